From an optimization exercise on the open Yosys and OpenROAD flow, aimed at small area and a short achievable clock period; shortcuts taken in it are not production practice. RTL that was checked went through simulation tests only; none was proved equivalent to the original. Runs are listed by start time; runs that overlapped did not see each other's results, and the first one shown may already differ from the original design. Some runs may be left out. An edit can pass the tests and still lose a function that they never use. No functional check of the RTL was part of runs 2, 3, 5, 7, 13, 17 and 41. Power is estimated from default activity; no workload was simulated.

==> flow/design.v <==
module counters(
input wire sysclk,
input wire foo_card,
input wire wfoo0_baz,
input wire wfoo0_blrb,
input wire wfoo0_zz1pb,
input wire [31:0] wfoo0_turn,
input wire debct_baz,
input wire debct_blrb,
input wire debct_zz1pb,
input wire debct_bar,
input wire [31:0] debct_turn,
input wire Z0_bar,
input wire Z0_baz,
input wire Z0_blrb,
input wire Z0_zz1pb,
input wire [31:0] Z0_turn,
input wire Y1_bar,
input wire Y1_baz,
input wire Y1_blrb,
input wire Y1_zz1pb,
input wire [31:0] Y1_turn,
input wire X2_bar,
input wire X2_baz,
input wire X2_blrb,
input wire X2_zz1pb,
input wire [31:0] X2_turn,
input wire W3_bar,
input wire W3_baz,
input wire W3_blrb,
input wire W3_zz1pb,
input wire [31:0] W3_turn,
output wire Z0_cwm,
output wire [31:0] Z0,
output wire Y1_cwm,
output wire [31:0] Y1,
output wire X2_cwm,
output wire [31:0] X2,
output wire W3_cwm,
output wire [31:0] W3,
output reg wfoo0_cwm,
output wire [31:0] wfoo0_llwln,
output wire debct_cwm,
output reg debct_pull,
output wire [31:0] debct,
output wire wdfilecardA2P
);
reg [31:0] wfoo0_llwln_var;
reg [31:0] debct_var;
reg [31:0] Z0_var;
reg [31:0] Y1_var;
reg [31:0] X2_var;
reg [31:0] W3_var;
reg main_wfoo0_cwm;
reg do_q3p_Z0;
reg do_q3p_Y1;
reg do_q3p_X2;
reg do_q3p_W3;
reg do_q3p_wfoo0;
reg do_q3p_debct;
reg Z0_cwm_i;
reg Y1_cwm_i;
reg X2_cwm_i;
reg W3_cwm_i;
reg debct_cwm_i;
reg file_card_i;
reg do_file_card_i;
reg prev_do_file_card;
  assign wfoo0_llwln = wfoo0_llwln_var;
  assign debct = debct_var;
  assign Z0 = Z0_var;
  assign Y1 = Y1_var;
  assign X2 = X2_var;
  assign W3 = W3_var;
  assign Z0_cwm = Z0_cwm_i;
  assign Y1_cwm = Y1_cwm_i;
  assign X2_cwm = X2_cwm_i;
  assign W3_cwm = W3_cwm_i;
  assign debct_cwm = debct_cwm_i;
  assign wdfilecardA2P = do_file_card_i;
  always @(posedge foo_card, posedge sysclk) begin
    if(foo_card == 1'b1) begin
      wfoo0_llwln_var <= {32{1'b0}};
      debct_var <= {32{1'b0}};
      Z0_var <= {32{1'b0}};
      Y1_var <= {32{1'b0}};
      X2_var <= {32{1'b0}};
      W3_var <= {32{1'b0}};
      wfoo0_cwm <= 1'b0;
      debct_cwm_i <= 1'b0;
      debct_pull <= 1'b0;
      Z0_cwm_i <= 1'b0;
      Y1_cwm_i <= 1'b0;
      X2_cwm_i <= 1'b0;
      W3_cwm_i <= 1'b0;
      main_wfoo0_cwm <= 1'b0;
      file_card_i <= 1'b0;
      do_q3p_wfoo0 <= 1'b0;
      do_file_card_i <= 1'b0;
      prev_do_file_card <= 1'b0;
      do_q3p_Z0 <= 1'b0;
      do_q3p_Y1 <= 1'b0;
      do_q3p_X2 <= 1'b0;
      do_q3p_W3 <= 1'b0;
      do_q3p_debct <= 1'b0;
    end else begin
      debct_pull <= 1'b0;
      do_file_card_i <= 1'b0;
      if(wfoo0_baz == 1'b1) begin
        wfoo0_llwln_var <= wfoo0_turn;
        main_wfoo0_cwm <= 1'b0;
        if(wfoo0_llwln_var == 32'b00000000000000000000000000000000) begin
          do_q3p_wfoo0 <= 1'b0;
        end
        else begin
          do_q3p_wfoo0 <= 1'b1;
        end
      end
      else begin
        if(do_q3p_wfoo0 == 1'b1 && wfoo0_blrb == 1'b1) begin
          wfoo0_llwln_var <= wfoo0_llwln_var - 1;
          if((wfoo0_llwln_var == 32'b00000000000000000000000000000000)) begin
            wfoo0_llwln_var <= wfoo0_turn;
            if(main_wfoo0_cwm == 1'b0) begin
              wfoo0_cwm <= 1'b1;
              main_wfoo0_cwm <= 1'b1;
            end
            else begin
              do_file_card_i <= 1'b1;
              do_q3p_wfoo0 <= 1'b0;
            end
          end
        end
      end
      if(wfoo0_zz1pb == 1'b0) begin
        wfoo0_cwm <= 1'b0;
      end
      if(Z0_baz == 1'b1) begin
        Z0_var <= Z0_turn;
        if(Z0_turn == 32'b00000000000000000000000000000000) begin
          do_q3p_Z0 <= 1'b0;
        end
        else begin
          do_q3p_Z0 <= 1'b1;
        end
      end
      else begin
        if(do_q3p_Z0 == 1'b1 && Z0_blrb == 1'b1) begin
          if(Z0_bar == 1'b0) begin
            if(Z0_cwm_i == 1'b0) begin
              if(do_q3p_Z0 == 1'b1) begin
                Z0_var <= Z0_var - 1;
                if((Z0_var == 32'b00000000000000000000000000000001)) begin
                  Z0_cwm_i <= 1'b1;
                  do_q3p_Z0 <= 1'b0;
                end
              end
            end
          end
          else begin
            Z0_var <= Z0_var - 1;
            if((Z0_var == 32'b00000000000000000000000000000000)) begin
              Z0_cwm_i <= 1'b1;
              Z0_var <= Z0_turn;
            end
          end
        end
      end
      if(Z0_zz1pb == 1'b0) begin
        Z0_cwm_i <= 1'b0;
      end
      if(Y1_baz == 1'b1) begin
        Y1_var <= Y1_turn;
        if(Y1_turn == 32'b00000000000000000000000000000000) begin
          do_q3p_Y1 <= 1'b0;
        end
        else begin
          do_q3p_Y1 <= 1'b1;
        end
      end
      else if(do_q3p_Y1 == 1'b1 && Y1_blrb == 1'b1) begin
        if(Y1_bar == 1'b0) begin
          if(Y1_cwm_i == 1'b0) begin
            if(do_q3p_Y1 == 1'b1) begin
              Y1_var <= Y1_var - 1;
              if((Y1_var == 32'b00000000000000000000000000000001)) begin
                Y1_cwm_i <= 1'b1;
                do_q3p_Y1 <= 1'b0;
              end
            end
          end
        end
        else begin
          Y1_var <= Y1_var - 1;
          if((Y1_var == 32'b00000000000000000000000000000000)) begin
            Y1_cwm_i <= 1'b1;
            Y1_var <= Y1_turn;
          end
        end
      end
      if(Y1_zz1pb == 1'b0) begin
        Y1_cwm_i <= 1'b0;
      end
      if(X2_baz == 1'b1) begin
        X2_var <= X2_turn;
        if(X2_turn == 32'b00000000000000000000000000000000) begin
          do_q3p_X2 <= 1'b0;
        end
        else begin
          do_q3p_X2 <= 1'b1;
        end
      end
      else if(do_q3p_X2 == 1'b1 && X2_blrb == 1'b1) begin
        if(X2_bar == 1'b0) begin
          if(X2_cwm_i == 1'b0) begin
            if(do_q3p_X2 == 1'b1) begin
              X2_var <= X2_var - 1;
              if((X2_var == 32'b00000000000000000000000000000001)) begin
                X2_cwm_i <= 1'b1;
                do_q3p_X2 <= 1'b0;
              end
            end
          end
        end
        else begin
          X2_var <= X2_var - 1;
          if((X2_var == 32'b00000000000000000000000000000000)) begin
            X2_cwm_i <= 1'b1;
            X2_var <= X2_turn;
          end
        end
      end
      if(X2_zz1pb == 1'b0) begin
        X2_cwm_i <= 1'b0;
      end
      if(W3_baz == 1'b1) begin
        W3_var <= W3_turn;
        if(W3_turn == 32'b00000000000000000000000000000000) begin
          do_q3p_W3 <= 1'b0;
        end
        else begin
          do_q3p_W3 <= 1'b1;
        end
      end
      else if(do_q3p_W3 == 1'b1 && W3_blrb == 1'b1) begin
        if(W3_bar == 1'b0) begin
          if(W3_cwm_i == 1'b0) begin
            if(do_q3p_W3 == 1'b1) begin
              W3_var <= W3_var - 1;
              if((W3_var == 32'b00000000000000000000000000000001)) begin
                W3_cwm_i <= 1'b1;
                do_q3p_W3 <= 1'b0;
              end
            end
          end
        end
        else begin
          W3_var <= W3_var - 1;
          if((W3_var == 32'b00000000000000000000000000000000)) begin
            W3_cwm_i <= 1'b1;
            W3_var <= W3_turn;
          end
        end
      end
      if(W3_zz1pb == 1'b0) begin
        W3_cwm_i <= 1'b0;
      end
      if(debct_baz == 1'b1) begin
        debct_var <= debct_turn;
        if(debct_turn == 32'b00000000000000000000000000000000) begin
          do_q3p_debct <= 1'b0;
        end
        else begin
          do_q3p_debct <= 1'b1;
        end
      end
      else if(do_q3p_debct == 1'b1 && debct_blrb == 1'b1) begin
        if(debct_bar == 1'b0) begin
          if(debct_cwm_i == 1'b0) begin
            if(do_q3p_debct == 1'b1) begin
              debct_var <= debct_var - 1;
              if((debct_var == 32'b00000000000000000000000000000001)) begin
                debct_cwm_i <= 1'b1;
                debct_pull <= 1'b1;
                do_q3p_debct <= 1'b0;
              end
            end
          end
        end
        else begin
          debct_var <= debct_var - 1;
          if((debct_var == 32'b00000000000000000000000000000000)) begin
            debct_cwm_i <= 1'b1;
            debct_pull <= 1'b1;
            debct_var <= debct_turn;
          end
        end
      end
      if(debct_zz1pb == 1'b0) begin
        debct_cwm_i <= 1'b0;
      end
    end
  end
endmodule
==> flow/run.sh <==
#!/bin/bash
# synth_recipe.tcl (not shown) runs the flow's synth.tcl, then flattens the netlist and writes it again
# the make line also repeats each setting of config.mk as NAME=value (left out here)
make -C /OpenROAD-flow-scripts/flow DESIGN_CONFIG=/design/flow/config.mk WORK_HOME=/design/flow/orfs CLKGATE_MAP_FILE= SYNTH_SCRIPT=/design/flow/synth_recipe.tcl finish
==> flow/config.mk <==
export PLATFORM = sky130hd
export DESIGN_NAME = counters
export DESIGN_NICKNAME = counters
export VERILOG_FILES = /design/flow/design.v
export SDC_FILE = /design/flow/constraint.sdc
export NUM_CORES = 4
export LEC_CHECK = 0
export CAP_MARGIN = 20
export CORE_MARGIN = 2
export CORE_UTILIZATION = 40
export SLEW_MARGIN = 20
==> flow/constraint.sdc <==
create_clock -name core_clock -period 3.3 [get_ports {sysclk}]
set_input_delay 0.6600 -clock core_clock [delete_from_list [all_inputs] [get_ports {sysclk}]]
set_output_delay 0.6600 -clock core_clock [all_outputs]
set_load 0.01 [all_outputs]
==> flow_summary.ini, run 1 <==
[status]
status = timing/DRC/antenna clean

[synth]
yosys_warnings = 1
syn-cell-area_sq_um = 13390
yosysSeqAreaShare_pct = 38.69
ys_ff_latch = 207
ys.flop_type = dfrtp_1
ys_types = 75
async_flop_share_pct = 100.0
syn_inst = 1638
synth_edf_count = 0
avgSynthCellArea_sq_um = 8.173
synth.net_count = 1867

[global_routing]
grt_pass1_wl_um = 91350
grt-ovfl-total = 0
grt_usage_pct = 32.54
grt_start_max_net_pins = 40
grt_pass1_vias = 15430
antenna_found_initial = 6

[die]
design.core.area_sq_um = 32780
die_y_um = 186.9
initial_utilization_pct = 40.84
boundaryPins = 417
chipWidth_um = 186.9
die_area_sq_um = 34950
num_rows = 66

[route]
drtIter0Drc = 1481
ant_nets = 0
wl_per_cell_um = 22.71
drtPass1Iterations = 5
wl_um = 58350
drc = 0
via_count = 16090
viasPerCell = 6.261

[pwr]
p_total_w = 0.008331
power_per_cell_area_nw_per_um2 = 427.4
vdd_ir_drop_max_mv = 0.4053
leakagePower_nw = 7.108

[worst_setup_path]
crit_fanout = 20
worstPathCellList = inv_1, ha_1, or4b_1, or4_4, o41a_2, nor2_1, buf_4, a22oi_1, o21ai_0
rrSetupSlack_ns = 0.22
r2r_cells = 9
cp-startpoint = X2_var[0]
cpPeakStageDelay_ns = 0.59
critical-path-slowest-cell = o41a_2
crit_cells = 9
critPathKind = flip-flop to flip-flop
worstPathBufferInverterCount = 2
rr_endpoint = X2_var[19]
cp.required_ns = 3.76
crit_family = simple AND/OR/NAND/NOR gates
end_kind = flip-flop
r2r_start = X2_var[0]
crit_path_start_kind = flip-flop
arrival_ns = 3.54

[clock_network]
clk_pin_slew_ns = 0.06
numCtsBuffers = 26
htree_levels = 1
clockBufferDepth = 3
clock-sinks = 207
hold_buffers = 0
cts_setup_buffers = 0
cts_tree = done
root_buffer = clkbuf_16
clock_latency_ns = 0.55
cts-resized-gates = 0

[placement]
port-buffer-count = 416
gp_congestion = 0.9922
dp_hpwl_um = 44900

[timing]
hold_viol = 0
period_minus_slack_ns = 3.085
period_share_pct = 93.47
hold_slack_ns = 0.4987
setup_viol = 0
skew_ns = 0.01774
max_slew.worst_pin.slew_ns = 0.9357
slew_violations = 0
slew-limit-headroom_pct = 37.20
grt_setup_unrepaired = false
fmax_ghz = 0.3242

[final_layout]
nNetsFinal = 2334
final_cell_mix = clkdlybuf4s50_1, dfrtp_1, nor2_1
fill_cells = 3006
area_growth_pct = 45.60
layout-drive-gt1-share_pct = 8.004
final_common_cell = clkdlybuf4s50_1

[min_path]
worstHoldEndpoint = wfoo0_cwm
holdCritPathClass = flip-flop to flip-flop
hp-start = wfoo0_cwm
hold_depth = 1

[flow_run]
maxCapViolCount = 0
sequential cells by signal, summed over array words and instances, names as in the netlist:
signal and count:
W3_var 32, wfoo0_cwm 1, Y1_var 32, X2_var 32
Z0_cwm_i 1, do_q3p_Y1 1, debct_var 32, do_q3p_Z0 1
do_q3p_W3 1, X2_cwm_i 1, do_q3p_wfoo0 1, wfoo0_llwln_var 32
debct_pull 1, main_wfoo0_cwm 1, W3_cwm_i 1, Z0_var 32
do_q3p_X2 1, debct_cwm_i 1, do_file_card_i 1, Y1_cwm_i 1
do_q3p_debct 1
cell usage after synthesis (6+ instances only):
master	instances	area, sq um
dfrtp_1	207	5180
nor2_1	167	626.9
a21oi_1	127	635.6
nand2_1	125	469.2
o21ai_0	115	575.6
nor4_1	111	694.4
nor3_1	105	525.5
nand3_1	90	450.4
clkbuf_1	65	244.0
nand4_1	40	250.2
or3_1	38	237.7
inv_1	32	120.1
a31oi_1	27	168.9
or4_1	23	172.7
o211ai_1	21	157.7
xnor2_1	21	183.9
a221o_1	16	160.2
and3_1	14	87.58
o21a_1	14	105.1
o22a_1	14	122.6
o311ai_0	14	122.6
o41ai_1	14	122.6
a22oi_1	13	97.59
nand2b_1	13	81.33
ha_1	12	150.1
mux2i_1	11	110.1
buf_2	10	50.05
and2_1	9	56.30
a211o_1	8	70.07
nand3b_1	8	60.06
o311a_1	8	80.08
o31a_1	8	70.07
o31ai_1	8	60.06
o32a_1	8	80.08
a211oi_1	7	52.55
a21o_1	7	52.55
a2bb2oi_1	7	61.31
nor2b_1	7	43.79
o22ai_1	7	43.79
buf_1	6	22.52
nor4b_1	6	52.55
or2_2	6	37.54
logic make-up (layout without fill, tap and decap cells):
family	count (synthesis)	count (layout)	synth area share [%]
AO/OA/AOI/OAI	471	471	23.21
XOR/XNOR	25	25	1.636
adder cells (fa/ha/maj)	12	12	1.121
buffers and inverters	118	604	3.486
flip-flops	207	207	38.69
multiplexers	13	13	0.9907
other	0	4	0
AND/OR/NAND/NOR	792	792	30.87
power by group:
group	switching (W)	internal, W
Clock	0.00114	0.00163
Combinational	0.00109	0.00117
Sequential	0.000477	0.00282
cell type report:
cell class / instances / area, sq um / share of cell area, %
antenna: 4 / 10.01 / 0.05135
clock buffer: 42 / 750.7 / 3.851
clock inverter: 5 / 61.31 / 0.3145
sequential: 207 / 5180 / 26.57
tap: 442 / 553.0 / 2.837
inverter: 35 / 135.1 / 0.6932
timing repair buffer: 522 / 5035 / 25.83
multi-input combinational: 1313 / 7767 / 39.85
per-stage QoR:
step	worst slack [ns]	setup TNS, ns	util, %	instances	area, sq um
final	0.2154	0	59.46	2570	19490
after CTS	0.1457	0	59.42	2566	19480
after floorplan	-0.04625	-9.573	-	1638	13390
after global routing	0.02435	0	59.46	2570	19490
after global placement	0.2648	0	56.95	2519	18670
after detailed placement	0.1714	0	56.95	2519	18670
metal layers:
| layer | vias up | GRT usage (%) | routed length [um] |
|---|---|---|---|
| met4 | 2 | 10.65 | 1845 |
| li1 | 7286 | - | - |
| met5 | - | 0 | 9 |
| met1 | 7736 | 43.28 | 23960 |
| met3 | 125 | 5.966 | 5425 |
| met2 | 943 | 53.56 | 27120 |
worst reg2reg max path: cells and delay by family (launching register included):
| kind | cells | cell delay [ns] |
|---|---|---|
| AND/OR/NAND/NOR | 3 | 1.22 |
| AO/OA/AOI/OAI | 3 | 0.79 |
| flip-flops | 1 | 0.42 |
| buffers and inverters | 2 | 0.32 |
| adder cells (fa/ha/maj) | 1 | 0.24 |
how the worst max path moves through the flow:
| stage | to |
|---|---|
| finish | X2_var[19] |
| detailed placement | X2_var[19] |
| CTS | X2_var[19] |
| global placement | Z0_var[27] |
| global route | X2_var[19] |
| floorplan | W3_cwm_i |
==> inputs of run 2 (changes only) <==
==> flow/design.v (replaced) <==
module counters_tmr(
input wire clk,
input wire rst,
input wire baz,
input wire blrb,
input wire bar,
input wire zz1pb,
input wire [31:0] turn,
output reg [31:0] cnt,
output reg cwm,
output wire expire
);
  reg armed;
  wire up_zero = ~|cnt[31:1];
  wire is_zero = up_zero & ~cnt[0];
  wire is_one = up_zero & cnt[0];
  wire go = ~baz & armed & blrb;
  wire reload = go & bar & is_zero;
  wire dec = go & (bar ? ~is_zero : ~cwm);
  wire shot = go & ~bar & ~cwm & is_one;
  assign expire = reload | shot;
  always @(posedge clk, posedge rst) begin
    if (rst) begin
      cnt <= 32'd0;
      cwm <= 1'b0;
      armed <= 1'b0;
    end else begin
      if (baz | reload) cnt <= turn;
      else if (dec) cnt <= cnt - 32'd1;
      if (baz) armed <= |turn;
      else if (shot) armed <= 1'b0;
      if (~zz1pb) cwm <= 1'b0;
      else if (expire) cwm <= 1'b1;
    end
  end
endmodule
module counters(
input wire sysclk,
input wire foo_card,
input wire wfoo0_baz,
input wire wfoo0_blrb,
input wire wfoo0_zz1pb,
input wire [31:0] wfoo0_turn,
input wire debct_baz,
input wire debct_blrb,
input wire debct_zz1pb,
input wire debct_bar,
input wire [31:0] debct_turn,
input wire Z0_bar,
input wire Z0_baz,
input wire Z0_blrb,
input wire Z0_zz1pb,
input wire [31:0] Z0_turn,
input wire Y1_bar,
input wire Y1_baz,
input wire Y1_blrb,
input wire Y1_zz1pb,
input wire [31:0] Y1_turn,
input wire X2_bar,
input wire X2_baz,
input wire X2_blrb,
input wire X2_zz1pb,
input wire [31:0] X2_turn,
input wire W3_bar,
input wire W3_baz,
input wire W3_blrb,
input wire W3_zz1pb,
input wire [31:0] W3_turn,
output wire Z0_cwm,
output wire [31:0] Z0,
output wire Y1_cwm,
output wire [31:0] Y1,
output wire X2_cwm,
output wire [31:0] X2,
output wire W3_cwm,
output wire [31:0] W3,
output reg wfoo0_cwm,
output wire [31:0] wfoo0_llwln,
output wire debct_cwm,
output reg debct_pull,
output wire [31:0] debct,
output wire wdfilecardA2P
);
  wire debct_exp, z0_exp, y1_exp, x2_exp, w3_exp;
  counters_tmr t_debct(.clk(sysclk), .rst(foo_card), .baz(debct_baz), .blrb(debct_blrb),
    .bar(debct_bar), .zz1pb(debct_zz1pb), .turn(debct_turn), .cnt(debct), .cwm(debct_cwm),
    .expire(debct_exp));
  counters_tmr t_Z0(.clk(sysclk), .rst(foo_card), .baz(Z0_baz), .blrb(Z0_blrb),
    .bar(Z0_bar), .zz1pb(Z0_zz1pb), .turn(Z0_turn), .cnt(Z0), .cwm(Z0_cwm),
    .expire(z0_exp));
  counters_tmr t_Y1(.clk(sysclk), .rst(foo_card), .baz(Y1_baz), .blrb(Y1_blrb),
    .bar(Y1_bar), .zz1pb(Y1_zz1pb), .turn(Y1_turn), .cnt(Y1), .cwm(Y1_cwm),
    .expire(y1_exp));
  counters_tmr t_X2(.clk(sysclk), .rst(foo_card), .baz(X2_baz), .blrb(X2_blrb),
    .bar(X2_bar), .zz1pb(X2_zz1pb), .turn(X2_turn), .cnt(X2), .cwm(X2_cwm),
    .expire(x2_exp));
  counters_tmr t_W3(.clk(sysclk), .rst(foo_card), .baz(W3_baz), .blrb(W3_blrb),
    .bar(W3_bar), .zz1pb(W3_zz1pb), .turn(W3_turn), .cnt(W3), .cwm(W3_cwm),
    .expire(w3_exp));
  reg [31:0] wd_cnt;
  reg wd_armed, wd_mark, wd_a2p;
  wire wd_zero = ~|wd_cnt;
  wire wd_go = ~wfoo0_baz & wd_armed & wfoo0_blrb;
  wire wd_hit = wd_go & wd_zero;
  assign wfoo0_llwln = wd_cnt;
  assign wdfilecardA2P = wd_a2p;
  always @(posedge sysclk, posedge foo_card) begin
    if (foo_card) begin
      wd_cnt <= 32'd0;
      wd_armed <= 1'b0;
      wd_mark <= 1'b0;
      wd_a2p <= 1'b0;
      wfoo0_cwm <= 1'b0;
      debct_pull <= 1'b0;
    end else begin
      debct_pull <= debct_exp;
      wd_a2p <= wd_hit & wd_mark;
      if (wfoo0_baz | wd_hit) wd_cnt <= wfoo0_turn;
      else if (wd_go) wd_cnt <= wd_cnt - 32'd1;
      if (wfoo0_baz) wd_armed <= ~wd_zero;
      else if (wd_hit & wd_mark) wd_armed <= 1'b0;
      if (wfoo0_baz) wd_mark <= 1'b0;
      else if (wd_hit) wd_mark <= 1'b1;
      if (~wfoo0_zz1pb) wfoo0_cwm <= 1'b0;
      else if (wd_hit & ~wd_mark) wfoo0_cwm <= 1'b1;
    end
  end
endmodule
==> run 2 against run 1 <==
Count of clock-buffer cells in the layout down 7. Global-route usage is 2.2 points lower. Combinational power decreased by 5%. First-iteration DRC count shrank 13%. Hold slack worse by 0.0012 ns. Final cell count is 4.6% lower. Largest cell class unchanged.
==> flow_summary.ini, run 2 <==
[timing]
postLayoutSetupSlackWorst_ns = 0.3547
fmax_ghz = 0.3395
period_share_pct = 89.25
hold_viol = 0
grt_setup_unrepaired = false
setup_viol = 0
slew_violations = 0
skew_ns = 0.01288
period_minus_slack_ns = 2.945
slew-limit-headroom_pct = 36.79
max_slew.worst_pin.slew_ns = 0.9474

[global_routing]
antenna_found_initial = 12
grt-ovfl-total = 0
grt_pass1_wl_um = 81640
grt_usage_pct = 30.36
grt_start_max_net_pins = 114
grt_pass1_vias = 14150

[placement]
dp_hpwl_um = 40380
gp_congestion = 0.9533
port-buffer-count = 416
preCtsSetupSlack_ns = 0.09447

[clock_network]
clock_latency_ns = 0.54
clock-sinks = 207
cts_setup_buffers = 0
cts-resized-gates = 0
cts_tree = done
clk_pin_slew_ns = 0.06
root_buffer = clkbuf_16
numCtsBuffers = 27
hold_buffers = 0
clockBufferDepth = 3
htree_levels = 1

[synth]
ys_types = 74
synth.net_count = 1765
synth_most_common_cell = dfrtp_1
synth_top_family_by_area = simple AND/OR/NAND/NOR gates
synth_compound_area_share_pct = 24.08
netlist_top_cells_count = dfrtp_1, nor2_1, nand2_1
synth-adder-area-share_pct = 0.6739
synth_edf_count = 0
ys.flop_type = dfrtp_1
avgSynthCellArea_sq_um = 8.434
syn-cell-area_sq_um = 13000
yosysSeqAreaShare_pct = 39.85
synth_top_area_share_pct = 39.85
syn_inst = 1541
async_flop_share_pct = 100.0
synth_xor_area_share_pct = 4.043
synth_top_cell_by_area = dfrtp_1
yosys_warnings = 2
muxShareOfSynthArea_pct = 0.4717
synthTopCellsByArea = dfrtp_1, o21ai_0, nor4_1
synthSimpleGateAreaFrac_pct = 27.36
ys_ff_latch = 207

[route]
drtIter0Drc = 1294
wl_um = 52870
wl_per_cell_um = 21.55
drc = 0
via_count = 14660
viasPerCell = 5.978
ant_nets = 0
drtPass1Iterations = 5

[die]
boundaryPins = 417
num_rows = 66
design.core.area_sq_um = 32290
die_y_um = 184.3
initial_utilization_pct = 40.25
chipWidth_um = 184.3
die_area_sq_um = 33950

[final_layout]
nNetsFinal = 2209
layout-drive-gt1-share_pct = 7.431
final_cell_mix = clkdlybuf4s50_1, dfrtp_1, nor2_1
fin_util_pct = 58.74
area_growth_pct = 45.93
final_common_cell = clkdlybuf4s50_1

[worst_setup_path]
arrival_ns = 3.37
critPathKind = flip-flop to flip-flop
cp-startpoint = t_X2.cnt[6]
end_kind = flip-flop
crit_fanout = 7
crit_path_start_kind = flip-flop
cp.required_ns = 3.72
r2r_start = t_X2.cnt[6]

[pwr]
vdd_ir_drop_max_mv = 0.3652
leakagePower_nw = 7.145
power_per_cell_area_nw_per_um2 = 448.1
p_total_w = 0.008499

[min_path]
hp-start = wfoo0_cwm
holdCritPathClass = flip-flop to flip-flop

[status]
status = timing/DRC/antenna clean

[flow_run]
maxCapViolCount = 0
==> run 2: cell count changes in the layout (fill, tap and decap cells not counted), moves of 26 or more <==
cell and change:
xnor2_1 +26, nor3_1 -29, a21oi_1 -43, nand3_1 -36
a22oi_1 +31, a221o_1 +28, buf_4 -30
==> run 2: metrics by stage <==
stage | instance area [sq um] | hold WS [ns] | cells | TNS (ns)
final | 18970 | 0.4975 | 2453 | 0
after global routing | 18960 | 0.5212 | 2451 | 0
after CTS | 18950 | 0.5008 | 2447 | 0
after detailed placement | 18030 | 0.4875 | 2398 | 0
after global placement | 18030 | 0.4764 | 2398 | 0
after floorplan | 13000 | 0.4979 | 1541 | -9.573
==> run 2: layout make-up <==
class / instances / area (sq um)
clock inverters: 14 / 183.9
inverters: 44 / 168.9
well taps: 442 / 553.0
clock buffers: 35 / 735.7
repair buffers: 488 / 4730
flip-flops and latches: 207 / 5180
multi-input cells: 1217 / 7401
fillers: 2904 / 13320
diodes: 6 / 15.01
==> run 2: logic make-up after synthesis <==
| family | count (synthesis) |
|---|---|
| xor gates and xnor gates | 60 |
| adders and majority gates | 7 |
| muxes | 6 |
| AOI/OAI and AO/OA | 455 |
| DFF | 207 |
| buffers and inverters | 117 |
| and+or+nand+nor | 689 |
==> run 2: final timing paths <==
check | endpoint | slack (ns) | depth (start not counted)
min in group asynchronous | t_W3.cnt[9] | 0.63 | 3
max reg2reg | t_X2.cnt[29] | 0.35 | 6
min reg2reg | wfoo0_cwm | 0.50 | 1
max | t_X2.cnt[29] | 0.35 | 6
max in group asynchronous | t_Z0.cnt[7] | 2.08 | 3
min | wfoo0_cwm | 0.50 | 1
==> run 2: power by group <==
part | switching (W) | internal, W
Sequential | 0.000466 | 0.00281
Combinational | 0.00101 | 0.00113
Clock | 0.00120 | 0.00188
==> run 2: per-layer routing <==
metal | part of all wire, % | vias up | global-route usage (%)
li1 | - | 6838 | -
met1 | 41 | 7055 | 39.68
met2 | 47 | 649 | 49.62
met3 | 8.5 | 110 | 6.738
met4 | 3.4 | 12 | 10.56
met5 | 0.15 | - | 0
==> run 2: worst max-delay path, cell delays in order, from the launching register on <==
cell       delay, ns
dfrtp_1         0.46
or4_1           0.57
nor4_1          0.54
o2111ai_1       0.37
nor2_1          0.47
a21oi_1         0.14
a221o_1         0.27
==> inputs of run 3 (changes only) <==
--- a/flow/config.mk
+++ b/flow/config.mk
@@ -7,5 +7,6 @@
 export LEC_CHECK = 0
 export CAP_MARGIN = 20
 export CORE_MARGIN = 2
-export CORE_UTILIZATION = 40
+export CORE_UTILIZATION = 60
+export SETUP_SLACK_MARGIN = 1.4
 export SLEW_MARGIN = 20
==> run 3 against run 2 <==
The run now fails in clock tree synthesis. Synthesized area unchanged. Synthesized cell count stayed put.
==> flow_summary.ini, run 3 <==
[status]
status = aborted with a tool error
error = [ERROR DPL-0038] Utilization greater than 100%, impossible to legalize
failed_stage = clock tree synthesis

[synth]
synthTopCellsByArea = dfrtp_1, o21ai_0, nor4_1
syn_inst = 1541
syn-cell-area_sq_um = 13000
synth_edf_count = 0
ys.flop_type = dfrtp_1
synth_top_cell_by_area = dfrtp_1
yosys_warnings = 2
synth_top_area_share_pct = 39.85
synth_most_common_cell = dfrtp_1
ys_types = 74
yosysSeqAreaShare_pct = 39.85
netlist_top_cells_count = dfrtp_1, nor2_1, nand2_1
synth.net_count = 1765
avgSynthCellArea_sq_um = 8.434
ys_ff_latch = 207
async_flop_share_pct = 100.0

[placement]
dp_hpwl_um = 37280
port-buffer-count = 416
dp.cells = 2201
gp_congestion = 0.9507

[die]
die_y_um = 151.2
boundaryPins = 417
chipWidth_um = 151.2
num_rows = 53
initial_utilization_pct = 61.44

[clock_network]
htree_levels = 1
cts-resized-gates = 1181
cts_setup_buffers = 367
clockBufferDepth = 3
root_buffer = clkbuf_16
numCtsBuffers = 23
clock-sinks = 207
hold_buffers = 0
## run 3: cell counts after synthesis
Identical to the previous run, type by type.
## run 3: worst max-delay path by stage
stage | from | end | slack, ns | depth (start not counted)
3_5_place_dp | Z0_bar | t_Z0.cnt[19] | 0.23 | 8
3_3_place_gp | X2_bar | t_X2.cnt[2] | 0.35 | 7
2_1_floorplan | foo_card | debct_pull | -0.05 | 1
## run 3: logic make-up after synthesis
kind of cell               share of synthesized area [%]
and+or+nand+nor                                    27.36
AOI/OAI and AO/OA                                  24.08
DFF                                                39.85
buffers and inverters                              3.523
xor gates and xnor gates                           4.043
adders and majority gates                         0.6738
muxes                                             0.4717
## run 3: per-stage QoR
stage                     hold WS [ns]  cell area, sq um  setup WS [ns]
after detailed placement        0.4829             18100         0.2347
after global placement          0.4750             18100         0.3533
after floorplan                 0.4979             13680       -0.04625
## run 3: power groups by stage
stage	Combinational [W]	Sequential, W	Clock, W
global placement	0.00207	0.00330	0
detailed placement	0.00213	0.00332	0
floorplan	0.000884	0.00333	0
==> inputs of run 4 (changes only) <==
--- a/flow/design.v
+++ b/flow/design.v
@@ -11,22 +11,27 @@
 output wire expire
 );
   reg armed;
+  wire [31:0] b;
+  genvar i;
+  assign b[0] = 1'b1;
+  generate for (i = 1; i < 32; i = i + 1) begin : g_b
+    assign b[i] = ~|cnt[i-1:0];
+  end endgenerate
   wire up_zero = ~|cnt[31:1];
   wire is_zero = up_zero & ~cnt[0];
   wire is_one = up_zero & cnt[0];
   wire go = ~baz & armed & blrb;
-  wire reload = go & bar & is_zero;
-  wire dec = go & (bar ? ~is_zero : ~cwm);
+  wire load = baz | (go & bar & is_zero);
+  wire dec = go & (bar | ~cwm);
   wire shot = go & ~bar & ~cwm & is_one;
-  assign expire = reload | shot;
+  assign expire = (go & bar & is_zero) | shot;
   always @(posedge clk, posedge rst) begin
     if (rst) begin
       cnt <= 32'd0;
       cwm <= 1'b0;
       armed <= 1'b0;
     end else begin
-      if (baz | reload) cnt <= turn;
-      else if (dec) cnt <= cnt - 32'd1;
+      cnt <= load ? turn : cnt ^ ({32{dec}} & b);
       if (baz) armed <= |turn;
       else if (shot) armed <= 1'b0;
       if (~zz1pb) cwm <= 1'b0;
@@ -100,6 +105,12 @@
   reg [31:0] wd_cnt;
   reg wd_armed, wd_mark, wd_a2p;
   wire wd_zero = ~|wd_cnt;
+  wire [31:0] wd_b;
+  genvar j;
+  assign wd_b[0] = 1'b1;
+  generate for (j = 1; j < 32; j = j + 1) begin : g_wb
+    assign wd_b[j] = ~|wd_cnt[j-1:0];
+  end endgenerate
   wire wd_go = ~wfoo0_baz & wd_armed & wfoo0_blrb;
   wire wd_hit = wd_go & wd_zero;
   assign wfoo0_llwln = wd_cnt;
@@ -115,8 +126,7 @@
     end else begin
       debct_pull <= debct_exp;
       wd_a2p <= wd_hit & wd_mark;
-      if (wfoo0_baz | wd_hit) wd_cnt <= wfoo0_turn;
-      else if (wd_go) wd_cnt <= wd_cnt - 32'd1;
+      wd_cnt <= (wfoo0_baz | wd_hit) ? wfoo0_turn : wd_cnt ^ ({32{wd_go}} & wd_b);
       if (wfoo0_baz) wd_armed <= ~wd_zero;
       else if (wd_hit & wd_mark) wd_armed <= 1'b0;
       if (wfoo0_baz) wd_mark <= 1'b0;
--- a/flow/config.mk
+++ b/flow/config.mk
@@ -7,6 +7,5 @@
 export LEC_CHECK = 0
 export CAP_MARGIN = 20
 export CORE_MARGIN = 2
-export CORE_UTILIZATION = 60
-export SETUP_SLACK_MARGIN = 1.4
+export CORE_UTILIZATION = 40
 export SLEW_MARGIN = 20
==> run 4 against run 3 <==
Now clean on timing, DRC and antenna. Synthesized cell count decreased by 19%. Synthesized area decreased by 14%.
==> flow_summary.ini, run 4 <==
[synth]
muxShareOfSynthArea_pct = 0.6364
syn-cell-area_sq_um = 11210
synth-adder-area-share_pct = 0.6699
synth.net_count = 1472
synth_top_cell_by_area = dfrtp_1
synth_compound_area_share_pct = 12.35
yosys_warnings = 2
yosysSeqAreaShare_pct = 46.22
avgSynthCellArea_sq_um = 8.973
syn_inst = 1249
synth_top_family_by_area = simple AND/OR/NAND/NOR gates
synthTopCellsByArea = dfrtp_1, nor2_1, a21oi_1
async_flop_share_pct = 100.0
synth_edf_count = 0
synth_xor_area_share_pct = 11.88
synthSimpleGateAreaFrac_pct = 25.78
synth_top_area_share_pct = 46.22
ys_types = 47
ys.flop_type = dfrtp_1
ys_ff_latch = 207
netlist_top_cells_count = nor2_1, dfrtp_1, a21oi_1
synth_most_common_cell = nor2_1

[clock_network]
root_buffer = clkbuf_16
hold_buffers = 0
clock-sinks = 207
clockBufferDepth = 3
clock_latency_ns = 0.53
clk_pin_slew_ns = 0.06
numCtsBuffers = 25
cts-resized-gates = 0
htree_levels = 1
cts_tree = done
cts_setup_buffers = 0

[global_routing]
use_met3_pct = 7.685
antenna_found_initial = 6
globalRouteMet2Util_pct = 42.76
grt_usage_pct = 25.95
grt-ovfl-total = 0
gr-usage-met1_pct = 32.29
grt_start_max_net_pins = 64
grt_pass1_vias = 11050
top_usage_layer = met2
grt_pass1_wl_um = 59530

[pwr]
p_total_w = 0.007664
p_int_w = 0.005550
vdd_ir_drop_max_mv = 0.3047
swShare_pct = 27.58
p_sw_w = 0.002114
power.share.sequential_pct = 40.0
power_frac_comb_pct = 20.4
power_per_cell_area_nw_per_um2 = 451.1
leakagePower_nw = 6.215
clockPowerShare_pct = 39.6

[timing]
slew-limit-headroom_pct = 47.29
slew_violations = 0
grt_setup_unrepaired = false
period_minus_slack_ns = 2.764
fmax_ghz = 0.3618
postLayoutSetupSlackWorst_ns = 0.5359
period_share_pct = 83.76
hold_viol = 0
skew_ns = 0.01851
setup_viol = 0
max_slew.worst_pin.slew_ns = 0.7890

[worst_setup_path]
arrival_ns = 3.13
cp.required_ns = 3.67
crit_fanout = 63
critPathKind = flip-flop to flip-flop
r2r_start = t_Y1.cnt[8]
crit_path_start_kind = flip-flop
rr_endpoint = t_Y1.cnt[14]
end_kind = flip-flop
r2r_cells = 7
rrSetupSlack_ns = 0.54

[placement]
port-buffer-count = 416
post_dp_cell_area_sq_um = 16080
dp_hpwl_um = 30320
dp.cells = 2031
gp_congestion = 0.8825
preCtsSetupSlack_ns = 0.1869

[route]
drc = 0
ant_nets = 0
drtPass1Iterations = 7
wl_per_cell_um = 18.91
drtIter0Drc = 620
wl_um = 39310
via_count = 11000
viasPerCell = 5.289

[status]
status = timing/DRC/antenna clean

[die]
chipWidth_um = 171.4
design.core.area_sq_um = 27710
die_area_sq_um = 29370
initial_utilization_pct = 40.45
boundaryPins = 417
die_y_um = 171.4
num_rows = 61

[min_path]
hold_depth = 2
worstHoldEndpoint = t_Y1.armed
holdCritPathClass = flip-flop to flip-flop
hp-start = t_Y1.armed

[final_layout]
fin_cells = 2079
final_cell_mix = clkdlybuf4s50_1, nor2_1, dfrtp_1
fill_cells = 2440
layout-drive-gt1-share_pct = 6.596
fin_area_sq_um = 16990
nNetsFinal = 1903
final_common_cell = clkdlybuf4s50_1
area_growth_pct = 51.58

[flow_run]
maxCapViolCount = 0
==> run 4: layer usage <==
metal / routed length, um / part of all wire, % / vias up
met5: 27 / 0.069 / -
met4: 1476 / 3.8 / 4
met3: 3552 / 9.0 / 80
met2: 17920 / 46 / 406
met1: 16340 / 42 / 5182
li1: - / - / 5323
==> run 4: worst max-delay path, stage by stage (launching register included) <==
cell and delay (ns):
dfrtp_1 0.44, or4_1 0.55, nor3_2 0.27, nand3_2 0.24
o41a_2 0.53, buf_4 0.32, nor2_1 0.19, a21oi_1 0.06
==> run 4: through the flow <==
stage,setup TNS [ns],util (%),hold slack [ns]
6_report,0,61.32,0.5352
5_1_grt,0,61.32,0.5589
4_1_cts,0,61.29,0.5391
3_3_place_gp,0,58.03,0.5317
3_5_place_dp,0,58.03,0.5264
2_1_floorplan,-9.573,-,0.4729
==> run 4: logic make-up (layout without fill, tap and decap cells) <==
kind of cell	count (synthesis)	after routing
other	0	3
adder cells (fa/ha/maj)	6	6
buffers and inverters	68	517
multiplexers	7	7
AND/OR/NAND/NOR	562	562
flip-flops	207	207
AO/OA/AOI/OAI	247	247
XOR/XNOR	152	152
==> run 4: layout make-up <==
type	instances	area [sq um]	area share, %
multi-input cells	974	5823	34.28
clock inverters	12	187.7	1.105
inverters	20	78.83	0.4640
well taps	378	473.0	2.784
flip-flops and latches	207	5180	30.49
clock buffers	33	715.7	4.213
repair buffers	452	4522	26.62
diodes	3	7.507	0.04419
==> run 4: power by group through the flow <==
stage,logic [W],clock network [W],registers (W)
final,0.00156,0.00304,0.00307
after global routing,0.00169,0.00320,0.00310
after CTS,0.00158,0.00309,0.00306
after detailed placement,0.00156,0,0.00310
after global placement,0.00156,0,0.00310
after floorplan,0.000515,0,0.00314
==> run 4: worst max-delay path by stage <==
stage | slack (ns) | from | end
floorplan | -0.05 | foo_card | debct_pull
global placement | 0.24 | Z0_baz | t_Z0.cnt[18]
detailed placement | 0.19 | Z0_baz | t_Z0.cnt[18]
CTS | 0.53 | t_Y1.cnt[8] | t_Y1.cnt[14]
global route | 0.35 | t_Y1.cnt[8] | t_Y1.cnt[14]
finish | 0.54 | t_Y1.cnt[8] | t_Y1.cnt[14]
==> inputs of run 5 (changes only) <==
--- a/flow/design.v
+++ b/flow/design.v
@@ -11,28 +11,66 @@
 output wire expire
 );
   reg armed;
+  reg nz;
   wire [31:0] b;
-  genvar i;
   assign b[0] = 1'b1;
-  generate for (i = 1; i < 32; i = i + 1) begin : g_b
-    assign b[i] = ~|cnt[i-1:0];
-  end endgenerate
+  wire b_g0 = ~|cnt[3:0];
+  wire b_g1 = ~|cnt[7:4];
+  wire b_g2 = ~|cnt[11:8];
+  wire b_g3 = ~|cnt[15:12];
+  wire b_g4 = ~|cnt[19:16];
+  wire b_g5 = ~|cnt[23:20];
+  wire b_g6 = ~|cnt[27:24];
+  wire b_g7 = ~|cnt[31:28];
+  assign b[1] = ~|cnt[0:0];
+  assign b[2] = ~|cnt[1:0];
+  assign b[3] = ~|cnt[2:0];
+  assign b[4] = b_g0;
+  assign b[5] = b_g0 & ~|cnt[4:4];
+  assign b[6] = b_g0 & ~|cnt[5:4];
+  assign b[7] = b_g0 & ~|cnt[6:4];
+  assign b[8] = b_g0 & b_g1;
+  assign b[9] = b_g0 & b_g1 & ~|cnt[8:8];
+  assign b[10] = b_g0 & b_g1 & ~|cnt[9:8];
+  assign b[11] = b_g0 & b_g1 & ~|cnt[10:8];
+  assign b[12] = b_g0 & b_g1 & b_g2;
+  assign b[13] = b_g0 & b_g1 & b_g2 & ~|cnt[12:12];
+  assign b[14] = b_g0 & b_g1 & b_g2 & ~|cnt[13:12];
+  assign b[15] = b_g0 & b_g1 & b_g2 & ~|cnt[14:12];
+  assign b[16] = b_g0 & b_g1 & b_g2 & b_g3;
+  assign b[17] = b_g0 & b_g1 & b_g2 & b_g3 & ~|cnt[16:16];
+  assign b[18] = b_g0 & b_g1 & b_g2 & b_g3 & ~|cnt[17:16];
+  assign b[19] = b_g0 & b_g1 & b_g2 & b_g3 & ~|cnt[18:16];
+  assign b[20] = b_g0 & b_g1 & b_g2 & b_g3 & b_g4;
+  assign b[21] = b_g0 & b_g1 & b_g2 & b_g3 & b_g4 & ~|cnt[20:20];
+  assign b[22] = b_g0 & b_g1 & b_g2 & b_g3 & b_g4 & ~|cnt[21:20];
+  assign b[23] = b_g0 & b_g1 & b_g2 & b_g3 & b_g4 & ~|cnt[22:20];
+  assign b[24] = b_g0 & b_g1 & b_g2 & b_g3 & b_g4 & b_g5;
+  assign b[25] = b_g0 & b_g1 & b_g2 & b_g3 & b_g4 & b_g5 & ~|cnt[24:24];
+  assign b[26] = b_g0 & b_g1 & b_g2 & b_g3 & b_g4 & b_g5 & ~|cnt[25:24];
+  assign b[27] = b_g0 & b_g1 & b_g2 & b_g3 & b_g4 & b_g5 & ~|cnt[26:24];
+  assign b[28] = b_g0 & b_g1 & b_g2 & b_g3 & b_g4 & b_g5 & b_g6;
+  assign b[29] = b_g0 & b_g1 & b_g2 & b_g3 & b_g4 & b_g5 & b_g6 & ~|cnt[28:28];
+  assign b[30] = b_g0 & b_g1 & b_g2 & b_g3 & b_g4 & b_g5 & b_g6 & ~|cnt[29:28];
+  assign b[31] = b_g0 & b_g1 & b_g2 & b_g3 & b_g4 & b_g5 & b_g6 & ~|cnt[30:28];
   wire up_zero = ~|cnt[31:1];
-  wire is_zero = up_zero & ~cnt[0];
   wire is_one = up_zero & cnt[0];
-  wire go = ~baz & armed & blrb;
-  wire load = baz | (go & bar & is_zero);
-  wire dec = go & (bar | ~cwm);
-  wire shot = go & ~bar & ~cwm & is_one;
-  assign expire = (go & bar & is_zero) | shot;
+  wire turn_nz = |turn;
+  wire run = armed & blrb;
+  wire load = baz | (run & bar & ~nz);
+  wire dec = run & (bar | ~cwm);
+  wire shot = ~baz & run & ~bar & ~cwm & is_one;
+  assign expire = (~baz & run & bar & ~nz) | shot;
   always @(posedge clk, posedge rst) begin
     if (rst) begin
       cnt <= 32'd0;
+      nz <= 1'b0;
       cwm <= 1'b0;
       armed <= 1'b0;
     end else begin
       cnt <= load ? turn : cnt ^ ({32{dec}} & b);
-      if (baz) armed <= |turn;
+      nz <= load ? turn_nz : dec ? ~is_one : nz;
+      if (baz) armed <= turn_nz;
       else if (shot) armed <= 1'b0;
       if (~zz1pb) cwm <= 1'b0;
       else if (expire) cwm <= 1'b1;
@@ -104,20 +142,60 @@
     .expire(w3_exp));
   reg [31:0] wd_cnt;
   reg wd_armed, wd_mark, wd_a2p;
-  wire wd_zero = ~|wd_cnt;
+  reg wd_nz;
   wire [31:0] wd_b;
-  genvar j;
   assign wd_b[0] = 1'b1;
-  generate for (j = 1; j < 32; j = j + 1) begin : g_wb
-    assign wd_b[j] = ~|wd_cnt[j-1:0];
-  end endgenerate
-  wire wd_go = ~wfoo0_baz & wd_armed & wfoo0_blrb;
-  wire wd_hit = wd_go & wd_zero;
+  wire wd_b_g0 = ~|wd_cnt[3:0];
+  wire wd_b_g1 = ~|wd_cnt[7:4];
+  wire wd_b_g2 = ~|wd_cnt[11:8];
+  wire wd_b_g3 = ~|wd_cnt[15:12];
+  wire wd_b_g4 = ~|wd_cnt[19:16];
+  wire wd_b_g5 = ~|wd_cnt[23:20];
+  wire wd_b_g6 = ~|wd_cnt[27:24];
+  wire wd_b_g7 = ~|wd_cnt[31:28];
+  assign wd_b[1] = ~|wd_cnt[0:0];
+  assign wd_b[2] = ~|wd_cnt[1:0];
+  assign wd_b[3] = ~|wd_cnt[2:0];
+  assign wd_b[4] = wd_b_g0;
+  assign wd_b[5] = wd_b_g0 & ~|wd_cnt[4:4];
+  assign wd_b[6] = wd_b_g0 & ~|wd_cnt[5:4];
+  assign wd_b[7] = wd_b_g0 & ~|wd_cnt[6:4];
+  assign wd_b[8] = wd_b_g0 & wd_b_g1;
+  assign wd_b[9] = wd_b_g0 & wd_b_g1 & ~|wd_cnt[8:8];
+  assign wd_b[10] = wd_b_g0 & wd_b_g1 & ~|wd_cnt[9:8];
+  assign wd_b[11] = wd_b_g0 & wd_b_g1 & ~|wd_cnt[10:8];
+  assign wd_b[12] = wd_b_g0 & wd_b_g1 & wd_b_g2;
+  assign wd_b[13] = wd_b_g0 & wd_b_g1 & wd_b_g2 & ~|wd_cnt[12:12];
+  assign wd_b[14] = wd_b_g0 & wd_b_g1 & wd_b_g2 & ~|wd_cnt[13:12];
+  assign wd_b[15] = wd_b_g0 & wd_b_g1 & wd_b_g2 & ~|wd_cnt[14:12];
+  assign wd_b[16] = wd_b_g0 & wd_b_g1 & wd_b_g2 & wd_b_g3;
+  assign wd_b[17] = wd_b_g0 & wd_b_g1 & wd_b_g2 & wd_b_g3 & ~|wd_cnt[16:16];
+  assign wd_b[18] = wd_b_g0 & wd_b_g1 & wd_b_g2 & wd_b_g3 & ~|wd_cnt[17:16];
+  assign wd_b[19] = wd_b_g0 & wd_b_g1 & wd_b_g2 & wd_b_g3 & ~|wd_cnt[18:16];
+  assign wd_b[20] = wd_b_g0 & wd_b_g1 & wd_b_g2 & wd_b_g3 & wd_b_g4;
+  assign wd_b[21] = wd_b_g0 & wd_b_g1 & wd_b_g2 & wd_b_g3 & wd_b_g4 & ~|wd_cnt[20:20];
+  assign wd_b[22] = wd_b_g0 & wd_b_g1 & wd_b_g2 & wd_b_g3 & wd_b_g4 & ~|wd_cnt[21:20];
+  assign wd_b[23] = wd_b_g0 & wd_b_g1 & wd_b_g2 & wd_b_g3 & wd_b_g4 & ~|wd_cnt[22:20];
+  assign wd_b[24] = wd_b_g0 & wd_b_g1 & wd_b_g2 & wd_b_g3 & wd_b_g4 & wd_b_g5;
+  assign wd_b[25] = wd_b_g0 & wd_b_g1 & wd_b_g2 & wd_b_g3 & wd_b_g4 & wd_b_g5 & ~|wd_cnt[24:24];
+  assign wd_b[26] = wd_b_g0 & wd_b_g1 & wd_b_g2 & wd_b_g3 & wd_b_g4 & wd_b_g5 & ~|wd_cnt[25:24];
+  assign wd_b[27] = wd_b_g0 & wd_b_g1 & wd_b_g2 & wd_b_g3 & wd_b_g4 & wd_b_g5 & ~|wd_cnt[26:24];
+  assign wd_b[28] = wd_b_g0 & wd_b_g1 & wd_b_g2 & wd_b_g3 & wd_b_g4 & wd_b_g5 & wd_b_g6;
+  assign wd_b[29] = wd_b_g0 & wd_b_g1 & wd_b_g2 & wd_b_g3 & wd_b_g4 & wd_b_g5 & wd_b_g6 & ~|wd_cnt[28:28];
+  assign wd_b[30] = wd_b_g0 & wd_b_g1 & wd_b_g2 & wd_b_g3 & wd_b_g4 & wd_b_g5 & wd_b_g6 & ~|wd_cnt[29:28];
+  assign wd_b[31] = wd_b_g0 & wd_b_g1 & wd_b_g2 & wd_b_g3 & wd_b_g4 & wd_b_g5 & wd_b_g6 & ~|wd_cnt[30:28];
+  wire wd_up_zero = ~|wd_cnt[31:1];
+  wire wd_is_one = wd_up_zero & wd_cnt[0];
+  wire wd_turn_nz = |wfoo0_turn;
+  wire wd_run = wd_armed & wfoo0_blrb;
+  wire wd_load = wfoo0_baz | (wd_run & ~wd_nz);
+  wire wd_hit = ~wfoo0_baz & wd_run & ~wd_nz;
   assign wfoo0_llwln = wd_cnt;
   assign wdfilecardA2P = wd_a2p;
   always @(posedge sysclk, posedge foo_card) begin
     if (foo_card) begin
       wd_cnt <= 32'd0;
+      wd_nz <= 1'b0;
       wd_armed <= 1'b0;
       wd_mark <= 1'b0;
       wd_a2p <= 1'b0;
@@ -126,8 +204,9 @@
     end else begin
       debct_pull <= debct_exp;
       wd_a2p <= wd_hit & wd_mark;
-      wd_cnt <= (wfoo0_baz | wd_hit) ? wfoo0_turn : wd_cnt ^ ({32{wd_go}} & wd_b);
-      if (wfoo0_baz) wd_armed <= ~wd_zero;
+      wd_cnt <= wd_load ? wfoo0_turn : wd_cnt ^ ({32{wd_run}} & wd_b);
+      wd_nz <= wd_load ? wd_turn_nz : wd_run ? ~wd_is_one : wd_nz;
+      if (wfoo0_baz) wd_armed <= wd_nz;
       else if (wd_hit & wd_mark) wd_armed <= 1'b0;
       if (wfoo0_baz) wd_mark <= 1'b0;
       else if (wd_hit) wd_mark <= 1'b1;
==> flow/flow/run.sh (new file) <==
#!/bin/bash
# The standard layout (standard.sh), with two changes:
#  - port buffers use the smallest buffer cell (buf_1) instead of the default choice;
#  - if flow/dont_use.txt exists, it replaces the platform's don't-use list
#    (it repeats the platform's list and adds slow wide OR/NOR cells).
set -uo pipefail
export BUFFER_PORTS_ARGS="-buffer_cell sky130_fd_sc_hd__buf_1"
args=()
if [[ -s flow/dont_use.txt ]]; then
  args+=("DONT_USE_CELLS=$(tr '\n' ' ' < flow/dont_use.txt)")
fi
echo "extra make args: ${args[*]:-}" > run_args.log
bash standard.sh "${args[@]}" finish > standard.log 2>&1
==> flow/flow/dont_use.txt (new file) <==
sky130_fd_sc_hd__probe_p_8
sky130_fd_sc_hd__probec_p_8
sky130_fd_sc_hd__lpflow_bleeder_1
sky130_fd_sc_hd__lpflow_clkbufkapwr_1
sky130_fd_sc_hd__lpflow_clkbufkapwr_16
sky130_fd_sc_hd__lpflow_clkbufkapwr_2
sky130_fd_sc_hd__lpflow_clkbufkapwr_4
sky130_fd_sc_hd__lpflow_clkbufkapwr_8
sky130_fd_sc_hd__lpflow_clkinvkapwr_1
sky130_fd_sc_hd__lpflow_clkinvkapwr_16
sky130_fd_sc_hd__lpflow_clkinvkapwr_2
sky130_fd_sc_hd__lpflow_clkinvkapwr_4
sky130_fd_sc_hd__lpflow_clkinvkapwr_8
sky130_fd_sc_hd__lpflow_decapkapwr_12
sky130_fd_sc_hd__lpflow_decapkapwr_3
sky130_fd_sc_hd__lpflow_decapkapwr_4
sky130_fd_sc_hd__lpflow_decapkapwr_6
sky130_fd_sc_hd__lpflow_decapkapwr_8
sky130_fd_sc_hd__lpflow_inputiso0n_1
sky130_fd_sc_hd__lpflow_inputiso0p_1
sky130_fd_sc_hd__lpflow_inputiso1n_1
sky130_fd_sc_hd__lpflow_inputiso1p_1
sky130_fd_sc_hd__lpflow_inputisolatch_1
sky130_fd_sc_hd__lpflow_isobufsrc_1
sky130_fd_sc_hd__lpflow_isobufsrc_16
sky130_fd_sc_hd__lpflow_isobufsrc_2
sky130_fd_sc_hd__lpflow_isobufsrc_4
sky130_fd_sc_hd__lpflow_isobufsrc_8
sky130_fd_sc_hd__lpflow_isobufsrckapwr_16
sky130_fd_sc_hd__lpflow_lsbuf_lh_hl_isowell_tap_1
sky130_fd_sc_hd__lpflow_lsbuf_lh_hl_isowell_tap_2
sky130_fd_sc_hd__lpflow_lsbuf_lh_hl_isowell_tap_4
sky130_fd_sc_hd__lpflow_lsbuf_lh_isowell_4
sky130_fd_sc_hd__lpflow_lsbuf_lh_isowell_tap_1
sky130_fd_sc_hd__lpflow_lsbuf_lh_isowell_tap_2
sky130_fd_sc_hd__lpflow_lsbuf_lh_isowell_tap_4
#
#
Define
fill
cells
sky130_fd_sc_hd__or4_1
sky130_fd_sc_hd__or4_2
sky130_fd_sc_hd__or4_4
sky130_fd_sc_hd__nor4_1
sky130_fd_sc_hd__nor4_2
sky130_fd_sc_hd__nor4_4
sky130_fd_sc_hd__or4b_1
sky130_fd_sc_hd__or4b_2
sky130_fd_sc_hd__or4b_4
sky130_fd_sc_hd__or4bb_1
sky130_fd_sc_hd__or4bb_2
sky130_fd_sc_hd__or4bb_4
sky130_fd_sc_hd__nor4b_1
sky130_fd_sc_hd__nor4b_2
sky130_fd_sc_hd__nor4b_4
sky130_fd_sc_hd__nor4bb_1
sky130_fd_sc_hd__nor4bb_2
sky130_fd_sc_hd__nor4bb_4
sky130_fd_sc_hd__or3_1
sky130_fd_sc_hd__or3_2
sky130_fd_sc_hd__or3_4
sky130_fd_sc_hd__nor3_1
sky130_fd_sc_hd__nor3_2
sky130_fd_sc_hd__nor3_4
sky130_fd_sc_hd__or3b_1
sky130_fd_sc_hd__or3b_2
sky130_fd_sc_hd__or3b_4
sky130_fd_sc_hd__nor3b_1
sky130_fd_sc_hd__nor3b_2
sky130_fd_sc_hd__nor3b_4
==> flow/standard.sh (new file) <==
#!/bin/bash
# synth_recipe.tcl (not shown) runs the flow's synth.tcl, then flattens the netlist and writes it again
# the make line also repeats each setting of config.mk as NAME=value (left out here)
make -C /OpenROAD-flow-scripts/flow DESIGN_CONFIG=/design/flow/config.mk WORK_HOME=/design/flow/orfs CLKGATE_MAP_FILE= SYNTH_SCRIPT=/design/flow/synth_recipe.tcl "${@:-finish}"
--- a/flow/config.mk
+++ b/flow/config.mk
@@ -8,4 +8,5 @@
 export CAP_MARGIN = 20
 export CORE_MARGIN = 2
 export CORE_UTILIZATION = 40
+export SETUP_SLACK_MARGIN = 0.8
 export SLEW_MARGIN = 20
removed: flow/run.sh
==> run 5 against run 4 <==
Sequential cell count grew 6. Non-clock buffer count is 13 lower. Global-route usage down 1.8 points. Total power shrank 2.9%. Critical path depth shrank 2. Still clean on timing, DRC and antenna. Die area grew 14%. Sequential share of layout area is 3.9 points higher. Final cell count increased by 13%. Clock power fell by 4%. Critical endpoint is now t_X2.cnt[25]. Highest routed layer unchanged. Synthesized cell count increased by 23%. Synthesized area increased by 14%.
==> flow_summary.ini, run 5 <==
[global_routing]
grt_pass1_vias = 12400
grt_start_max_net_pins = 59
grt_usage_pct = 24.12
antenna_found_initial = 5
grt_pass1_wl_um = 65140
grt-ovfl-total = 0

[route]
wl_per_cell_um = 17.56
via_count = 13040
drc = 0
wl_um = 41370
viasPerCell = 5.535
drtIter0Drc = 655
ant_nets = 0
drtPass1Iterations = 5

[die]
initial_utilization_pct = 40.59
die_y_um = 182.7
num_rows = 65
boundaryPins = 417
design.core.area_sq_um = 31470
die_area_sq_um = 33380
chipWidth_um = 182.7

[pwr]
leakagePower_nw = 6.158
power_per_cell_area_nw_per_um2 = 479.7
p_total_w = 0.007440
vdd_ir_drop_max_mv = 0.3856

[worst_setup_path]
r2r_cells = 5
rr_endpoint = t_X2.cnt[25]
r2r_start = t_X2.cnt[0]
crit_path_start_kind = flip-flop
arrival_ns = 2.57
end_kind = flip-flop
critPathKind = flip-flop to flip-flop
crit_fanout = 17
critical-path-slowest-cell = and4_1
cp.required_ns = 3.71
cpPeakStageDelay_ns = 0.66
worstPathCellList = nor2_1, and4_1, nand4_1, o31ai_1, a31oi_1
rrSetupSlack_ns = 1.14

[clock_network]
clockBufferDepth = 3
numCtsBuffers = 28
cts-resized-gates = 0
clock_latency_ns = 0.54
hold_buffers = 0
clk_pin_slew_ns = 0.06
cts_setup_buffers = 0
clock-sinks = 213
htree_levels = 1
root_buffer = clkbuf_16
cts_tree = done

[placement]
post_dp_cell_area_sq_um = 14630
gp_congestion = 0.8659
dp_hpwl_um = 31240
preCtsSetupSlack_ns = 0.8287
dp.cells = 2303
port-buffer-count = 416

[final_layout]
layout-drive-gt1-share_pct = 5.231
fin_area_sq_um = 15510
area_growth_pct = 21.41
final_cell_mix = buf_1, nor2_1, dfrtp_1
fill_cells = 3198
regArea_sq_um = 5330
fin_cells = 2356
fin_util_pct = 49.28
multi_input_area_sq_um = 6835
nNetsFinal = 2154
final_common_cell = buf_1

[synth]
synth_top_cell_by_area = dfrtp_1
netlist_top_cells_count = nor2_1, dfrtp_1, nand2_1
yosys_warnings = 2
syn_inst = 1542
synthTopCellsByArea = dfrtp_1, nor2_1, a31oi_1
yosysSeqAreaShare_pct = 41.72
synth_most_common_cell = nor2_1
ys.flop_type = dfrtp_1
avgSynthCellArea_sq_um = 8.285
synth_edf_count = 0
synth.net_count = 1765
ys_types = 62
syn-cell-area_sq_um = 12770
ys_ff_latch = 213
async_flop_share_pct = 100.0
synth_top_area_share_pct = 41.72

[timing]
max_slew.worst_pin.slew_ns = 0.9598
period_minus_slack_ns = 2.163
slew_violations = 0
grt_setup_unrepaired = false
period_share_pct = 65.53
setup_viol = 0
fmax_ghz = 0.4624
skew_ns = 0.008558
hold_viol = 0
postLayoutSetupSlackWorst_ns = 1.137
slew-limit-headroom_pct = 36.02

[min_path]
holdCritPathClass = input pin to asynchronous set/reset pin

[status]
status = timing/DRC/antenna clean

[flow_run]
maxCapViolCount = 0
[run 5: cell count changes in the layout (fill, tap and decap cells not counted), sizes merged, moves of 43 or more]
cell	change
xnor2	-55
buf	+403
nand2	+99
o21ai	+105
nor2	+85
nor3	-50
clkdlybuf4s50	-416
nor4	-90
a31oi	+78
a21oi	-158
and3	+43
nand4	+53
[run 5: layout make-up]
| type | instances | area share, % |
|---|---|---|
| multi-input cells | 1199 | 44.07 |
| clock buffers | 46 | 5.478 |
| repair buffers | 439 | 11.42 |
| well taps | 402 | 3.243 |
| diodes | 4 | 0.06454 |
| inverters | 50 | 1.234 |
| flip-flops and latches | 213 | 34.37 |
| clock inverters | 3 | 0.1210 |
[run 5: through the flow]
stage               TNS (ns)  hold WS (ns)
global placement           0        0.4754
finish                     0        0.2306
CTS                        0        0.2391
floorplan             -27.73        0.4892
detailed placement         0        0.4824
global route               0        0.2746
[run 5: cell families after synthesis]
| kind of cell | after synthesis | synth area share (%) |
|---|---|---|
| AND/OR/NAND/NOR | 810 | 32.65 |
| AO/OA/AOI/OAI | 304 | 14.60 |
| flip-flops | 213 | 41.72 |
| buffers and inverters | 130 | 4.907 |
| XOR/XNOR | 73 | 5.005 |
| multiplexers | 6 | 0.5191 |
| adder cells (fa/ha/maj) | 6 | 0.5876 |
[run 5: routing by layer]
layer | GRT usage [%] | vias to the layer above | wire length [um]
li1 | - | 6261 | -
met1 | 31.70 | 6264 | 17860
met2 | 39.45 | 435 | 19190
met3 | 5.049 | 76 | 2863
met4 | 8.452 | 4 | 1429
met5 | 0 | - | 27
[run 5: how the worst max path moves through the flow]
stage / slack (ns) / end / start / cells past startpoint
detailed placement: 0.83 / t_X2.cnt[25] / X2_bar / 6
global placement: 0.91 / t_X2.cnt[30] / X2_bar / 6
global route: 0.90 / t_Z0.cnt[30] / t_Z0.cnt[2] / 5
CTS: 1.12 / t_X2.cnt[25] / t_X2.cnt[1] / 5
floorplan: -0.13 / debct_pull / foo_card / 1
finish: 1.14 / t_X2.cnt[25] / t_X2.cnt[0] / 5
[run 5: critical path, delay by kind of cell (launching register included)]
family / cells / cell delay, ns
and+or+nand+nor: 3 / 1.20
DFF: 1 / 0.40
AOI/OAI and AO/OA: 2 / 0.44
[run 5: report_power, final]
group | switching, W | internal, W
clock network | 0.00117 | 0.00174
registers | 0.000288 | 0.00287
logic | 0.000862 | 0.000514
total | 0.00232 | 0.00512
==> inputs of run 6 (changes only) <==
==> flow/design.v: back to that of run 4 <==
==> run 6 against run 5 <==
Combinational power down 18%. Die area shrank 9.3%. Via count down 15%. Sequential power fell by 5%. Sequential cell count down 6. Count of clock-buffer cells in the layout fell by 7. Sequential share of layout area rose by 1.6 points. Clock power fell by 3%. Cell area is 7.1% lower.
==> flow_summary.ini, run 6 <==
[route]
drc = 0
via_count = 11120
drtPass1Iterations = 5
drtIter0Drc = 615
wl_per_cell_um = 16.14
viasPerCell = 5.136
wl_um = 34930
ant_nets = 0

[final_layout]
fill_cells = 2900
fin_area_sq_um = 14400
final_common_cell = buf_1
area_growth_pct = 24.55
layout-drive-gt1-share_pct = 3.989
final_cell_mix = buf_1, nor2_1, dfrtp_1
nNetsFinal = 1985

[worst_setup_path]
critPathKind = flip-flop to flip-flop
arrival_ns = 2.73
crit_path_start_kind = flip-flop
crit_fanout = 63
end_kind = flip-flop
cp.required_ns = 3.69

[clock_network]
clock-sinks = 207
clock_latency_ns = 0.53
numCtsBuffers = 26
root_buffer = clkbuf_16
cts_tree = done
htree_levels = 1
clk_pin_slew_ns = 0.06
cts_setup_buffers = 0
clockBufferDepth = 3

[placement]
preCtsSetupSlack_ns = 0.6542
port-buffer-count = 416
gp_congestion = 0.8890
post_dp_cell_area_sq_um = 13540
dp_hpwl_um = 27000

[timing]
fmax_ghz = 0.4269
hold_slack_ns = 0.2431
max_slew.worst_pin.slew_ns = 0.7270
period_minus_slack_ns = 2.343
grt_setup_unrepaired = false
skew_ns = 0.02012
period_share_pct = 70.99
slew_violations = 0
slew-limit-headroom_pct = 51.43
setup_viol = 0
hold_viol = 0
postLayoutSetupSlackWorst_ns = 0.9573
tns_ns = 0

[synth]
synth-adder-area-share_pct = 0.6493
syn_inst = 1359
synth_compound_area_share_pct = 12.51
avgSynthCellArea_sq_um = 8.508
synth_top_family_by_area = simple AND/OR/NAND/NOR gates
muxShareOfSynthArea_pct = 0.4329
synth.net_count = 1582
netlist_top_cells_count = nor2_1, dfrtp_1, a21oi_1
synth_top_cell_by_area = dfrtp_1
async_flop_share_pct = 100.0
yosys_warnings = 2
synthTopCellsByArea = dfrtp_1, nor2_1, a21oi_1
synth_xor_area_share_pct = 10.91
ys_types = 46
ys_ff_latch = 207
synth_edf_count = 0
synth_most_common_cell = nor2_1
synthSimpleGateAreaFrac_pct = 27.28
ys.flop_type = dfrtp_1
synth_top_area_share_pct = 44.80
syn-cell-area_sq_um = 11560
yosysSeqAreaShare_pct = 44.80

[die]
die_area_sq_um = 30280
num_rows = 62
boundaryPins = 417
design.core.area_sq_um = 28550
initial_utilization_pct = 40.50
die_y_um = 174.0
chipWidth_um = 174.0

[pwr]
leakagePower_nw = 5.542
power_per_cell_area_nw_per_um2 = 482.5
p_total_w = 0.006948
vdd_ir_drop_max_mv = 0.3600

[global_routing]
grt_pass1_vias = 10720
grt-ovfl-total = 0
grt_usage_pct = 22.52
antenna_found_initial = 1
grt_pass1_wl_um = 56020
grt_start_max_net_pins = 65

[min_path]
holdCritPathClass = input pin to asynchronous set/reset pin

[flow_run]
maxCapViolCount = 0

[status]
status = timing/DRC/antenna clean
==> run 6: area by class of cell <==
class	instances	area [sq um]	share of cell area, %
clock buffers	39	769.5	5.343
flip-flops and latches	207	5180	35.97
clock inverters	7	77.57	0.5387
well taps	384	480.5	3.336
diodes	1	2.502	0.01738
inverters	34	131.4	0.9123
multi-input cells	1063	6027	41.85
repair buffers	430	1733	12.03
==> run 6: cells by family (layout without fill, tap and decap cells) <==
| kind of cell | Yosys count | after routing |
|---|---|---|
| AO/OA/AOI/OAI | 245 | 245 |
| XOR/XNOR | 144 | 144 |
| flip-flops | 207 | 207 |
| buffers and inverters | 89 | 510 |
| AND/OR/NAND/NOR | 663 | 663 |
| other | 0 | 1 |
| multiplexers | 5 | 5 |
| adder cells (fa/ha/maj) | 6 | 6 |
==> run 6: power breakdown <==
group / internal [W] / total, W / switching [W]
sequential: 0.00276 / 0.00301 / 0.000248
combinational: 0.000441 / 0.00113 / 0.000684
clock: 0.00168 / 0.00281 / 0.00113
==> run 6: worst max-delay path: stages, from the launching register on <==
cell	delay, ns
dfrtp_1	0.42
nor2_2	0.30
and4_2	0.38
and4bb_4	0.36
a41oi_4	0.14
buf_6	0.27
nor2_1	0.24
a21oi_1	0.06
==> run 6: per-layer routing <==
metal / global-route usage, % / routed length, um / vias to the layer above
li1: - / - / 5442
met1: 29.29 / 14940 / 5240
met2: 37.45 / 16390 / 360
met3: 4.243 / 2167 / 78
met4: 8.263 / 1433 / 0
met5: 0 / 0 / -
==> run 6: path summary, 6_finish.rpt <==
| kind | start | endpoint | slack (ns) | cells after the start |
|---|---|---|---|---|
| max in group asynchronous | foo_card | wd_cnt[19] | 2.26 | 3 |
| worst min-delay path | foo_card | t_W3.cnt[27] | 0.24 | 2 |
| worst min register to register | t_debct.armed | t_debct.armed | 0.52 | 1 |
| worst max register to register | t_Y1.cnt[8] | t_Y1.cnt[7] | 0.96 | 7 |
| min in group core_clock | debct_zz1pb | t_debct.cwm | 0.33 | 2 |
| worst max-delay path | t_Y1.cnt[8] | t_Y1.cnt[7] | 0.96 | 7 |
==> run 6: what timing repair did <==
action,in CTS,in global routing
gates cloned,0,0
setup endpoints to repair,1,31
resized for setup,1,2
hold buffers,0,0
==> run 6: metrics by stage <==
stage	cells	util, %
floorplan	1359	-
global placement	2118	47.44
detailed placement	2118	47.44
CTS	2164	50.42
global route	2165	50.45
finish	2165	50.45
==> inputs of run 7 (changes only) <==
--- a/flow/design.v
+++ b/flow/design.v
@@ -11,28 +11,138 @@
 output wire expire
 );
   reg armed;
+  reg nz;
   wire [31:0] b;
-  genvar i;
   assign b[0] = 1'b1;
-  generate for (i = 1; i < 32; i = i + 1) begin : g_b
-    assign b[i] = ~|cnt[i-1:0];
-  end endgenerate
+  wire b_l0_1 = ~cnt[1] & ~cnt[0];
+  wire b_l0_3 = ~cnt[3] & ~cnt[2];
+  wire b_l0_5 = ~cnt[5] & ~cnt[4];
+  wire b_l0_7 = ~cnt[7] & ~cnt[6];
+  wire b_l0_9 = ~cnt[9] & ~cnt[8];
+  wire b_l0_11 = ~cnt[11] & ~cnt[10];
+  wire b_l0_13 = ~cnt[13] & ~cnt[12];
+  wire b_l0_15 = ~cnt[15] & ~cnt[14];
+  wire b_l0_17 = ~cnt[17] & ~cnt[16];
+  wire b_l0_19 = ~cnt[19] & ~cnt[18];
+  wire b_l0_21 = ~cnt[21] & ~cnt[20];
+  wire b_l0_23 = ~cnt[23] & ~cnt[22];
+  wire b_l0_25 = ~cnt[25] & ~cnt[24];
+  wire b_l0_27 = ~cnt[27] & ~cnt[26];
+  wire b_l0_29 = ~cnt[29] & ~cnt[28];
+  wire b_l0_31 = ~cnt[31] & ~cnt[30];
+  wire b_l1_2 = ~cnt[2] & b_l0_1;
+  wire b_l1_3 = b_l0_3 & b_l0_1;
+  wire b_l1_6 = ~cnt[6] & b_l0_5;
+  wire b_l1_7 = b_l0_7 & b_l0_5;
+  wire b_l1_10 = ~cnt[10] & b_l0_9;
+  wire b_l1_11 = b_l0_11 & b_l0_9;
+  wire b_l1_14 = ~cnt[14] & b_l0_13;
+  wire b_l1_15 = b_l0_15 & b_l0_13;
+  wire b_l1_18 = ~cnt[18] & b_l0_17;
+  wire b_l1_19 = b_l0_19 & b_l0_17;
+  wire b_l1_22 = ~cnt[22] & b_l0_21;
+  wire b_l1_23 = b_l0_23 & b_l0_21;
+  wire b_l1_26 = ~cnt[26] & b_l0_25;
+  wire b_l1_27 = b_l0_27 & b_l0_25;
+  wire b_l1_30 = ~cnt[30] & b_l0_29;
+  wire b_l1_31 = b_l0_31 & b_l0_29;
+  wire b_l2_4 = ~cnt[4] & b_l1_3;
+  wire b_l2_5 = b_l0_5 & b_l1_3;
+  wire b_l2_6 = b_l1_6 & b_l1_3;
+  wire b_l2_7 = b_l1_7 & b_l1_3;
+  wire b_l2_12 = ~cnt[12] & b_l1_11;
+  wire b_l2_13 = b_l0_13 & b_l1_11;
+  wire b_l2_14 = b_l1_14 & b_l1_11;
+  wire b_l2_15 = b_l1_15 & b_l1_11;
+  wire b_l2_20 = ~cnt[20] & b_l1_19;
+  wire b_l2_21 = b_l0_21 & b_l1_19;
+  wire b_l2_22 = b_l1_22 & b_l1_19;
+  wire b_l2_23 = b_l1_23 & b_l1_19;
+  wire b_l2_28 = ~cnt[28] & b_l1_27;
+  wire b_l2_29 = b_l0_29 & b_l1_27;
+  wire b_l2_30 = b_l1_30 & b_l1_27;
+  wire b_l2_31 = b_l1_31 & b_l1_27;
+  wire b_l3_8 = ~cnt[8] & b_l2_7;
+  wire b_l3_9 = b_l0_9 & b_l2_7;
+  wire b_l3_10 = b_l1_10 & b_l2_7;
+  wire b_l3_11 = b_l1_11 & b_l2_7;
+  wire b_l3_12 = b_l2_12 & b_l2_7;
+  wire b_l3_13 = b_l2_13 & b_l2_7;
+  wire b_l3_14 = b_l2_14 & b_l2_7;
+  wire b_l3_15 = b_l2_15 & b_l2_7;
+  wire b_l3_24 = ~cnt[24] & b_l2_23;
+  wire b_l3_25 = b_l0_25 & b_l2_23;
+  wire b_l3_26 = b_l1_26 & b_l2_23;
+  wire b_l3_27 = b_l1_27 & b_l2_23;
+  wire b_l3_28 = b_l2_28 & b_l2_23;
+  wire b_l3_29 = b_l2_29 & b_l2_23;
+  wire b_l3_30 = b_l2_30 & b_l2_23;
+  wire b_l3_31 = b_l2_31 & b_l2_23;
+  wire b_l4_16 = ~cnt[16] & b_l3_15;
+  wire b_l4_17 = b_l0_17 & b_l3_15;
+  wire b_l4_18 = b_l1_18 & b_l3_15;
+  wire b_l4_19 = b_l1_19 & b_l3_15;
+  wire b_l4_20 = b_l2_20 & b_l3_15;
+  wire b_l4_21 = b_l2_21 & b_l3_15;
+  wire b_l4_22 = b_l2_22 & b_l3_15;
+  wire b_l4_23 = b_l2_23 & b_l3_15;
+  wire b_l4_24 = b_l3_24 & b_l3_15;
+  wire b_l4_25 = b_l3_25 & b_l3_15;
+  wire b_l4_26 = b_l3_26 & b_l3_15;
+  wire b_l4_27 = b_l3_27 & b_l3_15;
+  wire b_l4_28 = b_l3_28 & b_l3_15;
+  wire b_l4_29 = b_l3_29 & b_l3_15;
+  wire b_l4_30 = b_l3_30 & b_l3_15;
+  wire b_l4_31 = b_l3_31 & b_l3_15;
+  assign b[1] = ~cnt[0];
+  assign b[2] = b_l0_1;
+  assign b[3] = b_l1_2;
+  assign b[4] = b_l1_3;
+  assign b[5] = b_l2_4;
+  assign b[6] = b_l2_5;
+  assign b[7] = b_l2_6;
+  assign b[8] = b_l2_7;
+  assign b[9] = b_l3_8;
+  assign b[10] = b_l3_9;
+  assign b[11] = b_l3_10;
+  assign b[12] = b_l3_11;
+  assign b[13] = b_l3_12;
+  assign b[14] = b_l3_13;
+  assign b[15] = b_l3_14;
+  assign b[16] = b_l3_15;
+  assign b[17] = b_l4_16;
+  assign b[18] = b_l4_17;
+  assign b[19] = b_l4_18;
+  assign b[20] = b_l4_19;
+  assign b[21] = b_l4_20;
+  assign b[22] = b_l4_21;
+  assign b[23] = b_l4_22;
+  assign b[24] = b_l4_23;
+  assign b[25] = b_l4_24;
+  assign b[26] = b_l4_25;
+  assign b[27] = b_l4_26;
+  assign b[28] = b_l4_27;
+  assign b[29] = b_l4_28;
+  assign b[30] = b_l4_29;
+  assign b[31] = b_l4_30;
   wire up_zero = ~|cnt[31:1];
-  wire is_zero = up_zero & ~cnt[0];
   wire is_one = up_zero & cnt[0];
-  wire go = ~baz & armed & blrb;
-  wire load = baz | (go & bar & is_zero);
-  wire dec = go & (bar | ~cwm);
-  wire shot = go & ~bar & ~cwm & is_one;
-  assign expire = (go & bar & is_zero) | shot;
+  wire turn_nz = |turn;
+  wire run = armed & blrb;
+  wire load = baz | (run & bar & ~nz);
+  wire dec = run & (bar | ~cwm);
+  wire shot = ~baz & run & ~bar & ~cwm & is_one;
+  assign expire = (~baz & run & bar & ~nz) | shot;
   always @(posedge clk, posedge rst) begin
     if (rst) begin
       cnt <= 32'd0;
+      nz <= 1'b0;
       cwm <= 1'b0;
       armed <= 1'b0;
     end else begin
       cnt <= load ? turn : cnt ^ ({32{dec}} & b);
-      if (baz) armed <= |turn;
+      nz <= load ? turn_nz : dec ? ~is_one : nz;
+      if (baz) armed <= turn_nz;
       else if (shot) armed <= 1'b0;
       if (~zz1pb) cwm <= 1'b0;
       else if (expire) cwm <= 1'b1;
@@ -104,20 +214,132 @@
     .expire(w3_exp));
   reg [31:0] wd_cnt;
   reg wd_armed, wd_mark, wd_a2p;
-  wire wd_zero = ~|wd_cnt;
+  reg wd_nz;
   wire [31:0] wd_b;
-  genvar j;
   assign wd_b[0] = 1'b1;
-  generate for (j = 1; j < 32; j = j + 1) begin : g_wb
-    assign wd_b[j] = ~|wd_cnt[j-1:0];
-  end endgenerate
-  wire wd_go = ~wfoo0_baz & wd_armed & wfoo0_blrb;
-  wire wd_hit = wd_go & wd_zero;
+  wire wd_b_l0_1 = ~wd_cnt[1] & ~wd_cnt[0];
+  wire wd_b_l0_3 = ~wd_cnt[3] & ~wd_cnt[2];
+  wire wd_b_l0_5 = ~wd_cnt[5] & ~wd_cnt[4];
+  wire wd_b_l0_7 = ~wd_cnt[7] & ~wd_cnt[6];
+  wire wd_b_l0_9 = ~wd_cnt[9] & ~wd_cnt[8];
+  wire wd_b_l0_11 = ~wd_cnt[11] & ~wd_cnt[10];
+  wire wd_b_l0_13 = ~wd_cnt[13] & ~wd_cnt[12];
+  wire wd_b_l0_15 = ~wd_cnt[15] & ~wd_cnt[14];
+  wire wd_b_l0_17 = ~wd_cnt[17] & ~wd_cnt[16];
+  wire wd_b_l0_19 = ~wd_cnt[19] & ~wd_cnt[18];
+  wire wd_b_l0_21 = ~wd_cnt[21] & ~wd_cnt[20];
+  wire wd_b_l0_23 = ~wd_cnt[23] & ~wd_cnt[22];
+  wire wd_b_l0_25 = ~wd_cnt[25] & ~wd_cnt[24];
+  wire wd_b_l0_27 = ~wd_cnt[27] & ~wd_cnt[26];
+  wire wd_b_l0_29 = ~wd_cnt[29] & ~wd_cnt[28];
+  wire wd_b_l0_31 = ~wd_cnt[31] & ~wd_cnt[30];
+  wire wd_b_l1_2 = ~wd_cnt[2] & wd_b_l0_1;
+  wire wd_b_l1_3 = wd_b_l0_3 & wd_b_l0_1;
+  wire wd_b_l1_6 = ~wd_cnt[6] & wd_b_l0_5;
+  wire wd_b_l1_7 = wd_b_l0_7 & wd_b_l0_5;
+  wire wd_b_l1_10 = ~wd_cnt[10] & wd_b_l0_9;
+  wire wd_b_l1_11 = wd_b_l0_11 & wd_b_l0_9;
+  wire wd_b_l1_14 = ~wd_cnt[14] & wd_b_l0_13;
+  wire wd_b_l1_15 = wd_b_l0_15 & wd_b_l0_13;
+  wire wd_b_l1_18 = ~wd_cnt[18] & wd_b_l0_17;
+  wire wd_b_l1_19 = wd_b_l0_19 & wd_b_l0_17;
+  wire wd_b_l1_22 = ~wd_cnt[22] & wd_b_l0_21;
+  wire wd_b_l1_23 = wd_b_l0_23 & wd_b_l0_21;
+  wire wd_b_l1_26 = ~wd_cnt[26] & wd_b_l0_25;
+  wire wd_b_l1_27 = wd_b_l0_27 & wd_b_l0_25;
+  wire wd_b_l1_30 = ~wd_cnt[30] & wd_b_l0_29;
+  wire wd_b_l1_31 = wd_b_l0_31 & wd_b_l0_29;
+  wire wd_b_l2_4 = ~wd_cnt[4] & wd_b_l1_3;
+  wire wd_b_l2_5 = wd_b_l0_5 & wd_b_l1_3;
+  wire wd_b_l2_6 = wd_b_l1_6 & wd_b_l1_3;
+  wire wd_b_l2_7 = wd_b_l1_7 & wd_b_l1_3;
+  wire wd_b_l2_12 = ~wd_cnt[12] & wd_b_l1_11;
+  wire wd_b_l2_13 = wd_b_l0_13 & wd_b_l1_11;
+  wire wd_b_l2_14 = wd_b_l1_14 & wd_b_l1_11;
+  wire wd_b_l2_15 = wd_b_l1_15 & wd_b_l1_11;
+  wire wd_b_l2_20 = ~wd_cnt[20] & wd_b_l1_19;
+  wire wd_b_l2_21 = wd_b_l0_21 & wd_b_l1_19;
+  wire wd_b_l2_22 = wd_b_l1_22 & wd_b_l1_19;
+  wire wd_b_l2_23 = wd_b_l1_23 & wd_b_l1_19;
+  wire wd_b_l2_28 = ~wd_cnt[28] & wd_b_l1_27;
+  wire wd_b_l2_29 = wd_b_l0_29 & wd_b_l1_27;
+  wire wd_b_l2_30 = wd_b_l1_30 & wd_b_l1_27;
+  wire wd_b_l2_31 = wd_b_l1_31 & wd_b_l1_27;
+  wire wd_b_l3_8 = ~wd_cnt[8] & wd_b_l2_7;
+  wire wd_b_l3_9 = wd_b_l0_9 & wd_b_l2_7;
+  wire wd_b_l3_10 = wd_b_l1_10 & wd_b_l2_7;
+  wire wd_b_l3_11 = wd_b_l1_11 & wd_b_l2_7;
+  wire wd_b_l3_12 = wd_b_l2_12 & wd_b_l2_7;
+  wire wd_b_l3_13 = wd_b_l2_13 & wd_b_l2_7;
+  wire wd_b_l3_14 = wd_b_l2_14 & wd_b_l2_7;
+  wire wd_b_l3_15 = wd_b_l2_15 & wd_b_l2_7;
+  wire wd_b_l3_24 = ~wd_cnt[24] & wd_b_l2_23;
+  wire wd_b_l3_25 = wd_b_l0_25 & wd_b_l2_23;
+  wire wd_b_l3_26 = wd_b_l1_26 & wd_b_l2_23;
+  wire wd_b_l3_27 = wd_b_l1_27 & wd_b_l2_23;
+  wire wd_b_l3_28 = wd_b_l2_28 & wd_b_l2_23;
+  wire wd_b_l3_29 = wd_b_l2_29 & wd_b_l2_23;
+  wire wd_b_l3_30 = wd_b_l2_30 & wd_b_l2_23;
+  wire wd_b_l3_31 = wd_b_l2_31 & wd_b_l2_23;
+  wire wd_b_l4_16 = ~wd_cnt[16] & wd_b_l3_15;
+  wire wd_b_l4_17 = wd_b_l0_17 & wd_b_l3_15;
+  wire wd_b_l4_18 = wd_b_l1_18 & wd_b_l3_15;
+  wire wd_b_l4_19 = wd_b_l1_19 & wd_b_l3_15;
+  wire wd_b_l4_20 = wd_b_l2_20 & wd_b_l3_15;
+  wire wd_b_l4_21 = wd_b_l2_21 & wd_b_l3_15;
+  wire wd_b_l4_22 = wd_b_l2_22 & wd_b_l3_15;
+  wire wd_b_l4_23 = wd_b_l2_23 & wd_b_l3_15;
+  wire wd_b_l4_24 = wd_b_l3_24 & wd_b_l3_15;
+  wire wd_b_l4_25 = wd_b_l3_25 & wd_b_l3_15;
+  wire wd_b_l4_26 = wd_b_l3_26 & wd_b_l3_15;
+  wire wd_b_l4_27 = wd_b_l3_27 & wd_b_l3_15;
+  wire wd_b_l4_28 = wd_b_l3_28 & wd_b_l3_15;
+  wire wd_b_l4_29 = wd_b_l3_29 & wd_b_l3_15;
+  wire wd_b_l4_30 = wd_b_l3_30 & wd_b_l3_15;
+  wire wd_b_l4_31 = wd_b_l3_31 & wd_b_l3_15;
+  assign wd_b[1] = ~wd_cnt[0];
+  assign wd_b[2] = wd_b_l0_1;
+  assign wd_b[3] = wd_b_l1_2;
+  assign wd_b[4] = wd_b_l1_3;
+  assign wd_b[5] = wd_b_l2_4;
+  assign wd_b[6] = wd_b_l2_5;
+  assign wd_b[7] = wd_b_l2_6;
+  assign wd_b[8] = wd_b_l2_7;
+  assign wd_b[9] = wd_b_l3_8;
+  assign wd_b[10] = wd_b_l3_9;
+  assign wd_b[11] = wd_b_l3_10;
+  assign wd_b[12] = wd_b_l3_11;
+  assign wd_b[13] = wd_b_l3_12;
+  assign wd_b[14] = wd_b_l3_13;
+  assign wd_b[15] = wd_b_l3_14;
+  assign wd_b[16] = wd_b_l3_15;
+  assign wd_b[17] = wd_b_l4_16;
+  assign wd_b[18] = wd_b_l4_17;
+  assign wd_b[19] = wd_b_l4_18;
+  assign wd_b[20] = wd_b_l4_19;
+  assign wd_b[21] = wd_b_l4_20;
+  assign wd_b[22] = wd_b_l4_21;
+  assign wd_b[23] = wd_b_l4_22;
+  assign wd_b[24] = wd_b_l4_23;
+  assign wd_b[25] = wd_b_l4_24;
+  assign wd_b[26] = wd_b_l4_25;
+  assign wd_b[27] = wd_b_l4_26;
+  assign wd_b[28] = wd_b_l4_27;
+  assign wd_b[29] = wd_b_l4_28;
+  assign wd_b[30] = wd_b_l4_29;
+  assign wd_b[31] = wd_b_l4_30;
+  wire wd_up_zero = ~|wd_cnt[31:1];
+  wire wd_is_one = wd_up_zero & wd_cnt[0];
+  wire wd_turn_nz = |wfoo0_turn;
+  wire wd_run = wd_armed & wfoo0_blrb;
+  wire wd_load = wfoo0_baz | (wd_run & ~wd_nz);
+  wire wd_hit = ~wfoo0_baz & wd_run & ~wd_nz;
   assign wfoo0_llwln = wd_cnt;
   assign wdfilecardA2P = wd_a2p;
   always @(posedge sysclk, posedge foo_card) begin
     if (foo_card) begin
       wd_cnt <= 32'd0;
+      wd_nz <= 1'b0;
       wd_armed <= 1'b0;
       wd_mark <= 1'b0;
       wd_a2p <= 1'b0;
@@ -126,8 +348,9 @@
     end else begin
       debct_pull <= debct_exp;
       wd_a2p <= wd_hit & wd_mark;
-      wd_cnt <= (wfoo0_baz | wd_hit) ? wfoo0_turn : wd_cnt ^ ({32{wd_go}} & wd_b);
-      if (wfoo0_baz) wd_armed <= ~wd_zero;
+      wd_cnt <= wd_load ? wfoo0_turn : wd_cnt ^ ({32{wd_run}} & wd_b);
+      wd_nz <= wd_load ? wd_turn_nz : wd_run ? ~wd_is_one : wd_nz;
+      if (wfoo0_baz) wd_armed <= wd_nz;
       else if (wd_hit & wd_mark) wd_armed <= 1'b0;
       if (wfoo0_baz) wd_mark <= 1'b0;
       else if (wd_hit) wd_mark <= 1'b1;
--- a/flow/config.mk
+++ b/flow/config.mk
@@ -8,5 +8,5 @@
 export CAP_MARGIN = 20
 export CORE_MARGIN = 2
 export CORE_UTILIZATION = 40
-export SETUP_SLACK_MARGIN = 0.8
+export SETUP_SLACK_MARGIN = 1.3
 export SLEW_MARGIN = 20
==> run 7 against run 6 <==
Final cell count rose by 8.2%. Synthesized cell count rose by 13%. Cell area rose by 7.3%.
==> flow_summary.ini, run 7 <==
[timing]
slew-limit-headroom_pct = 46.42
slew_violations = 0
period_share_pct = 58.02
hold_viol = 0
skew_ns = 0.007161
fmax_ghz = 0.5223
max_slew.worst_pin.slew_ns = 0.8037
period_minus_slack_ns = 1.915
setup_viol = 0
grt_setup_unrepaired = true
tns_ns = 0

[worst_setup_path]
arrival_ns = 1.25
worstPathCellList = buf_1
cpPeakStageDelay_ns = 0.45
crit_family = flip-flops
critPathKind = flip-flop to output port
critical-path-slowest-cell = dfrtp_1
crit_fanout = 7
worstPathBufferInverterCount = 1
cp.required_ns = 2.64
end_kind = output port
crit_path_start_kind = flip-flop

[final_layout]
final_cell_mix = buf_1, nor2_1, dfrtp_1
final_common_cell = buf_1
area_growth_pct = 21.34
fin_cells = 2342
fill_cells = 3172
fin_area_sq_um = 15450
layout-drive-gt1-share_pct = 5.570
nNetsFinal = 2143
fin_util_pct = 49.08

[die]
initial_utilization_pct = 40.45
die_area_sq_um = 33270
chipWidth_um = 182.4
die_y_um = 182.4
design.core.area_sq_um = 31470
boundaryPins = 417
num_rows = 65

[route]
drc = 0
wl_um = 41210
ant_nets = 0
via_count = 12950
viasPerCell = 5.529
wl_per_cell_um = 17.60
drtIter0Drc = 754
drtPass1Iterations = 5

[status]
status = timing/DRC/antenna clean

[global_routing]
grt_usage_pct = 24.05
antenna_found_initial = 3
grt-ovfl-total = 0
grt_pass1_wl_um = 65170
grt_start_max_net_pins = 108
grt_pass1_vias = 12490

[pwr]
p_total_w = 0.007426
vdd_ir_drop_max_mv = 0.3666
power_per_cell_area_nw_per_um2 = 480.7
leakagePower_nw = 6.113

[synth]
netlist_top_cells_count = nor2_1, dfrtp_1, nand2_1
ys.flop_type = dfrtp_1
syn-cell-area_sq_um = 12730
synth_top_area_share_pct = 41.87
synth_edf_count = 0
syn_inst = 1542
async_flop_share_pct = 100.0
synthTopCellsByArea = dfrtp_1, nor2_1, a31oi_1
synth_most_common_cell = nor2_1
synth_top_cell_by_area = dfrtp_1
yosysSeqAreaShare_pct = 41.87
yosys_warnings = 2
ys_types = 59
synth.net_count = 1765
ys_ff_latch = 213
avgSynthCellArea_sq_um = 8.255

[clock_network]
cts_tree = done
clock-sinks = 213
clockBufferDepth = 3
clock_latency_ns = 0.53
root_buffer = clkbuf_16
hold_buffers = 0
clk_pin_slew_ns = 0.06
numCtsBuffers = 26
htree_levels = 1

[placement]
port-buffer-count = 416
gp_congestion = 0.8883
dp.cells = 2292
post_dp_cell_area_sq_um = 14540
dp_hpwl_um = 30920

[min_path]
holdCritPathClass = input pin to asynchronous set/reset pin

[flow_run]
maxCapViolCount = 0
## run 7: cell count changes after synthesis, moves of 27 or more
cell,previous run,this run
a31oi_1,38,101
nand2_1,59,158
o21ai_0,21,121
a21oi_1,150,13
nor2_1,394,327
xor2_1,76,43
xnor2_1,68,30
nand4_1,38,65
## run 7: final cells by class
cell class                      instances  area [sq um]  area share [%]
Antenna cell                            1         2.502         0.01620
Clock buffer                           41         808.3           5.233
Clock inverter                          6         30.03          0.1944
Inverter                               45         172.7           1.118
Multi-Input combinational cell       1201          6873           44.50
Sequential cell                       213          5330           34.51
Tap cell                              402         503.0           3.256
Timing Repair Buffer                  433          1727           11.18
## run 7: worst paths after layout
path,start,to,slack [ns],depth (start not counted)
worst max-delay path,t_W3.cnt[26],W3[26],1.39,1
worst min-delay path,foo_card,t_debct.cnt[19],0.26,3
worst max register to register,t_debct.armed,t_debct.cnt[28],1.40,5
worst min register to register,wd_mark,wd_mark,0.53,2
max in group asynchronous,foo_card,t_W3.cnt[31],2.45,3
min in group core_clock,wfoo0_zz1pb,wfoo0_cwm,0.34,2
## run 7: metrics by stage
stage | hold WS, ns | setup slack [ns]
finish | 0.2622 | 1.385
global route | 0.3329 | 1.217
CTS | 0.3192 | 1.321
detailed placement | 0.5326 | 0.7838
global placement | 0.5140 | 0.8632
floorplan | 0.4823 | -0.1302
## run 7: where the power goes
| part | internal (W) | switching, W |
|---|---|---|
| Sequential | 0.00288 | 0.000316 |
| Clock | 0.00167 | 0.00114 |
| Combinational | 0.000535 | 0.000886 |
## run 7: metal layers
layer | share of wire (%) | wire [um] | vias to the layer above | track usage [%]
li1 | - | - | 6243 | -
met1 | 43 | 17620 | 6138 | 30.63
met2 | 46 | 18870 | 479 | 40.00
met3 | 8.5 | 3508 | 84 | 6.605
met4 | 2.9 | 1183 | 4 | 7.161
met5 | 0.066 | 27 | - | 0
## run 7: timing repair
action	CTS	global route
hold endpoints to repair	0	0
gates resized for setup	9	15
cloned	0	0
setup buffers	1	1
pin swaps	1	1
setup endpoints to repair	60	47
## run 7: kinds of logic after synthesis
logic type                 share of synthesized area, %
buffers and inverters                             4.688
xor gates and xnor gates                          5.023
and+or+nand+nor                                   32.14
DFF                                               41.87
adders and majority gates                        0.5897
AOI/OAI and AO/OA                                 15.26
muxes                                            0.4226
==> inputs of run 8 (changes only) <==
==> flow/design.v: back to that of run 4 <==
--- a/flow/config.mk
+++ b/flow/config.mk
@@ -8,5 +8,7 @@
 export CAP_MARGIN = 20
 export CORE_MARGIN = 2
 export CORE_UTILIZATION = 40
-export SETUP_SLACK_MARGIN = 1.3
+export CTS_CLUSTER_DIAMETER = 80
+export CTS_CLUSTER_SIZE = 30
+export SETUP_SLACK_MARGIN = 1.6
 export SLEW_MARGIN = 20
==> run 8 against run 7 <==
Total power grew 3.1%. Still clean. Utilization up 26 points. Largest power group unchanged. Clock skew rose by 0.028 ns.
==> flow_summary.ini, run 8 <==
[status]
status = timing/DRC/antenna clean

[timing]
hold_viol = 0
period_share_pct = 63.90
tns_ns = 0
setup_viol = 0
slew_violations = 0
period_minus_slack_ns = 2.109
max_slew.worst_pin.slew_ns = 0.7882
grt_setup_unrepaired = true
skew_ns = 0.03564
slew-limit-headroom_pct = 47.35
fmax_ghz = 0.4742

[synth]
synth_most_common_cell = nor2_1
netlist_top_cells_count = nor2_1, dfrtp_1, a21oi_1
syn_inst = 1359
yosys_warnings = 2
synth_top_cell_by_area = dfrtp_1
synthTopCellsByArea = dfrtp_1, nor2_1, a21oi_1
synth_top_area_share_pct = 44.80
avgSynthCellArea_sq_um = 8.508
ys_types = 46
synth.net_count = 1582
ys.flop_type = dfrtp_1
syn-cell-area_sq_um = 11560
async_flop_share_pct = 100.0
yosysSeqAreaShare_pct = 44.80
ys_ff_latch = 207
synth_edf_count = 0

[route]
wl_met3_um = 3409
viasPerCell = 5.521
drc = 0
ant_nets = 0
drtIter0Drc = 916
dr_wl_met2_um = 25210
highest_layer = met4
wl_per_cell_um = 20.43
via_count = 14050
wl_met1_um = 19820
drtPass1Iterations = 5
wl_um = 51990

[clock_network]
htree_levels = 1
hold_buffers = 0
clockBufferDepth = 3
clk_pin_slew_ns = 0.10
clock-sinks = 207
numCtsBuffers = 15
root_buffer = clkbuf_16
cts_tree = done
clock_latency_ns = 0.51

[worst_setup_path]
arrival_ns = 2.51
crit_fanout = 6
end_kind = flip-flop
cp.required_ns = 3.70
crit_path_start_kind = flip-flop
critPathKind = flip-flop to flip-flop

[die]
chipWidth_um = 174.0
num_rows = 62
design.core.area_sq_um = 28550
initial_utilization_pct = 40.50
die_y_um = 174.0
die_area_sq_um = 30280
boundaryPins = 417

[global_routing]
grt_pass1_vias = 13240
grt_pass1_wl_um = 70440
grt_usage_pct = 28.89
grt_start_max_net_pins = 76
grt-ovfl-total = 0
antenna_found_initial = 9

[flow_run]
maxCapViolCount = 0

[final_layout]
layout-drive-gt1-share_pct = 48.95
area_growth_pct = 85.84
nNetsFinal = 2366
final_common_cell = buf_4
fin_util_pct = 75.27
final_cell_mix = buf_4, buf_1, buf_6

[min_path]
holdCritPathClass = input pin to asynchronous set/reset pin

[pwr]
power_per_cell_area_nw_per_um2 = 356.3
vdd_ir_drop_max_mv = 0.3904
p_total_w = 0.007655
leakagePower_nw = 8.776

[placement]
gp_congestion = 0.8689
dp_hpwl_um = 27280
port-buffer-count = 416
-- run 8: cell count changes after synthesis, moves of 16 or more --
cell,delta
nand4b_1,-22
nor2_1,+67
o21ai_0,-100
clkbuf_1,-16
xnor2_1,+38
nand2_1,-99
a21oi_1,+137
nand4_1,-27
xor2_1,+33
a31oi_1,-63
-- run 8: area by class of cell --
| type | count | area [sq um] |
|---|---|---|
| clock buffer | 18 | 406.6 |
| inverter | 34 | 131.4 |
| tap | 384 | 480.5 |
| multi-input combinational | 1066 | 8159 |
| antenna | 10 | 25.02 |
| timing repair buffer | 819 | 6934 |
| sequential | 207 | 5213 |
| clock inverter | 7 | 137.6 |
| fill | 1861 | 7061 |
-- run 8: per-layer routing --
layer	up-vias	GRT usage [%]
li1	6238	-
met3	243	4.374
met2	686	47.69
met1	6885	36.07
met5	-	0
met4	0	16.88
-- run 8: critical path, cell delays in order, from the launching register on --
cell and delay (ns):
dfrtp_1 0.43, nor2_2 0.21, and4_4 0.27, and4bb_4 0.27
a41oi_4 0.13, buf_12 0.18, buf_12 0.14, buf_16 0.14
a21oi_1 0.23
-- run 8: path summary, 6_finish.rpt --
path                            slack (ns)  cells past startpoint           from               to
worst max-delay path                  1.19                      8   t_Y1.cnt[10]      t_Y1.cnt[6]
worst max register to register        1.19                      8   t_Y1.cnt[10]      t_Y1.cnt[6]
worst min register to register        0.52                      1      wfoo0_cwm        wfoo0_cwm
max in group asynchronous             2.12                      3       foo_card     t_Y1.cnt[24]
worst min-delay path                  0.30                      2       foo_card  t_debct.cnt[16]
min in group core_clock               0.35                      2  wfoo0_turn[5]        wd_cnt[5]
-- run 8: repair_timing --
item,CTS,global route
resized for setup,693,358
setup endpoints to repair,397,400
gates cloned,29,16
pin swaps,63,68
setup buffers,237,109
-- run 8: per-stage QoR --
stage | hold slack, ns | cells | instance area [sq um] | setup WS, ns
2_1_floorplan | 0.4813 | 1359 | 11960 | -0.04625
3_3_place_gp | 0.4769 | 2119 | 13750 | 0.7358
3_5_place_dp | 0.4980 | 2119 | 13750 | 0.6995
4_1_cts | 0.3062 | 2410 | 18970 | 1.370
5_1_grt | 0.3449 | 2543 | 21480 | 1.151
6_report | 0.2962 | 2545 | 21490 | 1.191
-- run 8: cells by family (layout without fill, tap and decap cells) --
family                   count (synthesis)  count (layout)  synth area share [%]
AND/OR/NAND/NOR                        663             664                 27.28
multiplexers                             5               5                0.4329
XOR/XNOR                               144             144                 10.91
AO/OA/AOI/OAI                          245             247                 12.51
flip-flops                             207             207                 44.80
buffers and inverters                   89             878                 3.420
adder cells (fa/ha/maj)                  6               6                0.6493
other                                    0              10                     0
-- run 8: report_power, final --
group,internal [W],switching [W]
Sequential,0.00276,0.000272
Clock,0.00103,0.00112
Combinational,0.00129,0.00117
==> inputs of run 9 (changes only) <==
--- a/flow/config.mk
+++ b/flow/config.mk
@@ -8,7 +8,5 @@
 export CAP_MARGIN = 20
 export CORE_MARGIN = 2
 export CORE_UTILIZATION = 40
-export CTS_CLUSTER_DIAMETER = 80
-export CTS_CLUSTER_SIZE = 30
 export SETUP_SLACK_MARGIN = 1.6
 export SLEW_MARGIN = 20
==> run 9 against run 8 <==
Synthesized cell count unchanged. Critical path type unchanged. Largest cell class unchanged. Clock skew down 0.021 ns. Sequential cell count unchanged. Hold slack worse by 0.023 ns. Largest power group unchanged.
==> flow_summary.ini, run 9 <==
[final_layout]
final_cell_mix = buf_4, buf_1, buf_6
area_growth_pct = 92.19
final_common_cell = buf_4
fin_cells = 2587
nNetsFinal = 2396
layout-drive-gt1-share_pct = 50.48
fin_util_pct = 77.84

[timing]
hold_viol = 0
postLayoutSetupSlackWorst_ns = 1.230
skew_ns = 0.01502
max_slew.worst_pin.slew_ns = 0.8035
period_minus_slack_ns = 2.070
setup_viol = 0
fmax_ghz = 0.4830
period_share_pct = 62.73
hold_slack_ns = 0.2727
slew-limit-headroom_pct = 46.32
tns_ns = 0
slew_violations = 0
grt_setup_unrepaired = true

[worst_setup_path]
cp.required_ns = 3.71
rrSetupSlack_ns = 1.23
crit_fanout = 7
critical-path-slowest-cell = dfrtp_1
crit_path_start_kind = flip-flop
r2r_cells = 10
rr_endpoint = t_Z0.cnt[26]
worstPathCellList = nor2_2, and4_4, and3_4, buf_6, buf_6, buf_6, buf_4, nand3_2, xor2_1, a21oi_2
cpMostUsedCell = buf_6
crit_end = t_Z0.cnt[26]
cpPeakStageDelay_ns = 0.44
end_kind = flip-flop
critPathKind = flip-flop to flip-flop
cp-startpoint = t_Z0.cnt[14]
arrival_ns = 2.48
r2r_start = t_Z0.cnt[14]

[global_routing]
grt_usage_pct = 29.74
grt_start_max_net_pins = 76
antenna_found_initial = 12
grt_pass1_vias = 13650
grt_pass1_wl_um = 72730
grt-ovfl-total = 0

[route]
via_count = 14420
viasPerCell = 5.574
drc = 0
wl_um = 54180
wl_per_cell_um = 20.94
ant_nets = 0
drtIter0Drc = 950
drtPass1Iterations = 5

[synth]
synth_top_cell_by_area = dfrtp_1
avgSynthCellArea_sq_um = 8.508
async_flop_share_pct = 100.0
synth_top_area_share_pct = 44.80
synthTopCellsByArea = dfrtp_1, nor2_1, a21oi_1
syn-cell-area_sq_um = 11560
synth.net_count = 1582
netlist_top_cells_count = nor2_1, dfrtp_1, a21oi_1
yosys_warnings = 2
ys.flop_type = dfrtp_1
synth_edf_count = 0
ys_types = 46
yosysSeqAreaShare_pct = 44.80
synth_most_common_cell = nor2_1
syn_inst = 1359
ys_ff_latch = 207

[placement]
dp_hpwl_um = 27280
port-buffer-count = 416
gp_congestion = 0.8689
preCtsSetupSlack_ns = 0.6995
dp.cells = 2119

[pwr]
leakagePower_nw = 9.138
clockPowerShare_pct = 33.7
power_frac_comb_pct = 30.1
p_int_w = 0.005784
vdd_ir_drop_max_mv = 0.3344
p_sw_w = 0.002626
power.share.sequential_pct = 36.2
power_per_cell_area_nw_per_um2 = 378.5
swShare_pct = 31.22

[flow_run]
maxCapViolCount = 0

[clock_network]
root_buffer = clkbuf_16
cts_tree = done
clock-sinks = 207
htree_levels = 1
hold_buffers = 0
clk_pin_slew_ns = 0.06
numCtsBuffers = 26
clock_latency_ns = 0.53
clockBufferDepth = 3

[die]
num_rows = 62
chipWidth_um = 174.0
die_area_sq_um = 30280
design.core.area_sq_um = 28550
initial_utilization_pct = 40.50
die_y_um = 174.0
boundaryPins = 417

[min_path]
holdCritPathClass = input pin to asynchronous set/reset pin

[status]
status = timing/DRC/antenna clean
run 9: cell types whose count changed in the layout (fill, tap and decap cells not counted), moves of 6 or more:
| cell | previous run | this run |
|---|---|---|
| buf_12 | 23 | 29 |
| clkbuf_16 | 25 | 34 |
| buf_4 | 256 | 268 |
| a31oi_4 | 3 | 9 |
| buf_1 | 222 | 216 |
run 9: through the flow:
step	power, W	area [sq um]
floorplan	0.003713	11960
global placement	0.004193	13750
detailed placement	0.004214	13750
CTS	0.007917	19750
global route	0.008704	22210
finish	0.008410	22220
run 9: critical path, delay by kind of cell, from the launching register on:
| family | cells | cell delay, ns |
|---|---|---|
| simple gates | 4 | 0.68 |
| buf+inv | 4 | 0.46 |
| flops | 1 | 0.44 |
| xor+xnor | 1 | 0.26 |
| compound gates | 1 | 0.10 |
run 9: repair_timing:
| item | CTS | global route |
|---|---|---|
| pin swaps | 64 | 90 |
| endpoints found under the hold margin | 0 | 0 |
| resized for setup | 761 | 327 |
| endpoints found under the setup margin | 399 | 402 |
| cloned | 35 | 11 |
| buffers inserted | 246 | 118 |
run 9: worst min path at each step:
stage	start	end	slack (ns)	depth (start not counted)
floorplan	t_debct.armed	t_debct.armed	0.48	1
global placement	wfoo0_cwm	wfoo0_cwm	0.48	1
detailed placement	t_debct.armed	t_debct.armed	0.50	1
CTS	foo_card	t_debct.cnt[18]	0.27	2
global route	foo_card	t_debct.cnt[20]	0.32	2
finish	foo_card	t_debct.cnt[21]	0.27	2
run 9: area by class of cell:
class | count | area (sq um)
Antenna cell | 14 | 35.03
Sequential cell | 207 | 5213
Timing Repair Buffer | 837 | 7194
Clock inverter | 5 | 50.05
Inverter | 34 | 131.4
Clock buffer | 39 | 780.7
Tap cell | 384 | 480.5
Fill cell | 1685 | 6326
Multi-Input combinational cell | 1067 | 8337
run 9: power by group through the flow:
stage	sequential [W]	clock [W]	combinational [W]
floorplan	0.00312	0	0.000589
global placement	0.00306	0	0.00114
detailed placement	0.00306	0	0.00115
CTS	0.00301	0.00287	0.00204
global route	0.00306	0.00298	0.00266
finish	0.00304	0.00284	0.00253
run 9: cells by family (layout without fill, tap and decap cells):
kind of cell | Yosys count | count (layout) | share of synthesized area (%)
flip-flops | 207 | 207 | 44.80
AO/OA/AOI/OAI | 245 | 248 | 12.51
other | 0 | 14 | 0
multiplexers | 5 | 5 | 0.4329
adder cells (fa/ha/maj) | 6 | 6 | 0.6493
XOR/XNOR | 144 | 144 | 10.91
AND/OR/NAND/NOR | 663 | 664 | 27.28
buffers and inverters | 89 | 915 | 3.420
run 9: per-layer routing:
metal / up-vias / wire length [um] / global-route usage [%]
li1: 6329 / - / -
met1: 7091 / 20730 / 37.18
met2: 750 / 26290 / 49.14
met3: 249 / 3621 / 4.965
met4: 0 / 3540 / 16.42
met5: - / 0 / 0
==> inputs of run 10 (changes only) <==
==> flow/flow/run.sh (replaced) <==
#!/bin/bash
# The standard layout (standard.sh), with these changes:
#  - port buffers use the smallest buffer cell (buf_1) instead of the default choice;
#  - if flow/dont_use.txt exists, it replaces the platform's don't-use list
#    (it repeats the platform's list and adds slow wide OR/NOR cells);
#  - each line of flow/make_args.txt (if it exists) is passed to make as VAR=value.
set -uo pipefail
export BUFFER_PORTS_ARGS="-buffer_cell sky130_fd_sc_hd__buf_1"
args=()
if [[ -s flow/dont_use.txt ]]; then
  args+=("DONT_USE_CELLS=$(tr '\n' ' ' < flow/dont_use.txt)")
fi
if [[ -s flow/make_args.txt ]]; then
  while IFS= read -r line; do
    [[ -n "$line" ]] && args+=("$line")
  done < flow/make_args.txt
fi
printf '%s\n' "${args[@]}" > run_args.log
bash standard.sh "${args[@]}" finish > standard.log 2>&1
==> flow/flow/make_args.txt (new file) <==
CTS_ARGS=-sink_clustering_enable -repair_clock_nets -dont_use_dummy_load
--- a/flow/config.mk
+++ b/flow/config.mk
@@ -8,5 +8,5 @@
 export CAP_MARGIN = 20
 export CORE_MARGIN = 2
 export CORE_UTILIZATION = 40
-export SETUP_SLACK_MARGIN = 1.6
+export SETUP_SLACK_MARGIN = 1.3
 export SLEW_MARGIN = 20
==> run 10 against run 9 <==
Still clean on timing, DRC and antenna. Utilization shrank 27 points. Cell area shrank 35%. Sequential share of layout area grew 12 points. Synthesized area is the same. Critical path depth shrank 3. Clock skew shrank 0.0036 ns. Total power shrank 23%. Register-to-register slack gained 0.08 ns. Die area is the same. Highest routed layer unchanged.
==> flow_summary.ini, run 10 <==
[status]
status = timing/DRC/antenna clean

[final_layout]
final_cell_mix = buf_1, nor2_1, dfrtp_1
fin_area_sq_um = 14510
area_growth_pct = 25.47
nNetsFinal = 2000
final_common_cell = buf_1
layout-drive-gt1-share_pct = 6.197
fin_cells = 2163

[synth]
netlist_top_cells_count = nor2_1, dfrtp_1, a21oi_1
async_flop_share_pct = 100.0
synthTopCellsByArea = dfrtp_1, nor2_1, a21oi_1
synth_top_area_share_pct = 44.80
yosysSeqAreaShare_pct = 44.80
ys_types = 46
syn-cell-area_sq_um = 11560
synth_edf_count = 0
synth.net_count = 1582
synth_most_common_cell = nor2_1
yosys_warnings = 2
syn_inst = 1359
ys_ff_latch = 207
ys.flop_type = dfrtp_1
avgSynthCellArea_sq_um = 8.508
synth_top_cell_by_area = dfrtp_1

[die]
initial_utilization_pct = 40.50
die_area_sq_um = 30280
design.core.area_sq_um = 28550
num_rows = 62
die_y_um = 174.0
boundaryPins = 417
chipWidth_um = 174.0

[clock_network]
htree_levels = 1
clock-sinks = 207
clockBufferDepth = 3
clk_pin_slew_ns = 0.05
clock_latency_ns = 0.51
root_buffer = clkbuf_16
cts_tree = done
numCtsBuffers = 25

[worst_setup_path]
end_kind = flip-flop
cp.required_ns = 3.68
crit_fanout = 31
crit_path_start_kind = flip-flop
critPathKind = flip-flop to flip-flop
arrival_ns = 2.37

[timing]
tns_ns = 0
grt_setup_unrepaired = true
period_share_pct = 60.45
slew_violations = 0
max_slew.worst_pin.slew_ns = 0.8050
setup_viol = 0
postLayoutSetupSlackWorst_ns = 1.305
skew_ns = 0.01145
slew-limit-headroom_pct = 46.22
fmax_ghz = 0.5013
period_minus_slack_ns = 1.995
hold_viol = 0

[pwr]
p_total_w = 0.006487
leakagePower_nw = 5.551
power_per_cell_area_nw_per_um2 = 447.1
vdd_ir_drop_max_mv = 0.3147

[global_routing]
antenna_found_initial = 1
grt_usage_pct = 22.61
grt-ovfl-total = 0
grt_pass1_vias = 10950
grt_pass1_wl_um = 56270
grt_start_max_net_pins = 79

[placement]
dp_hpwl_um = 26880
port-buffer-count = 416
gp_congestion = 0.8888
preCtsSetupSlack_ns = 0.7236
post_dp_cell_area_sq_um = 13560
dp.cells = 2119

[route]
drtIter0Drc = 666
drtPass1Iterations = 5
wl_per_cell_um = 16.41
wl_um = 35500
viasPerCell = 5.192
drc = 0
ant_nets = 0
via_count = 11230

[min_path]
holdCritPathClass = input pin to asynchronous set/reset pin

[flow_run]
maxCapViolCount = 0
## run 10: kinds of logic after synthesis
| family | Yosys count | synth area share (%) |
|---|---|---|
| DFF | 207 | 44.80 |
| adders and majority gates | 6 | 0.6493 |
| AOI/OAI and AO/OA | 245 | 12.51 |
| xor gates and xnor gates | 144 | 10.91 |
| muxes | 5 | 0.4329 |
| buffers and inverters | 89 | 3.420 |
| and+or+nand+nor | 663 | 27.28 |
## run 10: layout make-up
| cell class | instances | area [sq um] |
|---|---|---|
| Sequential cell | 207 | 5182 |
| Clock buffer | 25 | 625.6 |
| Antenna cell | 4 | 10.01 |
| Tap cell | 384 | 480.5 |
| Multi-Input combinational cell | 1064 | 6166 |
| Inverter | 34 | 131.4 |
| Timing Repair Buffer | 445 | 1912 |
| Fill cell | 2912 | 14040 |
## run 10: path summary, 6_finish.rpt
| check | to | startpoint | slack [ns] | cells after the start |
|---|---|---|---|---|
| worst max register to register | t_X2.cnt[15] | t_X2.cnt[24] | 1.31 | 7 |
| min in group core_clock | t_debct.cwm | debct_zz1pb | 0.35 | 2 |
| max in group asynchronous | t_Z0.cnt[0] | foo_card | 2.13 | 3 |
| worst min register to register | wfoo0_cwm | wfoo0_cwm | 0.51 | 1 |
| worst min-delay path | t_debct.cnt[7] | foo_card | 0.29 | 2 |
| worst max-delay path | t_X2.cnt[15] | t_X2.cnt[24] | 1.31 | 7 |
## run 10: report_power, final
part / switching [W] / internal, W / leakage [nW] / total, W
combinational: 0.000698 / 0.000465 / 2.91 / 0.00116
sequential: 0.000257 / 0.00277 / 2.33 / 0.00302
clock: 0.000980 / 0.00132 / 0.308 / 0.00230
## run 10: worst max-delay path, cell delays in order, from the launching register on
cell,delay (ns)
dfrtp_1,0.42
nor2_1,0.23
nand4bb_1,0.21
and4b_1,0.36
a41oi_4,0.14
buf_4,0.26
nor2_1,0.18
a21oi_1,0.06
## run 10: stage by stage
| step | hold slack (ns) | util, % |
|---|---|---|
| floorplan | 0.4813 | - |
| global placement | 0.4729 | 47.48 |
| detailed placement | 0.4959 | 47.48 |
| CTS | 0.2912 | 50.15 |
| global route | 0.3263 | 50.79 |
| finish | 0.2919 | 50.82 |
## run 10: what timing repair did
action | in CTS | in global routing
hold buffers | 0 | 0
gates resized for setup | 21 | 42
setup buffers | 5 | 6
pin swaps | 3 | 7
cloned | 2 | 2
setup endpoints to repair | 155 | 184
## run 10: per-layer routing
| metal | vias up | share of wire [%] | track usage [%] |
|---|---|---|---|
| met5 | - | 0 | 0 |
| met3 | 78 | 6.6 | 4.724 |
| met1 | 5331 | 43 | 29.20 |
| met4 | 0 | 3.7 | 9.384 |
| li1 | 5467 | - | - |
| met2 | 354 | 47 | 36.99 |
==> inputs of run 11 (changes only) <==
==> flow/flow/make_args.txt (replaced) <==
CTS_ARGS=-sink_clustering_enable -repair_clock_nets -dont_use_dummy_load -sink_clustering_size 20 -sink_clustering_max_diameter 100 -buf_list {sky130_fd_sc_hd__clkbuf_8 sky130_fd_sc_hd__clkbuf_16}
==> run 11 against run 10 <==
Still clean on timing, DRC and antenna. Hold slack improved by 0.029 ns. Synthesized cell count did not move. Clock power fell by 29%. Total power fell by 10%. Sequential cell count did not move. Maximum frequency rose by 1.5%. Critical endpoint is now t_debct.cnt[12]. Highest routed layer unchanged.
==> flow_summary.ini, run 11 <==
[die]
chipWidth_um = 174.0
initial_utilization_pct = 40.50
die_y_um = 174.0
die_area_sq_um = 30280
num_rows = 62
design.core.area_sq_um = 28550
boundaryPins = 417

[synth]
ys_types = 46
synth_top_area_share_pct = 44.80
synth.net_count = 1582
netlist_top_cells_count = nor2_1, dfrtp_1, a21oi_1
syn-cell-area_sq_um = 11560
synth_edf_count = 0
synth_top_cell_by_area = dfrtp_1
yosysSeqAreaShare_pct = 44.80
ys.flop_type = dfrtp_1
synth_most_common_cell = nor2_1
syn_inst = 1359
async_flop_share_pct = 100.0
yosys_warnings = 2
synthTopCellsByArea = dfrtp_1, nor2_1, a21oi_1
avgSynthCellArea_sq_um = 8.508
ys_ff_latch = 207

[global_routing]
grt_pass1_wl_um = 55990
grt-ovfl-total = 0
grt_pass1_vias = 10840
antenna_found_initial = 1
grt_start_max_net_pins = 79
grt_usage_pct = 22.52

[placement]
port-buffer-count = 416
gp_congestion = 0.8888
dp_hpwl_um = 26880
dp.cells = 2119
post_dp_cell_area_sq_um = 13560

[clock_network]
cts_tree = done
clock_latency_ns = 0.48
numCtsBuffers = 14
clock-sinks = 207
root_buffer = clkbuf_16
htree_levels = 1
clk_pin_slew_ns = 0.08
clockBufferDepth = 3
hold_buffers = 0

[worst_setup_path]
crit_path_start_kind = flip-flop
crit_fanout = 8
cp.required_ns = 3.66
worstPathCellList = nor2_2, and4_4, nand4_1, o31a_4, clkbuf_16, nor2_1, a21oi_1
critical-path-slowest-cell = o31a_4
end_kind = flip-flop
rrSetupSlack_ns = 1.33
arrival_ns = 2.32
critPathKind = flip-flop to flip-flop
cpPeakStageDelay_ns = 0.48

[timing]
hold_viol = 0
tns_ns = 0
setup_viol = 0
fmax_ghz = 0.5089
grt_setup_unrepaired = true
skew_ns = 0.02010
slew-limit-headroom_pct = 46.08
slew_violations = 0
hold_slack_ns = 0.3207
max_slew.worst_pin.slew_ns = 0.8072
period_minus_slack_ns = 1.965
period_share_pct = 59.55

[route]
drc = 0
wl_um = 35820
viasPerCell = 5.188
drtIter0Drc = 721
wl_per_cell_um = 16.62
drtPass1Iterations = 5
ant_nets = 0
via_count = 11180

[pwr]
vdd_ir_drop_max_mv = 0.3158
leakagePower_nw = 5.458
power_per_cell_area_nw_per_um2 = 406.3

[status]
status = timing/DRC/antenna clean

[final_layout]
area_growth_pct = 24.28
fin_area_sq_um = 14370
final_common_cell = buf_1
final_cell_mix = buf_1, nor2_1, dfrtp_1
layout-drive-gt1-share_pct = 6.787
fin_cells = 2155
nNetsFinal = 1993

[flow_run]
maxCapViolCount = 0

[min_path]
holdCritPathClass = input pin to asynchronous set/reset pin
run 11: cell types whose count changed in the layout (fill, tap and decap cells not counted), sizes merged:
cell,change
diode,-1
clkbuf,-9
buf,+2
run 11: area by class of cell:
class / count / area (sq um)
repair buffers: 449 / 2001
flip-flops and latches: 207 / 5181
clock buffers: 14 / 350.3
fillers: 2910 / 14180
multi-input cells: 1064 / 6218
diodes: 3 / 7.507
well taps: 384 / 480.5
inverters: 34 / 131.4
run 11: logic make-up after synthesis:
logic type                 after synthesis  share of synthesized area, %
and+or+nand+nor                        663                         27.28
DFF                                    207                         44.80
buffers and inverters                   89                         3.420
adders and majority gates                6                        0.6493
AOI/OAI and AO/OA                      245                         12.51
xor gates and xnor gates               144                         10.91
muxes                                    5                        0.4329
run 11: metrics by stage:
| stage | util (%) | worst slack, ns | power [W] |
|---|---|---|---|
| floorplan | - | -0.04625 | 0.003676 |
| global placement | 47.48 | 0.7777 | 0.004170 |
| detailed placement | 47.48 | 0.7236 | 0.004187 |
| CTS | 49.21 | 1.306 | 0.005872 |
| global route | 50.32 | 1.255 | 0.006172 |
| finish | 50.34 | 1.335 | 0.005838 |
run 11: worst paths after layout:
path / startpoint / cells past startpoint / end
max in group asynchronous: foo_card / 3 / t_Z0.cnt[30]
min in group core_clock: X2_zz1pb / 2 / t_X2.cwm
hold reg to reg: wfoo0_cwm / 1 / wfoo0_cwm
setup reg to reg: t_debct.cnt[21] / 7 / t_debct.cnt[12]
hold / removal: foo_card / 2 / t_Y1.cnt[3]
setup / recovery: t_debct.cnt[21] / 7 / t_debct.cnt[12]
run 11: layer usage:
metal  wire length (um)  up-vias  track usage [%]
met2              16710      350            36.69
met5                  0        -                0
met4               1459        0            9.454
met1              15310     5297            29.17
met3               2339       85            4.681
li1                   -     5448                -
run 11: repair_timing:
action                     CTS  global route
cloned                       2             4
gates resized for setup     22            62
setup endpoints to repair  155           173
pin swaps                    3             8
setup buffers                4             9
run 11: power breakdown:
part	total [W]	leakage, nW	switching, W	internal (W)
Clock	0.00164	0.173	0.000877	0.000760
Combinational	0.00118	2.95	0.000709	0.000476
Sequential	0.00302	2.33	0.000257	0.00276
Total	0.00584	5.46	0.00184	0.00400
run 11: critical path, delay by kind of cell, from the launching register on:
kind	cells	cell delay [ns]
AO/OA/AOI/OAI	2	0.54
buffers and inverters	1	0.20
AND/OR/NAND/NOR	4	0.69
flip-flops	1	0.42
==> inputs of run 12 (changes only) <==
==> flow/flow/run.sh (replaced) <==
#!/bin/bash
# The standard layout (standard.sh), with two changes:
#  - port buffers use the smallest buffer cell (buf_1) instead of the default choice;
#  - if flow/dont_use.txt exists, it replaces the platform's don't-use list
#    (it repeats the platform's list and adds slow wide OR/NOR cells).
set -uo pipefail
export BUFFER_PORTS_ARGS="-buffer_cell sky130_fd_sc_hd__buf_1"
args=()
if [[ -s flow/dont_use.txt ]]; then
  args+=("DONT_USE_CELLS=$(tr '\n' ' ' < flow/dont_use.txt)")
fi
echo "extra make args: ${args[*]:-}" > run_args.log
bash standard.sh "${args[@]}" finish > standard.log 2>&1
removed: flow/flow/make_args.txt
==> run 12 against run 11 <==
Highest routed layer unchanged. Final cell count up 1.3%. Synthesized cell count unchanged. Cell area grew 2.9%. Register-to-register slack gained 0.04 ns. Global-route usage grew 0.23 points. Count of clock-buffer cells in the layout up 24. Total power rose by 18%. Non-clock buffer count is 2 lower.
==> flow_summary.ini, run 12 <==
[die]
boundaryPins = 417
num_rows = 62
die_area_sq_um = 30280
die_y_um = 174.0
design.core.area_sq_um = 28550
chipWidth_um = 174.0
initial_utilization_pct = 40.50

[timing]
grt_setup_unrepaired = true
hold_viol = 0
slew_violations = 0
tns_ns = 0
slew-limit-headroom_pct = 45.17
skew_ns = 0.006470
fmax_ghz = 0.5049
max_slew.worst_pin.slew_ns = 0.8207
period_minus_slack_ns = 1.981
setup_viol = 0
period_share_pct = 60.02
hold_slack_ns = 0.2916

[synth]
synth_edf_count = 0
synthTopCellsByArea = dfrtp_1, nor2_1, a21oi_1
ys_types = 46
syn_inst = 1359
synth_top_area_share_pct = 44.80
yosys_warnings = 2
synth.net_count = 1582
avgSynthCellArea_sq_um = 8.508
ys.flop_type = dfrtp_1
netlist_top_cells_count = nor2_1, dfrtp_1, a21oi_1
synth_top_cell_by_area = dfrtp_1
ys_ff_latch = 207
yosysSeqAreaShare_pct = 44.80
synth_most_common_cell = nor2_1
syn-cell-area_sq_um = 11560
async_flop_share_pct = 100.0

[final_layout]
layout-drive-gt1-share_pct = 8.134
final_cell_mix = buf_1, nor2_1, dfrtp_1
fin_cells = 2182
area_growth_pct = 27.90
nNetsFinal = 2002
fin_util_pct = 51.80
final_common_cell = buf_1

[placement]
port-buffer-count = 416
gp_congestion = 0.8888
dp.cells = 2119
dp_hpwl_um = 26880

[clock_network]
root_buffer = clkbuf_16
clock_latency_ns = 0.51
clock-sinks = 207
clockBufferDepth = 3
numCtsBuffers = 25
clk_pin_slew_ns = 0.06
cts_tree = done
htree_levels = 1

[pwr]
p_total_w = 0.006862
vdd_ir_drop_max_mv = 0.3268
power_per_cell_area_nw_per_um2 = 464.0
leakagePower_nw = 5.654

[route]
viasPerCell = 5.172
ant_nets = 0
via_count = 11290
drtPass1Iterations = 7
wl_per_cell_um = 16.44
drc = 0
wl_um = 35860
drtIter0Drc = 698

[global_routing]
grt-ovfl-total = 0
antenna_found_initial = 1
grt_usage_pct = 22.75
grt_start_max_net_pins = 79
grt_pass1_wl_um = 56600
grt_pass1_vias = 10980

[flow_run]
maxCapViolCount = 0

[worst_setup_path]
worstPathCellList = buf_4, buf_4, buf_1
critical-path-slowest-cell = dfrtp_1
crit_fanout = 3
rr_endpoint = t_X2.cnt[15]
cpMostUsedCell = buf_4
r2r_cells = 7
cp-startpoint = t_debct.cnt[12]
r2r_start = t_X2.cnt[10]
cp.required_ns = 2.64
arrival_ns = 1.32
critPathKind = flip-flop to output port
crit_path_start_kind = flip-flop
crit_end = debct[12]
cpPeakStageDelay_ns = 0.40
rrSetupSlack_ns = 1.37
end_kind = output port

[status]
status = timing/DRC/antenna clean

[min_path]
holdCritPathClass = input pin to asynchronous set/reset pin
[run 12: cell type report]
type,count,area (sq um)
fill,2880,13760
multi-input combinational,1064,6250
sequential,207,5182
timing repair buffer,447,1952
clock buffer,38,734.5
tap,384,480.5
inverter,34,131.4
clock inverter,5,50.05
antenna,3,7.507
[run 12: worst min path at each step]
stage	depth (start not counted)	to	slack, ns
6_report	2	t_debct.cnt[5]	0.29
5_1_grt	2	t_debct.cnt[7]	0.32
4_1_cts	2	t_Y1.cnt[25]	0.29
3_5_place_dp	1	wfoo0_cwm	0.50
3_3_place_gp	1	wfoo0_cwm	0.47
2_1_floorplan	1	t_debct.armed	0.48
[run 12: what timing repair did]
item                       in CTS  in global routing
gates cloned                    2                  3
hold buffers                    0                  0
resized for setup              22                 69
buffers inserted                5                  7
pin swaps                       3                  9
setup endpoints to repair     154                184
[run 12: critical path, delay by kind of cell (launching register included)]
kind | cells | cell delay, ns
buf+inv | 3 | 0.40
flops | 1 | 0.40
[run 12: cells by family after synthesis]
group | Yosys count | share of synthesized area [%]
muxes | 5 | 0.4329
xor gates and xnor gates | 144 | 10.91
and+or+nand+nor | 663 | 27.28
DFF | 207 | 44.80
adders and majority gates | 6 | 0.6493
AOI/OAI and AO/OA | 245 | 12.51
buffers and inverters | 89 | 3.420
[run 12: layer usage]
metal / wire length (um) / global-route usage (%) / vias to the layer above
met2: 16890 / 37.05 / 362
met5: 0 / 0 / -
met1: 15350 / 29.56 / 5342
met4: 1349 / 9.419 / 0
li1: - / - / 5503
met3: 2281 / 4.703 / 79
[run 12: stage by stage]
step	instance area [sq um]	worst slack, ns
floorplan	11600	-0.04625
global placement	13560	0.7777
detailed placement	13560	0.7236
CTS	14480	1.310
global route	14780	1.258
finish	14790	1.319
[run 12: power breakdown]
group | total, W | switching (W) | internal [W]
combinational | 0.00118 | 0.000708 | 0.000474
sequential | 0.00302 | 0.000257 | 0.00277
clock | 0.00266 | 0.00106 | 0.00160
total | 0.00686 | 0.00203 | 0.00484
==> inputs of run 13 (changes only) <==
--- a/flow/design.v
+++ b/flow/design.v
@@ -11,28 +11,140 @@
 output wire expire
 );
   reg armed;
-  wire [31:0] b;
-  genvar i;
-  assign b[0] = 1'b1;
-  generate for (i = 1; i < 32; i = i + 1) begin : g_b
-    assign b[i] = ~|cnt[i-1:0];
-  end endgenerate
-  wire up_zero = ~|cnt[31:1];
-  wire is_zero = up_zero & ~cnt[0];
-  wire is_one = up_zero & cnt[0];
-  wire go = ~baz & armed & blrb;
-  wire load = baz | (go & bar & is_zero);
-  wire dec = go & (bar | ~cwm);
-  wire shot = go & ~bar & ~cwm & is_one;
-  assign expire = (go & bar & is_zero) | shot;
+  wire c_z0_1 = ~cnt[1] & ~cnt[0];
+  wire c_z2_3 = ~cnt[3] & ~cnt[2];
+  wire c_z4_5 = ~cnt[5] & ~cnt[4];
+  wire c_z6_7 = ~cnt[7] & ~cnt[6];
+  wire c_z8_9 = ~cnt[9] & ~cnt[8];
+  wire c_z10_11 = ~cnt[11] & ~cnt[10];
+  wire c_z12_13 = ~cnt[13] & ~cnt[12];
+  wire c_z14_15 = ~cnt[15] & ~cnt[14];
+  wire c_z16_17 = ~cnt[17] & ~cnt[16];
+  wire c_z18_19 = ~cnt[19] & ~cnt[18];
+  wire c_z20_21 = ~cnt[21] & ~cnt[20];
+  wire c_z22_23 = ~cnt[23] & ~cnt[22];
+  wire c_z24_25 = ~cnt[25] & ~cnt[24];
+  wire c_z26_27 = ~cnt[27] & ~cnt[26];
+  wire c_z28_29 = ~cnt[29] & ~cnt[28];
+  wire c_z30_31 = ~cnt[31] & ~cnt[30];
+  wire c_z0_2 = ~cnt[2] & c_z0_1;
+  wire c_z0_3 = c_z2_3 & c_z0_1;
+  wire c_z4_6 = ~cnt[6] & c_z4_5;
+  wire c_z4_7 = c_z6_7 & c_z4_5;
+  wire c_z8_10 = ~cnt[10] & c_z8_9;
+  wire c_z8_11 = c_z10_11 & c_z8_9;
+  wire c_z12_14 = ~cnt[14] & c_z12_13;
+  wire c_z12_15 = c_z14_15 & c_z12_13;
+  wire c_z16_18 = ~cnt[18] & c_z16_17;
+  wire c_z16_19 = c_z18_19 & c_z16_17;
+  wire c_z20_22 = ~cnt[22] & c_z20_21;
+  wire c_z20_23 = c_z22_23 & c_z20_21;
+  wire c_z24_26 = ~cnt[26] & c_z24_25;
+  wire c_z24_27 = c_z26_27 & c_z24_25;
+  wire c_z28_30 = ~cnt[30] & c_z28_29;
+  wire c_z28_31 = c_z30_31 & c_z28_29;
+  wire c_z0_4 = ~cnt[4] & c_z0_3;
+  wire c_z0_5 = c_z4_5 & c_z0_3;
+  wire c_z0_6 = c_z4_6 & c_z0_3;
+  wire c_z0_7 = c_z4_7 & c_z0_3;
+  wire c_z8_12 = ~cnt[12] & c_z8_11;
+  wire c_z8_13 = c_z12_13 & c_z8_11;
+  wire c_z8_14 = c_z12_14 & c_z8_11;
+  wire c_z8_15 = c_z12_15 & c_z8_11;
+  wire c_z16_20 = ~cnt[20] & c_z16_19;
+  wire c_z16_21 = c_z20_21 & c_z16_19;
+  wire c_z16_22 = c_z20_22 & c_z16_19;
+  wire c_z16_23 = c_z20_23 & c_z16_19;
+  wire c_z24_28 = ~cnt[28] & c_z24_27;
+  wire c_z24_29 = c_z28_29 & c_z24_27;
+  wire c_z24_30 = c_z28_30 & c_z24_27;
+  wire c_z24_31 = c_z28_31 & c_z24_27;
+  wire c_z0_8 = ~cnt[8] & c_z0_7;
+  wire c_z0_9 = c_z8_9 & c_z0_7;
+  wire c_z0_10 = c_z8_10 & c_z0_7;
+  wire c_z0_11 = c_z8_11 & c_z0_7;
+  wire c_z0_12 = c_z8_12 & c_z0_7;
+  wire c_z0_13 = c_z8_13 & c_z0_7;
+  wire c_z0_14 = c_z8_14 & c_z0_7;
+  wire c_z0_15 = c_z8_15 & c_z0_7;
+  wire c_z16_24 = ~cnt[24] & c_z16_23;
+  wire c_z16_25 = c_z24_25 & c_z16_23;
+  wire c_z16_26 = c_z24_26 & c_z16_23;
+  wire c_z16_27 = c_z24_27 & c_z16_23;
+  wire c_z16_28 = c_z24_28 & c_z16_23;
+  wire c_z16_29 = c_z24_29 & c_z16_23;
+  wire c_z16_30 = c_z24_30 & c_z16_23;
+  wire c_z16_31 = c_z24_31 & c_z16_23;
+  wire c_z0_16 = ~cnt[16] & c_z0_15;
+  wire c_z0_17 = c_z16_17 & c_z0_15;
+  wire c_z0_18 = c_z16_18 & c_z0_15;
+  wire c_z0_19 = c_z16_19 & c_z0_15;
+  wire c_z0_20 = c_z16_20 & c_z0_15;
+  wire c_z0_21 = c_z16_21 & c_z0_15;
+  wire c_z0_22 = c_z16_22 & c_z0_15;
+  wire c_z0_23 = c_z16_23 & c_z0_15;
+  wire c_z0_24 = c_z16_24 & c_z0_15;
+  wire c_z0_25 = c_z16_25 & c_z0_15;
+  wire c_z0_26 = c_z16_26 & c_z0_15;
+  wire c_z0_27 = c_z16_27 & c_z0_15;
+  wire c_z0_28 = c_z16_28 & c_z0_15;
+  wire c_z0_29 = c_z16_29 & c_z0_15;
+  wire c_z0_30 = c_z16_30 & c_z0_15;
+  wire c_z0_31 = c_z16_31 & c_z0_15;
+  wire [31:0] c_b;
+  assign c_b[0] = 1'b1;
+  assign c_b[1] = ~cnt[0];
+  assign c_b[2] = c_z0_1;
+  assign c_b[3] = c_z0_2;
+  assign c_b[4] = c_z0_3;
+  assign c_b[5] = c_z0_4;
+  assign c_b[6] = c_z0_5;
+  assign c_b[7] = c_z0_6;
+  assign c_b[8] = c_z0_7;
+  assign c_b[9] = c_z0_8;
+  assign c_b[10] = c_z0_9;
+  assign c_b[11] = c_z0_10;
+  assign c_b[12] = c_z0_11;
+  assign c_b[13] = c_z0_12;
+  assign c_b[14] = c_z0_13;
+  assign c_b[15] = c_z0_14;
+  assign c_b[16] = c_z0_15;
+  assign c_b[17] = c_z0_16;
+  assign c_b[18] = c_z0_17;
+  assign c_b[19] = c_z0_18;
+  assign c_b[20] = c_z0_19;
+  assign c_b[21] = c_z0_20;
+  assign c_b[22] = c_z0_21;
+  assign c_b[23] = c_z0_22;
+  assign c_b[24] = c_z0_23;
+  assign c_b[25] = c_z0_24;
+  assign c_b[26] = c_z0_25;
+  assign c_b[27] = c_z0_26;
+  assign c_b[28] = c_z0_27;
+  assign c_b[29] = c_z0_28;
+  assign c_b[30] = c_z0_29;
+  assign c_b[31] = c_z0_30;
+  wire c_up0 = ~cnt[1] & c_z2_3 & c_z4_7 & c_z8_15 & c_z16_31;
+  wire c_zero = c_b[31] & ~cnt[31];
+  wire is_one = c_up0 & cnt[0];
+  wire turn_nz = |turn;
+  wire run = armed & blrb;
+  reg nz;
+  wire at_zero = ~nz;
+  wire load = baz | (run & bar & at_zero);
+  wire dec = run & (bar | ~cwm);
+  wire shot = ~baz & run & ~bar & ~cwm & is_one;
+  assign expire = (~baz & run & bar & at_zero) | shot;
   always @(posedge clk, posedge rst) begin
     if (rst) begin
       cnt <= 32'd0;
+      nz <= 1'b0;
       cwm <= 1'b0;
       armed <= 1'b0;
     end else begin
-      cnt <= load ? turn : cnt ^ ({32{dec}} & b);
-      if (baz) armed <= |turn;
+      cnt <= load ? turn : cnt ^ ({32{dec}} & c_b);
+      nz <= load ? turn_nz : dec ? ~is_one : nz;
+      if (baz) armed <= turn_nz;
       else if (shot) armed <= 1'b0;
       if (~zz1pb) cwm <= 1'b0;
       else if (expire) cwm <= 1'b1;
@@ -104,20 +216,134 @@
     .expire(w3_exp));
   reg [31:0] wd_cnt;
   reg wd_armed, wd_mark, wd_a2p;
-  wire wd_zero = ~|wd_cnt;
-  wire [31:0] wd_b;
-  genvar j;
-  assign wd_b[0] = 1'b1;
-  generate for (j = 1; j < 32; j = j + 1) begin : g_wb
-    assign wd_b[j] = ~|wd_cnt[j-1:0];
-  end endgenerate
-  wire wd_go = ~wfoo0_baz & wd_armed & wfoo0_blrb;
-  wire wd_hit = wd_go & wd_zero;
+  wire w_z0_1 = ~wd_cnt[1] & ~wd_cnt[0];
+  wire w_z2_3 = ~wd_cnt[3] & ~wd_cnt[2];
+  wire w_z4_5 = ~wd_cnt[5] & ~wd_cnt[4];
+  wire w_z6_7 = ~wd_cnt[7] & ~wd_cnt[6];
+  wire w_z8_9 = ~wd_cnt[9] & ~wd_cnt[8];
+  wire w_z10_11 = ~wd_cnt[11] & ~wd_cnt[10];
+  wire w_z12_13 = ~wd_cnt[13] & ~wd_cnt[12];
+  wire w_z14_15 = ~wd_cnt[15] & ~wd_cnt[14];
+  wire w_z16_17 = ~wd_cnt[17] & ~wd_cnt[16];
+  wire w_z18_19 = ~wd_cnt[19] & ~wd_cnt[18];
+  wire w_z20_21 = ~wd_cnt[21] & ~wd_cnt[20];
+  wire w_z22_23 = ~wd_cnt[23] & ~wd_cnt[22];
+  wire w_z24_25 = ~wd_cnt[25] & ~wd_cnt[24];
+  wire w_z26_27 = ~wd_cnt[27] & ~wd_cnt[26];
+  wire w_z28_29 = ~wd_cnt[29] & ~wd_cnt[28];
+  wire w_z30_31 = ~wd_cnt[31] & ~wd_cnt[30];
+  wire w_z0_2 = ~wd_cnt[2] & w_z0_1;
+  wire w_z0_3 = w_z2_3 & w_z0_1;
+  wire w_z4_6 = ~wd_cnt[6] & w_z4_5;
+  wire w_z4_7 = w_z6_7 & w_z4_5;
+  wire w_z8_10 = ~wd_cnt[10] & w_z8_9;
+  wire w_z8_11 = w_z10_11 & w_z8_9;
+  wire w_z12_14 = ~wd_cnt[14] & w_z12_13;
+  wire w_z12_15 = w_z14_15 & w_z12_13;
+  wire w_z16_18 = ~wd_cnt[18] & w_z16_17;
+  wire w_z16_19 = w_z18_19 & w_z16_17;
+  wire w_z20_22 = ~wd_cnt[22] & w_z20_21;
+  wire w_z20_23 = w_z22_23 & w_z20_21;
+  wire w_z24_26 = ~wd_cnt[26] & w_z24_25;
+  wire w_z24_27 = w_z26_27 & w_z24_25;
+  wire w_z28_30 = ~wd_cnt[30] & w_z28_29;
+  wire w_z28_31 = w_z30_31 & w_z28_29;
+  wire w_z0_4 = ~wd_cnt[4] & w_z0_3;
+  wire w_z0_5 = w_z4_5 & w_z0_3;
+  wire w_z0_6 = w_z4_6 & w_z0_3;
+  wire w_z0_7 = w_z4_7 & w_z0_3;
+  wire w_z8_12 = ~wd_cnt[12] & w_z8_11;
+  wire w_z8_13 = w_z12_13 & w_z8_11;
+  wire w_z8_14 = w_z12_14 & w_z8_11;
+  wire w_z8_15 = w_z12_15 & w_z8_11;
+  wire w_z16_20 = ~wd_cnt[20] & w_z16_19;
+  wire w_z16_21 = w_z20_21 & w_z16_19;
+  wire w_z16_22 = w_z20_22 & w_z16_19;
+  wire w_z16_23 = w_z20_23 & w_z16_19;
+  wire w_z24_28 = ~wd_cnt[28] & w_z24_27;
+  wire w_z24_29 = w_z28_29 & w_z24_27;
+  wire w_z24_30 = w_z28_30 & w_z24_27;
+  wire w_z24_31 = w_z28_31 & w_z24_27;
+  wire w_z0_8 = ~wd_cnt[8] & w_z0_7;
+  wire w_z0_9 = w_z8_9 & w_z0_7;
+  wire w_z0_10 = w_z8_10 & w_z0_7;
+  wire w_z0_11 = w_z8_11 & w_z0_7;
+  wire w_z0_12 = w_z8_12 & w_z0_7;
+  wire w_z0_13 = w_z8_13 & w_z0_7;
+  wire w_z0_14 = w_z8_14 & w_z0_7;
+  wire w_z0_15 = w_z8_15 & w_z0_7;
+  wire w_z16_24 = ~wd_cnt[24] & w_z16_23;
+  wire w_z16_25 = w_z24_25 & w_z16_23;
+  wire w_z16_26 = w_z24_26 & w_z16_23;
+  wire w_z16_27 = w_z24_27 & w_z16_23;
+  wire w_z16_28 = w_z24_28 & w_z16_23;
+  wire w_z16_29 = w_z24_29 & w_z16_23;
+  wire w_z16_30 = w_z24_30 & w_z16_23;
+  wire w_z16_31 = w_z24_31 & w_z16_23;
+  wire w_z0_16 = ~wd_cnt[16] & w_z0_15;
+  wire w_z0_17 = w_z16_17 & w_z0_15;
+  wire w_z0_18 = w_z16_18 & w_z0_15;
+  wire w_z0_19 = w_z16_19 & w_z0_15;
+  wire w_z0_20 = w_z16_20 & w_z0_15;
+  wire w_z0_21 = w_z16_21 & w_z0_15;
+  wire w_z0_22 = w_z16_22 & w_z0_15;
+  wire w_z0_23 = w_z16_23 & w_z0_15;
+  wire w_z0_24 = w_z16_24 & w_z0_15;
+  wire w_z0_25 = w_z16_25 & w_z0_15;
+  wire w_z0_26 = w_z16_26 & w_z0_15;
+  wire w_z0_27 = w_z16_27 & w_z0_15;
+  wire w_z0_28 = w_z16_28 & w_z0_15;
+  wire w_z0_29 = w_z16_29 & w_z0_15;
+  wire w_z0_30 = w_z16_30 & w_z0_15;
+  wire w_z0_31 = w_z16_31 & w_z0_15;
+  wire [31:0] w_b;
+  assign w_b[0] = 1'b1;
+  assign w_b[1] = ~wd_cnt[0];
+  assign w_b[2] = w_z0_1;
+  assign w_b[3] = w_z0_2;
+  assign w_b[4] = w_z0_3;
+  assign w_b[5] = w_z0_4;
+  assign w_b[6] = w_z0_5;
+  assign w_b[7] = w_z0_6;
+  assign w_b[8] = w_z0_7;
+  assign w_b[9] = w_z0_8;
+  assign w_b[10] = w_z0_9;
+  assign w_b[11] = w_z0_10;
+  assign w_b[12] = w_z0_11;
+  assign w_b[13] = w_z0_12;
+  assign w_b[14] = w_z0_13;
+  assign w_b[15] = w_z0_14;
+  assign w_b[16] = w_z0_15;
+  assign w_b[17] = w_z0_16;
+  assign w_b[18] = w_z0_17;
+  assign w_b[19] = w_z0_18;
+  assign w_b[20] = w_z0_19;
+  assign w_b[21] = w_z0_20;
+  assign w_b[22] = w_z0_21;
+  assign w_b[23] = w_z0_22;
+  assign w_b[24] = w_z0_23;
+  assign w_b[25] = w_z0_24;
+  assign w_b[26] = w_z0_25;
+  assign w_b[27] = w_z0_26;
+  assign w_b[28] = w_z0_27;
+  assign w_b[29] = w_z0_28;
+  assign w_b[30] = w_z0_29;
+  assign w_b[31] = w_z0_30;
+  wire w_up0 = ~wd_cnt[1] & w_z2_3 & w_z4_7 & w_z8_15 & w_z16_31;
+  wire w_zero = w_b[31] & ~wd_cnt[31];
+  wire wd_turn_nz = |wfoo0_turn;
+  wire wd_run = wd_armed & wfoo0_blrb;
+  reg wd_nz;
+  wire wd_at_zero = ~wd_nz;
+  wire wd_is_one = w_up0 & wd_cnt[0];
+  wire wd_load = wfoo0_baz | (wd_run & wd_at_zero);
+  wire wd_hit = ~wfoo0_baz & wd_run & wd_at_zero;
   assign wfoo0_llwln = wd_cnt;
   assign wdfilecardA2P = wd_a2p;
   always @(posedge sysclk, posedge foo_card) begin
     if (foo_card) begin
       wd_cnt <= 32'd0;
+      wd_nz <= 1'b0;
       wd_armed <= 1'b0;
       wd_mark <= 1'b0;
       wd_a2p <= 1'b0;
@@ -126,8 +352,9 @@
     end else begin
       debct_pull <= debct_exp;
       wd_a2p <= wd_hit & wd_mark;
-      wd_cnt <= (wfoo0_baz | wd_hit) ? wfoo0_turn : wd_cnt ^ ({32{wd_go}} & wd_b);
-      if (wfoo0_baz) wd_armed <= ~wd_zero;
+      wd_cnt <= wd_load ? wfoo0_turn : wd_cnt ^ ({32{wd_run}} & w_b);
+      wd_nz <= wd_load ? wd_turn_nz : wd_run ? ~wd_is_one : wd_nz;
+      if (wfoo0_baz) wd_armed <= ~wd_at_zero;
       else if (wd_hit & wd_mark) wd_armed <= 1'b0;
       if (wfoo0_baz) wd_mark <= 1'b0;
       else if (wd_hit) wd_mark <= 1'b1;
==> flow/flow/run.sh (replaced) <==
#!/bin/bash
# The standard layout (standard.sh), with these changes:
#  - port buffers use the smallest buffer cell (buf_1) instead of the default choice;
#  - if flow/dont_use.txt exists, it replaces the platform's don't-use list
#    (it repeats the platform's list and adds slow wide OR/NOR cells);
#  - each line of flow/make_args.txt (if it exists) is passed to make as VAR=value.
set -uo pipefail
export BUFFER_PORTS_ARGS="-buffer_cell sky130_fd_sc_hd__buf_1"
args=()
if [[ -s flow/dont_use.txt ]]; then
  args+=("DONT_USE_CELLS=$(tr '\n' ' ' < flow/dont_use.txt)")
fi
if [[ -s flow/make_args.txt ]]; then
  while IFS= read -r line; do
    [[ -n "$line" ]] && args+=("$line")
  done < flow/make_args.txt
fi
printf '%s\n' "${args[@]}" > run_args.log
bash standard.sh "${args[@]}" finish > standard.log 2>&1
==> flow/flow/make_args.txt (new file) <==
CTS_ARGS=-sink_clustering_enable -repair_clock_nets -dont_use_dummy_load -sink_clustering_size 20 -sink_clustering_max_diameter 100 -buf_list {sky130_fd_sc_hd__clkbuf_8 sky130_fd_sc_hd__clkbuf_16}
--- a/flow/config.mk
+++ b/flow/config.mk
@@ -8,5 +8,5 @@
 export CAP_MARGIN = 20
 export CORE_MARGIN = 2
 export CORE_UTILIZATION = 40
-export SETUP_SLACK_MARGIN = 1.3
+export SETUP_SLACK_MARGIN = 1.4
 export SLEW_MARGIN = 20
==> run 13 against run 12 <==
Count of clock-buffer cells in the layout shrank 24. Non-clock buffer count up 11. Register-to-register slack better by 0.09 ns. Highest routed layer is now met5. Largest power group unchanged. Sequential power is 6% higher. Synthesized area is 9.0% higher. Critical path type unchanged. Sequential share of layout area increased by 0.077 points. Via count is 16% higher. Setup slack gained 0.13 ns. Final cell count increased by 5.6%. Critical path depth fell by 2. Global-route usage is 1.7 points higher. Synthesized cell count rose by 11%. Critical endpoint is now W3[22].
==> flow_summary.ini, run 13 <==
[die]
chipWidth_um = 181.5
initial_utilization_pct = 40.87
design.core.area_sq_um = 30830
num_rows = 64
die_area_sq_um = 32940
boundaryPins = 417
die_y_um = 181.5

[final_layout]
fill_cells = 3153
final_common_cell = buf_1
area_growth_pct = 20.45
multi_input_area_sq_um = 6948
regArea_sq_um = 5330
layout-drive-gt1-share_pct = 7.177
nNetsFinal = 2134
diodes = 0
fin_cells = 2305
final_cell_mix = buf_1, nor2_1, dfrtp_1

[synth]
yosys_warnings = 2
synth_edf_count = 0
synth_top_area_share_pct = 42.30
synth_top_cell_by_area = dfrtp_1
synth_most_common_cell = nor2_1
syn-cell-area_sq_um = 12600
ys.flop_type = dfrtp_1
ys_ff_latch = 213
synthTopCellsByArea = dfrtp_1, nor2_1, a31oi_1
netlist_top_cells_count = nor2_1, dfrtp_1, nand2_1
syn_inst = 1515
async_flop_share_pct = 100.0
synth.net_count = 1738
avgSynthCellArea_sq_um = 8.317
ys_types = 56
yosysSeqAreaShare_pct = 42.30

[timing]
skew_ns = 0.02695
hold_viol = 0
period_minus_slack_ns = 1.853
slew-limit-headroom_pct = 47.03
setup_viol = 0
grt_setup_unrepaired = true
postLayoutSetupSlackWorst_ns = 1.447
fmax_ghz = 0.5396
slew_violations = 0
period_share_pct = 56.16
max_slew.worst_pin.slew_ns = 0.7945

[clock_network]
numCtsBuffers = 14
hold_buffers = 0
clock_latency_ns = 0.49
clockBufferDepth = 3
htree_levels = 1
root_buffer = clkbuf_16
clk_pin_slew_ns = 0.09
cts_tree = done
clock-sinks = 213

[route]
viasPerCell = 5.671
drtIter0Drc = 891
ant_nets = 0
drtPass1Iterations = 5
wl_um = 42370
drc = 0
wl_per_cell_um = 18.38
via_count = 13070

[global_routing]
grt-ovfl-total = 0
antenna_found_initial = 3
grt_pass1_wl_um = 65860
grt_pass1_vias = 12220
grt_usage_pct = 24.42
grt_start_max_net_pins = 132

[worst_setup_path]
r2r_start = t_X2.cnt[20]
arrival_ns = 1.19
crit_family = flip-flops
crit_fanout = 6
rr_endpoint = t_X2.armed
worstPathCellList = buf_1
crit_path_start_kind = flip-flop
cp.required_ns = 2.64
worstPathBufferInverterCount = 1
end_kind = output port
critical-path-slowest-cell = dfrtp_1
crit_cells = 1
cpPeakStageDelay_ns = 0.47
critPathKind = flip-flop to output port
rrSetupSlack_ns = 1.46
r2r_cells = 5

[placement]
gp_congestion = 0.8892
preCtsSetupSlack_ns = 0.7970
dp_hpwl_um = 31790
dp.cells = 2270
port-buffer-count = 416

[pwr]
power_per_cell_area_nw_per_um2 = 419.7
vdd_ir_drop_max_mv = 0.3111
leakagePower_nw = 5.970

[status]
status = timing/DRC/antenna clean

[min_path]
hold_depth = 2
worstHoldEndpoint = wfoo0_cwm
hp-start = wfoo0_zz1pb
holdCritPathClass = input pin to flip-flop

[flow_run]
maxCapViolCount = 0
run 13: per-stage QoR:
stage	instance area [sq um]	power, W	util, %	TNS (ns)	hold WS [ns]
after detailed placement	14470	0.004679	46.95	0	0.5201
final	15180	0.006369	49.22	0	0.3730
after CTS	14870	0.006397	48.22	0	0.3382
after global placement	14470	0.004654	46.95	0	0.5066
after global routing	15180	0.006726	49.22	0	0.3760
after floorplan	12600	0.004037	-	-27.73	0.4931
run 13: power by group:
group	switching (W)	internal [W]
Sequential	0.000335	0.00288
Combinational	0.000910	0.000563
Clock	0.000920	0.000762
run 13: how the worst max path moves through the flow:
stage / start / to / slack [ns]
after floorplan: foo_card / debct_pull / -0.13
after global routing: wd_cnt[24] / wfoo0_llwln[24] / 1.39
after CTS: t_X2.armed / t_X2.cnt[31] / 1.36
after detailed placement: Z0_bar / t_Z0.cnt[30] / 0.80
after global placement: Z0_bar / t_Z0.cnt[30] / 0.86
final: t_W3.cnt[22] / W3[22] / 1.45
run 13: what timing repair did:
| item | CTS | global route |
|---|---|---|
| hold endpoints to repair | 0 | 0 |
| pin swaps | 1 | 8 |
| gates cloned | 0 | 2 |
| buffers inserted | 0 | 19 |
| gates resized for setup | 20 | 42 |
| endpoints found under the setup margin | 83 | 73 |
run 13: final cells by class:
type / instances / area share [%]
Clock buffer: 14 / 2.309
Inverter: 35 / 0.8904
Multi-Input combinational cell: 1189 / 45.78
Sequential cell: 213 / 35.12
Tap cell: 396 / 3.265
Timing Repair Buffer: 458 / 12.63
run 13: layer usage:
layer / part of all wire (%) / track usage (%)
met5: 0.087 / 0
met4: 2.6 / 6.699
met3: 7.4 / 4.493
met2: 47 / 40.72
met1: 43 / 32.61
run 13: cell families (layout without fill, tap and decap cells):
group,count (synthesis),after routing,synth area share (%)
and+or+nand+nor,793,795,32.34
AOI/OAI and AO/OA,309,309,14.94
DFF,213,213,42.30
buffers and inverters,115,507,4.250
xor gates and xnor gates,74,74,5.144
adders and majority gates,6,6,0.5958
muxes,5,5,0.4270
==> inputs of run 14 (changes only) <==
--- a/flow/design.v
+++ b/flow/design.v
@@ -129,8 +129,7 @@
   wire is_one = c_up0 & cnt[0];
   wire turn_nz = |turn;
   wire run = armed & blrb;
-  reg nz;
-  wire at_zero = ~nz;
+  wire at_zero = c_zero;
   wire load = baz | (run & bar & at_zero);
   wire dec = run & (bar | ~cwm);
   wire shot = ~baz & run & ~bar & ~cwm & is_one;
@@ -138,12 +137,10 @@
   always @(posedge clk, posedge rst) begin
     if (rst) begin
       cnt <= 32'd0;
-      nz <= 1'b0;
       cwm <= 1'b0;
       armed <= 1'b0;
     end else begin
       cnt <= load ? turn : cnt ^ ({32{dec}} & c_b);
-      nz <= load ? turn_nz : dec ? ~is_one : nz;
       if (baz) armed <= turn_nz;
       else if (shot) armed <= 1'b0;
       if (~zz1pb) cwm <= 1'b0;
@@ -333,9 +330,7 @@
   wire w_zero = w_b[31] & ~wd_cnt[31];
   wire wd_turn_nz = |wfoo0_turn;
   wire wd_run = wd_armed & wfoo0_blrb;
-  reg wd_nz;
-  wire wd_at_zero = ~wd_nz;
-  wire wd_is_one = w_up0 & wd_cnt[0];
+  wire wd_at_zero = w_zero;
   wire wd_load = wfoo0_baz | (wd_run & wd_at_zero);
   wire wd_hit = ~wfoo0_baz & wd_run & wd_at_zero;
   assign wfoo0_llwln = wd_cnt;
@@ -343,7 +338,6 @@
   always @(posedge sysclk, posedge foo_card) begin
     if (foo_card) begin
       wd_cnt <= 32'd0;
-      wd_nz <= 1'b0;
       wd_armed <= 1'b0;
       wd_mark <= 1'b0;
       wd_a2p <= 1'b0;
@@ -353,7 +347,6 @@
       debct_pull <= debct_exp;
       wd_a2p <= wd_hit & wd_mark;
       wd_cnt <= wd_load ? wfoo0_turn : wd_cnt ^ ({32{wd_run}} & w_b);
-      wd_nz <= wd_load ? wd_turn_nz : wd_run ? ~wd_is_one : wd_nz;
       if (wfoo0_baz) wd_armed <= ~wd_at_zero;
       else if (wd_hit & wd_mark) wd_armed <= 1'b0;
       if (wfoo0_baz) wd_mark <= 1'b0;
--- a/flow/config.mk
+++ b/flow/config.mk
@@ -8,5 +8,5 @@
 export CAP_MARGIN = 20
 export CORE_MARGIN = 2
 export CORE_UTILIZATION = 40
-export SETUP_SLACK_MARGIN = 1.4
+export SETUP_SLACK_MARGIN = 1.5
 export SLEW_MARGIN = 20
==> run 14 against run 13 <==
Synthesized area is 7.4% lower. First-iteration DRC count fell by 36%. Largest power group unchanged. Largest cell class unchanged. Non-clock buffer count is 62 higher. Maximum frequency fell by 0.45%. Combinational power is 3% higher. Synthesized cell count down 9.6%. Critical path depth increased by 7. Final cell count decreased by 2.5%.
==> flow_summary.ini, run 14 <==
[status]
status = timing/DRC/antenna clean

[timing]
hold_viol = 0
slew-limit-headroom_pct = 44.13
period_share_pct = 56.41
tns_ns = 0
grt_setup_unrepaired = true
fmax_ghz = 0.5372
setup_viol = 0
period_minus_slack_ns = 1.862
slew_violations = 0
max_slew.worst_pin.slew_ns = 0.8381
skew_ns = 0.01936

[worst_setup_path]
critPathKind = flip-flop to flip-flop
cpPeakStageDelay_ns = 0.47
critical-path-slowest-cell = dfrtp_2
crit_fanout = 8
cp.required_ns = 3.66
end_kind = flip-flop
worstPathCellList = nor2_1, and4_4, and4b_2, a41oi_4, buf_12, clkbuf_16, nor2_4, a31oi_2
worstPathBufferInverterCount = 2
crit_cells = 8
crit_path_start_kind = flip-flop
crit_family = simple AND/OR/NAND/NOR gates
arrival_ns = 2.22
r2r_cells = 8
rrSetupSlack_ns = 1.44

[pwr]
power_per_cell_area_nw_per_um2 = 382.6
vdd_ir_drop_max_mv = 0.3707
leakagePower_nw = 6.170
swShare_pct = 32.62
clockPowerShare_pct = 26.7
p_int_w = 0.004193
p_total_w = 0.006223
power.share.sequential_pct = 49.0
power_frac_comb_pct = 24.3
p_sw_w = 0.002030

[route]
drtPass1Iterations = 5
wl_um = 39570
drtIter0Drc = 571
viasPerCell = 5.275
ant_nets = 0
wl_per_cell_um = 17.61
drc = 0
via_count = 11850

[die]
chipWidth_um = 174.8
initial_utilization_pct = 40.63
design.core.area_sq_um = 28700
die_area_sq_um = 30540
boundaryPins = 417
num_rows = 62
die_y_um = 174.8

[final_layout]
layout-drive-gt1-share_pct = 23.07
regArea_sq_um = 5207
final_cell_mix = buf_1, nor2_1, dfrtp_1
multi_input_area_sq_um = 7257
final_common_cell = buf_1
fin_cells = 2247
fin_area_sq_um = 16270
fill_cells = 2623
area_growth_pct = 39.48
nNetsFinal = 2080

[clock_network]
clock-sinks = 207
clk_pin_slew_ns = 0.09
root_buffer = clkbuf_16
numCtsBuffers = 14
htree_levels = 1
clock_latency_ns = 0.49
cts_tree = done
clockBufferDepth = 3

[synth]
synthTopCellsByArea = dfrtp_1, nor2_1, a21oi_1
yosys_warnings = 2
syn-cell-area_sq_um = 11660
synth_most_common_cell = nor2_1
synth_edf_count = 0
async_flop_share_pct = 100.0
synth_top_cell_by_area = dfrtp_1
netlist_top_cells_count = nor2_1, dfrtp_1, a21oi_1
ys_types = 50
syn_inst = 1370
synth.net_count = 1593
ys.flop_type = dfrtp_1
synth_top_area_share_pct = 44.42
avgSynthCellArea_sq_um = 8.513
ys_ff_latch = 207
yosysSeqAreaShare_pct = 44.42

[placement]
gp_congestion = 0.8637
port-buffer-count = 416
dp.cells = 2130
dp_hpwl_um = 27910
post_dp_cell_area_sq_um = 13660

[global_routing]
grt-ovfl-total = 0
grt_start_max_net_pins = 140
grt_pass1_wl_um = 57930
grt_pass1_vias = 10950
grt_usage_pct = 23.46
antenna_found_initial = 11

[flow_run]
maxCapViolCount = 0

[min_path]
holdCritPathClass = input pin to asynchronous set/reset pin
[run 14: changes by cell type after synthesis, moves of 25 or more]
cell | before | now
o21ai_0 | 100 | 21
xor2_1 | 42 | 79
nand4b_1 | 36 | 11
a31oi_1 | 94 | 44
nor2_1 | 328 | 387
a21oi_1 | 23 | 146
nand2_1 | 148 | 77
clkbuf_1 | 34 | 4
o21ai_1 | 26 | 0
xnor2_1 | 32 | 59
[run 14: cell families after synthesis]
kind of cell             share of synthesized area, %
flip-flops                                      44.42
XOR/XNOR                                        10.36
AO/OA/AOI/OAI                                   11.92
buffers and inverters                           3.379
multiplexers                                   0.5150
AND/OR/NAND/NOR                                 28.76
adder cells (fa/ha/maj)                        0.6437
[run 14: final timing paths]
| kind | startpoint | endpoint |
|---|---|---|
| min in group core_clock | Z0_zz1pb | t_Z0.cwm |
| max in group asynchronous | foo_card | t_debct.cnt[16] |
| min reg2reg | wfoo0_cwm | wfoo0_cwm |
| max | t_Z0.cnt[4] | t_Z0.cnt[21] |
| min | foo_card | t_X2.armed |
| max reg2reg | t_Z0.cnt[4] | t_Z0.cnt[21] |
[run 14: per-layer routing]
layer | wire, um | vias up | global-route usage [%]
met5 | 59 | - | 0
met4 | 1240 | 8 | 8.646
met3 | 2746 | 83 | 5.918
met2 | 19020 | 385 | 38.29
met1 | 16510 | 5729 | 30.15
li1 | - | 5649 | -
[run 14: worst min-delay path: cells and delay by family]
kind	cells	cell delay (ns)
buffers and inverters	3	0.51
[run 14: timing repair]
item | CTS | global route
buffers inserted | 23 | 55
endpoints found under the setup margin | 219 | 238
pin swaps | 11 | 40
hold buffers | 0 | 0
gates resized for setup | 99 | 330
gates cloned | 3 | 14
[run 14: cell type report]
class / count / area share (%)
Antenna cell: 8 / 0.1231
Clock buffer: 14 / 2.154
Inverter: 27 / 0.6461
Multi-Input combinational cell: 1087 / 44.61
Sequential cell: 207 / 32.01
Tap cell: 384 / 2.954
Timing Repair Buffer: 520 / 17.50
[run 14: through the flow]
stage	hold WS, ns	setup WS [ns]	util [%]
floorplan	0.4832	-0.04625	-
global placement	0.5099	0.9474	47.58
detailed placement	0.5088	0.9078	47.58
CTS	0.2909	1.452	50.31
global route	0.2960	1.384	56.65
finish	0.2765	1.438	56.67
[run 14: power groups by stage]
stage | combinational, W | clock [W] | sequential, W
5_1_grt | 0.00165 | 0.00182 | 0.00309
6_report | 0.00151 | 0.00166 | 0.00305
3_5_place_dp | 0.00118 | 0 | 0.00307
2_1_floorplan | 0.000612 | 0 | 0.00313
4_1_cts | 0.00125 | 0.00173 | 0.00302
3_3_place_gp | 0.00118 | 0 | 0.00306
==> inputs of run 15 (changes only) <==
--- a/flow/config.mk
+++ b/flow/config.mk
@@ -8,5 +8,5 @@
 export CAP_MARGIN = 20
 export CORE_MARGIN = 2
 export CORE_UTILIZATION = 40
-export SETUP_SLACK_MARGIN = 1.5
+export SETUP_SLACK_MARGIN = 1.4
 export SLEW_MARGIN = 20
==> run 15 against run 14 <==
Register-to-register slack hardly changed. Maximum frequency decreased by 0.51%. Routed wire length down 8.2%. Non-clock buffer count down 65. Setup slack got worse by 0.0095 ns. Via count down 5.2%. Sequential power about the same. Critical path type unchanged. Largest power group unchanged.
==> flow_summary.ini, run 15 <==
[status]
status = timing/DRC/antenna clean

[synth]
netlist_top_cells_count = nor2_1, dfrtp_1, a21oi_1
synth_top_area_share_pct = 44.42
syn_inst = 1370
synth_top_cell_by_area = dfrtp_1
ys_types = 50
async_flop_share_pct = 100.0
avgSynthCellArea_sq_um = 8.513
synthTopCellsByArea = dfrtp_1, nor2_1, a21oi_1
synth_edf_count = 0
synth_most_common_cell = nor2_1
ys_ff_latch = 207
synth.net_count = 1593
ys.flop_type = dfrtp_1
syn-cell-area_sq_um = 11660
yosys_warnings = 2
yosysSeqAreaShare_pct = 44.42

[global_routing]
grt_start_max_net_pins = 113
grt-ovfl-total = 0
antenna_found_initial = 3
grt_usage_pct = 22.33
grt_pass1_vias = 10640
grt_pass1_wl_um = 55660

[route]
wl_um = 36340
via_count = 11240
drtIter0Drc = 752
drc = 0
ant_nets = 0
viasPerCell = 5.168
drtPass1Iterations = 5
wl_per_cell_um = 16.71

[timing]
max_slew.worst_pin.slew_ns = 0.6407
setup_viol = 0
skew_ns = 0.03174
grt_setup_unrepaired = true
hold_slack_ns = 0.3386
period_share_pct = 56.70
postLayoutSetupSlackWorst_ns = 1.429
period_minus_slack_ns = 1.871
hold_viol = 0
fmax_ghz = 0.5345
slew_violations = 0
slew-limit-headroom_pct = 57.29

[worst_setup_path]
crit_path_start_kind = flip-flop
crit_family = simple AND/OR/NAND/NOR gates
cp.required_ns = 3.70
arrival_ns = 2.27
r2r_cells = 7
cpMostUsedCell = buf_4
worstPathCellList = nor2_1, and3_1, nand4_1, o21ba_4, buf_4, buf_4, a21oi_1
cpPeakStageDelay_ns = 0.42
r2r_start = t_debct.cnt[18]
critPathKind = flip-flop to flip-flop
end_kind = flip-flop
rr_endpoint = t_debct.cnt[10]
crit_fanout = 6
worstPathBufferInverterCount = 2
rrSetupSlack_ns = 1.43
critical-path-slowest-cell = dfrtp_1

[placement]
preCtsSetupSlack_ns = 0.7343
dp_hpwl_um = 27030
post_dp_cell_area_sq_um = 13570
port-buffer-count = 416
gp_congestion = 0.8867
dp.cells = 2130

[die]
initial_utilization_pct = 40.63
num_rows = 62
die_y_um = 174.8
chipWidth_um = 174.8
design.core.area_sq_um = 28700
die_area_sq_um = 30540
boundaryPins = 417

[clock_network]
htree_levels = 1
hold_buffers = 0
clockBufferDepth = 3
clk_pin_slew_ns = 0.09
cts_tree = done
clock_latency_ns = 0.48
clock-sinks = 207
numCtsBuffers = 14
root_buffer = clkbuf_16

[final_layout]
regArea_sq_um = 5186
nNetsFinal = 2012
final_cell_mix = buf_1, nor2_1, dfrtp_1
fill_cells = 2874
fin_cells = 2175
final_common_cell = buf_1
fin_area_sq_um = 14530
area_growth_pct = 24.57
layout-drive-gt1-share_pct = 8.114
multi_input_area_sq_um = 6355

[pwr]
power_per_cell_area_nw_per_um2 = 407.9
leakagePower_nw = 5.538
vdd_ir_drop_max_mv = 0.2513

[flow_run]
maxCapViolCount = 0

[min_path]
holdCritPathClass = input pin to asynchronous set/reset pin
-- run 15: what timing repair did --
item                       4_1_cts  5_1_grt
pin swaps                        3       15
buffers inserted                 7       15
resized for setup               35       77
cloned                           0        5
setup endpoints to repair      171      191
-- run 15: per-stage QoR --
stage / util (%) / TNS, ns / total power [W]
after detailed placement: 47.28 / 0 / 0.004250
after CTS: 49.07 / 0 / 0.005923
after global routing: 50.61 / 0 / 0.006259
final: 50.61 / 0 / 0.005925
after global placement: 47.28 / 0 / 0.004232
after floorplan: - / -9.573 / 0.003727
-- run 15: worst max-delay path by stage --
| stage | slack (ns) | end | cells after the start | start |
|---|---|---|---|---|
| after floorplan | -0.05 | debct_pull | 1 | foo_card |
| final | 1.43 | t_debct.cnt[10] | 7 | t_debct.cnt[18] |
| after detailed placement | 0.73 | wd_cnt[23] | 9 | wfoo0_blrb |
| after global placement | 0.80 | wd_cnt[23] | 9 | wfoo0_blrb |
| after global routing | 1.34 | t_debct.cnt[10] | 7 | t_debct.cnt[9] |
| after CTS | 1.37 | wd_cnt[14] | 8 | wd_armed |
-- run 15: tightest hold or removal path: cells and delay by family --
kind	cells	cell delay (ns)
buffers and inverters	3	0.60
-- run 15: layout make-up --
cell class              instances  area share, %
diodes                          4        0.06890
repair buffers                455          14.05
clock buffers                  14          2.412
flip-flops and latches        207          35.70
well taps                     384          3.307
inverters                      27         0.7235
multi-input cells            1084          43.74
-- run 15: metal layers --
layer / wire (um) / GRT usage (%) / vias to the layer above
li1: - / - / 5512
met1: 15740 / 29.89 / 5319
met2: 17340 / 36.81 / 349
met3: 1968 / 3.547 / 60
met4: 1278 / 7.847 / 0
met5: 0 / 0 / -
-- run 15: kinds of logic after synthesis --
logic type / share of synthesized area [%]
buffers and inverters: 3.379
muxes: 0.5150
AOI/OAI and AO/OA: 11.92
adders and majority gates: 0.6437
xor gates and xnor gates: 10.36
DFF: 44.42
and+or+nand+nor: 28.76
-- run 15: report_power, final --
group / internal, W / switching, W / leakage (nW) / total, W
registers: 0.00277 / 0.000280 / 2.33 / 0.00305
clock network: 0.000760 / 0.000876 / 0.173 / 0.00164
logic: 0.000506 / 0.000737 / 3.04 / 0.00124
==> inputs of run 16 (changes only) <==
--- a/flow/config.mk
+++ b/flow/config.mk
@@ -7,6 +7,6 @@
 export LEC_CHECK = 0
 export CAP_MARGIN = 20
 export CORE_MARGIN = 2
-export CORE_UTILIZATION = 40
+export CORE_UTILIZATION = 55
 export SETUP_SLACK_MARGIN = 1.4
 export SLEW_MARGIN = 20
==> run 16 against run 15 <==
First-iteration DRC count shrank 30%. Sequential share of layout area is essentially flat. Synthesized cell count is the same. Clock power is essentially flat. Critical path depth grew 1. Non-clock buffer count grew 15.
==> flow_summary.ini, run 16 <==
[status]
status = timing/DRC/antenna clean

[route]
wl_per_cell_um = 17.39
wl_um = 36260
viasPerCell = 5.526
drtIter0Drc = 528
drtPass1Iterations = 5
via_count = 11520
drc = 0
ant_nets = 0

[synth]
synth_edf_count = 0
async_flop_share_pct = 100.0
ys_ff_latch = 207
syn-cell-area_sq_um = 11660
synth.net_count = 1593
synth_top_area_share_pct = 44.42
synthTopCellsByArea = dfrtp_1, nor2_1, a21oi_1
yosys_warnings = 2
synth_most_common_cell = nor2_1
yosysSeqAreaShare_pct = 44.42
synth_top_cell_by_area = dfrtp_1
avgSynthCellArea_sq_um = 8.513
syn_inst = 1370
netlist_top_cells_count = nor2_1, dfrtp_1, a21oi_1
ys.flop_type = dfrtp_1
ys_types = 50

[pwr]
power_per_cell_area_nw_per_um2 = 406.7
leakagePower_nw = 5.614
swShare_pct = 31.76
clockPowerShare_pct = 27.3
p_int_w = 0.004035
power.share.sequential_pct = 51.5
power_frac_comb_pct = 21.2
vdd_ir_drop_max_mv = 0.3268
p_sw_w = 0.001879
p_total_w = 0.005914

[timing]
tns_ns = 0
fmax_ghz = 0.5279
hold_viol = 0
period_share_pct = 57.41
slew_violations = 0
setup_viol = 0
period_minus_slack_ns = 1.894
grt_setup_unrepaired = true
skew_ns = 0.04004
slew-limit-headroom_pct = 44.76
max_slew.worst_pin.slew_ns = 0.8286

[clock_network]
htree_levels = 1
root_buffer = clkbuf_16
cts_tree = done
hold_buffers = 0
clk_pin_slew_ns = 0.09
numCtsBuffers = 14
clock_latency_ns = 0.48
clockBufferDepth = 3
clock-sinks = 207

[min_path]
holdCritPathClass = input pin to flip-flop

[global_routing]
grt_start_max_net_pins = 154
antenna_found_initial = 5
grt-ovfl-total = 0
grt_usage_pct = 30.79
grt_pass1_wl_um = 54740
grt_pass1_vias = 10640

[worst_setup_path]
worstPathBufferInverterCount = 2
end_kind = flip-flop
crit_fanout = 8
arrival_ns = 2.24
critPathKind = flip-flop to flip-flop
cp.required_ns = 3.64
crit_family = simple AND/OR/NAND/NOR gates
cpPeakStageDelay_ns = 0.44
crit_path_start_kind = flip-flop
worstPathCellList = nor2_2, and4b_2, and3b_2, a41oi_4, buf_6, clkbuf_16, nor2_1, a21oi_1
critical-path-slowest-cell = dfrtp_1

[final_layout]
final_cell_mix = buf_1, nor2_1, dfrtp_1
fin_area_sq_um = 14540
nNetsFinal = 2029
final_common_cell = buf_1
area_growth_pct = 24.70
layout-drive-gt1-share_pct = 9.368
fin_util_pct = 69.62

[placement]
port-buffer-count = 416
post_dp_cell_area_sq_um = 13450
gp_congestion = 0.9311
dp_hpwl_um = 27160

[die]
boundaryPins = 417
num_rows = 53
initial_utilization_pct = 55.83
design.core.area_sq_um = 20890
die_area_sq_um = 22380
die_y_um = 149.6
chipWidth_um = 149.6

[flow_run]
maxCapViolCount = 0
-- run 16: changes by cell type in the layout (fill, tap and decap cells not counted), moves of 2 or more --
| cell | previous run | this run |
|---|---|---|
| buf_4 | 20 | 38 |
| nor2_2 | 29 | 35 |
| nor2_1 | 349 | 344 |
| and4_2 | 6 | 3 |
| and4_4 | 7 | 10 |
| diode_2 | 4 | 6 |
-- run 16: timing repair --
action / CTS / global route
gates resized for setup: 25 / 92
endpoints found under the setup margin: 182 / 193
pin swaps: 6 / 19
setup buffers: 11 / 29
gates cloned: 3 / 2
-- run 16: logic make-up after synthesis --
| logic type | share of synthesized area, % |
|---|---|
| AOI/OAI and AO/OA | 11.92 |
| xor gates and xnor gates | 10.36 |
| adders and majority gates | 0.6437 |
| buffers and inverters | 3.379 |
| DFF | 44.42 |
| muxes | 0.5150 |
| and+or+nand+nor | 28.76 |
-- run 16: cell type report --
cell class / instances / area [sq um]
Clock buffer: 14 / 350.3
Tap cell: 275 / 344.1
Sequential cell: 207 / 5186
Timing Repair Buffer: 470 / 2121
Fill cell: 1865 / 6346
Multi-Input combinational cell: 1086 / 6421
Inverter: 27 / 105.1
Antenna cell: 6 / 15.01
-- run 16: power groups by stage --
stage	registers [W]	logic (W)	clock network (W)
floorplan	0.00313	0.000597	0
finish	0.00305	0.00125	0.00161
global placement	0.00306	0.00116	0
detailed placement	0.00307	0.00118	0
CTS	0.00302	0.00121	0.00163
global route	0.00308	0.00139	0.00173
-- run 16: stage by stage --
step	cells	hold WS (ns)	setup slack, ns
6_report	2085	0.3915	1.406
3_3_place_gp	2020	0.5038	0.7050
4_1_cts	2048	0.3886	1.401
3_5_place_dp	2020	0.5187	0.6041
5_1_grt	2082	0.3930	1.350
2_1_floorplan	1370	0.4741	-0.04625
-- run 16: path summary, 6_finish.rpt --
check / cells after the start / end / start / slack, ns
min in group asynchronous: 3 / t_X2.cnt[26] / foo_card / 0.42
max: 8 / t_W3.cnt[20] / t_W3.cnt[16] / 1.41
max reg2reg: 8 / t_W3.cnt[20] / t_W3.cnt[16] / 1.41
max in group asynchronous: 3 / wd_cnt[24] / foo_card / 2.23
min reg2reg: 1 / wd_cnt[28] / wd_cnt[28] / 0.52
min: 2 / t_Y1.cwm / Y1_zz1pb / 0.39
-- run 16: routing by layer --
layer	GRT usage, %	vias to the layer above	share of wire (%)
met3	6.311	66	8.1
met1	40.19	5480	40
met2	50.83	411	48
li1	-	5560	-
met5	0	-	0.063
met4	11.29	4	3.1
==> inputs of run 17 (changes only) <==
--- a/flow/design.v
+++ b/flow/design.v
@@ -129,7 +129,8 @@
   wire is_one = c_up0 & cnt[0];
   wire turn_nz = |turn;
   wire run = armed & blrb;
-  wire at_zero = c_zero;
+  reg nz;
+  wire at_zero = ~nz;
   wire load = baz | (run & bar & at_zero);
   wire dec = run & (bar | ~cwm);
   wire shot = ~baz & run & ~bar & ~cwm & is_one;
@@ -137,10 +138,12 @@
   always @(posedge clk, posedge rst) begin
     if (rst) begin
       cnt <= 32'd0;
+      nz <= 1'b0;
       cwm <= 1'b0;
       armed <= 1'b0;
     end else begin
       cnt <= load ? turn : cnt ^ ({32{dec}} & c_b);
+      nz <= load ? turn_nz : dec ? ~is_one : nz;
       if (baz) armed <= turn_nz;
       else if (shot) armed <= 1'b0;
       if (~zz1pb) cwm <= 1'b0;
@@ -330,7 +333,9 @@
   wire w_zero = w_b[31] & ~wd_cnt[31];
   wire wd_turn_nz = |wfoo0_turn;
   wire wd_run = wd_armed & wfoo0_blrb;
-  wire wd_at_zero = w_zero;
+  reg wd_nz;
+  wire wd_at_zero = ~wd_nz;
+  wire wd_is_one = w_up0 & wd_cnt[0];
   wire wd_load = wfoo0_baz | (wd_run & wd_at_zero);
   wire wd_hit = ~wfoo0_baz & wd_run & wd_at_zero;
   assign wfoo0_llwln = wd_cnt;
@@ -338,6 +343,7 @@
   always @(posedge sysclk, posedge foo_card) begin
     if (foo_card) begin
       wd_cnt <= 32'd0;
+      wd_nz <= 1'b0;
       wd_armed <= 1'b0;
       wd_mark <= 1'b0;
       wd_a2p <= 1'b0;
@@ -347,6 +353,7 @@
       debct_pull <= debct_exp;
       wd_a2p <= wd_hit & wd_mark;
       wd_cnt <= wd_load ? wfoo0_turn : wd_cnt ^ ({32{wd_run}} & w_b);
+      wd_nz <= wd_load ? wd_turn_nz : wd_run ? ~wd_is_one : wd_nz;
       if (wfoo0_baz) wd_armed <= ~wd_at_zero;
       else if (wd_hit & wd_mark) wd_armed <= 1'b0;
       if (wfoo0_baz) wd_mark <= 1'b0;
--- a/flow/config.mk
+++ b/flow/config.mk
@@ -7,6 +7,6 @@
 export LEC_CHECK = 0
 export CAP_MARGIN = 20
 export CORE_MARGIN = 2
-export CORE_UTILIZATION = 55
-export SETUP_SLACK_MARGIN = 1.4
+export CORE_UTILIZATION = 40
+export SETUP_SLACK_MARGIN = 1.45
 export SLEW_MARGIN = 20
==> run 17 against run 16 <==
Hold slack worse by 0.020 ns. Global-route usage shrank 6.2 points. Combinational power up 19%. Maximum frequency grew 3.2%. Final cell count up 11%. Utilization shrank 20 points. Critical path depth is 7 lower. Synthesized area increased by 8.0%. Clock skew fell by 0.013 ns. Setup slack better by 0.059 ns. Non-clock buffer count shrank 4. Sequential power is 6% higher.
==> flow_summary.ini, run 17 <==
[route]
drtPass1Iterations = 5
viasPerCell = 5.684
drtIter0Drc = 958
ant_nets = 0
wl_um = 42560
highest_layer = met5
wl_met3_um = 3374
dr_wl_met2_um = 19870
wl_met1_um = 18090
via_count = 13150
drc = 0
wl_per_cell_um = 18.39

[worst_setup_path]
crit_cells = 1
r2r_cells = 5
r2r_start = wd_cnt[1]
rrSetupSlack_ns = 1.50
crit_path_start_kind = flip-flop
rr_endpoint = wd_cnt[22]
critical-path-slowest-cell = dfrtp_1
crit_fanout = 6
crit_end = wfoo0_llwln[19]
cp.required_ns = 2.64
critPathKind = flip-flop to output port
cp-startpoint = wd_cnt[19]
cpPeakStageDelay_ns = 0.51
worstPathCellList = buf_1
end_kind = output port
arrival_ns = 1.17
crit_family = flip-flops
worstPathBufferInverterCount = 1

[synth]
yosys_warnings = 2
avgSynthCellArea_sq_um = 8.317
ys_types = 56
async_flop_share_pct = 100.0
netlist_top_cells_count = nor2_1, dfrtp_1, nand2_1
synth_most_common_cell = nor2_1
syn-cell-area_sq_um = 12600
ys_ff_latch = 213
ys.flop_type = dfrtp_1
synthTopCellsByArea = dfrtp_1, nor2_1, a31oi_1
synth_top_cell_by_area = dfrtp_1
syn_inst = 1515
synth_top_area_share_pct = 42.30
yosysSeqAreaShare_pct = 42.30
synth_edf_count = 0
synth.net_count = 1738

[global_routing]
grt_pass1_vias = 12310
grt_start_max_net_pins = 132
grt-ovfl-total = 0
grt_pass1_wl_um = 66240
grt_usage_pct = 24.58
antenna_found_initial = 3

[timing]
hold_viol = 0
max_slew.worst_pin.slew_ns = 0.8366
slew-limit-headroom_pct = 44.22
hold_slack_ns = 0.3720
grt_setup_unrepaired = true
period_share_pct = 55.60
period_minus_slack_ns = 1.835
tns_ns = 0
setup_viol = 0
fmax_ghz = 0.5450
skew_ns = 0.02696
slew_violations = 0

[clock_network]
numCtsBuffers = 14
htree_levels = 1
clock-sinks = 213
clock_latency_ns = 0.49
clockBufferDepth = 3
hold_buffers = 0
root_buffer = clkbuf_16
clk_pin_slew_ns = 0.09
cts_tree = done

[final_layout]
final_common_cell = buf_1
nNetsFinal = 2143
fill_cells = 3130
layout-drive-gt1-share_pct = 8.603
diodes = 0
multi_input_area_sq_um = 7000
regArea_sq_um = 5339
area_growth_pct = 21.64
final_cell_mix = buf_1, nor2_1, dfrtp_1

[placement]
dp_hpwl_um = 31790
gp_congestion = 0.8892
port-buffer-count = 416

[pwr]
power_per_cell_area_nw_per_um2 = 417.3
vdd_ir_drop_max_mv = 0.3132
leakagePower_nw = 6.046

[die]
die_y_um = 181.5
design.core.area_sq_um = 30830
chipWidth_um = 181.5
die_area_sq_um = 32940
initial_utilization_pct = 40.87
boundaryPins = 417
num_rows = 64

[flow_run]
maxCapViolCount = 0

[min_path]
holdCritPathClass = input pin to flip-flop
hold_depth = 2

[status]
status = timing/DRC/antenna clean
[run 17: layer usage]
| layer | up-vias | global-route usage (%) |
|---|---|---|
| met5 | - | 0 |
| met4 | 6 | 7.024 |
| met3 | 70 | 4.493 |
| met2 | 543 | 40.97 |
| met1 | 6324 | 32.74 |
| li1 | 6209 | - |
[run 17: stage by stage]
stage                     power, W  area (sq um)  utilization, %  setup WS (ns)  cells
final                     0.006395         15330           49.71          1.465   2314
after detailed placement  0.004679         14470           46.95         0.7970   2270
after floorplan           0.004037         12600               -        -0.1302   1515
after CTS                 0.006407         14950           48.49          1.433   2289
after global routing      0.006752         15330           49.71          1.399   2314
after global placement    0.004654         14470           46.95         0.8597   2270
[run 17: cell families after synthesis]
group	synth area share, %
adder cells (fa/ha/maj)	0.5958
buffers and inverters	4.250
AND/OR/NAND/NOR	32.34
multiplexers	0.4270
AO/OA/AOI/OAI	14.94
XOR/XNOR	5.144
flip-flops	42.30
[run 17: layout make-up]
| cell class | count | area share, % |
|---|---|---|
| inverter | 35 | 0.8817 |
| clock buffer | 14 | 2.286 |
| multi-input combinational | 1190 | 45.68 |
| tap | 396 | 3.233 |
| sequential | 213 | 34.84 |
| timing repair buffer | 466 | 13.09 |
[run 17: how the worst min path moves through the flow]
stage | start | endpoint | slack, ns
after floorplan | wd_armed | wd_armed | 0.49
after global placement | wfoo0_cwm | wfoo0_cwm | 0.51
after detailed placement | wfoo0_cwm | wfoo0_cwm | 0.52
after CTS | wfoo0_zz1pb | wfoo0_cwm | 0.34
after global routing | wfoo0_zz1pb | wfoo0_cwm | 0.38
final | wfoo0_zz1pb | wfoo0_cwm | 0.37
[run 17: power breakdown]
part | switching (W) | total [W] | internal (W)
sequential | 0.000339 | 0.00322 | 0.00288
combinational | 0.000916 | 0.00149 | 0.000578
clock | 0.000920 | 0.00168 | 0.000762
[run 17: what timing repair did]
item,CTS,global route
resized for setup,38,48
cloned,1,2
pin swaps,4,11
endpoints found under the setup margin,111,86
buffers inserted,4,23
==> inputs of run 18 (changes only) <==
--- a/flow/design.v
+++ b/flow/design.v
@@ -129,8 +129,7 @@
   wire is_one = c_up0 & cnt[0];
   wire turn_nz = |turn;
   wire run = armed & blrb;
-  reg nz;
-  wire at_zero = ~nz;
+  wire at_zero = c_zero;
   wire load = baz | (run & bar & at_zero);
   wire dec = run & (bar | ~cwm);
   wire shot = ~baz & run & ~bar & ~cwm & is_one;
@@ -138,12 +137,10 @@
   always @(posedge clk, posedge rst) begin
     if (rst) begin
       cnt <= 32'd0;
-      nz <= 1'b0;
       cwm <= 1'b0;
       armed <= 1'b0;
     end else begin
       cnt <= load ? turn : cnt ^ ({32{dec}} & c_b);
-      nz <= load ? turn_nz : dec ? ~is_one : nz;
       if (baz) armed <= turn_nz;
       else if (shot) armed <= 1'b0;
       if (~zz1pb) cwm <= 1'b0;
@@ -333,9 +330,7 @@
   wire w_zero = w_b[31] & ~wd_cnt[31];
   wire wd_turn_nz = |wfoo0_turn;
   wire wd_run = wd_armed & wfoo0_blrb;
-  reg wd_nz;
-  wire wd_at_zero = ~wd_nz;
-  wire wd_is_one = w_up0 & wd_cnt[0];
+  wire wd_at_zero = w_zero;
   wire wd_load = wfoo0_baz | (wd_run & wd_at_zero);
   wire wd_hit = ~wfoo0_baz & wd_run & wd_at_zero;
   assign wfoo0_llwln = wd_cnt;
@@ -343,7 +338,6 @@
   always @(posedge sysclk, posedge foo_card) begin
     if (foo_card) begin
       wd_cnt <= 32'd0;
-      wd_nz <= 1'b0;
       wd_armed <= 1'b0;
       wd_mark <= 1'b0;
       wd_a2p <= 1'b0;
@@ -353,7 +347,6 @@
       debct_pull <= debct_exp;
       wd_a2p <= wd_hit & wd_mark;
       wd_cnt <= wd_load ? wfoo0_turn : wd_cnt ^ ({32{wd_run}} & w_b);
-      wd_nz <= wd_load ? wd_turn_nz : wd_run ? ~wd_is_one : wd_nz;
       if (wfoo0_baz) wd_armed <= ~wd_at_zero;
       else if (wd_hit & wd_mark) wd_armed <= 1'b0;
       if (wfoo0_baz) wd_mark <= 1'b0;
--- a/flow/flow/run.sh
+++ b/flow/flow/run.sh
@@ -3,12 +3,18 @@
 #  - port buffers use the smallest buffer cell (buf_1) instead of the default choice;
 #  - if flow/dont_use.txt exists, it replaces the platform's don't-use list
 #    (it repeats the platform's list and adds slow wide OR/NOR cells);
+#  - if flow/abc.script exists, synthesis is synth_recipe.tcl unchanged except that
+#    Yosys's abc call runs that ABC script (flow/synth.tcl);
 #  - each line of flow/make_args.txt (if it exists) is passed to make as VAR=value.
 set -uo pipefail
 export BUFFER_PORTS_ARGS="-buffer_cell sky130_fd_sc_hd__buf_1"
 args=()
 if [[ -s flow/dont_use.txt ]]; then
   args+=("DONT_USE_CELLS=$(tr '\n' ' ' < flow/dont_use.txt)")
+fi
+if [[ -s flow/abc.script ]]; then
+  export MY_ABC_SCRIPT="$PWD/flow/abc.script"
+  args+=("SYNTH_SCRIPT=$PWD/flow/synth.tcl")
 fi
 if [[ -s flow/make_args.txt ]]; then
   while IFS= read -r line; do
==> flow/flow/abc.script (new file) <==
&get -n
&st
&dch
&nf
&put
==> flow/flow/synth.tcl (new file) <==
proc synth {args} { yosys synth -nofsm -noshare {*}$args }
if { [info exists ::env(MY_ABC_SCRIPT)] } {
  proc abc {args} {
    set i [lsearch -exact $args -script]
    if { $i >= 0 } { set args [lreplace $args [expr {$i+1}] [expr {$i+1}] $::env(MY_ABC_SCRIPT)] }
    puts "abc override: $args"
    yosys abc {*}$args
  }
}
source $::env(SCRIPTS_DIR)/synth.tcl
# left out here: clear keep_hierarchy, flatten, clean up, hide names made inside functions, write 1_2_yosys.v
--- a/flow/config.mk
+++ b/flow/config.mk
@@ -8,5 +8,5 @@
 export CAP_MARGIN = 20
 export CORE_MARGIN = 2
 export CORE_UTILIZATION = 40
-export SETUP_SLACK_MARGIN = 1.45
+export SETUP_SLACK_MARGIN = 1.4
 export SLEW_MARGIN = 20
==> run 18 against run 17 <==
Utilization increased by 6.5 points. Hold slack got worse by 0.031 ns. Final cell count decreased by 6.5%. Clock power about the same. Non-clock buffer count increased by 51.
==> flow_summary.ini, run 18 <==
[status]
status = timing/DRC/antenna clean

[worst_setup_path]
arrival_ns = 2.29
critPathKind = flip-flop to flip-flop
worstPathBufferInverterCount = 2
critical-path-slowest-cell = dfrtp_1
crit_path_start_kind = flip-flop
cp-startpoint = t_debct.cnt[9]
cpPeakStageDelay_ns = 0.42
worstPathCellList = nor2_2, and4_4, nand3_4, o41ai_4, buf_6, buf_12, a21oi_2, a21o_1
end_kind = flip-flop
crit_fanout = 6
crit_family = compound AO/OA/AOI/OAI gates
r2r_start = t_debct.cnt[9]
cp.required_ns = 3.68

[synth]
syn_inst = 1275
syn-cell-area_sq_um = 11000
synthTopCellsByArea = dfrtp_1, nor2_1, xor2_1
synth_top_area_share_pct = 47.08
ys.flop_type = dfrtp_1
synth_most_common_cell = nor2_1
yosysSeqAreaShare_pct = 47.08
ys_ff_latch = 207
synth_edf_count = 0
netlist_top_cells_count = nor2_1, dfrtp_1, nand2_1
yosys_warnings = 2
synth_top_cell_by_area = dfrtp_1
ys_types = 33
async_flop_share_pct = 100.0
avgSynthCellArea_sq_um = 8.629
synth.net_count = 1498

[clock_network]
hold_buffers = 0
clockBufferDepth = 3
numCtsBuffers = 14
clk_pin_slew_ns = 0.09
cts_tree = done
clock-sinks = 207
root_buffer = clkbuf_16
htree_levels = 1
clock_latency_ns = 0.48

[route]
drtPass1Iterations = 5
ant_nets = 0
wl_um = 40160
drc = 0
wl_per_cell_um = 18.57
via_count = 11920
drtIter0Drc = 845
viasPerCell = 5.511

[timing]
grt_setup_unrepaired = true
fmax_ghz = 0.5227
slew_violations = 0
hold_viol = 0
setup_viol = 0
period_share_pct = 57.98
slew-limit-headroom_pct = 52.34
period_minus_slack_ns = 1.913
tns_ns = 0
skew_ns = 0.04039
max_slew.worst_pin.slew_ns = 0.7149

[die]
chipWidth_um = 169.8
die_area_sq_um = 28850
design.core.area_sq_um = 26950
die_y_um = 169.8
num_rows = 60
boundaryPins = 417
initial_utilization_pct = 40.82

[final_layout]
final_common_cell = buf_1
area_growth_pct = 37.78
final_cell_mix = buf_1, nor2_1, dfrtp_1
nNetsFinal = 2045
fill_cells = 2582
regArea_sq_um = 5205
multi_input_area_sq_um = 6507
layout-drive-gt1-share_pct = 14.78

[min_path]
holdCritPathClass = input pin to asynchronous set/reset pin

[pwr]
power.share.sequential_pct = 50.2
clockPowerShare_pct = 27.2
p_sw_w = 0.001988
power_per_cell_area_nw_per_um2 = 401.8
p_total_w = 0.006090
p_int_w = 0.004102
swShare_pct = 32.64
vdd_ir_drop_max_mv = 0.3286
power_frac_comb_pct = 22.5
leakagePower_nw = 5.835

[global_routing]
grt_pass1_vias = 11210
grt_start_max_net_pins = 98
grt-ovfl-total = 0
grt_pass1_wl_um = 59700
antenna_found_initial = 3
grt_usage_pct = 25.79

[flow_run]
maxCapViolCount = 0

[placement]
port-buffer-count = 416
gp_congestion = 0.8928
dp_hpwl_um = 28040
==> run 18: final timing paths <==
path,end,slack [ns],depth (start not counted)
worst max-delay path,t_debct.cnt[5],1.39,8
worst min-delay path,t_W3.cnt[11],0.34,2
worst max register to register,t_debct.cnt[5],1.39,8
worst min register to register,wd_armed,0.50,1
max in group asynchronous,t_X2.cnt[4],2.15,3
min in group core_clock,t_W3.cwm,0.37,2
==> run 18: timing repair <==
item | 4_1_cts | 5_1_grt
gates resized for setup | 79 | 101
cloned | 8 | 11
pin swaps | 15 | 31
buffers inserted | 32 | 48
setup endpoints to repair | 192 | 166
endpoints found under the hold margin | 0 | 0
==> run 18: cell type report <==
class	instances	area share (%)
Tap cell	341	2.815
Inverter	17	0.4705
Antenna cell	2	0.03302
Clock buffer	14	2.311
Multi-Input combinational cell	1065	42.93
Timing Repair Buffer	517	17.10
Sequential cell	207	34.34
==> run 18: routing by layer <==
metal	GRT usage [%]	share of wire, %	wire length, um	vias up
met5	0	0.032	13	-
met4	6.986	2.8	1110	2
met3	7.233	8.7	3496	72
met2	43.99	49	19630	474
met1	32.17	40	15910	5716
li1	-	-	-	5656
==> run 18: per-stage QoR <==
step	cells	worst slack (ns)	cell area, sq um	util (%)	hold slack (ns)
floorplan	1275	0.3035	11190	-	0.4583
CTS	2102	1.355	14280	52.99	0.3441
global placement	2048	0.7345	13320	49.44	0.4727
finish	2163	1.387	15160	56.24	0.3407
global route	2161	1.308	15150	56.23	0.3607
detailed placement	2048	0.6680	13320	49.44	0.4776
==> run 18: logic make-up after synthesis <==
logic type / count (synthesis) / synth area share (%)
flops: 207 / 47.08
simple gates: 649 / 27.76
mux: 7 / 0.7165
compound gates: 281 / 14.58
xor+xnor: 108 / 8.598
fa+ha+maj: 6 / 0.6823
buf+inv: 17 / 0.5800
==> run 18: power by group through the flow <==
stage,combinational (W),clock [W],sequential (W)
after floorplan,0.000552,0,0.00313
after global placement,0.00115,0,0.00307
after detailed placement,0.00116,0,0.00307
after CTS,0.00126,0.00171,0.00304
after global routing,0.00152,0.00179,0.00309
final,0.00137,0.00166,0.00306
==> inputs of run 19 (changes only) <==
==> flow/flow/abc.script (replaced) <==
&get -n
&st
&dch
&nf
&put
buffer -c
topo
stime -c
upsize -c
dnsize -c
==> run 19 against run 18 <==
Hold slack got worse by 0.029 ns. Sequential power is essentially flat. Non-clock buffer count rose by 31. Clock skew decreased by 0.022 ns. Via count rose by 2.1%. Final cell count increased by 3.0%. First-iteration DRC count is 11% lower. Setup slack worse by 0.034 ns. Sequential share of layout area down 2.3 points. Die area rose by 3.3%. Critical path type unchanged. Largest cell class unchanged. Highest routed layer is now met4.
==> flow_summary.ini, run 19 <==
[placement]
dp.cells = 2085
preCtsSetupSlack_ns = 0.6603
dp_hpwl_um = 27740
port-buffer-count = 416
gp_congestion = 0.8893

[timing]
setup_viol = 0
grt_setup_unrepaired = true
slew-limit-headroom_pct = 36.11
period_share_pct = 59.00
hold_viol = 0
skew_ns = 0.01814
fmax_ghz = 0.5136
postLayoutSetupSlackWorst_ns = 1.353
hold_slack_ns = 0.3120
max_slew.worst_pin.slew_ns = 0.9584
period_minus_slack_ns = 1.947
slew_violations = 0
tns_ns = 0

[worst_setup_path]
critPathKind = flip-flop to flip-flop
cpMostUsedCell = buf_6
cp.required_ns = 3.70
cpPeakStageDelay_ns = 0.47
r2r_start = t_debct.cnt[8]
critical-path-slowest-cell = dfrtp_2
end_kind = flip-flop
rr_endpoint = t_debct.cnt[6]
worstPathCellList = nor2_4, and4_4, nand3_4, o41ai_4, buf_6, buf_6, buf_16, nand2_2, o21ai_1
r2r_cells = 9
arrival_ns = 2.35
rrSetupSlack_ns = 1.35
crit_path_start_kind = flip-flop
crit_fanout = 6

[global_routing]
grt_start_max_net_pins = 76
grt_pass1_vias = 11270
antenna_found_initial = 2
grt-ovfl-total = 0
grt_usage_pct = 24.79
grt_pass1_wl_um = 60730

[synth]
synth_top_cell_by_area = dfrtp_1
synthTopCellsByArea = dfrtp_1, nor2_1, xor2_1
async_flop_share_pct = 100.0
syn-cell-area_sq_um = 11380
yosys_warnings = 2
yosysSeqAreaShare_pct = 45.53
synth_most_common_cell = nor2_1
synth_top_area_share_pct = 45.53
ys.flop_type = dfrtp_1
netlist_top_cells_count = nor2_1, dfrtp_1, nand2_1
ys_ff_latch = 207
synth_edf_count = 0
ys_types = 49
avgSynthCellArea_sq_um = 8.560
syn_inst = 1329
synth.net_count = 1552

[die]
design.core.area_sq_um = 27860
chipWidth_um = 172.6
num_rows = 61
die_y_um = 172.6
boundaryPins = 417
die_area_sq_um = 29800
initial_utilization_pct = 40.84

[pwr]
p_int_w = 0.004191
p_sw_w = 0.002050
power_per_cell_area_nw_per_um2 = 383.5
p_total_w = 0.006241
leakagePower_nw = 6.170
power.share.sequential_pct = 48.9
swShare_pct = 32.85
vdd_ir_drop_max_mv = 0.2743
clockPowerShare_pct = 26.6
power_frac_comb_pct = 24.6

[clock_network]
cts_tree = done
root_buffer = clkbuf_16
hold_buffers = 0
clock_latency_ns = 0.48
numCtsBuffers = 14
clock-sinks = 207
htree_levels = 1
clockBufferDepth = 3
clk_pin_slew_ns = 0.09

[final_layout]
layout-drive-gt1-share_pct = 21.60
final_cell_mix = buf_1, nor2_1, dfrtp_1
multi_input_area_sq_um = 7036
fin_cells = 2227
regArea_sq_um = 5213
final_common_cell = buf_1
nNetsFinal = 2072
fill_cells = 2558
area_growth_pct = 43.05

[flow_run]
maxCapViolCount = 0

[route]
ant_nets = 0
via_count = 12170
wl_per_cell_um = 18.44
wl_um = 41080
drc = 0
drtPass1Iterations = 5
drtIter0Drc = 750
viasPerCell = 5.463

[status]
status = timing/DRC/antenna clean

[min_path]
holdCritPathClass = input pin to asynchronous set/reset pin
[run 19: changes by cell type in the layout (fill, tap and decap cells not counted), sizes merged, moves of 3 or more]
cell,before,now
buf,508,534
clkinv,16,0
inv,1,16
a31o,7,1
clkbuf,23,28
a41oi,8,11
[run 19: routing by layer]
metal	vias to the layer above	track usage, %	part of all wire [%]
li1	5704	-	-
met1	5898	33.77	43
met2	482	40.04	47
met3	81	4.529	6.7
met4	0	7.977	3.3
met5	-	0	0
[run 19: repair_timing]
item	in CTS	in global routing
setup endpoints to repair	199	185
cloned	11	21
setup buffers	28	66
gates resized for setup	87	262
pin swaps	14	52
[run 19: worst max-delay path, delay by kind of cell (launching register included)]
family,cells,cell delay [ns]
buffers and inverters,3,0.44
DFF,1,0.47
and+or+nand+nor,4,0.55
AOI/OAI and AO/OA,2,0.40
[run 19: stage by stage]
| stage | instance area, sq um | utilization (%) |
|---|---|---|
| 2_1_floorplan | 11420 | - |
| 3_3_place_gp | 13360 | 47.94 |
| 3_5_place_dp | 13360 | 47.94 |
| 4_1_cts | 14440 | 51.82 |
| 5_1_grt | 16270 | 58.41 |
| 6_report | 16270 | 58.41 |
[run 19: power by group through the flow]
stage / clock network (W) / logic [W] / registers (W)
6_report: 0.00166 / 0.00154 / 0.00305
5_1_grt: 0.00181 / 0.00168 / 0.00309
4_1_cts: 0.00171 / 0.00127 / 0.00302
3_5_place_dp: 0 / 0.00115 / 0.00307
3_3_place_gp: 0 / 0.00114 / 0.00306
2_1_floorplan: 0 / 0.000561 / 0.00313
[run 19: cells by family after synthesis]
group | share of synthesized area [%]
compound gates | 14.83
fa+ha+maj | 0.6599
mux | 0.6930
buf+inv | 2.991
simple gates | 26.98
flops | 45.53
xor+xnor | 8.315
[run 19: area by class of cell]
class,count,share of cell area (%)
multi-input cells,1061,43.23
flip-flops and latches,207,32.03
repair buffers,548,19.23
well taps,378,2.906
clock buffers,14,2.153
inverters,17,0.4152
diodes,2,0.03076
[run 19: worst max path at each step]
stage	start	endpoint	depth (start not counted)
2_1_floorplan	foo_card	debct_pull	1
3_3_place_gp	X2_blrb	t_X2.cnt[4]	6
3_5_place_dp	X2_blrb	t_X2.cnt[4]	6
4_1_cts	wd_cnt[4]	wd_cnt[14]	8
5_1_grt	t_debct.cnt[8]	t_debct.cnt[1]	9
6_report	t_debct.cnt[8]	t_debct.cnt[6]	9
==> inputs of run 20 (changes only) <==
--- a/flow/design.v
+++ b/flow/design.v
@@ -129,7 +129,8 @@
   wire is_one = c_up0 & cnt[0];
   wire turn_nz = |turn;
   wire run = armed & blrb;
-  wire at_zero = c_zero;
+  reg nz;
+  wire at_zero = ~nz;
   wire load = baz | (run & bar & at_zero);
   wire dec = run & (bar | ~cwm);
   wire shot = ~baz & run & ~bar & ~cwm & is_one;
@@ -137,10 +138,12 @@
   always @(posedge clk, posedge rst) begin
     if (rst) begin
       cnt <= 32'd0;
+      nz <= 1'b0;
       cwm <= 1'b0;
       armed <= 1'b0;
     end else begin
       cnt <= load ? turn : cnt ^ ({32{dec}} & c_b);
+      nz <= load ? turn_nz : dec ? ~is_one : nz;
       if (baz) armed <= turn_nz;
       else if (shot) armed <= 1'b0;
       if (~zz1pb) cwm <= 1'b0;
==> flow/flow/run.sh (replaced) <==
#!/bin/bash
# The standard layout (standard.sh), with these changes:
#  - port buffers use the smallest buffer cell (buf_1) instead of the default choice;
#  - if flow/dont_use.txt exists, it replaces the platform's don't-use list
#    (it repeats the platform's list and adds slow wide OR/NOR cells);
#  - each line of flow/make_args.txt (if it exists) is passed to make as VAR=value.
set -uo pipefail
export BUFFER_PORTS_ARGS="-buffer_cell sky130_fd_sc_hd__buf_1"
args=()
if [[ -s flow/dont_use.txt ]]; then
  args+=("DONT_USE_CELLS=$(tr '\n' ' ' < flow/dont_use.txt)")
fi
if [[ -s flow/make_args.txt ]]; then
  while IFS= read -r line; do
    [[ -n "$line" ]] && args+=("$line")
  done < flow/make_args.txt
fi
printf '%s\n' "${args[@]}" > run_args.log
bash standard.sh "${args[@]}" finish > standard.log 2>&1
--- a/flow/config.mk
+++ b/flow/config.mk
@@ -8,5 +8,5 @@
 export CAP_MARGIN = 20
 export CORE_MARGIN = 2
 export CORE_UTILIZATION = 40
-export SETUP_SLACK_MARGIN = 1.4
+export SETUP_SLACK_MARGIN = 1.45
 export SLEW_MARGIN = 20
removed: flow/flow/abc.script
removed: flow/flow/synth.tcl
==> run 20 against run 19 <==
Still clean on timing, DRC and antenna. Setup slack better by 0.089 ns. Clock power barely moved. Final cell count shrank 0.76%. Sequential share of layout area rose by 3.9 points. Synthesized area rose by 3.5%. Utilization decreased by 7.2 points. Routed wire length shrank 8.2%. Cell area is 9.2% lower. First-iteration DRC count fell by 11%. Register-to-register slack better by 0.14 ns. Highest routed layer is now met5.
==> flow_summary.ini, run 20 <==
[timing]
setup_viol = 0
postLayoutSetupSlackWorst_ns = 1.442
period_minus_slack_ns = 1.858
slew-limit-headroom_pct = 54.64
tns_ns = 0
grt_setup_unrepaired = true
period_share_pct = 56.30
slew_violations = 0
skew_ns = 0.02616
fmax_ghz = 0.5382
max_slew.worst_pin.slew_ns = 0.6804
hold_viol = 0

[route]
dr_wl_met2_um = 17800
via_count = 11530
highest_layer = met5
drtIter0Drc = 664
wl_met1_um = 16160
ant_nets = 0
wl_um = 37720
drtPass1Iterations = 5
wl_per_cell_um = 17.07
drc = 0
viasPerCell = 5.215
wl_met3_um = 2719

[clock_network]
root_buffer = clkbuf_16
clockBufferDepth = 3
hold_buffers = 0
clock-sinks = 212
htree_levels = 1
numCtsBuffers = 14
clk_pin_slew_ns = 0.09
cts_tree = done
clock_latency_ns = 0.49

[min_path]
holdCritPathClass = input pin to asynchronous set/reset pin

[pwr]
power_per_cell_area_nw_per_um2 = 407.2
vdd_ir_drop_max_mv = 0.3486
leakagePower_nw = 5.823

[worst_setup_path]
arrival_ns = 1.20
cp.required_ns = 2.64
crit_family = flip-flops
worstPathBufferInverterCount = 1
end_kind = output port
r2r_cells = 6
crit_path_start_kind = flip-flop
cpPeakStageDelay_ns = 0.49
crit_cells = 1
crit_fanout = 4
critical-path-slowest-cell = dfrtp_1
worstPathCellList = buf_1
critPathKind = flip-flop to output port

[placement]
gp_congestion = 0.8677
dp_hpwl_um = 28060
preCtsSetupSlack_ns = 0.8184
port-buffer-count = 416

[die]
die_area_sq_um = 30830
num_rows = 62
boundaryPins = 417
design.core.area_sq_um = 28860
chipWidth_um = 175.6
initial_utilization_pct = 40.81
die_y_um = 175.6

[final_layout]
final_common_cell = buf_1
fill_cells = 2887
nNetsFinal = 2048
multi_input_area_sq_um = 6462
regArea_sq_um = 5309
area_growth_pct = 25.48
fin_util_pct = 51.21
layout-drive-gt1-share_pct = 9.874
final_cell_mix = buf_1, nor2_1, dfrtp_1

[synth]
ys.flop_type = dfrtp_1
yosysSeqAreaShare_pct = 45.05
synth_most_common_cell = nor2_1
async_flop_share_pct = 100.0
avgSynthCellArea_sq_um = 8.412
synth.net_count = 1623
synthTopCellsByArea = dfrtp_1, nor2_1, a21oi_1
syn-cell-area_sq_um = 11780
synth_edf_count = 0
syn_inst = 1400
yosys_warnings = 2
ys_types = 45
netlist_top_cells_count = nor2_1, dfrtp_1, a21oi_1
synth_top_cell_by_area = dfrtp_1
synth_top_area_share_pct = 45.05
ys_ff_latch = 212

[global_routing]
antenna_found_initial = 3
grt-ovfl-total = 0
grt_start_max_net_pins = 84
grt_usage_pct = 23.03
grt_pass1_vias = 10850
grt_pass1_wl_um = 57740

[status]
status = timing/DRC/antenna clean

[flow_run]
maxCapViolCount = 0
==> run 20: cell count changes in the layout (fill, tap and decap cells not counted), moves of 23 or more <==
cell / delta
dfrtp_1: +28
a21oi_1: +67
nor2_1: +126
o21ai_0: -48
dfrtp_2: -23
buf_4: -40
nor2_4: -54
xnor2_1: +25
==> run 20: where the power goes <==
part / leakage (nW) / internal (W) / switching, W
registers: 2.38 / 0.00284 / 0.000275
clock network: 0.173 / 0.000761 / 0.000898
logic: 3.27 / 0.000499 / 0.000748
==> run 20: per-stage QoR <==
step	instances	area, sq um	hold slack (ns)	power, W
global placement	2148	13890	0.4870	0.004342
finish	2210	14780	0.3436	0.006017
floorplan	1400	12000	0.4741	0.003808
global route	2207	14770	0.3731	0.006342
detailed placement	2148	13890	0.4976	0.004359
CTS	2172	14370	0.3582	0.006054
==> run 20: what timing repair did <==
action | 4_1_cts | 5_1_grt
cloned | 2 | 6
buffers inserted | 8 | 29
pin swaps | 6 | 12
resized for setup | 31 | 51
endpoints found under the setup margin | 128 | 128
==> run 20: area by class of cell <==
class	count	area share, %
inverter	33	0.8806
sequential	212	35.93
multi-input combinational	1098	43.73
tap	384	3.251
timing repair buffer	466	13.78
clock buffer	14	2.371
antenna	3	0.05080
==> run 20: routing by layer <==
metal / global-route usage, % / vias up
li1: - / 5586
met5: 0 / -
met1: 29.59 / 5484
met4: 6.198 / 2
met2: 39.12 / 402
met3: 5.260 / 52
==> run 20: kinds of logic after synthesis <==
family	after synthesis	share of synthesized area [%]
and+or+nand+nor	711	29.20
AOI/OAI and AO/OA	232	11.10
DFF	212	45.05
xor gates and xnor gates	130	9.669
buffers and inverters	97	3.283
muxes	12	1.062
adders and majority gates	6	0.6375
==> run 20: worst paths after layout <==
kind	slack, ns	end	startpoint
worst min register to register	0.52	wd_armed	wd_armed
worst min-delay path	0.34	t_X2.cnt[8]	foo_card
max in group asynchronous	2.40	wd_cnt[20]	foo_card
worst max-delay path	1.44	W3[5]	t_W3.cnt[5]
worst max register to register	1.49	t_X2.nz	t_X2.cnt[16]
min in group core_clock	0.38	t_debct.cwm	debct_zz1pb
==> inputs of run 21 (changes only) <==
--- a/flow/design.v
+++ b/flow/design.v
@@ -129,8 +129,7 @@
   wire is_one = c_up0 & cnt[0];
   wire turn_nz = |turn;
   wire run = armed & blrb;
-  reg nz;
-  wire at_zero = ~nz;
+  wire at_zero = c_zero;
   wire load = baz | (run & bar & at_zero);
   wire dec = run & (bar | ~cwm);
   wire shot = ~baz & run & ~bar & ~cwm & is_one;
@@ -138,12 +137,10 @@
   always @(posedge clk, posedge rst) begin
     if (rst) begin
       cnt <= 32'd0;
-      nz <= 1'b0;
       cwm <= 1'b0;
       armed <= 1'b0;
     end else begin
       cnt <= load ? turn : cnt ^ ({32{dec}} & c_b);
-      nz <= load ? turn_nz : dec ? ~is_one : nz;
       if (baz) armed <= turn_nz;
       else if (shot) armed <= 1'b0;
       if (~zz1pb) cwm <= 1'b0;
--- a/flow/flow/run.sh
+++ b/flow/flow/run.sh
@@ -3,12 +3,18 @@
 #  - port buffers use the smallest buffer cell (buf_1) instead of the default choice;
 #  - if flow/dont_use.txt exists, it replaces the platform's don't-use list
 #    (it repeats the platform's list and adds slow wide OR/NOR cells);
+#  - if flow/abc.script exists, synthesis is synth_recipe.tcl unchanged except that
+#    Yosys's abc call runs that ABC script (flow/synth.tcl);
 #  - each line of flow/make_args.txt (if it exists) is passed to make as VAR=value.
 set -uo pipefail
 export BUFFER_PORTS_ARGS="-buffer_cell sky130_fd_sc_hd__buf_1"
 args=()
 if [[ -s flow/dont_use.txt ]]; then
   args+=("DONT_USE_CELLS=$(tr '\n' ' ' < flow/dont_use.txt)")
+fi
+if [[ -s flow/abc.script ]]; then
+  export MY_ABC_SCRIPT="$PWD/flow/abc.script"
+  args+=("SYNTH_SCRIPT=$PWD/flow/synth.tcl")
 fi
 if [[ -s flow/make_args.txt ]]; then
   while IFS= read -r line; do
==> run 21 against run 20 <==
Critical endpoint is now t_Z0.cnt[6]. Clock power is essentially flat. Largest cell class unchanged. Highest routed layer unchanged. Via count grew 3.1%. Final cell count grew 1.7%.
==> flow_summary.ini, run 21 <==
[placement]
gp_congestion = 0.8732
dp.cells = 2133
dp_hpwl_um = 28530
port-buffer-count = 416

[timing]
slew-limit-headroom_pct = 39.42
period_minus_slack_ns = 1.889
hold_viol = 0
slew_violations = 0
period_share_pct = 57.23
setup_viol = 0
skew_ns = 0.01817
hold_slack_ns = 0.3470
fmax_ghz = 0.5295
tns_ns = 0
max_slew.worst_pin.slew_ns = 0.9067
grt_setup_unrepaired = true

[pwr]
p_sw_w = 0.002011
p_int_w = 0.004155
power_per_cell_area_nw_per_um2 = 389.2
swShare_pct = 32.61
vdd_ir_drop_max_mv = 0.2752
power_frac_comb_pct = 23.5
clockPowerShare_pct = 26.9
leakagePower_nw = 6.045
power.share.sequential_pct = 49.6

[clock_network]
htree_levels = 1
clockBufferDepth = 3
clock_latency_ns = 0.49
numCtsBuffers = 14
clk_pin_slew_ns = 0.09
clock-sinks = 207
cts_tree = done
root_buffer = clkbuf_16

[status]
status = timing/DRC/antenna clean

[final_layout]
nNetsFinal = 2084
final_common_cell = buf_1
final_cell_mix = buf_1, nor2_1, dfrtp_1
fin_cells = 2247
area_growth_pct = 35.83
fill_cells = 2776
layout-drive-gt1-share_pct = 17.81

[global_routing]
grt-ovfl-total = 0
grt_usage_pct = 23.97
antenna_found_initial = 6
grt_start_max_net_pins = 64
grt_pass1_vias = 11010
grt_pass1_wl_um = 59170

[die]
chipWidth_um = 174.8
design.core.area_sq_um = 28700
die_area_sq_um = 30540
boundaryPins = 417
die_y_um = 174.8
initial_utilization_pct = 40.63
num_rows = 62

[route]
drtIter0Drc = 668
viasPerCell = 5.288
via_count = 11880
wl_per_cell_um = 18.21
wl_um = 40930
drc = 0
drtPass1Iterations = 5
ant_nets = 0

[synth]
synth_most_common_cell = nor2_1
ys.flop_type = dfrtp_1
ys_ff_latch = 207
synth_top_area_share_pct = 44.42
yosys_warnings = 2
async_flop_share_pct = 100.0
syn_inst = 1370
synth.net_count = 1593
synth_top_cell_by_area = dfrtp_1
yosysSeqAreaShare_pct = 44.42
ys_types = 50
synthTopCellsByArea = dfrtp_1, nor2_1, a21oi_1
avgSynthCellArea_sq_um = 8.513
netlist_top_cells_count = nor2_1, dfrtp_1, a21oi_1
syn-cell-area_sq_um = 11660
synth_edf_count = 0

[worst_setup_path]
worstPathBufferInverterCount = 2
critPathKind = flip-flop to flip-flop
end_kind = flip-flop
crit_fanout = 8
cpPeakStageDelay_ns = 0.42
critical-path-slowest-cell = dfrtp_1
arrival_ns = 2.26
cp.required_ns = 3.67
crit_family = simple AND/OR/NAND/NOR gates
worstPathCellList = nor2_2, and4_4, and4b_2, a41oi_4, buf_6, clkbuf_16, nor2_4, a21oi_1
crit_path_start_kind = flip-flop

[flow_run]
maxCapViolCount = 0

[min_path]
holdCritPathClass = input pin to asynchronous set/reset pin
==> run 21: cell count changes in the layout (fill, tap and decap cells not counted), moves of 13 or more <==
cell       change
dfrtp_1       -23
nor2_4        +42
dfrtp_2       +18
nor2_2        +37
clkbuf_16     +13
nor2_1        -76
buf_4         +29
==> run 21: cells by family after synthesis <==
family          Yosys count  synth area share, %
fa+ha+maj                 6               0.6437
buf+inv                  80                3.379
compound gates          239                11.92
mux                       6               0.5150
simple gates            694                28.76
flops                   207                44.42
xor+xnor                138                10.36
==> run 21: cell type report <==
class / instances / area [sq um] / share of cell area (%)
Antenna cell: 4 / 10.01 / 0.06319
Clock buffer: 14 / 350.3 / 2.212
Tap cell: 384 / 480.5 / 3.033
Timing Repair Buffer: 525 / 2853 / 18.01
Sequential cell: 207 / 5206 / 32.86
Inverter: 27 / 105.1 / 0.6635
Multi-Input combinational cell: 1086 / 6837 / 43.16
==> run 21: worst paths after layout <==
| kind | cells past startpoint | from | slack, ns | endpoint |
|---|---|---|---|---|
| max | 8 | t_Z0.cnt[9] | 1.41 | t_Z0.cnt[6] |
| min | 2 | foo_card | 0.35 | t_X2.cnt[22] |
| max reg2reg | 8 | t_Z0.cnt[9] | 1.41 | t_Z0.cnt[6] |
| min reg2reg | 1 | wd_armed | 0.53 | wd_armed |
| max in group asynchronous | 4 | foo_card | 2.11 | t_X2.cnt[8] |
| min in group core_clock | 2 | W3_zz1pb | 0.37 | t_W3.cwm |
==> run 21: power by group through the flow <==
| stage | combinational [W] | clock, W | sequential [W] |
|---|---|---|---|
| floorplan | 0.000604 | 0 | 0.00313 |
| global placement | 0.00119 | 0 | 0.00306 |
| detailed placement | 0.00120 | 0 | 0.00307 |
| CTS | 0.00124 | 0.00172 | 0.00303 |
| global route | 0.00159 | 0.00180 | 0.00309 |
| finish | 0.00145 | 0.00166 | 0.00306 |
==> run 21: timing repair <==
item / CTS / global route
cloned: 5 / 18
setup endpoints to repair: 195 / 204
hold buffers: 0 / 0
gates resized for setup: 58 / 204
buffers inserted: 10 / 63
pin swaps: 10 / 41
==> run 21: per-layer routing <==
metal	track usage, %	vias to the layer above	routed length (um)
met4	6.424	4	1070
met5	0	-	27
li1	-	5667	-
met2	40.86	431	19810
met1	30.74	5717	16960
met3	5.374	64	3055
==> run 21: per-stage QoR <==
step / area [sq um] / setup slack (ns) / utilization, % / power (W)
3_5_place_dp: 13690 / 0.8182 / 47.69 / 0.004265
6_report: 15840 / 1.411 / 55.19 / 0.006166
4_1_cts: 14390 / 1.431 / 50.12 / 0.005992
3_3_place_gp: 13690 / 0.9065 / 47.69 / 0.004250
2_1_floorplan: 11760 / -0.04625 / - / 0.003735
5_1_grt: 15830 / 1.346 / 55.17 / 0.006481
==> inputs of run 22 (changes only) <==
--- a/flow/design.v
+++ b/flow/design.v
@@ -129,7 +129,8 @@
   wire is_one = c_up0 & cnt[0];
   wire turn_nz = |turn;
   wire run = armed & blrb;
-  wire at_zero = c_zero;
+  reg nz;
+  wire at_zero = ~nz;
   wire load = baz | (run & bar & at_zero);
   wire dec = run & (bar | ~cwm);
   wire shot = ~baz & run & ~bar & ~cwm & is_one;
@@ -137,10 +138,12 @@
   always @(posedge clk, posedge rst) begin
     if (rst) begin
       cnt <= 32'd0;
+      nz <= 1'b0;
       cwm <= 1'b0;
       armed <= 1'b0;
     end else begin
       cnt <= load ? turn : cnt ^ ({32{dec}} & c_b);
+      nz <= load ? turn_nz : dec ? ~is_one : nz;
       if (baz) armed <= turn_nz;
       else if (shot) armed <= 1'b0;
       if (~zz1pb) cwm <= 1'b0;
--- a/flow/flow/run.sh
+++ b/flow/flow/run.sh
@@ -5,6 +5,7 @@
 #    (it repeats the platform's list and adds slow wide OR/NOR cells);
 #  - if flow/abc.script exists, synthesis is synth_recipe.tcl unchanged except that
 #    Yosys's abc call runs that ABC script (flow/synth.tcl);
+#  - if flow/post_gpl.tcl exists, it runs after global placement (sizes output port buffers);
 #  - each line of flow/make_args.txt (if it exists) is passed to make as VAR=value.
 set -uo pipefail
 export BUFFER_PORTS_ARGS="-buffer_cell sky130_fd_sc_hd__buf_1"
@@ -16,6 +17,9 @@
   export MY_ABC_SCRIPT="$PWD/flow/abc.script"
   args+=("SYNTH_SCRIPT=$PWD/flow/synth.tcl")
 fi
+if [[ -s flow/post_gpl.tcl ]]; then
+  export POST_GLOBAL_PLACE_TCL="$PWD/flow/post_gpl.tcl"
+fi
 if [[ -s flow/make_args.txt ]]; then
   while IFS= read -r line; do
     [[ -n "$line" ]] && args+=("$line")
==> flow/flow/post_gpl.tcl (new file) <==
# After global placement: size the output port buffers up to buf_2.
set n 0
foreach bterm [[ord::get_db_block] getBTerms] {
  if { [$bterm getIoType] != "OUTPUT" } { continue }
  set net [$bterm getNet]
  if { $net == "NULL" } { continue }
  foreach iterm [$net getITerms] {
    if { ![$iterm isOutputSignal] } { continue }
    set inst [$iterm getInst]
    if { [[$inst getMaster] getName] == "sky130_fd_sc_hd__buf_1" } {
      replace_cell [$inst getName] sky130_fd_sc_hd__buf_2
      incr n
    }
  }
}
puts "post_gpl: resized $n output buffers to buf_2"
--- a/flow/config.mk
+++ b/flow/config.mk
@@ -8,5 +8,5 @@
 export CAP_MARGIN = 20
 export CORE_MARGIN = 2
 export CORE_UTILIZATION = 40
-export SETUP_SLACK_MARGIN = 1.45
+export SETUP_SLACK_MARGIN = 1.5
 export SLEW_MARGIN = 20
==> run 22 against run 21 <==
Still clean. Non-clock buffer count shrank 36. Register-to-register slack gained 0.07 ns. Count of clock-buffer cells in the layout unchanged. Global-route usage shrank 1.2 points. Synthesized area is 0.98% higher. Total power fell by 0.56%. Routed wire length shrank 8.8%. Synthesized cell count increased by 2.2%. Sequential cell count is 5 higher. Critical path type unchanged. Largest power group unchanged. Highest routed layer unchanged.
==> flow_summary.ini, run 22 <==
[clock_network]
cts_tree = done
root_buffer = clkbuf_16
clk_pin_slew_ns = 0.09
numCtsBuffers = 14
htree_levels = 1
clock_latency_ns = 0.49
hold_buffers = 0
clock-sinks = 212
clockBufferDepth = 3

[placement]
dp_hpwl_um = 27520
port-buffer-count = 416
post_dp_cell_area_sq_um = 14220

[synth]
avgSynthCellArea_sq_um = 8.412
async_flop_share_pct = 100.0
synthTopCellsByArea = dfrtp_1, nor2_1, a21oi_1
ys.flop_type = dfrtp_1
synth_top_cell_by_area = dfrtp_1
netlist_top_cells_count = nor2_1, dfrtp_1, a21oi_1
syn-cell-area_sq_um = 11780
yosys_warnings = 2
ys_ff_latch = 212
synth_top_area_share_pct = 45.05
synth_most_common_cell = nor2_1
syn_inst = 1400
synth.net_count = 1623
yosysSeqAreaShare_pct = 45.05
synth_edf_count = 0
ys_types = 45

[flow_run]
maxCapViolCount = 0

[pwr]
swShare_pct = 31.52
p_int_w = 0.004199
power_per_cell_area_nw_per_um2 = 397.7
power_frac_comb_pct = 22.0
power.share.sequential_pct = 50.8
vdd_ir_drop_max_mv = 0.2566
leakagePower_nw = 6.450
clockPowerShare_pct = 27.2
p_sw_w = 0.001933

[final_layout]
final_cell_mix = nor2_1, buf_1, buf_2
nNetsFinal = 2070
fin_area_sq_um = 15420
final_common_cell = nor2_1
fill_cells = 2846
layout-drive-gt1-share_pct = 24.17
area_growth_pct = 30.93

[min_path]
holdCritPathClass = input pin to asynchronous set/reset pin

[timing]
period_share_pct = 55.07
fmax_ghz = 0.5503
period_minus_slack_ns = 1.817
slew-limit-headroom_pct = 54.62
slew_violations = 0
hold_viol = 0
max_slew.worst_pin.slew_ns = 0.6793
skew_ns = 0.03618
setup_viol = 0
hold_slack_ns = 0.2412
grt_setup_unrepaired = true

[global_routing]
grt_usage_pct = 22.82
grt-ovfl-total = 0
grt_pass1_wl_um = 57280
grt_start_max_net_pins = 73
grt_pass1_vias = 10960
antenna_found_initial = 4

[die]
initial_utilization_pct = 40.81
boundaryPins = 417
die_area_sq_um = 30830
num_rows = 62
die_y_um = 175.6
chipWidth_um = 175.6
design.core.area_sq_um = 28860

[status]
status = timing/DRC/antenna clean

[route]
wl_per_cell_um = 16.73
drtPass1Iterations = 5
drc = 0
ant_nets = 0
via_count = 11510
viasPerCell = 5.160
drtIter0Drc = 581
wl_um = 37330

[worst_setup_path]
end_kind = flip-flop
arrival_ns = 2.18
cp.required_ns = 3.66
crit_fanout = 4
critPathKind = flip-flop to flip-flop
crit_path_start_kind = flip-flop
run 22: changes by cell type after synthesis, moves of 7 or more:
| cell | delta |
|---|---|
| nand2_1 | +17 |
| nand3_1 | +17 |
| buf_4 | -7 |
| o41ai_1 | -9 |
| nand4_1 | -11 |
| xor2_1 | -8 |
| buf_2 | -22 |
| and3_1 | -10 |
| nand2b_1 | -9 |
| clkbuf_1 | +38 |
run 22: power by group through the flow:
stage | sequential, W | clock, W | combinational, W
4_1_cts | 0.00309 | 0.00173 | 0.00129
3_5_place_dp | 0.00314 | 0 | 0.00127
3_3_place_gp | 0.00314 | 0 | 0.00120
2_1_floorplan | 0.00321 | 0 | 0.000605
6_report | 0.00311 | 0.00167 | 0.00135
5_1_grt | 0.00315 | 0.00181 | 0.00150
run 22: kinds of logic (layout without fill, tap and decap cells):
logic type | count (synthesis) | after routing | share of synthesized area (%)
AND/OR/NAND/NOR | 711 | 717 | 29.20
AO/OA/AOI/OAI | 232 | 232 | 11.10
flip-flops | 212 | 212 | 45.05
XOR/XNOR | 130 | 130 | 9.669
buffers and inverters | 97 | 536 | 3.283
multiplexers | 12 | 12 | 1.062
adder cells (fa/ha/maj) | 6 | 6 | 0.6375
other | 0 | 2 | 0
run 22: metal layers:
| metal | share of wire, % | global-route usage (%) |
|---|---|---|
| met5 | 0.062 | 0 |
| met4 | 2.8 | 6.302 |
| met3 | 7.6 | 5.649 |
| met2 | 48 | 38.57 |
| met1 | 41 | 29.14 |
run 22: worst paths after layout:
kind / startpoint / endpoint / slack [ns] / cells after the start
setup / recovery: t_X2.cnt[19] / t_X2.nz / 1.48 / 6
hold / removal: foo_card / t_Y1.cnt[24] / 0.24 / 2
setup reg to reg: t_X2.cnt[19] / t_X2.nz / 1.48 / 6
hold reg to reg: wd_armed / wd_armed / 0.52 / 1
max in group asynchronous: foo_card / t_debct.cnt[1] / 2.16 / 3
min in group core_clock: wfoo0_turn[0] / wd_cnt[0] / 0.38 / 3
run 22: area by class of cell:
cell class                      count  area (sq um)  share of cell area [%]
Antenna cell                        2         5.005                 0.03246
Clock buffer                       14         350.3                   2.272
Inverter                           33         130.1                  0.8440
Multi-Input combinational cell   1097          6644                   43.09
Sequential cell                   212          5329                   34.56
Tap cell                          384         480.5                   3.116
Timing Repair Buffer              489          2480                   16.08
run 22: per-stage QoR:
step / TNS, ns / cells / power (W) / utilization, % / setup WS (ns)
finish: 0 / 2231 / 0.006131 / 53.43 / 1.483
global route: 0 / 2230 / 0.006465 / 53.42 / 1.408
CTS: 0 / 2191 / 0.006108 / 51.40 / 1.468
detailed placement: 0 / 2150 / 0.004410 / 49.26 / 0.7442
global placement: 0 / 2150 / 0.004334 / 48.40 / 0.7764
floorplan: -24.63 / 1400 / 0.003817 / - / -0.1162
run 22: critical path: stages (launching register included):
cell and delay [ns]:
dfrtp_2 0.46, nor2_4 0.13, and4bb_2 0.24, and4b_2 0.26, and4b_2 0.29, a21oi_2 0.06
mux2_2 0.25
run 22: timing repair:
action	in CTS	in global routing
buffers inserted	23	34
resized for setup	33	98
setup endpoints to repair	137	123
cloned	4	4
pin swaps	10	49
==> inputs of run 23 (changes only) <==
--- a/flow/config.mk
+++ b/flow/config.mk
@@ -8,5 +8,6 @@
 export CAP_MARGIN = 20
 export CORE_MARGIN = 2
 export CORE_UTILIZATION = 40
-export SETUP_SLACK_MARGIN = 1.5
+export SETUP_SLACK_MARGIN = 1.45
 export SLEW_MARGIN = 20
+export TNS_END_PERCENT = 0
removed: flow/flow/post_gpl.tcl
==> run 23 against run 22 <==
Sequential cell count stayed put. Global-route usage is 0.20 points higher. Largest cell class unchanged. Register-to-register slack got worse by 0.05 ns. Critical path type unchanged. Total power shrank 2.0%. First-iteration DRC count up 27%. Via count is 0.19% lower. Sequential share of layout area up 2.2 points. Sequential power about the same. Maximum frequency down 2.4%. Count of clock-buffer cells in the layout did not move. Critical path depth stayed put.
==> flow_summary.ini, run 23 <==
[synth]
syn_inst = 1400
synth_most_common_cell = nor2_1
synth_top_area_share_pct = 45.05
syn-cell-area_sq_um = 11780
yosys_warnings = 2
async_flop_share_pct = 100.0
ys.flop_type = dfrtp_1
netlist_top_cells_count = nor2_1, dfrtp_1, a21oi_1
yosysSeqAreaShare_pct = 45.05
avgSynthCellArea_sq_um = 8.412
ys_ff_latch = 212
synth_top_cell_by_area = dfrtp_1
synth.net_count = 1623
synthTopCellsByArea = dfrtp_1, nor2_1, a21oi_1
synth_edf_count = 0
ys_types = 45

[timing]
tns_ns = 0
period_minus_slack_ns = 1.863
slew-limit-headroom_pct = 49.37
skew_ns = 0.03489
grt_setup_unrepaired = true
max_slew.worst_pin.slew_ns = 0.7579
period_share_pct = 56.44
hold_viol = 0
setup_viol = 0
slew_violations = 0
hold_slack_ns = 0.2807
fmax_ghz = 0.5369

[pwr]
power_per_cell_area_nw_per_um2 = 415.9
vdd_ir_drop_max_mv = 0.2512
power.share.sequential_pct = 51.7
p_total_w = 0.006009
power_frac_comb_pct = 20.4
p_sw_w = 0.001927
swShare_pct = 32.07
leakagePower_nw = 5.670
clockPowerShare_pct = 27.9
p_int_w = 0.004082

[final_layout]
fin_cells = 2192
area_growth_pct = 22.68
final_cell_mix = buf_1, nor2_1, dfrtp_1
layout-drive-gt1-share_pct = 6.039
nNetsFinal = 2030
final_common_cell = buf_1
regArea_sq_um = 5306
fill_cells = 2892
multi_input_area_sq_um = 6280

[worst_setup_path]
crit_path_start_kind = flip-flop
rrSetupSlack_ns = 1.44
cpMostUsedCell = and4b_2
critPathKind = flip-flop to flip-flop
worstPathCellList = nor2_4, and4bb_2, and4b_2, and4b_2, a21oi_1, mux2_2
crit_fanout = 4
end_kind = flip-flop
critical-path-slowest-cell = dfrtp_2
cpPeakStageDelay_ns = 0.45
arrival_ns = 2.22
cp.required_ns = 3.66

[clock_network]
cts_tree = done
hold_buffers = 0
clockBufferDepth = 3
clock-sinks = 212
root_buffer = clkbuf_16
numCtsBuffers = 14
clk_pin_slew_ns = 0.09
htree_levels = 1
clock_latency_ns = 0.49

[global_routing]
grt_usage_pct = 23.02
grt_pass1_vias = 10790
antenna_found_initial = 2
grt_start_max_net_pins = 82
grt_pass1_wl_um = 57580
grt-ovfl-total = 0

[placement]
dp_hpwl_um = 28240
port-buffer-count = 416
dp.cells = 2150

[flow_run]
maxCapViolCount = 0

[die]
design.core.area_sq_um = 28860
die_y_um = 175.6
num_rows = 62
die_area_sq_um = 30830
initial_utilization_pct = 40.81
chipWidth_um = 175.6
boundaryPins = 417

[route]
wl_per_cell_um = 17.17
via_count = 11490
drtIter0Drc = 738
drtPass1Iterations = 5
viasPerCell = 5.242
ant_nets = 0
wl_um = 37650
drc = 0

[status]
status = timing/DRC/antenna clean

[min_path]
holdCritPathClass = input pin to asynchronous set/reset pin
[run 23: layout make-up]
cell class,instances,share of cell area (%)
inverter,33,0.8833
timing repair buffer,448,13.12
antenna,3,0.05196
tap,384,3.326
sequential,212,36.73
multi-input combinational,1098,43.47
clock buffer,14,2.425
[run 23: kinds of logic after synthesis]
group	after synthesis	synth area share (%)
AND/OR/NAND/NOR	711	29.20
AO/OA/AOI/OAI	232	11.10
flip-flops	212	45.05
XOR/XNOR	130	9.669
buffers and inverters	97	3.283
multiplexers	12	1.062
adder cells (fa/ha/maj)	6	0.6375
[run 23: metrics by stage]
| stage | area [sq um] | utilization (%) | worst slack [ns] |
|---|---|---|---|
| after floorplan | 11780 | - | -0.1162 |
| after global placement | 13780 | 47.77 | 0.7619 |
| after detailed placement | 13780 | 47.77 | 0.7075 |
| after CTS | 14170 | 49.09 | 1.297 |
| after global routing | 14440 | 50.05 | 1.370 |
| final | 14450 | 50.07 | 1.437 |
[run 23: power groups by stage]
| stage | Sequential, W | Combinational, W | Clock [W] |
|---|---|---|---|
| 2_1_floorplan | 0.00321 | 0.000586 | 0 |
| 3_3_place_gp | 0.00314 | 0.00120 | 0 |
| 5_1_grt | 0.00315 | 0.00137 | 0.00184 |
| 4_1_cts | 0.00310 | 0.00121 | 0.00174 |
| 3_5_place_dp | 0.00315 | 0.00121 | 0 |
| 6_report | 0.00311 | 0.00123 | 0.00167 |
[run 23: per-layer routing]
metal / track usage [%] / vias up / wire length (um)
li1: - / 5540 / -
met1: 31.87 / 5515 / 16760
met2: 37.94 / 397 / 17810
met3: 4.177 / 38 / 2458
met4: 4.649 / 0 / 624
met5: 0 / - / 0
[run 23: final timing paths]
check / end / cells past startpoint / start
worst max register to register: t_X2.nz / 6 / t_X2.cnt[16]
max in group asynchronous: wd_cnt[7] / 3 / foo_card
worst min register to register: wd_armed / 1 / wd_armed
worst min-delay path: t_Y1.cnt[26] / 2 / foo_card
min in group core_clock: t_Z0.cnt[0] / 3 / Z0_turn[0]
worst max-delay path: t_X2.nz / 6 / t_X2.cnt[16]
[run 23: what timing repair did]
| item | in CTS | in global routing |
|---|---|---|
| setup endpoints to repair | 123 | 173 |
| pin swaps | 2 | 11 |
| gates cloned | 0 | 8 |
| buffers inserted | 3 | 14 |
| resized for setup | 7 | 40 |
[run 23: worst max-delay path, delay by kind of cell (launching register included)]
kind,cells,cell delay [ns]
DFF,1,0.45
muxes,1,0.26
and+or+nand+nor,4,0.93
AOI/OAI and AO/OA,1,0.08
==> inputs of run 24 (changes only) <==
--- a/flow/config.mk
+++ b/flow/config.mk
@@ -8,6 +8,5 @@
 export CAP_MARGIN = 20
 export CORE_MARGIN = 2
 export CORE_UTILIZATION = 40
-export SETUP_SLACK_MARGIN = 1.45
+export SETUP_SLACK_MARGIN = 1.35
 export SLEW_MARGIN = 20
-export TNS_END_PERCENT = 0
==> run 24 against run 23 <==
Critical path depth fell by 5. Synthesized area did not move. Synthesized cell count did not move. Via count fell by 1.5%. Final cell count fell by 0.59%. Largest power group unchanged.
==> flow_summary.ini, run 24 <==
[status]
status = timing/DRC/antenna clean

[synth]
synthTopCellsByArea = dfrtp_1, nor2_1, a21oi_1
synth_top_area_share_pct = 45.05
synth.net_count = 1623
syn_inst = 1400
synth_most_common_cell = nor2_1
async_flop_share_pct = 100.0
yosys_warnings = 2
syn-cell-area_sq_um = 11780
netlist_top_cells_count = nor2_1, dfrtp_1, a21oi_1
yosysSeqAreaShare_pct = 45.05
ys_ff_latch = 212
avgSynthCellArea_sq_um = 8.412
ys.flop_type = dfrtp_1
ys_types = 45
synth_top_cell_by_area = dfrtp_1
synth_edf_count = 0

[worst_setup_path]
arrival_ns = 1.20
rrSetupSlack_ns = 1.46
worstPathBufferInverterCount = 1
crit_fanout = 5
cpPeakStageDelay_ns = 0.44
cp.required_ns = 2.64
critPathKind = flip-flop to output port
worstPathCellList = buf_1
critical-path-slowest-cell = dfrtp_1
r2r_cells = 7
rr_endpoint = wd_cnt[2]
crit_family = flip-flops
crit_path_start_kind = flip-flop
r2r_start = wd_cnt[10]
end_kind = output port

[pwr]
p_int_w = 0.004078
swShare_pct = 31.53
power.share.sequential_pct = 52.1
vdd_ir_drop_max_mv = 0.2927
p_sw_w = 0.001878
power_per_cell_area_nw_per_um2 = 414.3
leakagePower_nw = 5.627
power_frac_comb_pct = 20.3
clockPowerShare_pct = 27.5

[route]
viasPerCell = 5.195
wl_met1_um = 16010
drtPass1Iterations = 5
drtIter0Drc = 733
dr_wl_met2_um = 16980
ant_nets = 0
wl_met3_um = 2419
via_count = 11320
wl_per_cell_um = 16.76
wl_um = 36510
drc = 0
highest_layer = met4

[global_routing]
grt_usage_pct = 22.56
grt_start_max_net_pins = 65
grt_pass1_wl_um = 56370
antenna_found_initial = 1
grt-ovfl-total = 0
grt_pass1_vias = 10680

[timing]
skew_ns = 0.03657
slew_violations = 0
slew-limit-headroom_pct = 36.27
fmax_ghz = 0.5374
period_share_pct = 56.39
max_slew.worst_pin.slew_ns = 0.9539
postLayoutSetupSlackWorst_ns = 1.439
period_minus_slack_ns = 1.861
tns_ns = 0
hold_viol = 0
grt_setup_unrepaired = true
setup_viol = 0

[final_layout]
nNetsFinal = 2019
final_common_cell = buf_1
area_growth_pct = 22.08
fin_cells = 2179
fin_area_sq_um = 14380
fin_util_pct = 49.82
layout-drive-gt1-share_pct = 5.072
final_cell_mix = buf_1, nor2_1, dfrtp_1

[clock_network]
numCtsBuffers = 14
clk_pin_slew_ns = 0.09
root_buffer = clkbuf_16
clock_latency_ns = 0.48
htree_levels = 1
cts_tree = done
clock-sinks = 212
clockBufferDepth = 3

[placement]
post_dp_cell_area_sq_um = 13850
dp_hpwl_um = 28190
port-buffer-count = 416
preCtsSetupSlack_ns = 0.7429
dp.cells = 2153

[die]
die_area_sq_um = 30830
boundaryPins = 417
die_y_um = 175.6
initial_utilization_pct = 40.81
chipWidth_um = 175.6
num_rows = 62
design.core.area_sq_um = 28860

[flow_run]
maxCapViolCount = 0

[min_path]
holdCritPathClass = input pin to asynchronous set/reset pin
-- run 24: final cells by class --
| type | instances | area, sq um |
|---|---|---|
| fillers | 2895 | 14480 |
| multi-input cells | 1095 | 6242 |
| flip-flops and latches | 212 | 5309 |
| diodes | 1 | 2.502 |
| clock buffers | 14 | 350.3 |
| well taps | 384 | 480.5 |
| inverters | 33 | 130.1 |
| repair buffers | 440 | 1862 |
-- run 24: logic make-up after synthesis --
group                    share of synthesized area (%)
multiplexers                                     1.062
adder cells (fa/ha/maj)                         0.6375
XOR/XNOR                                         9.669
AO/OA/AOI/OAI                                    11.10
AND/OR/NAND/NOR                                  29.20
buffers and inverters                            3.283
flip-flops                                       45.05
-- run 24: how the worst max path moves through the flow --
stage	start	endpoint	slack, ns	cells after the start
2_1_floorplan	foo_card	debct_pull	-0.12	1
3_3_place_gp	X2_blrb	t_X2.cnt[26]	0.80	7
3_5_place_dp	X2_blrb	t_X2.cnt[26]	0.74	7
4_1_cts	t_Y1.cwm	t_Y1.cnt[26]	1.36	6
5_1_grt	wd_cnt[9]	wd_cnt[7]	1.34	7
6_report	t_X2.cnt[2]	X2[2]	1.44	1
-- run 24: metal layers --
layer | GRT usage, % | up-vias
li1 | - | 5527
met1 | 30.25 | 5354
met2 | 37.14 | 389
met3 | 4.416 | 50
met4 | 6.612 | 0
met5 | 0 | -
-- run 24: power groups by stage --
stage / Sequential, W / Combinational [W] / Clock (W)
6_report: 0.00311 / 0.00121 / 0.00164
4_1_cts: 0.00310 / 0.00122 / 0.00172
2_1_floorplan: 0.00321 / 0.000589 / 0
3_3_place_gp: 0.00314 / 0.00120 / 0
3_5_place_dp: 0.00315 / 0.00121 / 0
5_1_grt: 0.00315 / 0.00135 / 0.00180
-- run 24: stage by stage --
stage | power [W] | hold WS, ns
6_report | 0.005957 | 0.3514
5_1_grt | 0.006297 | 0.3586
4_1_cts | 0.006037 | 0.3429
3_5_place_dp | 0.004357 | 0.5025
3_3_place_gp | 0.004340 | 0.5022
2_1_floorplan | 0.003798 | 0.4655
-- run 24: repair_timing --
item / in CTS / in global routing
pin swaps: 2 / 5
endpoints found under the hold margin: 0 / 0
gates cloned: 1 / 3
buffers inserted: 2 / 5
endpoints found under the setup margin: 78 / 84
resized for setup: 12 / 25
hold buffers: 0 / 0
==> inputs of run 25 (changes only) <==
--- a/flow/config.mk
+++ b/flow/config.mk
@@ -8,5 +8,5 @@
 export CAP_MARGIN = 20
 export CORE_MARGIN = 2
 export CORE_UTILIZATION = 40
-export SETUP_SLACK_MARGIN = 1.35
+export SETUP_SLACK_MARGIN = 1.4
 export SLEW_MARGIN = 20
==> run 25 against run 24 <==
Hold slack got worse by 0.23 ns. Clock skew decreased by 0.021 ns. Synthesized cell count unchanged. Still clean on timing, DRC and antenna. Largest power group unchanged. Sequential power about the same. Total power increased by 0.58%. Critical path type unchanged. Via count increased by 0.74%. Maximum frequency increased by 1.8%.
==> flow_summary.ini, run 25 <==
[route]
drtPass1Iterations = 7
ant_nets = 0
wl_met1_um = 15660
wl_um = 36850
drtIter0Drc = 775
via_count = 11400
viasPerCell = 5.210
drc = 0
dr_wl_met2_um = 17570
highest_layer = met4
wl_met3_um = 2598
wl_per_cell_um = 16.84

[worst_setup_path]
arrival_ns = 1.17
crit_family = flip-flops
r2r_cells = 6
rrSetupSlack_ns = 1.48
end_kind = output port
crit_path_start_kind = flip-flop
crit_fanout = 5
worstPathCellList = buf_1
r2r_start = t_X2.cnt[16]
cpPeakStageDelay_ns = 0.44
critical-path-slowest-cell = dfrtp_1
worstPathBufferInverterCount = 1
rr_endpoint = t_X2.nz
critPathKind = flip-flop to output port
cp.required_ns = 2.64

[synth]
avgSynthCellArea_sq_um = 8.412
synth_edf_count = 0
synth_top_cell_by_area = dfrtp_1
yosys_warnings = 2
yosysSeqAreaShare_pct = 45.05
synth_most_common_cell = nor2_1
synth.net_count = 1623
synth_top_area_share_pct = 45.05
ys_types = 45
synthTopCellsByArea = dfrtp_1, nor2_1, a21oi_1
async_flop_share_pct = 100.0
ys_ff_latch = 212
ys.flop_type = dfrtp_1
netlist_top_cells_count = nor2_1, dfrtp_1, a21oi_1
syn-cell-area_sq_um = 11780
syn_inst = 1400

[global_routing]
grt_start_max_net_pins = 90
grt_usage_pct = 22.66
grt_pass1_vias = 10900
grt_pass1_wl_um = 56680
grt-ovfl-total = 0
antenna_found_initial = 1

[clock_network]
clock_latency_ns = 0.48
root_buffer = clkbuf_16
clk_pin_slew_ns = 0.09
htree_levels = 1
cts_tree = done
numCtsBuffers = 14
clockBufferDepth = 3
clock-sinks = 212

[timing]
period_minus_slack_ns = 1.828
max_slew.worst_pin.slew_ns = 0.7008
fmax_ghz = 0.5469
slew_violations = 0
slew-limit-headroom_pct = 53.07
skew_ns = 0.01594
hold_viol = 0
period_share_pct = 55.41
setup_viol = 0
grt_setup_unrepaired = true

[placement]
dp_hpwl_um = 27830
port-buffer-count = 416

[final_layout]
final_common_cell = buf_1
fin_util_pct = 50.30
area_growth_pct = 23.26
fill_cells = 2928
nNetsFinal = 2029
final_cell_mix = buf_1, nor2_1, dfrtp_1
layout-drive-gt1-share_pct = 7.206

[die]
design.core.area_sq_um = 28860
die_y_um = 175.6
num_rows = 62
initial_utilization_pct = 40.81
chipWidth_um = 175.6
die_area_sq_um = 30830
boundaryPins = 417

[min_path]
holdCritPathClass = input pin to asynchronous set/reset pin

[status]
status = timing/DRC/antenna clean

[pwr]
p_total_w = 0.005991
leakagePower_nw = 5.674
vdd_ir_drop_max_mv = 0.3510
power_per_cell_area_nw_per_um2 = 412.7

[flow_run]
maxCapViolCount = 0
-- run 25: cell counts after synthesis --
Identical to the previous run, type by type.
-- run 25: power by group --
part	leakage (nW)	switching (W)	internal [W]
clock network	0.173	0.000900	0.000761
registers	2.38	0.000267	0.00284
logic	3.13	0.000740	0.000486
total	5.67	0.00191	0.00408
-- run 25: layout make-up --
class / count / area (sq um) / share of cell area [%]
multi-input combinational: 1096 / 6340 / 43.68
sequential: 212 / 5309 / 36.57
clock buffer: 14 / 350.3 / 2.414
inverter: 33 / 130.1 / 0.8965
timing repair buffer: 449 / 1903 / 13.11
tap: 384 / 480.5 / 3.310
antenna: 1 / 2.502 / 0.01724
-- run 25: timing repair --
item	4_1_cts	5_1_grt
gates resized for setup	15	39
pin swaps	3	9
cloned	2	4
hold buffers	0	0
setup buffers	7	11
setup endpoints to repair	115	94
-- run 25: cell families after synthesis --
| group | after synthesis | share of synthesized area [%] |
|---|---|---|
| AND/OR/NAND/NOR | 711 | 29.20 |
| XOR/XNOR | 130 | 9.669 |
| buffers and inverters | 97 | 3.283 |
| flip-flops | 212 | 45.05 |
| multiplexers | 12 | 1.062 |
| adder cells (fa/ha/maj) | 6 | 0.6375 |
| AO/OA/AOI/OAI | 232 | 11.10 |
-- run 25: per-layer routing --
metal	GRT usage, %	up-vias
met5	0	-
met4	6.715	0
met3	4.827	61
met2	38.02	366
met1	29.48	5432
li1	-	5545
-- run 25: per-stage QoR --
step | cells | area (sq um) | hold WS (ns) | setup WS, ns | TNS (ns)
after floorplan | 1400 | 11920 | 0.4741 | -0.1162 | -24.63
after global placement | 2150 | 13840 | 0.4852 | 0.6580 | 0
after detailed placement | 2150 | 13840 | 0.4998 | 0.5886 | 0
after CTS | 2173 | 14300 | 0.1188 | 1.397 | 0
after global routing | 2189 | 14520 | 0.1300 | 1.378 | 0
final | 2189 | 14520 | 0.1218 | 1.472 | 0
-- run 25: worst max-delay path by stage --
stage                        end      startpoint  slack [ns]  depth (start not counted)
global placement    t_Y1.cnt[29]         Y1_blrb        0.66                          7
CTS                 t_Y1.cnt[29]     t_Y1.cnt[2]        1.40                          6
detailed placement  t_Y1.cnt[29]         Y1_blrb        0.59                          7
global route        t_Z0.cnt[29]    t_Z0.cnt[20]        1.38                          6
finish                  debct[4]  t_debct.cnt[4]        1.47                          1
floorplan             debct_pull        foo_card       -0.12                          1
==> inputs of run 26 (changes only) <==
==> flow/flow/abc.script (new file) <==
&get -n
&st
&dch
&nf -p
&put
buffer -c
topo
stime -c
upsize -c
dnsize -c
==> flow/flow/synth.tcl (new file) <==
proc synth {args} { yosys synth -nofsm -noshare {*}$args }
if { [info exists ::env(MY_ABC_SCRIPT)] } {
  proc abc {args} {
    set i [lsearch -exact $args -script]
    if { $i >= 0 } { set args [lreplace $args [expr {$i+1}] [expr {$i+1}] $::env(MY_ABC_SCRIPT)] }
    puts "abc override: $args"
    yosys abc {*}$args
  }
}
source $::env(SCRIPTS_DIR)/synth.tcl
# left out here: clear keep_hierarchy, flatten, clean up, hide names made inside functions, write 1_2_yosys.v
--- a/flow/config.mk
+++ b/flow/config.mk
@@ -8,5 +8,5 @@
 export CAP_MARGIN = 20
 export CORE_MARGIN = 2
 export CORE_UTILIZATION = 40
-export SETUP_SLACK_MARGIN = 1.4
+export SETUP_SLACK_MARGIN = 1.45
 export SLEW_MARGIN = 20
==> run 26 against run 25 <==
Die area is 2.8% lower. First-iteration DRC count fell by 17%. Total power is 1.5% higher. Critical path type unchanged. Critical endpoint is now wfoo0_llwln[4]. Highest routed layer unchanged.
==> flow_summary.ini, run 26 <==
[clock_network]
htree_levels = 1
clk_pin_slew_ns = 0.09
cts_tree = done
clockBufferDepth = 3
clock-sinks = 212
root_buffer = clkbuf_16
numCtsBuffers = 14
clock_latency_ns = 0.47
hold_buffers = 0

[synth]
synth_most_common_cell = nor2_1
yosys_warnings = 2
ys_ff_latch = 212
synth_top_cell_by_area = dfrtp_1
syn_inst = 1352
avgSynthCellArea_sq_um = 8.462
yosysSeqAreaShare_pct = 46.37
syn-cell-area_sq_um = 11440
synth_edf_count = 0
synth.net_count = 1575
synthTopCellsByArea = dfrtp_1, nor2_1, o21ai_0
ys_types = 47
async_flop_share_pct = 100.0
ys.flop_type = dfrtp_1
synth_top_area_share_pct = 46.37
netlist_top_cells_count = nor2_1, dfrtp_1, nand2_1

[timing]
tns_ns = 0
hold_viol = 0
skew_ns = 0.02198
max_slew.worst_pin.slew_ns = 0.9225
fmax_ghz = 0.5494
grt_setup_unrepaired = true
period_share_pct = 55.16
period_minus_slack_ns = 1.820
setup_viol = 0
slew-limit-headroom_pct = 38.37
slew_violations = 0

[worst_setup_path]
cp.required_ns = 2.64
r2r_cells = 7
critPathKind = flip-flop to output port
crit_family = flip-flops
arrival_ns = 1.16
end_kind = output port
crit_path_start_kind = flip-flop
r2r_start = wd_cnt[17]
cpPeakStageDelay_ns = 0.42
critical-path-slowest-cell = dfrtp_1
rrSetupSlack_ns = 1.50
rr_endpoint = wfoo0_cwm
crit_fanout = 4
worstPathBufferInverterCount = 2
worstPathCellList = buf_4, buf_1

[route]
drc = 0
ant_nets = 0
via_count = 11370
drtPass1Iterations = 5
wl_um = 35670
drtIter0Drc = 645
wl_per_cell_um = 16.53
viasPerCell = 5.267

[final_layout]
area_growth_pct = 24.70
nNetsFinal = 1999
final_common_cell = buf_1
final_cell_mix = buf_1, nor2_1, dfrtp_1
fill_cells = 2810
layout-drive-gt1-share_pct = 9.301
fin_cells = 2158

[global_routing]
grt-ovfl-total = 0
grt_usage_pct = 22.88
grt_pass1_wl_um = 56570
grt_start_max_net_pins = 52
antenna_found_initial = 6
grt_pass1_vias = 10800

[die]
die_area_sq_um = 29970
num_rows = 61
initial_utilization_pct = 40.85
design.core.area_sq_um = 28010
boundaryPins = 417
die_y_um = 173.1
chipWidth_um = 173.1

[placement]
dp.cells = 2112
port-buffer-count = 416
dp_hpwl_um = 27390

[flow_run]
maxCapViolCount = 0

[pwr]
leakagePower_nw = 5.560
vdd_ir_drop_max_mv = 0.4066
power_per_cell_area_nw_per_um2 = 426.1

[min_path]
worstHoldEndpoint = t_debct.cwm
holdCritPathClass = input pin to flip-flop
hp-start = debct_zz1pb
hold_depth = 2

[status]
status = timing/DRC/antenna clean
[run 26: cell count changes in the layout (fill, tap and decap cells not counted), moves of 21 or more]
cell	change
o21ai_0	+120
a21oi_1	-108
nor2_1	-95
nand2_1	+75
xnor2_1	-26
a31oi_1	+22
nor2b_1	-21
[run 26: area by class of cell]
type,count,area (sq um),area share [%]
clock buffer,14,350.3,2.455
multi-input combinational,1075,6095,42.72
timing repair buffer,459,1956,13.71
tap,378,473.0,3.315
antenna,6,15.01,0.1052
inverter,14,60.06,0.4209
sequential,212,5319,37.28
[run 26: worst max path at each step]
stage	start	end	cells past startpoint
floorplan	foo_card	debct_pull	1
global placement	W3_blrb	t_W3.cnt[23]	7
global route	t_debct.cnt[1]	debct[1]	1
detailed placement	W3_blrb	t_W3.cnt[23]	7
CTS	t_debct.cnt[1]	t_debct.cnt[27]	6
finish	wd_cnt[4]	wfoo0_llwln[4]	2
[run 26: layer usage]
metal | wire length, um | vias up | track usage (%)
met5 | 0 | - | 0
met4 | 1230 | 0 | 8.121
met3 | 1962 | 62 | 3.562
met2 | 16890 | 369 | 37.65
met1 | 15580 | 5398 | 30.65
li1 | - | 5538 | -
[run 26: worst reg2reg max path, cell delays in order, from the launching register on]
cell,delay (ns)
dfrtp_1,0.43
nor2_4,0.18
and4_4,0.25
buf_4,0.14
and4_4,0.25
nand4_1,0.18
nor2_1,0.20
o21a_1,0.13
[run 26: metrics by stage]
| stage | power, W | instance area, sq um | hold WS, ns | util (%) | setup slack, ns |
|---|---|---|---|---|---|
| floorplan | 0.003846 | 11460 | 0.4980 | - | -0.1162 |
| global placement | 0.004387 | 13430 | 0.4730 | 47.95 | 0.9642 |
| detailed placement | 0.004406 | 13430 | 0.4800 | 47.95 | 0.9387 |
| CTS | 0.006086 | 13930 | 0.3369 | 49.72 | 1.442 |
| global route | 0.006432 | 14270 | 0.3507 | 50.94 | 1.421 |
| finish | 0.006080 | 14270 | 0.3634 | 50.94 | 1.480 |
[run 26: power breakdown]
part	switching (W)	total, W	internal [W]	leakage (nW)
Combinational	0.000780	0.00128	0.000503	2.92
Sequential	0.000302	0.00316	0.00285	2.47
Clock	0.000881	0.00164	0.000761	0.173
Total	0.00196	0.00608	0.00412	5.56
[run 26: cells by family after synthesis]
kind of cell             count (synthesis)  share of synthesized area [%]
XOR/XNOR                                97                          7.426
flip-flops                             212                          46.37
adder cells (fa/ha/maj)                  6                         0.6562
multiplexers                             1                        0.08749
AND/OR/NAND/NOR                        664                          26.92
AO/OA/AOI/OAI                          305                          15.74
buffers and inverters                   67                          2.799
[run 26: timing repair]
| action | in CTS | in global routing |
|---|---|---|
| setup buffers | 9 | 13 |
| cloned | 2 | 2 |
| setup endpoints to repair | 90 | 119 |
| resized for setup | 32 | 80 |
| hold endpoints to repair | 0 | 0 |
| pin swaps | 8 | 12 |
==> inputs of run 27 (changes only) <==
--- a/flow/design.v
+++ b/flow/design.v
@@ -129,8 +129,7 @@
   wire is_one = c_up0 & cnt[0];
   wire turn_nz = |turn;
   wire run = armed & blrb;
-  reg nz;
-  wire at_zero = ~nz;
+  wire at_zero = c_zero;
   wire load = baz | (run & bar & at_zero);
   wire dec = run & (bar | ~cwm);
   wire shot = ~baz & run & ~bar & ~cwm & is_one;
@@ -138,12 +137,10 @@
   always @(posedge clk, posedge rst) begin
     if (rst) begin
       cnt <= 32'd0;
-      nz <= 1'b0;
       cwm <= 1'b0;
       armed <= 1'b0;
     end else begin
       cnt <= load ? turn : cnt ^ ({32{dec}} & c_b);
-      nz <= load ? turn_nz : dec ? ~is_one : nz;
       if (baz) armed <= turn_nz;
       else if (shot) armed <= 1'b0;
       if (~zz1pb) cwm <= 1'b0;
--- a/flow/config.mk
+++ b/flow/config.mk
@@ -8,5 +8,5 @@
 export CAP_MARGIN = 20
 export CORE_MARGIN = 2
 export CORE_UTILIZATION = 40
-export SETUP_SLACK_MARGIN = 1.45
+export SETUP_SLACK_MARGIN = 1.4
 export SLEW_MARGIN = 20
==> run 27 against run 26 <==
Hold slack better by 0.0088 ns. Sequential share of layout area fell by 3.4 points. Clock skew grew 0.013 ns. Global-route usage rose by 0.84 points. Total power up 0.92%. First-iteration DRC count increased by 22%. Setup slack lost 0.12 ns. Critical path depth is 8 higher. Clock power is 2% higher. Sequential cell count fell by 5. Die area fell by 1.3%. Synthesized area fell by 1.4%. Largest cell class unchanged.
==> flow_summary.ini, run 27 <==
[status]
status = timing/DRC/antenna clean

[synth]
ys_ff_latch = 207
netlist_top_cells_count = nor2_1, dfrtp_1, nand2_1
yosys_warnings = 2
syn-cell-area_sq_um = 11280
avgSynthCellArea_sq_um = 8.554
syn_inst = 1319
synthTopCellsByArea = dfrtp_1, nor2_1, xor2_1
synth_edf_count = 0
ys_types = 44
synth.net_count = 1542
synth_top_cell_by_area = dfrtp_1
yosysSeqAreaShare_pct = 45.91
ys.flop_type = dfrtp_1
async_flop_share_pct = 100.0
synth_top_area_share_pct = 45.91
synth_most_common_cell = nor2_1

[final_layout]
fill_cells = 2703
final_common_cell = buf_1
layout-drive-gt1-share_pct = 17.42
area_growth_pct = 36.49
final_cell_mix = buf_1, nor2_1, dfrtp_1
fin_area_sq_um = 15400
nNetsFinal = 2050

[die]
die_area_sq_um = 29570
initial_utilization_pct = 40.61
chipWidth_um = 172.0
design.core.area_sq_um = 27780
boundaryPins = 417
die_y_um = 172.0
num_rows = 61

[placement]
preCtsSetupSlack_ns = 0.8769
dp_hpwl_um = 27130
port-buffer-count = 416
post_dp_cell_area_sq_um = 13280

[global_routing]
grt_pass1_vias = 10600
grt_usage_pct = 23.71
grt-ovfl-total = 0
grt_start_max_net_pins = 155
grt_pass1_wl_um = 56080
antenna_found_initial = 4

[route]
drc = 0
drtIter0Drc = 788
via_count = 11640
wl_per_cell_um = 17.53
viasPerCell = 5.267
drtPass1Iterations = 5
ant_nets = 0
wl_um = 38720

[worst_setup_path]
end_kind = flip-flop
cp.required_ns = 3.67
critPathKind = flip-flop to flip-flop
cpPeakStageDelay_ns = 0.43
cp-startpoint = wd_cnt[17]
crit_fanout = 5
arrival_ns = 2.31
r2r_start = wd_cnt[17]
rrSetupSlack_ns = 1.36
crit_path_start_kind = flip-flop
worstPathCellList = nor2_4, and4_4, nand4_1, buf_4, buf_4, buf_6, buf_6, buf_6, o21ai_2, o21ai_1
cpMostUsedCell = buf_6
critical-path-slowest-cell = dfrtp_1

[min_path]
hp-start = wfoo0_turn[9]
holdCritPathClass = input pin to flip-flop

[clock_network]
clockBufferDepth = 3
clk_pin_slew_ns = 0.09
htree_levels = 1
clock_latency_ns = 0.48
hold_buffers = 0
numCtsBuffers = 14
clock-sinks = 207
cts_tree = done
root_buffer = clkbuf_16

[timing]
grt_setup_unrepaired = true
hold_viol = 0
postLayoutSetupSlackWorst_ns = 1.358
slew-limit-headroom_pct = 42.25
period_minus_slack_ns = 1.942
max_slew.worst_pin.slew_ns = 0.8662
slew_violations = 0
fmax_ghz = 0.5148
period_share_pct = 58.86
skew_ns = 0.03516
setup_viol = 0

[pwr]
power_per_cell_area_nw_per_um2 = 398.4
vdd_ir_drop_max_mv = 0.3960
leakagePower_nw = 5.933

[flow_run]
maxCapViolCount = 0
## run 27: cell types whose count changed in the layout (fill, tap and decap cells not counted), sizes merged, moves of 13 or more
cell,change
nor2,+26
a21oi,+57
o21ai,-67
buf,+74
a31oi,-13
nand2,-56
## run 27: per-stage QoR
stage,total power (W),setup TNS (ns),utilization [%],hold slack (ns),cells
after floorplan,0.003684,-9.573,-,0.4980,1319
after global placement,0.004186,0,47.80,0.4731,2076
after detailed placement,0.004200,0,47.80,0.4860,2076
after CTS,0.006020,0,51.90,0.3545,2145
after global routing,0.006464,0,55.41,0.3696,2206
final,0.006136,0,55.44,0.3722,2209
## run 27: final timing paths
path                                end  cells past startpoint
setup / recovery               wd_armed                     10
max in group asynchronous   t_X2.cnt[5]                      3
hold / removal                wd_cnt[9]                      3
setup reg to reg               wd_armed                     10
hold reg to reg               wfoo0_cwm                      1
min in group asynchronous  t_Y1.cnt[21]                      3
## run 27: worst max-delay path, delay by kind of cell (launching register included)
family	cells	cell delay [ns]
compound gates	2	0.20
flops	1	0.43
buf+inv	5	0.63
simple gates	3	0.58
## run 27: kinds of logic after synthesis
| logic type | after synthesis | synth area share [%] |
|---|---|---|
| adders and majority gates | 6 | 0.6653 |
| buffers and inverters | 70 | 2.861 |
| muxes | 7 | 0.6986 |
| DFF | 207 | 45.91 |
| and+or+nand+nor | 638 | 26.50 |
| xor gates and xnor gates | 107 | 8.306 |
| AOI/OAI and AO/OA | 284 | 15.06 |
## run 27: power breakdown
group | internal, W | total [W] | switching [W] | leakage (nW)
Clock | 0.000762 | 0.00168 | 0.000915 | 0.173
Combinational | 0.000600 | 0.00140 | 0.000803 | 3.40
Sequential | 0.00277 | 0.00305 | 0.000283 | 2.36
Total | 0.00413 | 0.00614 | 0.00200 | 5.93
## run 27: final cells by class
type	instances	area, sq um	area share [%]
multi-input combinational	1046	6397	41.54
sequential	207	5211	33.84
timing repair buffer	539	2875	18.67
tap	378	473.0	3.071
clock buffer	14	350.3	2.275
inverter	19	78.83	0.5118
antenna	6	15.01	0.09749
## run 27: timing repair
action / in CTS / in global routing
resized for setup: 97 / 159
hold endpoints to repair: 0 / 0
setup endpoints to repair: 193 / 178
cloned: 8 / 9
pin swaps: 13 / 32
buffers inserted: 47 / 49
## run 27: routing by layer
metal / routed length [um] / GRT usage (%) / vias to the layer above
met2: 18390 / 38.97 / 399
met3: 2988 / 5.882 / 44
met5: 13 / 0 / -
met4: 914 / 6.869 / 2
li1: - / - / 5624
met1: 16410 / 31.05 / 5566
==> inputs of run 28 (changes only) <==
--- a/flow/design.v
+++ b/flow/design.v
@@ -129,7 +129,8 @@
   wire is_one = c_up0 & cnt[0];
   wire turn_nz = |turn;
   wire run = armed & blrb;
-  wire at_zero = c_zero;
+  reg nz;
+  wire at_zero = ~nz;
   wire load = baz | (run & bar & at_zero);
   wire dec = run & (bar | ~cwm);
   wire shot = ~baz & run & ~bar & ~cwm & is_one;
@@ -137,10 +138,12 @@
   always @(posedge clk, posedge rst) begin
     if (rst) begin
       cnt <= 32'd0;
+      nz <= 1'b0;
       cwm <= 1'b0;
       armed <= 1'b0;
     end else begin
       cnt <= load ? turn : cnt ^ ({32{dec}} & c_b);
+      nz <= load ? turn_nz : dec ? ~is_one : nz;
       if (baz) armed <= turn_nz;
       else if (shot) armed <= 1'b0;
       if (~zz1pb) cwm <= 1'b0;
==> flow/flow/abc.script (replaced) <==
&get -n
&st
&dch
&nf -p
&st
&dch
&nf -p
&put
buffer -c
topo
stime -c
upsize -c
dnsize -c
==> run 28 against run 27 <==
Still clean. Hold slack worse by 0.22 ns. Die area up 0.22%. Total power down 2.4%. Cell area down 9.5%. Final cell count down 4.3%. Maximum frequency up 5.7%.
==> flow_summary.ini, run 28 <==
[status]
status = timing/DRC/antenna clean

[global_routing]
grt_pass1_wl_um = 54990
grt-ovfl-total = 0
grt_pass1_vias = 10300
grt_start_max_net_pins = 62
grt_usage_pct = 23.35
antenna_found_initial = 9

[synth]
ys_ff_latch = 212
synthTopCellsByArea = dfrtp_1, nor2_1, xor2_1
synthSimpleGateAreaFrac_pct = 26.05
async_flop_share_pct = 100.0
synth_top_area_share_pct = 46.91
synth_xor_area_share_pct = 7.048
yosysSeqAreaShare_pct = 46.91
syn-cell-area_sq_um = 11310
synth_top_cell_by_area = dfrtp_1
netlist_top_cells_count = nor2_1, dfrtp_1, nand2_1
ys_types = 46
ys.flop_type = dfrtp_1
synth-adder-area-share_pct = 0.6639
avgSynthCellArea_sq_um = 8.567
muxShareOfSynthArea_pct = 0.5200
synth_compound_area_share_pct = 15.63
synth.net_count = 1543
yosys_warnings = 2
synth_top_family_by_area = simple AND/OR/NAND/NOR gates
synth_most_common_cell = nor2_1
syn_inst = 1320
synth_edf_count = 0

[die]
initial_utilization_pct = 40.70
die_area_sq_um = 29630
num_rows = 61
die_y_um = 172.1
design.core.area_sq_um = 27780
chipWidth_um = 172.1
boundaryPins = 417

[final_layout]
fin_area_sq_um = 13940
fin_cells = 2115
regArea_sq_um = 5309
final_common_cell = buf_1
final_cell_mix = buf_1, nor2_1, dfrtp_1
fill_cells = 2810
area_growth_pct = 23.30
nNetsFinal = 1954
fin_util_pct = 50.19
multi_input_area_sq_um = 5866
layout-drive-gt1-share_pct = 6.998

[route]
drc = 0
wl_um = 36310
viasPerCell = 5.241
via_count = 11090
ant_nets = 0
drtIter0Drc = 740
drtPass1Iterations = 5
wl_per_cell_um = 17.17

[worst_setup_path]
rrSetupSlack_ns = 1.46
r2r_cells = 6
r2r_start = t_X2.cnt[1]
crit_family = simple AND/OR/NAND/NOR gates
cpPeakStageDelay_ns = 0.44
end_kind = flip-flop
cp-startpoint = t_X2.cnt[1]
cp.required_ns = 3.63
crit_fanout = 6
arrival_ns = 2.17
critical-path-slowest-cell = dfrtp_1
rr_endpoint = t_X2.cnt[27]
worstPathCellList = nor2_1, and3_1, and3_4, nand2_2, o41ai_2, a31oi_1
crit_path_start_kind = flip-flop
worstPathBufferInverterCount = 0
critPathKind = flip-flop to flip-flop

[timing]
period_minus_slack_ns = 1.837
skew_ns = 0.01782
period_share_pct = 55.66
max_slew.worst_pin.slew_ns = 0.6091
hold_viol = 0
setup_viol = 0
slew_violations = 0
slew-limit-headroom_pct = 59.39
grt_setup_unrepaired = true
fmax_ghz = 0.5444

[placement]
port-buffer-count = 416
dp.cells = 2075
dp_hpwl_um = 28190
post_dp_cell_area_sq_um = 13270

[clock_network]
clockBufferDepth = 3
clk_pin_slew_ns = 0.09
cts_tree = done
htree_levels = 1
numCtsBuffers = 14
hold_buffers = 0
root_buffer = clkbuf_16
clock-sinks = 212
clock_latency_ns = 0.48

[pwr]
leakagePower_nw = 5.452
vdd_ir_drop_max_mv = 0.2255
power_per_cell_area_nw_per_um2 = 429.4

[flow_run]
maxCapViolCount = 0

[min_path]
holdCritPathClass = input pin to asynchronous set/reset pin
[run 28: how the worst max path moves through the flow]
stage / end / slack, ns / cells past startpoint
2_1_floorplan: debct_pull / -0.12 / 1
3_3_place_gp: wd_cnt[20] / 0.98 / 6
3_5_place_dp: t_X2.cnt[22] / 0.92 / 7
4_1_cts: wd_cnt[8] / 1.38 / 7
5_1_grt: t_debct.cnt[27] / 1.38 / 6
6_report: t_X2.cnt[27] / 1.46 / 6
[run 28: what timing repair did]
| action | 4_1_cts | 5_1_grt |
|---|---|---|
| setup endpoints to repair | 69 | 109 |
| pin swaps | 1 | 10 |
| cloned | 1 | 2 |
| buffers inserted | 3 | 12 |
| gates resized for setup | 15 | 51 |
[run 28: layout make-up]
cell class,instances,share of cell area (%)
sequential,212,38.07
timing repair buffer,447,13.19
multi-input combinational,1034,42.07
clock buffer,14,2.513
antenna,8,0.1436
inverter,22,0.6192
tap,378,3.392
[run 28: kinds of logic after synthesis]
| family | Yosys count |
|---|---|
| xor+xnor | 91 |
| compound gates | 306 |
| flops | 212 |
| simple gates | 623 |
| fa+ha+maj | 6 |
| mux | 5 |
| buf+inv | 77 |
[run 28: stage by stage]
stage | setup TNS (ns) | hold slack (ns) | setup slack (ns) | total power [W]
2_1_floorplan | -24.63 | 0.4926 | -0.1162 | 0.003822
3_3_place_gp | 0 | 0.4748 | 0.9780 | 0.004361
3_5_place_dp | 0 | 0.4821 | 0.9189 | 0.004371
4_1_cts | 0 | 0.1383 | 1.385 | 0.006039
5_1_grt | 0 | 0.1463 | 1.377 | 0.006359
6_report | 0 | 0.1524 | 1.463 | 0.005987
[run 28: power breakdown]
part	internal (W)	switching, W	total (W)
clock	0.000760	0.000871	0.00163
sequential	0.00285	0.000296	0.00314
combinational	0.000473	0.000740	0.00121
total	0.00408	0.00191	0.00599
[run 28: layer usage]
layer / track usage, % / part of all wire [%] / vias to the layer above / wire [um]
li1: - / - / 5427 / -
met1: 30.09 / 41 / 5185 / 14940
met2: 38.31 / 48 / 408 / 17270
met3: 6.043 / 8.3 / 61 / 2998
met4: 7.782 / 2.9 / 4 / 1069
met5: 0 / 0.069 / - / 25
==> inputs of run 29 (changes only) <==
==> flow/flow/abc.script (replaced) <==
&get -n
&st
&dch
&nf -p -C 32
&put
buffer -c
topo
stime -c
upsize -c
dnsize -c
==> run 29 against run 28 <==
Highest routed layer is now met4. Sequential cell count unchanged. Utilization up 0.097 points. Largest cell class unchanged. Synthesized area up 0.80%. Largest power group unchanged. Still clean on timing, DRC and antenna. First-iteration DRC count down 3.1%. Maximum frequency down 2.2%. Cell area up 0.74%.
==> flow_summary.ini, run 29 <==
[timing]
fmax_ghz = 0.5327
postLayoutSetupSlackWorst_ns = 1.423
grt_setup_unrepaired = true
slew-limit-headroom_pct = 36.80
max_slew.worst_pin.slew_ns = 0.9460
setup_viol = 0
slew_violations = 0
period_share_pct = 56.89
skew_ns = 0.02202
hold_viol = 0
period_minus_slack_ns = 1.877

[synth]
synth_top_area_share_pct = 46.54
yosysSeqAreaShare_pct = 46.54
netlist_top_cells_count = nor2_1, dfrtp_1, nand2_1
synthTopCellsByArea = dfrtp_1, nor2_1, o21ai_0
ys_ff_latch = 212
ys.flop_type = dfrtp_1
syn_inst = 1353
synth_top_cell_by_area = dfrtp_1
synth_most_common_cell = nor2_1
synth_edf_count = 0
syn-cell-area_sq_um = 11400
yosys_warnings = 2
avgSynthCellArea_sq_um = 8.425
async_flop_share_pct = 100.0
synth.net_count = 1576
ys_types = 50

[placement]
port-buffer-count = 416
dp.cells = 2111
dp_hpwl_um = 29480
preCtsSetupSlack_ns = 0.9286

[final_layout]
fin_util_pct = 50.29
final_cell_mix = buf_1, nor2_1, dfrtp_1
nNetsFinal = 1984
layout-drive-gt1-share_pct = 7.504
fin_cells = 2142
final_common_cell = buf_1
area_growth_pct = 23.24

[worst_setup_path]
cpPeakStageDelay_ns = 0.48
crit_cells = 1
end_kind = output port
cp.required_ns = 2.64
crit_fanout = 4
critical-path-slowest-cell = dfrtp_1
critPathKind = flip-flop to output port
r2r_cells = 8
crit_path_start_kind = flip-flop
crit_family = flip-flops
arrival_ns = 1.22
worstPathBufferInverterCount = 1
worstPathCellList = buf_1

[global_routing]
grt_start_max_net_pins = 38
grt_usage_pct = 24.35
grt_pass1_wl_um = 59010
antenna_found_initial = 5
grt_pass1_vias = 10770
grt-ovfl-total = 0

[pwr]
power_per_cell_area_nw_per_um2 = 431.2
vdd_ir_drop_max_mv = 0.3394
leakagePower_nw = 5.497

[clock_network]
htree_levels = 1
clk_pin_slew_ns = 0.09
clockBufferDepth = 3
cts_tree = done
clock_latency_ns = 0.47
hold_buffers = 0
root_buffer = clkbuf_16
clock-sinks = 212
numCtsBuffers = 14

[die]
die_area_sq_um = 29860
design.core.area_sq_um = 27930
num_rows = 61
boundaryPins = 417
initial_utilization_pct = 40.80
die_y_um = 172.8
chipWidth_um = 172.8

[route]
viasPerCell = 5.309
drtPass1Iterations = 5
via_count = 11370
wl_um = 37570
ant_nets = 0
wl_per_cell_um = 17.54
drc = 0
drtIter0Drc = 717

[status]
status = timing/DRC/antenna clean

[min_path]
holdCritPathClass = input pin to asynchronous set/reset pin

[flow_run]
maxCapViolCount = 0
## run 29: area by class of cell
| class | count | area [sq um] |
|---|---|---|
| fillers | 2839 | 13890 |
| multi-input cells | 1071 | 5942 |
| flip-flops and latches | 212 | 5314 |
| repair buffers | 447 | 1892 |
| well taps | 378 | 473.0 |
| clock buffers | 14 | 350.3 |
| inverters | 15 | 63.81 |
| diodes | 5 | 12.51 |
## run 29: metal layers
layer / wire, um / global-route usage (%)
met1: 15730 / 31.40
met2: 17470 / 39.33
met3: 3077 / 6.640
met4: 1303 / 8.757
met5: 0 / 0
## run 29: worst paths after layout
kind	slack, ns	to	from
setup reg to reg	1.46	wd_cnt[5]	wd_cnt[4]
setup / recovery	1.42	W3[9]	t_W3.cnt[9]
hold reg to reg	0.51	wfoo0_cwm	wfoo0_cwm
min in group core_clock	0.37	t_debct.cwm	debct_zz1pb
hold / removal	0.37	t_debct.cnt[1]	foo_card
max in group asynchronous	2.08	t_Z0.nz	foo_card
## run 29: kinds of logic after synthesis
kind of cell	count (synthesis)	share of synthesized area, %
AOI/OAI and AO/OA	302	15.37
xor gates and xnor gates	96	7.377
adders and majority gates	6	0.6586
buffers and inverters	71	2.920
DFF	212	46.54
muxes	1	0.08782
and+or+nand+nor	665	27.05
## run 29: power by group
group          leakage, nW  internal (W)  switching (W)
combinational         2.85      0.000483       0.000788
sequential            2.47       0.00285       0.000296
clock                0.173      0.000761       0.000878
total                 5.50       0.00409        0.00196
## run 29: repair_timing
action	in CTS	in global routing
setup buffers	1	9
setup endpoints to repair	89	106
pin swaps	1	7
gates resized for setup	25	61
cloned	0	2
## run 29: metrics by stage
step / cell area [sq um] / setup TNS, ns / total power [W] / hold slack (ns)
after floorplan: 11400 / -24.63 / 0.003834 / 0.4980
after detailed placement: 13370 / 0 / 0.004416 / 0.4898
after global routing: 14040 / 0 / 0.006429 / 0.3492
after CTS: 13770 / 0 / 0.006093 / 0.3435
after global placement: 13370 / 0 / 0.004398 / 0.4822
final: 14050 / 0 / 0.006057 / 0.3693
==> inputs of run 30 (changes only) <==
==> flow/flow/abc.script (replaced) <==
&get -n
&st
&dch
&nf -p
&put
buffer -c
topo
stime -c
upsize -c
dnsize -c
==> run 30 against run 29 <==
Setup slack better by 0.028 ns. Critical path depth stayed put. Combinational power hardly changed. Maximum frequency is 1.5% higher. Still clean. Critical endpoint is now debct[17]. Register-to-register slack better by 0.04 ns. Sequential share of layout area is 0.25 points higher. Highest routed layer unchanged.
==> flow_summary.ini, run 30 <==
[clock_network]
numCtsBuffers = 14
cts_tree = done
root_buffer = clkbuf_16
hold_buffers = 0
clock-sinks = 212
htree_levels = 1
clock_latency_ns = 0.49
clockBufferDepth = 3
clk_pin_slew_ns = 0.09

[die]
chipWidth_um = 173.1
initial_utilization_pct = 40.85
die_area_sq_um = 29970
num_rows = 61
boundaryPins = 417
die_y_um = 173.1
design.core.area_sq_um = 28010

[placement]
dp_hpwl_um = 27000
post_dp_cell_area_sq_um = 13340
port-buffer-count = 416

[worst_setup_path]
worstPathBufferInverterCount = 1
r2r_cells = 7
rrSetupSlack_ns = 1.50
end_kind = output port
worstPathCellList = buf_1
crit_path_start_kind = flip-flop
critical-path-slowest-cell = dfrtp_1
rr_endpoint = wd_cnt[5]
cp-startpoint = t_debct.cnt[17]
r2r_start = wd_cnt[2]
cp.required_ns = 2.64
crit_fanout = 3
crit_family = flip-flops
cpPeakStageDelay_ns = 0.44
arrival_ns = 1.19
critPathKind = flip-flop to output port

[pwr]
power_per_cell_area_nw_per_um2 = 433.1
p_int_w = 0.004085
power_frac_comb_pct = 20.6
p_total_w = 0.006042
vdd_ir_drop_max_mv = 0.2453
clockPowerShare_pct = 27.4
p_sw_w = 0.001957
leakagePower_nw = 5.445
power.share.sequential_pct = 52.0
swShare_pct = 32.40

[final_layout]
final_cell_mix = buf_1, nor2_1, dfrtp_1
multi_input_area_sq_um = 5991
fin_area_sq_um = 13950
nNetsFinal = 1974
fill_cells = 2890
layout-drive-gt1-share_pct = 6.861
final_common_cell = buf_1
fin_util_pct = 49.80
regArea_sq_um = 5311
area_growth_pct = 21.93

[timing]
slew_violations = 0
skew_ns = 0.03017
fmax_ghz = 0.5408
period_minus_slack_ns = 1.849
tns_ns = 0
hold_slack_ns = 0.3394
hold_viol = 0
grt_setup_unrepaired = true
setup_viol = 0
period_share_pct = 56.04
max_slew.worst_pin.slew_ns = 0.7279
slew-limit-headroom_pct = 51.47

[global_routing]
grt_usage_pct = 22.86
antenna_found_initial = 2
grt_start_max_net_pins = 133
grt_pass1_vias = 10920
grt_pass1_wl_um = 56660
grt-ovfl-total = 0

[synth]
ys_types = 47
syn-cell-area_sq_um = 11440
netlist_top_cells_count = nor2_1, dfrtp_1, nand2_1
synth_top_area_share_pct = 46.37
synth_most_common_cell = nor2_1
avgSynthCellArea_sq_um = 8.462
ys_ff_latch = 212
synth_edf_count = 0
yosysSeqAreaShare_pct = 46.37
ys.flop_type = dfrtp_1
synth.net_count = 1575
synthTopCellsByArea = dfrtp_1, nor2_1, o21ai_0
syn_inst = 1352
yosys_warnings = 2
async_flop_share_pct = 100.0
synth_top_cell_by_area = dfrtp_1

[route]
via_count = 11270
ant_nets = 0
viasPerCell = 5.295
wl_per_cell_um = 16.61
drtIter0Drc = 703
wl_um = 35370
drtPass1Iterations = 5
drc = 0

[min_path]
holdCritPathClass = input pin to asynchronous set/reset pin

[flow_run]
maxCapViolCount = 0

[status]
status = timing/DRC/antenna clean
run 30: cell count changes after synthesis, sizes merged, moves of 2 or more:
cell	delta
nand2b	-2
xor2	+2
nor2	-3
o21ai	-2
buf	-2
a21oi	+2
a21o	+2
nand4	-3
nand4b	+3
run 30: cell type report:
type / count / area share (%)
Multi-Input combinational cell: 1073 / 42.95
Sequential cell: 212 / 38.08
Timing Repair Buffer: 436 / 12.64
Tap cell: 378 / 3.390
Clock buffer: 14 / 2.511
Inverter: 14 / 0.4036
Antenna cell: 2 / 0.03588
run 30: power by group through the flow:
stage	registers, W	logic, W	clock network [W]
floorplan	0.00324	0.000605	0
global placement	0.00316	0.00121	0
detailed placement	0.00317	0.00123	0
CTS	0.00312	0.00124	0.00173
global route	0.00318	0.00140	0.00181
finish	0.00314	0.00124	0.00166
run 30: how the worst max path moves through the flow:
stage	end	slack (ns)	cells past startpoint
after floorplan	debct_pull	-0.12	1
after global placement	t_W3.cnt[23]	0.97	7
after detailed placement	t_W3.cnt[23]	0.92	7
after CTS	wd_cnt[5]	1.38	7
after global routing	t_X2.cnt[30]	1.32	6
final	debct[17]	1.45	1
run 30: metrics by stage:
stage,instances,worst slack [ns]
2_1_floorplan,1352,-0.1162
3_3_place_gp,2105,0.9738
3_5_place_dp,2105,0.9240
4_1_cts,2120,1.384
5_1_grt,2129,1.320
6_report,2129,1.451
run 30: metal layers:
metal	GRT usage [%]	wire [um]
met1	29.13	14950
met2	37.82	16660
met3	4.639	2292
met4	9.746	1467
met5	0	0
run 30: timing repair:
item,in CTS,in global routing
endpoints found under the setup margin,75,125
pin swaps,1,7
endpoints found under the hold margin,0,0
setup buffers,1,6
resized for setup,14,64
cloned,0,1
run 30: cells by family (layout without fill, tap and decap cells):
| logic type | count (synthesis) | in the layout | share of synthesized area (%) |
|---|---|---|---|
| multiplexers | 1 | 1 | 0.08749 |
| AO/OA/AOI/OAI | 305 | 305 | 15.74 |
| buffers and inverters | 67 | 464 | 2.799 |
| XOR/XNOR | 97 | 97 | 7.426 |
| AND/OR/NAND/NOR | 664 | 664 | 26.92 |
| other | 0 | 2 | 0 |
| flip-flops | 212 | 212 | 46.37 |
| adder cells (fa/ha/maj) | 6 | 6 | 0.6562 |
==> inputs of run 31 (changes only) <==
==> flow/flow/post_gpl.tcl (new file) <==
# After global placement: size the output port buffers up to buf_2.
set n 0
foreach bterm [[ord::get_db_block] getBTerms] {
  if { [$bterm getIoType] != "OUTPUT" } { continue }
  set net [$bterm getNet]
  if { $net == "NULL" } { continue }
  foreach iterm [$net getITerms] {
    if { ![$iterm isOutputSignal] } { continue }
    set inst [$iterm getInst]
    if { [[$inst getMaster] getName] == "sky130_fd_sc_hd__buf_1" } {
      replace_cell [$inst getName] sky130_fd_sc_hd__buf_2
      incr n
    }
  }
}
puts "post_gpl: resized $n output buffers to buf_2"
--- a/flow/config.mk
+++ b/flow/config.mk
@@ -8,5 +8,5 @@
 export CAP_MARGIN = 20
 export CORE_MARGIN = 2
 export CORE_UTILIZATION = 40
-export SETUP_SLACK_MARGIN = 1.4
+export SETUP_SLACK_MARGIN = 1.5
 export SLEW_MARGIN = 20
==> run 31 against run 30 <==
Still clean on timing, DRC and antenna. Combinational power grew 16%. Synthesized cell count is the same. Clock power is essentially flat. Hold slack gained 0.015 ns. First-iteration DRC count grew 8.4%. Register-to-register slack lost 0.07 ns. Maximum frequency shrank 1.2%. Setup slack lost 0.023 ns. Via count grew 3.1%. Global-route usage grew 1.0 points. Critical path depth grew 7. Critical path type is now flip-flop to flip-flop. Critical endpoint is now wd_cnt[3]. Largest cell class unchanged.
==> flow_summary.ini, run 31 <==
[route]
wl_per_cell_um = 17.53
ant_nets = 0
wl_um = 38210
drtIter0Drc = 762
via_count = 11630
drtPass1Iterations = 5
drc = 0
viasPerCell = 5.335

[synth]
synth_top_area_share_pct = 46.37
synth_top_cell_by_area = dfrtp_1
syn-cell-area_sq_um = 11440
async_flop_share_pct = 100.0
synth_edf_count = 0
avgSynthCellArea_sq_um = 8.462
yosysSeqAreaShare_pct = 46.37
synth.net_count = 1575
synthTopCellsByArea = dfrtp_1, nor2_1, o21ai_0
ys_types = 47
yosys_warnings = 2
synth_most_common_cell = nor2_1
ys_ff_latch = 212
netlist_top_cells_count = nor2_1, dfrtp_1, nand2_1
syn_inst = 1352
ys.flop_type = dfrtp_1

[global_routing]
grt_start_max_net_pins = 45
antenna_found_initial = 4
grt-ovfl-total = 0
grt_pass1_wl_um = 58470
grt_pass1_vias = 11160
grt_usage_pct = 23.88

[clock_network]
htree_levels = 1
clockBufferDepth = 3
clk_pin_slew_ns = 0.09
clock-sinks = 212
clock_latency_ns = 0.48
cts_tree = done
root_buffer = clkbuf_16
numCtsBuffers = 14
hold_buffers = 0

[worst_setup_path]
arrival_ns = 2.22
r2r_start = wd_cnt[16]
crit_path_start_kind = flip-flop
cp-startpoint = wd_cnt[16]
crit_fanout = 5
end_kind = flip-flop
cp.required_ns = 3.65
critPathKind = flip-flop to flip-flop

[timing]
slew_violations = 0
setup_viol = 0
grt_setup_unrepaired = true
period_share_pct = 56.73
skew_ns = 0.03207
hold_viol = 0
slew-limit-headroom_pct = 39.45
fmax_ghz = 0.5342
max_slew.worst_pin.slew_ns = 0.9063
postLayoutSetupSlackWorst_ns = 1.428
period_minus_slack_ns = 1.872

[final_layout]
final_cell_mix = nor2_1, buf_1, buf_2
nNetsFinal = 2022
fin_cells = 2179
final_common_cell = nor2_1
layout-drive-gt1-share_pct = 24.04
area_growth_pct = 31.30

[die]
chipWidth_um = 173.1
boundaryPins = 417
die_y_um = 173.1
design.core.area_sq_um = 28010
initial_utilization_pct = 40.85
num_rows = 61
die_area_sq_um = 29970

[pwr]
leakagePower_nw = 6.363
vdd_ir_drop_max_mv = 0.3977
power_per_cell_area_nw_per_um2 = 416.0

[placement]
port-buffer-count = 416
dp_hpwl_um = 28370
dp.cells = 2110
preCtsSetupSlack_ns = 0.9701

[min_path]
holdCritPathClass = input pin to asynchronous set/reset pin

[status]
status = timing/DRC/antenna clean

[flow_run]
maxCapViolCount = 0
run 31: cell counts after synthesis:
No cell type changed its count.
run 31: final timing paths:
check,slack [ns],cells after the start,endpoint
max in group asynchronous,2.19,3,t_Y1.cnt[16]
min in group core_clock,0.37,2,t_W3.cwm
worst max-delay path,1.43,8,wd_cnt[3]
worst min register to register,0.52,1,wfoo0_cwm
worst min-delay path,0.35,2,t_W3.cnt[26]
worst max register to register,1.43,8,wd_cnt[3]
run 31: logic make-up after synthesis:
kind of cell,count (synthesis),share of synthesized area [%]
AND/OR/NAND/NOR,664,26.92
AO/OA/AOI/OAI,305,15.74
flip-flops,212,46.37
XOR/XNOR,97,7.426
buffers and inverters,67,2.799
adder cells (fa/ha/maj),6,0.6562
multiplexers,1,0.08749
run 31: area by class of cell:
cell class	count	area [sq um]
fillers	2759	12990
multi-input cells	1077	6287
flip-flops and latches	212	5325
repair buffers	480	2516
well taps	378	473.0
clock buffers	14	350.3
inverters	14	60.06
diodes	4	10.01
run 31: repair_timing:
action / CTS / global route
cloned: 3 / 6
setup endpoints to repair: 123 / 138
pin swaps: 9 / 43
resized for setup: 54 / 133
buffers inserted: 12 / 30
run 31: report_power, final:
| part | switching (W) | total, W | internal [W] | leakage [nW] |
|---|---|---|---|---|
| Combinational | 0.000824 | 0.00144 | 0.000620 | 3.73 |
| Sequential | 0.000296 | 0.00315 | 0.00285 | 2.46 |
| Clock | 0.000894 | 0.00165 | 0.000761 | 0.173 |
| Total | 0.00201 | 0.00625 | 0.00424 | 6.36 |
run 31: layer usage:
metal  wire length, um  GRT usage (%)  up-vias
met4               922          6.003        0
li1                  -              -     5595
met5                 0              0        -
met1             16230          30.87     5555
met3              2692          5.409       58
met2             18370          40.55      417
run 31: stage by stage:
stage,setup TNS (ns),hold slack [ns],utilization (%),total power (W),area (sq um)
after floorplan,-24.63,0.4980,-,0.003853,11500
after global placement,0,0.4728,48.01,0.004400,13450
after detailed placement,0,0.5075,48.91,0.004479,13700
after CTS,0,0.3508,51.20,0.006203,14340
after global routing,0,0.3573,53.60,0.006591,15010
final,0,0.3540,53.63,0.006249,15020
run 31: critical path, cell delays in order, from the launching register on:
cell and delay, ns:
dfrtp_2 0.45, nor2_4 0.16, and4_4 0.27, nand4_4 0.10
o31ai_4 0.24, buf_6 0.21, buf_12 0.13, a21oi_2 0.03
a21o_1 0.15
==> inputs of run 32 (changes only) <==
--- a/flow/config.mk
+++ b/flow/config.mk
@@ -8,5 +8,5 @@
 export CAP_MARGIN = 20
 export CORE_MARGIN = 2
 export CORE_UTILIZATION = 40
-export SETUP_SLACK_MARGIN = 1.5
+export SETUP_SLACK_MARGIN = 1.45
 export SLEW_MARGIN = 20
==> run 32 against run 31 <==
Still clean. Count of clock-buffer cells in the layout unchanged. Synthesized area unchanged. Clock skew rose by 0.0013 ns. Die area unchanged. Setup slack improved by 0.029 ns. Synthesized cell count is the same. Routed wire length fell by 5.9%. Utilization is 2.1 points lower. Sequential share of layout area increased by 1.3 points. Clock power about the same. Cell area is 3.9% lower. Total power down 1.6%. Highest routed layer is now met5.
==> flow_summary.ini, run 32 <==
[clock_network]
numCtsBuffers = 14
clk_pin_slew_ns = 0.09
root_buffer = clkbuf_16
clockBufferDepth = 3
cts_tree = done
clock-sinks = 212
clock_latency_ns = 0.49
htree_levels = 1

[synth]
synth_top_family_by_area = simple AND/OR/NAND/NOR gates
syn-cell-area_sq_um = 11440
synthSimpleGateAreaFrac_pct = 26.92
synth_top_area_share_pct = 46.37
synth_compound_area_share_pct = 15.74
async_flop_share_pct = 100.0
yosysSeqAreaShare_pct = 46.37
syn_inst = 1352
muxShareOfSynthArea_pct = 0.08749
synth_top_cell_by_area = dfrtp_1
netlist_top_cells_count = nor2_1, dfrtp_1, nand2_1
synth.net_count = 1575
ys_ff_latch = 212
synth_edf_count = 0
yosys_warnings = 2
synth_most_common_cell = nor2_1
synthTopCellsByArea = dfrtp_1, nor2_1, o21ai_0
synth-adder-area-share_pct = 0.6562
ys.flop_type = dfrtp_1
avgSynthCellArea_sq_um = 8.462
ys_types = 47
synth_xor_area_share_pct = 7.426

[worst_setup_path]
cp.required_ns = 2.64
rrSetupSlack_ns = 1.52
crit_fanout = 6
r2r_start = wd_cnt[8]
cpPeakStageDelay_ns = 0.51
rr_endpoint = wd_cnt[3]
crit_path_start_kind = flip-flop
arrival_ns = 1.18
worstPathBufferInverterCount = 1
critPathKind = flip-flop to output port
worstPathCellList = buf_2
crit_family = flip-flops
critical-path-slowest-cell = dfrtp_1
end_kind = output port
r2r_cells = 8

[final_layout]
layout-drive-gt1-share_pct = 19.67
multi_input_area_sq_um = 6070
regArea_sq_um = 5311
final_common_cell = nor2_1
fill_cells = 2785
area_growth_pct = 26.19
fin_util_pct = 51.54
final_cell_mix = nor2_1, buf_1, dfrtp_1
nNetsFinal = 1994

[min_path]
holdCritPathClass = input pin to asynchronous set/reset pin

[route]
wl_per_cell_um = 16.73
via_count = 11330
drc = 0
viasPerCell = 5.272
ant_nets = 0
wl_um = 35970
drtPass1Iterations = 5
drtIter0Drc = 648

[flow_run]
maxCapViolCount = 0

[global_routing]
grt_pass1_vias = 10870
grt_start_max_net_pins = 52
antenna_found_initial = 3
grt_pass1_wl_um = 56880
grt-ovfl-total = 0
grt_usage_pct = 23.09

[timing]
max_slew.worst_pin.slew_ns = 0.9098
period_share_pct = 55.84
grt_setup_unrepaired = true
slew-limit-headroom_pct = 39.22
slew_violations = 0
fmax_ghz = 0.5427
hold_viol = 0
period_minus_slack_ns = 1.843
skew_ns = 0.03334
setup_viol = 0

[placement]
port-buffer-count = 416
dp_hpwl_um = 27480

[pwr]
leakagePower_nw = 6.107
power_per_cell_area_nw_per_um2 = 426.1
p_total_w = 0.006152
vdd_ir_drop_max_mv = 0.3620

[die]
die_area_sq_um = 29970
chipWidth_um = 173.1
initial_utilization_pct = 40.85
die_y_um = 173.1
design.core.area_sq_um = 28010
num_rows = 61
boundaryPins = 417

[status]
status = timing/DRC/antenna clean
## run 32: cell types whose count changed in the layout (fill, tap and decap cells not counted), moves of 8 or more
cell,change
dfrtp_1,+11
o21ai_1,-12
nor2_1,+10
nor2_2,-8
nand2_1,+13
dfrtp_2,-11
o21ai_0,+19
buf_4,-16
## run 32: worst register-to-register path, cell delays in order (launching register included)
cell and delay, ns:
dfrtp_1 0.45, nor2_2 0.18, and4_4 0.27, nand4_4 0.12, o31ai_4 0.19, buf_4 0.15
buf_6 0.12, a21oi_1 0.05, a21o_1 0.15
## run 32: cell families (layout without fill, tap and decap cells)
family / after synthesis / in the layout
XOR/XNOR: 97 / 97
other: 0 / 3
buffers and inverters: 67 / 482
multiplexers: 1 / 1
adder cells (fa/ha/maj): 6 / 6
AO/OA/AOI/OAI: 305 / 306
flip-flops: 212 / 212
AND/OR/NAND/NOR: 664 / 665
## run 32: per-stage QoR
| stage | cells | cell area [sq um] | hold WS [ns] | worst slack [ns] | setup TNS (ns) |
|---|---|---|---|---|---|
| 2_1_floorplan | 1352 | 11460 | 0.4980 | -0.1162 | -24.63 |
| 6_report | 2150 | 14440 | 0.3550 | 1.457 | 0 |
| 5_1_grt | 2150 | 14440 | 0.3741 | 1.369 | 0 |
| 4_1_cts | 2134 | 14160 | 0.3581 | 1.441 | 0 |
| 3_5_place_dp | 2112 | 13680 | 0.4780 | 0.9122 | 0 |
| 3_3_place_gp | 2112 | 13430 | 0.4730 | 0.9642 | 0 |
## run 32: worst max-delay path by stage
stage	start	end	slack, ns	cells past startpoint
after floorplan	foo_card	debct_pull	-0.12	1
after global placement	W3_blrb	t_W3.cnt[23]	0.96	7
after detailed placement	W3_blrb	t_W3.cnt[23]	0.91	7
after CTS	t_debct.cnt[0]	t_debct.cnt[27]	1.44	6
after global routing	t_debct.cnt[2]	t_debct.cnt[30]	1.37	6
final	t_Y1.cnt[9]	Y1[9]	1.46	1
## run 32: layer usage
metal | track usage, % | part of all wire [%] | vias to the layer above | routed length [um]
li1 | - | - | 5530 | -
met1 | 30.52 | 43 | 5389 | 15640
met2 | 38.47 | 48 | 354 | 17200
met3 | 3.694 | 5.3 | 59 | 1897
met4 | 7.839 | 3.4 | 2 | 1206
met5 | 1.282 | 0.083 | - | 30
## run 32: repair_timing
| item | CTS | global route |
|---|---|---|
| hold buffers | 0 | 0 |
| setup buffers | 7 | 11 |
| endpoints found under the setup margin | 94 | 122 |
| cloned | 1 | 2 |
| pin swaps | 6 | 10 |
| resized for setup | 32 | 67 |
## run 32: power breakdown
part	switching, W	internal (W)	leakage, nW	total, W
Sequential	0.000292	0.00285	2.48	0.00314
Clock	0.000903	0.000761	0.173	0.00166
Combinational	0.000782	0.000563	3.46	0.00134
## run 32: final cells by class
type	instances	share of cell area (%)
clock buffer	14	2.427
inverter	14	0.4160
multi-input combinational	1075	42.04
antenna	3	0.05200
tap	378	3.276
timing repair buffer	454	15.00
sequential	212	36.79
==> inputs of run 33 (changes only) <==
--- a/flow/config.mk
+++ b/flow/config.mk
@@ -7,6 +7,6 @@
 export LEC_CHECK = 0
 export CAP_MARGIN = 20
 export CORE_MARGIN = 2
-export CORE_UTILIZATION = 40
-export SETUP_SLACK_MARGIN = 1.45
+export CORE_UTILIZATION = 55
+export SETUP_SLACK_MARGIN = 1.4
 export SLEW_MARGIN = 20
removed: flow/flow/post_gpl.tcl
==> run 33 against run 32 <==
Critical path type is now flip-flop to flip-flop. Largest cell class unchanged. Routed wire length is 0.38% higher. Final cell count is 5.5% lower. Synthesized cell count stayed put. Utilization is 17 points higher. Largest power group unchanged. Count of clock-buffer cells in the layout stayed put. Global-route usage is 8.3 points higher. Critical endpoint is now wd_cnt[3]. Sequential share of layout area is 1.4 points higher. Sequential power hardly changed. Maximum frequency is 1.4% lower.
==> flow_summary.ini, run 33 <==
[synth]
yosysSeqAreaShare_pct = 46.37
synth_most_common_cell = nor2_1
ys.flop_type = dfrtp_1
synth_top_area_share_pct = 46.37
synth_edf_count = 0
netlist_top_cells_count = nor2_1, dfrtp_1, nand2_1
synthTopCellsByArea = dfrtp_1, nor2_1, o21ai_0
syn_inst = 1352
async_flop_share_pct = 100.0
yosys_warnings = 2
synth_top_cell_by_area = dfrtp_1
ys_types = 47
ys_ff_latch = 212
synth.net_count = 1575
syn-cell-area_sq_um = 11440
avgSynthCellArea_sq_um = 8.462

[worst_setup_path]
crit_path_start_kind = flip-flop
end_kind = flip-flop
cpMostUsedCell = buf_6
worstPathCellList = nor2_2, and4_4, nand4_4, o31ai_4, buf_6, buf_6, a21oi_1, a21o_1
crit_fanout = 6
crit_family = simple AND/OR/NAND/NOR gates
cp.required_ns = 3.65
arrival_ns = 2.22
critical-path-slowest-cell = dfrtp_1
worstPathBufferInverterCount = 2
cpPeakStageDelay_ns = 0.43
critPathKind = flip-flop to flip-flop

[pwr]
power_frac_comb_pct = 21.1
clockPowerShare_pct = 27.0
leakagePower_nw = 5.515
power_per_cell_area_nw_per_um2 = 435.8
vdd_ir_drop_max_mv = 0.3373
p_int_w = 0.004099
swShare_pct = 32.37
p_sw_w = 0.001962
power.share.sequential_pct = 51.9

[die]
initial_utilization_pct = 56.36
boundaryPins = 417
die_y_um = 148.2
die_area_sq_um = 21970
num_rows = 52
chipWidth_um = 148.2
design.core.area_sq_um = 20300

[final_layout]
layout-drive-gt1-share_pct = 7.269
final_cell_mix = buf_1, nor2_1, dfrtp_1
multi_input_area_sq_um = 5983
fill_cells = 1792
regArea_sq_um = 5314
final_common_cell = buf_1
nNetsFinal = 1986
area_growth_pct = 21.57

[placement]
dp_hpwl_um = 27510
port-buffer-count = 416
preCtsSetupSlack_ns = 0.9980

[route]
via_count = 11470
drtIter0Drc = 729
wl_per_cell_um = 17.77
wl_um = 36100
drtPass1Iterations = 7
ant_nets = 0
viasPerCell = 5.644
drc = 0

[global_routing]
gr-usage-met1_pct = 40.05
grt_usage_pct = 31.39
grt_pass1_vias = 10700
grt_pass1_wl_um = 55130
use_met3_pct = 8.313
globalRouteMet2Util_pct = 51.30
antenna_found_initial = 1
grt_start_max_net_pins = 117
top_usage_layer = met2
grt-ovfl-total = 0

[clock_network]
clock-sinks = 212
clock_latency_ns = 0.48
numCtsBuffers = 14
clk_pin_slew_ns = 0.08
cts_tree = done
clockBufferDepth = 3
htree_levels = 1
root_buffer = clkbuf_16

[timing]
max_slew.worst_pin.slew_ns = 0.6513
period_minus_slack_ns = 1.870
setup_viol = 0
slew_violations = 0
hold_viol = 0
slew-limit-headroom_pct = 56.58
period_share_pct = 56.66
skew_ns = 0.02651
postLayoutSetupSlackWorst_ns = 1.430
tns_ns = 0
fmax_ghz = 0.5349
grt_setup_unrepaired = true

[flow_run]
maxCapViolCount = 0

[status]
status = timing/DRC/antenna clean

[min_path]
holdCritPathClass = input pin to asynchronous set/reset pin
[run 33: routing by layer]
metal | up-vias | routed length, um
li1 | 5508 | -
met1 | 5365 | 14060
met2 | 505 | 17070
met3 | 90 | 3376
met4 | 0 | 1604
met5 | - | 0
[run 33: kinds of logic (layout without fill, tap and decap cells)]
family / Yosys count / after routing / synth area share, %
buf+inv: 67 / 476 / 2.799
simple gates: 664 / 664 / 26.92
xor+xnor: 97 / 97 / 7.426
mux: 1 / 1 / 0.08749
flops: 212 / 212 / 46.37
compound gates: 305 / 305 / 15.74
other cells: 0 / 1 / 0
fa+ha+maj: 6 / 6 / 0.6562
[run 33: what timing repair did]
item                       in CTS  in global routing
setup buffers                   0                 15
setup endpoints to repair      55                127
pin swaps                       0                 12
hold buffers                    0                  0
gates cloned                    0                  3
resized for setup              11                 70
[run 33: cell type report]
| cell class | count | share of cell area (%) |
|---|---|---|
| Sequential cell | 212 | 38.21 |
| Inverter | 14 | 0.4048 |
| Tap cell | 270 | 2.429 |
| Antenna cell | 1 | 0.01799 |
| Timing Repair Buffer | 448 | 13.40 |
| Multi-Input combinational cell | 1073 | 43.02 |
| Clock buffer | 14 | 2.519 |
[run 33: worst paths after layout]
kind | endpoint | slack, ns | startpoint | cells after the start
setup reg to reg | wd_cnt[3] | 1.43 | wd_cnt[12] | 8
hold / removal | t_Y1.cnt[16] | 0.35 | foo_card | 3
hold reg to reg | wfoo0_cwm | 0.54 | wfoo0_cwm | 1
min in group core_clock | t_Z0.cwm | 0.39 | Z0_zz1pb | 2
setup / recovery | wd_cnt[3] | 1.43 | wd_cnt[12] | 8
max in group asynchronous | wd_cnt[9] | 2.37 | foo_card | 3
[run 33: metrics by stage]
stage	power (W)	cell area (sq um)	hold WS, ns	instances	util [%]
floorplan	0.003843	11440	0.4980	1352	-
global placement	0.004380	13220	0.4751	1999	65.12
detailed placement	0.004403	13220	0.4882	1999	65.12
CTS	0.006017	13590	0.3722	2013	66.96
global route	0.006358	13910	0.3855	2032	68.52
finish	0.006061	13910	0.3463	2032	68.52
[run 33: worst register-to-register path: cells and delay by family, from the launching register on]
family,cells,cell delay (ns)
flops,1,0.43
simple gates,3,0.59
compound gates,3,0.46
buf+inv,2,0.30
[run 33: power groups by stage]
stage	logic, W	clock network [W]	registers (W)
floorplan	0.000605	0	0.00324
global placement	0.00121	0	0.00317
detailed placement	0.00123	0	0.00317
CTS	0.00124	0.00165	0.00312
global route	0.00142	0.00175	0.00319
finish	0.00128	0.00163	0.00315
==> inputs of run 34 (changes only) <==
--- a/flow/config.mk
+++ b/flow/config.mk
@@ -7,6 +7,7 @@
 export LEC_CHECK = 0
 export CAP_MARGIN = 20
 export CORE_MARGIN = 2
-export CORE_UTILIZATION = 55
+export CORE_UTILIZATION = 40
+export PLACE_DENSITY = 0.7
 export SETUP_SLACK_MARGIN = 1.4
 export SLEW_MARGIN = 20
==> run 34 against run 33 <==
Maximum frequency decreased by 2.7%. Cell area increased by 1.7%. Global-route usage decreased by 7.8 points. Utilization decreased by 18 points. Combinational power about the same. Critical endpoint unchanged. Largest cell class unchanged.
==> flow_summary.ini, run 34 <==
[global_routing]
grt_pass1_vias = 11130
grt_pass1_wl_um = 57620
antenna_found_initial = 7
grt_start_max_net_pins = 75
grt-ovfl-total = 0
grt_usage_pct = 23.54

[timing]
grt_setup_unrepaired = true
max_slew.worst_pin.slew_ns = 0.5676
fmax_ghz = 0.5204
postLayoutSetupSlackWorst_ns = 1.378
tns_ns = 0
slew-limit-headroom_pct = 62.16
period_share_pct = 58.23
setup_viol = 0
slew_violations = 0
hold_viol = 0
period_minus_slack_ns = 1.922
skew_ns = 0.03026

[die]
design.core.area_sq_um = 28010
boundaryPins = 417
die_y_um = 173.1
initial_utilization_pct = 40.85
num_rows = 61
chipWidth_um = 173.1
die_area_sq_um = 29970

[final_layout]
nNetsFinal = 1992
regArea_sq_um = 5313
fill_cells = 2799
fin_area_sq_um = 14140
final_common_cell = buf_1
final_cell_mix = buf_1, nor2_1, dfrtp_1
area_growth_pct = 23.58
fin_cells = 2152
multi_input_area_sq_um = 6011
layout-drive-gt1-share_pct = 8.263

[synth]
synth-adder-area-share_pct = 0.6562
avgSynthCellArea_sq_um = 8.462
synth_edf_count = 0
syn-cell-area_sq_um = 11440
synth_xor_area_share_pct = 7.426
syn_inst = 1352
yosysSeqAreaShare_pct = 46.37
synthSimpleGateAreaFrac_pct = 26.92
ys_types = 47
async_flop_share_pct = 100.0
yosys_warnings = 2
synth.net_count = 1575
ys.flop_type = dfrtp_1
synth_compound_area_share_pct = 15.74
synth_top_cell_by_area = dfrtp_1
synth_top_area_share_pct = 46.37
synth_top_family_by_area = simple AND/OR/NAND/NOR gates
netlist_top_cells_count = nor2_1, dfrtp_1, nand2_1
ys_ff_latch = 212
synth_most_common_cell = nor2_1
synthTopCellsByArea = dfrtp_1, nor2_1, o21ai_0
muxShareOfSynthArea_pct = 0.08749

[placement]
dp.cells = 2106
port-buffer-count = 416
post_dp_cell_area_sq_um = 13370
preCtsSetupSlack_ns = 0.8996
dp_hpwl_um = 28240

[pwr]
p_total_w = 0.006099
leakagePower_nw = 5.536
vdd_ir_drop_max_mv = 0.2581
power_per_cell_area_nw_per_um2 = 431.4

[route]
wl_um = 37340
drc = 0
wl_per_cell_um = 17.35
via_count = 11650
ant_nets = 0
viasPerCell = 5.412
drtPass1Iterations = 5
drtIter0Drc = 804

[clock_network]
clock-sinks = 212
clockBufferDepth = 3
cts_tree = done
clk_pin_slew_ns = 0.09
clock_latency_ns = 0.49
root_buffer = clkbuf_16
htree_levels = 1
numCtsBuffers = 14

[worst_setup_path]
crit_path_start_kind = flip-flop
worstPathBufferInverterCount = 1
worstPathCellList = nor2_2, and4_4, nand4_4, o31ai_4, buf_6, a21oi_1, a21o_1
arrival_ns = 2.28
critical-path-slowest-cell = dfrtp_1
cpPeakStageDelay_ns = 0.44
critPathKind = flip-flop to flip-flop
crit_fanout = 6
end_kind = flip-flop
cp.required_ns = 3.66
crit_family = compound AO/OA/AOI/OAI gates

[min_path]
holdCritPathClass = input pin to asynchronous set/reset pin

[flow_run]
maxCapViolCount = 0

[status]
status = timing/DRC/antenna clean
run 34: final timing paths:
path                            startpoint           to  slack, ns  depth (start not counted)
worst max-delay path            wd_cnt[12]    wd_cnt[3]       1.38                          7
worst min-delay path              foo_card  t_Z0.cnt[7]       0.21                          2
worst max register to register  wd_cnt[12]    wd_cnt[3]       1.38                          7
worst min register to register   wfoo0_cwm    wfoo0_cwm       0.50                          1
max in group asynchronous         foo_card  t_X2.cnt[8]       2.30                          3
min in group core_clock           X2_zz1pb     t_X2.cwm       0.38                          2
run 34: stage by stage:
step,hold WS (ns),utilization [%]
final,0.2060,50.48
after global routing,0.2457,50.45
after CTS,0.2091,49.10
after detailed placement,0.4859,47.73
after global placement,0.4762,47.73
after floorplan,0.4980,-
run 34: cell families after synthesis:
group           Yosys count
fa+ha+maj                 6
mux                       1
flops                   212
xor+xnor                 97
buf+inv                  67
simple gates            664
compound gates          305
run 34: final cells by class:
class	instances	area share (%)
Sequential cell	212	37.58
Inverter	14	0.4248
Timing Repair Buffer	453	13.54
Multi-Input combinational cell	1074	42.51
Clock buffer	14	2.478
Tap cell	378	3.345
Antenna cell	7	0.1239
run 34: per-layer routing:
metal	vias up	wire [um]	track usage [%]
met3	86	3170	6.135
met2	514	18020	39.88
met4	2	1328	9.251
li1	5528	-	-
met1	5517	14810	28.67
met5	-	13	0
run 34: report_power, final:
| part | switching [W] | internal [W] |
|---|---|---|
| registers | 0.000299 | 0.00285 |
| clock network | 0.000900 | 0.000761 |
| logic | 0.000792 | 0.000495 |
| total | 0.00199 | 0.00411 |
run 34: timing repair:
action                                  CTS  global route
gates cloned                              0             3
setup buffers                             0            22
hold buffers                              0             0
endpoints found under the setup margin   81           129
resized for setup                        17            82
pin swaps                                 0            13
==> inputs of run 35 (changes only) <==
==> flow/flow/abc.script (replaced) <==
&get -n
&st
&dch
&nf -p
&put
topo
stime -c
upsize -c
dnsize -c
--- a/flow/config.mk
+++ b/flow/config.mk
@@ -8,6 +8,5 @@
 export CAP_MARGIN = 20
 export CORE_MARGIN = 2
 export CORE_UTILIZATION = 40
-export PLACE_DENSITY = 0.7
 export SETUP_SLACK_MARGIN = 1.4
 export SLEW_MARGIN = 20
==> run 35 against run 34 <==
Sequential cell count stayed put. Utilization up 0.63 points. Maximum frequency increased by 3.2%. First-iteration DRC count decreased by 8.6%. Die area shrank 2.7%. Setup slack gained 0.060 ns. Register-to-register slack better by 0.08 ns. Sequential share of layout area is 0.15 points higher. Synthesized cell count down 3.9%.
==> flow_summary.ini, run 35 <==
[status]
status = timing/DRC/antenna clean

[synth]
synth_top_cell_by_area = dfrtp_1
netlist_top_cells_count = nor2_1, dfrtp_1, nand2_1
syn_inst = 1299
ys_ff_latch = 212
yosysSeqAreaShare_pct = 47.70
synth_edf_count = 0
synth_top_area_share_pct = 47.70
ys.flop_type = dfrtp_1
synth.net_count = 1522
synth_most_common_cell = nor2_1
syn-cell-area_sq_um = 11120
ys_types = 37
async_flop_share_pct = 100.0
avgSynthCellArea_sq_um = 8.561
yosys_warnings = 2
synthTopCellsByArea = dfrtp_1, nor2_1, o21ai_0

[pwr]
p_sw_w = 0.001991
p_int_w = 0.004097
power_frac_comb_pct = 20.7
swShare_pct = 32.70
vdd_ir_drop_max_mv = 0.3225
power.share.sequential_pct = 51.9
power_per_cell_area_nw_per_um2 = 432.4
leakagePower_nw = 5.454
clockPowerShare_pct = 27.4

[worst_setup_path]
worstPathCellList = buf_1
worstPathBufferInverterCount = 1
r2r_cells = 8
crit_fanout = 4
crit_family = flip-flops
arrival_ns = 1.20
r2r_start = wd_cnt[1]
rr_endpoint = wd_cnt[3]
crit_path_start_kind = flip-flop
critical-path-slowest-cell = dfrtp_1
critPathKind = flip-flop to output port
end_kind = output port
rrSetupSlack_ns = 1.46
cp.required_ns = 2.64
cpPeakStageDelay_ns = 0.46

[global_routing]
grt_start_max_net_pins = 90
grt_usage_pct = 24.18
grt_pass1_vias = 10520
grt-ovfl-total = 0
antenna_found_initial = 8
grt_pass1_wl_um = 56280

[die]
num_rows = 61
initial_utilization_pct = 40.36
die_y_um = 170.7
design.core.area_sq_um = 27550
die_area_sq_um = 29150
boundaryPins = 417
chipWidth_um = 170.7

[min_path]
holdCritPathClass = input pin to asynchronous set/reset pin

[final_layout]
final_cell_mix = buf_1, nor2_1, dfrtp_1
fin_cells = 2143
regArea_sq_um = 5313
layout-drive-gt1-share_pct = 6.758
nNetsFinal = 1986
fill_cells = 2770
area_growth_pct = 26.62
fin_area_sq_um = 14080
multi_input_area_sq_um = 6027
final_common_cell = buf_1

[timing]
setup_viol = 0
period_minus_slack_ns = 1.862
period_share_pct = 56.41
skew_ns = 0.01962
fmax_ghz = 0.5372
hold_viol = 0
slew-limit-headroom_pct = 54.59
postLayoutSetupSlackWorst_ns = 1.438
slew_violations = 0
tns_ns = 0
max_slew.worst_pin.slew_ns = 0.6781
grt_setup_unrepaired = true

[clock_network]
clk_pin_slew_ns = 0.09
htree_levels = 1
clock-sinks = 212
clock_latency_ns = 0.49
numCtsBuffers = 14
clockBufferDepth = 3
cts_tree = done
hold_buffers = 0
root_buffer = clkbuf_16

[placement]
port-buffer-count = 416
dp.cells = 2104
preCtsSetupSlack_ns = 1.010
post_dp_cell_area_sq_um = 13330
dp_hpwl_um = 28210

[route]
wl_um = 37440
ant_nets = 0
wl_per_cell_um = 17.47
via_count = 11430
drtIter0Drc = 735
drc = 0
drtPass1Iterations = 5
viasPerCell = 5.334

[flow_run]
maxCapViolCount = 0
==> run 35: cell types whose count changed after synthesis, sizes merged <==
cell | before | now
inv | 14 | 0
clkinv | 0 | 14
and2b | 0 | 4
nor2b | 8 | 4
clkbuf | 32 | 0
buf | 21 | 0
==> run 35: logic make-up after synthesis <==
group	synth area share (%)
AO/OA/AOI/OAI	15.75
XOR/XNOR	7.640
adder cells (fa/ha/maj)	0.6750
buffers and inverters	0.4725
flip-flops	47.70
multiplexers	0.09001
AND/OR/NAND/NOR	27.67
==> run 35: routing by layer <==
metal / share of wire (%) / global-route usage [%] / routed length [um] / vias up
met5: 0.13 / 0 / 49 / -
met4: 2.9 / 7.581 / 1096 / 8
met3: 8.7 / 6.893 / 3269 / 65
met2: 47 / 40.22 / 17700 / 406
met1: 41 / 30.43 / 15320 / 5434
li1: - / - / - / 5517
==> run 35: power groups by stage <==
stage | logic, W | clock network (W) | registers (W)
after floorplan | 0.000577 | 0 | 0.00324
after global placement | 0.00120 | 0 | 0.00317
after detailed placement | 0.00122 | 0 | 0.00318
after CTS | 0.00123 | 0.00172 | 0.00313
after global routing | 0.00142 | 0.00181 | 0.00320
final | 0.00126 | 0.00167 | 0.00316
==> run 35: repair_timing <==
action | CTS | global route
hold endpoints to repair | 0 | 0
gates resized for setup | 9 | 68
pin swaps | 0 | 9
setup endpoints to repair | 44 | 126
gates cloned | 0 | 6
buffers inserted | 0 | 15
==> run 35: through the flow <==
step / power (W) / hold slack [ns] / utilization, %
final: 0.006088 / 0.2823 / 51.11
after global routing: 0.006431 / 0.3413 / 51.11
after CTS: 0.006079 / 0.3200 / 49.78
after detailed placement: 0.004396 / 0.4832 / 48.39
after global placement: 0.004378 / 0.4746 / 48.39
after floorplan: 0.003817 / 0.4884 / -
==> run 35: cell type report <==
type / count / share of cell area [%]
inverter: 14 / 0.4532
multi-input combinational: 1077 / 42.80
clock buffer: 14 / 2.488
timing repair buffer: 444 / 13.10
tap: 378 / 3.359
antenna: 4 / 0.07109
sequential: 212 / 37.73
==> run 35: worst max-delay path by stage <==
stage,from,to,depth (start not counted)
5_1_grt,wd_cnt[1],wd_cnt[10],8
3_5_place_dp,wfoo0_blrb,wd_cnt[20],6
2_1_floorplan,wd_cnt[17],wd_cnt[3],6
6_report,t_Y1.cnt[16],Y1[16],1
3_3_place_gp,wfoo0_blrb,wd_cnt[29],6
4_1_cts,wd_cnt[19],wd_cnt[3],7
==> inputs of run 36 (changes only) <==
==> flow/flow/abc.script (replaced) <==
&get -n
&st
&dch
&nf -p
&put
==> run 36 against run 35 <==
First-iteration DRC count rose by 23%. Register-to-register slack got worse by 0.14 ns. Still clean on timing, DRC and antenna. Setup slack got worse by 0.12 ns. Clock skew rose by 0.0017 ns. Clock power barely moved. Hold slack improved by 0.0066 ns. Sequential power barely moved. Synthesized cell count did not move. Critical path depth rose by 6. Cell area rose by 2.5%. Critical endpoint is now wd_cnt[19]. Maximum frequency fell by 6.2%.
==> flow_summary.ini, run 36 <==
[synth]
netlist_top_cells_count = nor2_1, dfrtp_1, nand2_1
synth_top_family_by_area = simple AND/OR/NAND/NOR gates
synth.net_count = 1522
async_flop_share_pct = 100.0
synth_compound_area_share_pct = 15.69
synth-adder-area-share_pct = 0.6776
synth_top_area_share_pct = 47.88
ys_types = 31
ys_ff_latch = 212
synth_edf_count = 0
yosysSeqAreaShare_pct = 47.88
synthTopCellsByArea = dfrtp_1, nor2_1, o21ai_0
synth_most_common_cell = nor2_1
muxShareOfSynthArea_pct = 0.09034
synthSimpleGateAreaFrac_pct = 27.52
avgSynthCellArea_sq_um = 8.529
synth_top_cell_by_area = dfrtp_1
synth_xor_area_share_pct = 7.668
syn-cell-area_sq_um = 11080
syn_inst = 1299
yosys_warnings = 2
ys.flop_type = dfrtp_1

[clock_network]
root_buffer = clkbuf_16
hold_buffers = 0
htree_levels = 1
clock_latency_ns = 0.48
clk_pin_slew_ns = 0.09
cts_tree = done
clock-sinks = 212
numCtsBuffers = 14
clockBufferDepth = 3

[die]
boundaryPins = 417
num_rows = 60
design.core.area_sq_um = 27100
chipWidth_um = 170.4
die_y_um = 170.4
initial_utilization_pct = 40.88
die_area_sq_um = 29050

[global_routing]
top_usage_layer = met2
gr-usage-met1_pct = 33.11
grt_pass1_vias = 10840
grt_pass1_wl_um = 58240
grt_start_max_net_pins = 90
antenna_found_initial = 2
use_met3_pct = 6.070
globalRouteMet2Util_pct = 41.83
grt-ovfl-total = 0
grt_usage_pct = 25.24

[route]
wl_per_cell_um = 18.01
via_count = 11650
ant_nets = 0
wl_um = 39030
drtPass1Iterations = 5
drtIter0Drc = 902
viasPerCell = 5.377
drc = 0

[placement]
dp_hpwl_um = 28680
dp.cells = 2102
port-buffer-count = 416

[timing]
skew_ns = 0.02127
grt_setup_unrepaired = true
setup_viol = 0
max_slew.worst_pin.slew_ns = 0.7321
slew_violations = 0
hold_viol = 0
period_minus_slack_ns = 1.984
fmax_ghz = 0.5039
period_share_pct = 60.13
hold_slack_ns = 0.2889
slew-limit-headroom_pct = 50.97
tns_ns = 0

[final_layout]
final_cell_mix = buf_1, nor2_1, dfrtp_1
final_common_cell = buf_1
fin_cells = 2167
area_growth_pct = 30.30
fill_cells = 2643
nNetsFinal = 2017
layout-drive-gt1-share_pct = 9.598

[worst_setup_path]
r2r_start = wd_cnt[24]
cpPeakStageDelay_ns = 0.45
critical-path-slowest-cell = dfrtp_2
rrSetupSlack_ns = 1.32
rr_endpoint = wd_cnt[19]
end_kind = flip-flop
arrival_ns = 2.35
cp.required_ns = 3.66
worstPathCellList = nor2_4, and4b_1, nand4_1, o31ai_4, buf_6, clkbuf_16, o21ai_1
crit_path_start_kind = flip-flop
critPathKind = flip-flop to flip-flop
crit_fanout = 6
r2r_cells = 7

[pwr]
vdd_ir_drop_max_mv = 0.2988
power_per_cell_area_nw_per_um2 = 427.1
leakagePower_nw = 5.692

[min_path]
holdCritPathClass = input pin to asynchronous set/reset pin

[status]
status = timing/DRC/antenna clean

[flow_run]
maxCapViolCount = 0
[run 36: final cells by class]
cell class	instances	area [sq um]	share of cell area (%)
sequential	212	5319	36.84
tap	372	465.4	3.224
multi-input combinational	1078	6085	42.15
timing repair buffer	474	2146	14.86
inverter	14	63.81	0.4420
clock buffer	14	350.3	2.427
antenna	3	7.507	0.05200
[run 36: how the worst max path moves through the flow]
stage / from / to / slack (ns)
floorplan: wd_cnt[1] / wd_cnt[3] / 0.86
global placement: X2_blrb / t_X2.cnt[10] / 1.07
detailed placement: wfoo0_blrb / wd_cnt[20] / 0.98
CTS: t_Z0.armed / t_Z0.cnt[25] / 1.41
global route: wd_cnt[5] / wd_cnt[27] / 1.27
finish: wd_cnt[24] / wd_cnt[19] / 1.32
[run 36: worst max-delay path: cells and delay by family (launching register included)]
kind                   cells  cell delay (ns)
buffers and inverters      2             0.38
AOI/OAI and AO/OA          2             0.46
DFF                        1             0.45
and+or+nand+nor            3             0.59
[run 36: per-layer routing]
metal	routed length, um	up-vias
li1	-	5582
met1	16650	5531
met2	18260	472
met3	3143	66
met4	989	0
met5	0	-
[run 36: power by group]
part,total [W],switching [W],leakage [nW],internal [W]
logic,0.00136,0.000824,3.05,0.000532
clock network,0.00165,0.000893,0.173,0.000761
registers,0.00315,0.000302,2.47,0.00285
[run 36: per-stage QoR]
step	cell area (sq um)	power, W	util, %	setup WS, ns
2_1_floorplan	11190	0.003822	-	0.8568
3_3_place_gp	13340	0.004401	49.24	1.075
3_5_place_dp	13340	0.004419	49.24	0.9782
4_1_cts	13890	0.006120	51.24	1.409
5_1_grt	14430	0.006515	53.26	1.266
6_report	14440	0.006166	53.27	1.316
[run 36: timing repair]
action,in CTS,in global routing
pin swaps,8,15
cloned,4,7
setup buffers,10,27
setup endpoints to repair,46,114
gates resized for setup,18,81
[run 36: kinds of logic after synthesis]
| kind of cell | count (synthesis) |
|---|---|
| xor+xnor | 97 |
| fa+ha+maj | 6 |
| flops | 212 |
| simple gates | 664 |
| compound gates | 305 |
| mux | 1 |
| buf+inv | 14 |
==> inputs of run 37 (changes only) <==
==> flow/flow/abc.script (replaced) <==
&get -n
&st
&dch
&nf -p
&put
buffer -c
topo
stime -c
upsize -c
dnsize -c
--- a/flow/config.mk
+++ b/flow/config.mk
@@ -8,5 +8,5 @@
 export CAP_MARGIN = 20
 export CORE_MARGIN = 2
 export CORE_UTILIZATION = 40
-export SETUP_SLACK_MARGIN = 1.4
+export SETUP_SLACK_MARGIN = 1.42
 export SLEW_MARGIN = 20
==> run 37 against run 36 <==
Still clean. Cell area shrank 2.3%. First-iteration DRC count shrank 22%. Clock power is essentially flat. Synthesized cell count is 4.1% higher. Setup slack better by 0.14 ns. Register-to-register slack improved by 0.14 ns. Non-clock buffer count is 31 lower. Total power shrank 1.6%. Critical path depth is 6 lower. Sequential share of layout area increased by 0.83 points. Maximum frequency is 7.6% higher. Critical endpoint is now debct[17]. Largest cell class unchanged. Largest power group unchanged.
==> flow_summary.ini, run 37 <==
[pwr]
p_total_w = 0.006066
vdd_ir_drop_max_mv = 0.2448
leakagePower_nw = 5.509
power_per_cell_area_nw_per_um2 = 430.1

[timing]
period_minus_slack_ns = 1.844
skew_ns = 0.02872
hold_slack_ns = 0.3392
grt_setup_unrepaired = true
max_slew.worst_pin.slew_ns = 0.7396
slew-limit-headroom_pct = 50.69
setup_viol = 0
hold_viol = 0
period_share_pct = 55.89
slew_violations = 0
fmax_ghz = 0.5422

[die]
chipWidth_um = 173.1
num_rows = 61
die_y_um = 173.1
die_area_sq_um = 29970
boundaryPins = 417
initial_utilization_pct = 40.85
design.core.area_sq_um = 28010

[worst_setup_path]
crit_fanout = 3
critPathKind = flip-flop to output port
worstPathCellList = buf_1
critical-path-slowest-cell = dfrtp_1
arrival_ns = 1.18
worstPathBufferInverterCount = 1
end_kind = output port
cp.required_ns = 2.64
rrSetupSlack_ns = 1.46
cpPeakStageDelay_ns = 0.44
crit_path_start_kind = flip-flop
crit_family = flip-flops

[final_layout]
final_common_cell = buf_1
fin_util_pct = 50.35
fill_cells = 2883
nNetsFinal = 1983
final_cell_mix = buf_1, nor2_1, dfrtp_1
area_growth_pct = 23.27
layout-drive-gt1-share_pct = 8.077
regArea_sq_um = 5314
multi_input_area_sq_um = 6046
fin_cells = 2138

[clock_network]
cts_tree = done
clock_latency_ns = 0.49
clk_pin_slew_ns = 0.09
htree_levels = 1
clock-sinks = 212
numCtsBuffers = 14
clockBufferDepth = 3
root_buffer = clkbuf_16

[route]
drtIter0Drc = 706
drc = 0
wl_um = 35750
via_count = 11310
wl_per_cell_um = 16.72
viasPerCell = 5.289
drtPass1Iterations = 5
ant_nets = 0

[global_routing]
grt_start_max_net_pins = 133
grt_pass1_vias = 10920
antenna_found_initial = 2
grt_usage_pct = 22.86
grt_pass1_wl_um = 56660
grt-ovfl-total = 0

[synth]
synth_top_cell_by_area = dfrtp_1
netlist_top_cells_count = nor2_1, dfrtp_1, nand2_1
async_flop_share_pct = 100.0
yosysSeqAreaShare_pct = 46.37
ys_types = 47
synth_most_common_cell = nor2_1
ys.flop_type = dfrtp_1
synth_edf_count = 0
synth.net_count = 1575
syn_inst = 1352
synth_top_area_share_pct = 46.37
syn-cell-area_sq_um = 11440
synthTopCellsByArea = dfrtp_1, nor2_1, o21ai_0
yosys_warnings = 2
avgSynthCellArea_sq_um = 8.462
ys_ff_latch = 212

[status]
status = timing/DRC/antenna clean

[flow_run]
maxCapViolCount = 0

[placement]
dp_hpwl_um = 27000
port-buffer-count = 416
dp.cells = 2105

[min_path]
holdCritPathClass = input pin to asynchronous set/reset pin
==> run 37: cell families (layout without fill, tap and decap cells) <==
kind of cell	Yosys count	in the layout	synth area share, %
other	0	2	0
xor gates and xnor gates	97	97	7.426
DFF	212	212	46.37
and+or+nand+nor	664	666	26.92
adders and majority gates	6	6	0.6562
buffers and inverters	67	471	2.799
AOI/OAI and AO/OA	305	305	15.74
muxes	1	1	0.08749
==> run 37: per-layer routing <==
metal / track usage, % / vias to the layer above / part of all wire [%]
met5: 0 / - / 0
met4: 9.746 / 0 / 4.2
met3: 4.639 / 79 / 6.3
met2: 37.82 / 360 / 47
met1: 29.13 / 5359 / 42
li1: - / 5509 / -
==> run 37: through the flow <==
step | cell area [sq um] | worst slack [ns] | TNS (ns)
6_report | 14100 | 1.456 | 0
5_1_grt | 14100 | 1.389 | 0
2_1_floorplan | 11440 | -0.1162 | -24.63
4_1_cts | 13750 | 1.391 | 0
3_5_place_dp | 13340 | 0.9240 | 0
3_3_place_gp | 13340 | 0.9738 | 0
==> run 37: final timing paths <==
path	depth (start not counted)	endpoint	start
hold / removal	3	t_Z0.cnt[13]	foo_card
min in group core_clock	3	wd_cnt[22]	wfoo0_turn[22]
setup reg to reg	8	wd_cnt[5]	wd_cnt[25]
setup / recovery	1	debct[17]	t_debct.cnt[17]
hold reg to reg	1	wfoo0_cwm	wfoo0_cwm
max in group asynchronous	3	wd_cnt[16]	foo_card
==> run 37: power breakdown <==
| part | total (W) | switching [W] | internal (W) |
|---|---|---|---|
| sequential | 0.00314 | 0.000291 | 0.00285 |
| combinational | 0.00126 | 0.000780 | 0.000484 |
| clock | 0.00166 | 0.000898 | 0.000761 |
| total | 0.00607 | 0.00197 | 0.00410 |
==> run 37: repair_timing <==
item,CTS,global route
hold buffers,0,0
pin swaps,1,14
resized for setup,23,76
cloned,0,5
setup endpoints to repair,86,110
setup buffers,1,11
==> run 37: worst register-to-register path, delay by kind of cell (launching register included) <==
kind / cells / cell delay (ns)
simple gates: 3 / 0.57
flops: 1 / 0.43
buf+inv: 2 / 0.29
compound gates: 3 / 0.45
==> run 37: cell type report <==
cell class / instances / share of cell area [%]
Multi-Input combinational cell: 1075 / 42.87
Timing Repair Buffer: 443 / 13.16
Sequential cell: 212 / 37.68
Clock buffer: 14 / 2.484
Tap cell: 378 / 3.353
Antenna cell: 2 / 0.03549
Inverter: 14 / 0.4258
==> inputs of run 38 (changes only) <==
--- a/flow/config.mk
+++ b/flow/config.mk
@@ -8,5 +8,5 @@
 export CAP_MARGIN = 20
 export CORE_MARGIN = 2
 export CORE_UTILIZATION = 40
-export SETUP_SLACK_MARGIN = 1.42
+export SETUP_SLACK_MARGIN = 1.37
 export SLEW_MARGIN = 20
==> run 38 against run 37 <==
Still clean. Register-to-register slack barely moved. Utilization fell by 0.84 points. Total power fell by 0.66%. Sequential power about the same. Largest power group unchanged.
==> flow_summary.ini, run 38 <==
[pwr]
clockPowerShare_pct = 27.5
p_sw_w = 0.001949
power_per_cell_area_nw_per_um2 = 434.5
leakagePower_nw = 5.419
swShare_pct = 32.34
power.share.sequential_pct = 52.0
p_int_w = 0.004077
power_frac_comb_pct = 20.5
vdd_ir_drop_max_mv = 0.2366

[clock_network]
numCtsBuffers = 14
htree_levels = 1
clockBufferDepth = 3
hold_buffers = 0
clock-sinks = 212
clk_pin_slew_ns = 0.09
clock_latency_ns = 0.48
cts_tree = done
root_buffer = clkbuf_16

[global_routing]
grt_usage_pct = 22.86
grt_start_max_net_pins = 133
antenna_found_initial = 2
grt_pass1_vias = 10920
grt_pass1_wl_um = 56660
grt-ovfl-total = 0

[timing]
slew_violations = 0
hold_viol = 0
period_share_pct = 57.55
postLayoutSetupSlackWorst_ns = 1.401
setup_viol = 0
grt_setup_unrepaired = true
fmax_ghz = 0.5265
slew-limit-headroom_pct = 51.00
period_minus_slack_ns = 1.899
max_slew.worst_pin.slew_ns = 0.7350
skew_ns = 0.02788

[die]
boundaryPins = 417
chipWidth_um = 173.1
initial_utilization_pct = 40.85
die_area_sq_um = 29970
num_rows = 61
design.core.area_sq_um = 28010
die_y_um = 173.1

[synth]
synthTopCellsByArea = dfrtp_1, nor2_1, o21ai_0
avgSynthCellArea_sq_um = 8.462
ys.flop_type = dfrtp_1
async_flop_share_pct = 100.0
synth.net_count = 1575
yosysSeqAreaShare_pct = 46.37
synth_most_common_cell = nor2_1
ys_ff_latch = 212
ys_types = 47
yosys_warnings = 2
syn-cell-area_sq_um = 11440
syn_inst = 1352
synth_top_cell_by_area = dfrtp_1
netlist_top_cells_count = nor2_1, dfrtp_1, nand2_1
synth_edf_count = 0
synth_top_area_share_pct = 46.37

[worst_setup_path]
cpPeakStageDelay_ns = 0.46
critPathKind = flip-flop to output port
rrSetupSlack_ns = 1.46
crit_path_start_kind = flip-flop
r2r_start = wd_cnt[8]
cp.required_ns = 2.64
end_kind = output port
critical-path-slowest-cell = dfrtp_1
arrival_ns = 1.24
rr_endpoint = wd_cnt[5]
worstPathCellList = buf_1
r2r_cells = 7
worstPathBufferInverterCount = 1
crit_fanout = 4
crit_family = flip-flops

[final_layout]
final_cell_mix = buf_1, nor2_1, dfrtp_1
fin_cells = 2124
area_growth_pct = 21.20
nNetsFinal = 1969
regArea_sq_um = 5308
multi_input_area_sq_um = 5952
fill_cells = 2893
layout-drive-gt1-share_pct = 5.677
final_common_cell = buf_1

[route]
drc = 0
wl_um = 35330
viasPerCell = 5.281
wl_per_cell_um = 16.64
drtIter0Drc = 695
drtPass1Iterations = 5
ant_nets = 0
via_count = 11220

[status]
status = timing/DRC/antenna clean

[placement]
port-buffer-count = 416
dp_hpwl_um = 27000
preCtsSetupSlack_ns = 0.9240
dp.cells = 2105

[min_path]
holdCritPathClass = input pin to asynchronous set/reset pin

[flow_run]
maxCapViolCount = 0
run 38: cell counts after synthesis:
Identical to the previous run, type by type.
run 38: through the flow:
stage / util (%) / TNS (ns) / instance area (sq um) / hold slack, ns / total power, W
floorplan: - / -24.63 / 11440 / 0.4980 / 0.003843
global placement: 47.62 / 0 / 13340 / 0.4780 / 0.004378
detailed placement: 47.62 / 0 / 13340 / 0.4815 / 0.004397
CTS: 48.96 / 0 / 13710 / 0.3498 / 0.006082
global route: 49.51 / 0 / 13870 / 0.3558 / 0.006382
finish: 49.51 / 0 / 13870 / 0.3371 / 0.006026
run 38: how the worst max path moves through the flow:
stage               depth (start not counted)            start  slack, ns      endpoint
floorplan                                   1         foo_card      -0.12    debct_pull
global placement                            7          W3_blrb       0.97  t_W3.cnt[23]
detailed placement                          7          W3_blrb       0.92  t_W3.cnt[23]
CTS                                         7        wd_cnt[0]       1.36     wd_cnt[5]
global route                                6     t_X2.cnt[16]       1.32  t_X2.cnt[30]
finish                                      1  t_debct.cnt[18]       1.40     debct[18]
run 38: cell families (layout without fill, tap and decap cells):
kind of cell	Yosys count	count (layout)	synth area share (%)
muxes	1	1	0.08749
DFF	212	212	46.37
AOI/OAI and AO/OA	305	305	15.74
buffers and inverters	67	459	2.799
xor gates and xnor gates	97	97	7.426
other	0	2	0
and+or+nand+nor	664	664	26.92
adders and majority gates	6	6	0.6562
run 38: tightest hold or removal path: cells and delay by family:
family	cells	cell delay, ns
buffers and inverters	3	0.57
run 38: repair_timing:
action	4_1_cts	5_1_grt
resized for setup	10	47
buffers inserted	1	2
setup endpoints to repair	64	116
cloned	0	0
pin swaps	1	2
run 38: metal layers:
layer / up-vias / track usage [%] / part of all wire (%) / wire [um]
met4: 0 / 9.746 / 4.1 / 1451
met1: 5340 / 29.14 / 43 / 15060
li1: 5465 / - / - / -
met2: 336 / 37.80 / 47 / 16610
met3: 76 / 4.639 / 6.3 / 2214
met5: - / 0 / 0 / 0
run 38: power by group through the flow:
stage	combinational [W]	clock, W	sequential, W
4_1_cts	0.00124	0.00173	0.00312
5_1_grt	0.00139	0.00181	0.00318
6_report	0.00124	0.00165	0.00314
2_1_floorplan	0.000605	0	0.00324
3_5_place_dp	0.00123	0	0.00317
3_3_place_gp	0.00121	0	0.00316
run 38: cell type report:
class,instances,area share (%)
Multi-Input combinational cell,1073,42.92
Inverter,14,0.4060
Sequential cell,212,38.27
Timing Repair Buffer,431,12.42
Tap cell,378,3.411
Clock buffer,14,2.526
Antenna cell,2,0.03609
==> inputs of run 39 (changes only) <==
==> flow/flow/make_args.txt (replaced) <==
CTS_ARGS=-sink_clustering_enable -repair_clock_nets -dont_use_dummy_load -sink_clustering_size 20 -sink_clustering_max_diameter 100 -buf_list {sky130_fd_sc_hd__clkbuf_8 sky130_fd_sc_hd__clkbuf_16}
MATCH_CELL_FOOTPRINT=0
--- a/flow/config.mk
+++ b/flow/config.mk
@@ -8,5 +8,5 @@
 export CAP_MARGIN = 20
 export CORE_MARGIN = 2
 export CORE_UTILIZATION = 40
-export SETUP_SLACK_MARGIN = 1.37
+export SETUP_SLACK_MARGIN = 1.4
 export SLEW_MARGIN = 20
==> run 39 against run 38 <==
Synthesized cell count is the same. Hold slack gained 0.0023 ns. Sequential cell count is the same. Combinational power is essentially flat. Utilization grew 0.29 points. Register-to-register slack gained 0.04 ns. Global-route usage is the same. Cell area grew 0.60%. Critical path type unchanged. Largest power group unchanged.
==> flow_summary.ini, run 39 <==
[route]
ant_nets = 0
wl_per_cell_um = 16.61
via_count = 11270
wl_um = 35370
drc = 0
drtIter0Drc = 703
drtPass1Iterations = 5
viasPerCell = 5.295

[synth]
async_flop_share_pct = 100.0
yosys_warnings = 2
syn-cell-area_sq_um = 11440
synth_top_cell_by_area = dfrtp_1
ys_ff_latch = 212
syn_inst = 1352
ys.flop_type = dfrtp_1
synth.net_count = 1575
synth_top_area_share_pct = 46.37
ys_types = 47
synth_most_common_cell = nor2_1
netlist_top_cells_count = nor2_1, dfrtp_1, nand2_1
yosysSeqAreaShare_pct = 46.37
synth_edf_count = 0
avgSynthCellArea_sq_um = 8.462
synthTopCellsByArea = dfrtp_1, nor2_1, o21ai_0

[die]
die_y_um = 173.1
boundaryPins = 417
chipWidth_um = 173.1
die_area_sq_um = 29970
num_rows = 61
initial_utilization_pct = 40.85
design.core.area_sq_um = 28010

[timing]
tns_ns = 0
skew_ns = 0.03017
hold_viol = 0
fmax_ghz = 0.5408
hold_slack_ns = 0.3394
slew_violations = 0
grt_setup_unrepaired = true
max_slew.worst_pin.slew_ns = 0.7279
setup_viol = 0
slew-limit-headroom_pct = 51.47
period_share_pct = 56.04
period_minus_slack_ns = 1.849

[clock_network]
clock-sinks = 212
clockBufferDepth = 3
clock_latency_ns = 0.49
root_buffer = clkbuf_16
numCtsBuffers = 14
hold_buffers = 0
clk_pin_slew_ns = 0.09
cts_tree = done
htree_levels = 1

[final_layout]
final_cell_mix = buf_1, nor2_1, dfrtp_1
fin_util_pct = 49.80
fill_cells = 2890
final_common_cell = buf_1
area_growth_pct = 21.93
layout-drive-gt1-share_pct = 6.861
fin_area_sq_um = 13950
nNetsFinal = 1974

[flow_run]
maxCapViolCount = 0

[worst_setup_path]
rrSetupSlack_ns = 1.50
critical-path-slowest-cell = dfrtp_1
cp.required_ns = 2.64
crit_family = flip-flops
crit_path_start_kind = flip-flop
rr_endpoint = wd_cnt[5]
critPathKind = flip-flop to output port
r2r_cells = 7
worstPathCellList = buf_1
r2r_start = wd_cnt[2]
crit_fanout = 3
arrival_ns = 1.19
end_kind = output port
cpPeakStageDelay_ns = 0.44
worstPathBufferInverterCount = 1

[global_routing]
grt_pass1_vias = 10920
grt-ovfl-total = 0
grt_start_max_net_pins = 133
grt_usage_pct = 22.86
grt_pass1_wl_um = 56660
antenna_found_initial = 2

[min_path]
holdCritPathClass = input pin to asynchronous set/reset pin

[status]
status = timing/DRC/antenna clean

[placement]
post_dp_cell_area_sq_um = 13340
port-buffer-count = 416
dp_hpwl_um = 27000

[pwr]
power_per_cell_area_nw_per_um2 = 433.1
vdd_ir_drop_max_mv = 0.2453
leakagePower_nw = 5.445
[run 39: cell counts after synthesis]
No cell type changed its count.
[run 39: stage by stage]
step / setup slack (ns) / total power, W / cells
2_1_floorplan: -0.1162 / 0.003843 / 1352
3_3_place_gp: 0.9738 / 0.004378 / 2105
3_5_place_dp: 0.9240 / 0.004397 / 2105
4_1_cts: 1.384 / 0.006083 / 2120
5_1_grt: 1.320 / 0.006397 / 2129
6_report: 1.451 / 0.006042 / 2129
[run 39: worst max-delay path by stage]
stage / end / slack [ns] / start / cells after the start
6_report: debct[17] / 1.45 / t_debct.cnt[17] / 1
5_1_grt: t_X2.cnt[30] / 1.32 / t_X2.cnt[16] / 6
3_3_place_gp: t_W3.cnt[23] / 0.97 / W3_blrb / 7
4_1_cts: wd_cnt[5] / 1.38 / wd_cnt[24] / 7
3_5_place_dp: t_W3.cnt[23] / 0.92 / W3_blrb / 7
2_1_floorplan: debct_pull / -0.12 / foo_card / 1
[run 39: cells by family (layout without fill, tap and decap cells)]
family,Yosys count,after routing,share of synthesized area [%]
DFF,212,212,46.37
AOI/OAI and AO/OA,305,305,15.74
buffers and inverters,67,464,2.799
muxes,1,1,0.08749
other,0,2,0
and+or+nand+nor,664,664,26.92
adders and majority gates,6,6,0.6562
xor gates and xnor gates,97,97,7.426
[run 39: repair_timing]
action	4_1_cts	5_1_grt
gates cloned	0	1
buffers inserted	1	6
resized for setup	14	64
setup endpoints to repair	75	125
pin swaps	1	7
[run 39: layout make-up]
cell class	count	area [sq um]	area share, %
Clock buffer	14	350.3	2.511
Sequential cell	212	5311	38.08
Timing Repair Buffer	436	1763	12.64
Antenna cell	2	5.005	0.03588
Inverter	14	56.30	0.4036
Multi-Input combinational cell	1073	5991	42.95
Tap cell	378	473.0	3.390
[run 39: report_power, final]
| part | total [W] | internal, W | switching (W) |
|---|---|---|---|
| combinational | 0.00124 | 0.000472 | 0.000772 |
| clock | 0.00166 | 0.000761 | 0.000896 |
| sequential | 0.00314 | 0.00285 | 0.000289 |
| total | 0.00604 | 0.00408 | 0.00196 |
[run 39: per-layer routing]
metal	track usage, %	vias up	wire, um
met5	0	-	0
met4	9.746	0	1467
met3	4.639	80	2292
met2	37.82	360	16660
met1	29.13	5355	14950
li1	-	5479	-
==> inputs of run 40 (changes only) <==
==> flow/flow/make_args.txt (replaced) <==
CTS_ARGS=-sink_clustering_enable -repair_clock_nets -dont_use_dummy_load -sink_clustering_size 20 -sink_clustering_max_diameter 100 -buf_list {sky130_fd_sc_hd__clkbuf_8 sky130_fd_sc_hd__clkbuf_16}
SKIP_LAST_GASP=1
==> run 40 against run 39 <==
Still clean. Die area did not move. Global-route usage is the same. Register-to-register slack about the same. Cell area did not move. Synthesized cell count unchanged. Highest routed layer unchanged.
==> flow_summary.ini, run 40 <==
[synth]
ys.flop_type = dfrtp_1
ys_ff_latch = 212
synth_top_area_share_pct = 46.37
yosys_warnings = 2
synth_most_common_cell = nor2_1
netlist_top_cells_count = nor2_1, dfrtp_1, nand2_1
syn-cell-area_sq_um = 11440
avgSynthCellArea_sq_um = 8.462
syn_inst = 1352
async_flop_share_pct = 100.0
synth_edf_count = 0
yosysSeqAreaShare_pct = 46.37
ys_types = 47
synth.net_count = 1575
synth_top_cell_by_area = dfrtp_1
synthTopCellsByArea = dfrtp_1, nor2_1, o21ai_0

[placement]
preCtsSetupSlack_ns = 0.9240
dp_hpwl_um = 27000
port-buffer-count = 416

[timing]
setup_viol = 0
postLayoutSetupSlackWorst_ns = 1.451
slew-limit-headroom_pct = 51.47
hold_viol = 0
skew_ns = 0.03017
max_slew.worst_pin.slew_ns = 0.7279
tns_ns = 0
fmax_ghz = 0.5408
grt_setup_unrepaired = true
slew_violations = 0
period_minus_slack_ns = 1.849
period_share_pct = 56.04

[worst_setup_path]
cp.required_ns = 2.64
cpPeakStageDelay_ns = 0.44
end_kind = output port
crit_family = flip-flops
critPathKind = flip-flop to output port
worstPathBufferInverterCount = 1
cp-startpoint = t_debct.cnt[17]
crit_path_start_kind = flip-flop
r2r_start = wd_cnt[2]
crit_fanout = 3
arrival_ns = 1.19
critical-path-slowest-cell = dfrtp_1
worstPathCellList = buf_1

[clock_network]
clock_latency_ns = 0.49
hold_buffers = 0
clk_pin_slew_ns = 0.09
numCtsBuffers = 14
clockBufferDepth = 3
clock-sinks = 212
cts_tree = done
htree_levels = 1
root_buffer = clkbuf_16

[final_layout]
layout-drive-gt1-share_pct = 6.861
area_growth_pct = 21.93
fin_util_pct = 49.80
nNetsFinal = 1974
final_cell_mix = buf_1, nor2_1, dfrtp_1
final_common_cell = buf_1
fill_cells = 2890

[route]
drc = 0
wl_per_cell_um = 16.61
wl_um = 35370
dr_wl_met2_um = 16660
drtPass1Iterations = 5
wl_met3_um = 2292
highest_layer = met4
ant_nets = 0
wl_met1_um = 14950
viasPerCell = 5.295
drtIter0Drc = 703
via_count = 11270

[global_routing]
grt_pass1_wl_um = 56660
grt_pass1_vias = 10920
grt-ovfl-total = 0
antenna_found_initial = 2
grt_start_max_net_pins = 133
grt_usage_pct = 22.86

[min_path]
holdCritPathClass = input pin to asynchronous set/reset pin

[die]
chipWidth_um = 173.1
die_area_sq_um = 29970
initial_utilization_pct = 40.85
num_rows = 61
design.core.area_sq_um = 28010
boundaryPins = 417
die_y_um = 173.1

[pwr]
power.share.sequential_pct = 52.0
vdd_ir_drop_max_mv = 0.2453
power_per_cell_area_nw_per_um2 = 433.1
clockPowerShare_pct = 27.4
leakagePower_nw = 5.445
p_int_w = 0.004085
p_sw_w = 0.001957
power_frac_comb_pct = 20.6
swShare_pct = 32.40
p_total_w = 0.006042

[status]
status = timing/DRC/antenna clean

[flow_run]
maxCapViolCount = 0
-- run 40: cell counts after synthesis --
Identical to the previous run, type by type.
-- run 40: worst paths after layout --
check | to | slack [ns] | cells past startpoint
min | t_Z0.cnt[12] | 0.34 | 3
min in group core_clock | wd_cnt[22] | 0.37 | 3
min reg2reg | wfoo0_cwm | 0.49 | 1
max reg2reg | wd_cnt[5] | 1.50 | 7
max in group asynchronous | t_X2.cnt[21] | 2.33 | 3
max | debct[17] | 1.45 | 1
-- run 40: timing repair --
action | 4_1_cts | 5_1_grt
gates cloned | 0 | 1
pin swaps | 1 | 7
resized for setup | 14 | 64
endpoints found under the setup margin | 75 | 125
buffers inserted | 1 | 6
-- run 40: final cells by class --
cell class	count	area (sq um)	share of cell area, %
antenna	2	5.005	0.03588
clock buffer	14	350.3	2.511
inverter	14	56.30	0.4036
multi-input combinational	1073	5991	42.95
sequential	212	5311	38.08
tap	378	473.0	3.390
timing repair buffer	436	1763	12.64
-- run 40: logic make-up (layout without fill, tap and decap cells) --
group                    count (synthesis)  in the layout  synth area share, %
AND/OR/NAND/NOR                        664            664                26.92
AO/OA/AOI/OAI                          305            305                15.74
flip-flops                             212            212                46.37
XOR/XNOR                                97             97                7.426
buffers and inverters                   67            464                2.799
adder cells (fa/ha/maj)                  6              6               0.6562
multiplexers                             1              1              0.08749
other                                    0              2                    0
-- run 40: through the flow --
stage	instance area, sq um	hold WS [ns]	std cells
6_report	13950	0.3394	2129
5_1_grt	13950	0.3558	2129
4_1_cts	13720	0.3498	2120
3_5_place_dp	13340	0.4815	2105
3_3_place_gp	13340	0.4780	2105
2_1_floorplan	11440	0.4980	1352
-- run 40: routing by layer --
layer  GRT usage, %  up-vias
met1          29.13     5355
met2          37.82      360
met3          4.639       80
met5              0        -
li1               -     5479
met4          9.746        0
-- run 40: power groups by stage --
stage               logic [W]  clock network [W]  registers (W)
CTS                   0.00124            0.00173        0.00312
detailed placement    0.00123                  0        0.00317
floorplan            0.000605                  0        0.00324
finish                0.00124            0.00166        0.00314
global route          0.00140            0.00181        0.00318
global placement      0.00121                  0        0.00316
==> inputs of run 41 (changes only) <==
--- a/flow/design.v
+++ b/flow/design.v
@@ -333,7 +333,9 @@
   wire w_zero = w_b[31] & ~wd_cnt[31];
   wire wd_turn_nz = |wfoo0_turn;
   wire wd_run = wd_armed & wfoo0_blrb;
-  wire wd_at_zero = w_zero;
+  reg wd_nz;
+  wire wd_at_zero = ~wd_nz;
+  wire wd_is_one = w_up0 & wd_cnt[0];
   wire wd_load = wfoo0_baz | (wd_run & wd_at_zero);
   wire wd_hit = ~wfoo0_baz & wd_run & wd_at_zero;
   assign wfoo0_llwln = wd_cnt;
@@ -341,6 +343,7 @@
   always @(posedge sysclk, posedge foo_card) begin
     if (foo_card) begin
       wd_cnt <= 32'd0;
+      wd_nz <= 1'b0;
       wd_armed <= 1'b0;
       wd_mark <= 1'b0;
       wd_a2p <= 1'b0;
@@ -350,6 +353,7 @@
       debct_pull <= debct_exp;
       wd_a2p <= wd_hit & wd_mark;
       wd_cnt <= wd_load ? wfoo0_turn : wd_cnt ^ ({32{wd_run}} & w_b);
+      wd_nz <= wd_load ? wd_turn_nz : wd_run ? ~wd_is_one : wd_nz;
       if (wfoo0_baz) wd_armed <= ~wd_at_zero;
       else if (wd_hit & wd_mark) wd_armed <= 1'b0;
       if (wfoo0_baz) wd_mark <= 1'b0;
==> flow/flow/make_args.txt (replaced) <==
CTS_ARGS=-sink_clustering_enable -repair_clock_nets -dont_use_dummy_load -sink_clustering_size 20 -sink_clustering_max_diameter 100 -buf_list {sky130_fd_sc_hd__clkbuf_8 sky130_fd_sc_hd__clkbuf_16}
==> run 41 against run 40 <==
Still clean. Count of clock-buffer cells in the layout unchanged. Register-to-register slack got worse by 0.02 ns. Cell area increased by 1.3%. Clock skew decreased by 0.011 ns. Final cell count increased by 1.5%. Via count increased by 0.85%.
==> flow_summary.ini, run 41 <==
[worst_setup_path]
critical-path-slowest-cell = dfrtp_1
worstPathBufferInverterCount = 1
cp.required_ns = 2.64
critPathKind = flip-flop to output port
crit_path_start_kind = flip-flop
r2r_cells = 6
worstPathCellList = buf_1
crit_fanout = 6
end_kind = output port
cpPeakStageDelay_ns = 0.47
arrival_ns = 1.17
crit_family = flip-flops
rrSetupSlack_ns = 1.48
crit_cells = 1

[route]
ant_nets = 0
viasPerCell = 5.264
drc = 0
wl_um = 36230
wl_per_cell_um = 16.77
drtIter0Drc = 743
via_count = 11370
drtPass1Iterations = 5

[synth]
synthTopCellsByArea = dfrtp_1, nor2_1, o21ai_0
yosysSeqAreaShare_pct = 45.76
yosys_warnings = 2
synth_edf_count = 0
avgSynthCellArea_sq_um = 8.441
syn_inst = 1380
synth.net_count = 1603
async_flop_share_pct = 100.0
synth_most_common_cell = nor2_1
ys.flop_type = dfrtp_1
netlist_top_cells_count = nor2_1, dfrtp_1, nand2_1
synth_top_area_share_pct = 45.76
syn-cell-area_sq_um = 11650
ys_ff_latch = 213
ys_types = 54
synth_top_cell_by_area = dfrtp_1

[placement]
dp_hpwl_um = 27840
port-buffer-count = 416

[final_layout]
fill_cells = 2910
layout-drive-gt1-share_pct = 6.986
area_growth_pct = 21.33
final_cell_mix = buf_1, nor2_1, dfrtp_1
final_common_cell = buf_1
nNetsFinal = 2000

[timing]
fmax_ghz = 0.5472
hold_viol = 0
period_minus_slack_ns = 1.828
slew_violations = 0
grt_setup_unrepaired = true
skew_ns = 0.01950
setup_viol = 0
period_share_pct = 55.38
max_slew.worst_pin.slew_ns = 0.9536
slew-limit-headroom_pct = 36.29
hold_slack_ns = 0.3692

[clock_network]
hold_buffers = 0
clock_latency_ns = 0.48
numCtsBuffers = 14
htree_levels = 1
clk_pin_slew_ns = 0.09
clockBufferDepth = 3
cts_tree = done
root_buffer = clkbuf_16
clock-sinks = 213

[die]
design.core.area_sq_um = 28700
boundaryPins = 417
initial_utilization_pct = 40.58
die_area_sq_um = 30500
num_rows = 62
chipWidth_um = 174.7
die_y_um = 174.7

[flow_run]
maxCapViolCount = 0

[pwr]
power_frac_comb_pct = 20.5
power.share.sequential_pct = 52.0
power_per_cell_area_nw_per_um2 = 430.1
p_total_w = 0.006078
p_sw_w = 0.001975
vdd_ir_drop_max_mv = 0.2718
swShare_pct = 32.50
p_int_w = 0.004103
clockPowerShare_pct = 27.5
leakagePower_nw = 5.545

[global_routing]
grt_pass1_vias = 10530
grt_start_max_net_pins = 56
grt-ovfl-total = 0
grt_usage_pct = 22.60
antenna_found_initial = 1
grt_pass1_wl_um = 56640

[status]
status = timing/DRC/antenna clean

[min_path]
holdCritPathClass = input pin to asynchronous set/reset pin
run 41: area by class of cell:
| type | count | area, sq um | area share, % |
|---|---|---|---|
| Inverter | 11 | 45.04 | 0.3187 |
| Tap cell | 384 | 480.5 | 3.399 |
| Clock buffer | 14 | 350.3 | 2.479 |
| Sequential cell | 213 | 5334 | 37.74 |
| Multi-Input combinational cell | 1100 | 6140 | 43.44 |
| Antenna cell | 1 | 2.502 | 0.01771 |
| Timing Repair Buffer | 437 | 1782 | 12.61 |
run 41: cell families (layout without fill, tap and decap cells):
| group | count (synthesis) | in the layout | synth area share (%) |
|---|---|---|---|
| other | 0 | 1 | 0 |
| AO/OA/AOI/OAI | 300 | 300 | 14.70 |
| XOR/XNOR | 95 | 95 | 7.143 |
| AND/OR/NAND/NOR | 695 | 697 | 28.60 |
| buffers and inverters | 69 | 462 | 2.932 |
| multiplexers | 2 | 2 | 0.2148 |
| flip-flops | 213 | 213 | 45.76 |
| adder cells (fa/ha/maj) | 6 | 6 | 0.6445 |
run 41: worst paths after layout:
check | from | endpoint
setup / recovery | wd_cnt[8] | wfoo0_llwln[8]
hold / removal | foo_card | t_W3.cnt[18]
setup reg to reg | t_W3.cnt[8] | t_W3.cnt[31]
hold reg to reg | wfoo0_cwm | wfoo0_cwm
max in group asynchronous | foo_card | wd_cnt[5]
min in group core_clock | wfoo0_zz1pb | wfoo0_cwm
run 41: what timing repair did:
action                                 in CTS  in global routing
buffers inserted                            0                  6
pin swaps                                   0                  4
cloned                                      0                  2
setup endpoints to repair                  39                 83
endpoints found under the hold margin       0                  0
resized for setup                           9                 48
run 41: routing by layer:
| layer | global-route usage [%] | up-vias | wire length, um | share of wire [%] |
|---|---|---|---|---|
| met5 | 0 | - | 0 | 0 |
| met4 | 5.069 | 0 | 719 | 2.0 |
| met3 | 3.329 | 44 | 2053 | 5.7 |
| met2 | 37.88 | 330 | 17540 | 48 |
| met1 | 31.05 | 5424 | 15920 | 44 |
| li1 | - | 5572 | - | - |
run 41: power by group through the flow:
stage / Sequential (W) / Combinational, W / Clock (W)
CTS: 0.00315 / 0.00125 / 0.00175
global route: 0.00320 / 0.00140 / 0.00184
global placement: 0.00319 / 0.00123 / 0
detailed placement: 0.00319 / 0.00124 / 0
floorplan: 0.00326 / 0.000616 / 0
finish: 0.00316 / 0.00125 / 0.00167
run 41: through the flow:
| stage | util (%) | TNS [ns] | area, sq um | std cells | setup WS [ns] |
|---|---|---|---|---|---|
| after floorplan | - | -27.73 | 11650 | 1380 | -0.1302 |
| after global placement | 47.33 | 0 | 13580 | 2137 | 1.021 |
| after detailed placement | 47.33 | 0 | 13580 | 2137 | 0.9791 |
| after CTS | 48.59 | 0 | 13950 | 2151 | 1.411 |
| after global routing | 49.24 | 0 | 14130 | 2160 | 1.388 |
| final | 49.24 | 0 | 14130 | 2160 | 1.473 |
==> inputs of run 42 (changes only) <==
--- a/flow/design.v
+++ b/flow/design.v
@@ -333,9 +333,7 @@
   wire w_zero = w_b[31] & ~wd_cnt[31];
   wire wd_turn_nz = |wfoo0_turn;
   wire wd_run = wd_armed & wfoo0_blrb;
-  reg wd_nz;
-  wire wd_at_zero = ~wd_nz;
-  wire wd_is_one = w_up0 & wd_cnt[0];
+  wire wd_at_zero = w_zero;
   wire wd_load = wfoo0_baz | (wd_run & wd_at_zero);
   wire wd_hit = ~wfoo0_baz & wd_run & wd_at_zero;
   assign wfoo0_llwln = wd_cnt;
@@ -343,7 +341,6 @@
   always @(posedge sysclk, posedge foo_card) begin
     if (foo_card) begin
       wd_cnt <= 32'd0;
-      wd_nz <= 1'b0;
       wd_armed <= 1'b0;
       wd_mark <= 1'b0;
       wd_a2p <= 1'b0;
@@ -353,7 +350,6 @@
       debct_pull <= debct_exp;
       wd_a2p <= wd_hit & wd_mark;
       wd_cnt <= wd_load ? wfoo0_turn : wd_cnt ^ ({32{wd_run}} & w_b);
-      wd_nz <= wd_load ? wd_turn_nz : wd_run ? ~wd_is_one : wd_nz;
       if (wfoo0_baz) wd_armed <= ~wd_at_zero;
       else if (wd_hit & wd_mark) wd_armed <= 1'b0;
       if (wfoo0_baz) wd_mark <= 1'b0;
--- a/flow/config.mk
+++ b/flow/config.mk
@@ -10,3 +10,4 @@
 export CORE_UTILIZATION = 40
 export SETUP_SLACK_MARGIN = 1.4
 export SLEW_MARGIN = 20
+export TNS_END_PERCENT = 50
==> run 42 against run 41 <==
Still clean on timing, DRC and antenna. Clock skew up 0.0089 ns. Hold slack worse by 0.035 ns. Non-clock buffer count unchanged. Synthesized cell count down 2.0%. Utilization up 0.57 points.
==> flow_summary.ini, run 42 <==
[status]
status = timing/DRC/antenna clean

[synth]
netlist_top_cells_count = nor2_1, dfrtp_1, nand2_1
synth_top_cell_by_area = dfrtp_1
synth-adder-area-share_pct = 0.6562
synth_xor_area_share_pct = 7.426
avgSynthCellArea_sq_um = 8.462
synth_most_common_cell = nor2_1
yosysSeqAreaShare_pct = 46.37
synth_top_area_share_pct = 46.37
ys_types = 47
yosys_warnings = 2
ys.flop_type = dfrtp_1
synth_edf_count = 0
syn_inst = 1352
async_flop_share_pct = 100.0
syn-cell-area_sq_um = 11440
ys_ff_latch = 212
synthSimpleGateAreaFrac_pct = 26.92
synth_compound_area_share_pct = 15.74
synth_top_family_by_area = simple AND/OR/NAND/NOR gates
synth.net_count = 1575
muxShareOfSynthArea_pct = 0.08749
synthTopCellsByArea = dfrtp_1, nor2_1, o21ai_0

[route]
drtIter0Drc = 729
via_count = 11270
drc = 0
viasPerCell = 5.292
wl_um = 35390
drtPass1Iterations = 5
wl_per_cell_um = 16.61
ant_nets = 0

[die]
die_y_um = 173.1
design.core.area_sq_um = 28010
initial_utilization_pct = 40.85
boundaryPins = 417
num_rows = 61
die_area_sq_um = 29970
chipWidth_um = 173.1

[final_layout]
regArea_sq_um = 5311
fill_cells = 2892
fin_cells = 2130
final_cell_mix = buf_1, nor2_1, dfrtp_1
multi_input_area_sq_um = 5991
final_common_cell = buf_1
layout-drive-gt1-share_pct = 6.857
nNetsFinal = 1975
area_growth_pct = 21.95

[global_routing]
grt_pass1_wl_um = 56630
grt-ovfl-total = 0
antenna_found_initial = 2
grt_usage_pct = 22.86
grt_start_max_net_pins = 133
grt_pass1_vias = 10910

[timing]
period_minus_slack_ns = 1.857
grt_setup_unrepaired = true
slew-limit-headroom_pct = 50.43
fmax_ghz = 0.5386
hold_viol = 0
slew_violations = 0
setup_viol = 0
max_slew.worst_pin.slew_ns = 0.7436
skew_ns = 0.02844
period_share_pct = 56.26
tns_ns = 0

[worst_setup_path]
critical-path-slowest-cell = dfrtp_2
crit_end = debct[18]
cpPeakStageDelay_ns = 0.43
crit_fanout = 4
worstPathBufferInverterCount = 1
end_kind = output port
rr_endpoint = t_debct.cnt[25]
cp.required_ns = 2.64
crit_cells = 1
worstPathCellList = buf_1
rrSetupSlack_ns = 1.48
r2r_start = t_debct.cnt[2]
cp-startpoint = t_debct.cnt[18]
crit_path_start_kind = flip-flop
critPathKind = flip-flop to output port
crit_family = flip-flops
r2r_cells = 6
arrival_ns = 1.20

[clock_network]
root_buffer = clkbuf_16
cts_tree = done
clockBufferDepth = 3
clock_latency_ns = 0.49
clk_pin_slew_ns = 0.09
numCtsBuffers = 14
htree_levels = 1
clock-sinks = 212

[pwr]
vdd_ir_drop_max_mv = 0.2461
power_per_cell_area_nw_per_um2 = 432.9
leakagePower_nw = 5.446

[min_path]
holdCritPathClass = input pin to asynchronous set/reset pin

[placement]
port-buffer-count = 416
dp_hpwl_um = 27000
dp.cells = 2105

[flow_run]
maxCapViolCount = 0
==> run 42: where the power goes <==
part | internal [W] | switching, W | total [W]
combinational | 0.000471 | 0.000773 | 0.00124
clock | 0.000761 | 0.000893 | 0.00165
sequential | 0.00285 | 0.000290 | 0.00314
==> run 42: logic make-up after synthesis <==
logic type / after synthesis
fa+ha+maj: 6
buf+inv: 67
compound gates: 305
xor+xnor: 97
mux: 1
simple gates: 664
flops: 212
==> run 42: worst min-delay path by stage <==
stage	startpoint	endpoint	slack (ns)
6_report	foo_card	t_Z0.cnt[12]	0.33
3_3_place_gp	wfoo0_cwm	wfoo0_cwm	0.48
2_1_floorplan	wd_mark	wd_a2p	0.50
5_1_grt	wfoo0_zz1pb	wfoo0_cwm	0.36
3_5_place_dp	wfoo0_cwm	wfoo0_cwm	0.48
4_1_cts	foo_card	t_Z0.cnt[12]	0.35
==> run 42: stage by stage <==
step / area [sq um] / hold slack (ns) / setup slack (ns) / total power [W] / utilization [%]
global placement: 13340 / 0.4780 / 0.9738 / 0.004378 / 47.62
finish: 13950 / 0.3344 / 1.443 / 0.006040 / 49.81
detailed placement: 13340 / 0.4815 / 0.9240 / 0.004397 / 47.62
CTS: 13720 / 0.3498 / 1.339 / 0.006083 / 48.98
floorplan: 11440 / 0.4980 / -0.1162 / 0.003843 / -
global route: 13950 / 0.3558 / 1.383 / 0.006396 / 49.81
==> run 42: timing repair <==
action / in CTS / in global routing
pin swaps: 1 / 8
hold buffers: 0 / 0
cloned: 0 / 1
resized for setup: 12 / 66
setup endpoints to repair: 75 / 128
buffers inserted: 1 / 7
==> run 42: worst register-to-register path, delay by kind of cell, from the launching register on <==
kind               cells  cell delay, ns
AOI/OAI and AO/OA      2            0.31
DFF                    1            0.45
and+or+nand+nor        4            0.89
==> run 42: cell type report <==
cell class / instances / share of cell area [%]
Timing Repair Buffer: 437 / 12.65
Inverter: 14 / 0.4036
Sequential cell: 212 / 38.07
Antenna cell: 2 / 0.03587
Multi-Input combinational cell: 1073 / 42.94
Clock buffer: 14 / 2.511
Tap cell: 378 / 3.390
==> run 42: routing by layer <==
| layer | share of wire [%] | vias up | global-route usage (%) |
|---|---|---|---|
| met2 | 47 | 363 | 37.80 |
| met3 | 6.6 | 82 | 4.639 |
| li1 | - | 5485 | - |
| met4 | 4.2 | 0 | 9.746 |
| met1 | 42 | 5342 | 29.14 |
| met5 | 0 | - | 0 |
==> inputs of run 43 (changes only) <==
==> flow/flow/make_args.txt (replaced) <==
CTS_ARGS=-sink_clustering_enable -repair_clock_nets -dont_use_dummy_load -sink_clustering_size 16 -sink_clustering_max_diameter 80 -buf_list {sky130_fd_sc_hd__clkbuf_8 sky130_fd_sc_hd__clkbuf_16}
--- a/flow/config.mk
+++ b/flow/config.mk
@@ -10,4 +10,3 @@
 export CORE_UTILIZATION = 40
 export SETUP_SLACK_MARGIN = 1.4
 export SLEW_MARGIN = 20
-export TNS_END_PERCENT = 50
==> run 43 against run 42 <==
Routed wire length is 0.34% higher. Count of clock-buffer cells in the layout rose by 3. Register-to-register slack about the same. Cell area up 0.20%. Maximum frequency is 1.2% lower. Critical path type unchanged. Sequential cell count unchanged. Final cell count is the same. Largest cell class unchanged. Critical path depth stayed put. Via count about the same. Combinational power barely moved.
==> flow_summary.ini, run 43 <==
[route]
drc = 0
wl_per_cell_um = 16.67
wl_um = 35510
ant_nets = 0
drtIter0Drc = 733
drtPass1Iterations = 5
via_count = 11280
viasPerCell = 5.295

[worst_setup_path]
crit_fanout = 4
rrSetupSlack_ns = 1.48
r2r_cells = 7
crit_family = flip-flops
crit_path_start_kind = flip-flop
critical-path-slowest-cell = dfrtp_1
critPathKind = flip-flop to output port
r2r_start = wd_cnt[2]
worstPathBufferInverterCount = 1
cpPeakStageDelay_ns = 0.45
cp.required_ns = 2.64
end_kind = output port
worstPathCellList = buf_1
rr_endpoint = wd_cnt[5]
arrival_ns = 1.22

[clock_network]
cts_tree = done
hold_buffers = 0
numCtsBuffers = 17
clockBufferDepth = 3
clk_pin_slew_ns = 0.08
clock_latency_ns = 0.49
htree_levels = 1
clock-sinks = 212
root_buffer = clkbuf_16

[timing]
slew-limit-headroom_pct = 51.29
setup_viol = 0
tns_ns = 0
max_slew.worst_pin.slew_ns = 0.7307
fmax_ghz = 0.5323
period_share_pct = 56.93
grt_setup_unrepaired = true
skew_ns = 0.02421
hold_slack_ns = 0.3234
slew_violations = 0
hold_viol = 0
period_minus_slack_ns = 1.879

[die]
chipWidth_um = 173.1
design.core.area_sq_um = 28010
die_area_sq_um = 29970
boundaryPins = 417
initial_utilization_pct = 40.85
num_rows = 61
die_y_um = 173.1

[final_layout]
fin_area_sq_um = 13980
layout-drive-gt1-share_pct = 6.518
nNetsFinal = 1974
area_growth_pct = 22.19
final_cell_mix = buf_1, nor2_1, dfrtp_1
fin_util_pct = 49.91
final_common_cell = buf_1

[synth]
ys_ff_latch = 212
yosys_warnings = 2
netlist_top_cells_count = nor2_1, dfrtp_1, nand2_1
avgSynthCellArea_sq_um = 8.462
synth.net_count = 1575
synthTopCellsByArea = dfrtp_1, nor2_1, o21ai_0
synth_most_common_cell = nor2_1
yosysSeqAreaShare_pct = 46.37
ys_types = 47
async_flop_share_pct = 100.0
syn-cell-area_sq_um = 11440
syn_inst = 1352
synth_top_area_share_pct = 46.37
synth_top_cell_by_area = dfrtp_1
synth_edf_count = 0
ys.flop_type = dfrtp_1

[global_routing]
antenna_found_initial = 2
grt_usage_pct = 22.92
grt_pass1_wl_um = 56720
grt_pass1_vias = 10930
grt-ovfl-total = 0
grt_start_max_net_pins = 133

[placement]
dp_hpwl_um = 27000
post_dp_cell_area_sq_um = 13340
port-buffer-count = 416

[pwr]
vdd_ir_drop_max_mv = 0.3376
power_per_cell_area_nw_per_um2 = 445.5
p_total_w = 0.006228
leakagePower_nw = 5.467

[status]
status = timing/DRC/antenna clean

[flow_run]
maxCapViolCount = 0

[min_path]
holdCritPathClass = input pin to asynchronous set/reset pin
## run 43: cell counts after synthesis
No cell type changed its count.
## run 43: metrics by stage
stage	std cells	setup slack (ns)
after global placement	2105	0.9738
after detailed placement	2105	0.9240
final	2130	1.421
after global routing	2129	1.368
after floorplan	1352	-0.1162
after CTS	2123	1.385
## run 43: area by class of cell
type,count,area [sq um]
Multi-Input combinational cell,1074,5977
Clock buffer,17,425.4
Inverter,14,56.30
Sequential cell,212,5309
Antenna cell,3,7.507
Tap cell,378,473.0
Timing Repair Buffer,432,1732
Fill cell,2884,14030
## run 43: cell families after synthesis
logic type | after synthesis | synth area share, %
adder cells (fa/ha/maj) | 6 | 0.6562
AND/OR/NAND/NOR | 664 | 26.92
AO/OA/AOI/OAI | 305 | 15.74
multiplexers | 1 | 0.08749
XOR/XNOR | 97 | 7.426
flip-flops | 212 | 46.37
buffers and inverters | 67 | 2.799
## run 43: timing repair
action | in CTS | in global routing
resized for setup | 16 | 55
setup buffers | 1 | 3
setup endpoints to repair | 73 | 119
pin swaps | 1 | 5
gates cloned | 0 | 1
## run 43: worst min-delay path, stage by stage
cell,delay (ns)
buf_1,0.10
clkinvlp_4,0.11
buf_12,0.37
## run 43: how the worst max path moves through the flow
stage | cells past startpoint | from | to
finish | 1 | t_debct.cnt[16] | debct[16]
global placement | 7 | W3_blrb | t_W3.cnt[23]
floorplan | 1 | foo_card | debct_pull
CTS | 7 | wd_cnt[24] | wd_cnt[5]
detailed placement | 7 | W3_blrb | t_W3.cnt[23]
global route | 1 | t_debct.cnt[16] | debct[16]
## run 43: where the power goes
| group | total, W | internal (W) | switching (W) | leakage [nW] |
|---|---|---|---|---|
| sequential | 0.00314 | 0.00285 | 0.000286 | 2.48 |
| clock | 0.00185 | 0.000916 | 0.000937 | 0.210 |
| combinational | 0.00124 | 0.000466 | 0.000771 | 2.78 |
| total | 0.00623 | 0.00423 | 0.00199 | 5.47 |
## run 43: per-layer routing
metal	vias to the layer above	routed length (um)	part of all wire, %	track usage [%]
met4	0	1691	4.8	10.73
met5	-	0	0	0
met1	5340	15090	42	29.02
met3	86	2214	6.2	4.903
met2	377	16520	47	37.48
li1	5475	-	-	-
==> inputs of run 44 (changes only) <==
--- a/flow/flow/dont_use.txt
+++ b/flow/flow/dont_use.txt
@@ -57,15 +57,3 @@
 sky130_fd_sc_hd__nor4bb_1
 sky130_fd_sc_hd__nor4bb_2
 sky130_fd_sc_hd__nor4bb_4
-sky130_fd_sc_hd__or3_1
-sky130_fd_sc_hd__or3_2
-sky130_fd_sc_hd__or3_4
-sky130_fd_sc_hd__nor3_1
-sky130_fd_sc_hd__nor3_2
-sky130_fd_sc_hd__nor3_4
-sky130_fd_sc_hd__or3b_1
-sky130_fd_sc_hd__or3b_2
-sky130_fd_sc_hd__or3b_4
-sky130_fd_sc_hd__nor3b_1
-sky130_fd_sc_hd__nor3b_2
-sky130_fd_sc_hd__nor3b_4
==> flow/flow/make_args.txt (replaced) <==
CTS_ARGS=-sink_clustering_enable -repair_clock_nets -dont_use_dummy_load -sink_clustering_size 20 -sink_clustering_max_diameter 100 -buf_list {sky130_fd_sc_hd__clkbuf_8 sky130_fd_sc_hd__clkbuf_16}
==> run 44 against run 43 <==
Still clean. Count of clock-buffer cells in the layout is 3 lower. Sequential share of layout area fell by 2.2 points. Setup slack worse by 0.13 ns. Hold slack got worse by 0.025 ns. Clock skew grew 0.0093 ns. Maximum frequency shrank 6.4%. Global-route usage up 1.7 points. Final cell count grew 2.3%. Die area hardly changed. Clock power shrank 11%. Via count grew 3.7%. Utilization up 3.3 points. Critical endpoint is now wd_cnt[23].
==> flow_summary.ini, run 44 <==
[synth]
synthSimpleGateAreaFrac_pct = 27.12
yosysSeqAreaShare_pct = 46.36
ys_ff_latch = 212
synth_most_common_cell = nor2_1
synth.net_count = 1559
syn-cell-area_sq_um = 11440
netlist_top_cells_count = nor2_1, dfrtp_1, o21ai_0
synth_edf_count = 0
synth-adder-area-share_pct = 0.6561
ys.flop_type = dfrtp_1
ys_types = 55
synth_top_cell_by_area = dfrtp_1
synth_top_family_by_area = simple AND/OR/NAND/NOR gates
yosys_warnings = 2
synth_top_area_share_pct = 46.36
muxShareOfSynthArea_pct = 0.08748
synthTopCellsByArea = dfrtp_1, nor2_1, o21ai_0
async_flop_share_pct = 100.0
avgSynthCellArea_sq_um = 8.565
synth_xor_area_share_pct = 7.884
syn_inst = 1336
synth_compound_area_share_pct = 15.62

[clock_network]
clk_pin_slew_ns = 0.09
cts_tree = done
clock-sinks = 212
numCtsBuffers = 14
clockBufferDepth = 3
clock_latency_ns = 0.48
root_buffer = clkbuf_16
htree_levels = 1

[final_layout]
final_common_cell = buf_1
area_growth_pct = 30.22
nNetsFinal = 2023
fill_cells = 2714
final_cell_mix = buf_1, nor2_1, dfrtp_1
layout-drive-gt1-share_pct = 12.85

[route]
via_count = 11700
highest_layer = met5
viasPerCell = 5.372
drtIter0Drc = 794
wl_met3_um = 3170
ant_nets = 0
wl_per_cell_um = 17.82
dr_wl_met2_um = 18240
wl_um = 38810
drc = 0
wl_met1_um = 16120
drtPass1Iterations = 5

[timing]
postLayoutSetupSlackWorst_ns = 1.293
hold_slack_ns = 0.2981
slew-limit-headroom_pct = 49.51
setup_viol = 0
period_minus_slack_ns = 2.007
period_share_pct = 60.82
max_slew.worst_pin.slew_ns = 0.7558
tns_ns = 0
grt_setup_unrepaired = true
slew_violations = 0
fmax_ghz = 0.4982
skew_ns = 0.03353
hold_viol = 0

[worst_setup_path]
arrival_ns = 2.36
cp.required_ns = 3.66
cp-startpoint = wd_cnt[16]
crit_fanout = 8
end_kind = flip-flop
r2r_start = wd_cnt[16]
crit_path_start_kind = flip-flop
critPathKind = flip-flop to flip-flop

[global_routing]
grt_pass1_vias = 11140
grt_start_max_net_pins = 64
antenna_found_initial = 6
grt_pass1_wl_um = 60160
grt_usage_pct = 24.63
grt-ovfl-total = 0

[placement]
port-buffer-count = 416
preCtsSetupSlack_ns = 0.7057
dp_hpwl_um = 28950

[die]
die_y_um = 173.1
die_area_sq_um = 29970
chipWidth_um = 173.1
initial_utilization_pct = 40.85
design.core.area_sq_um = 28010
num_rows = 61
boundaryPins = 417

[pwr]
vdd_ir_drop_max_mv = 0.2748
leakagePower_nw = 5.755
power_per_cell_area_nw_per_um2 = 415.1

[flow_run]
maxCapViolCount = 0

[status]
status = timing/DRC/antenna clean

[min_path]
holdCritPathClass = input pin to asynchronous set/reset pin
-- run 44: kinds of logic after synthesis --
group	after synthesis
fa+ha+maj	6
simple gates	647
compound gates	308
xor+xnor	103
flops	212
buf+inv	59
mux	1
-- run 44: final cells by class --
type | instances | area [sq um] | share of cell area [%]
Inverter | 12 | 48.80 | 0.3275
Multi-Input combinational cell | 1066 | 6361 | 42.69
Clock buffer | 14 | 350.3 | 2.351
Sequential cell | 212 | 5325 | 35.74
Antenna cell | 2 | 5.005 | 0.03359
Tap cell | 378 | 473.0 | 3.174
Timing Repair Buffer | 494 | 2337 | 15.69
-- run 44: worst max-delay path, stage by stage, from the launching register on --
cell and delay, ns:
dfrtp_1 0.43, nor2_1 0.22, and4_2 0.35, nand4b_4 0.14, o31ai_4 0.24, buf_6 0.18, buf_12 0.12, buf_16 0.12
o21ai_1 0.08
-- run 44: path summary, 6_finish.rpt --
kind,to,slack (ns),cells past startpoint
max,wd_cnt[23],1.29,8
min,debct_pull,0.30,2
max reg2reg,wd_cnt[23],1.29,8
min reg2reg,wfoo0_cwm,0.51,1
max in group asynchronous,t_Y1.cnt[8],2.02,4
min in group core_clock,wd_cnt[5],0.38,2
-- run 44: repair_timing --
item	in CTS	in global routing
pin swaps	17	21
cloned	4	1
hold buffers	0	0
endpoints found under the hold margin	0	0
buffers inserted	33	22
gates resized for setup	61	84
setup endpoints to repair	110	122
-- run 44: per-layer routing --
layer | up-vias | GRT usage (%)
met5 | - | 1.282
met2 | 448 | 40.60
met3 | 65 | 6.640
li1 | 5615 | -
met1 | 5562 | 31.39
met4 | 10 | 7.910
-- run 44: per-stage QoR --
step	cell area, sq um	std cells	total power (W)	utilization (%)
global placement	13540	2102	0.004426	48.35
finish	14900	2178	0.006185	53.20
floorplan	11560	1336	0.003870	-
detailed placement	13540	2102	0.004443	48.35
CTS	14490	2153	0.006191	51.74
global route	14900	2178	0.006521	53.20
-- run 44: power breakdown --
group / internal (W) / switching, W
Sequential: 0.00285 / 0.000323
Combinational: 0.000539 / 0.000822
Clock: 0.000761 / 0.000886
==> inputs of run 45 (changes only) <==
--- a/flow/flow/dont_use.txt
+++ b/flow/flow/dont_use.txt
@@ -57,3 +57,66 @@
 sky130_fd_sc_hd__nor4bb_1
 sky130_fd_sc_hd__nor4bb_2
 sky130_fd_sc_hd__nor4bb_4
+sky130_fd_sc_hd__or3_1
+sky130_fd_sc_hd__or3_2
+sky130_fd_sc_hd__or3_4
+sky130_fd_sc_hd__nor3_1
+sky130_fd_sc_hd__nor3_2
+sky130_fd_sc_hd__nor3_4
+sky130_fd_sc_hd__or3b_1
+sky130_fd_sc_hd__or3b_2
+sky130_fd_sc_hd__or3b_4
+sky130_fd_sc_hd__nor3b_1
+sky130_fd_sc_hd__nor3b_2
+sky130_fd_sc_hd__nor3b_4
+sky130_fd_sc_hd__a2111o_1
+sky130_fd_sc_hd__a2111o_2
+sky130_fd_sc_hd__a2111o_4
+sky130_fd_sc_hd__a2111oi_0
+sky130_fd_sc_hd__a2111oi_1
+sky130_fd_sc_hd__a2111oi_2
+sky130_fd_sc_hd__a2111oi_4
+sky130_fd_sc_hd__a221o_1
+sky130_fd_sc_hd__a221o_2
+sky130_fd_sc_hd__a221o_4
+sky130_fd_sc_hd__a221oi_1
+sky130_fd_sc_hd__a221oi_2
+sky130_fd_sc_hd__a221oi_4
+sky130_fd_sc_hd__a222oi_1
+sky130_fd_sc_hd__a311o_1
+sky130_fd_sc_hd__a311o_2
+sky130_fd_sc_hd__a311o_4
+sky130_fd_sc_hd__a311oi_1
+sky130_fd_sc_hd__a311oi_2
+sky130_fd_sc_hd__a311oi_4
+sky130_fd_sc_hd__a41o_1
+sky130_fd_sc_hd__a41o_2
+sky130_fd_sc_hd__a41o_4
+sky130_fd_sc_hd__a41oi_1
+sky130_fd_sc_hd__a41oi_2
+sky130_fd_sc_hd__a41oi_4
+sky130_fd_sc_hd__o2111a_1
+sky130_fd_sc_hd__o2111a_2
+sky130_fd_sc_hd__o2111a_4
+sky130_fd_sc_hd__o2111ai_1
+sky130_fd_sc_hd__o2111ai_2
+sky130_fd_sc_hd__o2111ai_4
+sky130_fd_sc_hd__o221a_1
+sky130_fd_sc_hd__o221a_2
+sky130_fd_sc_hd__o221a_4
+sky130_fd_sc_hd__o221ai_1
+sky130_fd_sc_hd__o221ai_2
+sky130_fd_sc_hd__o221ai_4
+sky130_fd_sc_hd__o311a_1
+sky130_fd_sc_hd__o311a_2
+sky130_fd_sc_hd__o311a_4
+sky130_fd_sc_hd__o311ai_0
+sky130_fd_sc_hd__o311ai_1
+sky130_fd_sc_hd__o311ai_2
+sky130_fd_sc_hd__o311ai_4
+sky130_fd_sc_hd__o41a_1
+sky130_fd_sc_hd__o41a_2
+sky130_fd_sc_hd__o41a_4
+sky130_fd_sc_hd__o41ai_1
+sky130_fd_sc_hd__o41ai_2
+sky130_fd_sc_hd__o41ai_4
==> run 45 against run 44 <==
Synthesized cell count is 1.9% higher. Global-route usage shrank 1.5 points. Via count decreased by 3.2%. Critical path type unchanged. Largest power group unchanged.
==> flow_summary.ini, run 45 <==
[status]
status = timing/DRC/antenna clean

[timing]
hold_slack_ns = 0.2776
period_share_pct = 56.81
tns_ns = 0
fmax_ghz = 0.5334
skew_ns = 0.02815
period_minus_slack_ns = 1.875
grt_setup_unrepaired = true
setup_viol = 0
slew_violations = 0
hold_viol = 0
max_slew.worst_pin.slew_ns = 0.7394
slew-limit-headroom_pct = 50.60

[final_layout]
multi_input_area_sq_um = 5928
fill_cells = 2885
regArea_sq_um = 5309
final_cell_mix = buf_1, nor2_1, dfrtp_1
area_growth_pct = 23.19
final_common_cell = buf_1
layout-drive-gt1-share_pct = 6.576
nNetsFinal = 1989

[synth]
ys_ff_latch = 212
yosysSeqAreaShare_pct = 46.76
synth.net_count = 1584
yosys_warnings = 2
ys_types = 42
syn_inst = 1361
ys.flop_type = dfrtp_1
avgSynthCellArea_sq_um = 8.336
synth_most_common_cell = nor2_1
synth_top_cell_by_area = dfrtp_1
syn-cell-area_sq_um = 11350
synthTopCellsByArea = dfrtp_1, nor2_1, o21ai_0
synth_top_area_share_pct = 46.76
synth_edf_count = 0
async_flop_share_pct = 100.0
netlist_top_cells_count = nor2_1, dfrtp_1, nand2_1

[route]
viasPerCell = 5.283
drtPass1Iterations = 5
drc = 0
ant_nets = 0
via_count = 11330
wl_um = 36800
drtIter0Drc = 686
wl_per_cell_um = 17.16

[global_routing]
globalRouteMet2Util_pct = 37.58
grt_pass1_vias = 10420
antenna_found_initial = 2
use_met3_pct = 6.271
grt_start_max_net_pins = 58
grt-ovfl-total = 0
gr-usage-met1_pct = 30.55
grt_pass1_wl_um = 55010
top_usage_layer = met2
grt_usage_pct = 23.17

[pwr]
leakagePower_nw = 5.467
vdd_ir_drop_max_mv = 0.3948
power_per_cell_area_nw_per_um2 = 433.5

[worst_setup_path]
crit_cells = 8
critPathKind = flip-flop to flip-flop
end_kind = flip-flop
worstPathBufferInverterCount = 2
crit_family = simple AND/OR/NAND/NOR gates
critical-path-slowest-cell = dfrtp_1
crit_fanout = 11
worstPathCellList = nor2_1, and4b_2, nand4_4, o31ai_4, buf_4, buf_12, a21oi_1, a21o_1
r2r_cells = 8
cpPeakStageDelay_ns = 0.43
cp.required_ns = 3.68
arrival_ns = 2.25
crit_path_start_kind = flip-flop

[die]
die_area_sq_um = 29730
boundaryPins = 417
chipWidth_um = 172.4
num_rows = 61
initial_utilization_pct = 40.73
die_y_um = 172.4
design.core.area_sq_um = 27860

[min_path]
holdCritPathClass = input pin to asynchronous set/reset pin

[flow_run]
maxCapViolCount = 0

[clock_network]
clk_pin_slew_ns = 0.09
clock-sinks = 212
numCtsBuffers = 14
clockBufferDepth = 3
root_buffer = clkbuf_16
htree_levels = 1
clock_latency_ns = 0.49
hold_buffers = 0
cts_tree = done

[placement]
dp_hpwl_um = 27990
port-buffer-count = 416
run 45: cell count changes in the layout (fill, tap and decap cells not counted), moves of 23 or more:
cell     before  now
a31oi_1      51   74
buf_4        61   19
nand2_1     139  169
nor2_1      230  298
nor3_1       33    0
o21ai_0     116  148
o21ai_1      38   13
run 45: repair_timing:
action                                  4_1_cts  5_1_grt
endpoints found under the hold margin         0        0
endpoints found under the setup margin       72      128
pin swaps                                     1        8
setup buffers                                 1        8
gates cloned                                  0        3
gates resized for setup                      17       61
run 45: per-stage QoR:
step	setup slack, ns	total power, W	util (%)	cells	area [sq um]
floorplan	-0.1162	0.003822	-	1361	11350
detailed placement	0.9759	0.004388	47.77	2116	13310
finish	1.425	0.006059	50.17	2144	13980
global placement	1.034	0.004371	47.77	2116	13310
global route	1.329	0.006383	50.16	2143	13970
CTS	1.355	0.006086	49.16	2131	13690
run 45: worst paths after layout:
kind | end | startpoint | slack, ns
hold reg to reg | wfoo0_cwm | wfoo0_cwm | 0.49
hold / removal | debct_pull | foo_card | 0.28
setup / recovery | wd_cnt[17] | wd_cnt[26] | 1.43
setup reg to reg | wd_cnt[17] | wd_cnt[26] | 1.43
min in group core_clock | wd_cnt[28] | wfoo0_turn[28] | 0.36
max in group asynchronous | t_Z0.cnt[4] | foo_card | 2.25
run 45: power breakdown:
part | leakage (nW) | internal, W | switching (W)
registers | 2.47 | 0.00285 | 0.000292
clock network | 0.173 | 0.000761 | 0.000913
logic | 2.82 | 0.000471 | 0.000772
total | 5.47 | 0.00408 | 0.00198
run 45: area by class of cell:
cell class | count | area share, %
Antenna cell | 2 | 0.03581
Multi-Input combinational cell | 1080 | 42.41
Tap cell | 378 | 3.384
Inverter | 16 | 0.4565
Clock buffer | 14 | 2.506
Timing Repair Buffer | 442 | 13.22
Sequential cell | 212 | 37.98
run 45: worst register-to-register path: stages (launching register included):
cell	delay, ns
dfrtp_1	0.43
nor2_1	0.14
and4b_2	0.30
nand4_4	0.13
o31ai_4	0.23
buf_4	0.19
buf_12	0.13
a21oi_1	0.05
a21o_1	0.15
run 45: routing by layer:
| metal | share of wire, % | vias to the layer above |
|---|---|---|
| met5 | 0.022 | - |
| met3 | 8.4 | 53 |
| met1 | 42 | 5378 |
| met4 | 2.4 | 2 |
| li1 | - | 5502 |
| met2 | 47 | 392 |
run 45: cell families after synthesis:
kind of cell / share of synthesized area [%]
flops: 46.76
compound gates: 15.07
fa+ha+maj: 0.6616
mux: 0.08823
xor+xnor: 7.179
simple gates: 27.45
buf+inv: 2.790

==> what the ideal ports hide <==
No port has a modelled driver above. Below, the same layouts with a new extraction and two added sets of constraints.
Step 1 (the two cells are an assumption about what drives the block):
set clk [get_ports {sysclk}]
set_driving_cell -lib_cell sky130_fd_sc_hd__clkbuf_16 $clk
set_driving_cell -lib_cell sky130_fd_sc_hd__buf_2 [delete_from_list [all_inputs] $clk]
Step 2 adds t to the input delays and takes it off the output delays; t is the mean of the earliest and latest rising clock arrival at the registers after step 1. Input paths then give back, and output paths get back, about the clock's delay inside the block.
Three values: ideal, step 1, step 2; two values: the first two.
run	shift t [ns]	setup slack, ns	worst hold slack (ns)	worst setup path after step 2	worst register clock-pin slew, ns
run 1	0.593	0.215 / 0.215 / 0.215	0.499 / 0.499 / 0.499	register to register	0.06 / 0.06
run 2	0.585	0.355 / 0.355 / 0.016	0.497 / 0.497 / 0.497	input to register	0.06 / 0.06
run 4	0.569	0.536 / 0.536 / 0.127	0.535 / 0.535 / 0.535	input to register	0.06 / 0.06
run 5	0.591	1.137 / 1.137 / 0.781	0.231 / 0.195 / 0.493	input to register	0.06 / 0.06
run 6	0.577	0.957 / 0.957 / 0.619	0.243 / 0.213 / 0.524	input to register	0.06 / 0.06
run 7	0.573	1.385 / 1.334 / 0.955	0.262 / 0.231 / 0.533	input to register	0.06 / 0.06
run 8	0.545	1.191 / 1.191 / 0.890	0.296 / 0.268 / 0.521	input to register	0.12 / 0.12
run 9	0.578	1.230 / 1.230 / 0.754	0.273 / 0.244 / 0.516	input to register	0.06 / 0.06
run 10	0.556	1.305 / 1.305 / 0.870	0.292 / 0.283 / 0.511	input to register	0.06 / 0.06
run 11	0.525	1.335 / 1.326 / 0.915	0.321 / 0.314 / 0.523	input to register	0.09 / 0.09
run 12	0.560	1.319 / 1.269 / 0.874	0.292 / 0.283 / 0.511	input to register	0.06 / 0.06
run 13	0.524	1.447 / 1.395 / 1.071	0.373 / 0.355 / 0.541	input to register	0.09 / 0.09
run 14	0.528	1.438 / 1.388 / 1.019	0.277 / 0.251 / 0.524	input to register	0.09 / 0.09
run 15	0.518	1.429 / 1.416 / 1.090	0.339 / 0.309 / 0.530	input to register	0.09 / 0.09
run 16	0.504	1.406 / 1.383 / 1.053	0.391 / 0.364 / 0.524	input to register	0.09 / 0.09
run 17	0.524	1.465 / 1.415 / 1.155	0.372 / 0.349 / 0.540	input to register	0.09 / 0.09
run 18	0.512	1.387 / 1.372 / 1.037	0.341 / 0.312 / 0.501	input to register	0.09 / 0.09
run 19	0.516	1.353 / 1.353 / 1.004	0.312 / 0.305 / 0.502	input to register	0.09 / 0.09
run 20	0.523	1.442 / 1.393 / 1.071	0.344 / 0.338 / 0.518	input to register	0.09 / 0.09
run 21	0.530	1.411 / 1.369 / 1.105	0.347 / 0.317 / 0.532	input to register	0.09 / 0.09
run 22	0.526	1.483 / 1.456 / 1.074	0.241 / 0.214 / 0.519	input to register	0.09 / 0.09
run 23	0.528	1.437 / 1.407 / 1.019	0.281 / 0.275 / 0.505	input to register	0.09 / 0.09
run 24	0.516	1.439 / 1.389 / 0.999	0.351 / 0.326 / 0.520	input to register	0.09 / 0.09
run 25	0.524	1.472 / 1.422 / 1.042	0.122 / 0.092 / 0.510	input to register	0.09 / 0.09
run 26	0.514	1.480 / 1.430 / 1.182	0.363 / 0.337 / 0.499	input to register	0.09 / 0.09
run 27	0.517	1.358 / 1.342 / 1.033	0.372 / 0.347 / 0.503	input to register	0.09 / 0.09
run 28	0.518	1.463 / 1.416 / 1.097	0.152 / 0.124 / 0.495	input to register	0.09 / 0.09
run 29	0.519	1.423 / 1.371 / 1.178	0.369 / 0.338 / 0.508	input to register	0.09 / 0.09
run 30	0.522	1.451 / 1.401 / 1.148	0.339 / 0.335 / 0.494	input to register	0.09 / 0.09
run 31	0.518	1.428 / 1.428 / 1.212	0.354 / 0.345 / 0.521	input to register	0.09 / 0.09
run 32	0.523	1.457 / 1.410 / 1.167	0.355 / 0.330 / 0.491	input to register	0.09 / 0.09
run 33	0.518	1.430 / 1.407 / 1.130	0.346 / 0.317 / 0.542	input to register	0.09 / 0.09
run 34	0.525	1.378 / 1.378 / 1.176	0.206 / 0.178 / 0.502	input to register	0.09 / 0.09
run 35	0.526	1.438 / 1.389 / 1.115	0.282 / 0.258 / 0.500	input to register	0.09 / 0.09
run 36	0.520	1.316 / 1.316 / 1.131	0.289 / 0.260 / 0.501	input to register	0.09 / 0.09
run 37	0.522	1.456 / 1.405 / 1.163	0.339 / 0.334 / 0.493	input to register	0.09 / 0.09
run 38	0.520	1.401 / 1.351 / 1.144	0.337 / 0.332 / 0.494	input to register	0.09 / 0.09
run 39	0.522	1.451 / 1.401 / 1.148	0.339 / 0.335 / 0.494	input to register	0.09 / 0.09
run 40	0.522	1.451 / 1.401 / 1.148	0.339 / 0.335 / 0.494	input to register	0.09 / 0.09
run 41	0.522	1.472 / 1.424 / 1.127	0.369 / 0.347 / 0.503	input to register	0.09 / 0.09
run 42	0.521	1.443 / 1.393 / 1.149	0.334 / 0.330 / 0.494	input to register	0.09 / 0.09
run 43	0.528	1.421 / 1.370 / 1.154	0.323 / 0.318 / 0.491	input to register	0.08 / 0.08
run 44	0.517	1.293 / 1.293 / 0.957	0.298 / 0.270 / 0.513	input to register	0.09 / 0.09
run 45	0.528	1.425 / 1.392 / 1.192	0.278 / 0.249 / 0.490	input to register	0.09 / 0.09
After both steps setup and hold are still met in every run listed. For run 9, which loses most, drivers alone change the setup slack by 0.000 ns; drivers and shift together by -0.476 ns.
